Background: an optimization exercise with open tools, aiming at small area and a short achievable clock period. Do not read the settings as production practice.
At most, simulation tests tie the RTL to the original design; equivalence was not proved.
Runs are listed by start time; runs that overlapped did not see each other's results, and the first one shown may already differ from the original design.
Not every run is shown, and edits may drop behaviour that the tests do not exercise.
The RTL of run 6 was laid out without a check of its function.
No activity file was given, so power comes from the tool's default toggle rates.

==> design/flow/design.v <==
module fifo #(
    parameter DEPTH = 32,          
    parameter DATA_WIDTH = 8,      
    parameter PTR_SIZE = 5
) (
    input  wire                   clk,
    input  wire                   rst,
    input  wire                   wr_en,
    input  wire                   re_en,
    input  wire [DATA_WIDTH-1:0]  data_in,
    output wire [DATA_WIDTH-1:0]  data_out,
    output wire                   empty,
    output wire                   full
);
    reg [DATA_WIDTH-1:0] memory [0:DEPTH-1];
    reg [PTR_SIZE-1:0] wr_ptr;
    reg [PTR_SIZE-1:0] rd_ptr;
    reg empty_reg;
    reg full_reg;
    integer i;
    wire wr_fire = wr_en && !full_reg;
    wire rd_fire = re_en && !empty_reg;
    wire [PTR_SIZE-1:0] used = wr_ptr - rd_ptr;
    always @ (posedge clk or posedge rst) begin
        if (rst)
            wr_ptr <= 0;
        else if (wr_fire)
            wr_ptr <= wr_ptr + 1;
    end
    always @ (posedge clk or posedge rst) begin
        if (rst)
            empty_reg <= 1;
        else if (wr_fire && !rd_fire)
            empty_reg <= 0;
        else if (rd_fire && !wr_fire && (used == 1))
            empty_reg <= 1;
    end
    always @ (posedge clk or posedge rst) begin
        if (rst)
            full_reg <= 0;
        else if (wr_fire && !rd_fire && (used == DEPTH - 1))
            full_reg <= 1;
        else if (rd_fire && !wr_fire)
            full_reg <= 0;
    end
    always @ (posedge clk or posedge rst) begin
        if (rst)
            rd_ptr <= 0;
        else if (rd_fire)
            rd_ptr <= rd_ptr + 1;
    end
    always @ (posedge clk or posedge rst) begin
        if (rst) begin
            for (i = 0; i < DEPTH; i = i + 1)
                memory[i] <= {DATA_WIDTH{1'b0}};
        end else if (wr_fire)
            memory[wr_ptr[$clog2(DEPTH)-1:0]] <= data_in;
    end
    assign data_out = (empty_reg) ? {DATA_WIDTH{1'bx}} : memory[rd_ptr[$clog2(DEPTH)-1:0]];
    assign empty = empty_reg;
    assign full  = full_reg;
endmodule
module multiplier #(
    parameter DATA_WIDTH    = 8,                   
    parameter PRODUCT_WIDTH = DATA_WIDTH * 2
) (
    input  wire [DATA_WIDTH-1:0] in1,         
    input  wire [DATA_WIDTH-1:0] in2,          
    output wire [PRODUCT_WIDTH-1:0] product 
);
    assign product = in1 * in2;
endmodule
module adder #(
    parameter DATA_WIDTH = 8,              
    parameter SUM_WIDTH  = DATA_WIDTH + 1   
)(
    input  wire [DATA_WIDTH-1:0] in1,        
    input  wire [DATA_WIDTH-1:0] in2,        
    output wire [SUM_WIDTH-1:0] sum          
);
    assign sum = in1 + in2;
endmodule
module component (
    input  wire         clk,
    input  wire         rst,
    input  wire [31:0]  fifo1_data_in,
    input  wire [31:0]  fifo2_data_in,
    input  wire [31:0]  fifo3_data_in,
    input  wire         fifo1_write_en,
    input  wire         fifo2_write_en,
    input  wire         fifo3_write_en,
    input  wire         fifo1_read_en,
    input  wire         fifo2_read_en,
    input  wire         fifo3_read_en,
    output wire [31:0]  result_out,
    output wire         fifo1_empty,
    output wire         fifo2_empty,
    output wire         fifo3_empty,
    output wire         fifo1_full,
    output wire         fifo2_full,
    output wire         fifo3_full
);
    wire [31:0] fifo1_data_out;
    wire [31:0] fifo2_data_out;
    wire [31:0] fifo3_data_out;
    wire [31:0] mult_result;
    fifo #(
        .DEPTH(16),
        .DATA_WIDTH(32),
        .PTR_SIZE(5)
    ) fifo1_inst (
        .clk(clk),
        .rst(rst),
        .wr_en(fifo1_write_en),
        .re_en(fifo1_read_en),
        .data_in(fifo1_data_in),
        .data_out(fifo1_data_out),
        .empty(fifo1_empty),
        .full(fifo1_full)
    );
    fifo #(
        .DEPTH(16),
        .DATA_WIDTH(32),
        .PTR_SIZE(5)
    ) fifo2_inst (
        .clk(clk),
        .rst(rst),
        .wr_en(fifo2_write_en),
        .re_en(fifo2_read_en),
        .data_in(fifo2_data_in),
        .data_out(fifo2_data_out),
        .empty(fifo2_empty),
        .full(fifo2_full)
    );
    fifo #(
        .DEPTH(16),
        .DATA_WIDTH(32),
        .PTR_SIZE(5)
    ) fifo3_inst (
        .clk(clk),
        .rst(rst),
        .wr_en(fifo3_write_en),
        .re_en(fifo3_read_en),
        .data_in(fifo3_data_in),
        .data_out(fifo3_data_out),
        .empty(fifo3_empty),
        .full(fifo3_full)
    );
    multiplier #(
        .DATA_WIDTH(32),
        .PRODUCT_WIDTH(32)
    ) mult_inst (
        .in1(fifo1_data_out),
        .in2(fifo2_data_out),
        .product(mult_result)
    );
    adder #(
        .DATA_WIDTH(32),
        .SUM_WIDTH(32)
    ) adder_inst (
        .in1(mult_result),
        .in2(fifo3_data_out),
        .sum(result_out)
    );
endmodule
==> design/flow/run.sh <==
#!/bin/bash
# synth_recipe.tcl (not shown) runs the flow's synth.tcl, then flattens the netlist and writes it again
# the make line also repeats each setting of config.mk as NAME=value (left out here)
make -C /OpenROAD-flow-scripts/flow DESIGN_CONFIG=/design/flow/config.mk WORK_HOME=/design/flow/orfs CLKGATE_MAP_FILE= SYNTH_SCRIPT=/design/flow/synth_recipe.tcl finish
==> design/flow/config.mk <==
export PLATFORM = sky130hd
export DESIGN_NAME = component
export DESIGN_NICKNAME = component
export VERILOG_FILES = /design/flow/design.v
export SDC_FILE = /design/flow/constraint.sdc
export NUM_CORES = 4
export LEC_CHECK = 0
export CAP_MARGIN = 20
export CORE_MARGIN = 2
export CORE_UTILIZATION = 45
export PLACE_DENSITY = 0.6
export SLEW_MARGIN = 20
==> design/flow/constraint.sdc <==
create_clock -name core_clock -period 13.0 [get_ports {clk}]
set_input_delay 2.6000 -clock core_clock [delete_from_list [all_inputs] [get_ports {clk}]]
set_output_delay 2.6000 -clock core_clock [all_outputs]
set_load 0.01 [all_outputs]
==> notes.md, run 1 <==
Clock Skew=43.9 ps; initial DRC count=just over 5000; Via Count=approximately 59000; status=complete, no violations; post-route setup TNS=0 ps; critical path required time=approximately 10000 ps; Multi-input gate area=0.0442 mm²; Slew Limit Fails=0; clk root buf=clkbuf_16; area share of the largest cell type after synthesis=0.453; Die Wd=between 400 and 500 µm; count leader, synth=dfrtp_1; number of flops mapped to enable cells by yosys=0; relative slew slack=0.249; crit path DAT=around 10000 ps; crit path time final=roughly 13000 ps; Nets=a little under 8000; Ys Warns=2; fraction of registers with async set/reset=1.00; register area=0.0394 mm²; register area share after synthesis=0.453; cell mode on critical path=fa_1; prevailing post-synth register cell=dfrtp_1; fillers=16600; Avg Cell Area, Syn=around 12 µm²; gr ovfl total=0; hold path cells=1; Synth area leaders=dfrtp_1, mux2_2, fa_1; Initial Util=0.452; maximum single-stage delay on the critical path=between 500 and 600 ps; final WL=~270000 µm; Crit Path Max Fanout=17; CTS tree=done; clock buffer depth=3; biggest regs=fifo1_inst.memory (512), fifo2_inst.memory (512), fifo3_inst.memory (512); row count=approximately 160; post-route ant nets=0; cts bufs inserted=170; Yosys cell types=96; Final Cycle Share=0.973; r2r worst-path depth=5; Area Growth Syn to Fin=13.9%; Hold Violations, Final=0; first-pass GRT wire length=about 410000 µm; Place WS=about 98 ps; H-tree depth=4; Initial DRT Pass Iterations=6; FMAX=0.0790 GHz; DRC=0; Synth Cell Area=between 0.08 and 0.09 mm²; Critical Path Sink Type=primary output; vias in the first global route=61300; Mapped Nets=7810; CP startpoint kind=register; layout cells sized above 1=0.328; RD Place Congestion=just over 0.9; clk latency of the worst-skew pair=between 800 and 900 ps; CTS sink count=around 1600; largest net degree at the start of global routing=roughly 190; R2R setup slack=around 9500 ps; Least-Margin Pin Slew=around 1100 ps; Yosys reg bits=1572; Worst Slack Setup Final=346 ps; slowest CP cell=dfrtp_4; Synth top cells by count=dfrtp_1, mux2_2, inv_1, fa_1, nor2_1; routed len/inst=about 27 µm; vias per cell=about 6; die outline area=0.196 mm²; max_cap viols=0; Cells after Synth=7105; clk slew on worst S/H paths=roughly 60 ps; kind of critical path=reg2out; Port Buf Inserts=141; GRT Overall Usage=0.275; chip height=443 µm; Ports=142; final core occ=0.515; Core Area=0.192 mm²; Final Setup Violations=0; hold crit path type=reg2reg; initial antenna violation count=13; Synth area leader=dfrtp_1; detailed placement HPWL=roughly 170000 µm
==> routing by layer <==
layer  global-route usage  part of all wire  vias up
met5                    0           0.00030        -
met4               0.0803             0.027       14
met3               0.0428             0.061      438
met2                0.448              0.48     1895
met1                0.378              0.43    31600
li1                     -                 -    25100
==> cells in the final DEF (no fill, tap or decap), drive strengths merged, types with 33 or more instances in the layout <==
master and n:
a221oi 94, clkinv 33, nand2b 109, a222oi 81, and3 43, fa 441
buf 353, mux2i 71, xnor2 94, ha 160, o21ai 112, inv 541
a21oi 107, nor2b 49, nor2 366, nand2 290, dfrtp 1569, a22oi 214
clkbuf 263, a31oi 34, nand3 99, nand4 34, and2 42, clkdlybuf4s50 137
a22o 81, mux2 1559, or2 35
==> logic make-up (layout without fill, tap and decap cells) <==
group / count (synthesis) / in the layout / share of synthesized area
muxes: 1638 / 1638 / 0.213
AOI/OAI and AO/OA: 964 / 964 / 0.0843
other: 0 / 4 / 0
xor gates and xnor gates: 119 / 119 / 0.0127
adders and majority gates: 601 / 601 / 0.125
and+or+nand+nor: 1136 / 1136 / 0.0624
buffers and inverters: 1075 / 1340 / 0.0496
DFF: 1572 / 1572 / 0.453
==> stage by stage <==
stage	cells	instance area [µm²]	hold WS [ps]
final	9900	98800	489
after global routing	9899	98800	510
after CTS	9877	98400	492
after detailed placement	9550	92200	481
after global placement	9550	92200	477
after floorplan	7105	86800	462
==> worst max-delay path: cells and delay by family, from the launching register on <==
kind | cells | cell delay, ps
DFF | 1 | 570
AOI/OAI and AO/OA | 7 | 1620
and+or+nand+nor | 6 | 1230
buffers and inverters | 11 | 1860
adders and majority gates | 9 | 3890
==> layout make-up <==
cell class	count	area share
clock inverter	45	0.00508
clock buffer	262	0.0511
sequential	1572	0.398
timing repair buffer	494	0.0459
antenna	4	0.000101
inverter	539	0.0206
tap	2526	0.0320
multi-input combinational	4458	0.447
==> path summary, 6_finish.rpt <==
check / from / end
max: fifo1_inst.rd_ptr[2]$_DFFE_PP0P_ / result_out[28]
min: fifo1_inst.wr_ptr[4]$_DFFE_PP0P_ / fifo1_inst.wr_ptr[4]$_DFFE_PP0P_
max reg2reg: fifo3_inst.full_reg$_DFFE_PP0P_ / fifo3_inst.memory[3][27]$_DFFE_PP0P_
min reg2reg: fifo1_inst.wr_ptr[4]$_DFFE_PP0P_ / fifo1_inst.wr_ptr[4]$_DFFE_PP0P_
max in group asynchronous: rst / fifo1_inst.memory[15][10]$_DFFE_PP0P_
min in group asynchronous: rst / fifo3_inst.memory[5][8]$_DFFE_PP0P_
==> repair_timing <==
action | CTS | global route
pin swaps | 15 | 18
hold buffers | 0 | 0
gates resized for setup | 107 | 48
endpoints found under the setup margin | 8 | 7
setup buffers | 20 | 19
Power of run 1 is left out: the tool's default activity adds up to more than one toggle a clock period on the data nets, which glitch-free logic cannot reach.
==> run 2: too many edits to list; what changed since run 1 <==
design/flow/design.v: 165 -> 3295 lines; modules unchanged: 0
  fifo: edited, 62 -> 56 lines
  multiplier: edited, 10 -> 2930 lines, shown in part
  adder: edited, 10 -> 254 lines
  component: edited, 83 -> 55 lines
==> module fifo as of run 2 <==
module fifo #(
    parameter DATA_WIDTH = 32
) (
    input  wire                   clk,
    input  wire                   rst,
    input  wire                   wr_en,
    input  wire                   re_en,
    input  wire [DATA_WIDTH-1:0]  data_in,
    output wire [DATA_WIDTH-1:0]  next_head,
    output wire                   empty,
    output wire                   full
);
    localparam MDEPTH = 15;
    reg [DATA_WIDTH-1:0] memory [0:MDEPTH-1];
    reg [DATA_WIDTH-1:0] head;
    reg [3:0] wr_ptr;
    reg [3:0] rd_ptr;
    reg [4:0] count;
    reg empty_reg;
    reg full_reg;
    reg one_reg;
    integer i;
    wire wr_fire = wr_en && !full_reg;
    wire rd_fire = re_en && !empty_reg;
    wire ld_din = wr_fire && (empty_reg || (rd_fire && one_reg));
    wire ld_mem = rd_fire && !one_reg;
    wire push   = wr_fire && !ld_din;
    assign next_head = ld_din ? data_in : (ld_mem ? memory[rd_ptr] : head);
    wire [4:0] count_next = count + {4'd0, wr_fire} - {4'd0, rd_fire};
    always @ (posedge clk or posedge rst) begin
        if (rst) begin
            wr_ptr    <= 4'd0;
            rd_ptr    <= 4'd0;
            count     <= 5'd0;
            empty_reg <= 1'b1;
            full_reg  <= 1'b0;
            one_reg   <= 1'b0;
        end else begin
            if (push)
                wr_ptr <= (wr_ptr == MDEPTH - 1) ? 4'd0 : wr_ptr + 4'd1;
            if (ld_mem)
                rd_ptr <= (rd_ptr == MDEPTH - 1) ? 4'd0 : rd_ptr + 4'd1;
            count     <= count_next;
            empty_reg <= (count_next == 5'd0);
            full_reg  <= (count_next == 5'd16);
            one_reg   <= (count_next == 5'd1);
        end
    end
    always @ (posedge clk) begin
        head <= next_head;
        if (push)
            memory[wr_ptr] <= data_in;
    end
    assign empty = empty_reg;
    assign full  = full_reg;
endmodule
==> module multiplier, changes in run 2, first 104 of 2937 lines <==
@@ -1,10 +1,2930 @@
 module multiplier #(
-    parameter DATA_WIDTH    = 8,                   
-    parameter PRODUCT_WIDTH = DATA_WIDTH * 2
+    parameter NB = 125
 ) (
-    input  wire [DATA_WIDTH-1:0] in1,         
-    input  wire [DATA_WIDTH-1:0] in2,          
-    output wire [PRODUCT_WIDTH-1:0] product 
+    input  wire [31:0] a,
+    input  wire [31:0] b,
+    input  wire [31:0] c,
+    output wire [NB-1:0] rows
 );
-    assign product = in1 * in2;
+    wire t1;
+    wire t2;
+    wire t3;
+    wire t4;
+    wire t5;
+    wire t6;
+    wire t7;
+    wire t8;
+    wire t9;
+    wire t10;
+    wire t11;
+    wire t12;
+    wire t13;
+    wire t14;
+    wire t15;
+    wire t16;
+    wire t17;
+    wire t18;
+    wire t19;
+    wire t20;
+    wire t21;
+    wire t22;
+    wire t23;
+    wire t24;
+    wire t25;
+    wire t26;
+    wire t27;
+    wire t28;
+    wire t29;
+    wire t30;
+    wire t31;
+    wire t32;
+    wire t33;
+    wire t34;
+    wire t35;
+    wire t36;
+    wire t37;
+    wire t38;
+    wire t39;
+    wire t40;
+    wire t41;
+    wire t42;
+    wire t43;
+    wire t44;
+    wire t45;
+    wire t46;
+    wire t47;
+    wire t48;
+    wire t49;
+    wire t50;
+    wire t51;
+    wire t52;
+    wire t53;
+    wire t54;
+    wire t55;
+    wire t56;
+    wire t57;
+    wire t58;
+    wire t59;
+    wire t60;
+    wire t61;
+    wire t62;
+    wire t63;
+    wire t64;
+    wire t65;
+    wire t66;
+    wire t67;
+    wire t68;
+    wire t69;
+    wire t70;
+    wire t71;
+    wire t72;
+    wire t73;
+    wire t74;
+    wire t75;
+    wire t76;
+    wire t77;
+    wire t78;
+    wire t79;
+    wire t80;
+    wire t81;
+    wire t82;
+    wire t83;
+    wire t84;
+    wire t85;
+    wire t86;
+    wire t87;
+    wire t88;
+    wire t89;
==> module adder as of run 2 <==
module adder #(
    parameter NB = 125
) (
    input  wire [NB-1:0] rows,
    output wire [31:0] sum
);
    wire u1;
    wire u2;
    wire u3;
    wire u4;
    wire u5;
    wire u6;
    wire u7;
    wire u8;
    wire u9;
    wire u10;
    wire u11;
    wire u12;
    wire u13;
    wire u14;
    wire u15;
    wire u16;
    wire u17;
    wire u18;
    wire u19;
    wire u20;
    wire u21;
    wire u22;
    wire u23;
    wire u24;
    wire u25;
    wire u26;
    wire u27;
    wire u28;
    wire u29;
    wire u30;
    wire u31;
    wire u32;
    wire u33;
    wire u34;
    wire u35;
    wire u36;
    wire u37;
    wire u38;
    wire u39;
    wire u40;
    wire u41;
    wire u42;
    wire u43;
    wire u44;
    wire u45;
    wire u46;
    wire u47;
    wire u48;
    wire u49;
    wire u50;
    wire u51;
    wire u52;
    wire u53;
    wire u54;
    wire u55;
    wire u56;
    wire u57;
    wire u58;
    wire u59;
    wire u60;
    wire u61;
    wire u62;
    wire u63;
    wire u64;
    wire u65;
    wire u66;
    wire u67;
    wire u68;
    wire u69;
    wire u70;
    wire u71;
    wire u72;
    wire u73;
    wire u74;
    wire u75;
    wire u76;
    wire u77;
    wire u78;
    wire u79;
    wire u80;
    wire u81;
    wire u82;
    wire u83;
    wire u84;
    wire u85;
    wire u86;
    wire u87;
    wire u88;
    wire u89;
    wire u90;
    wire u91;
    wire u92;
    wire u93;
    wire u94;
    wire u95;
    wire u96;
    wire u97;
    wire u98;
    wire u99;
    wire u100;
    wire u101;
    wire u102;
    wire u103;
    wire u104;
    wire u105;
    wire u106;
    wire u107;
    wire u108;
    wire u109;
    wire u110;
    wire u111;
    wire u112;
    wire u113;
    wire u114;
    wire u115;
    wire u116;
    wire u117;
    wire u118;
    wire u119;
    wire u120;
    wire u121;
    wire u122;
    assign u1 = rows[5] ^ rows[6];
    assign u2 = rows[5] & rows[6];
    assign u3 = rows[9] ^ rows[10] ^ rows[11];
    assign u4 = (rows[9] & rows[10]) | (rows[9] & rows[11]) | (rows[10] & rows[11]);
    assign u5 = rows[13] ^ rows[14] ^ rows[15];
    assign u6 = (rows[13] & rows[14]) | (rows[13] & rows[15]) | (rows[14] & rows[15]);
    assign u7 = rows[17] ^ rows[18] ^ rows[19];
    assign u8 = (rows[17] & rows[18]) | (rows[17] & rows[19]) | (rows[18] & rows[19]);
    assign u9 = rows[21] ^ rows[22] ^ rows[23];
    assign u10 = (rows[21] & rows[22]) | (rows[21] & rows[23]) | (rows[22] & rows[23]);
    assign u11 = rows[25] ^ rows[26] ^ rows[27];
    assign u12 = (rows[25] & rows[26]) | (rows[25] & rows[27]) | (rows[26] & rows[27]);
    assign u13 = rows[29] ^ rows[30] ^ rows[31];
    assign u14 = (rows[29] & rows[30]) | (rows[29] & rows[31]) | (rows[30] & rows[31]);
    assign u15 = rows[33] ^ rows[34] ^ rows[35];
    assign u16 = (rows[33] & rows[34]) | (rows[33] & rows[35]) | (rows[34] & rows[35]);
    assign u17 = rows[37] ^ rows[38] ^ rows[39];
    assign u18 = (rows[37] & rows[38]) | (rows[37] & rows[39]) | (rows[38] & rows[39]);
    assign u19 = rows[41] ^ rows[42] ^ rows[43];
    assign u20 = (rows[41] & rows[42]) | (rows[41] & rows[43]) | (rows[42] & rows[43]);
    assign u21 = rows[45] ^ rows[46] ^ rows[47];
    assign u22 = (rows[45] & rows[46]) | (rows[45] & rows[47]) | (rows[46] & rows[47]);
    assign u23 = rows[49] ^ rows[50] ^ rows[51];
    assign u24 = (rows[49] & rows[50]) | (rows[49] & rows[51]) | (rows[50] & rows[51]);
    assign u25 = rows[53] ^ rows[54] ^ rows[55];
    assign u26 = (rows[53] & rows[54]) | (rows[53] & rows[55]) | (rows[54] & rows[55]);
    assign u27 = rows[57] ^ rows[58] ^ rows[59];
    assign u28 = (rows[57] & rows[58]) | (rows[57] & rows[59]) | (rows[58] & rows[59]);
    assign u29 = rows[61] ^ rows[62] ^ rows[63];
    assign u30 = (rows[61] & rows[62]) | (rows[61] & rows[63]) | (rows[62] & rows[63]);
    assign u31 = rows[65] ^ rows[66] ^ rows[67];
    assign u32 = (rows[65] & rows[66]) | (rows[65] & rows[67]) | (rows[66] & rows[67]);
    assign u33 = rows[69] ^ rows[70] ^ rows[71];
    assign u34 = (rows[69] & rows[70]) | (rows[69] & rows[71]) | (rows[70] & rows[71]);
    assign u35 = rows[73] ^ rows[74] ^ rows[75];
    assign u36 = (rows[73] & rows[74]) | (rows[73] & rows[75]) | (rows[74] & rows[75]);
    assign u37 = rows[77] ^ rows[78] ^ rows[79];
    assign u38 = (rows[77] & rows[78]) | (rows[77] & rows[79]) | (rows[78] & rows[79]);
    assign u39 = rows[81] ^ rows[82] ^ rows[83];
    assign u40 = (rows[81] & rows[82]) | (rows[81] & rows[83]) | (rows[82] & rows[83]);
    assign u41 = rows[85] ^ rows[86] ^ rows[87];
    assign u42 = (rows[85] & rows[86]) | (rows[85] & rows[87]) | (rows[86] & rows[87]);
    assign u43 = rows[89] ^ rows[90] ^ rows[91];
    assign u44 = (rows[89] & rows[90]) | (rows[89] & rows[91]) | (rows[90] & rows[91]);
    assign u45 = rows[93] ^ rows[94] ^ rows[95];
    assign u46 = (rows[93] & rows[94]) | (rows[93] & rows[95]) | (rows[94] & rows[95]);
    assign u47 = rows[97] ^ rows[98] ^ rows[99];
    assign u48 = (rows[97] & rows[98]) | (rows[97] & rows[99]) | (rows[98] & rows[99]);
    assign u49 = rows[101] ^ rows[102] ^ rows[103];
    assign u50 = (rows[101] & rows[102]) | (rows[101] & rows[103]) | (rows[102] & rows[103]);
    assign u51 = rows[105] ^ rows[106] ^ rows[107];
    assign u52 = (rows[105] & rows[106]) | (rows[105] & rows[107]) | (rows[106] & rows[107]);
    assign u53 = rows[109] ^ rows[110] ^ rows[111];
    assign u54 = (rows[109] & rows[110]) | (rows[109] & rows[111]) | (rows[110] & rows[111]);
    assign u55 = rows[113] ^ rows[114] ^ rows[115];
    assign u56 = (rows[113] & rows[114]) | (rows[113] & rows[115]) | (rows[114] & rows[115]);
    assign u57 = rows[117] ^ rows[118] ^ rows[119];
    assign u58 = (rows[117] & rows[118]) | (rows[117] & rows[119]) | (rows[118] & rows[119]);
    assign u59 = rows[121] ^ rows[122] ^ rows[123];
    assign u60 = (rows[121] & rows[122]) | (rows[121] & rows[123]) | (rows[122] & rows[123]);
    assign u61 = rows[2] ^ rows[3];
    assign u62 = rows[2] & rows[3];
    assign u63 = rows[7] ^ rows[8] ^ u1;
    assign u64 = (rows[7] & rows[8]) | (rows[7] & u1) | (rows[8] & u1);
    assign u65 = rows[12] ^ u2 ^ u3;
    assign u66 = (rows[12] & u2) | (rows[12] & u3) | (u2 & u3);
    assign u67 = rows[16] ^ u4 ^ u5;
    assign u68 = (rows[16] & u4) | (rows[16] & u5) | (u4 & u5);
    assign u69 = rows[20] ^ u6 ^ u7;
    assign u70 = (rows[20] & u6) | (rows[20] & u7) | (u6 & u7);
    assign u71 = rows[24] ^ u8 ^ u9;
    assign u72 = (rows[24] & u8) | (rows[24] & u9) | (u8 & u9);
    assign u73 = rows[28] ^ u10 ^ u11;
    assign u74 = (rows[28] & u10) | (rows[28] & u11) | (u10 & u11);
    assign u75 = rows[32] ^ u12 ^ u13;
    assign u76 = (rows[32] & u12) | (rows[32] & u13) | (u12 & u13);
    assign u77 = rows[36] ^ u14 ^ u15;
    assign u78 = (rows[36] & u14) | (rows[36] & u15) | (u14 & u15);
    assign u79 = rows[40] ^ u16 ^ u17;
    assign u80 = (rows[40] & u16) | (rows[40] & u17) | (u16 & u17);
    assign u81 = rows[44] ^ u18 ^ u19;
    assign u82 = (rows[44] & u18) | (rows[44] & u19) | (u18 & u19);
    assign u83 = rows[48] ^ u20 ^ u21;
    assign u84 = (rows[48] & u20) | (rows[48] & u21) | (u20 & u21);
    assign u85 = rows[52] ^ u22 ^ u23;
    assign u86 = (rows[52] & u22) | (rows[52] & u23) | (u22 & u23);
    assign u87 = rows[56] ^ u24 ^ u25;
    assign u88 = (rows[56] & u24) | (rows[56] & u25) | (u24 & u25);
    assign u89 = rows[60] ^ u26 ^ u27;
    assign u90 = (rows[60] & u26) | (rows[60] & u27) | (u26 & u27);
    assign u91 = rows[64] ^ u28 ^ u29;
    assign u92 = (rows[64] & u28) | (rows[64] & u29) | (u28 & u29);
    assign u93 = rows[68] ^ u30 ^ u31;
    assign u94 = (rows[68] & u30) | (rows[68] & u31) | (u30 & u31);
    assign u95 = rows[72] ^ u32 ^ u33;
    assign u96 = (rows[72] & u32) | (rows[72] & u33) | (u32 & u33);
    assign u97 = rows[76] ^ u34 ^ u35;
    assign u98 = (rows[76] & u34) | (rows[76] & u35) | (u34 & u35);
    assign u99 = rows[80] ^ u36 ^ u37;
    assign u100 = (rows[80] & u36) | (rows[80] & u37) | (u36 & u37);
    assign u101 = rows[84] ^ u38 ^ u39;
    assign u102 = (rows[84] & u38) | (rows[84] & u39) | (u38 & u39);
    assign u103 = rows[88] ^ u40 ^ u41;
    assign u104 = (rows[88] & u40) | (rows[88] & u41) | (u40 & u41);
    assign u105 = rows[92] ^ u42 ^ u43;
    assign u106 = (rows[92] & u42) | (rows[92] & u43) | (u42 & u43);
    assign u107 = rows[96] ^ u44 ^ u45;
    assign u108 = (rows[96] & u44) | (rows[96] & u45) | (u44 & u45);
    assign u109 = rows[100] ^ u46 ^ u47;
    assign u110 = (rows[100] & u46) | (rows[100] & u47) | (u46 & u47);
    assign u111 = rows[104] ^ u48 ^ u49;
    assign u112 = (rows[104] & u48) | (rows[104] & u49) | (u48 & u49);
    assign u113 = rows[108] ^ u50 ^ u51;
    assign u114 = (rows[108] & u50) | (rows[108] & u51) | (u50 & u51);
    assign u115 = rows[112] ^ u52 ^ u53;
    assign u116 = (rows[112] & u52) | (rows[112] & u53) | (u52 & u53);
    assign u117 = rows[116] ^ u54 ^ u55;
    assign u118 = (rows[116] & u54) | (rows[116] & u55) | (u54 & u55);
    assign u119 = rows[120] ^ u56 ^ u57;
    assign u120 = (rows[120] & u56) | (rows[120] & u57) | (u56 & u57);
    assign u121 = rows[124] ^ u58 ^ u59;
    assign u122 = (rows[124] & u58) | (rows[124] & u59) | (u58 & u59);
    wire [31:0] x = {u120, u118, u116, u114, u112, u110, u108, u106, u104, u102, u100, u98, u96, u94, u92, u90, u88, u86, u84, u82, u80, u78, u76, u74, u72, u70, u68, u66, u64, u62, rows[4], rows[0]};
    wire [31:0] y = {u121, u119, u117, u115, u113, u111, u109, u107, u105, u103, u101, u99, u97, u95, u93, u91, u89, u87, u85, u83, u81, u79, u77, u75, u73, u71, u69, u67, u65, u63, u61, rows[1]};
    assign sum = x + y;
endmodule
==> module component as of run 2 <==
module component (
    input  wire         clk,
    input  wire         rst,
    input  wire [31:0]  fifo1_data_in,
    input  wire [31:0]  fifo2_data_in,
    input  wire [31:0]  fifo3_data_in,
    input  wire         fifo1_write_en,
    input  wire         fifo2_write_en,
    input  wire         fifo3_write_en,
    input  wire         fifo1_read_en,
    input  wire         fifo2_read_en,
    input  wire         fifo3_read_en,
    output wire [31:0]  result_out,
    output wire         fifo1_empty,
    output wire         fifo2_empty,
    output wire         fifo3_empty,
    output wire         fifo1_full,
    output wire         fifo2_full,
    output wire         fifo3_full
);
    wire [31:0] fifo1_next;
    wire [31:0] fifo2_next;
    wire [31:0] fifo3_next;
    fifo #(.DATA_WIDTH(32)) fifo1_inst (
        .clk(clk), .rst(rst),
        .wr_en(fifo1_write_en), .re_en(fifo1_read_en),
        .data_in(fifo1_data_in), .next_head(fifo1_next),
        .empty(fifo1_empty), .full(fifo1_full)
    );
    fifo #(.DATA_WIDTH(32)) fifo2_inst (
        .clk(clk), .rst(rst),
        .wr_en(fifo2_write_en), .re_en(fifo2_read_en),
        .data_in(fifo2_data_in), .next_head(fifo2_next),
        .empty(fifo2_empty), .full(fifo2_full)
    );
    fifo #(.DATA_WIDTH(32)) fifo3_inst (
        .clk(clk), .rst(rst),
        .wr_en(fifo3_write_en), .re_en(fifo3_read_en),
        .data_in(fifo3_data_in), .next_head(fifo3_next),
        .empty(fifo3_empty), .full(fifo3_full)
    );
    localparam NB = 125;   
    wire [NB-1:0] rows_next;
    reg  [NB-1:0] rows;
    multiplier #(.NB(NB)) mult_inst (
        .a(fifo1_next), .b(fifo2_next), .c(fifo3_next),
        .rows(rows_next)
    );
    always @ (posedge clk)
        rows <= rows_next;
    adder #(.NB(NB)) adder_inst (
        .rows(rows),
        .sum(result_out)
    );
endmodule
==> run 2 against run 1 <==
Still clean. Die area is 9.1% lower. Via count is 29% lower. Global-route usage is 4.8 points lower. Largest cell class is now registers.
==> notes.md, run 2 <==
CTS tree=done; relative slew slack=0.236 (-0.0129); clk slew on worst S/H paths=60 ps (about the same); GRT Overall Usage=0.227 (-0.0479); RSZ-0062 raised after global routing=no; clk root buf=clkbuf_16; die outline area=0.178 mm² (-9.1%); Least-Margin Pin Slew=1140 ps (+20.1 ps); post-route setup TNS=0 ps (unchanged); H-tree depth=4 (unchanged); Final Setup Violations=0 (unchanged); count leader, synth=edfxtp_1; CTS sink count=1704 (+8.4%); fraction of registers with async set/reset=0.0282 (-0.972); Yosys cell types=79 (-18%); Finished Layout Cells=7490 (-24%); Hold Path End=fifo3_inst.head[16]$_DFF_P_; Yosys reg bits=1704 (+8.4%); Ys Warns=2 (unchanged); detailed placement HPWL=125000 µm (-28%); Initial DRT Pass Iterations=6 (unchanged); Setup Buffers After CTS=0 (-100%); Mapped Nets=5442 (-30%); Synth Cell Area=0.0788 mm² (-9.2%); Final Cycle Share=0.700 (-0.274); Synth area leader=edfxtp_1; DRC=0 (unchanged); n_diodes=0 (-4); Critical Path Sink Type=register; FMAX=0.110 GHz (+39%); chip height=422 µm (-4.7%); cts bufs inserted=177 (+4.1%); Avg Cell Area, Syn=16.3 µm² (+34%); critical path required time=13700 ps (+3300 ps); Critical R2R Capture=rows[124]$_DFF_P_; biggest regs=fifo1_inst.memory (480), fifo2_inst.memory (480), fifo3_inst.memory (480); RD Place Congestion=0.888 (-2.2%); clock buffer depth=3 (unchanged); register area share after synthesis=0.620 (+0.166); worst hold start=fifo3_inst.head[16]$_DFF_P_; layout cells sized above 1=0.159 (-0.170); Slew Limit Fails=0 (unchanged); routed len/inst=26.7 µm (-2.2%); final WL=200000 µm (-26%); gr ovfl total=0 (unchanged); placed insts=7163 (-25%); Nets=5636 (-29%); fillers=14300 (-14%); area share of the largest cell type after synthesis=0.551 (+0.0983); vias per cell=5.58 (-6.3%); Via Count=41800 (-29%); Die Wd=422 µm (-4.7%); CP startpoint kind=input port; Cells after Synth=4823 (-32%); clk latency of the worst-skew pair=830 ps (about the same); status=complete, no violations; row count=153 (-5.0%); crit path time final=9100 ps (-3560 ps); worst r2r src=fifo1_inst.rd_ptr[0]$_DFFE_PP0N_; Port Buf Inserts=141 (unchanged); initial DRC count=3835 (-25%); Clock Skew=37.5 ps (-6.34 ps); number of flops mapped to enable cells by yosys=1445 (+1445); hold crit path type=reg2reg; Crit Path Max Fanout=29 (+12); max_cap viols=0 (unchanged); Multi-input gate area=0.0275 mm² (-38%); commonest non-fill, non-tap cell in the layout=edfxtp_1; hold path cells=2 (+1); commonest non-fill, non-tap cells in the layout=edfxtp_1, nand2_1, fa_1, inv_1, mux4_2; post-route ant nets=0 (unchanged); Initial Util=0.453 (+0.00123); r2r worst-path depth=20 (+15); vias in the first global route=43500 (-29%); initial antenna violation count=13 (unchanged); Ports=142 (unchanged); prevailing post-synth register cell=edfxtp_1; Area Growth Syn to Fin=12.7%; R2R setup slack=4840 ps (-4610 ps); Synth area leaders=edfxtp_1, fa_1, mux4_2; largest net degree at the start of global routing=112 (-40%); register area=0.0489 mm² (+24%); kind of critical path=in2reg; Synth top cells by count=edfxtp_1, nand2_1, fa_1, inv_1, mux4_2; hold buffers post-CTS=0 (unchanged); Core Area=0.174 mm² (-9.5%); crit path DAT=9790 ps (-260 ps); Resize count post-CTS=0 (-100%); first-pass GRT wire length=296000 µm (-27%); Hold Violations, Final=0 (unchanged)
[run 2: cell types whose count changed after synthesis, moves of 93 or more]
cell / change
mux2_2: -1553
dfrtp_1: -1524
edfxtp_1: +1445
mux4_2: +332
nand2_1: +225
nor2_1: -224
dfxtp_1: +211
a22oi_1: -198
clkbuf_1: -194
inv_1: -154
and2_1: +109
a221oi_1: -93
[run 2: cell type report]
class,count,area share
Clock buffer,242,0.0539
Clock inverter,85,0.00985
Inverter,393,0.0166
Multi-Input combinational cell,2478,0.310
Sequential cell,1704,0.550
Tap cell,2325,0.0328
Timing Repair Buffer,263,0.0265
[run 2: layer usage]
metal,vias up,GRT usage,wire length [µm]
met5,-,0,118
met4,16,0.0664,5230
met3,327,0.0352,11500
met2,1312,0.373,98900
met1,22300,0.314,84200
li1,17900,-,-
[run 2: critical path, stage by stage]
cell and delay (ps):
clkdlybuf4s50_1 660, nor3b_2 220, buf_4 400, a21oi_1 230
a22o_1 230, a31oi_1 820, inv_1 700, nand2_1 240
fa_1 460, fa_1 490, fa_1 450, xor2_1 180
xnor2_1 220, xnor2_1 170, xnor2_1 160, xnor2_1 160
xnor2_1 150, xnor3_1 270, xor3_1 360, xnor3_1 380
xnor3_1 200
[run 2: how the worst max path moves through the flow]
stage / slack [ps] / cells past startpoint / end / from
after floorplan: 4640 / 26 / rows[124]$_DFF_P_ / fifo1_write_en
after global placement: 3440 / 23 / rows[124]$_DFF_P_ / fifo1_read_en
after detailed placement: 3230 / 21 / rows[124]$_DFF_P_ / fifo1_read_en
after CTS: 3870 / 16 / result_out[31] / fifo3_inst.head[3]$_DFFE_PP_
after global routing: 3680 / 21 / rows[124]$_DFF_P_ / fifo1_read_en
final: 3900 / 21 / rows[124]$_DFF_P_ / fifo1_read_en
[run 2: cell families (layout without fill, tap and decap cells)]
logic type,Yosys count,count (layout),share of synthesized area
simple gates,990,990,0.0575
xor+xnor,95,95,0.0121
buf+inv,641,983,0.0352
fa+ha+maj,515,515,0.124
compound gates,373,373,0.0307
flops,1704,1704,0.620
mux,505,505,0.121
[run 2: through the flow]
step,instance area (µm²),hold WS [ps],util,setup slack [ps]
detailed placement,83100,559,0.478,3230
floorplan,78800,454,-,4640
global placement,83100,564,0.478,3440
CTS,88800,577,0.511,3870
finish,88800,589,0.511,3900
global route,88800,615,0.511,3680
Power of run 2 is left out for the same reason.
==> inputs of run 3 (changes only) <==
--- a/design/flow/design.v
+++ b/design/flow/design.v
@@ -15,34 +15,43 @@
     reg [DATA_WIDTH-1:0] head;
     reg [3:0] wr_ptr;
-    reg [3:0] rd_ptr;
+    reg [MDEPTH-1:0] rd_sel;    
     reg [4:0] count;
     reg empty_reg;
     reg full_reg;
     reg one_reg;
+    reg many_reg;
     integer i;
     wire wr_fire = wr_en && !full_reg;
     wire rd_fire = re_en && !empty_reg;
-    wire ld_din = wr_fire && (empty_reg || (rd_fire && one_reg));
-    wire ld_mem = rd_fire && !one_reg;
+    wire ld_din = wr_en && (empty_reg || (re_en && one_reg));
+    wire ld_mem = re_en && many_reg;
     wire push   = wr_fire && !ld_din;
-    assign next_head = ld_din ? data_in : (ld_mem ? memory[rd_ptr] : head);
+    reg [DATA_WIDTH-1:0] mem_out;
+    always @* begin
+        mem_out = {DATA_WIDTH{1'b0}};
+        for (i = 0; i < MDEPTH; i = i + 1)
+            mem_out = mem_out | (memory[i] & {DATA_WIDTH{rd_sel[i]}});
+    end
+    assign next_head = ld_din ? data_in : (ld_mem ? mem_out : head);
     wire [4:0] count_next = count + {4'd0, wr_fire} - {4'd0, rd_fire};
     always @ (posedge clk or posedge rst) begin
         if (rst) begin
             wr_ptr    <= 4'd0;
-            rd_ptr    <= 4'd0;
+            rd_sel    <= {{(MDEPTH-1){1'b0}}, 1'b1};
             count     <= 5'd0;
             empty_reg <= 1'b1;
             full_reg  <= 1'b0;
             one_reg   <= 1'b0;
+            many_reg  <= 1'b0;
         end else begin
             if (push)
                 wr_ptr <= (wr_ptr == MDEPTH - 1) ? 4'd0 : wr_ptr + 4'd1;
             if (ld_mem)
-                rd_ptr <= (rd_ptr == MDEPTH - 1) ? 4'd0 : rd_ptr + 4'd1;
+                rd_sel <= {rd_sel[MDEPTH-2:0], rd_sel[MDEPTH-1]};
             count     <= count_next;
             empty_reg <= (count_next == 5'd0);
             full_reg  <= (count_next == 5'd16);
             one_reg   <= (count_next == 5'd1);
+            many_reg  <= (count_next >= 5'd2);
         end
     end
@@ -56,5 +65,5 @@
 endmodule
 module multiplier #(
-    parameter NB = 125
+    parameter NB = 182
 ) (
     input  wire [31:0] a,
@@ -1347,118 +1356,4 @@
     wire t1283;
     wire t1284;
-    wire t1285;
-    wire t1286;
-    wire t1287;
-    wire t1288;
-    wire t1289;
-    wire t1290;
-    wire t1291;
-    wire t1292;
-    wire t1293;
-    wire t1294;
-    wire t1295;
-    wire t1296;
-    wire t1297;
-    wire t1298;
-    wire t1299;
-    wire t1300;
-    wire t1301;
-    wire t1302;
-    wire t1303;
-    wire t1304;
-    wire t1305;
-    wire t1306;
-    wire t1307;
-    wire t1308;
-    wire t1309;
-    wire t1310;
-    wire t1311;
-    wire t1312;
-    wire t1313;
-    wire t1314;
-    wire t1315;
-    wire t1316;
-    wire t1317;
-    wire t1318;
-    wire t1319;
-    wire t1320;
-    wire t1321;
-    wire t1322;
-    wire t1323;
-    wire t1324;
-    wire t1325;
-    wire t1326;
-    wire t1327;
-    wire t1328;
-    wire t1329;
-    wire t1330;
-    wire t1331;
-    wire t1332;
-    wire t1333;
-    wire t1334;
-    wire t1335;
-    wire t1336;
-    wire t1337;
-    wire t1338;
-    wire t1339;
-    wire t1340;
-    wire t1341;
-    wire t1342;
-    wire t1343;
-    wire t1344;
-    wire t1345;
-    wire t1346;
-    wire t1347;
-    wire t1348;
-    wire t1349;
-    wire t1350;
-    wire t1351;
-    wire t1352;
-    wire t1353;
-    wire t1354;
-    wire t1355;
-    wire t1356;
-    wire t1357;
-    wire t1358;
-    wire t1359;
-    wire t1360;
-    wire t1361;
-    wire t1362;
-    wire t1363;
-    wire t1364;
-    wire t1365;
-    wire t1366;
-    wire t1367;
-    wire t1368;
-    wire t1369;
-    wire t1370;
-    wire t1371;
-    wire t1372;
-    wire t1373;
-    wire t1374;
-    wire t1375;
-    wire t1376;
-    wire t1377;
-    wire t1378;
-    wire t1379;
-    wire t1380;
-    wire t1381;
-    wire t1382;
-    wire t1383;
-    wire t1384;
-    wire t1385;
-    wire t1386;
-    wire t1387;
-    wire t1388;
-    wire t1389;
-    wire t1390;
-    wire t1391;
-    wire t1392;
-    wire t1393;
-    wire t1394;
-    wire t1395;
-    wire t1396;
-    wire t1397;
-    wire t1398;
     assign t1 = a[0] & b[0];
     assign t2 = a[0] & b[1];
@@ -2745,118 +2640,4 @@
     assign t1283 = t1123 ^ t1125 ^ t1127;
     assign t1284 = (t1123 & t1125) | (t1123 & t1127) | (t1125 & t1127);
-    assign t1285 = t7 ^ t8;
-    assign t1286 = t7 & t8;
-    assign t1287 = t11 ^ t12 ^ t13;
-    assign t1288 = (t11 & t12) | (t11 & t13) | (t12 & t13);
-    assign t1289 = t14 ^ t15;
-    assign t1290 = t14 & t15;
-    assign t1291 = t18 ^ t19 ^ t20;
-    assign t1292 = (t18 & t19) | (t18 & t20) | (t19 & t20);
-    assign t1293 = t21 ^ c[5] ^ t1129;
-    assign t1294 = (t21 & c[5]) | (t21 & t1129) | (c[5] & t1129);
-    assign t1295 = t27 ^ t28 ^ c[6];
-    assign t1296 = (t27 & t28) | (t27 & c[6]) | (t28 & c[6]);
-    assign t1297 = t1130 ^ t1131 ^ t1133;
-    assign t1298 = (t1130 & t1131) | (t1130 & t1133) | (t1131 & t1133);
-    assign t1299 = c[7] ^ t1132 ^ t1134;
-    assign t1300 = (c[7] & t1132) | (c[7] & t1134) | (t1132 & t1134);
-    assign t1301 = t1135 ^ t1137 ^ t1139;
-    assign t1302 = (t1135 & t1137) | (t1135 & t1139) | (t1137 & t1139);
-    assign t1303 = t1136 ^ t1138 ^ t1140;
-    assign t1304 = (t1136 & t1138) | (t1136 & t1140) | (t1138 & t1140);
-    assign t1305 = t1141 ^ t1143 ^ t1145;
-    assign t1306 = (t1141 & t1143) | (t1141 & t1145) | (t1143 & t1145);
-    assign t1307 = t1142 ^ t1144 ^ t1146;
-    assign t1308 = (t1142 & t1144) | (t1142 & t1146) | (t1144 & t1146);
-    assign t1309 = t1147 ^ t1149 ^ t1151;
-    assign t1310 = (t1147 & t1149) | (t1147 & t1151) | (t1149 & t1151);
-    assign t1311 = t1148 ^ t1150 ^ t1152;
-    assign t1312 = (t1148 & t1150) | (t1148 & t1152) | (t1150 & t1152);
-    assign t1313 = t1153 ^ t1155 ^ t1157;
-    assign t1314 = (t1153 & t1155) | (t1153 & t1157) | (t1155 & t1157);
-    assign t1315 = t1154 ^ t1156 ^ t1158;
-    assign t1316 = (t1154 & t1156) | (t1154 & t1158) | (t1156 & t1158);
-    assign t1317 = t1159 ^ t1161 ^ t1163;
-    assign t1318 = (t1159 & t1161) | (t1159 & t1163) | (t1161 & t1163);
-    assign t1319 = t1160 ^ t1162 ^ t1164;
-    assign t1320 = (t1160 & t1162) | (t1160 & t1164) | (t1162 & t1164);
-    assign t1321 = t1165 ^ t1167 ^ t1169;
-    assign t1322 = (t1165 & t1167) | (t1165 & t1169) | (t1167 & t1169);
-    assign t1323 = t1166 ^ t1168 ^ t1170;
-    assign t1324 = (t1166 & t1168) | (t1166 & t1170) | (t1168 & t1170);
-    assign t1325 = t1171 ^ t1173 ^ t1175;
-    assign t1326 = (t1171 & t1173) | (t1171 & t1175) | (t1173 & t1175);
-    assign t1327 = t1172 ^ t1174 ^ t1176;
-    assign t1328 = (t1172 & t1174) | (t1172 & t1176) | (t1174 & t1176);
-    assign t1329 = t1177 ^ t1179 ^ t1181;
-    assign t1330 = (t1177 & t1179) | (t1177 & t1181) | (t1179 & t1181);
-    assign t1331 = t1178 ^ t1180 ^ t1182;
-    assign t1332 = (t1178 & t1180) | (t1178 & t1182) | (t1180 & t1182);
-    assign t1333 = t1183 ^ t1185 ^ t1187;
-    assign t1334 = (t1183 & t1185) | (t1183 & t1187) | (t1185 & t1187);
-    assign t1335 = t1184 ^ t1186 ^ t1188;
-    assign t1336 = (t1184 & t1186) | (t1184 & t1188) | (t1186 & t1188);
-    assign t1337 = t1189 ^ t1191 ^ t1193;
-    assign t1338 = (t1189 & t1191) | (t1189 & t1193) | (t1191 & t1193);
-    assign t1339 = t1190 ^ t1192 ^ t1194;
-    assign t1340 = (t1190 & t1192) | (t1190 & t1194) | (t1192 & t1194);
-    assign t1341 = t1195 ^ t1197 ^ t1199;
-    assign t1342 = (t1195 & t1197) | (t1195 & t1199) | (t1197 & t1199);
-    assign t1343 = t1196 ^ t1198 ^ t1200;
-    assign t1344 = (t1196 & t1198) | (t1196 & t1200) | (t1198 & t1200);
-    assign t1345 = t1201 ^ t1203 ^ t1205;
-    assign t1346 = (t1201 & t1203) | (t1201 & t1205) | (t1203 & t1205);
-    assign t1347 = t1202 ^ t1204 ^ t1206;
-    assign t1348 = (t1202 & t1204) | (t1202 & t1206) | (t1204 & t1206);
-    assign t1349 = t1207 ^ t1209 ^ t1211;
-    assign t1350 = (t1207 & t1209) | (t1207 & t1211) | (t1209 & t1211);
-    assign t1351 = t1208 ^ t1210 ^ t1212;
-    assign t1352 = (t1208 & t1210) | (t1208 & t1212) | (t1210 & t1212);
-    assign t1353 = t1213 ^ t1215 ^ t1217;
-    assign t1354 = (t1213 & t1215) | (t1213 & t1217) | (t1215 & t1217);
-    assign t1355 = t1214 ^ t1216 ^ t1218;
-    assign t1356 = (t1214 & t1216) | (t1214 & t1218) | (t1216 & t1218);
-    assign t1357 = t1219 ^ t1221 ^ t1223;
-    assign t1358 = (t1219 & t1221) | (t1219 & t1223) | (t1221 & t1223);
-    assign t1359 = t1220 ^ t1222 ^ t1224;
-    assign t1360 = (t1220 & t1222) | (t1220 & t1224) | (t1222 & t1224);
-    assign t1361 = t1225 ^ t1227 ^ t1229;
-    assign t1362 = (t1225 & t1227) | (t1225 & t1229) | (t1227 & t1229);
-    assign t1363 = t1226 ^ t1228 ^ t1230;
-    assign t1364 = (t1226 & t1228) | (t1226 & t1230) | (t1228 & t1230);
-    assign t1365 = t1231 ^ t1233 ^ t1235;
-    assign t1366 = (t1231 & t1233) | (t1231 & t1235) | (t1233 & t1235);
-    assign t1367 = t1232 ^ t1234 ^ t1236;
-    assign t1368 = (t1232 & t1234) | (t1232 & t1236) | (t1234 & t1236);
-    assign t1369 = t1237 ^ t1239 ^ t1241;
-    assign t1370 = (t1237 & t1239) | (t1237 & t1241) | (t1239 & t1241);
-    assign t1371 = t1238 ^ t1240 ^ t1242;
-    assign t1372 = (t1238 & t1240) | (t1238 & t1242) | (t1240 & t1242);
-    assign t1373 = t1243 ^ t1245 ^ t1247;
-    assign t1374 = (t1243 & t1245) | (t1243 & t1247) | (t1245 & t1247);
-    assign t1375 = t1244 ^ t1246 ^ t1248;
-    assign t1376 = (t1244 & t1246) | (t1244 & t1248) | (t1246 & t1248);
-    assign t1377 = t1249 ^ t1251 ^ t1253;
-    assign t1378 = (t1249 & t1251) | (t1249 & t1253) | (t1251 & t1253);
-    assign t1379 = t1250 ^ t1252 ^ t1254;
-    assign t1380 = (t1250 & t1252) | (t1250 & t1254) | (t1252 & t1254);
-    assign t1381 = t1255 ^ t1257 ^ t1259;
-    assign t1382 = (t1255 & t1257) | (t1255 & t1259) | (t1257 & t1259);
-    assign t1383 = t1256 ^ t1258 ^ t1260;
-    assign t1384 = (t1256 & t1258) | (t1256 & t1260) | (t1258 & t1260);
-    assign t1385 = t1261 ^ t1263 ^ t1265;
-    assign t1386 = (t1261 & t1263) | (t1261 & t1265) | (t1263 & t1265);
-    assign t1387 = t1262 ^ t1264 ^ t1266;
-    assign t1388 = (t1262 & t1264) | (t1262 & t1266) | (t1264 & t1266);
-    assign t1389 = t1267 ^ t1269 ^ t1271;
-    assign t1390 = (t1267 & t1269) | (t1267 & t1271) | (t1269 & t1271);
-    assign t1391 = t1268 ^ t1270 ^ t1272;
-    assign t1392 = (t1268 & t1270) | (t1268 & t1272) | (t1270 & t1272);
-    assign t1393 = t1273 ^ t1275 ^ t1277;
-    assign t1394 = (t1273 & t1275) | (t1273 & t1277) | (t1275 & t1277);
-    assign t1395 = t1274 ^ t1276 ^ t1278;
-    assign t1396 = (t1274 & t1276) | (t1274 & t1278) | (t1276 & t1278);
-    assign t1397 = t1279 ^ t1281 ^ t1283;
-    assign t1398 = (t1279 & t1281) | (t1279 & t1283) | (t1281 & t1283);
     assign rows[0] = t1;   
     assign rows[1] = c[0];   
@@ -2868,123 +2649,180 @@
     assign rows[7] = t6;   
     assign rows[8] = c[2];   
-    assign rows[9] = t9;   
-    assign rows[10] = t10;   
-    assign rows[11] = c[3];   
-    assign rows[12] = t1285;   
-    assign rows[13] = c[4];   
-    assign rows[14] = t1286;   
-    assign rows[15] = t1287;   
-    assign rows[16] = t1289;   
-    assign rows[17] = t1288;   
-    assign rows[18] = t1290;   
-    assign rows[19] = t1291;   
-    assign rows[20] = t1293;   
-    assign rows[21] = t1292;   
-    assign rows[22] = t1294;   
-    assign rows[23] = t1295;   
-    assign rows[24] = t1297;   
-    assign rows[25] = t1296;   
-    assign rows[26] = t1298;   
-    assign rows[27] = t1299;   
-    assign rows[28] = t1301;   
-    assign rows[29] = t1300;   
-    assign rows[30] = t1302;   
-    assign rows[31] = t1303;   
-    assign rows[32] = t1305;   
-    assign rows[33] = t1304;   
-    assign rows[34] = t1306;   
-    assign rows[35] = t1307;   
-    assign rows[36] = t1309;   
-    assign rows[37] = t1308;   
-    assign rows[38] = t1310;   
-    assign rows[39] = t1311;   
-    assign rows[40] = t1313;   
-    assign rows[41] = t1312;   
-    assign rows[42] = t1314;   
-    assign rows[43] = t1315;   
-    assign rows[44] = t1317;   
-    assign rows[45] = t1316;   
-    assign rows[46] = t1318;   
-    assign rows[47] = t1319;   
-    assign rows[48] = t1321;   
-    assign rows[49] = t1320;   
-    assign rows[50] = t1322;   
-    assign rows[51] = t1323;   
-    assign rows[52] = t1325;   
-    assign rows[53] = t1324;   
-    assign rows[54] = t1326;   
-    assign rows[55] = t1327;   
-    assign rows[56] = t1329;   
-    assign rows[57] = t1328;   
-    assign rows[58] = t1330;   
-    assign rows[59] = t1331;   
-    assign rows[60] = t1333;   
-    assign rows[61] = t1332;   
-    assign rows[62] = t1334;   
-    assign rows[63] = t1335;   
-    assign rows[64] = t1337;   
-    assign rows[65] = t1336;   
-    assign rows[66] = t1338;   
-    assign rows[67] = t1339;   
-    assign rows[68] = t1341;   
-    assign rows[69] = t1340;   
-    assign rows[70] = t1342;   
-    assign rows[71] = t1343;   
-    assign rows[72] = t1345;   
-    assign rows[73] = t1344;   
-    assign rows[74] = t1346;   
-    assign rows[75] = t1347;   
-    assign rows[76] = t1349;   
-    assign rows[77] = t1348;   
-    assign rows[78] = t1350;   
-    assign rows[79] = t1351;   
-    assign rows[80] = t1353;   
-    assign rows[81] = t1352;   
-    assign rows[82] = t1354;   
-    assign rows[83] = t1355;   
-    assign rows[84] = t1357;   
-    assign rows[85] = t1356;   
-    assign rows[86] = t1358;   
-    assign rows[87] = t1359;   
-    assign rows[88] = t1361;   
-    assign rows[89] = t1360;   
-    assign rows[90] = t1362;   
-    assign rows[91] = t1363;   
-    assign rows[92] = t1365;   
-    assign rows[93] = t1364;   
-    assign rows[94] = t1366;   
-    assign rows[95] = t1367;   
-    assign rows[96] = t1369;   
-    assign rows[97] = t1368;   
-    assign rows[98] = t1370;   
-    assign rows[99] = t1371;   
-    assign rows[100] = t1373;   
-    assign rows[101] = t1372;   
-    assign rows[102] = t1374;   
-    assign rows[103] = t1375;   
-    assign rows[104] = t1377;   
-    assign rows[105] = t1376;   
-    assign rows[106] = t1378;   
-    assign rows[107] = t1379;   
-    assign rows[108] = t1381;   
-    assign rows[109] = t1380;   
-    assign rows[110] = t1382;   
-    assign rows[111] = t1383;   
-    assign rows[112] = t1385;   
-    assign rows[113] = t1384;   
-    assign rows[114] = t1386;   
-    assign rows[115] = t1387;   
-    assign rows[116] = t1389;   
-    assign rows[117] = t1388;   
-    assign rows[118] = t1390;   
-    assign rows[119] = t1391;   
-    assign rows[120] = t1393;   
-    assign rows[121] = t1392;   
-    assign rows[122] = t1394;   
-    assign rows[123] = t1395;   
-    assign rows[124] = t1397;   
+    assign rows[9] = t7;   
+    assign rows[10] = t8;   
+    assign rows[11] = t9;   
+    assign rows[12] = t10;   
+    assign rows[13] = c[3];   
+    assign rows[14] = t11;   
+    assign rows[15] = t12;   
+    assign rows[16] = t13;   
+    assign rows[17] = t14;   
+    assign rows[18] = t15;   
+    assign rows[19] = c[4];   
+    assign rows[20] = t18;   
+    assign rows[21] = t19;   
+    assign rows[22] = t20;   
+    assign rows[23] = t21;   
+    assign rows[24] = c[5];   
+    assign rows[25] = t1129;   
+    assign rows[26] = t27;   
+    assign rows[27] = t28;   
+    assign rows[28] = c[6];   
+    assign rows[29] = t1130;   
+    assign rows[30] = t1131;   
+    assign rows[31] = t1133;   
+    assign rows[32] = c[7];   
+    assign rows[33] = t1132;   
+    assign rows[34] = t1134;   
+    assign rows[35] = t1135;   
+    assign rows[36] = t1137;   
+    assign rows[37] = t1139;   
+    assign rows[38] = t1136;   
+    assign rows[39] = t1138;   
+    assign rows[40] = t1140;   
+    assign rows[41] = t1141;   
+    assign rows[42] = t1143;   
+    assign rows[43] = t1145;   
+    assign rows[44] = t1142;   
+    assign rows[45] = t1144;   
+    assign rows[46] = t1146;   
+    assign rows[47] = t1147;   
+    assign rows[48] = t1149;   
+    assign rows[49] = t1151;   
+    assign rows[50] = t1148;   
+    assign rows[51] = t1150;   
+    assign rows[52] = t1152;   
+    assign rows[53] = t1153;   
+    assign rows[54] = t1155;   
+    assign rows[55] = t1157;   
+    assign rows[56] = t1154;   
+    assign rows[57] = t1156;   
+    assign rows[58] = t1158;   
+    assign rows[59] = t1159;   
+    assign rows[60] = t1161;   
+    assign rows[61] = t1163;   
+    assign rows[62] = t1160;   
+    assign rows[63] = t1162;   
+    assign rows[64] = t1164;   
+    assign rows[65] = t1165;   
+    assign rows[66] = t1167;   
+    assign rows[67] = t1169;   
+    assign rows[68] = t1166;   
+    assign rows[69] = t1168;   
+    assign rows[70] = t1170;   
+    assign rows[71] = t1171;   
+    assign rows[72] = t1173;   
+    assign rows[73] = t1175;   
+    assign rows[74] = t1172;   
+    assign rows[75] = t1174;   
+    assign rows[76] = t1176;   
+    assign rows[77] = t1177;   
+    assign rows[78] = t1179;   
+    assign rows[79] = t1181;   
+    assign rows[80] = t1178;   
+    assign rows[81] = t1180;   
+    assign rows[82] = t1182;   
+    assign rows[83] = t1183;   
+    assign rows[84] = t1185;   
+    assign rows[85] = t1187;   
+    assign rows[86] = t1184;   
+    assign rows[87] = t1186;   
+    assign rows[88] = t1188;   
+    assign rows[89] = t1189;   
+    assign rows[90] = t1191;   
+    assign rows[91] = t1193;   
+    assign rows[92] = t1190;   
+    assign rows[93] = t1192;   
+    assign rows[94] = t1194;   
+    assign rows[95] = t1195;   
+    assign rows[96] = t1197;   
+    assign rows[97] = t1199;   
+    assign rows[98] = t1196;   
+    assign rows[99] = t1198;   
+    assign rows[100] = t1200;   
+    assign rows[101] = t1201;   
+    assign rows[102] = t1203;   
+    assign rows[103] = t1205;   
+    assign rows[104] = t1202;   
+    assign rows[105] = t1204;   
+    assign rows[106] = t1206;   
+    assign rows[107] = t1207;   
+    assign rows[108] = t1209;   
+    assign rows[109] = t1211;   
+    assign rows[110] = t1208;   
+    assign rows[111] = t1210;   
+    assign rows[112] = t1212;   
+    assign rows[113] = t1213;   
+    assign rows[114] = t1215;   
+    assign rows[115] = t1217;   
+    assign rows[116] = t1214;   
+    assign rows[117] = t1216;   
+    assign rows[118] = t1218;   
+    assign rows[119] = t1219;   
+    assign rows[120] = t1221;   
+    assign rows[121] = t1223;   
+    assign rows[122] = t1220;   
+    assign rows[123] = t1222;   
+    assign rows[124] = t1224;   
+    assign rows[125] = t1225;   
+    assign rows[126] = t1227;   
+    assign rows[127] = t1229;   
+    assign rows[128] = t1226;   
+    assign rows[129] = t1228;   
+    assign rows[130] = t1230;   
+    assign rows[131] = t1231;   
+    assign rows[132] = t1233;   
+    assign rows[133] = t1235;   
+    assign rows[134] = t1232;   
+    assign rows[135] = t1234;   
+    assign rows[136] = t1236;   
+    assign rows[137] = t1237;   
+    assign rows[138] = t1239;   
+    assign rows[139] = t1241;   
+    assign rows[140] = t1238;   
+    assign rows[141] = t1240;   
+    assign rows[142] = t1242;   
+    assign rows[143] = t1243;   
+    assign rows[144] = t1245;   
+    assign rows[145] = t1247;   
+    assign rows[146] = t1244;   
+    assign rows[147] = t1246;   
+    assign rows[148] = t1248;   
+    assign rows[149] = t1249;   
+    assign rows[150] = t1251;   
+    assign rows[151] = t1253;   
+    assign rows[152] = t1250;   
+    assign rows[153] = t1252;   
+    assign rows[154] = t1254;   
+    assign rows[155] = t1255;   
+    assign rows[156] = t1257;   
+    assign rows[157] = t1259;   
+    assign rows[158] = t1256;   
+    assign rows[159] = t1258;   
+    assign rows[160] = t1260;   
+    assign rows[161] = t1261;   
+    assign rows[162] = t1263;   
+    assign rows[163] = t1265;   
+    assign rows[164] = t1262;   
+    assign rows[165] = t1264;   
+    assign rows[166] = t1266;   
+    assign rows[167] = t1267;   
+    assign rows[168] = t1269;   
+    assign rows[169] = t1271;   
+    assign rows[170] = t1268;   
+    assign rows[171] = t1270;   
+    assign rows[172] = t1272;   
+    assign rows[173] = t1273;   
+    assign rows[174] = t1275;   
+    assign rows[175] = t1277;   
+    assign rows[176] = t1274;   
+    assign rows[177] = t1276;   
+    assign rows[178] = t1278;   
+    assign rows[179] = t1279;   
+    assign rows[180] = t1281;   
+    assign rows[181] = t1283;   
 endmodule
 module adder #(
-    parameter NB = 125
+    parameter NB = 182
 ) (
     input  wire [NB-1:0] rows,
@@ -3113,128 +2951,356 @@
     wire u121;
     wire u122;
-    assign u1 = rows[5] ^ rows[6];
-    assign u2 = rows[5] & rows[6];
-    assign u3 = rows[9] ^ rows[10] ^ rows[11];
-    assign u4 = (rows[9] & rows[10]) | (rows[9] & rows[11]) | (rows[10] & rows[11]);
-    assign u5 = rows[13] ^ rows[14] ^ rows[15];
-    assign u6 = (rows[13] & rows[14]) | (rows[13] & rows[15]) | (rows[14] & rows[15]);
-    assign u7 = rows[17] ^ rows[18] ^ rows[19];
-    assign u8 = (rows[17] & rows[18]) | (rows[17] & rows[19]) | (rows[18] & rows[19]);
-    assign u9 = rows[21] ^ rows[22] ^ rows[23];
-    assign u10 = (rows[21] & rows[22]) | (rows[21] & rows[23]) | (rows[22] & rows[23]);
-    assign u11 = rows[25] ^ rows[26] ^ rows[27];
-    assign u12 = (rows[25] & rows[26]) | (rows[25] & rows[27]) | (rows[26] & rows[27]);
+    wire u123;
+    wire u124;
+    wire u125;
+    wire u126;
+    wire u127;
+    wire u128;
+    wire u129;
+    wire u130;
+    wire u131;
+    wire u132;
+    wire u133;
+    wire u134;
+    wire u135;
+    wire u136;
+    wire u137;
+    wire u138;
+    wire u139;
+    wire u140;
+    wire u141;
+    wire u142;
+    wire u143;
+    wire u144;
+    wire u145;
+    wire u146;
+    wire u147;
+    wire u148;
+    wire u149;
+    wire u150;
+    wire u151;
+    wire u152;
+    wire u153;
+    wire u154;
+    wire u155;
+    wire u156;
+    wire u157;
+    wire u158;
+    wire u159;
+    wire u160;
+    wire u161;
+    wire u162;
+    wire u163;
+    wire u164;
+    wire u165;
+    wire u166;
+    wire u167;
+    wire u168;
+    wire u169;
+    wire u170;
+    wire u171;
+    wire u172;
+    wire u173;
+    wire u174;
+    wire u175;
+    wire u176;
+    wire u177;
+    wire u178;
+    wire u179;
+    wire u180;
+    wire u181;
+    wire u182;
+    wire u183;
+    wire u184;
+    wire u185;
+    wire u186;
+    wire u187;
+    wire u188;
+    wire u189;
+    wire u190;
+    wire u191;
+    wire u192;
+    wire u193;
+    wire u194;
+    wire u195;
+    wire u196;
+    wire u197;
+    wire u198;
+    wire u199;
+    wire u200;
+    wire u201;
+    wire u202;
+    wire u203;
+    wire u204;
+    wire u205;
+    wire u206;
+    wire u207;
+    wire u208;
+    wire u209;
+    wire u210;
+    wire u211;
+    wire u212;
+    wire u213;
+    wire u214;
+    wire u215;
+    wire u216;
+    wire u217;
+    wire u218;
+    wire u219;
+    wire u220;
+    wire u221;
+    wire u222;
+    wire u223;
+    wire u224;
+    wire u225;
+    wire u226;
+    wire u227;
+    wire u228;
+    wire u229;
+    wire u230;
+    wire u231;
+    wire u232;
+    wire u233;
+    wire u234;
+    wire u235;
+    wire u236;
+    assign u1 = rows[9] ^ rows[10];
+    assign u2 = rows[9] & rows[10];
+    assign u3 = rows[14] ^ rows[15] ^ rows[16];
+    assign u4 = (rows[14] & rows[15]) | (rows[14] & rows[16]) | (rows[15] & rows[16]);
+    assign u5 = rows[17] ^ rows[18];
+    assign u6 = rows[17] & rows[18];
+    assign u7 = rows[20] ^ rows[21] ^ rows[22];
+    assign u8 = (rows[20] & rows[21]) | (rows[20] & rows[22]) | (rows[21] & rows[22]);
+    assign u9 = rows[23] ^ rows[24] ^ rows[25];
+    assign u10 = (rows[23] & rows[24]) | (rows[23] & rows[25]) | (rows[24] & rows[25]);
+    assign u11 = rows[26] ^ rows[27] ^ rows[28];
+    assign u12 = (rows[26] & rows[27]) | (rows[26] & rows[28]) | (rows[27] & rows[28]);
     assign u13 = rows[29] ^ rows[30] ^ rows[31];
     assign u14 = (rows[29] & rows[30]) | (rows[29] & rows[31]) | (rows[30] & rows[31]);
-    assign u15 = rows[33] ^ rows[34] ^ rows[35];
-    assign u16 = (rows[33] & rows[34]) | (rows[33] & rows[35]) | (rows[34] & rows[35]);
-    assign u17 = rows[37] ^ rows[38] ^ rows[39];
-    assign u18 = (rows[37] & rows[38]) | (rows[37] & rows[39]) | (rows[38] & rows[39]);
-    assign u19 = rows[41] ^ rows[42] ^ rows[43];
-    assign u20 = (rows[41] & rows[42]) | (rows[41] & rows[43]) | (rows[42] & rows[43]);
-    assign u21 = rows[45] ^ rows[46] ^ rows[47];
-    assign u22 = (rows[45] & rows[46]) | (rows[45] & rows[47]) | (rows[46] & rows[47]);
-    assign u23 = rows[49] ^ rows[50] ^ rows[51];
-    assign u24 = (rows[49] & rows[50]) | (rows[49] & rows[51]) | (rows[50] & rows[51]);
-    assign u25 = rows[53] ^ rows[54] ^ rows[55];
-    assign u26 = (rows[53] & rows[54]) | (rows[53] & rows[55]) | (rows[54] & rows[55]);
-    assign u27 = rows[57] ^ rows[58] ^ rows[59];
-    assign u28 = (rows[57] & rows[58]) | (rows[57] & rows[59]) | (rows[58] & rows[59]);
-    assign u29 = rows[61] ^ rows[62] ^ rows[63];
-    assign u30 = (rows[61] & rows[62]) | (rows[61] & rows[63]) | (rows[62] & rows[63]);
-    assign u31 = rows[65] ^ rows[66] ^ rows[67];
-    assign u32 = (rows[65] & rows[66]) | (rows[65] & rows[67]) | (rows[66] & rows[67]);
-    assign u33 = rows[69] ^ rows[70] ^ rows[71];
-    assign u34 = (rows[69] & rows[70]) | (rows[69] & rows[71]) | (rows[70] & rows[71]);
-    assign u35 = rows[73] ^ rows[74] ^ rows[75];
-    assign u36 = (rows[73] & rows[74]) | (rows[73] & rows[75]) | (rows[74] & rows[75]);
-    assign u37 = rows[77] ^ rows[78] ^ rows[79];
-    assign u38 = (rows[77] & rows[78]) | (rows[77] & rows[79]) | (rows[78] & rows[79]);
-    assign u39 = rows[81] ^ rows[82] ^ rows[83];
-    assign u40 = (rows[81] & rows[82]) | (rows[81] & rows[83]) | (rows[82] & rows[83]);
-    assign u41 = rows[85] ^ rows[86] ^ rows[87];
-    assign u42 = (rows[85] & rows[86]) | (rows[85] & rows[87]) | (rows[86] & rows[87]);
-    assign u43 = rows[89] ^ rows[90] ^ rows[91];
-    assign u44 = (rows[89] & rows[90]) | (rows[89] & rows[91]) | (rows[90] & rows[91]);
-    assign u45 = rows[93] ^ rows[94] ^ rows[95];
-    assign u46 = (rows[93] & rows[94]) | (rows[93] & rows[95]) | (rows[94] & rows[95]);
-    assign u47 = rows[97] ^ rows[98] ^ rows[99];
-    assign u48 = (rows[97] & rows[98]) | (rows[97] & rows[99]) | (rows[98] & rows[99]);
-    assign u49 = rows[101] ^ rows[102] ^ rows[103];
-    assign u50 = (rows[101] & rows[102]) | (rows[101] & rows[103]) | (rows[102] & rows[103]);
-    assign u51 = rows[105] ^ rows[106] ^ rows[107];
-    assign u52 = (rows[105] & rows[106]) | (rows[105] & rows[107]) | (rows[106] & rows[107]);
-    assign u53 = rows[109] ^ rows[110] ^ rows[111];
-    assign u54 = (rows[109] & rows[110]) | (rows[109] & rows[111]) | (rows[110] & rows[111]);
-    assign u55 = rows[113] ^ rows[114] ^ rows[115];
-    assign u56 = (rows[113] & rows[114]) | (rows[113] & rows[115]) | (rows[114] & rows[115]);
-    assign u57 = rows[117] ^ rows[118] ^ rows[119];
-    assign u58 = (rows[117] & rows[118]) | (rows[117] & rows[119]) | (rows[118] & rows[119]);
-    assign u59 = rows[121] ^ rows[122] ^ rows[123];
-    assign u60 = (rows[121] & rows[122]) | (rows[121] & rows[123]) | (rows[122] & rows[123]);
-    assign u61 = rows[2] ^ rows[3];
-    assign u62 = rows[2] & rows[3];
-    assign u63 = rows[7] ^ rows[8] ^ u1;
-    assign u64 = (rows[7] & rows[8]) | (rows[7] & u1) | (rows[8] & u1);
-    assign u65 = rows[12] ^ u2 ^ u3;
-    assign u66 = (rows[12] & u2) | (rows[12] & u3) | (u2 & u3);
-    assign u67 = rows[16] ^ u4 ^ u5;
-    assign u68 = (rows[16] & u4) | (rows[16] & u5) | (u4 & u5);
-    assign u69 = rows[20] ^ u6 ^ u7;
-    assign u70 = (rows[20] & u6) | (rows[20] & u7) | (u6 & u7);
-    assign u71 = rows[24] ^ u8 ^ u9;
-    assign u72 = (rows[24] & u8) | (rows[24] & u9) | (u8 & u9);
-    assign u73 = rows[28] ^ u10 ^ u11;
-    assign u74 = (rows[28] & u10) | (rows[28] & u11) | (u10 & u11);
-    assign u75 = rows[32] ^ u12 ^ u13;
-    assign u76 = (rows[32] & u12) | (rows[32] & u13) | (u12 & u13);
-    assign u77 = rows[36] ^ u14 ^ u15;
-    assign u78 = (rows[36] & u14) | (rows[36] & u15) | (u14 & u15);
-    assign u79 = rows[40] ^ u16 ^ u17;
-    assign u80 = (rows[40] & u16) | (rows[40] & u17) | (u16 & u17);
-    assign u81 = rows[44] ^ u18 ^ u19;
-    assign u82 = (rows[44] & u18) | (rows[44] & u19) | (u18 & u19);
-    assign u83 = rows[48] ^ u20 ^ u21;
-    assign u84 = (rows[48] & u20) | (rows[48] & u21) | (u20 & u21);
-    assign u85 = rows[52] ^ u22 ^ u23;
-    assign u86 = (rows[52] & u22) | (rows[52] & u23) | (u22 & u23);
-    assign u87 = rows[56] ^ u24 ^ u25;
-    assign u88 = (rows[56] & u24) | (rows[56] & u25) | (u24 & u25);
-    assign u89 = rows[60] ^ u26 ^ u27;
-    assign u90 = (rows[60] & u26) | (rows[60] & u27) | (u26 & u27);
-    assign u91 = rows[64] ^ u28 ^ u29;
-    assign u92 = (rows[64] & u28) | (rows[64] & u29) | (u28 & u29);
-    assign u93 = rows[68] ^ u30 ^ u31;
-    assign u94 = (rows[68] & u30) | (rows[68] & u31) | (u30 & u31);
-    assign u95 = rows[72] ^ u32 ^ u33;
-    assign u96 = (rows[72] & u32) | (rows[72] & u33) | (u32 & u33);
-    assign u97 = rows[76] ^ u34 ^ u35;
-    assign u98 = (rows[76] & u34) | (rows[76] & u35) | (u34 & u35);
-    assign u99 = rows[80] ^ u36 ^ u37;
-    assign u100 = (rows[80] & u36) | (rows[80] & u37) | (u36 & u37);
-    assign u101 = rows[84] ^ u38 ^ u39;
-    assign u102 = (rows[84] & u38) | (rows[84] & u39) | (u38 & u39);
-    assign u103 = rows[88] ^ u40 ^ u41;
-    assign u104 = (rows[88] & u40) | (rows[88] & u41) | (u40 & u41);
-    assign u105 = rows[92] ^ u42 ^ u43;
-    assign u106 = (rows[92] & u42) | (rows[92] & u43) | (u42 & u43);
-    assign u107 = rows[96] ^ u44 ^ u45;
-    assign u108 = (rows[96] & u44) | (rows[96] & u45) | (u44 & u45);
-    assign u109 = rows[100] ^ u46 ^ u47;
-    assign u110 = (rows[100] & u46) | (rows[100] & u47) | (u46 & u47);
-    assign u111 = rows[104] ^ u48 ^ u49;
-    assign u112 = (rows[104] & u48) | (rows[104] & u49) | (u48 & u49);
-    assign u113 = rows[108] ^ u50 ^ u51;
-    assign u114 = (rows[108] & u50) | (rows[108] & u51) | (u50 & u51);
-    assign u115 = rows[112] ^ u52 ^ u53;
-    assign u116 = (rows[112] & u52) | (rows[112] & u53) | (u52 & u53);
-    assign u117 = rows[116] ^ u54 ^ u55;
-    assign u118 = (rows[116] & u54) | (rows[116] & u55) | (u54 & u55);
-    assign u119 = rows[120] ^ u56 ^ u57;
-    assign u120 = (rows[120] & u56) | (rows[120] & u57) | (u56 & u57);
-    assign u121 = rows[124] ^ u58 ^ u59;
-    assign u122 = (rows[124] & u58) | (rows[124] & u59) | (u58 & u59);
-    wire [31:0] x = {u120, u118, u116, u114, u112, u110, u108, u106, u104, u102, u100, u98, u96, u94, u92, u90, u88, u86, u84, u82, u80, u78, u76, u74, u72, u70, u68, u66, u64, u62, rows[4], rows[0]};
-    wire [31:0] y = {u121, u119, u117, u115, u113, u111, u109, u107, u105, u103, u101, u99, u97, u95, u93, u91, u89, u87, u85, u83, u81, u79, u77, u75, u73, u71, u69, u67, u65, u63, u61, rows[1]};
+    assign u15 = rows[32] ^ rows[33] ^ rows[34];
+    assign u16 = (rows[32] & rows[33]) | (rows[32] & rows[34]) | (rows[33] & rows[34]);
+    assign u17 = rows[35] ^ rows[36] ^ rows[37];
+    assign u18 = (rows[35] & rows[36]) | (rows[35] & rows[37]) | (rows[36] & rows[37]);
+    assign u19 = rows[38] ^ rows[39] ^ rows[40];
+    assign u20 = (rows[38] & rows[39]) | (rows[38] & rows[40]) | (rows[39] & rows[40]);
+    assign u21 = rows[41] ^ rows[42] ^ rows[43];
+    assign u22 = (rows[41] & rows[42]) | (rows[41] & rows[43]) | (rows[42] & rows[43]);
+    assign u23 = rows[44] ^ rows[45] ^ rows[46];
+    assign u24 = (rows[44] & rows[45]) | (rows[44] & rows[46]) | (rows[45] & rows[46]);
+    assign u25 = rows[47] ^ rows[48] ^ rows[49];
+    assign u26 = (rows[47] & rows[48]) | (rows[47] & rows[49]) | (rows[48] & rows[49]);
+    assign u27 = rows[50] ^ rows[51] ^ rows[52];
+    assign u28 = (rows[50] & rows[51]) | (rows[50] & rows[52]) | (rows[51] & rows[52]);
+    assign u29 = rows[53] ^ rows[54] ^ rows[55];
+    assign u30 = (rows[53] & rows[54]) | (rows[53] & rows[55]) | (rows[54] & rows[55]);
+    assign u31 = rows[56] ^ rows[57] ^ rows[58];
+    assign u32 = (rows[56] & rows[57]) | (rows[56] & rows[58]) | (rows[57] & rows[58]);
+    assign u33 = rows[59] ^ rows[60] ^ rows[61];
+    assign u34 = (rows[59] & rows[60]) | (rows[59] & rows[61]) | (rows[60] & rows[61]);
+    assign u35 = rows[62] ^ rows[63] ^ rows[64];
+    assign u36 = (rows[62] & rows[63]) | (rows[62] & rows[64]) | (rows[63] & rows[64]);
+    assign u37 = rows[65] ^ rows[66] ^ rows[67];
+    assign u38 = (rows[65] & rows[66]) | (rows[65] & rows[67]) | (rows[66] & rows[67]);
+    assign u39 = rows[68] ^ rows[69] ^ rows[70];
+    assign u40 = (rows[68] & rows[69]) | (rows[68] & rows[70]) | (rows[69] & rows[70]);
+    assign u41 = rows[71] ^ rows[72] ^ rows[73];
+    assign u42 = (rows[71] & rows[72]) | (rows[71] & rows[73]) | (rows[72] & rows[73]);
+    assign u43 = rows[74] ^ rows[75] ^ rows[76];
+    assign u44 = (rows[74] & rows[75]) | (rows[74] & rows[76]) | (rows[75] & rows[76]);
+    assign u45 = rows[77] ^ rows[78] ^ rows[79];
+    assign u46 = (rows[77] & rows[78]) | (rows[77] & rows[79]) | (rows[78] & rows[79]);
+    assign u47 = rows[80] ^ rows[81] ^ rows[82];
+    assign u48 = (rows[80] & rows[81]) | (rows[80] & rows[82]) | (rows[81] & rows[82]);
+    assign u49 = rows[83] ^ rows[84] ^ rows[85];
+    assign u50 = (rows[83] & rows[84]) | (rows[83] & rows[85]) | (rows[84] & rows[85]);
+    assign u51 = rows[86] ^ rows[87] ^ rows[88];
+    assign u52 = (rows[86] & rows[87]) | (rows[86] & rows[88]) | (rows[87] & rows[88]);
+    assign u53 = rows[89] ^ rows[90] ^ rows[91];
+    assign u54 = (rows[89] & rows[90]) | (rows[89] & rows[91]) | (rows[90] & rows[91]);
+    assign u55 = rows[92] ^ rows[93] ^ rows[94];
+    assign u56 = (rows[92] & rows[93]) | (rows[92] & rows[94]) | (rows[93] & rows[94]);
+    assign u57 = rows[95] ^ rows[96] ^ rows[97];
+    assign u58 = (rows[95] & rows[96]) | (rows[95] & rows[97]) | (rows[96] & rows[97]);
+    assign u59 = rows[98] ^ rows[99] ^ rows[100];
+    assign u60 = (rows[98] & rows[99]) | (rows[98] & rows[100]) | (rows[99] & rows[100]);
+    assign u61 = rows[101] ^ rows[102] ^ rows[103];
+    assign u62 = (rows[101] & rows[102]) | (rows[101] & rows[103]) | (rows[102] & rows[103]);
+    assign u63 = rows[104] ^ rows[105] ^ rows[106];
+    assign u64 = (rows[104] & rows[105]) | (rows[104] & rows[106]) | (rows[105] & rows[106]);
+    assign u65 = rows[107] ^ rows[108] ^ rows[109];
+    assign u66 = (rows[107] & rows[108]) | (rows[107] & rows[109]) | (rows[108] & rows[109]);
+    assign u67 = rows[110] ^ rows[111] ^ rows[112];
+    assign u68 = (rows[110] & rows[111]) | (rows[110] & rows[112]) | (rows[111] & rows[112]);
+    assign u69 = rows[113] ^ rows[114] ^ rows[115];
+    assign u70 = (rows[113] & rows[114]) | (rows[113] & rows[115]) | (rows[114] & rows[115]);
+    assign u71 = rows[116] ^ rows[117] ^ rows[118];
+    assign u72 = (rows[116] & rows[117]) | (rows[116] & rows[118]) | (rows[117] & rows[118]);
+    assign u73 = rows[119] ^ rows[120] ^ rows[121];
+    assign u74 = (rows[119] & rows[120]) | (rows[119] & rows[121]) | (rows[120] & rows[121]);
+    assign u75 = rows[122] ^ rows[123] ^ rows[124];
+    assign u76 = (rows[122] & rows[123]) | (rows[122] & rows[124]) | (rows[123] & rows[124]);
+    assign u77 = rows[125] ^ rows[126] ^ rows[127];
+    assign u78 = (rows[125] & rows[126]) | (rows[125] & rows[127]) | (rows[126] & rows[127]);
+    assign u79 = rows[128] ^ rows[129] ^ rows[130];
+    assign u80 = (rows[128] & rows[129]) | (rows[128] & rows[130]) | (rows[129] & rows[130]);
+    assign u81 = rows[131] ^ rows[132] ^ rows[133];
+    assign u82 = (rows[131] & rows[132]) | (rows[131] & rows[133]) | (rows[132] & rows[133]);
+    assign u83 = rows[134] ^ rows[135] ^ rows[136];
+    assign u84 = (rows[134] & rows[135]) | (rows[134] & rows[136]) | (rows[135] & rows[136]);
+    assign u85 = rows[137] ^ rows[138] ^ rows[139];
+    assign u86 = (rows[137] & rows[138]) | (rows[137] & rows[139]) | (rows[138] & rows[139]);
+    assign u87 = rows[140] ^ rows[141] ^ rows[142];
+    assign u88 = (rows[140] & rows[141]) | (rows[140] & rows[142]) | (rows[141] & rows[142]);
+    assign u89 = rows[143] ^ rows[144] ^ rows[145];
+    assign u90 = (rows[143] & rows[144]) | (rows[143] & rows[145]) | (rows[144] & rows[145]);
+    assign u91 = rows[146] ^ rows[147] ^ rows[148];
+    assign u92 = (rows[146] & rows[147]) | (rows[146] & rows[148]) | (rows[147] & rows[148]);
+    assign u93 = rows[149] ^ rows[150] ^ rows[151];
+    assign u94 = (rows[149] & rows[150]) | (rows[149] & rows[151]) | (rows[150] & rows[151]);
+    assign u95 = rows[152] ^ rows[153] ^ rows[154];
+    assign u96 = (rows[152] & rows[153]) | (rows[152] & rows[154]) | (rows[153] & rows[154]);
+    assign u97 = rows[155] ^ rows[156] ^ rows[157];
+    assign u98 = (rows[155] & rows[156]) | (rows[155] & rows[157]) | (rows[156] & rows[157]);
+    assign u99 = rows[158] ^ rows[159] ^ rows[160];
+    assign u100 = (rows[158] & rows[159]) | (rows[158] & rows[160]) | (rows[159] & rows[160]);
+    assign u101 = rows[161] ^ rows[162] ^ rows[163];
+    assign u102 = (rows[161] & rows[162]) | (rows[161] & rows[163]) | (rows[162] & rows[163]);
+    assign u103 = rows[164] ^ rows[165] ^ rows[166];
+    assign u104 = (rows[164] & rows[165]) | (rows[164] & rows[166]) | (rows[165] & rows[166]);
+    assign u105 = rows[167] ^ rows[168] ^ rows[169];
+    assign u106 = (rows[167] & rows[168]) | (rows[167] & rows[169]) | (rows[168] & rows[169]);
+    assign u107 = rows[170] ^ rows[171] ^ rows[172];
+    assign u108 = (rows[170] & rows[171]) | (rows[170] & rows[172]) | (rows[171] & rows[172]);
+    assign u109 = rows[173] ^ rows[174] ^ rows[175];
+    assign u110 = (rows[173] & rows[174]) | (rows[173] & rows[175]) | (rows[174] & rows[175]);
+    assign u111 = rows[176] ^ rows[177] ^ rows[178];
+    assign u112 = (rows[176] & rows[177]) | (rows[176] & rows[178]) | (rows[177] & rows[178]);
+    assign u113 = rows[179] ^ rows[180] ^ rows[181];
+    assign u114 = (rows[179] & rows[180]) | (rows[179] & rows[181]) | (rows[180] & rows[181]);
+    assign u115 = rows[5] ^ rows[6];
+    assign u116 = rows[5] & rows[6];
+    assign u117 = rows[11] ^ rows[12] ^ rows[13];
+    assign u118 = (rows[11] & rows[12]) | (rows[11] & rows[13]) | (rows[12] & rows[13]);
+    assign u119 = rows[19] ^ u2 ^ u3;
+    assign u120 = (rows[19] & u2) | (rows[19] & u3) | (u2 & u3);
+    assign u121 = u4 ^ u6 ^ u7;
+    assign u122 = (u4 & u6) | (u4 & u7) | (u6 & u7);
+    assign u123 = u8 ^ u10 ^ u11;
+    assign u124 = (u8 & u10) | (u8 & u11) | (u10 & u11);
+    assign u125 = u12 ^ u14 ^ u15;
+    assign u126 = (u12 & u14) | (u12 & u15) | (u14 & u15);
+    assign u127 = u16 ^ u18 ^ u19;
+    assign u128 = (u16 & u18) | (u16 & u19) | (u18 & u19);
+    assign u129 = u20 ^ u22 ^ u23;
+    assign u130 = (u20 & u22) | (u20 & u23) | (u22 & u23);
+    assign u131 = u24 ^ u26 ^ u27;
+    assign u132 = (u24 & u26) | (u24 & u27) | (u26 & u27);
+    assign u133 = u28 ^ u30 ^ u31;
+    assign u134 = (u28 & u30) | (u28 & u31) | (u30 & u31);
+    assign u135 = u32 ^ u34 ^ u35;
+    assign u136 = (u32 & u34) | (u32 & u35) | (u34 & u35);
+    assign u137 = u36 ^ u38 ^ u39;
+    assign u138 = (u36 & u38) | (u36 & u39) | (u38 & u39);
+    assign u139 = u40 ^ u42 ^ u43;
+    assign u140 = (u40 & u42) | (u40 & u43) | (u42 & u43);
+    assign u141 = u44 ^ u46 ^ u47;
+    assign u142 = (u44 & u46) | (u44 & u47) | (u46 & u47);
+    assign u143 = u48 ^ u50 ^ u51;
+    assign u144 = (u48 & u50) | (u48 & u51) | (u50 & u51);
+    assign u145 = u52 ^ u54 ^ u55;
+    assign u146 = (u52 & u54) | (u52 & u55) | (u54 & u55);
+    assign u147 = u56 ^ u58 ^ u59;
+    assign u148 = (u56 & u58) | (u56 & u59) | (u58 & u59);
+    assign u149 = u60 ^ u62 ^ u63;
+    assign u150 = (u60 & u62) | (u60 & u63) | (u62 & u63);
+    assign u151 = u64 ^ u66 ^ u67;
+    assign u152 = (u64 & u66) | (u64 & u67) | (u66 & u67);
+    assign u153 = u68 ^ u70 ^ u71;
+    assign u154 = (u68 & u70) | (u68 & u71) | (u70 & u71);
+    assign u155 = u72 ^ u74 ^ u75;
+    assign u156 = (u72 & u74) | (u72 & u75) | (u74 & u75);
+    assign u157 = u76 ^ u78 ^ u79;
+    assign u158 = (u76 & u78) | (u76 & u79) | (u78 & u79);
+    assign u159 = u80 ^ u82 ^ u83;
+    assign u160 = (u80 & u82) | (u80 & u83) | (u82 & u83);
+    assign u161 = u84 ^ u86 ^ u87;
+    assign u162 = (u84 & u86) | (u84 & u87) | (u86 & u87);
+    assign u163 = u88 ^ u90 ^ u91;
+    assign u164 = (u88 & u90) | (u88 & u91) | (u90 & u91);
+    assign u165 = u92 ^ u94 ^ u95;
+    assign u166 = (u92 & u94) | (u92 & u95) | (u94 & u95);
+    assign u167 = u96 ^ u98 ^ u99;
+    assign u168 = (u96 & u98) | (u96 & u99) | (u98 & u99);
+    assign u169 = u100 ^ u102 ^ u103;
+    assign u170 = (u100 & u102) | (u100 & u103) | (u102 & u103);
+    assign u171 = u104 ^ u106 ^ u107;
+    assign u172 = (u104 & u106) | (u104 & u107) | (u106 & u107);
+    assign u173 = u108 ^ u110 ^ u111;
+    assign u174 = (u108 & u110) | (u108 & u111) | (u110 & u111);
+    assign u175 = rows[2] ^ rows[3];
+    assign u176 = rows[2] & rows[3];
+    assign u177 = rows[7] ^ rows[8] ^ u115;
+    assign u178 = (rows[7] & rows[8]) | (rows[7] & u115) | (rows[8] & u115);
+    assign u179 = u1 ^ u116 ^ u117;
+    assign u180 = (u1 & u116) | (u1 & u117) | (u116 & u117);
+    assign u181 = u5 ^ u118 ^ u119;
+    assign u182 = (u5 & u118) | (u5 & u119) | (u118 & u119);
+    assign u183 = u9 ^ u120 ^ u121;
+    assign u184 = (u9 & u120) | (u9 & u121) | (u120 & u121);
+    assign u185 = u13 ^ u122 ^ u123;
+    assign u186 = (u13 & u122) | (u13 & u123) | (u122 & u123);
+    assign u187 = u17 ^ u124 ^ u125;
+    assign u188 = (u17 & u124) | (u17 & u125) | (u124 & u125);
+    assign u189 = u21 ^ u126 ^ u127;
+    assign u190 = (u21 & u126) | (u21 & u127) | (u126 & u127);
+    assign u191 = u25 ^ u128 ^ u129;
+    assign u192 = (u25 & u128) | (u25 & u129) | (u128 & u129);
+    assign u193 = u29 ^ u130 ^ u131;
+    assign u194 = (u29 & u130) | (u29 & u131) | (u130 & u131);
+    assign u195 = u33 ^ u132 ^ u133;
+    assign u196 = (u33 & u132) | (u33 & u133) | (u132 & u133);
+    assign u197 = u37 ^ u134 ^ u135;
+    assign u198 = (u37 & u134) | (u37 & u135) | (u134 & u135);
+    assign u199 = u41 ^ u136 ^ u137;
+    assign u200 = (u41 & u136) | (u41 & u137) | (u136 & u137);
+    assign u201 = u45 ^ u138 ^ u139;
+    assign u202 = (u45 & u138) | (u45 & u139) | (u138 & u139);
+    assign u203 = u49 ^ u140 ^ u141;
+    assign u204 = (u49 & u140) | (u49 & u141) | (u140 & u141);
+    assign u205 = u53 ^ u142 ^ u143;
+    assign u206 = (u53 & u142) | (u53 & u143) | (u142 & u143);
+    assign u207 = u57 ^ u144 ^ u145;
+    assign u208 = (u57 & u144) | (u57 & u145) | (u144 & u145);
+    assign u209 = u61 ^ u146 ^ u147;
+    assign u210 = (u61 & u146) | (u61 & u147) | (u146 & u147);
+    assign u211 = u65 ^ u148 ^ u149;
+    assign u212 = (u65 & u148) | (u65 & u149) | (u148 & u149);
+    assign u213 = u69 ^ u150 ^ u151;
+    assign u214 = (u69 & u150) | (u69 & u151) | (u150 & u151);
+    assign u215 = u73 ^ u152 ^ u153;
+    assign u216 = (u73 & u152) | (u73 & u153) | (u152 & u153);
+    assign u217 = u77 ^ u154 ^ u155;
+    assign u218 = (u77 & u154) | (u77 & u155) | (u154 & u155);
+    assign u219 = u81 ^ u156 ^ u157;
+    assign u220 = (u81 & u156) | (u81 & u157) | (u156 & u157);
+    assign u221 = u85 ^ u158 ^ u159;
+    assign u222 = (u85 & u158) | (u85 & u159) | (u158 & u159);
+    assign u223 = u89 ^ u160 ^ u161;
+    assign u224 = (u89 & u160) | (u89 & u161) | (u160 & u161);
+    assign u225 = u93 ^ u162 ^ u163;
+    assign u226 = (u93 & u162) | (u93 & u163) | (u162 & u163);
+    assign u227 = u97 ^ u164 ^ u165;
+    assign u228 = (u97 & u164) | (u97 & u165) | (u164 & u165);
+    assign u229 = u101 ^ u166 ^ u167;
+    assign u230 = (u101 & u166) | (u101 & u167) | (u166 & u167);
+    assign u231 = u105 ^ u168 ^ u169;
+    assign u232 = (u105 & u168) | (u105 & u169) | (u168 & u169);
+    assign u233 = u109 ^ u170 ^ u171;
+    assign u234 = (u109 & u170) | (u109 & u171) | (u170 & u171);
+    assign u235 = u113 ^ u172 ^ u173;
+    assign u236 = (u113 & u172) | (u113 & u173) | (u172 & u173);
+    wire [31:0] x = {u234, u232, u230, u228, u226, u224, u222, u220, u218, u216, u214, u212, u210, u208, u206, u204, u202, u200, u198, u196, u194, u192, u190, u188, u186, u184, u182, u180, u178, u176, rows[4], rows[0]};
+    wire [31:0] y = {u235, u233, u231, u229, u227, u225, u223, u221, u219, u217, u215, u213, u211, u209, u207, u205, u203, u201, u199, u197, u195, u193, u191, u189, u187, u185, u183, u181, u179, u177, u175, rows[1]};
     assign sum = x + y;
 endmodule
@@ -3280,5 +3346,5 @@
         .empty(fifo3_empty), .full(fifo3_full)
     );
-    localparam NB = 125;   
+    localparam NB = 182;   
     wire [NB-1:0] rows_next;
     reg  [NB-1:0] rows;
--- a/design/flow/config.mk
+++ b/design/flow/config.mk
@@ -10,3 +10,4 @@
 export CORE_UTILIZATION = 45
 export PLACE_DENSITY = 0.6
+export SETUP_SLACK_MARGIN = 5
 export SLEW_MARGIN = 20
==> run 3 against run 2 <==
Synthesized cell count up 15%. Critical path type is now reg2out. Utilization up 0.45 points. Worst hold slack worse by 63 ps. Highest routed layer unchanged. Die area down 0.35%. Largest cell class unchanged.
==> notes.md, run 3 <==
commonest non-fill, non-tap cell in the layout=edfxtp_1; largest family of logic cells by synthesized area=adder cells; Least-Margin Pin Slew=1090 ps (-51.1 ps); Synth Area in Compound Gates=0.0945 (+0.0638); placed instance area=0.0829 mm² (-0.25%); Cells after Synth=5569 (+15%); fraction of registers with async set/reset=0.0468 (+0.0187); Yosys reg bits=1794 (+5.3%); cts bufs inserted=180 (+1.7%); Synth top cells by count=edfxtp_1, inv_1, nand2_1, a22oi_1, fa_1; final WL=232000 µm (+16%); Nets=6377 (+13%); crit path DAT=5350 ps (-4440 ps); CP startpoint kind=register; Die Wd=422 µm (-0.18%); hold buffers post-CTS=0 (unchanged); largest net degree at the start of global routing=52 (-54%); Synth area leaders=edfxtp_1, fa_1, dfxtp_1; Final Setup Violations=0 (unchanged); status=complete, no violations; clk latency of the worst-skew pair=850 ps (+20 ps); Crit Path Max Fanout=4 (-86%); Ports=142 (unchanged); FMAX=0.126 GHz (+14%); vias per cell=5.83 (+4.4%); first-pass GRT wire length=338000 µm (+14%); Hold Violations, Final=0 (unchanged); die outline area=0.178 mm² (-0.35%); highest metal used=met5; area share of the largest cell type after synthesis=0.554 (+0.00311); count leader, synth=edfxtp_1; gr ovfl total=0 (unchanged); commonest non-fill, non-tap cells in the layout=edfxtp_1, nand2_1, inv_1, a22oi_1, fa_1; number of flops mapped to enable cells by yosys=1448 (+0.21%); post-synthesis xor/xnor area fraction=0.0117 (-0.000355); layout cells sized above 1=0.106 (-0.0521); Initial DRT Pass Iterations=6 (unchanged); Via Count=48100 (+15%); Mapped Nets=6188 (+14%); Yosys cell types=70 (-11%); GRT Overall Usage=0.260 (+0.0336); adder-cell share of the synthesized area=0.124 (+0.000442); Clock Skew=63.6 ps (+26.1 ps); post-route setup TNS=0 ps (unchanged); CTS tree=done; metal1 wirelength=94700 µm (+13%); crit path time final=7950 ps (-1150 ps); RD Place Congestion=0.883 (-0.62%); Core Area=0.174 mm² (-0.11%); routed len/inst=28.2 µm (+5.6%); row count=153 (unchanged); Initial Util=0.452 (-0.00111); Critical Path Sink Type=primary output; fillers=14400 (+0.82%); relative slew slack=0.266 (+0.0300); Synth area leader=edfxtp_1; biggest regs=fifo1_inst.memory (480), fifo2_inst.memory (480), fifo3_inst.memory (480); final core occ=0.515 (+0.00449); DRC=0 (unchanged); clock buffer depth=3 (unchanged); vias in the first global route=48700 (+12%); hold crit path type=reg2reg; prevailing post-synth register cell=edfxtp_1; register area share after synthesis=0.648 (+0.0279); Synth Cell Area=0.0785 mm² (-0.36%); met2 routed WL=110000 µm (+11%); critical path required time=10400 ps (-3300 ps); post-route design area=0.0895 mm² (+0.77%); Avg Cell Area, Syn=14.1 µm² (-14%); chip height=422 µm (-0.18%); hold slack=526 ps (-62.9 ps); CTS sink count=1794 (+5.3%); Synth Area in Simple Gates=0.0727 (+0.0152); initial antenna violation count=12 (-1); met3 wire len=19900 µm (+73%); max_cap viols=0 (unchanged); Ys Warns=2 (unchanged); clk slew on worst S/H paths=60 ps (about the same); Final Cycle Share=0.612 (-0.0881); Area Growth Syn to Fin=14.0%; multiplexer share of the synthesized area=0 (-0.121); H-tree depth=4 (unchanged); Port Buf Inserts=141 (unchanged); initial DRC count=5364 (+40%); RSZ-0062 raised after global routing=yes; post-route ant nets=0 (unchanged); clk root buf=clkbuf_16; kind of critical path=reg2out; Slew Limit Fails=0 (unchanged); detailed placement HPWL=133000 µm (+6.9%)
[run 3: cell count changes after synthesis, moves of 61 or more]
cell	previous run	this run
buf_2	34	95
mux4_2	340	0
mux2i_1	147	0
nand4_1	5	92
nand2_1	515	610
inv_1	382	610
a22oi_1	15	514
a221oi_1	0	63
[run 3: repair_timing]
action,CTS,global route
pin swaps,14,16
endpoints found under the hold margin,0,0
gates resized for setup,51,42
setup endpoints to repair,20,17
setup buffers,8,6
[run 3: layout make-up]
class / count / area, µm² / share of cell area
Clock inverter: 87 / 1030 / 0.0115
Inverter: 620 / 2330 / 0.0260
Tap cell: 2325 / 2910 / 0.0325
Multi-Input combinational cell: 2840 / 24500 / 0.274
Timing Repair Buffer: 322 / 2750 / 0.0308
Sequential cell: 1794 / 50800 / 0.568
Antenna cell: 7 / 17.5 / 0.000196
Clock buffer: 245 / 5050 / 0.0565
[run 3: metal layers]
| metal | vias up | track usage |
|---|---|---|
| li1 | 20200 | - |
| met1 | 25100 | 0.357 |
| met2 | 2239 | 0.419 |
| met3 | 420 | 0.0486 |
| met4 | 10 | 0.0888 |
| met5 | - | 0 |
[run 3: path summary, 6_finish.rpt]
check | cells after the start | from | slack [ps] | to
setup reg to reg | 15 | fifo1_inst.rd_sel[13]$_DFFE_PP0P_ | 7010 | rows[169]$_DFF_P_
hold / removal | 2 | fifo3_inst.head[25]$_DFF_P_ | 530 | fifo3_inst.head[25]$_DFF_P_
max in group asynchronous | 3 | rst | 9430 | fifo2_inst.many_reg$_DFF_PP0_
min in group asynchronous | 2 | rst | 2270 | fifo1_inst.rd_sel[13]$_DFFE_PP0P_
setup / recovery | 16 | rows[56]$_DFF_P_ | 5050 | result_out[31]
hold reg to reg | 2 | fifo3_inst.head[25]$_DFF_P_ | 530 | fifo3_inst.head[25]$_DFF_P_
[run 3: critical path, stage by stage (launching register included)]
cell and delay [ps]:
dfxtp_1 300, inv_1 50, fa_1 530, inv_1 60, fa_1 510, fa_1 510, ha_1 360, nand4_1 180
nor3_2 80, and3_1 180, a31o_2 270, o221ai_4 390, o21bai_4 110, a31o_2 310, a211oi_2 210, xnor2_1 140
dlygate4sd2_1 300
[run 3: cells by family after synthesis]
| group | Yosys count |
|---|---|
| adder cells (fa/ha/maj) | 515 |
| AO/OA/AOI/OAI | 989 |
| buffers and inverters | 935 |
| flip-flops | 1794 |
| XOR/XNOR | 102 |
| AND/OR/NAND/NOR | 1234 |
[run 3: metrics by stage]
| step | std cells | setup slack [ps] |
|---|---|---|
| CTS | 8227 | 4870 |
| floorplan | 5569 | 6060 |
| finish | 8240 | 5050 |
| global route | 8236 | 4890 |
| global placement | 7887 | 4730 |
| detailed placement | 7887 | 4630 |
Power of run 3 is not shown: the default activity estimate is doubtful for this run.
==> inputs of run 4 (changes only) <==
==> design/flow/flow/run.sh (new file) <==
#!/bin/bash
set -euo pipefail
MARGIN=${MARGIN:-6}
bash standard.sh \
  SETUP_SLACK_MARGIN=$MARGIN \
  "CTS_ARGS=-sink_clustering_enable -repair_clock_nets -dont_use_dummy_load -buf_list sky130_fd_sc_hd__clkbuf_8" \
  "BUFFER_PORTS_ARGS=-buffer_cell sky130_fd_sc_hd__buf_2" \
  finish > make_finish.log 2>&1
==> design/flow/standard.sh (new file) <==
#!/bin/bash
# synth_recipe.tcl (not shown) runs the flow's synth.tcl, then flattens the netlist and writes it again
# the make line also repeats each setting of config.mk as NAME=value (left out here)
make -C /OpenROAD-flow-scripts/flow DESIGN_CONFIG=/design/flow/config.mk WORK_HOME=/design/flow/orfs CLKGATE_MAP_FILE= SYNTH_SCRIPT=/design/flow/synth_recipe.tcl "${@:-finish}"
--- a/design/flow/config.mk
+++ b/design/flow/config.mk
@@ -10,4 +10,3 @@
 export CORE_UTILIZATION = 45
 export PLACE_DENSITY = 0.6
-export SETUP_SLACK_MARGIN = 5
 export SLEW_MARGIN = 20
removed: design/flow/run.sh
==> run 4 against run 3 <==
Worst hold slack hardly changed. Register-to-register slack improved by 330 ps. Clock skew increased by 31 ps. First-iteration DRC count is 3.3% higher. Wire length up 0.81%. Utilization shrank 1.1 points. Setup slack lost 60 ps. Final cell count about the same. Maximum frequency fell by 0.75%. Non-clock buffer count rose by 19. Critical path depth rose by 2. Sequential share of layout area grew 1.3 points. Critical path type unchanged. Critical endpoint unchanged. Largest cell class unchanged. Highest routed layer unchanged.
==> notes.md, run 4 <==
slowest CP cell=fa_1; DRC=0 (unchanged); Ports=142 (unchanged); Ys Warns=2 (unchanged); commonest non-fill, non-tap cell in the layout=edfxtp_1; crit path DAT=5410 ps (+60 ps); Avg Cell Area, Syn=14.1 µm² (unchanged); Least-Margin Pin Slew=1210 ps (+123 ps); gr ovfl total=0 (unchanged); status=complete, no violations; CTS sink count=1794 (unchanged); clk latency of the worst-skew pair=1040 ps (+190 ps); Slew Limit Fails=0 (unchanged); post-synthesis xor/xnor area fraction=0.0117 (unchanged); RD Place Congestion=0.887 (+0.48%); RSZ-0062 raised after global routing=yes; Crit Path Max Fanout=4 (unchanged); Final Cycle Share=0.616 (+0.00465); Synth Area in Compound Gates=0.0945 (unchanged); Synth Cell Area=0.0785 mm² (unchanged); register area share after synthesis=0.648 (unchanged); Synth area leader=edfxtp_1; chip height=422 µm (unchanged); count leader, synth=edfxtp_1; routed len/inst=28.4 µm (+0.77%); Yosys reg bits=1794 (unchanged); first-pass GRT wire length=338000 µm (+0.11%); biggest regs=fifo1_inst.memory (480), fifo2_inst.memory (480), fifo3_inst.memory (480); final core occ=0.504 (-0.0111); relative slew slack=0.183 (-0.0825); Mapped Nets=6188 (unchanged); Initial Util=0.452 (unchanged); met3 GRT Util=0.0552 (+0.00663); hold slack=527 ps (+0.194 ps); layout cells sized above 1=0.146 (+0.0393); max_cap viols=0 (unchanged); FMAX=0.125 GHz (-0.75%); vias per cell=5.88 (+0.91%); post-route ant nets=0 (unchanged); Synth Area in Simple Gates=0.0727 (unchanged); multiplexer share of the synthesized area=0 (unchanged); vias in the first global route=49300 (+1.1%); Core Area=0.174 mm² (unchanged); largest family of logic cells by synthesized area=adder cells; Worst path top cell family by delay=adder cells; maximum single-stage delay on the critical path=550 ps (+20 ps); prevailing post-synth register cell=edfxtp_1; Initial DRT Pass Iterations=6 (unchanged); die outline area=0.178 mm² (unchanged); fraction of registers with async set/reset=0.0468 (unchanged); cell mode on critical path=fa_1; Worst Slack Setup Final=4990 ps (-60.5 ps); CP startpoint kind=register; CP Buf/Inv Count=5 (+2); GR met1 Demand/Resource=0.358 (+0.00131); commonest non-fill, non-tap cells in the layout=edfxtp_1, nand2_1, inv_1, a22oi_1, fa_1; area share of the largest cell type after synthesis=0.554 (unchanged); row count=153 (unchanged); detailed placement HPWL=132000 µm (-0.85%); Synth area leaders=edfxtp_1, fa_1, dfxtp_1; CTS tree=done; clk root buf=clkbuf_8; Port Buf Inserts=141 (unchanged); number of flops mapped to enable cells by yosys=1448 (unchanged); adder-cell share of the synthesized area=0.124 (unchanged); Hold Violations, Final=0 (unchanged); critical path cell sequence=inv_2 -> fa_1 -> inv_1 -> fa_1 -> fa_1 -> ha_4 -> buf_4 -> buf_4 -> nand3_1 -> nor3_2 -> and3_1 -> a31o_2 -> o221ai_4 -> o21bai_4 -> a31o_4 -> a211oi_2 -> xnor2_1 -> buf_2; post-route setup TNS=0 ps (unchanged); Die Wd=422 µm (unchanged); cts bufs inserted=311 (+73%); hold buffers post-CTS=0 (unchanged); H-tree depth=5 (+1); hold crit path type=reg2reg; Via Count=48500 (+0.96%); crit path time final=8010 ps (+60.5 ps); M2 GR Usage=0.413 (-0.00598); Critical Path Sink Type=primary output; Area Growth Syn to Fin=11.5%; kind of critical path=reg2out; Synth top cells by count=edfxtp_1, inv_1, nand2_1, a22oi_1, fa_1; Nets=6528 (+2.4%); largest net degree at the start of global routing=58 (+12%); GRT Overall Usage=0.261 (+0.000429); initial DRC count=5543 (+3.3%); Place WS=4940 ps (+316 ps); final WL=234000 µm (+0.81%); initial antenna violation count=32 (+20); GRT busiest layer=met2; Clock Skew=94.9 ps (+31.3 ps); clk slew on worst S/H paths=60 ps (about the same); clock buffer depth=4 (+1); Yosys cell types=70 (unchanged); Cells after Synth=5569 (unchanged); critical path required time=10400 ps (about the same); Final Setup Violations=0 (unchanged)
-- run 4: layer usage --
layer  wire (µm)  vias up
met2      110000     2502
met3       21800      509
met5         169        -
li1            -    20300
met4        7630       26
met1       94500    25100
-- run 4: final timing paths --
check / slack [ps] / depth (start not counted) / to / from
worst min register to register: 530 / 2 / fifo1_inst.rd_sel[14]$_DFFE_PP0P_ / fifo1_inst.rd_sel[14]$_DFFE_PP0P_
worst max-delay path: 4990 / 18 / result_out[31] / rows[44]$_DFF_P_
max in group asynchronous: 10020 / 3 / fifo2_inst.rd_sel[14]$_DFFE_PP0P_ / rst
worst min-delay path: 530 / 2 / fifo1_inst.rd_sel[14]$_DFFE_PP0P_ / fifo1_inst.rd_sel[14]$_DFFE_PP0P_
min in group asynchronous: 1710 / 2 / fifo3_inst.rd_sel[7]$_DFFE_PP0P_ / rst
worst max register to register: 7340 / 17 / rows[180]$_DFF_P_ / fifo1_inst.rd_sel[3]$_DFFE_PP0P_
-- run 4: kinds of logic after synthesis --
kind of cell / count (synthesis)
AO/OA/AOI/OAI: 989
adder cells (fa/ha/maj): 515
XOR/XNOR: 102
flip-flops: 1794
AND/OR/NAND/NOR: 1234
buffers and inverters: 935
-- run 4: final cells by class --
class	instances	area (µm²)
fillers	14600	86100
flip-flops and latches	1794	50800
multi-input cells	2840	24800
clock buffers	311	4280
well taps	2325	2910
inverters	620	2340
repair buffers	341	2300
diodes	12	30.0
repair inverters	1	5.00
-- run 4: timing repair --
item | 4_1_cts | 5_1_grt
gates resized for setup | 108 | 49
setup buffers | 24 | 18
cloned | 0 | 1
pin swaps | 58 | 49
endpoints found under the setup margin | 26 | 32
-- run 4: through the flow --
stage          std cells  area, µm²
3_5_place_dp        7878      82200
4_1_cts             8213      87200
3_3_place_gp        7878      82200
5_1_grt             8242      87500
6_report            8244      87500
2_1_floorplan       5569      78500
-- run 4: worst reg2reg max path, cell delays in order, from the launching register on --
cell,delay [ps]
dfrtp_1,700
buf_4,440
a22oi_1,210
nand4_1,190
nor2_1,150
o31a_1,480
clkinvlp_4,460
and2_1,300
fa_1,510
fa_1,410
inv_1,90
fa_1,410
fa_1,440
xnor2_1,210
xnor2_1,150
xnor2_1,160
xnor2_1,150
xnor2_1,130
Power of run 4 is not shown: the default activity estimate is doubtful for this run.
==> run 5: too many edits to list; what changed since run 4 <==
design/flow/design.v: 3361 -> 3239 lines; modules unchanged: 2
  multiplier: edited, 2759 -> 2871 lines, shown in part
  adder: edited, 482 -> 248 lines
==> module multiplier, changes in run 5, first 77 of 1944 lines <==
@@ -1291,4 +1291,60 @@
     wire t1283;
     wire t1284;
+    wire t1285;
+    wire t1286;
+    wire t1287;
+    wire t1288;
+    wire t1289;
+    wire t1290;
+    wire t1291;
+    wire t1292;
+    wire t1293;
+    wire t1294;
+    wire t1295;
+    wire t1296;
+    wire t1297;
+    wire t1298;
+    wire t1299;
+    wire t1300;
+    wire t1301;
+    wire t1302;
+    wire t1303;
+    wire t1304;
+    wire t1305;
+    wire t1306;
+    wire t1307;
+    wire t1308;
+    wire t1309;
+    wire t1310;
+    wire t1311;
+    wire t1312;
+    wire t1313;
+    wire t1314;
+    wire t1315;
+    wire t1316;
+    wire t1317;
+    wire t1318;
+    wire t1319;
+    wire t1320;
+    wire t1321;
+    wire t1322;
+    wire t1323;
+    wire t1324;
+    wire t1325;
+    wire t1326;
+    wire t1327;
+    wire t1328;
+    wire t1329;
+    wire t1330;
+    wire t1331;
+    wire t1332;
+    wire t1333;
+    wire t1334;
+    wire t1335;
+    wire t1336;
+    wire t1337;
+    wire t1338;
+    wire t1339;
+    wire t1340;
     assign t1 = a[0] & b[0];
     assign t2 = a[0] & b[1];
@@ -1839,740 +1895,796 @@
     assign t547 = t475 ^ t476;
     assign t548 = t475 & t476;
-    assign t549 = t497 ^ t498 ^ t499;
-    assign t550 = (t497 & t498) | (t497 & t499) | (t498 & t499);
-    assign t551 = t500 ^ t501 ^ t502;
-    assign t552 = (t500 & t501) | (t500 & t502) | (t501 & t502);
-    assign t553 = t503 ^ t504 ^ t505;
-    assign t554 = (t503 & t504) | (t503 & t505) | (t504 & t505);
-    assign t555 = t506 ^ t507 ^ t508;
-    assign t556 = (t506 & t507) | (t506 & t508) | (t507 & t508);
-    assign t557 = t509 ^ t510;
-    assign t558 = t509 & t510;
-    assign t559 = t172 ^ t173;
-    assign t560 = t172 & t173;
-    assign t561 = t191 ^ t192 ^ t193;
==> module adder as of run 5 <==
module adder #(
    parameter NB = 182
) (
    input  wire [NB-1:0] rows,
    output wire [31:0] sum
);
    wire u1;
    wire u2;
    wire u3;
    wire u4;
    wire u5;
    wire u6;
    wire u7;
    wire u8;
    wire u9;
    wire u10;
    wire u11;
    wire u12;
    wire u13;
    wire u14;
    wire u15;
    wire u16;
    wire u17;
    wire u18;
    wire u19;
    wire u20;
    wire u21;
    wire u22;
    wire u23;
    wire u24;
    wire u25;
    wire u26;
    wire u27;
    wire u28;
    wire u29;
    wire u30;
    wire u31;
    wire u32;
    wire u33;
    wire u34;
    wire u35;
    wire u36;
    wire u37;
    wire u38;
    wire u39;
    wire u40;
    wire u41;
    wire u42;
    wire u43;
    wire u44;
    wire u45;
    wire u46;
    wire u47;
    wire u48;
    wire u49;
    wire u50;
    wire u51;
    wire u52;
    wire u53;
    wire u54;
    wire u55;
    wire u56;
    wire u57;
    wire u58;
    wire u59;
    wire u60;
    wire u61;
    wire u62;
    wire u63;
    wire u64;
    wire u65;
    wire u66;
    wire u67;
    wire u68;
    wire u69;
    wire u70;
    wire u71;
    wire u72;
    wire u73;
    wire u74;
    wire u75;
    wire u76;
    wire u77;
    wire u78;
    wire u79;
    wire u80;
    wire u81;
    wire u82;
    wire u83;
    wire u84;
    wire u85;
    wire u86;
    wire u87;
    wire u88;
    wire u89;
    wire u90;
    wire u91;
    wire u92;
    wire u93;
    wire u94;
    wire u95;
    wire u96;
    wire u97;
    wire u98;
    wire u99;
    wire u100;
    wire u101;
    wire u102;
    wire u103;
    wire u104;
    wire u105;
    wire u106;
    wire u107;
    wire u108;
    wire u109;
    wire u110;
    wire u111;
    wire u112;
    wire u113;
    wire u114;
    wire u115;
    wire u116;
    wire u117;
    wire u118;
    wire u119;
    assign u1 = rows[5] ^ rows[6];
    assign u2 = rows[5] & rows[6];
    assign u3 = rows[9] ^ rows[10] ^ rows[11];
    assign u4 = (rows[9] & rows[10]) | (rows[9] & rows[11]) | (rows[10] & rows[11]);
    assign u5 = rows[13] ^ rows[14] ^ rows[15];
    assign u6 = (rows[13] & rows[14]) | (rows[13] & rows[15]) | (rows[14] & rows[15]);
    assign u7 = rows[17] ^ rows[18] ^ rows[19];
    assign u8 = (rows[17] & rows[18]) | (rows[17] & rows[19]) | (rows[18] & rows[19]);
    assign u9 = rows[21] ^ rows[22] ^ rows[23];
    assign u10 = (rows[21] & rows[22]) | (rows[21] & rows[23]) | (rows[22] & rows[23]);
    assign u11 = rows[25] ^ rows[26] ^ rows[27];
    assign u12 = (rows[25] & rows[26]) | (rows[25] & rows[27]) | (rows[26] & rows[27]);
    assign u13 = rows[29] ^ rows[30] ^ rows[31];
    assign u14 = (rows[29] & rows[30]) | (rows[29] & rows[31]) | (rows[30] & rows[31]);
    assign u15 = rows[33] ^ rows[34] ^ rows[35];
    assign u16 = (rows[33] & rows[34]) | (rows[33] & rows[35]) | (rows[34] & rows[35]);
    assign u17 = rows[37] ^ rows[38] ^ rows[39];
    assign u18 = (rows[37] & rows[38]) | (rows[37] & rows[39]) | (rows[38] & rows[39]);
    assign u19 = rows[41] ^ rows[42] ^ rows[43];
    assign u20 = (rows[41] & rows[42]) | (rows[41] & rows[43]) | (rows[42] & rows[43]);
    assign u21 = rows[45] ^ rows[46] ^ rows[47];
    assign u22 = (rows[45] & rows[46]) | (rows[45] & rows[47]) | (rows[46] & rows[47]);
    assign u23 = rows[49] ^ rows[50] ^ rows[51];
    assign u24 = (rows[49] & rows[50]) | (rows[49] & rows[51]) | (rows[50] & rows[51]);
    assign u25 = rows[53] ^ rows[54] ^ rows[55];
    assign u26 = (rows[53] & rows[54]) | (rows[53] & rows[55]) | (rows[54] & rows[55]);
    assign u27 = rows[57] ^ rows[58] ^ rows[59];
    assign u28 = (rows[57] & rows[58]) | (rows[57] & rows[59]) | (rows[58] & rows[59]);
    assign u29 = rows[61] ^ rows[62] ^ rows[63];
    assign u30 = (rows[61] & rows[62]) | (rows[61] & rows[63]) | (rows[62] & rows[63]);
    assign u31 = rows[65] ^ rows[66] ^ rows[67];
    assign u32 = (rows[65] & rows[66]) | (rows[65] & rows[67]) | (rows[66] & rows[67]);
    assign u33 = rows[69] ^ rows[70] ^ rows[71];
    assign u34 = (rows[69] & rows[70]) | (rows[69] & rows[71]) | (rows[70] & rows[71]);
    assign u35 = rows[73] ^ rows[74] ^ rows[75];
    assign u36 = (rows[73] & rows[74]) | (rows[73] & rows[75]) | (rows[74] & rows[75]);
    assign u37 = rows[77] ^ rows[78] ^ rows[79];
    assign u38 = (rows[77] & rows[78]) | (rows[77] & rows[79]) | (rows[78] & rows[79]);
    assign u39 = rows[81] ^ rows[82] ^ rows[83];
    assign u40 = (rows[81] & rows[82]) | (rows[81] & rows[83]) | (rows[82] & rows[83]);
    assign u41 = rows[85] ^ rows[86] ^ rows[87];
    assign u42 = (rows[85] & rows[86]) | (rows[85] & rows[87]) | (rows[86] & rows[87]);
    assign u43 = rows[89] ^ rows[90] ^ rows[91];
    assign u44 = (rows[89] & rows[90]) | (rows[89] & rows[91]) | (rows[90] & rows[91]);
    assign u45 = rows[93] ^ rows[94] ^ rows[95];
    assign u46 = (rows[93] & rows[94]) | (rows[93] & rows[95]) | (rows[94] & rows[95]);
    assign u47 = rows[97] ^ rows[98] ^ rows[99];
    assign u48 = (rows[97] & rows[98]) | (rows[97] & rows[99]) | (rows[98] & rows[99]);
    assign u49 = rows[101] ^ rows[102] ^ rows[103];
    assign u50 = (rows[101] & rows[102]) | (rows[101] & rows[103]) | (rows[102] & rows[103]);
    assign u51 = rows[105] ^ rows[106] ^ rows[107];
    assign u52 = (rows[105] & rows[106]) | (rows[105] & rows[107]) | (rows[106] & rows[107]);
    assign u53 = rows[109] ^ rows[110] ^ rows[111];
    assign u54 = (rows[109] & rows[110]) | (rows[109] & rows[111]) | (rows[110] & rows[111]);
    assign u55 = rows[113] ^ rows[114] ^ rows[115];
    assign u56 = (rows[113] & rows[114]) | (rows[113] & rows[115]) | (rows[114] & rows[115]);
    assign u57 = rows[117] ^ rows[118] ^ rows[119];
    assign u58 = (rows[117] & rows[118]) | (rows[117] & rows[119]) | (rows[118] & rows[119]);
    assign u59 = rows[2] ^ rows[3];
    assign u60 = rows[2] & rows[3];
    assign u61 = rows[7] ^ rows[8] ^ u1;
    assign u62 = (rows[7] & rows[8]) | (rows[7] & u1) | (rows[8] & u1);
    assign u63 = rows[12] ^ u2 ^ u3;
    assign u64 = (rows[12] & u2) | (rows[12] & u3) | (u2 & u3);
    assign u65 = rows[16] ^ u4 ^ u5;
    assign u66 = (rows[16] & u4) | (rows[16] & u5) | (u4 & u5);
    assign u67 = rows[20] ^ u6 ^ u7;
    assign u68 = (rows[20] & u6) | (rows[20] & u7) | (u6 & u7);
    assign u69 = rows[24] ^ u8 ^ u9;
    assign u70 = (rows[24] & u8) | (rows[24] & u9) | (u8 & u9);
    assign u71 = rows[28] ^ u10 ^ u11;
    assign u72 = (rows[28] & u10) | (rows[28] & u11) | (u10 & u11);
    assign u73 = rows[32] ^ u12 ^ u13;
    assign u74 = (rows[32] & u12) | (rows[32] & u13) | (u12 & u13);
    assign u75 = rows[36] ^ u14 ^ u15;
    assign u76 = (rows[36] & u14) | (rows[36] & u15) | (u14 & u15);
    assign u77 = rows[40] ^ u16 ^ u17;
    assign u78 = (rows[40] & u16) | (rows[40] & u17) | (u16 & u17);
    assign u79 = rows[44] ^ u18 ^ u19;
    assign u80 = (rows[44] & u18) | (rows[44] & u19) | (u18 & u19);
    assign u81 = rows[48] ^ u20 ^ u21;
    assign u82 = (rows[48] & u20) | (rows[48] & u21) | (u20 & u21);
    assign u83 = rows[52] ^ u22 ^ u23;
    assign u84 = (rows[52] & u22) | (rows[52] & u23) | (u22 & u23);
    assign u85 = rows[56] ^ u24 ^ u25;
    assign u86 = (rows[56] & u24) | (rows[56] & u25) | (u24 & u25);
    assign u87 = rows[60] ^ u26 ^ u27;
    assign u88 = (rows[60] & u26) | (rows[60] & u27) | (u26 & u27);
    assign u89 = rows[64] ^ u28 ^ u29;
    assign u90 = (rows[64] & u28) | (rows[64] & u29) | (u28 & u29);
    assign u91 = rows[68] ^ u30 ^ u31;
    assign u92 = (rows[68] & u30) | (rows[68] & u31) | (u30 & u31);
    assign u93 = rows[72] ^ u32 ^ u33;
    assign u94 = (rows[72] & u32) | (rows[72] & u33) | (u32 & u33);
    assign u95 = rows[76] ^ u34 ^ u35;
    assign u96 = (rows[76] & u34) | (rows[76] & u35) | (u34 & u35);
    assign u97 = rows[80] ^ u36 ^ u37;
    assign u98 = (rows[80] & u36) | (rows[80] & u37) | (u36 & u37);
    assign u99 = rows[84] ^ u38 ^ u39;
    assign u100 = (rows[84] & u38) | (rows[84] & u39) | (u38 & u39);
    assign u101 = rows[88] ^ u40 ^ u41;
    assign u102 = (rows[88] & u40) | (rows[88] & u41) | (u40 & u41);
    assign u103 = rows[92] ^ u42 ^ u43;
    assign u104 = (rows[92] & u42) | (rows[92] & u43) | (u42 & u43);
    assign u105 = rows[96] ^ u44 ^ u45;
    assign u106 = (rows[96] & u44) | (rows[96] & u45) | (u44 & u45);
    assign u107 = rows[100] ^ u46 ^ u47;
    assign u108 = (rows[100] & u46) | (rows[100] & u47) | (u46 & u47);
    assign u109 = rows[104] ^ u48 ^ u49;
    assign u110 = (rows[104] & u48) | (rows[104] & u49) | (u48 & u49);
    assign u111 = rows[108] ^ u50 ^ u51;
    assign u112 = (rows[108] & u50) | (rows[108] & u51) | (u50 & u51);
    assign u113 = rows[112] ^ u52 ^ u53;
    assign u114 = (rows[112] & u52) | (rows[112] & u53) | (u52 & u53);
    assign u115 = rows[116] ^ u54 ^ u55;
    assign u116 = (rows[116] & u54) | (rows[116] & u55) | (u54 & u55);
    assign u117 = rows[120] ^ u56 ^ u57;
    assign u118 = (rows[120] & u56) | (rows[120] & u57) | (u56 & u57);
    assign u119 = rows[121] ^ rows[122] ^ rows[123] ^ rows[124] ^ rows[125] ^ rows[126] ^ rows[127] ^ rows[128] ^ rows[129] ^ rows[130] ^ rows[131] ^ rows[132] ^ rows[133] ^ rows[134] ^ rows[135] ^ rows[136] ^ rows[137] ^ rows[138] ^ rows[139] ^ rows[140] ^ rows[141] ^ rows[142] ^ rows[143] ^ rows[144] ^ rows[145] ^ rows[146] ^ rows[147] ^ rows[148] ^ rows[149] ^ rows[150] ^ rows[151] ^ rows[152] ^ rows[153] ^ rows[154] ^ rows[155] ^ rows[156] ^ rows[157] ^ rows[158] ^ rows[159] ^ rows[160] ^ rows[161] ^ rows[162] ^ rows[163] ^ rows[164] ^ rows[165] ^ rows[166] ^ rows[167] ^ rows[168] ^ rows[169] ^ rows[170] ^ rows[171] ^ rows[172] ^ rows[173] ^ rows[174] ^ rows[175] ^ rows[176] ^ rows[177] ^ rows[178] ^ rows[179] ^ rows[180] ^ rows[181] ^ u58 ^ u118;
    wire [31:0] x = {u119, u116, u114, u112, u110, u108, u106, u104, u102, u100, u98, u96, u94, u92, u90, u88, u86, u84, u82, u80, u78, u76, u74, u72, u70, u68, u66, u64, u62, u60, rows[4], rows[0]};
    wire [31:0] y = {1'b0, u117, u115, u113, u111, u109, u107, u105, u103, u101, u99, u97, u95, u93, u91, u89, u87, u85, u83, u81, u79, u77, u75, u73, u71, u69, u67, u65, u63, u61, u59, rows[1]};
    assign sum = x + y;
endmodule
==> design/flow/flow/run.sh (replaced) <==
#!/bin/bash
set -euo pipefail
MARGIN=${MARGIN:-6}
bash standard.sh \
  SETUP_SLACK_MARGIN=$MARGIN \
  "CTS_ARGS=-sink_clustering_enable -repair_clock_nets -dont_use_dummy_load -buf_list sky130_fd_sc_hd__clkbuf_16 -sink_clustering_size 30 -sink_clustering_max_diameter 100" \
  "BUFFER_PORTS_ARGS=-buffer_cell sky130_fd_sc_hd__buf_2" \
  finish > make_finish.log 2>&1
==> run 5 against run 4 <==
Global-route usage is 0.27 points higher. Flip-flop and latch count is 2 higher. Critical path type is now in2reg. Critical path depth is 1 lower. Worst hold slack better by 79 ps. Die area is 2.0% lower. Largest cell class unchanged. Register-to-register slack worse by 340 ps.
==> notes.md, run 5 <==
final WL=230000 µm (-1.8%); hold buffers post-CTS=0 (unchanged); Hold Path End=fifo3_inst.wr_ptr[1]$_DFFE_PP0P_; CP startpoint kind=input port; Clock Skew=138 ps (+43.2 ps); R2R setup slack=7000 ps (-340 ps); initial antenna violation count=25 (-22%); number of flops mapped to enable cells by yosys=1446 (-0.14%); clk slew on worst S/H paths=120 ps (+60 ps); chip height=417 µm (-0.99%); hold path cells=2 (unchanged); relative slew slack=0.207 (+0.0240); r2r worst-path depth=17 (unchanged); RSZ-0062 raised after global routing=yes; prevailing post-synth register cell=edfxtp_1; fraction of registers with async set/reset=0.0468 (-0.0000521); vias in the first global route=46800 (-5.0%); Critical Path Sink Type=register; post-route ant nets=0 (unchanged); initial DRC count=5832 (+5.2%); routed len/inst=29.8 µm (+5.0%); Initial Util=0.453 (+0.00137); Synth top cells by count=edfxtp_1, a22oi_1, nor2_1, inv_1, fa_1; max_cap viols=0 (unchanged); commonest non-fill, non-tap cells in the layout=edfxtp_1, a22oi_1, nor2_1, inv_1, fa_1; layout cells sized above 1=0.0978 (-0.0480); H-tree depth=3 (-2); clock buffer depth=3 (-1); Via Count=46700 (-3.7%); Cells after Synth=5398 (-3.1%); post-route setup TNS=0 ps (unchanged); Hold Violations, Final=0 (unchanged); clk root buf=clkbuf_16; GRT busiest layer=met2; Die Wd=417 µm (-0.99%); clk latency of the worst-skew pair=780 ps (-260 ps); die outline area=0.174 mm² (-2.0%); CTS tree=done; Critical R2R Capture=rows[120]$_DFF_P_; Synth Cell Area=0.0769 mm² (-2.0%); largest net degree at the start of global routing=65 (+12%); count leader, synth=edfxtp_1; Synth area leaders=edfxtp_1, fa_1, dfxtp_1; peak supply drop=between 0.0002 and 0.00025 V; met3 GRT Util=0.0394 (-0.0158); detailed placement HPWL=139000 µm (+5.1%); Ports=142 (unchanged); hold crit path type=reg2reg; Port Buf Inserts=141 (unchanged); Area Growth Syn to Fin=8.03%; RD Place Congestion=0.944 (+6.5%); area share of the largest cell type after synthesis=0.564 (+0.0105); Yosys cell types=65 (-7.1%); Ys Warns=2 (unchanged); register area share after synthesis=0.661 (+0.0134); Place WS=4820 ps (-121 ps); Worst Slack Setup Final=6040 ps (+1060 ps); PwrDens=approximately 240 mW/mm²; Least-Margin Pin Slew=1180 ps (-35.7 ps); cts bufs inserted=73 (-77%); DRC=0 (unchanged); commonest non-fill, non-tap cell in the layout=edfxtp_1; status=complete, no violations; FMAX=0.144 GHz (+15%); GR met1 Demand/Resource=0.360 (+0.00191); Synth area leader=edfxtp_1; Initial DRT Pass Iterations=5 (-1); GRT Overall Usage=0.263 (+0.00271); kind of critical path=in2reg; first-pass GRT wire length=333000 µm (-1.6%); Mapped Nets=6017 (-2.8%); biggest regs=fifo1_inst.memory (480), fifo2_inst.memory (480), fifo3_inst.memory (480); M2 GR Usage=0.440 (+0.0269); Nets=6104 (-6.5%); Core Area=0.170 mm² (-2.3%); worst hold start=fifo3_inst.wr_ptr[1]$_DFFE_PP0P_; gr ovfl total=0 (unchanged); Final Setup Violations=0 (unchanged); critical path required time=13590 ps (+3190 ps); crit path time final=6960 ps (-1060 ps); vias per cell=6.06 (+3.0%); Yosys reg bits=1796 (+0.11%); worst r2r src=fifo1_inst.rd_sel[8]$_DFFE_PP0P_; origin of the worst setup path=fifo1_read_en; Avg Cell Area, Syn=14.3 µm² (+1.1%); Final Cycle Share=0.535 (-0.0812); row count=151 (-1.3%); leak pwr=slightly below 30 nW; CTS sink count=1796 (+0.11%); Slew Limit Fails=0 (unchanged); crit path DAT=7550 ps (+2140 ps); Crit Path Max Fanout=47 (+43)
==> run 5: changes by cell type in the layout (fill, tap and decap cells not counted), moves of 64 or more <==
cell,delta
nand2_1,-250
and2_1,-177
inv_1,-143
clkbuf_8,-311
a21oi_1,+64
nor2_1,+356
clkbuf_16,+73
==> run 5: worst max path at each step <==
stage                     cells past startpoint  slack, ps                 to
final                                        17       6040  rows[116]$_DFF_P_
after global routing                         12       5890     result_out[27]
after CTS                                    14       5950     result_out[29]
after detailed placement                     18       4820  rows[120]$_DFF_P_
after global placement                       18       4870  rows[120]$_DFF_P_
after floorplan                              17       6180  rows[120]$_DFF_P_
==> run 5: per-layer routing <==
metal	wire, µm	share of wire
met2	113000	0.49
met5	147	0.00064
met1	91300	0.40
met4	6980	0.030
met3	18900	0.082
==> run 5: layout make-up <==
| type | instances | area [µm²] |
|---|---|---|
| antenna | 10 | 25.0 |
| clock buffer | 73 | 1830 |
| fill | 14500 | 86600 |
| inverter | 479 | 1830 |
| multi-input combinational | 2823 | 23800 |
| sequential | 1796 | 50900 |
| tap | 2218 | 2780 |
| timing repair buffer | 312 | 2030 |
==> run 5: cells by family after synthesis <==
family                   count (synthesis)  synth area share
AO/OA/AOI/OAI                         1019            0.0952
XOR/XNOR                               100            0.0114
adder cells (fa/ha/maj)                515             0.127
buffers and inverters                  779            0.0387
flip-flops                            1796             0.661
multiplexers                             1          0.000130
AND/OR/NAND/NOR                       1188            0.0669
==> run 5: through the flow <==
| step | hold WS, ps | utilization | power, W | instance area [µm²] | instances |
|---|---|---|---|---|---|
| 2_1_floorplan | 533 | - | 0.0134 | 76900 | 5398 |
| 3_3_place_gp | 582 | 0.476 | 0.0171 | 80800 | 7610 |
| 3_5_place_dp | 590 | 0.476 | 0.0172 | 80800 | 7611 |
| 4_1_cts | 618 | 0.488 | 0.0202 | 82900 | 7693 |
| 5_1_grt | 663 | 0.490 | 0.0216 | 83100 | 7707 |
| 6_report | 605 | 0.490 | 0.0201 | 83100 | 7711 |
==> run 5: worst max-delay path, stage by stage <==
cell      delay (ps)
buf_2            120
nand2_2           70
buf_8            220
a21oi_1          170
nand4_1          100
nor2_1           260
o31a_1           650
clkinv_1         500
nand2_1          210
fa_1             460
fa_1             510
inv_1             70
fa_1             530
inv_1             50
fa_1             490
inv_1             50
fa_1             430
==> run 5: where the power goes <==
part	internal (W)	switching [W]	leakage [nW]	total (W)
clock network	0.00102	0.00168	0.900	0.00270
registers	0.00713	0.000291	16.4	0.00742
logic	0.00364	0.00637	12.4	0.0100
==> run 5: timing repair <==
| item | CTS | global route |
|---|---|---|
| resized for setup | 38 | 35 |
| endpoints found under the setup margin | 24 | 30 |
| hold endpoints to repair | 0 | 0 |
| buffers inserted | 9 | 8 |
| pin swaps | 13 | 26 |
==> inputs of run 6 (changes only) <==
--- a/design/flow/design.v
+++ b/design/flow/design.v
@@ -65,5 +65,5 @@
 endmodule
 module multiplier #(
-    parameter NB = 182
+    parameter NB = 154
 ) (
     input  wire [31:0] a,
@@ -1412,4 +1412,62 @@
     wire t1339;
     wire t1340;
+    wire t1341;
+    wire t1342;
+    wire t1343;
+    wire t1344;
+    wire t1345;
+    wire t1346;
+    wire t1347;
+    wire t1348;
+    wire t1349;
+    wire t1350;
+    wire t1351;
+    wire t1352;
+    wire t1353;
+    wire t1354;
+    wire t1355;
+    wire t1356;
+    wire t1357;
+    wire t1358;
+    wire t1359;
+    wire t1360;
+    wire t1361;
+    wire t1362;
+    wire t1363;
+    wire t1364;
+    wire t1365;
+    wire t1366;
+    wire t1367;
+    wire t1368;
+    wire t1369;
+    wire t1370;
+    wire t1371;
+    wire t1372;
+    wire t1373;
+    wire t1374;
+    wire t1375;
+    wire t1376;
+    wire t1377;
+    wire t1378;
+    wire t1379;
+    wire t1380;
+    wire t1381;
+    wire t1382;
+    wire t1383;
+    wire t1384;
+    wire t1385;
+    wire t1386;
+    wire t1387;
+    wire t1388;
+    wire t1389;
+    wire t1390;
+    wire t1391;
+    wire t1392;
+    wire t1393;
+    wire t1394;
+    wire t1395;
+    wire t1396;
+    wire t1397;
+    wire t1398;
     assign t1 = a[0] & b[0];
     assign t2 = a[0] & b[1];
@@ -2752,4 +2810,62 @@
     assign t1339 = t1225 ^ t1227 ^ t1229;
     assign t1340 = (t1225 & t1227) | (t1225 & t1229) | (t1227 & t1229);
+    assign t1341 = t4 ^ t5;
+    assign t1342 = t4 & t5;
+    assign t1343 = t9 ^ t10 ^ c[3];
+    assign t1344 = (t9 & t10) | (t9 & c[3]) | (t10 & c[3]);
+    assign t1345 = c[4] ^ t1232 ^ t1233;
+    assign t1346 = (c[4] & t1232) | (c[4] & t1233) | (t1232 & t1233);
+    assign t1347 = t1234 ^ t1236 ^ t1237;
+    assign t1348 = (t1234 & t1236) | (t1234 & t1237) | (t1236 & t1237);
+    assign t1349 = t1238 ^ t1240 ^ t1241;
+    assign t1350 = (t1238 & t1240) | (t1238 & t1241) | (t1240 & t1241);
+    assign t1351 = t1242 ^ t1244 ^ t1245;
+    assign t1352 = (t1242 & t1244) | (t1242 & t1245) | (t1244 & t1245);
+    assign t1353 = t1246 ^ t1248 ^ t1249;
+    assign t1354 = (t1246 & t1248) | (t1246 & t1249) | (t1248 & t1249);
+    assign t1355 = t1250 ^ t1252 ^ t1253;
+    assign t1356 = (t1250 & t1252) | (t1250 & t1253) | (t1252 & t1253);
+    assign t1357 = t1254 ^ t1256 ^ t1257;
+    assign t1358 = (t1254 & t1256) | (t1254 & t1257) | (t1256 & t1257);
+    assign t1359 = t1258 ^ t1260 ^ t1261;
+    assign t1360 = (t1258 & t1260) | (t1258 & t1261) | (t1260 & t1261);
+    assign t1361 = t1262 ^ t1264 ^ t1265;
+    assign t1362 = (t1262 & t1264) | (t1262 & t1265) | (t1264 & t1265);
+    assign t1363 = t1266 ^ t1268 ^ t1269;
+    assign t1364 = (t1266 & t1268) | (t1266 & t1269) | (t1268 & t1269);
+    assign t1365 = t1270 ^ t1272 ^ t1273;
+    assign t1366 = (t1270 & t1272) | (t1270 & t1273) | (t1272 & t1273);
+    assign t1367 = t1274 ^ t1276 ^ t1277;
+    assign t1368 = (t1274 & t1276) | (t1274 & t1277) | (t1276 & t1277);
+    assign t1369 = t1278 ^ t1280 ^ t1281;
+    assign t1370 = (t1278 & t1280) | (t1278 & t1281) | (t1280 & t1281);
+    assign t1371 = t1282 ^ t1284 ^ t1285;
+    assign t1372 = (t1282 & t1284) | (t1282 & t1285) | (t1284 & t1285);
+    assign t1373 = t1286 ^ t1288 ^ t1289;
+    assign t1374 = (t1286 & t1288) | (t1286 & t1289) | (t1288 & t1289);
+    assign t1375 = t1290 ^ t1292 ^ t1293;
+    assign t1376 = (t1290 & t1292) | (t1290 & t1293) | (t1292 & t1293);
+    assign t1377 = t1294 ^ t1296 ^ t1297;
+    assign t1378 = (t1294 & t1296) | (t1294 & t1297) | (t1296 & t1297);
+    assign t1379 = t1298 ^ t1300 ^ t1301;
+    assign t1380 = (t1298 & t1300) | (t1298 & t1301) | (t1300 & t1301);
+    assign t1381 = t1302 ^ t1304 ^ t1305;
+    assign t1382 = (t1302 & t1304) | (t1302 & t1305) | (t1304 & t1305);
+    assign t1383 = t1306 ^ t1308 ^ t1309;
+    assign t1384 = (t1306 & t1308) | (t1306 & t1309) | (t1308 & t1309);
+    assign t1385 = t1310 ^ t1312 ^ t1313;
+    assign t1386 = (t1310 & t1312) | (t1310 & t1313) | (t1312 & t1313);
+    assign t1387 = t1314 ^ t1316 ^ t1317;
+    assign t1388 = (t1314 & t1316) | (t1314 & t1317) | (t1316 & t1317);
+    assign t1389 = t1318 ^ t1320 ^ t1321;
+    assign t1390 = (t1318 & t1320) | (t1318 & t1321) | (t1320 & t1321);
+    assign t1391 = t1322 ^ t1324 ^ t1325;
+    assign t1392 = (t1322 & t1324) | (t1322 & t1325) | (t1324 & t1325);
+    assign t1393 = t1326 ^ t1328 ^ t1329;
+    assign t1394 = (t1326 & t1328) | (t1326 & t1329) | (t1328 & t1329);
+    assign t1395 = t1330 ^ t1332 ^ t1333;
+    assign t1396 = (t1330 & t1332) | (t1330 & t1333) | (t1332 & t1333);
+    assign t1397 = t1334 ^ t1336 ^ t1337;
+    assign t1398 = (t1334 & t1336) | (t1334 & t1337) | (t1336 & t1337);
     assign rows[0] = t1;   
     assign rows[1] = c[0];   
@@ -2757,184 +2873,156 @@
     assign rows[3] = t3;   
     assign rows[4] = c[1];   
-    assign rows[5] = t4;   
-    assign rows[6] = t5;   
-    assign rows[7] = t6;   
-    assign rows[8] = c[2];   
-    assign rows[9] = t9;   
-    assign rows[10] = t10;   
-    assign rows[11] = c[3];   
-    assign rows[12] = t1231;   
-    assign rows[13] = c[4];   
-    assign rows[14] = t1232;   
-    assign rows[15] = t1233;   
-    assign rows[16] = t1235;   
-    assign rows[17] = t1234;   
-    assign rows[18] = t1236;   
-    assign rows[19] = t1237;   
-    assign rows[20] = t1239;   
-    assign rows[21] = t1238;   
-    assign rows[22] = t1240;   
-    assign rows[23] = t1241;   
-    assign rows[24] = t1243;   
-    assign rows[25] = t1242;   
-    assign rows[26] = t1244;   
-    assign rows[27] = t1245;   
-    assign rows[28] = t1247;   
-    assign rows[29] = t1246;   
-    assign rows[30] = t1248;   
-    assign rows[31] = t1249;   
-    assign rows[32] = t1251;   
-    assign rows[33] = t1250;   
-    assign rows[34] = t1252;   
-    assign rows[35] = t1253;   
-    assign rows[36] = t1255;   
-    assign rows[37] = t1254;   
-    assign rows[38] = t1256;   
-    assign rows[39] = t1257;   
-    assign rows[40] = t1259;   
-    assign rows[41] = t1258;   
-    assign rows[42] = t1260;   
-    assign rows[43] = t1261;   
-    assign rows[44] = t1263;   
-    assign rows[45] = t1262;   
-    assign rows[46] = t1264;   
-    assign rows[47] = t1265;   
-    assign rows[48] = t1267;   
-    assign rows[49] = t1266;   
-    assign rows[50] = t1268;   
-    assign rows[51] = t1269;   
-    assign rows[52] = t1271;   
-    assign rows[53] = t1270;   
-    assign rows[54] = t1272;   
-    assign rows[55] = t1273;   
-    assign rows[56] = t1275;   
-    assign rows[57] = t1274;   
-    assign rows[58] = t1276;   
-    assign rows[59] = t1277;   
-    assign rows[60] = t1279;   
-    assign rows[61] = t1278;   
-    assign rows[62] = t1280;   
-    assign rows[63] = t1281;   
-    assign rows[64] = t1283;   
-    assign rows[65] = t1282;   
-    assign rows[66] = t1284;   
-    assign rows[67] = t1285;   
-    assign rows[68] = t1287;   
-    assign rows[69] = t1286;   
-    assign rows[70] = t1288;   
-    assign rows[71] = t1289;   
-    assign rows[72] = t1291;   
-    assign rows[73] = t1290;   
-    assign rows[74] = t1292;   
-    assign rows[75] = t1293;   
-    assign rows[76] = t1295;   
-    assign rows[77] = t1294;   
-    assign rows[78] = t1296;   
-    assign rows[79] = t1297;   
-    assign rows[80] = t1299;   
-    assign rows[81] = t1298;   
-    assign rows[82] = t1300;   
-    assign rows[83] = t1301;   
-    assign rows[84] = t1303;   
-    assign rows[85] = t1302;   
-    assign rows[86] = t1304;   
-    assign rows[87] = t1305;   
-    assign rows[88] = t1307;   
-    assign rows[89] = t1306;   
-    assign rows[90] = t1308;   
-    assign rows[91] = t1309;   
-    assign rows[92] = t1311;   
-    assign rows[93] = t1310;   
-    assign rows[94] = t1312;   
-    assign rows[95] = t1313;   
-    assign rows[96] = t1315;   
-    assign rows[97] = t1314;   
-    assign rows[98] = t1316;   
-    assign rows[99] = t1317;   
-    assign rows[100] = t1319;   
-    assign rows[101] = t1318;   
-    assign rows[102] = t1320;   
-    assign rows[103] = t1321;   
-    assign rows[104] = t1323;   
-    assign rows[105] = t1322;   
-    assign rows[106] = t1324;   
-    assign rows[107] = t1325;   
-    assign rows[108] = t1327;   
-    assign rows[109] = t1326;   
-    assign rows[110] = t1328;   
-    assign rows[111] = t1329;   
-    assign rows[112] = t1331;   
-    assign rows[113] = t1330;   
-    assign rows[114] = t1332;   
-    assign rows[115] = t1333;   
-    assign rows[116] = t1335;   
-    assign rows[117] = t1334;   
-    assign rows[118] = t1336;   
-    assign rows[119] = t1337;   
-    assign rows[120] = t1339;   
-    assign rows[121] = t497;   
-    assign rows[122] = t498;   
-    assign rows[123] = t499;   
-    assign rows[124] = t500;   
-    assign rows[125] = t501;   
-    assign rows[126] = t502;   
-    assign rows[127] = t503;   
-    assign rows[128] = t504;   
-    assign rows[129] = t505;   
-    assign rows[130] = t506;   
-    assign rows[131] = t507;   
-    assign rows[132] = t508;   
-    assign rows[133] = t509;   
-    assign rows[134] = t510;   
-    assign rows[135] = t511;   
-    assign rows[136] = t512;   
-    assign rows[137] = t513;   
-    assign rows[138] = t514;   
-    assign rows[139] = t515;   
-    assign rows[140] = t516;   
-    assign rows[141] = t517;   
-    assign rows[142] = t518;   
-    assign rows[143] = t519;   
-    assign rows[144] = t520;   
-    assign rows[145] = t521;   
-    assign rows[146] = t522;   
-    assign rows[147] = t523;   
-    assign rows[148] = t524;   
-    assign rows[149] = t525;   
-    assign rows[150] = t526;   
-    assign rows[151] = t527;   
-    assign rows[152] = t528;   
-    assign rows[153] = c[31];   
-    assign rows[154] = t542;   
-    assign rows[155] = t544;   
-    assign rows[156] = t546;   
-    assign rows[157] = t548;   
-    assign rows[158] = t694;   
-    assign rows[159] = t696;   
-    assign rows[160] = t698;   
-    assign rows[161] = t700;   
-    assign rows[162] = t702;   
-    assign rows[163] = t704;   
-    assign rows[164] = t706;   
-    assign rows[165] = t708;   
-    assign rows[166] = t710;   
-    assign rows[167] = t898;   
-    assign rows[168] = t900;   
-    assign rows[169] = t902;   
-    assign rows[170] = t904;   
-    assign rows[171] = t906;   
-    assign rows[172] = t908;   
-    assign rows[173] = t1074;   
-    assign rows[174] = t1076;   
-    assign rows[175] = t1078;   
-    assign rows[176] = t1080;   
-    assign rows[177] = t1226;   
-    assign rows[178] = t1228;   
-    assign rows[179] = t1230;   
-    assign rows[180] = t1338;   
-    assign rows[181] = t1340;   
+    assign rows[5] = t6;   
+    assign rows[6] = c[2];   
+    assign rows[7] = t1341;   
+    assign rows[8] = t1231;   
+    assign rows[9] = t1342;   
+    assign rows[10] = t1343;   
+    assign rows[11] = t1235;   
+    assign rows[12] = t1344;   
+    assign rows[13] = t1345;   
+    assign rows[14] = t1239;   
+    assign rows[15] = t1346;   
+    assign rows[16] = t1347;   
+    assign rows[17] = t1243;   
+    assign rows[18] = t1348;   
+    assign rows[19] = t1349;   
+    assign rows[20] = t1247;   
+    assign rows[21] = t1350;   
+    assign rows[22] = t1351;   
+    assign rows[23] = t1251;   
+    assign rows[24] = t1352;   
+    assign rows[25] = t1353;   
+    assign rows[26] = t1255;   
+    assign rows[27] = t1354;   
+    assign rows[28] = t1355;   
+    assign rows[29] = t1259;   
+    assign rows[30] = t1356;   
+    assign rows[31] = t1357;   
+    assign rows[32] = t1263;   
+    assign rows[33] = t1358;   
+    assign rows[34] = t1359;   
+    assign rows[35] = t1267;   
+    assign rows[36] = t1360;   
+    assign rows[37] = t1361;   
+    assign rows[38] = t1271;   
+    assign rows[39] = t1362;   
+    assign rows[40] = t1363;   
+    assign rows[41] = t1275;   
+    assign rows[42] = t1364;   
+    assign rows[43] = t1365;   
+    assign rows[44] = t1279;   
+    assign rows[45] = t1366;   
+    assign rows[46] = t1367;   
+    assign rows[47] = t1283;   
+    assign rows[48] = t1368;   
+    assign rows[49] = t1369;   
+    assign rows[50] = t1287;   
+    assign rows[51] = t1370;   
+    assign rows[52] = t1371;   
+    assign rows[53] = t1291;   
+    assign rows[54] = t1372;   
+    assign rows[55] = t1373;   
+    assign rows[56] = t1295;   
+    assign rows[57] = t1374;   
+    assign rows[58] = t1375;   
+    assign rows[59] = t1299;   
+    assign rows[60] = t1376;   
+    assign rows[61] = t1377;   
+    assign rows[62] = t1303;   
+    assign rows[63] = t1378;   
+    assign rows[64] = t1379;   
+    assign rows[65] = t1307;   
+    assign rows[66] = t1380;   
+    assign rows[67] = t1381;   
+    assign rows[68] = t1311;   
+    assign rows[69] = t1382;   
+    assign rows[70] = t1383;   
+    assign rows[71] = t1315;   
+    assign rows[72] = t1384;   
+    assign rows[73] = t1385;   
+    assign rows[74] = t1319;   
+    assign rows[75] = t1386;   
+    assign rows[76] = t1387;   
+    assign rows[77] = t1323;   
+    assign rows[78] = t1388;   
+    assign rows[79] = t1389;   
+    assign rows[80] = t1327;   
+    assign rows[81] = t1390;   
+    assign rows[82] = t1391;   
+    assign rows[83] = t1331;   
+    assign rows[84] = t1392;   
+    assign rows[85] = t1393;   
+    assign rows[86] = t1335;   
+    assign rows[87] = t1394;   
+    assign rows[88] = t1395;   
+    assign rows[89] = t1339;   
+    assign rows[90] = t1396;   
+    assign rows[91] = t1397;   
+    assign rows[92] = t497;   
+    assign rows[93] = t498;   
+    assign rows[94] = t499;   
+    assign rows[95] = t500;   
+    assign rows[96] = t501;   
+    assign rows[97] = t502;   
+    assign rows[98] = t503;   
+    assign rows[99] = t504;   
+    assign rows[100] = t505;   
+    assign rows[101] = t506;   
+    assign rows[102] = t507;   
+    assign rows[103] = t508;   
+    assign rows[104] = t509;   
+    assign rows[105] = t510;   
+    assign rows[106] = t511;   
+    assign rows[107] = t512;   
+    assign rows[108] = t513;   
+    assign rows[109] = t514;   
+    assign rows[110] = t515;   
+    assign rows[111] = t516;   
+    assign rows[112] = t517;   
+    assign rows[113] = t518;   
+    assign rows[114] = t519;   
+    assign rows[115] = t520;   
+    assign rows[116] = t521;   
+    assign rows[117] = t522;   
+    assign rows[118] = t523;   
+    assign rows[119] = t524;   
+    assign rows[120] = t525;   
+    assign rows[121] = t526;   
+    assign rows[122] = t527;   
+    assign rows[123] = t528;   
+    assign rows[124] = c[31];   
+    assign rows[125] = t542;   
+    assign rows[126] = t544;   
+    assign rows[127] = t546;   
+    assign rows[128] = t548;   
+    assign rows[129] = t694;   
+    assign rows[130] = t696;   
+    assign rows[131] = t698;   
+    assign rows[132] = t700;   
+    assign rows[133] = t702;   
+    assign rows[134] = t704;   
+    assign rows[135] = t706;   
+    assign rows[136] = t708;   
+    assign rows[137] = t710;   
+    assign rows[138] = t898;   
+    assign rows[139] = t900;   
+    assign rows[140] = t902;   
+    assign rows[141] = t904;   
+    assign rows[142] = t906;   
+    assign rows[143] = t908;   
+    assign rows[144] = t1074;   
+    assign rows[145] = t1076;   
+    assign rows[146] = t1078;   
+    assign rows[147] = t1080;   
+    assign rows[148] = t1226;   
+    assign rows[149] = t1228;   
+    assign rows[150] = t1230;   
+    assign rows[151] = t1338;   
+    assign rows[152] = t1340;   
+    assign rows[153] = t1398;   
 endmodule
 module adder #(
-    parameter NB = 182
+    parameter NB = 154
 ) (
     input  wire [NB-1:0] rows,
@@ -3002,183 +3090,67 @@
     wire u60;
     wire u61;
-    wire u62;
-    wire u63;
-    wire u64;
-    wire u65;
-    wire u66;
-    wire u67;
-    wire u68;
-    wire u69;
-    wire u70;
-    wire u71;
-    wire u72;
-    wire u73;
-    wire u74;
-    wire u75;
-    wire u76;
-    wire u77;
-    wire u78;
-    wire u79;
-    wire u80;
-    wire u81;
-    wire u82;
-    wire u83;
-    wire u84;
-    wire u85;
-    wire u86;
-    wire u87;
-    wire u88;
-    wire u89;
-    wire u90;
-    wire u91;
-    wire u92;
-    wire u93;
-    wire u94;
-    wire u95;
-    wire u96;
-    wire u97;
-    wire u98;
-    wire u99;
-    wire u100;
-    wire u101;
-    wire u102;
-    wire u103;
-    wire u104;
-    wire u105;
-    wire u106;
-    wire u107;
-    wire u108;
-    wire u109;
-    wire u110;
-    wire u111;
-    wire u112;
-    wire u113;
-    wire u114;
-    wire u115;
-    wire u116;
-    wire u117;
-    wire u118;
-    wire u119;
-    assign u1 = rows[5] ^ rows[6];
-    assign u2 = rows[5] & rows[6];
-    assign u3 = rows[9] ^ rows[10] ^ rows[11];
-    assign u4 = (rows[9] & rows[10]) | (rows[9] & rows[11]) | (rows[10] & rows[11]);
-    assign u5 = rows[13] ^ rows[14] ^ rows[15];
-    assign u6 = (rows[13] & rows[14]) | (rows[13] & rows[15]) | (rows[14] & rows[15]);
-    assign u7 = rows[17] ^ rows[18] ^ rows[19];
-    assign u8 = (rows[17] & rows[18]) | (rows[17] & rows[19]) | (rows[18] & rows[19]);
-    assign u9 = rows[21] ^ rows[22] ^ rows[23];
-    assign u10 = (rows[21] & rows[22]) | (rows[21] & rows[23]) | (rows[22] & rows[23]);
-    assign u11 = rows[25] ^ rows[26] ^ rows[27];
-    assign u12 = (rows[25] & rows[26]) | (rows[25] & rows[27]) | (rows[26] & rows[27]);
-    assign u13 = rows[29] ^ rows[30] ^ rows[31];
-    assign u14 = (rows[29] & rows[30]) | (rows[29] & rows[31]) | (rows[30] & rows[31]);
-    assign u15 = rows[33] ^ rows[34] ^ rows[35];
-    assign u16 = (rows[33] & rows[34]) | (rows[33] & rows[35]) | (rows[34] & rows[35]);
-    assign u17 = rows[37] ^ rows[38] ^ rows[39];
-    assign u18 = (rows[37] & rows[38]) | (rows[37] & rows[39]) | (rows[38] & rows[39]);
-    assign u19 = rows[41] ^ rows[42] ^ rows[43];
-    assign u20 = (rows[41] & rows[42]) | (rows[41] & rows[43]) | (rows[42] & rows[43]);
-    assign u21 = rows[45] ^ rows[46] ^ rows[47];
-    assign u22 = (rows[45] & rows[46]) | (rows[45] & rows[47]) | (rows[46] & rows[47]);
-    assign u23 = rows[49] ^ rows[50] ^ rows[51];
-    assign u24 = (rows[49] & rows[50]) | (rows[49] & rows[51]) | (rows[50] & rows[51]);
-    assign u25 = rows[53] ^ rows[54] ^ rows[55];
-    assign u26 = (rows[53] & rows[54]) | (rows[53] & rows[55]) | (rows[54] & rows[55]);
-    assign u27 = rows[57] ^ rows[58] ^ rows[59];
-    assign u28 = (rows[57] & rows[58]) | (rows[57] & rows[59]) | (rows[58] & rows[59]);
-    assign u29 = rows[61] ^ rows[62] ^ rows[63];
-    assign u30 = (rows[61] & rows[62]) | (rows[61] & rows[63]) | (rows[62] & rows[63]);
-    assign u31 = rows[65] ^ rows[66] ^ rows[67];
-    assign u32 = (rows[65] & rows[66]) | (rows[65] & rows[67]) | (rows[66] & rows[67]);
-    assign u33 = rows[69] ^ rows[70] ^ rows[71];
-    assign u34 = (rows[69] & rows[70]) | (rows[69] & rows[71]) | (rows[70] & rows[71]);
-    assign u35 = rows[73] ^ rows[74] ^ rows[75];
-    assign u36 = (rows[73] & rows[74]) | (rows[73] & rows[75]) | (rows[74] & rows[75]);
-    assign u37 = rows[77] ^ rows[78] ^ rows[79];
-    assign u38 = (rows[77] & rows[78]) | (rows[77] & rows[79]) | (rows[78] & rows[79]);
-    assign u39 = rows[81] ^ rows[82] ^ rows[83];
-    assign u40 = (rows[81] & rows[82]) | (rows[81] & rows[83]) | (rows[82] & rows[83]);
-    assign u41 = rows[85] ^ rows[86] ^ rows[87];
-    assign u42 = (rows[85] & rows[86]) | (rows[85] & rows[87]) | (rows[86] & rows[87]);
-    assign u43 = rows[89] ^ rows[90] ^ rows[91];
-    assign u44 = (rows[89] & rows[90]) | (rows[89] & rows[91]) | (rows[90] & rows[91]);
-    assign u45 = rows[93] ^ rows[94] ^ rows[95];
-    assign u46 = (rows[93] & rows[94]) | (rows[93] & rows[95]) | (rows[94] & rows[95]);
-    assign u47 = rows[97] ^ rows[98] ^ rows[99];
-    assign u48 = (rows[97] & rows[98]) | (rows[97] & rows[99]) | (rows[98] & rows[99]);
-    assign u49 = rows[101] ^ rows[102] ^ rows[103];
-    assign u50 = (rows[101] & rows[102]) | (rows[101] & rows[103]) | (rows[102] & rows[103]);
-    assign u51 = rows[105] ^ rows[106] ^ rows[107];
-    assign u52 = (rows[105] & rows[106]) | (rows[105] & rows[107]) | (rows[106] & rows[107]);
-    assign u53 = rows[109] ^ rows[110] ^ rows[111];
-    assign u54 = (rows[109] & rows[110]) | (rows[109] & rows[111]) | (rows[110] & rows[111]);
-    assign u55 = rows[113] ^ rows[114] ^ rows[115];
-    assign u56 = (rows[113] & rows[114]) | (rows[113] & rows[115]) | (rows[114] & rows[115]);
-    assign u57 = rows[117] ^ rows[118] ^ rows[119];
-    assign u58 = (rows[117] & rows[118]) | (rows[117] & rows[119]) | (rows[118] & rows[119]);
-    assign u59 = rows[2] ^ rows[3];
-    assign u60 = rows[2] & rows[3];
-    assign u61 = rows[7] ^ rows[8] ^ u1;
-    assign u62 = (rows[7] & rows[8]) | (rows[7] & u1) | (rows[8] & u1);
-    assign u63 = rows[12] ^ u2 ^ u3;
-    assign u64 = (rows[12] & u2) | (rows[12] & u3) | (u2 & u3);
-    assign u65 = rows[16] ^ u4 ^ u5;
-    assign u66 = (rows[16] & u4) | (rows[16] & u5) | (u4 & u5);
-    assign u67 = rows[20] ^ u6 ^ u7;
-    assign u68 = (rows[20] & u6) | (rows[20] & u7) | (u6 & u7);
-    assign u69 = rows[24] ^ u8 ^ u9;
-    assign u70 = (rows[24] & u8) | (rows[24] & u9) | (u8 & u9);
-    assign u71 = rows[28] ^ u10 ^ u11;
-    assign u72 = (rows[28] & u10) | (rows[28] & u11) | (u10 & u11);
-    assign u73 = rows[32] ^ u12 ^ u13;
-    assign u74 = (rows[32] & u12) | (rows[32] & u13) | (u12 & u13);
-    assign u75 = rows[36] ^ u14 ^ u15;
-    assign u76 = (rows[36] & u14) | (rows[36] & u15) | (u14 & u15);
-    assign u77 = rows[40] ^ u16 ^ u17;
-    assign u78 = (rows[40] & u16) | (rows[40] & u17) | (u16 & u17);
-    assign u79 = rows[44] ^ u18 ^ u19;
-    assign u80 = (rows[44] & u18) | (rows[44] & u19) | (u18 & u19);
-    assign u81 = rows[48] ^ u20 ^ u21;
-    assign u82 = (rows[48] & u20) | (rows[48] & u21) | (u20 & u21);
-    assign u83 = rows[52] ^ u22 ^ u23;
-    assign u84 = (rows[52] & u22) | (rows[52] & u23) | (u22 & u23);
-    assign u85 = rows[56] ^ u24 ^ u25;
-    assign u86 = (rows[56] & u24) | (rows[56] & u25) | (u24 & u25);
-    assign u87 = rows[60] ^ u26 ^ u27;
-    assign u88 = (rows[60] & u26) | (rows[60] & u27) | (u26 & u27);
-    assign u89 = rows[64] ^ u28 ^ u29;
-    assign u90 = (rows[64] & u28) | (rows[64] & u29) | (u28 & u29);
-    assign u91 = rows[68] ^ u30 ^ u31;
-    assign u92 = (rows[68] & u30) | (rows[68] & u31) | (u30 & u31);
-    assign u93 = rows[72] ^ u32 ^ u33;
-    assign u94 = (rows[72] & u32) | (rows[72] & u33) | (u32 & u33);
-    assign u95 = rows[76] ^ u34 ^ u35;
-    assign u96 = (rows[76] & u34) | (rows[76] & u35) | (u34 & u35);
-    assign u97 = rows[80] ^ u36 ^ u37;
-    assign u98 = (rows[80] & u36) | (rows[80] & u37) | (u36 & u37);
-    assign u99 = rows[84] ^ u38 ^ u39;
-    assign u100 = (rows[84] & u38) | (rows[84] & u39) | (u38 & u39);
-    assign u101 = rows[88] ^ u40 ^ u41;
-    assign u102 = (rows[88] & u40) | (rows[88] & u41) | (u40 & u41);
-    assign u103 = rows[92] ^ u42 ^ u43;
-    assign u104 = (rows[92] & u42) | (rows[92] & u43) | (u42 & u43);
-    assign u105 = rows[96] ^ u44 ^ u45;
-    assign u106 = (rows[96] & u44) | (rows[96] & u45) | (u44 & u45);
-    assign u107 = rows[100] ^ u46 ^ u47;
-    assign u108 = (rows[100] & u46) | (rows[100] & u47) | (u46 & u47);
-    assign u109 = rows[104] ^ u48 ^ u49;
-    assign u110 = (rows[104] & u48) | (rows[104] & u49) | (u48 & u49);
-    assign u111 = rows[108] ^ u50 ^ u51;
-    assign u112 = (rows[108] & u50) | (rows[108] & u51) | (u50 & u51);
-    assign u113 = rows[112] ^ u52 ^ u53;
-    assign u114 = (rows[112] & u52) | (rows[112] & u53) | (u52 & u53);
-    assign u115 = rows[116] ^ u54 ^ u55;
-    assign u116 = (rows[116] & u54) | (rows[116] & u55) | (u54 & u55);
-    assign u117 = rows[120] ^ u56 ^ u57;
-    assign u118 = (rows[120] & u56) | (rows[120] & u57) | (u56 & u57);
-    assign u119 = rows[121] ^ rows[122] ^ rows[123] ^ rows[124] ^ rows[125] ^ rows[126] ^ rows[127] ^ rows[128] ^ rows[129] ^ rows[130] ^ rows[131] ^ rows[132] ^ rows[133] ^ rows[134] ^ rows[135] ^ rows[136] ^ rows[137] ^ rows[138] ^ rows[139] ^ rows[140] ^ rows[141] ^ rows[142] ^ rows[143] ^ rows[144] ^ rows[145] ^ rows[146] ^ rows[147] ^ rows[148] ^ rows[149] ^ rows[150] ^ rows[151] ^ rows[152] ^ rows[153] ^ rows[154] ^ rows[155] ^ rows[156] ^ rows[157] ^ rows[158] ^ rows[159] ^ rows[160] ^ rows[161] ^ rows[162] ^ rows[163] ^ rows[164] ^ rows[165] ^ rows[166] ^ rows[167] ^ rows[168] ^ rows[169] ^ rows[170] ^ rows[171] ^ rows[172] ^ rows[173] ^ rows[174] ^ rows[175] ^ rows[176] ^ rows[177] ^ rows[178] ^ rows[179] ^ rows[180] ^ rows[181] ^ u58 ^ u118;
-    wire [31:0] x = {u119, u116, u114, u112, u110, u108, u106, u104, u102, u100, u98, u96, u94, u92, u90, u88, u86, u84, u82, u80, u78, u76, u74, u72, u70, u68, u66, u64, u62, u60, rows[4], rows[0]};
-    wire [31:0] y = {1'b0, u117, u115, u113, u111, u109, u107, u105, u103, u101, u99, u97, u95, u93, u91, u89, u87, u85, u83, u81, u79, u77, u75, u73, u71, u69, u67, u65, u63, u61, u59, rows[1]};
+    assign u1 = rows[2] ^ rows[3];
+    assign u2 = rows[2] & rows[3];
+    assign u3 = rows[5] ^ rows[6] ^ rows[7];
+    assign u4 = (rows[5] & rows[6]) | (rows[5] & rows[7]) | (rows[6] & rows[7]);
+    assign u5 = rows[8] ^ rows[9] ^ rows[10];
+    assign u6 = (rows[8] & rows[9]) | (rows[8] & rows[10]) | (rows[9] & rows[10]);
+    assign u7 = rows[11] ^ rows[12] ^ rows[13];
+    assign u8 = (rows[11] & rows[12]) | (rows[11] & rows[13]) | (rows[12] & rows[13]);
+    assign u9 = rows[14] ^ rows[15] ^ rows[16];
+    assign u10 = (rows[14] & rows[15]) | (rows[14] & rows[16]) | (rows[15] & rows[16]);
+    assign u11 = rows[17] ^ rows[18] ^ rows[19];
+    assign u12 = (rows[17] & rows[18]) | (rows[17] & rows[19]) | (rows[18] & rows[19]);
+    assign u13 = rows[20] ^ rows[21] ^ rows[22];
+    assign u14 = (rows[20] & rows[21]) | (rows[20] & rows[22]) | (rows[21] & rows[22]);
+    assign u15 = rows[23] ^ rows[24] ^ rows[25];
+    assign u16 = (rows[23] & rows[24]) | (rows[23] & rows[25]) | (rows[24] & rows[25]);
+    assign u17 = rows[26] ^ rows[27] ^ rows[28];
+    assign u18 = (rows[26] & rows[27]) | (rows[26] & rows[28]) | (rows[27] & rows[28]);
+    assign u19 = rows[29] ^ rows[30] ^ rows[31];
+    assign u20 = (rows[29] & rows[30]) | (rows[29] & rows[31]) | (rows[30] & rows[31]);
+    assign u21 = rows[32] ^ rows[33] ^ rows[34];
+    assign u22 = (rows[32] & rows[33]) | (rows[32] & rows[34]) | (rows[33] & rows[34]);
+    assign u23 = rows[35] ^ rows[36] ^ rows[37];
+    assign u24 = (rows[35] & rows[36]) | (rows[35] & rows[37]) | (rows[36] & rows[37]);
+    assign u25 = rows[38] ^ rows[39] ^ rows[40];
+    assign u26 = (rows[38] & rows[39]) | (rows[38] & rows[40]) | (rows[39] & rows[40]);
+    assign u27 = rows[41] ^ rows[42] ^ rows[43];
+    assign u28 = (rows[41] & rows[42]) | (rows[41] & rows[43]) | (rows[42] & rows[43]);
+    assign u29 = rows[44] ^ rows[45] ^ rows[46];
+    assign u30 = (rows[44] & rows[45]) | (rows[44] & rows[46]) | (rows[45] & rows[46]);
+    assign u31 = rows[47] ^ rows[48] ^ rows[49];
+    assign u32 = (rows[47] & rows[48]) | (rows[47] & rows[49]) | (rows[48] & rows[49]);
+    assign u33 = rows[50] ^ rows[51] ^ rows[52];
+    assign u34 = (rows[50] & rows[51]) | (rows[50] & rows[52]) | (rows[51] & rows[52]);
+    assign u35 = rows[53] ^ rows[54] ^ rows[55];
+    assign u36 = (rows[53] & rows[54]) | (rows[53] & rows[55]) | (rows[54] & rows[55]);
+    assign u37 = rows[56] ^ rows[57] ^ rows[58];
+    assign u38 = (rows[56] & rows[57]) | (rows[56] & rows[58]) | (rows[57] & rows[58]);
+    assign u39 = rows[59] ^ rows[60] ^ rows[61];
+    assign u40 = (rows[59] & rows[60]) | (rows[59] & rows[61]) | (rows[60] & rows[61]);
+    assign u41 = rows[62] ^ rows[63] ^ rows[64];
+    assign u42 = (rows[62] & rows[63]) | (rows[62] & rows[64]) | (rows[63] & rows[64]);
+    assign u43 = rows[65] ^ rows[66] ^ rows[67];
+    assign u44 = (rows[65] & rows[66]) | (rows[65] & rows[67]) | (rows[66] & rows[67]);
+    assign u45 = rows[68] ^ rows[69] ^ rows[70];
+    assign u46 = (rows[68] & rows[69]) | (rows[68] & rows[70]) | (rows[69] & rows[70]);
+    assign u47 = rows[71] ^ rows[72] ^ rows[73];
+    assign u48 = (rows[71] & rows[72]) | (rows[71] & rows[73]) | (rows[72] & rows[73]);
+    assign u49 = rows[74] ^ rows[75] ^ rows[76];
+    assign u50 = (rows[74] & rows[75]) | (rows[74] & rows[76]) | (rows[75] & rows[76]);
+    assign u51 = rows[77] ^ rows[78] ^ rows[79];
+    assign u52 = (rows[77] & rows[78]) | (rows[77] & rows[79]) | (rows[78] & rows[79]);
+    assign u53 = rows[80] ^ rows[81] ^ rows[82];
+    assign u54 = (rows[80] & rows[81]) | (rows[80] & rows[82]) | (rows[81] & rows[82]);
+    assign u55 = rows[83] ^ rows[84] ^ rows[85];
+    assign u56 = (rows[83] & rows[84]) | (rows[83] & rows[85]) | (rows[84] & rows[85]);
+    assign u57 = rows[86] ^ rows[87] ^ rows[88];
+    assign u58 = (rows[86] & rows[87]) | (rows[86] & rows[88]) | (rows[87] & rows[88]);
+    assign u59 = rows[89] ^ rows[90] ^ rows[91];
+    assign u60 = (rows[89] & rows[90]) | (rows[89] & rows[91]) | (rows[90] & rows[91]);
+    assign u61 = rows[92] ^ rows[93] ^ rows[94] ^ rows[95] ^ rows[96] ^ rows[97] ^ rows[98] ^ rows[99] ^ rows[100] ^ rows[101] ^ rows[102] ^ rows[103] ^ rows[104] ^ rows[105] ^ rows[106] ^ rows[107] ^ rows[108] ^ rows[109] ^ rows[110] ^ rows[111] ^ rows[112] ^ rows[113] ^ rows[114] ^ rows[115] ^ rows[116] ^ rows[117] ^ rows[118] ^ rows[119] ^ rows[120] ^ rows[121] ^ rows[122] ^ rows[123] ^ rows[124] ^ rows[125] ^ rows[126] ^ rows[127] ^ rows[128] ^ rows[129] ^ rows[130] ^ rows[131] ^ rows[132] ^ rows[133] ^ rows[134] ^ rows[135] ^ rows[136] ^ rows[137] ^ rows[138] ^ rows[139] ^ rows[140] ^ rows[141] ^ rows[142] ^ rows[143] ^ rows[144] ^ rows[145] ^ rows[146] ^ rows[147] ^ rows[148] ^ rows[149] ^ rows[150] ^ rows[151] ^ rows[152] ^ rows[153] ^ u60;
+    wire [31:0] x = {u61, u58, u56, u54, u52, u50, u48, u46, u44, u42, u40, u38, u36, u34, u32, u30, u28, u26, u24, u22, u20, u18, u16, u14, u12, u10, u8, u6, u4, u2, rows[4], rows[0]};
+    wire [31:0] y = {1'b0, u59, u57, u55, u53, u51, u49, u47, u45, u43, u41, u39, u37, u35, u33, u31, u29, u27, u25, u23, u21, u19, u17, u15, u13, u11, u9, u7, u5, u3, u1, rows[1]};
     assign sum = x + y;
 endmodule
@@ -3224,5 +3196,5 @@
         .empty(fifo3_empty), .full(fifo3_full)
     );
-    localparam NB = 182;   
+    localparam NB = 154;   
     wire [NB-1:0] rows_next;
     reg  [NB-1:0] rows;
==> run 6 against run 5 <==
Still clean. Worst hold slack better by 9.7 ps. Die area decreased by 0.51%. Combinational power hardly changed. Clock skew shrank 25 ps. Setup slack gained 82 ps. Final cell count grew 0.60%. Sequential power decreased by 1%. Clock-buffer cell count down 1. Critical path depth grew 1. Final area fell by 0.20%. Non-clock buffer count grew 21. Largest cell class unchanged.
==> notes.md, run 6 <==
Slew Limit Fails=0 (unchanged); routed len/inst=29.2 µm (-2.1%); register area share after synthesis=0.657 (-0.00364); post-route design area=0.0829 mm² (-0.20%); DRC=0 (unchanged); crit path time final=6870 ps (-81.6 ps); placed instance area=0.0805 mm² (-0.39%); biggest regs=fifo1_inst.memory (480), fifo2_inst.memory (480), fifo3_inst.memory (480); Mapped Nets=6047 (+0.50%); Initial Util=0.453 (-0.000826); detailed placement HPWL=135000 µm (-3.0%); CTS sink count=1770 (-1.4%); Die Wd=416 µm (-0.26%); Cells after Synth=5428 (+0.56%); placed insts=7639 (+0.37%); Synth top cells by count=edfxtp_1, inv_1, a22oi_1, nor2_1, fa_1; CTS tree=done; relative slew slack=0.214 (+0.00671); Yosys reg bits=1770 (-1.4%); count leader, synth=edfxtp_1; Initial DRT Pass Iterations=6 (+1); hold buffers post-CTS=0 (unchanged); layout cells sized above 1=0.0985 (+0.000743); leak pwr=29.4 nW (-1.0%); kind of critical path=in2reg; hold crit path type=reg2reg; die outline area=0.173 mm² (-0.51%); area share of the largest cell type after synthesis=0.567 (+0.00214); PwrDens=238 mW/mm² (-1.5%); Synth area leader=edfxtp_1; max_cap viols=0 (unchanged); post-route ant nets=0 (unchanged); Least-Margin Pin Slew=1180 ps (+2.37 ps); Avg Cell Area, Syn=14.1 µm² (-1.1%); Nets=6154 (+0.82%); clk slew on worst S/H paths=110 ps (about the same); Hold Violations, Final=0 (unchanged); initial DRC count=5675 (-2.7%); R2R setup slack=6870 ps (-130 ps); Worst path top cell family by delay=adder cells; gr ovfl total=0 (unchanged); final core occ=0.490 (+0.000658); post-route setup TNS=0 ps (unchanged); fraction of registers with async set/reset=0.0475 (+0.000687); H-tree depth=3 (unchanged); Ports=142 (unchanged); critical path required time=13580 ps (about the same); prevailing post-synth register cell=edfxtp_1; Final Cycle Share=0.529 (-0.00627); final WL=226000 µm (-1.5%); commonest non-fill, non-tap cell in the layout=edfxtp_1; Synth Cell Area=0.0765 mm² (-0.52%); chip height=416 µm (-0.26%); Synth area leaders=edfxtp_1, fa_1, dfxtp_1; initial antenna violation count=25 (unchanged); peak supply drop=0.000267 V (+15%); FMAX=0.145 GHz (+1.2%); Final Setup Violations=0 (unchanged); Ys Warns=2 (unchanged); Port Buf Inserts=141 (unchanged); cts bufs inserted=72 (-1.4%); critical path cell sequence=buf_2 -> nand2_2 -> buf_12 -> a21oi_1 -> nand4_1 -> nor2_1 -> o31a_1 -> inv_1 -> nand2_1 -> fa_1 -> inv_1 -> fa_1 -> inv_1 -> fa_1 -> fa_1 -> inv_1 -> fa_1 -> fa_1; vias in the first global route=46900 (+0.19%); GRT Overall Usage=0.260 (-0.00384); Clock Skew=113 ps (-24.9 ps); Yosys cell types=57 (-12%); largest net degree at the start of global routing=66 (+1.5%); clk latency of the worst-skew pair=790 ps (about the same); first-pass GRT wire length=328000 µm (-1.6%); Crit Path Max Fanout=47 (unchanged); vias per cell=6.00 (-0.98%); Finished Layout Cells=7757 (+0.60%); CP startpoint kind=input port; cell mode on critical path=fa_1; clock buffer depth=3 (unchanged); number of flops mapped to enable cells by yosys=1444 (-0.14%); Critical Path Sink Type=register; Area Growth Syn to Fin=8.37%; row count=151 (unchanged); commonest non-fill, non-tap cells in the layout=edfxtp_1, a22oi_1, inv_1, fa_1, nor2_1; Via Count=46500 (-0.39%); RSZ-0062 raised after global routing=yes; clk root buf=clkbuf_16; RD Place Congestion=0.923 (-2.2%); slowest CP cell=fa_1; CP Buf/Inv Count=6 (unchanged); maximum single-stage delay on the critical path=610 ps (-40 ps); Core Area=0.169 mm² (-0.33%); fillers=14400 (-0.65%); crit path DAT=7450 ps (-100 ps); status=complete, no violations
[run 6: cell types whose count changed in the layout (fill, tap and decap cells not counted), moves of 10 or more]
| cell | before | now |
|---|---|---|
| nand2_1 | 358 | 392 |
| dfxtp_1 | 265 | 242 |
| nor2b_1 | 16 | 31 |
| clkinvlp_4 | 7 | 21 |
| inv_1 | 457 | 513 |
| nor2_1 | 473 | 416 |
| buf_4 | 163 | 173 |
| and2_1 | 5 | 15 |
| a21oi_1 | 139 | 153 |
| a21oi_2 | 34 | 20 |
[run 6: repair_timing]
item	CTS	global route
setup buffers	6	32
cloned	1	1
gates resized for setup	31	51
setup endpoints to repair	28	22
pin swaps	4	3
[run 6: power by group]
| part | switching, W | internal [W] | leakage, nW |
|---|---|---|---|
| clock network | 0.00165 | 0.00100 | 0.887 |
| logic | 0.00624 | 0.00355 | 12.3 |
| registers | 0.000281 | 0.00705 | 16.1 |
[run 6: worst reg2reg max path: stages (launching register included)]
cell and delay (ps):
dfrtp_1 810, buf_4 500, a22oi_1 170, nand4_1 250
nor2_1 130, nor3_4 420, a21oi_4 80, clkinv_2 160
nand2_2 80, fa_1 510, fa_1 430, inv_1 90
fa_1 470, fa_1 530, inv_1 50, fa_2 350
fa_1 540, inv_1 50, fa_1 420
[run 6: worst paths after layout]
check	cells past startpoint	endpoint	start
setup / recovery	18	rows[70]$_DFF_P_	fifo2_read_en
setup reg to reg	18	rows[91]$_DFF_P_	fifo1_inst.rd_sel[4]$_DFFE_PP0P_
min in group asynchronous	2	fifo3_inst.rd_sel[2]$_DFFE_PP0P_	rst
hold / removal	2	fifo3_inst.wr_ptr[1]$_DFFE_PP0P_	fifo3_inst.wr_ptr[1]$_DFFE_PP0P_
hold reg to reg	2	fifo3_inst.wr_ptr[1]$_DFFE_PP0P_	fifo3_inst.wr_ptr[1]$_DFFE_PP0P_
max in group asynchronous	3	fifo1_inst.count[3]$_DFF_PP0_	rst
[run 6: final cells by class]
| cell class | instances | area [µm²] | area share |
|---|---|---|---|
| multi-input combinational | 2817 | 23600 | 0.285 |
| timing repair inverter | 1 | 5.00 | 0.0000603 |
| sequential | 1770 | 50300 | 0.607 |
| timing repair buffer | 333 | 2300 | 0.0277 |
| clock buffer | 72 | 1800 | 0.0217 |
| tap | 2218 | 2780 | 0.0335 |
| antenna | 6 | 15.0 | 0.000181 |
| inverter | 540 | 2120 | 0.0255 |
[run 6: per-stage QoR]
step | hold slack [ps] | power (W) | worst slack [ps]
floorplan | 535 | 0.0133 | 6010
global placement | 573 | 0.0169 | 4620
detailed placement | 595 | 0.0171 | 4560
CTS | 615 | 0.0198 | 5950
global route | 655 | 0.0212 | 5980
finish | 615 | 0.0198 | 6130
[run 6: cells by family (layout without fill, tap and decap cells)]
family                   after synthesis  in the layout  synth area share
buffers and inverters                842            946            0.0413
flip-flops                          1770           1770             0.657
AND/OR/NAND/NOR                     1188           1188            0.0676
XOR/XNOR                             101            101            0.0116
other                                  0              6                 0
adder cells (fa/ha/maj)              515            515             0.127
AO/OA/AOI/OAI                       1012           1013            0.0947
[run 6: layer usage]
| layer | track usage | vias to the layer above | wire length (µm) |
|---|---|---|---|
| li1 | - | 19600 | - |
| met1 | 0.349 | 24300 | 90000 |
| met2 | 0.435 | 2293 | 110000 |
| met3 | 0.0418 | 394 | 18500 |
| met4 | 0.0772 | 28 | 7250 |
| met5 | 0 | - | 197 |
==> inputs of run 7 (changes only) <==
--- a/design/flow/design.v
+++ b/design/flow/design.v
@@ -11,20 +11,25 @@
     output wire                   full
 );
-    localparam MDEPTH = 15;
+    localparam MDEPTH = 14;
     reg [DATA_WIDTH-1:0] memory [0:MDEPTH-1];
-    reg [DATA_WIDTH-1:0] head;
+    reg [DATA_WIDTH-1:0] head;       
+    reg [DATA_WIDTH-1:0] second;     
     reg [3:0] wr_ptr;
-    reg [MDEPTH-1:0] rd_sel;    
+    reg [MDEPTH-1:0] rd_sel;         
     reg [4:0] count;
     reg empty_reg;
     reg full_reg;
-    reg one_reg;
-    reg many_reg;
+    reg one_reg;                     
+    reg two_reg;                     
+    reg many_reg;                    
     integer i;
     wire wr_fire = wr_en && !full_reg;
     wire rd_fire = re_en && !empty_reg;
-    wire ld_din = wr_en && (empty_reg || (re_en && one_reg));
-    wire ld_mem = re_en && many_reg;
-    wire push   = wr_fire && !ld_din;
+    wire ld_din  = wr_en && (empty_reg || (re_en && one_reg));
+    wire ld_sec  = re_en && (two_reg || many_reg);
+    wire sec_din = wr_en && ((one_reg && !re_en) || (two_reg && re_en));
+    wire pop     = re_en && many_reg;
+    wire push    = wr_fire && !ld_din && !sec_din;
+    assign next_head = ld_din ? data_in : (ld_sec ? second : head);
     reg [DATA_WIDTH-1:0] mem_out;
     always @* begin
@@ -33,5 +38,4 @@
             mem_out = mem_out | (memory[i] & {DATA_WIDTH{rd_sel[i]}});
     end
-    assign next_head = ld_din ? data_in : (ld_mem ? mem_out : head);
     wire [4:0] count_next = count + {4'd0, wr_fire} - {4'd0, rd_fire};
     always @ (posedge clk or posedge rst) begin
@@ -43,9 +47,10 @@
             full_reg  <= 1'b0;
             one_reg   <= 1'b0;
+            two_reg   <= 1'b0;
             many_reg  <= 1'b0;
         end else begin
             if (push)
                 wr_ptr <= (wr_ptr == MDEPTH - 1) ? 4'd0 : wr_ptr + 4'd1;
-            if (ld_mem)
+            if (pop)
                 rd_sel <= {rd_sel[MDEPTH-2:0], rd_sel[MDEPTH-1]};
             count     <= count_next;
@@ -53,9 +58,14 @@
             full_reg  <= (count_next == 5'd16);
             one_reg   <= (count_next == 5'd1);
-            many_reg  <= (count_next >= 5'd2);
+            two_reg   <= (count_next == 5'd2);
+            many_reg  <= (count_next >= 5'd3);
         end
     end
     always @ (posedge clk) begin
         head <= next_head;
+        if (sec_din)
+            second <= data_in;
+        else if (pop)
+            second <= mem_out;
         if (push)
             memory[wr_ptr] <= data_in;
--- a/design/flow/flow/run.sh
+++ b/design/flow/flow/run.sh
@@ -1,5 +1,5 @@
 #!/bin/bash
 set -euo pipefail
-MARGIN=${MARGIN:-6}
+MARGIN=${MARGIN:-7.5}
 bash standard.sh \
   SETUP_SLACK_MARGIN=$MARGIN \
==> run 7 against run 6 <==
Critical endpoint is now result_out[24]. Setup slack improved by 210 ps. Final area rose by 7.8%. Highest routed layer unchanged. Register-to-register slack improved by 1000 ps.
==> notes.md, run 7 <==
status=complete, no violations; chip height=418 µm (+0.46%); worst r2r src=fifo2_inst.empty_reg$_DFF_PP1_; prevailing post-synth register cell=edfxtp_1; multiplexer share of the synthesized area=0.0159 (+0.0159); CTS tree=done; commonest non-fill, non-tap cell in the layout=edfxtp_1; DRC=0 (unchanged); Initial Util=0.452 (-0.000843); Clock Skew=85.2 ps (-28.0 ps); Area Growth Syn to Fin=15.8%; FMAX=0.150 GHz (+3.2%); count leader, synth=edfxtp_1; Synth Area in Compound Gates=0.102 (+0.00731); GRT Overall Usage=0.267 (+0.00785); crit path time final=6660 ps (-212 ps); initial antenna violation count=21 (-16%); register area share after synthesis=0.651 (-0.00602); maximum single-stage delay on the critical path=580 ps (-30 ps); relative slew slack=0.279 (+0.0650); largest net degree at the start of global routing=66 (unchanged); Hold Violations, Final=0 (unchanged); gr ovfl total=0 (unchanged); CP Buf/Inv Count=2 (-4); detailed placement HPWL=137000 µm (+1.6%); hold buffers post-CTS=0 (unchanged); Mapped Nets=5980 (-1.1%); Avg Cell Area, Syn=14.4 µm² (+2.2%); area share of the largest cell type after synthesis=0.561 (-0.00519); largest family of logic cells by synthesized area=adder cells; initial DRC count=5468 (-3.6%); kind of critical path=reg2out; Hold Path End=fifo2_inst.rd_sel[13]$_DFFE_PP0P_; die outline area=0.175 mm² (+0.91%); clk root buf=clkbuf_16; max_cap viols=0 (unchanged); clock buffer depth=3 (unchanged); row count=152 (+0.66%); Yosys reg bits=1770 (unchanged); vias per cell=5.95 (-0.81%); CP startpoint kind=register; Synth Cell Area=0.0772 mm² (+0.92%); critical path cell sequence=fa_1 -> ha_4 -> a21o_1 -> a21oi_2 -> nand4_1 -> a31oi_4 -> buf_12 -> o211ai_4 -> a221o_2 -> a2111o_1 -> nand3_2 -> buf_6; hold crit path type=reg2reg; vias in the first global route=47900 (+2.1%); r2r worst-path depth=18 (unchanged); clk latency of the worst-skew pair=750 ps (-40 ps); Core Area=0.171 mm² (+1.1%); commonest non-fill, non-tap cells in the layout=edfxtp_1, nor2_1, inv_1, fa_1, nand2_1; CTS sink count=1770 (unchanged); Crit Path Max Fanout=5 (-89%); R2R setup slack=7880 ps (+1010 ps); Synth Area in Simple Gates=0.0511 (-0.0165); H-tree depth=3 (unchanged); Critical R2R Capture=rows[85]$_DFF_P_; first-pass GRT wire length=339000 µm (+3.6%); clk slew on worst S/H paths=110 ps (about the same); Initial DRT Pass Iterations=6 (unchanged); fraction of registers with async set/reset=0.0475 (unchanged); Ports=142 (unchanged); post-route setup TNS=0 ps (unchanged); Final Setup Violations=0 (unchanged); RD Place Congestion=0.920 (-0.31%); adder-cell share of the synthesized area=0.126 (-0.00116); Via Count=47500 (+2.0%); Slew Limit Fails=0 (unchanged); post-route ant nets=0 (unchanged); Cells after Synth=5361 (-1.2%); hold path cells=1 (-1); worst hold start=fifo2_inst.rd_sel[12]$_DFFE_PP0P_; final WL=235000 µm (+3.7%); Synth area leaders=edfxtp_1, fa_1, dfxtp_1; cts bufs inserted=73 (+1.4%); Die Wd=418 µm (+0.46%); layout cells sized above 1=0.212 (+0.113); Final Cycle Share=0.512 (-0.0163); critical path required time=10400 ps (-3180 ps); number of flops mapped to enable cells by yosys=1444 (unchanged); Nets=6357 (+3.3%); Ys Warns=2 (unchanged); Least-Margin Pin Slew=1080 ps (-97.5 ps); post-synthesis xor/xnor area fraction=0.0119 (+0.000348); Port Buf Inserts=141 (unchanged); crit path DAT=4060 ps (-3390 ps); biggest regs=fifo1_inst.memory (448), fifo2_inst.memory (448), fifo3_inst.memory (448); slowest CP cell=fa_1; routed len/inst=29.4 µm (+0.81%); RSZ-0062 raised after global routing=yes; Synth top cells by count=edfxtp_1, nor2_1, inv_1, fa_1, nand2_1; Critical Path Sink Type=primary output; Worst path top cell family by delay=compound AO/OA/AOI/OAI gates; Yosys cell types=61 (+7.0%); Synth area leader=edfxtp_1
## run 7: changes by cell type in the layout (fill, tap and decap cells not counted), moves of 96 or more
cell,change
a21oi_1,-98
a221oi_1,+233
a22o_1,+136
a22oi_1,-338
a41oi_1,+96
fa_1,-104
fa_2,+104
nand2_1,-101
nand4_1,-120
## run 7: what timing repair did
item | CTS | global route
pin swaps | 155 | 118
endpoints found under the setup margin | 116 | 93
buffers inserted | 230 | 47
resized for setup | 550 | 170
cloned | 34 | 3
## run 7: layout make-up
type	instances	area (µm²)
timing repair buffer	594	6230
clock buffer	73	1830
multi-input combinational	2744	26000
inverter	555	2280
antenna	7	17.5
fill	13800	81600
tap	2233	2790
sequential	1770	50300
## run 7: per-layer routing
layer,GRT usage,share of wire,vias to the layer above
li1,-,-,20000
met1,0.363,0.40,24900
met2,0.442,0.48,2128
met3,0.0378,0.078,452
met4,0.0926,0.040,12
met5,0,0.00030,-
## run 7: how the worst max path moves through the flow
stage,start,endpoint,slack [ps],depth (start not counted)
finish,rows[25]$_DFF_P_,result_out[24],6340,12
global route,fifo3_inst.head[2]$_DFFE_PP_,result_out[31],6200,14
CTS,fifo3_inst.head[2]$_DFFE_PP_,result_out[31],6190,14
detailed placement,fifo2_read_en,rows[91]$_DFF_P_,4280,17
global placement,fifo2_read_en,rows[91]$_DFF_P_,4390,17
floorplan,fifo1_read_en,rows[91]$_DFF_P_,6160,18
## run 7: worst register-to-register path, delay by kind of cell, from the launching register on
kind / cells / cell delay [ps]
adder cells (fa/ha/maj): 6 / 2910
buffers and inverters: 7 / 1010
flip-flops: 1 / 600
AND/OR/NAND/NOR: 3 / 310
AO/OA/AOI/OAI: 2 / 210
## run 7: cell families (layout without fill, tap and decap cells)
group           count (synthesis)  count (layout)
mux                           117             117
buf+inv                       848            1222
simple gates                 1002            1003
fa+ha+maj                     515             515
other cells                     0               7
compound gates               1004            1004
flops                        1770            1770
xor+xnor                      105             105
## run 7: per-stage QoR
stage	area [µm²]	instances	setup WS, ps	util	hold slack, ps
after CTS	88400	7919	6190	0.517	519
after floorplan	77800	5361	6160	-	481
after global placement	81400	7580	4390	0.476	490
final	89400	7976	6340	0.523	516
after global routing	89400	7973	6200	0.523	535
after detailed placement	81400	7582	4280	0.476	494
Power of run 7 is not shown: the default activity estimate is doubtful for this run.
==> run 8: too many edits to list; what changed since run 7 <==
design/flow/design.v: 3221 -> 1939 lines; modules unchanged: 1
  multiplier: edited, 2959 -> 1673 lines, shown in part
  adder: edited, 132 -> 136 lines
  component: edited, 55 -> 55 lines
==> module multiplier as of run 8, first 124 of 1673 lines <==
module multiplier #(
    parameter NB = 124
) (
    input  wire [31:0] a,
    input  wire [31:0] b,
    input  wire [31:0] c,
    output wire [NB-1:0] rows
);
    wire t1;
    wire t2;
    wire t3;
    wire t4;
    wire t5;
    wire t6;
    wire t7;
    wire t8;
    wire t9;
    wire t10;
    wire t11;
    wire t12;
    wire t13;
    wire t14;
    wire t15;
    wire t16;
    wire t17;
    wire t18;
    wire t19;
    wire t20;
    wire t21;
    wire t22;
    wire t23;
    wire t24;
    wire t25;
    wire t26;
    wire t27;
    wire t28;
    wire t29;
    wire t30;
    wire t31;
    wire t32;
    wire t33;
    wire t34;
    wire t35;
    wire t36;
    wire t37;
    wire t38;
    wire t39;
    wire t40;
    wire t41;
    wire t42;
    wire t43;
    wire t44;
    wire t45;
    wire t46;
    wire t47;
    wire t48;
    wire t49;
    wire t50;
    wire t51;
    wire t52;
    wire t53;
    wire t54;
    wire t55;
    wire t56;
    wire t57;
    wire t58;
    wire t59;
    wire t60;
    wire t61;
    wire t62;
    wire t63;
    wire t64;
    wire t65;
    wire t66;
    wire t67;
    wire t68;
    wire t69;
    wire t70;
    wire t71;
    wire t72;
    wire t73;
    wire t74;
    wire t75;
    wire t76;
    wire t77;
    wire t78;
    wire t79;
    wire t80;
    wire t81;
    wire t82;
    wire t83;
    wire t84;
    wire t85;
    wire t86;
    wire t87;
    wire t88;
    wire t89;
    wire t90;
    wire t91;
    wire t92;
    wire t93;
    wire t94;
    wire t95;
    wire t96;
    wire t97;
    wire t98;
    wire t99;
    wire t100;
    wire t101;
    wire t102;
    wire t103;
    wire t104;
    wire t105;
    wire t106;
    wire t107;
    wire t108;
    wire t109;
    wire t110;
    wire t111;
    wire t112;
    wire t113;
    wire t114;
    wire t115;
    wire t116;
==> module adder as of run 8 <==
module adder #(
    parameter NB = 124
) (
    input  wire [NB-1:0] rows,
    output wire [31:0] sum
);
    wire u1;
    wire u2;
    wire u3;
    wire u4;
    wire u5;
    wire u6;
    wire u7;
    wire u8;
    wire u9;
    wire u10;
    wire u11;
    wire u12;
    wire u13;
    wire u14;
    wire u15;
    wire u16;
    wire u17;
    wire u18;
    wire u19;
    wire u20;
    wire u21;
    wire u22;
    wire u23;
    wire u24;
    wire u25;
    wire u26;
    wire u27;
    wire u28;
    wire u29;
    wire u30;
    wire u31;
    wire u32;
    wire u33;
    wire u34;
    wire u35;
    wire u36;
    wire u37;
    wire u38;
    wire u39;
    wire u40;
    wire u41;
    wire u42;
    wire u43;
    wire u44;
    wire u45;
    wire u46;
    wire u47;
    wire u48;
    wire u49;
    wire u50;
    wire u51;
    wire u52;
    wire u53;
    wire u54;
    wire u55;
    wire u56;
    wire u57;
    wire u58;
    wire u59;
    wire u60;
    wire u61;
    wire u62;
    wire u63;
    assign u1 = rows[0] ^ rows[1];
    assign u2 = rows[0] & rows[1];
    assign u3 = rows[3] ^ rows[4];
    assign u4 = rows[3] & rows[4];
    assign u5 = rows[5] ^ rows[6] ^ rows[7];
    assign u6 = (rows[5] & rows[6]) | (rows[5] & rows[7]) | (rows[6] & rows[7]);
    assign u7 = rows[8] ^ rows[9] ^ rows[10];
    assign u8 = (rows[8] & rows[9]) | (rows[8] & rows[10]) | (rows[9] & rows[10]);
    assign u9 = rows[11] ^ rows[12] ^ rows[13];
    assign u10 = (rows[11] & rows[12]) | (rows[11] & rows[13]) | (rows[12] & rows[13]);
    assign u11 = rows[14] ^ rows[15] ^ rows[16];
    assign u12 = (rows[14] & rows[15]) | (rows[14] & rows[16]) | (rows[15] & rows[16]);
    assign u13 = rows[17] ^ rows[18] ^ rows[19];
    assign u14 = (rows[17] & rows[18]) | (rows[17] & rows[19]) | (rows[18] & rows[19]);
    assign u15 = rows[20] ^ rows[21] ^ rows[22];
    assign u16 = (rows[20] & rows[21]) | (rows[20] & rows[22]) | (rows[21] & rows[22]);
    assign u17 = rows[23] ^ rows[24] ^ rows[25];
    assign u18 = (rows[23] & rows[24]) | (rows[23] & rows[25]) | (rows[24] & rows[25]);
    assign u19 = rows[26] ^ rows[27] ^ rows[28];
    assign u20 = (rows[26] & rows[27]) | (rows[26] & rows[28]) | (rows[27] & rows[28]);
    assign u21 = rows[29] ^ rows[30] ^ rows[31];
    assign u22 = (rows[29] & rows[30]) | (rows[29] & rows[31]) | (rows[30] & rows[31]);
    assign u23 = rows[32] ^ rows[33] ^ rows[34];
    assign u24 = (rows[32] & rows[33]) | (rows[32] & rows[34]) | (rows[33] & rows[34]);
    assign u25 = rows[35] ^ rows[36] ^ rows[37];
    assign u26 = (rows[35] & rows[36]) | (rows[35] & rows[37]) | (rows[36] & rows[37]);
    assign u27 = rows[38] ^ rows[39] ^ rows[40];
    assign u28 = (rows[38] & rows[39]) | (rows[38] & rows[40]) | (rows[39] & rows[40]);
    assign u29 = rows[41] ^ rows[42] ^ rows[43];
    assign u30 = (rows[41] & rows[42]) | (rows[41] & rows[43]) | (rows[42] & rows[43]);
    assign u31 = rows[44] ^ rows[45] ^ rows[46];
    assign u32 = (rows[44] & rows[45]) | (rows[44] & rows[46]) | (rows[45] & rows[46]);
    assign u33 = rows[47] ^ rows[48] ^ rows[49];
    assign u34 = (rows[47] & rows[48]) | (rows[47] & rows[49]) | (rows[48] & rows[49]);
    assign u35 = rows[50] ^ rows[51] ^ rows[52];
    assign u36 = (rows[50] & rows[51]) | (rows[50] & rows[52]) | (rows[51] & rows[52]);
    assign u37 = rows[53] ^ rows[54] ^ rows[55];
    assign u38 = (rows[53] & rows[54]) | (rows[53] & rows[55]) | (rows[54] & rows[55]);
    assign u39 = rows[56] ^ rows[57] ^ rows[58];
    assign u40 = (rows[56] & rows[57]) | (rows[56] & rows[58]) | (rows[57] & rows[58]);
    assign u41 = rows[59] ^ rows[60] ^ rows[61];
    assign u42 = (rows[59] & rows[60]) | (rows[59] & rows[61]) | (rows[60] & rows[61]);
    assign u43 = rows[62] ^ rows[63] ^ rows[64];
    assign u44 = (rows[62] & rows[63]) | (rows[62] & rows[64]) | (rows[63] & rows[64]);
    assign u45 = rows[65] ^ rows[66] ^ rows[67];
    assign u46 = (rows[65] & rows[66]) | (rows[65] & rows[67]) | (rows[66] & rows[67]);
    assign u47 = rows[68] ^ rows[69] ^ rows[70];
    assign u48 = (rows[68] & rows[69]) | (rows[68] & rows[70]) | (rows[69] & rows[70]);
    assign u49 = rows[71] ^ rows[72] ^ rows[73];
    assign u50 = (rows[71] & rows[72]) | (rows[71] & rows[73]) | (rows[72] & rows[73]);
    assign u51 = rows[74] ^ rows[75] ^ rows[76];
    assign u52 = (rows[74] & rows[75]) | (rows[74] & rows[76]) | (rows[75] & rows[76]);
    assign u53 = rows[77] ^ rows[78] ^ rows[79];
    assign u54 = (rows[77] & rows[78]) | (rows[77] & rows[79]) | (rows[78] & rows[79]);
    assign u55 = rows[80] ^ rows[81] ^ rows[82];
    assign u56 = (rows[80] & rows[81]) | (rows[80] & rows[82]) | (rows[81] & rows[82]);
    assign u57 = rows[83] ^ rows[84] ^ rows[85];
    assign u58 = (rows[83] & rows[84]) | (rows[83] & rows[85]) | (rows[84] & rows[85]);
    assign u59 = rows[86] ^ rows[87] ^ rows[88];
    assign u60 = (rows[86] & rows[87]) | (rows[86] & rows[88]) | (rows[87] & rows[88]);
    assign u61 = rows[89] ^ rows[90] ^ rows[91];
    assign u62 = (rows[89] & rows[90]) | (rows[89] & rows[91]) | (rows[90] & rows[91]);
    assign u63 = rows[92] ^ rows[93] ^ rows[94] ^ rows[95] ^ rows[96] ^ rows[97] ^ rows[98] ^ rows[99] ^ rows[100] ^ rows[101] ^ rows[102] ^ rows[103] ^ rows[104] ^ rows[105] ^ rows[106] ^ rows[107] ^ rows[108] ^ rows[109] ^ rows[110] ^ rows[111] ^ rows[112] ^ rows[113] ^ rows[114] ^ rows[115] ^ rows[116] ^ rows[117] ^ rows[118] ^ rows[119] ^ rows[120] ^ rows[121] ^ rows[122] ^ rows[123] ^ u62;
    wire [31:0] x = {u63, u60, u58, u56, u54, u52, u50, u48, u46, u44, u42, u40, u38, u36, u34, u32, u30, u28, u26, u24, u22, u20, u18, u16, u14, u12, u10, u8, u6, u4, u2, rows[2]};
    wire [31:0] y = {1'b0, u61, u59, u57, u55, u53, u51, u49, u47, u45, u43, u41, u39, u37, u35, u33, u31, u29, u27, u25, u23, u21, u19, u17, u15, u13, u11, u9, u7, u5, u3, u1};
    assign sum = x + y;
endmodule
==> module component, changes in run 8 <==
@@ -40,5 +40,5 @@
         .empty(fifo3_empty), .full(fifo3_full)
     );
-    localparam NB = 154;   
+    localparam NB = 124;   
     wire [NB-1:0] rows_next;
     reg  [NB-1:0] rows;
==> design/flow/flow/run.sh (replaced) <==
#!/bin/bash
set -euo pipefail
MARGIN=${MARGIN:-6.5}
bash standard.sh \
  SETUP_SLACK_MARGIN=$MARGIN \
  "CTS_ARGS=-sink_clustering_enable -repair_clock_nets -dont_use_dummy_load -buf_list sky130_fd_sc_hd__clkbuf_16 -sink_clustering_size 24 -sink_clustering_max_diameter 90" \
  "BUFFER_PORTS_ARGS=-buffer_cell sky130_fd_sc_hd__buf_2" \
  finish > make_finish.log 2>&1
==> run 8 against run 7 <==
Critical endpoint is now rows[64]$_DFF_P_. Maximum frequency rose by 1.8%. Synthesized cell count rose by 4.5%. Critical path depth rose by 5. Via count rose by 12%. Setup slack improved by 120 ps. Final area fell by 2.8%. Worst hold slack got worse by 13 ps. Clock-buffer cell count rose by 16. Final cell count barely moved. Sequential share of layout area rose by 0.86 points. Clock skew rose by 39 ps.
==> notes.md, run 8 <==
Via Count=53000 (+12%); kind of critical path=in2reg; CTS tree=done; r2r worst-path depth=16 (-2); GRT Overall Usage=0.282 (+0.0143); first-pass GRT wire length=361000 µm (+6.5%); Core Area=0.170 mm² (-0.66%); clk root buf=clkbuf_16; Ys Warns=2 (unchanged); detailed placement HPWL=145000 µm (+6.3%); status=complete, no violations; die outline area=0.175 mm² (-0.14%); largest net degree at the start of global routing=66 (unchanged); FMAX=0.153 GHz (+1.8%); Nets=6156 (-3.2%); Critical Path Sink Type=register; CP startpoint kind=input port; hold path cells=1 (unchanged); crit path DAT=7130 ps (+3070 ps); prevailing post-synth register cell=edfxtp_1; Yosys cell types=75 (+23%); Port Buf Inserts=141 (unchanged); hold buffers post-CTS=0 (unchanged); vias per cell=6.65 (+12%); Initial DRT Pass Iterations=13 (+7); worst r2r src=fifo1_inst.empty_reg$_DFF_PP1_; Final Setup Violations=0 (unchanged); Crit Path Max Fanout=22 (+17); Synth area leader=edfxtp_1; Place WS=4480 ps (+200 ps); H-tree depth=3 (unchanged); RD Place Congestion=0.967 (+5.1%); worst hold start=fifo2_inst.wr_ptr[0]$_DFFE_PP0P_; RSZ-0062 raised after global routing=yes; Hold Violations, Final=0 (unchanged); Ports=142 (unchanged); Cells after Synth=5601 (+4.5%); Critical R2R Capture=rows[64]$_DFF_P_; chip height=418 µm (about the same); number of flops mapped to enable cells by yosys=1445 (+0.069%); fraction of registers with async set/reset=0.0484 (+0.000902); Synth area leaders=edfxtp_1, fa_1, dfxtp_1; post-route ant nets=0 (unchanged); initial DRC count=7846 (+43%); clk slew on worst S/H paths=90 ps (-20 ps); layout cells sized above 1=0.173 (-0.0392); Least-Margin Pin Slew=1180 ps (+93.6 ps); Initial Util=0.454 (+0.00236); initial antenna violation count=26 (+24%); CTS sink count=1737 (-1.9%); register area share after synthesis=0.644 (-0.00753); count leader, synth=edfxtp_1; routed len/inst=32.4 µm (+10%); Avg Cell Area, Syn=13.8 µm² (-4.4%); fillers=14100 (+2.1%); final WL=259000 µm (+10%); Mapped Nets=6003 (+0.38%); R2R setup slack=7880 ps (about the same); vias in the first global route=50500 (+5.5%); relative slew slack=0.208 (-0.0706); row count=151 (-0.66%); critical path required time=13580 ps (+3180 ps); Worst Slack Setup Final=6450 ps (+115 ps); Final Cycle Share=0.504 (-0.00885); cts bufs inserted=89 (+22%); Synth Cell Area=0.0771 mm² (-0.14%); Yosys reg bits=1737 (-1.9%); Hold Path End=fifo2_inst.wr_ptr[0]$_DFFE_PP0P_; Die Wd=418 µm (about the same); max_cap viols=0 (unchanged); commonest non-fill, non-tap cell in the layout=edfxtp_1; Clock Skew=124 ps (+38.5 ps); crit path time final=6550 ps (-115 ps); clk latency of the worst-skew pair=790 ps (+40 ps); clock buffer depth=3 (unchanged); area share of the largest cell type after synthesis=0.563 (+0.00117); gr ovfl total=0 (unchanged); biggest regs=fifo1_inst.memory (448), fifo2_inst.memory (448), fifo3_inst.memory (448); post-route setup TNS=0 ps (unchanged); Synth top cells by count=edfxtp_1, clkbuf_1, a21oi_1, a221oi_1, o21ai_0; hold crit path type=reg2reg; Area Growth Syn to Fin=12.7%; DRC=0 (unchanged); commonest non-fill, non-tap cells in the layout=edfxtp_1, a21oi_1, buf_4, a221oi_1, o21ai_0; Slew Limit Fails=0 (unchanged)
==> run 8: changes by cell type in the layout (fill, tap and decap cells not counted), moves of 197 or more <==
cell,change
o221ai_1,+197
nor2_1,-316
inv_1,-227
o21ai_0,+223
o22ai_1,+214
a21oi_1,+244
==> run 8: worst max-delay path by stage <==
stage | slack, ps | from | endpoint | cells past startpoint
global route | 6350 | fifo1_read_en | rows[64]$_DFF_P_ | 17
finish | 6450 | fifo1_read_en | rows[64]$_DFF_P_ | 17
CTS | 6470 | fifo2_read_en | rows[82]$_DFF_P_ | 20
detailed placement | 4480 | fifo2_read_en | rows[82]$_DFF_P_ | 20
floorplan | 6230 | fifo2_read_en | rows[85]$_DFF_P_ | 21
global placement | 4520 | fifo2_read_en | rows[82]$_DFF_P_ | 20
==> run 8: critical path, cell delays in order <==
cell	delay, ps
buf_2	170
a21oi_4	100
buf_12	150
nor2b_4	240
buf_4	180
a21oi_2	70
buf_6	210
clkinvlp_4	180
buf_6	310
o22ai_1	120
o21ai_0	170
o221ai_1	420
fa_1	690
fa_1	510
inv_1	50
fa_1	440
fa_1	450
==> run 8: kinds of logic after synthesis <==
kind of cell	after synthesis	share of synthesized area
AND/OR/NAND/NOR	599	0.0329
multiplexers	130	0.0178
adder cells (fa/ha/maj)	298	0.0699
AO/OA/AOI/OAI	1963	0.182
XOR/XNOR	105	0.0123
buffers and inverters	769	0.0407
flip-flops	1737	0.644
==> run 8: timing repair <==
action / 4_1_cts / 5_1_grt
gates resized for setup: 212 / 197
endpoints found under the setup margin: 87 / 36
gates cloned: 18 / 32
buffers inserted: 56 / 147
pin swaps: 19 / 55
==> run 8: final cells by class <==
cell class                      instances  area [µm²]  share of cell area
Antenna cell                            7        17.5            0.000201
Clock buffer                           89        2230              0.0256
Inverter                              282        1260              0.0145
Multi-Input combinational cell       3110       26100               0.300
Sequential cell                      1737       49700               0.571
Tap cell                             2218        2780              0.0319
Timing Repair Buffer                  531        4880              0.0562
Timing Repair inverter                  3        22.5            0.000259
==> run 8: per-stage QoR <==
stage          hold WS, ps  instance area, µm²  utilization  instances
2_1_floorplan          462               77500            -       5601
3_3_place_gp           480               80300        0.473       7628
3_5_place_dp           489               80300        0.473       7628
4_1_cts                503               84300        0.496       7791
5_1_grt                516               86900        0.512       7973
6_report               503               86900        0.512       7977
==> run 8: per-layer routing <==
metal / wire length, µm / GRT usage
met1: 102000 / 0.383
met2: 118000 / 0.447
met3: 26300 / 0.0612
met4: 12700 / 0.0987
met5: 169 / 0
Power of run 8 is not shown: default switching activity piles up to over one toggle a cycle in this logic, so the estimate is an artifact.
--- run 9: outline of the changes from run 8 ---
design/flow/design.v: 1939 -> 3249 lines; modules unchanged: 1
  multiplier: edited, 1673 -> 2871 lines, shown in part
  adder: edited, 136 -> 248 lines
  component: edited, 55 -> 55 lines
==> module multiplier as of run 9, first 124 of 2871 lines <==
module multiplier #(
    parameter NB = 182
) (
    input  wire [31:0] a,
    input  wire [31:0] b,
    input  wire [31:0] c,
    output wire [NB-1:0] rows
);
    wire t1;
    wire t2;
    wire t3;
    wire t4;
    wire t5;
    wire t6;
    wire t7;
    wire t8;
    wire t9;
    wire t10;
    wire t11;
    wire t12;
    wire t13;
    wire t14;
    wire t15;
    wire t16;
    wire t17;
    wire t18;
    wire t19;
    wire t20;
    wire t21;
    wire t22;
    wire t23;
    wire t24;
    wire t25;
    wire t26;
    wire t27;
    wire t28;
    wire t29;
    wire t30;
    wire t31;
    wire t32;
    wire t33;
    wire t34;
    wire t35;
    wire t36;
    wire t37;
    wire t38;
    wire t39;
    wire t40;
    wire t41;
    wire t42;
    wire t43;
    wire t44;
    wire t45;
    wire t46;
    wire t47;
    wire t48;
    wire t49;
    wire t50;
    wire t51;
    wire t52;
    wire t53;
    wire t54;
    wire t55;
    wire t56;
    wire t57;
    wire t58;
    wire t59;
    wire t60;
    wire t61;
    wire t62;
    wire t63;
    wire t64;
    wire t65;
    wire t66;
    wire t67;
    wire t68;
    wire t69;
    wire t70;
    wire t71;
    wire t72;
    wire t73;
    wire t74;
    wire t75;
    wire t76;
    wire t77;
    wire t78;
    wire t79;
    wire t80;
    wire t81;
    wire t82;
    wire t83;
    wire t84;
    wire t85;
    wire t86;
    wire t87;
    wire t88;
    wire t89;
    wire t90;
    wire t91;
    wire t92;
    wire t93;
    wire t94;
    wire t95;
    wire t96;
    wire t97;
    wire t98;
    wire t99;
    wire t100;
    wire t101;
    wire t102;
    wire t103;
    wire t104;
    wire t105;
    wire t106;
    wire t107;
    wire t108;
    wire t109;
    wire t110;
    wire t111;
    wire t112;
    wire t113;
    wire t114;
    wire t115;
    wire t116;
==> module adder as of run 9 <==
module adder #(
    parameter NB = 182
) (
    input  wire [NB-1:0] rows,
    output wire [31:0] sum
);
    wire u1;
    wire u2;
    wire u3;
    wire u4;
    wire u5;
    wire u6;
    wire u7;
    wire u8;
    wire u9;
    wire u10;
    wire u11;
    wire u12;
    wire u13;
    wire u14;
    wire u15;
    wire u16;
    wire u17;
    wire u18;
    wire u19;
    wire u20;
    wire u21;
    wire u22;
    wire u23;
    wire u24;
    wire u25;
    wire u26;
    wire u27;
    wire u28;
    wire u29;
    wire u30;
    wire u31;
    wire u32;
    wire u33;
    wire u34;
    wire u35;
    wire u36;
    wire u37;
    wire u38;
    wire u39;
    wire u40;
    wire u41;
    wire u42;
    wire u43;
    wire u44;
    wire u45;
    wire u46;
    wire u47;
    wire u48;
    wire u49;
    wire u50;
    wire u51;
    wire u52;
    wire u53;
    wire u54;
    wire u55;
    wire u56;
    wire u57;
    wire u58;
    wire u59;
    wire u60;
    wire u61;
    wire u62;
    wire u63;
    wire u64;
    wire u65;
    wire u66;
    wire u67;
    wire u68;
    wire u69;
    wire u70;
    wire u71;
    wire u72;
    wire u73;
    wire u74;
    wire u75;
    wire u76;
    wire u77;
    wire u78;
    wire u79;
    wire u80;
    wire u81;
    wire u82;
    wire u83;
    wire u84;
    wire u85;
    wire u86;
    wire u87;
    wire u88;
    wire u89;
    wire u90;
    wire u91;
    wire u92;
    wire u93;
    wire u94;
    wire u95;
    wire u96;
    wire u97;
    wire u98;
    wire u99;
    wire u100;
    wire u101;
    wire u102;
    wire u103;
    wire u104;
    wire u105;
    wire u106;
    wire u107;
    wire u108;
    wire u109;
    wire u110;
    wire u111;
    wire u112;
    wire u113;
    wire u114;
    wire u115;
    wire u116;
    wire u117;
    wire u118;
    wire u119;
    assign u1 = rows[5] ^ rows[6];
    assign u2 = rows[5] & rows[6];
    assign u3 = rows[9] ^ rows[10] ^ rows[11];
    assign u4 = (rows[9] & rows[10]) | (rows[9] & rows[11]) | (rows[10] & rows[11]);
    assign u5 = rows[13] ^ rows[14] ^ rows[15];
    assign u6 = (rows[13] & rows[14]) | (rows[13] & rows[15]) | (rows[14] & rows[15]);
    assign u7 = rows[17] ^ rows[18] ^ rows[19];
    assign u8 = (rows[17] & rows[18]) | (rows[17] & rows[19]) | (rows[18] & rows[19]);
    assign u9 = rows[21] ^ rows[22] ^ rows[23];
    assign u10 = (rows[21] & rows[22]) | (rows[21] & rows[23]) | (rows[22] & rows[23]);
    assign u11 = rows[25] ^ rows[26] ^ rows[27];
    assign u12 = (rows[25] & rows[26]) | (rows[25] & rows[27]) | (rows[26] & rows[27]);
    assign u13 = rows[29] ^ rows[30] ^ rows[31];
    assign u14 = (rows[29] & rows[30]) | (rows[29] & rows[31]) | (rows[30] & rows[31]);
    assign u15 = rows[33] ^ rows[34] ^ rows[35];
    assign u16 = (rows[33] & rows[34]) | (rows[33] & rows[35]) | (rows[34] & rows[35]);
    assign u17 = rows[37] ^ rows[38] ^ rows[39];
    assign u18 = (rows[37] & rows[38]) | (rows[37] & rows[39]) | (rows[38] & rows[39]);
    assign u19 = rows[41] ^ rows[42] ^ rows[43];
    assign u20 = (rows[41] & rows[42]) | (rows[41] & rows[43]) | (rows[42] & rows[43]);
    assign u21 = rows[45] ^ rows[46] ^ rows[47];
    assign u22 = (rows[45] & rows[46]) | (rows[45] & rows[47]) | (rows[46] & rows[47]);
    assign u23 = rows[49] ^ rows[50] ^ rows[51];
    assign u24 = (rows[49] & rows[50]) | (rows[49] & rows[51]) | (rows[50] & rows[51]);
    assign u25 = rows[53] ^ rows[54] ^ rows[55];
    assign u26 = (rows[53] & rows[54]) | (rows[53] & rows[55]) | (rows[54] & rows[55]);
    assign u27 = rows[57] ^ rows[58] ^ rows[59];
    assign u28 = (rows[57] & rows[58]) | (rows[57] & rows[59]) | (rows[58] & rows[59]);
    assign u29 = rows[61] ^ rows[62] ^ rows[63];
    assign u30 = (rows[61] & rows[62]) | (rows[61] & rows[63]) | (rows[62] & rows[63]);
    assign u31 = rows[65] ^ rows[66] ^ rows[67];
    assign u32 = (rows[65] & rows[66]) | (rows[65] & rows[67]) | (rows[66] & rows[67]);
    assign u33 = rows[69] ^ rows[70] ^ rows[71];
    assign u34 = (rows[69] & rows[70]) | (rows[69] & rows[71]) | (rows[70] & rows[71]);
    assign u35 = rows[73] ^ rows[74] ^ rows[75];
    assign u36 = (rows[73] & rows[74]) | (rows[73] & rows[75]) | (rows[74] & rows[75]);
    assign u37 = rows[77] ^ rows[78] ^ rows[79];
    assign u38 = (rows[77] & rows[78]) | (rows[77] & rows[79]) | (rows[78] & rows[79]);
    assign u39 = rows[81] ^ rows[82] ^ rows[83];
    assign u40 = (rows[81] & rows[82]) | (rows[81] & rows[83]) | (rows[82] & rows[83]);
    assign u41 = rows[85] ^ rows[86] ^ rows[87];
    assign u42 = (rows[85] & rows[86]) | (rows[85] & rows[87]) | (rows[86] & rows[87]);
    assign u43 = rows[89] ^ rows[90] ^ rows[91];
    assign u44 = (rows[89] & rows[90]) | (rows[89] & rows[91]) | (rows[90] & rows[91]);
    assign u45 = rows[93] ^ rows[94] ^ rows[95];
    assign u46 = (rows[93] & rows[94]) | (rows[93] & rows[95]) | (rows[94] & rows[95]);
    assign u47 = rows[97] ^ rows[98] ^ rows[99];
    assign u48 = (rows[97] & rows[98]) | (rows[97] & rows[99]) | (rows[98] & rows[99]);
    assign u49 = rows[101] ^ rows[102] ^ rows[103];
    assign u50 = (rows[101] & rows[102]) | (rows[101] & rows[103]) | (rows[102] & rows[103]);
    assign u51 = rows[105] ^ rows[106] ^ rows[107];
    assign u52 = (rows[105] & rows[106]) | (rows[105] & rows[107]) | (rows[106] & rows[107]);
    assign u53 = rows[109] ^ rows[110] ^ rows[111];
    assign u54 = (rows[109] & rows[110]) | (rows[109] & rows[111]) | (rows[110] & rows[111]);
    assign u55 = rows[113] ^ rows[114] ^ rows[115];
    assign u56 = (rows[113] & rows[114]) | (rows[113] & rows[115]) | (rows[114] & rows[115]);
    assign u57 = rows[117] ^ rows[118] ^ rows[119];
    assign u58 = (rows[117] & rows[118]) | (rows[117] & rows[119]) | (rows[118] & rows[119]);
    assign u59 = rows[2] ^ rows[3];
    assign u60 = rows[2] & rows[3];
    assign u61 = rows[7] ^ rows[8] ^ u1;
    assign u62 = (rows[7] & rows[8]) | (rows[7] & u1) | (rows[8] & u1);
    assign u63 = rows[12] ^ u2 ^ u3;
    assign u64 = (rows[12] & u2) | (rows[12] & u3) | (u2 & u3);
    assign u65 = rows[16] ^ u4 ^ u5;
    assign u66 = (rows[16] & u4) | (rows[16] & u5) | (u4 & u5);
    assign u67 = rows[20] ^ u6 ^ u7;
    assign u68 = (rows[20] & u6) | (rows[20] & u7) | (u6 & u7);
    assign u69 = rows[24] ^ u8 ^ u9;
    assign u70 = (rows[24] & u8) | (rows[24] & u9) | (u8 & u9);
    assign u71 = rows[28] ^ u10 ^ u11;
    assign u72 = (rows[28] & u10) | (rows[28] & u11) | (u10 & u11);
    assign u73 = rows[32] ^ u12 ^ u13;
    assign u74 = (rows[32] & u12) | (rows[32] & u13) | (u12 & u13);
    assign u75 = rows[36] ^ u14 ^ u15;
    assign u76 = (rows[36] & u14) | (rows[36] & u15) | (u14 & u15);
    assign u77 = rows[40] ^ u16 ^ u17;
    assign u78 = (rows[40] & u16) | (rows[40] & u17) | (u16 & u17);
    assign u79 = rows[44] ^ u18 ^ u19;
    assign u80 = (rows[44] & u18) | (rows[44] & u19) | (u18 & u19);
    assign u81 = rows[48] ^ u20 ^ u21;
    assign u82 = (rows[48] & u20) | (rows[48] & u21) | (u20 & u21);
    assign u83 = rows[52] ^ u22 ^ u23;
    assign u84 = (rows[52] & u22) | (rows[52] & u23) | (u22 & u23);
    assign u85 = rows[56] ^ u24 ^ u25;
    assign u86 = (rows[56] & u24) | (rows[56] & u25) | (u24 & u25);
    assign u87 = rows[60] ^ u26 ^ u27;
    assign u88 = (rows[60] & u26) | (rows[60] & u27) | (u26 & u27);
    assign u89 = rows[64] ^ u28 ^ u29;
    assign u90 = (rows[64] & u28) | (rows[64] & u29) | (u28 & u29);
    assign u91 = rows[68] ^ u30 ^ u31;
    assign u92 = (rows[68] & u30) | (rows[68] & u31) | (u30 & u31);
    assign u93 = rows[72] ^ u32 ^ u33;
    assign u94 = (rows[72] & u32) | (rows[72] & u33) | (u32 & u33);
    assign u95 = rows[76] ^ u34 ^ u35;
    assign u96 = (rows[76] & u34) | (rows[76] & u35) | (u34 & u35);
    assign u97 = rows[80] ^ u36 ^ u37;
    assign u98 = (rows[80] & u36) | (rows[80] & u37) | (u36 & u37);
    assign u99 = rows[84] ^ u38 ^ u39;
    assign u100 = (rows[84] & u38) | (rows[84] & u39) | (u38 & u39);
    assign u101 = rows[88] ^ u40 ^ u41;
    assign u102 = (rows[88] & u40) | (rows[88] & u41) | (u40 & u41);
    assign u103 = rows[92] ^ u42 ^ u43;
    assign u104 = (rows[92] & u42) | (rows[92] & u43) | (u42 & u43);
    assign u105 = rows[96] ^ u44 ^ u45;
    assign u106 = (rows[96] & u44) | (rows[96] & u45) | (u44 & u45);
    assign u107 = rows[100] ^ u46 ^ u47;
    assign u108 = (rows[100] & u46) | (rows[100] & u47) | (u46 & u47);
    assign u109 = rows[104] ^ u48 ^ u49;
    assign u110 = (rows[104] & u48) | (rows[104] & u49) | (u48 & u49);
    assign u111 = rows[108] ^ u50 ^ u51;
    assign u112 = (rows[108] & u50) | (rows[108] & u51) | (u50 & u51);
    assign u113 = rows[112] ^ u52 ^ u53;
    assign u114 = (rows[112] & u52) | (rows[112] & u53) | (u52 & u53);
    assign u115 = rows[116] ^ u54 ^ u55;
    assign u116 = (rows[116] & u54) | (rows[116] & u55) | (u54 & u55);
    assign u117 = rows[120] ^ u56 ^ u57;
    assign u118 = (rows[120] & u56) | (rows[120] & u57) | (u56 & u57);
    assign u119 = rows[121] ^ rows[122] ^ rows[123] ^ rows[124] ^ rows[125] ^ rows[126] ^ rows[127] ^ rows[128] ^ rows[129] ^ rows[130] ^ rows[131] ^ rows[132] ^ rows[133] ^ rows[134] ^ rows[135] ^ rows[136] ^ rows[137] ^ rows[138] ^ rows[139] ^ rows[140] ^ rows[141] ^ rows[142] ^ rows[143] ^ rows[144] ^ rows[145] ^ rows[146] ^ rows[147] ^ rows[148] ^ rows[149] ^ rows[150] ^ rows[151] ^ rows[152] ^ rows[153] ^ rows[154] ^ rows[155] ^ rows[156] ^ rows[157] ^ rows[158] ^ rows[159] ^ rows[160] ^ rows[161] ^ rows[162] ^ rows[163] ^ rows[164] ^ rows[165] ^ rows[166] ^ rows[167] ^ rows[168] ^ rows[169] ^ rows[170] ^ rows[171] ^ rows[172] ^ rows[173] ^ rows[174] ^ rows[175] ^ rows[176] ^ rows[177] ^ rows[178] ^ rows[179] ^ rows[180] ^ rows[181] ^ u58 ^ u118;
    wire [31:0] x = {u119, u116, u114, u112, u110, u108, u106, u104, u102, u100, u98, u96, u94, u92, u90, u88, u86, u84, u82, u80, u78, u76, u74, u72, u70, u68, u66, u64, u62, u60, rows[4], rows[0]};
    wire [31:0] y = {1'b0, u117, u115, u113, u111, u109, u107, u105, u103, u101, u99, u97, u95, u93, u91, u89, u87, u85, u83, u81, u79, u77, u75, u73, u71, u69, u67, u65, u63, u61, u59, rows[1]};
    assign sum = x + y;
endmodule
==> module component, changes in run 9 <==
@@ -40,5 +40,5 @@
         .empty(fifo3_empty), .full(fifo3_full)
     );
-    localparam NB = 124;   
+    localparam NB = 182;   
     wire [NB-1:0] rows_next;
     reg  [NB-1:0] rows;
--- a/design/flow/flow/run.sh
+++ b/design/flow/flow/run.sh
@@ -1,5 +1,5 @@
 #!/bin/bash
 set -euo pipefail
-MARGIN=${MARGIN:-6.5}
+MARGIN=${MARGIN:-6.3}
 bash standard.sh \
   SETUP_SLACK_MARGIN=$MARGIN \
==> run 9 against run 8 <==
Global-route usage is 2.9 points lower. Area after synthesis is 0.77% higher. Non-clock buffer count fell by 232. Clock skew fell by 29 ps. Die area rose by 0.76%. Worst hold slack improved by 21 ps. Final cell count is 2.7% lower. Clock-buffer cell count up 2. Utilization is 1.9 points lower. Sequential share of layout area is 3.0 points higher. Wire length is 14% lower. Critical path type is now reg2out.
==> notes.md, run 9 <==
Avg Cell Area, Syn=14.5 µm² (+5.6%); slowest CP cell=fa_2; status=complete, no violations; Port Buf Inserts=141 (unchanged); relative slew slack=0.228 (+0.0196); H-tree depth=3 (unchanged); Hold Violations, Final=0 (unchanged); max_cap viols=0 (unchanged); vias in the first global route=46300 (-8.4%); Clock Skew=95.0 ps (-28.7 ps); Via Count=45800 (-14%); Slew Limit Fails=0 (unchanged); Final Cycle Share=0.516 (+0.0121); crit path DAT=4100 ps (-3030 ps); post-route ant nets=0 (unchanged); RD Place Congestion=0.938 (-3.0%); crit path time final=6700 ps (+157 ps); gr ovfl total=0 (unchanged); die outline area=0.176 mm² (+0.76%); Yosys cell types=66 (-12%); number of flops mapped to enable cells by yosys=1446 (+0.069%); Synth Cell Area=0.0777 mm² (+0.77%); DRC=0 (unchanged); worst r2r src=fifo1_inst.empty_reg$_DFF_PP1_; first-pass GRT wire length=324000 µm (-10%); FMAX=0.149 GHz (-2.3%); Mapped Nets=5966 (-0.62%); Synth area leader=edfxtp_1; Synth area leaders=edfxtp_1, fa_1, dfxtp_1; row count=152 (+0.66%); commonest non-fill, non-tap cell in the layout=edfxtp_1; critical path cell sequence=fa_1 -> fa_2 -> ha_4 -> o21ai_0 -> nor3_2 -> nand2_4 -> buf_4 -> a31oi_1 -> nor2_1 -> nor2_1 -> o21ai_0 -> xnor2_1 -> buf_2; CTS sink count=1796 (+3.4%); Initial Util=0.453 (-0.00104); layout cells sized above 1=0.110 (-0.0624); initial antenna violation count=39 (+50%); Initial DRT Pass Iterations=5 (-8); final WL=222000 µm (-14%); CP Buf/Inv Count=2 (-5); chip height=420 µm (+0.38%); clock buffer depth=3 (unchanged); hold path cells=1 (unchanged); critical path required time=10400 ps (-3180 ps); cts bufs inserted=91 (+2.2%); post-route design area=0.0846 mm² (-2.7%); clk latency of the worst-skew pair=760 ps (-30 ps); Worst path top cell family by delay=adder cells; final core occ=0.493 (-0.0189); Yosys reg bits=1796 (+3.4%); Area Growth Syn to Fin=8.81%; fillers=14700 (+3.9%); Ys Warns=2 (unchanged); Crit Path Max Fanout=4 (-82%); kind of critical path=reg2out; RSZ-0062 raised after global routing=yes; count leader, synth=edfxtp_1; prevailing post-synth register cell=edfxtp_1; placed instance area=0.0816 mm² (+1.6%); largest net degree at the start of global routing=66 (unchanged); Nets=6063 (-1.5%); hold crit path type=reg2reg; Synth top cells by count=edfxtp_1, nor2_1, inv_1, fa_1, nand2_1; r2r worst-path depth=17 (+1); routed len/inst=28.6 µm (-12%); Critical R2R Capture=rows[120]$_DFF_P_; Die Wd=420 µm (+0.38%); GRT Overall Usage=0.253 (-0.0288); clk slew on worst S/H paths=90 ps (about the same); Critical Path Sink Type=primary output; vias per cell=5.90 (-11%); R2R setup slack=7850 ps (-30 ps); fraction of registers with async set/reset=0.0468 (-0.00159); Ports=142 (unchanged); maximum single-stage delay on the critical path=660 ps (-30 ps); CTS tree=done; CP startpoint kind=register; clk root buf=clkbuf_16; post-route setup TNS=0 ps (unchanged); commonest non-fill, non-tap cells in the layout=edfxtp_1, nor2_1, inv_1, fa_1, nand2_1; Core Area=0.172 mm² (+1.0%); worst hold start=fifo3_inst.wr_ptr[0]$_DFFE_PP0P_; area share of the largest cell type after synthesis=0.559 (-0.00390); Least-Margin Pin Slew=1160 ps (-16.9 ps); register area share after synthesis=0.654 (+0.0104); detailed placement HPWL=136000 µm (-6.7%); biggest regs=fifo1_inst.memory (448), fifo2_inst.memory (448), fifo3_inst.memory (448); Final Setup Violations=0 (unchanged); initial DRC count=4563 (-42%); Hold Path End=fifo3_inst.wr_ptr[0]$_DFFE_PP0P_; Cells after Synth=5347 (-4.5%); hold buffers post-CTS=0 (unchanged)
==> run 9: cell count changes after synthesis, sizes merged, moves of 115 or more <==
| cell | before | now |
|---|---|---|
| o21ai | 301 | 49 |
| a21oi | 349 | 126 |
| buf | 152 | 37 |
| nor2 | 225 | 621 |
| fa | 221 | 439 |
| inv | 274 | 488 |
| o221ai | 224 | 0 |
| o22ai | 218 | 0 |
==> run 9: kinds of logic after synthesis <==
group / Yosys count / synth area share
multiplexers: 118 / 0.0159
AO/OA/AOI/OAI: 1004 / 0.102
AND/OR/NAND/NOR: 1021 / 0.0523
flip-flops: 1796 / 0.654
buffers and inverters: 789 / 0.0387
adder cells (fa/ha/maj): 515 / 0.125
XOR/XNOR: 104 / 0.0117
==> run 9: cell type report <==
type | count | area, µm² | share of cell area
Timing Repair Buffer | 299 | 1950 | 0.0230
Antenna cell | 9 | 22.5 | 0.000266
Clock buffer | 91 | 2280 | 0.0269
Inverter | 494 | 1870 | 0.0222
Tap cell | 2310 | 2890 | 0.0342
Sequential cell | 1796 | 50900 | 0.601
Multi-Input combinational cell | 2762 | 24700 | 0.292
==> run 9: how the worst max path moves through the flow <==
stage	startpoint	endpoint	slack, ps	depth (start not counted)
after CTS	fifo3_inst.head[3]$_DFFE_PP_	result_out[30]	6230	14
after global placement	fifo1_read_en	rows[120]$_DFF_P_	4810	14
after detailed placement	fifo1_read_en	rows[120]$_DFF_P_	4680	14
final	rows[17]$_DFF_P_	result_out[19]	6300	13
after floorplan	fifo2_read_en	rows[120]$_DFF_P_	6290	15
after global routing	rows[17]$_DFF_P_	result_out[19]	6120	13
==> run 9: what timing repair did <==
item / CTS / global route
gates resized for setup: 62 / 43
setup buffers: 9 / 8
setup endpoints to repair: 56 / 25
pin swaps: 27 / 12
==> run 9: through the flow <==
stage               std cells  setup WS (ps)  hold WS, ps
floorplan                5347           6290          482
global placement         7644           4810          499
detailed placement       7644           4680          505
CTS                      7744           6230          521
global route             7760           6120          550
finish                   7761           6300          524
==> run 9: per-layer routing <==
metal / up-vias / GRT usage / part of all wire / routed length, µm
met3: 344 / 0.0379 / 0.072 / 16100
li1: 19500 / - / - / -
met2: 1857 / 0.414 / 0.48 / 106000
met5: - / 0 / 0.00081 / 179
met1: 24100 / 0.353 / 0.42 / 92900
met4: 30 / 0.0703 / 0.029 / 6500
Power of run 9 is not shown: the default activity estimate is doubtful for this run.
==> inputs of run 10 (changes only) <==
==> design/flow/flow/run.sh (replaced) <==
#!/bin/bash
set -euo pipefail
MARGIN=${MARGIN:-6.3}
bash standard.sh \
  SETUP_SLACK_MARGIN=$MARGIN \
  "CTS_ARGS=-sink_clustering_enable -repair_clock_nets -dont_use_dummy_load -buf_list sky130_fd_sc_hd__clkbuf_16 -sink_clustering_size 27 -sink_clustering_max_diameter 90" \
  "BUFFER_PORTS_ARGS=-buffer_cell sky130_fd_sc_hd__buf_2" \
  finish > make_finish.log 2>&1
--- a/design/flow/config.mk
+++ b/design/flow/config.mk
@@ -8,5 +8,5 @@
 export CAP_MARGIN = 20
 export CORE_MARGIN = 2
-export CORE_UTILIZATION = 45
-export PLACE_DENSITY = 0.6
+export CORE_UTILIZATION = 55
+export PLACE_DENSITY = 0.7
 export SLEW_MARGIN = 20
==> run 10 against run 9 <==
Global-route usage up 4.1 points. Final area down 0.97%. Critical endpoint is now result_out[30]. Highest routed layer unchanged. Setup slack better by 76 ps. Clock skew up 1.7 ps. Non-clock buffer count down 7. Register-to-register slack better by 50 ps. Area after synthesis unchanged. Critical path depth down 1.
==> notes.md, run 10 <==
first-pass GRT wire length=312000 µm (-3.5%); Core Area=0.140 mm² (-18%); relative slew slack=0.210 (-0.0178); H-tree depth=3 (unchanged); Hold Path End=fifo1_inst.rd_sel[3]$_DFFE_PP0P_; final WL=212000 µm (-4.4%); largest net degree at the start of global routing=66 (unchanged); Die Wd=380 µm (-9.5%); RSZ-0062 raised after global routing=yes; Critical Path Sink Type=primary output; number of flops mapped to enable cells by yosys=1446 (unchanged); Avg Cell Area, Syn=14.5 µm² (unchanged); post-route ant nets=0 (unchanged); kind of critical path=reg2out; prevailing post-synth register cell=edfxtp_1; layout cells sized above 1=0.108 (-0.00226); CTS tree=done; Synth top cells by count=edfxtp_1, nor2_1, inv_1, fa_1, nand2_1; status=complete, no violations; fillers=10500 (-28%); gr ovfl total=0 (unchanged); commonest non-fill, non-tap cells in the layout=edfxtp_1, nor2_1, inv_1, fa_1, nand2_1; post-synthesis xor/xnor area fraction=0.0117 (unchanged); Ys Warns=2 (unchanged); Area Growth Syn to Fin=7.75%; row count=137 (-9.9%); critical path required time=10400 ps (about the same); initial DRC count=5627 (+23%); R2R setup slack=7900 ps (+50 ps); Hold Violations, Final=0 (unchanged); Ports=142 (unchanged); multiplexer share of the synthesized area=0.0159 (unchanged); cts bufs inserted=81 (-11%); DRC=0 (unchanged); commonest non-fill, non-tap cell in the layout=edfxtp_1; Synth Cell Area=0.0777 mm² (unchanged); crit path DAT=4030 ps (-70 ps); Synth Area in Compound Gates=0.102 (unchanged); count leader, synth=edfxtp_1; Clock Skew=96.7 ps (+1.70 ps); worst hold start=fifo1_inst.rd_sel[3]$_DFFE_PP0P_; hold crit path type=reg2reg; GRT Overall Usage=0.294 (+0.0413); routed len/inst=29.0 µm (+1.5%); Mapped Nets=5966 (unchanged); largest family of logic cells by synthesized area=adder cells; area share of the largest cell type after synthesis=0.559 (unchanged); RD Place Congestion=0.955 (+1.8%); die outline area=0.144 mm² (-18%); biggest regs=fifo1_inst.memory (448), fifo2_inst.memory (448), fifo3_inst.memory (448); max_cap viols=0 (unchanged); Port Buf Inserts=141 (unchanged); Synth area leaders=edfxtp_1, fa_1, dfxtp_1; Crit Path Max Fanout=5 (+1); CP startpoint kind=register; register area share after synthesis=0.654 (unchanged); clk root buf=clkbuf_16; Via Count=46200 (+0.88%); detailed placement HPWL=131000 µm (-3.7%); worst r2r src=fifo1_inst.two_reg$_DFF_PP0_; hold path cells=1 (unchanged); r2r worst-path depth=17 (unchanged); Final Cycle Share=0.510 (-0.00585); clk latency of the worst-skew pair=720 ps (-40 ps); clock buffer depth=3 (unchanged); crit path time final=6630 ps (-76.1 ps); Initial DRT Pass Iterations=6 (+1); Initial Util=0.556 (+0.103); Multi-input gate area=0.0247 mm² (about the same); Critical R2R Capture=rows[120]$_DFF_P_; Yosys reg bits=1796 (unchanged); CTS sink count=1796 (unchanged); Cells after Synth=5347 (unchanged); Slew Limit Fails=0 (unchanged); slowest CP cell=fa_2; initial antenna violation count=25 (-36%); register area=0.0509 mm² (about the same); chip height=380 µm (-9.5%); maximum single-stage delay on the critical path=620 ps (-40 ps); adder-cell share of the synthesized area=0.125 (unchanged); hold buffers post-CTS=0 (unchanged); FMAX=0.151 GHz (+1.1%); Synth Area in Simple Gates=0.0523 (unchanged); vias in the first global route=46500 (+0.46%); clk slew on worst S/H paths=100 ps (about the same); post-route setup TNS=0 ps (unchanged); Least-Margin Pin Slew=1170 ps (+14.4 ps); Yosys cell types=66 (unchanged); Final Setup Violations=0 (unchanged); Synth area leader=edfxtp_1; Nets=6047 (-0.26%); critical path cell sequence=fa_2 -> fa_1 -> ha_4 -> o211ai_1 -> a21oi_2 -> a21oi_2 -> a31oi_4 -> nand3b_1 -> o2111a_2 -> nor3_2 -> nand3b_1 -> buf_2; vias per cell=6.32 (+7.1%); fraction of registers with async set/reset=0.0468 (unchanged)
## run 10: cell counts after synthesis
Identical to the previous run, type by type.
## run 10: metal layers
metal / up-vias / wire length [µm] / GRT usage / share of wire
li1: 19400 / - / - / -
met1: 23700 / 84100 / 0.423 / 0.40
met2: 2661 / 98500 / 0.460 / 0.46
met3: 406 / 22000 / 0.0516 / 0.10
met4: 18 / 7430 / 0.0957 / 0.035
met5: - / 115 / 0 / 0.00054
## run 10: final cells by class
class,instances,area share
clock buffers,81,0.0242
well taps,1876,0.0280
diodes,6,0.000179
multi-input cells,2763,0.295
repair buffers,292,0.0227
flip-flops and latches,1796,0.607
inverters,494,0.0224
## run 10: stage by stage
step	instance area, µm²	worst slack [ps]	instances	util	hold WS (ps)
global route	83700	6170	7306	0.599	542
finish	83700	6370	7308	0.599	515
global placement	81000	5150	7199	0.579	489
detailed placement	81000	5170	7200	0.579	496
CTS	83400	6300	7290	0.596	518
floorplan	77800	6290	5347	-	482
## run 10: what timing repair did
item	4_1_cts	5_1_grt
gates resized for setup	49	45
setup endpoints to repair	46	31
setup buffers	8	12
pin swaps	22	24
cloned	1	0
## run 10: cell families after synthesis
group / count (synthesis)
simple gates: 1021
xor+xnor: 104
buf+inv: 789
compound gates: 1004
flops: 1796
fa+ha+maj: 515
mux: 118
## run 10: worst max-delay path by stage
stage / start / endpoint / slack [ps] / cells after the start
after floorplan: fifo2_read_en / rows[120]$_DFF_P_ / 6290 / 15
after global placement: fifo1_read_en / rows[120]$_DFF_P_ / 5150 / 14
after detailed placement: fifo2_read_en / rows[120]$_DFF_P_ / 5170 / 14
after CTS: fifo3_inst.head[3]$_DFFE_PP_ / result_out[17] / 6300 / 14
after global routing: rows[25]$_DFF_P_ / result_out[30] / 6170 / 12
final: rows[19]$_DFF_P_ / result_out[30] / 6370 / 12
## run 10: worst max-delay path, delay by kind of cell (launching register included)
kind | cells | cell delay (ps)
buffers and inverters | 1 | 140
AO/OA/AOI/OAI | 5 | 1030
AND/OR/NAND/NOR | 3 | 410
flip-flops | 1 | 330
adder cells (fa/ha/maj) | 3 | 1390
Power of run 10 is not shown: the default activity estimate is doubtful for this run.
==> inputs of run 11 (changes only) <==
==> design/flow/design.v: back to that of run 8 <==
==> design/flow/flow/run.sh (replaced) <==
#!/bin/bash
set -euo pipefail
MARGIN=${MARGIN:-6.2}
bash standard.sh \
  SETUP_SLACK_MARGIN=$MARGIN \
  "CTS_ARGS=-sink_clustering_enable -repair_clock_nets -dont_use_dummy_load -buf_list sky130_fd_sc_hd__clkbuf_16 -sink_clustering_size 24 -sink_clustering_max_diameter 90" \
  "BUFFER_PORTS_ARGS=-buffer_cell sky130_fd_sc_hd__buf_2" \
  finish > make_finish.log 2>&1
--- a/design/flow/config.mk
+++ b/design/flow/config.mk
@@ -8,5 +8,5 @@
 export CAP_MARGIN = 20
 export CORE_MARGIN = 2
-export CORE_UTILIZATION = 55
-export PLACE_DENSITY = 0.7
+export CORE_UTILIZATION = 45
+export PLACE_DENSITY = 0.6
 export SLEW_MARGIN = 20
==> run 11 against run 10 <==
Maximum frequency decreased by 1.5%. Area after synthesis decreased by 0.76%. Clock-buffer cell count increased by 10. Non-clock buffer count increased by 69. Clock skew decreased by 2.5 ps. Via count increased by 11%.
==> notes.md, run 11 <==
Slew Limit Fails=0 (unchanged); RD Place Congestion=0.933 (-2.3%); vias per cell=6.60 (+4.5%); CP startpoint kind=input port; Final Setup Violations=0 (unchanged); status=complete, no violations; max_cap viols=0 (unchanged); first-pass GRT wire length=348000 µm (+11%); Synth top cells by count=edfxtp_1, clkbuf_1, a21oi_1, a221oi_1, o21ai_0; Place WS=4440 ps (-736 ps); Cells after Synth=5601 (+4.8%); Avg Cell Area, Syn=13.8 µm² (-5.3%); Finished Layout Cells=7796 (+6.7%); highest metal used=met5; detailed placement HPWL=146000 µm (+12%); initial antenna violation count=24 (-4.0%); routed len/inst=31.1 µm (+7.1%); GRT Overall Usage=0.270 (-0.0243); Yosys reg bits=1737 (-3.3%); gr ovfl total=0 (unchanged); number of flops mapped to enable cells by yosys=1445 (-0.069%); relative slew slack=0.187 (-0.0230); Die Wd=418 µm (+10%); Crit Path Max Fanout=27 (+22); Least-Margin Pin Slew=1220 ps (+46.9 ps); Clock Skew=94.2 ps (-2.51 ps); commonest non-fill, non-tap cells in the layout=edfxtp_1, a21oi_1, a221oi_1, o21ai_0, inv_1; chip height=418 µm (+10%); area share of the largest cell type after synthesis=0.563 (+0.00390); metal1 wirelength=98500 µm (+17%); Ys Warns=2 (unchanged); Final Cycle Share=0.517 (+0.00762); Core Area=0.170 mm² (+21%); initial DRC count=6415 (+14%); CTS sink count=1737 (-3.3%); Critical Path Sink Type=register; DRC=0 (unchanged); hold slack=494 ps (-21.3 ps); clk slew on worst S/H paths=60 ps (-40 ps); biggest regs=fifo1_inst.memory (448), fifo2_inst.memory (448), fifo3_inst.memory (448); clk latency of the worst-skew pair=740 ps (+20 ps); Mapped Nets=6003 (+0.62%); met2 routed WL=112000 µm (+14%); critical path required time=13520 ps (+3120 ps); cts bufs inserted=91 (+12%); Yosys cell types=75 (+14%); largest net degree at the start of global routing=69 (+4.5%); placed insts=7633 (+6.0%); CTS tree=done; Hold Violations, Final=0 (unchanged); Synth area leaders=edfxtp_1, fa_1, dfxtp_1; Synth Cell Area=0.0771 mm² (-0.76%); vias in the first global route=49500 (+6.5%); count leader, synth=edfxtp_1; Nets=5977 (-1.2%); hold crit path type=reg2reg; Initial Util=0.454 (-0.102); crit path time final=6730 ps (+99.0 ps); Worst Slack Setup Final=6270 ps (-99.0 ps); met3 wire len=20800 µm (-5.5%); Via Count=51500 (+11%); Port Buf Inserts=141 (unchanged); crit path DAT=7250 ps (+3220 ps); kind of critical path=in2reg; FMAX=0.149 GHz (-1.5%); fraction of registers with async set/reset=0.0484 (+0.00159); row count=151 (+10%); Area Growth Syn to Fin=8.93%; register area share after synthesis=0.644 (-0.0104); H-tree depth=3 (unchanged); fillers=14400 (+37%); final WL=242000 µm (+14%); layout cells sized above 1=0.131 (+0.0233); post-route setup TNS=0 ps (unchanged); clk root buf=clkbuf_16; Ports=142 (unchanged); post-route ant nets=0 (unchanged); clock buffer depth=3 (unchanged); Synth area leader=edfxtp_1; prevailing post-synth register cell=edfxtp_1; Initial DRT Pass Iterations=8 (+2); RSZ-0062 raised after global routing=yes; die outline area=0.175 mm² (+21%); commonest non-fill, non-tap cell in the layout=edfxtp_1
run 11: area by class of cell:
| class | instances | area, µm² | share of cell area |
|---|---|---|---|
| antenna | 5 | 12.5 | 0.000149 |
| clock buffer | 91 | 2280 | 0.0271 |
| inverter | 282 | 1150 | 0.0137 |
| multi-input combinational | 3102 | 25300 | 0.302 |
| sequential | 1737 | 49700 | 0.591 |
| tap | 2218 | 2780 | 0.0330 |
| timing repair buffer | 361 | 2790 | 0.0332 |
run 11: per-stage QoR:
stage	util	instance area [µm²]
after detailed placement	0.473	80300
after CTS	0.489	83100
after global routing	0.495	84000
after floorplan	-	77400
after global placement	0.473	80300
final	0.495	84000
run 11: worst max-delay path: stages:
cell     delay [ps]
buf_2           310
and2_4          350
buf_4           160
nor2_4           40
a21oi_4         160
buf_12          190
nand2_2         400
o22ai_1         350
a21oi_2          70
fa_1            540
inv_1            50
fa_1            480
fa_2            580
inv_1            60
fa_2            390
fa_1            450
run 11: worst paths after layout:
kind                                                  startpoint                           endpoint  slack [ps]  cells past startpoint
worst max register to register     fifo1_inst.many_reg$_DFF_PP0_                   rows[67]$_DFF_P_        7810                     14
max in group asynchronous                                    rst  fifo1_inst.rd_sel[11]$_DFFE_PP0P_        9840                      3
min in group asynchronous                                    rst  fifo3_inst.rd_sel[10]$_DFFE_PP0P_        1870                      2
worst max-delay path                              fifo2_write_en                   rows[76]$_DFF_P_        6270                     16
worst min-delay path            fifo2_inst.wr_ptr[0]$_DFFE_PP0P_   fifo2_inst.wr_ptr[0]$_DFFE_PP0P_         490                      1
worst min register to register  fifo2_inst.wr_ptr[0]$_DFFE_PP0P_   fifo2_inst.wr_ptr[0]$_DFFE_PP0P_         490                      1
run 11: kinds of logic (layout without fill, tap and decap cells):
kind of cell / count (synthesis) / count (layout) / share of synthesized area
mux: 130 / 130 / 0.0178
simple gates: 599 / 605 / 0.0329
other cells: 0 / 5 / 0
compound gates: 1963 / 1964 / 0.182
flops: 1737 / 1737 / 0.644
xor+xnor: 105 / 105 / 0.0123
buf+inv: 769 / 734 / 0.0407
fa+ha+maj: 298 / 298 / 0.0699
run 11: layer usage:
| layer | vias up | global-route usage |
|---|---|---|
| met5 | - | 0 |
| met4 | 26 | 0.0942 |
| met3 | 600 | 0.0463 |
| met2 | 2690 | 0.430 |
| met1 | 26400 | 0.374 |
| li1 | 21800 | - |
run 11: what timing repair did:
action / 4_1_cts / 5_1_grt
hold buffers: 0 / 0
setup endpoints to repair: 67 / 33
cloned: 4 / 11
buffers inserted: 15 / 37
pin swaps: 1 / 8
resized for setup: 84 / 103
Power of run 11 is not shown: default switching activity piles up to over one toggle a cycle in this logic, so the estimate is an artifact.
--- run 12: outline of the changes from run 11 ---
design/flow/design.v: 1939 -> 3248 lines; modules unchanged: 0
  fifo: edited, 75 -> 74 lines
  multiplier: edited, 1673 -> 2871 lines, shown in part
  adder: edited, 136 -> 248 lines
  component: edited, 55 -> 55 lines
==> module fifo, changes in run 12 <==
@@ -27,9 +27,8 @@
     wire rd_fire = re_en && !empty_reg;
     wire ld_din  = wr_en && (empty_reg || (re_en && one_reg));
-    wire ld_sec  = re_en && (two_reg || many_reg);
     wire sec_din = wr_en && ((one_reg && !re_en) || (two_reg && re_en));
     wire pop     = re_en && many_reg;
     wire push    = wr_fire && !ld_din && !sec_din;
-    assign next_head = ld_din ? data_in : (ld_sec ? second : head);
+    assign next_head = ld_din ? data_in : (re_en ? second : head);
     reg [DATA_WIDTH-1:0] mem_out;
     always @* begin
==> module multiplier as of run 12, first 124 of 2871 lines <==
module multiplier #(
    parameter NB = 182
) (
    input  wire [31:0] a,
    input  wire [31:0] b,
    input  wire [31:0] c,
    output wire [NB-1:0] rows
);
    wire t1;
    wire t2;
    wire t3;
    wire t4;
    wire t5;
    wire t6;
    wire t7;
    wire t8;
    wire t9;
    wire t10;
    wire t11;
    wire t12;
    wire t13;
    wire t14;
    wire t15;
    wire t16;
    wire t17;
    wire t18;
    wire t19;
    wire t20;
    wire t21;
    wire t22;
    wire t23;
    wire t24;
    wire t25;
    wire t26;
    wire t27;
    wire t28;
    wire t29;
    wire t30;
    wire t31;
    wire t32;
    wire t33;
    wire t34;
    wire t35;
    wire t36;
    wire t37;
    wire t38;
    wire t39;
    wire t40;
    wire t41;
    wire t42;
    wire t43;
    wire t44;
    wire t45;
    wire t46;
    wire t47;
    wire t48;
    wire t49;
    wire t50;
    wire t51;
    wire t52;
    wire t53;
    wire t54;
    wire t55;
    wire t56;
    wire t57;
    wire t58;
    wire t59;
    wire t60;
    wire t61;
    wire t62;
    wire t63;
    wire t64;
    wire t65;
    wire t66;
    wire t67;
    wire t68;
    wire t69;
    wire t70;
    wire t71;
    wire t72;
    wire t73;
    wire t74;
    wire t75;
    wire t76;
    wire t77;
    wire t78;
    wire t79;
    wire t80;
    wire t81;
    wire t82;
    wire t83;
    wire t84;
    wire t85;
    wire t86;
    wire t87;
    wire t88;
    wire t89;
    wire t90;
    wire t91;
    wire t92;
    wire t93;
    wire t94;
    wire t95;
    wire t96;
    wire t97;
    wire t98;
    wire t99;
    wire t100;
    wire t101;
    wire t102;
    wire t103;
    wire t104;
    wire t105;
    wire t106;
    wire t107;
    wire t108;
    wire t109;
    wire t110;
    wire t111;
    wire t112;
    wire t113;
    wire t114;
    wire t115;
    wire t116;
==> module adder as of run 12 <==
module adder #(
    parameter NB = 182
) (
    input  wire [NB-1:0] rows,
    output wire [31:0] sum
);
    wire u1;
    wire u2;
    wire u3;
    wire u4;
    wire u5;
    wire u6;
    wire u7;
    wire u8;
    wire u9;
    wire u10;
    wire u11;
    wire u12;
    wire u13;
    wire u14;
    wire u15;
    wire u16;
    wire u17;
    wire u18;
    wire u19;
    wire u20;
    wire u21;
    wire u22;
    wire u23;
    wire u24;
    wire u25;
    wire u26;
    wire u27;
    wire u28;
    wire u29;
    wire u30;
    wire u31;
    wire u32;
    wire u33;
    wire u34;
    wire u35;
    wire u36;
    wire u37;
    wire u38;
    wire u39;
    wire u40;
    wire u41;
    wire u42;
    wire u43;
    wire u44;
    wire u45;
    wire u46;
    wire u47;
    wire u48;
    wire u49;
    wire u50;
    wire u51;
    wire u52;
    wire u53;
    wire u54;
    wire u55;
    wire u56;
    wire u57;
    wire u58;
    wire u59;
    wire u60;
    wire u61;
    wire u62;
    wire u63;
    wire u64;
    wire u65;
    wire u66;
    wire u67;
    wire u68;
    wire u69;
    wire u70;
    wire u71;
    wire u72;
    wire u73;
    wire u74;
    wire u75;
    wire u76;
    wire u77;
    wire u78;
    wire u79;
    wire u80;
    wire u81;
    wire u82;
    wire u83;
    wire u84;
    wire u85;
    wire u86;
    wire u87;
    wire u88;
    wire u89;
    wire u90;
    wire u91;
    wire u92;
    wire u93;
    wire u94;
    wire u95;
    wire u96;
    wire u97;
    wire u98;
    wire u99;
    wire u100;
    wire u101;
    wire u102;
    wire u103;
    wire u104;
    wire u105;
    wire u106;
    wire u107;
    wire u108;
    wire u109;
    wire u110;
    wire u111;
    wire u112;
    wire u113;
    wire u114;
    wire u115;
    wire u116;
    wire u117;
    wire u118;
    wire u119;
    assign u1 = rows[5] ^ rows[6];
    assign u2 = rows[5] & rows[6];
    assign u3 = rows[9] ^ rows[10] ^ rows[11];
    assign u4 = (rows[9] & rows[10]) | (rows[9] & rows[11]) | (rows[10] & rows[11]);
    assign u5 = rows[13] ^ rows[14] ^ rows[15];
    assign u6 = (rows[13] & rows[14]) | (rows[13] & rows[15]) | (rows[14] & rows[15]);
    assign u7 = rows[17] ^ rows[18] ^ rows[19];
    assign u8 = (rows[17] & rows[18]) | (rows[17] & rows[19]) | (rows[18] & rows[19]);
    assign u9 = rows[21] ^ rows[22] ^ rows[23];
    assign u10 = (rows[21] & rows[22]) | (rows[21] & rows[23]) | (rows[22] & rows[23]);
    assign u11 = rows[25] ^ rows[26] ^ rows[27];
    assign u12 = (rows[25] & rows[26]) | (rows[25] & rows[27]) | (rows[26] & rows[27]);
    assign u13 = rows[29] ^ rows[30] ^ rows[31];
    assign u14 = (rows[29] & rows[30]) | (rows[29] & rows[31]) | (rows[30] & rows[31]);
    assign u15 = rows[33] ^ rows[34] ^ rows[35];
    assign u16 = (rows[33] & rows[34]) | (rows[33] & rows[35]) | (rows[34] & rows[35]);
    assign u17 = rows[37] ^ rows[38] ^ rows[39];
    assign u18 = (rows[37] & rows[38]) | (rows[37] & rows[39]) | (rows[38] & rows[39]);
    assign u19 = rows[41] ^ rows[42] ^ rows[43];
    assign u20 = (rows[41] & rows[42]) | (rows[41] & rows[43]) | (rows[42] & rows[43]);
    assign u21 = rows[45] ^ rows[46] ^ rows[47];
    assign u22 = (rows[45] & rows[46]) | (rows[45] & rows[47]) | (rows[46] & rows[47]);
    assign u23 = rows[49] ^ rows[50] ^ rows[51];
    assign u24 = (rows[49] & rows[50]) | (rows[49] & rows[51]) | (rows[50] & rows[51]);
    assign u25 = rows[53] ^ rows[54] ^ rows[55];
    assign u26 = (rows[53] & rows[54]) | (rows[53] & rows[55]) | (rows[54] & rows[55]);
    assign u27 = rows[57] ^ rows[58] ^ rows[59];
    assign u28 = (rows[57] & rows[58]) | (rows[57] & rows[59]) | (rows[58] & rows[59]);
    assign u29 = rows[61] ^ rows[62] ^ rows[63];
    assign u30 = (rows[61] & rows[62]) | (rows[61] & rows[63]) | (rows[62] & rows[63]);
    assign u31 = rows[65] ^ rows[66] ^ rows[67];
    assign u32 = (rows[65] & rows[66]) | (rows[65] & rows[67]) | (rows[66] & rows[67]);
    assign u33 = rows[69] ^ rows[70] ^ rows[71];
    assign u34 = (rows[69] & rows[70]) | (rows[69] & rows[71]) | (rows[70] & rows[71]);
    assign u35 = rows[73] ^ rows[74] ^ rows[75];
    assign u36 = (rows[73] & rows[74]) | (rows[73] & rows[75]) | (rows[74] & rows[75]);
    assign u37 = rows[77] ^ rows[78] ^ rows[79];
    assign u38 = (rows[77] & rows[78]) | (rows[77] & rows[79]) | (rows[78] & rows[79]);
    assign u39 = rows[81] ^ rows[82] ^ rows[83];
    assign u40 = (rows[81] & rows[82]) | (rows[81] & rows[83]) | (rows[82] & rows[83]);
    assign u41 = rows[85] ^ rows[86] ^ rows[87];
    assign u42 = (rows[85] & rows[86]) | (rows[85] & rows[87]) | (rows[86] & rows[87]);
    assign u43 = rows[89] ^ rows[90] ^ rows[91];
    assign u44 = (rows[89] & rows[90]) | (rows[89] & rows[91]) | (rows[90] & rows[91]);
    assign u45 = rows[93] ^ rows[94] ^ rows[95];
    assign u46 = (rows[93] & rows[94]) | (rows[93] & rows[95]) | (rows[94] & rows[95]);
    assign u47 = rows[97] ^ rows[98] ^ rows[99];
    assign u48 = (rows[97] & rows[98]) | (rows[97] & rows[99]) | (rows[98] & rows[99]);
    assign u49 = rows[101] ^ rows[102] ^ rows[103];
    assign u50 = (rows[101] & rows[102]) | (rows[101] & rows[103]) | (rows[102] & rows[103]);
    assign u51 = rows[105] ^ rows[106] ^ rows[107];
    assign u52 = (rows[105] & rows[106]) | (rows[105] & rows[107]) | (rows[106] & rows[107]);
    assign u53 = rows[109] ^ rows[110] ^ rows[111];
    assign u54 = (rows[109] & rows[110]) | (rows[109] & rows[111]) | (rows[110] & rows[111]);
    assign u55 = rows[113] ^ rows[114] ^ rows[115];
    assign u56 = (rows[113] & rows[114]) | (rows[113] & rows[115]) | (rows[114] & rows[115]);
    assign u57 = rows[117] ^ rows[118] ^ rows[119];
    assign u58 = (rows[117] & rows[118]) | (rows[117] & rows[119]) | (rows[118] & rows[119]);
    assign u59 = rows[2] ^ rows[3];
    assign u60 = rows[2] & rows[3];
    assign u61 = rows[7] ^ rows[8] ^ u1;
    assign u62 = (rows[7] & rows[8]) | (rows[7] & u1) | (rows[8] & u1);
    assign u63 = rows[12] ^ u2 ^ u3;
    assign u64 = (rows[12] & u2) | (rows[12] & u3) | (u2 & u3);
    assign u65 = rows[16] ^ u4 ^ u5;
    assign u66 = (rows[16] & u4) | (rows[16] & u5) | (u4 & u5);
    assign u67 = rows[20] ^ u6 ^ u7;
    assign u68 = (rows[20] & u6) | (rows[20] & u7) | (u6 & u7);
    assign u69 = rows[24] ^ u8 ^ u9;
    assign u70 = (rows[24] & u8) | (rows[24] & u9) | (u8 & u9);
    assign u71 = rows[28] ^ u10 ^ u11;
    assign u72 = (rows[28] & u10) | (rows[28] & u11) | (u10 & u11);
    assign u73 = rows[32] ^ u12 ^ u13;
    assign u74 = (rows[32] & u12) | (rows[32] & u13) | (u12 & u13);
    assign u75 = rows[36] ^ u14 ^ u15;
    assign u76 = (rows[36] & u14) | (rows[36] & u15) | (u14 & u15);
    assign u77 = rows[40] ^ u16 ^ u17;
    assign u78 = (rows[40] & u16) | (rows[40] & u17) | (u16 & u17);
    assign u79 = rows[44] ^ u18 ^ u19;
    assign u80 = (rows[44] & u18) | (rows[44] & u19) | (u18 & u19);
    assign u81 = rows[48] ^ u20 ^ u21;
    assign u82 = (rows[48] & u20) | (rows[48] & u21) | (u20 & u21);
    assign u83 = rows[52] ^ u22 ^ u23;
    assign u84 = (rows[52] & u22) | (rows[52] & u23) | (u22 & u23);
    assign u85 = rows[56] ^ u24 ^ u25;
    assign u86 = (rows[56] & u24) | (rows[56] & u25) | (u24 & u25);
    assign u87 = rows[60] ^ u26 ^ u27;
    assign u88 = (rows[60] & u26) | (rows[60] & u27) | (u26 & u27);
    assign u89 = rows[64] ^ u28 ^ u29;
    assign u90 = (rows[64] & u28) | (rows[64] & u29) | (u28 & u29);
    assign u91 = rows[68] ^ u30 ^ u31;
    assign u92 = (rows[68] & u30) | (rows[68] & u31) | (u30 & u31);
    assign u93 = rows[72] ^ u32 ^ u33;
    assign u94 = (rows[72] & u32) | (rows[72] & u33) | (u32 & u33);
    assign u95 = rows[76] ^ u34 ^ u35;
    assign u96 = (rows[76] & u34) | (rows[76] & u35) | (u34 & u35);
    assign u97 = rows[80] ^ u36 ^ u37;
    assign u98 = (rows[80] & u36) | (rows[80] & u37) | (u36 & u37);
    assign u99 = rows[84] ^ u38 ^ u39;
    assign u100 = (rows[84] & u38) | (rows[84] & u39) | (u38 & u39);
    assign u101 = rows[88] ^ u40 ^ u41;
    assign u102 = (rows[88] & u40) | (rows[88] & u41) | (u40 & u41);
    assign u103 = rows[92] ^ u42 ^ u43;
    assign u104 = (rows[92] & u42) | (rows[92] & u43) | (u42 & u43);
    assign u105 = rows[96] ^ u44 ^ u45;
    assign u106 = (rows[96] & u44) | (rows[96] & u45) | (u44 & u45);
    assign u107 = rows[100] ^ u46 ^ u47;
    assign u108 = (rows[100] & u46) | (rows[100] & u47) | (u46 & u47);
    assign u109 = rows[104] ^ u48 ^ u49;
    assign u110 = (rows[104] & u48) | (rows[104] & u49) | (u48 & u49);
    assign u111 = rows[108] ^ u50 ^ u51;
    assign u112 = (rows[108] & u50) | (rows[108] & u51) | (u50 & u51);
    assign u113 = rows[112] ^ u52 ^ u53;
    assign u114 = (rows[112] & u52) | (rows[112] & u53) | (u52 & u53);
    assign u115 = rows[116] ^ u54 ^ u55;
    assign u116 = (rows[116] & u54) | (rows[116] & u55) | (u54 & u55);
    assign u117 = rows[120] ^ u56 ^ u57;
    assign u118 = (rows[120] & u56) | (rows[120] & u57) | (u56 & u57);
    assign u119 = rows[121] ^ rows[122] ^ rows[123] ^ rows[124] ^ rows[125] ^ rows[126] ^ rows[127] ^ rows[128] ^ rows[129] ^ rows[130] ^ rows[131] ^ rows[132] ^ rows[133] ^ rows[134] ^ rows[135] ^ rows[136] ^ rows[137] ^ rows[138] ^ rows[139] ^ rows[140] ^ rows[141] ^ rows[142] ^ rows[143] ^ rows[144] ^ rows[145] ^ rows[146] ^ rows[147] ^ rows[148] ^ rows[149] ^ rows[150] ^ rows[151] ^ rows[152] ^ rows[153] ^ rows[154] ^ rows[155] ^ rows[156] ^ rows[157] ^ rows[158] ^ rows[159] ^ rows[160] ^ rows[161] ^ rows[162] ^ rows[163] ^ rows[164] ^ rows[165] ^ rows[166] ^ rows[167] ^ rows[168] ^ rows[169] ^ rows[170] ^ rows[171] ^ rows[172] ^ rows[173] ^ rows[174] ^ rows[175] ^ rows[176] ^ rows[177] ^ rows[178] ^ rows[179] ^ rows[180] ^ rows[181] ^ u58 ^ u118;
    wire [31:0] x = {u119, u116, u114, u112, u110, u108, u106, u104, u102, u100, u98, u96, u94, u92, u90, u88, u86, u84, u82, u80, u78, u76, u74, u72, u70, u68, u66, u64, u62, u60, rows[4], rows[0]};
    wire [31:0] y = {1'b0, u117, u115, u113, u111, u109, u107, u105, u103, u101, u99, u97, u95, u93, u91, u89, u87, u85, u83, u81, u79, u77, u75, u73, u71, u69, u67, u65, u63, u61, u59, rows[1]};
    assign sum = x + y;
endmodule
==> module component, changes in run 12 <==
@@ -40,5 +40,5 @@
         .empty(fifo3_empty), .full(fifo3_full)
     );
-    localparam NB = 124;   
+    localparam NB = 182;   
     wire [NB-1:0] rows_next;
     reg  [NB-1:0] rows;
==> design/flow/flow/run.sh (replaced) <==
#!/bin/bash
set -euo pipefail
MARGIN=${MARGIN:-6.3}
bash standard.sh \
  SETUP_SLACK_MARGIN=$MARGIN \
  "CTS_ARGS=-sink_clustering_enable -repair_clock_nets -dont_use_dummy_load -buf_list sky130_fd_sc_hd__clkbuf_16 -sink_clustering_size 27 -sink_clustering_max_diameter 90" \
  "BUFFER_PORTS_ARGS=-buffer_cell sky130_fd_sc_hd__buf_2" \
  finish > make_finish.log 2>&1
--- a/design/flow/config.mk
+++ b/design/flow/config.mk
@@ -8,5 +8,5 @@
 export CAP_MARGIN = 20
 export CORE_MARGIN = 2
-export CORE_UTILIZATION = 45
-export PLACE_DENSITY = 0.6
+export CORE_UTILIZATION = 55
+export PLACE_DENSITY = 0.7
 export SLEW_MARGIN = 20
==> run 12 against run 11 <==
Via count fell by 12%. Clock skew fell by 11 ps. Area after synthesis grew 0.69%. Clock-buffer cell count decreased by 12. First-iteration DRC count down 22%. Sequential share of layout area is 1.7 points higher. Utilization rose by 10 points. Worst hold slack improved by 36 ps. Wire length shrank 14%. Final cell count fell by 6.9%. Flip-flop and latch count rose by 59. Largest cell class unchanged. Highest routed layer unchanged.
==> notes.md, run 12 <==
status=complete, no violations; count leader, synth=edfxtp_1; DRC=0 (unchanged); Synth Area in Simple Gates=0.0503 (+0.0174); fillers=10600 (-26%); Crit Path Max Fanout=3 (-89%); Synth area leaders=edfxtp_1, fa_1, dfxtp_1; Initial Util=0.555 (+0.101); Final Cycle Share=0.550 (+0.0321); kind of critical path=reg2out; biggest regs=fifo1_inst.memory (448), fifo2_inst.memory (448), fifo3_inst.memory (448); Cells after Synth=5301 (-5.4%); Yosys reg bits=1796 (+3.4%); initial antenna violation count=18 (-25%); Synth area leader=edfxtp_1; routed len/inst=28.8 µm (-7.2%); clk root buf=clkbuf_16; Clock Skew=83.0 ps (-11.2 ps); crit path DAT=4540 ps (-2710 ps); Area Growth Syn to Fin=7.67%; max_cap viols=0 (unchanged); Avg Cell Area, Syn=14.7 µm² (+6.4%); cts bufs inserted=79 (-13%); row count=137 (-9.3%); Initial DRT Pass Iterations=6 (-2); prevailing post-synth register cell=edfxtp_1; Least-Margin Pin Slew=1130 ps (-86.6 ps); r2r worst-path depth=14 (unchanged); commonest non-fill, non-tap cells in the layout=edfxtp_1, nor2_1, inv_1, fa_1, a221oi_1; Synth Area in Compound Gates=0.101 (-0.0815); die outline area=0.144 mm² (-17%); gr ovfl total=0 (unchanged); multiplexer share of the synthesized area=0.0183 (+0.000457); H-tree depth=3 (unchanged); detailed placement HPWL=130000 µm (-11%); CP startpoint kind=register; Ports=142 (unchanged); post-synthesis xor/xnor area fraction=0.0118 (-0.000471); Yosys cell types=57 (-24%); clock buffer depth=3 (unchanged); RSZ-0062 raised after global routing=yes; Synth Cell Area=0.0777 mm² (+0.69%); clk latency of the worst-skew pair=740 ps (about the same); first-pass GRT wire length=307000 µm (-12%); Die Wd=380 µm (-9.1%); critical path required time=10400 ps (-3120 ps); hold buffers post-CTS=0 (unchanged); largest family of logic cells by synthesized area=adder cells; number of flops mapped to enable cells by yosys=1446 (+0.069%); register area share after synthesis=0.655 (+0.0109); Mapped Nets=5920 (-1.4%); area share of the largest cell type after synthesis=0.559 (-0.00348); Worst Slack Setup Final=5860 ps (-417 ps); vias per cell=6.28 (-5.0%); Slew Limit Fails=0 (unchanged); final WL=209000 µm (-14%); Critical Path Sink Type=primary output; chip height=380 µm (-9.1%); Nets=5995 (+0.30%); vias in the first global route=46100 (-6.9%); Hold Violations, Final=0 (unchanged); RD Place Congestion=0.959 (+2.8%); post-route ant nets=0 (unchanged); clk slew on worst S/H paths=100 ps (+40 ps); Synth top cells by count=edfxtp_1, nor2_1, inv_1, fa_1, a221oi_1; Ys Warns=2 (unchanged); commonest non-fill, non-tap cell in the layout=edfxtp_1; relative slew slack=0.237 (+0.0498); adder-cell share of the synthesized area=0.125 (+0.0556); GRT Overall Usage=0.289 (+0.0195); crit path time final=7140 ps (+417 ps); hold path cells=1 (unchanged); Final Setup Violations=0 (unchanged); Core Area=0.140 mm² (-18%); R2R setup slack=7920 ps (+110 ps); fraction of registers with async set/reset=0.0468 (-0.00159); Place WS=5210 ps (+769 ps); Port Buf Inserts=141 (unchanged); hold crit path type=reg2reg; post-route setup TNS=0 ps (unchanged); FMAX=0.140 GHz (-5.8%); CTS tree=done; largest net degree at the start of global routing=68 (-1.4%); Via Count=45500 (-12%); layout cells sized above 1=0.107 (-0.0242); initial DRC count=4978 (-22%); CTS sink count=1796 (+3.4%)
[run 12: layout make-up]
class                   count  area [µm²]  share of cell area
repair buffers            295        1920              0.0230
diodes                      6        15.0            0.000180
flip-flops and latches   1796       50900               0.608
multi-input cells        2717       24600               0.295
inverters                 487        1850              0.0221
well taps                1876        2350              0.0281
clock buffers              79        1980              0.0236
[run 12: repair_timing]
| action | 4_1_cts | 5_1_grt |
|---|---|---|
| pin swaps | 27 | 32 |
| cloned | 2 | 1 |
| hold endpoints to repair | 0 | 0 |
| endpoints found under the setup margin | 50 | 37 |
| resized for setup | 61 | 40 |
| setup buffers | 9 | 13 |
[run 12: kinds of logic after synthesis]
logic type / count (synthesis)
DFF: 1796
muxes: 136
AOI/OAI and AO/OA: 973
adders and majority gates: 515
xor gates and xnor gates: 105
and+or+nand+nor: 985
buffers and inverters: 791
[run 12: final timing paths]
| kind | from | to |
|---|---|---|
| min in group asynchronous | rst | fifo2_inst.rd_sel[4]$_DFFE_PP0P_ |
| min | fifo3_inst.wr_ptr[0]$_DFFE_PP0P_ | fifo3_inst.wr_ptr[0]$_DFFE_PP0P_ |
| max in group asynchronous | rst | fifo1_inst.rd_sel[8]$_DFFE_PP0P_ |
| min reg2reg | fifo3_inst.wr_ptr[0]$_DFFE_PP0P_ | fifo3_inst.wr_ptr[0]$_DFFE_PP0P_ |
| max reg2reg | fifo1_inst.empty_reg$_DFF_PP1_ | rows[108]$_DFF_P_ |
| max | rows[25]$_DFF_P_ | result_out[31] |
[run 12: metal layers]
metal	part of all wire	global-route usage	vias to the layer above
met5	0.00065	0	-
met4	0.036	0.0944	22
met3	0.11	0.0715	421
met2	0.47	0.455	2409
met1	0.39	0.399	23400
li1	-	-	19300
[run 12: worst max-delay path: stages, from the launching register on]
cell and delay, ps:
dfxtp_1 330, fa_1 580, fa_1 460, ha_4 310, and2_4 160, nor3b_4 400, a2111oi_4 130, buf_4 180
o31ai_4 340, a31o_4 230, nand4_1 150, a31oi_2 240, xnor2_1 140, buf_2 160
[run 12: metrics by stage]
step / utilization / instances / instance area [µm²] / hold WS (ps)
floorplan: - / 5301 / 77800 / 481
global route: 0.598 / 7255 / 83600 / 567
detailed placement: 0.579 / 7146 / 80900 / 513
global placement: 0.579 / 7145 / 80900 / 502
CTS: 0.596 / 7236 / 83300 / 528
finish: 0.598 / 7256 / 83600 / 530
Power of run 12 is not shown: the default activity estimate is doubtful for this run.
==> inputs of run 13 (changes only) <==
--- a/design/flow/flow/run.sh
+++ b/design/flow/flow/run.sh
@@ -1,5 +1,5 @@
 #!/bin/bash
 set -euo pipefail
-MARGIN=${MARGIN:-6.3}
+MARGIN=${MARGIN:-6.5}
 bash standard.sh \
   SETUP_SLACK_MARGIN=$MARGIN \
==> run 13 against run 12 <==
Final cell count up 0.18%. Clock skew down 26 ps. Die area unchanged. Sequential share of layout area down 0.37 points. Register-to-register slack better by 190 ps. Synthesized cell count unchanged. Critical path depth up 1. Final area up 0.62%. Worst hold slack worse by 3.4 ps. Wire length up 0.59%. Utilization up 0.37 points. Critical endpoint is now result_out[12].
==> notes.md, run 13 <==
Synth top cells by count=edfxtp_1, nor2_1, inv_1, fa_1, a221oi_1; first-pass GRT wire length=308000 µm (+0.49%); Crit Path Max Fanout=5 (+2); clk latency of the worst-skew pair=730 ps (about the same); Synth area leaders=edfxtp_1, fa_1, dfxtp_1; detailed placement HPWL=129000 µm (about the same); crit path DAT=4540 ps (about the same); r2r worst-path depth=13 (-1); hold path cells=1 (unchanged); Synth area leader=edfxtp_1; vias per cell=6.32 (+0.66%); row count=137 (unchanged); Ports=142 (unchanged); Cells after Synth=5301 (unchanged); largest net degree at the start of global routing=68 (unchanged); Via Count=45900 (+0.84%); die outline area=0.144 mm² (unchanged); count leader, synth=edfxtp_1; Ys Warns=2 (unchanged); layout cells sized above 1=0.115 (+0.00760); RSZ-0062 raised after global routing=yes; kind of critical path=reg2out; post-route ant nets=0 (unchanged); hold buffers post-CTS=0 (unchanged); Core Area=0.140 mm² (unchanged); Critical Path Sink Type=primary output; biggest regs=fifo1_inst.memory (448), fifo2_inst.memory (448), fifo3_inst.memory (448); max_cap viols=0 (unchanged); relative slew slack=0.246 (+0.00881); Yosys cell types=57 (unchanged); CTS sink count=1796 (unchanged); CTS tree=done; Avg Cell Area, Syn=14.7 µm² (unchanged); hold crit path type=reg2reg; Yosys reg bits=1796 (unchanged); commonest non-fill, non-tap cell in the layout=edfxtp_1; register area share after synthesis=0.655 (unchanged); Initial Util=0.555 (unchanged); chip height=380 µm (unchanged); cts bufs inserted=80 (+1.3%); clock buffer depth=3 (unchanged); initial DRC count=5773 (+16%); post-route setup TNS=0 ps (unchanged); area share of the largest cell type after synthesis=0.559 (unchanged); status=complete, no violations; clk slew on worst S/H paths=100 ps (about the same); crit path time final=7140 ps (-4.18 ps); prevailing post-synth register cell=edfxtp_1; number of flops mapped to enable cells by yosys=1446 (unchanged); critical path required time=10400 ps (about the same); initial antenna violation count=19 (+1); Port Buf Inserts=141 (unchanged); fraction of registers with async set/reset=0.0468 (unchanged); commonest non-fill, non-tap cells in the layout=edfxtp_1, nor2_1, inv_1, fa_1, a221oi_1; Hold Violations, Final=0 (unchanged); final WL=210000 µm (+0.59%); H-tree depth=3 (unchanged); RD Place Congestion=0.969 (+1.0%); Least-Margin Pin Slew=1120 ps (-13.1 ps); Slew Limit Fails=0 (unchanged); clk root buf=clkbuf_16; Nets=6005 (+0.17%); Die Wd=380 µm (unchanged); Final Cycle Share=0.549 (about the same); Area Growth Syn to Fin=8.34%; Synth Cell Area=0.0777 mm² (unchanged); FMAX=0.140 GHz (about the same); Initial DRT Pass Iterations=6 (unchanged); Clock Skew=56.7 ps (-26.3 ps); GRT Overall Usage=0.290 (+0.000687); Final Setup Violations=0 (unchanged); gr ovfl total=0 (unchanged); vias in the first global route=45700 (-0.88%); routed len/inst=29.0 µm (+0.41%); CP startpoint kind=register; DRC=0 (unchanged); Mapped Nets=5920 (unchanged)
-- run 13: layer usage --
| layer | routed length [µm] | part of all wire | track usage | up-vias |
|---|---|---|---|---|
| met5 | 134 | 0.00064 | 0 | - |
| met4 | 7040 | 0.033 | 0.0866 | 22 |
| met3 | 21800 | 0.10 | 0.0598 | 411 |
| met2 | 98000 | 0.47 | 0.457 | 2563 |
| met1 | 83500 | 0.40 | 0.412 | 23600 |
| li1 | - | - | - | 19300 |
-- run 13: through the flow --
stage / instance area, µm² / hold slack, ps / setup WS [ps] / util / cells
after global routing: 84100 / 540 / 5710 / 0.601 / 7265
final: 84100 / 527 / 5860 / 0.602 / 7269
after detailed placement: 80900 / 500 / 4680 / 0.579 / 7131
after CTS: 83600 / 523 / 5780 / 0.598 / 7233
after global placement: 80900 / 489 / 4800 / 0.578 / 7130
after floorplan: 78000 / 481 / 6420 / - / 5301
-- run 13: worst paths after layout --
kind,start,slack (ps),endpoint
worst max-delay path,fifo3_inst.head[4]$_DFFE_PP_,5860,result_out[12]
worst min-delay path,fifo3_inst.rd_sel[7]$_DFFE_PP0P_,530,fifo3_inst.rd_sel[7]$_DFFE_PP0P_
worst max register to register,fifo2_inst.one_reg$_DFF_PP0_,8110,rows[120]$_DFF_P_
worst min register to register,fifo3_inst.rd_sel[7]$_DFFE_PP0P_,530,fifo3_inst.rd_sel[7]$_DFFE_PP0P_
max in group asynchronous,rst,9870,fifo1_inst.rd_sel[5]$_DFFE_PP0P_
min in group asynchronous,rst,1860,fifo2_inst.rd_sel[4]$_DFFE_PP0P_
-- run 13: cell type report --
| class | instances | area [µm²] |
|---|---|---|
| fill | 10500 | 55700 |
| multi-input combinational | 2716 | 24800 |
| antenna | 9 | 22.5 |
| inverter | 487 | 1870 |
| sequential | 1796 | 50900 |
| timing repair buffer | 305 | 2220 |
| clock buffer | 80 | 2000 |
| tap | 1876 | 2350 |
-- run 13: cell families (layout without fill, tap and decap cells) --
group                      count (synthesis)  count (layout)  share of synthesized area
other                                      0               9                          0
AOI/OAI and AO/OA                        973             974                      0.101
and+or+nand+nor                          985             986                     0.0503
xor gates and xnor gates                 105             105                     0.0118
DFF                                     1796            1796                      0.655
muxes                                    136             136                     0.0183
buffers and inverters                    791             872                     0.0384
adders and majority gates                515             515                      0.125
-- run 13: critical path, stage by stage (launching register included) --
cell,delay (ps)
edfxtp_1,550
fa_2,610
fa_1,470
ha_4,270
a21o_1,210
a21oi_4,220
a21oi_4,120
buf_4,150
buf_6,110
buf_6,110
a211o_4,280
a21o_1,170
a21oi_2,160
xnor2_2,180
buf_4,200
-- run 13: repair_timing --
item                       in CTS  in global routing
setup endpoints to repair      93                 41
pin swaps                      37                 31
resized for setup             111                 51
cloned                          2                  2
setup buffers                  20                 25
Power of run 13 is not shown: the default activity estimate is doubtful for this run.
==> inputs of run 14 (changes only) <==
--- a/design/flow/design.v
+++ b/design/flow/design.v
@@ -16,5 +16,5 @@
     reg [DATA_WIDTH-1:0] second;     
     reg [3:0] wr_ptr;
-    reg [MDEPTH-1:0] rd_sel;         
+    reg [3:0] rd_ptr;
     reg [4:0] count;
     reg empty_reg;
@@ -27,13 +27,14 @@
     wire rd_fire = re_en && !empty_reg;
     wire ld_din  = wr_en && (empty_reg || (re_en && one_reg));
+    wire ld_sec  = re_en && (two_reg || many_reg);
     wire sec_din = wr_en && ((one_reg && !re_en) || (two_reg && re_en));
     wire pop     = re_en && many_reg;
     wire push    = wr_fire && !ld_din && !sec_din;
-    assign next_head = ld_din ? data_in : (re_en ? second : head);
+    assign next_head = ld_din ? data_in : (ld_sec ? second : head);
     reg [DATA_WIDTH-1:0] mem_out;
     always @* begin
         mem_out = {DATA_WIDTH{1'b0}};
         for (i = 0; i < MDEPTH; i = i + 1)
-            mem_out = mem_out | (memory[i] & {DATA_WIDTH{rd_sel[i]}});
+            mem_out = mem_out | (memory[i] & {DATA_WIDTH{rd_ptr == i}});
     end
     wire [4:0] count_next = count + {4'd0, wr_fire} - {4'd0, rd_fire};
@@ -41,5 +42,5 @@
         if (rst) begin
             wr_ptr    <= 4'd0;
-            rd_sel    <= {{(MDEPTH-1){1'b0}}, 1'b1};
+            rd_ptr    <= 4'd0;
             count     <= 5'd0;
             empty_reg <= 1'b1;
@@ -52,5 +53,5 @@
                 wr_ptr <= (wr_ptr == MDEPTH - 1) ? 4'd0 : wr_ptr + 4'd1;
             if (pop)
-                rd_sel <= {rd_sel[MDEPTH-2:0], rd_sel[MDEPTH-1]};
+                rd_ptr <= (rd_ptr == MDEPTH - 1) ? 4'd0 : rd_ptr + 4'd1;
             count     <= count_next;
             empty_reg <= (count_next == 5'd0);
--- a/design/flow/flow/run.sh
+++ b/design/flow/flow/run.sh
@@ -1,5 +1,5 @@
 #!/bin/bash
 set -euo pipefail
-MARGIN=${MARGIN:-6.5}
+MARGIN=${MARGIN:-6.3}
 bash standard.sh \
   SETUP_SLACK_MARGIN=$MARGIN \
==> run 14 against run 13 <==
Global-route usage grew 1.2 points. Clock-buffer cell count shrank 2. Non-clock buffer count shrank 2. Highest routed layer unchanged. Final area shrank 1.3%. Area after synthesis shrank 1.1%. First-iteration DRC count shrank 4.2%. Wire length grew 2.0%. Utilization shrank 0.42 points. Flip-flop and latch count shrank 30.
==> notes.md, run 14 <==
status=complete, no violations; Initial Util=0.553 (-0.00247); Ys Warns=2 (unchanged); kind of critical path=reg2out; Initial DRT Pass Iterations=5 (-1); Yosys cell types=66 (+16%); post-route ant nets=0 (unchanged); count leader, synth=edfxtp_1; register area share after synthesis=0.652 (-0.00283); Crit Path Max Fanout=4 (-1); FMAX=0.147 GHz (+4.6%); prevailing post-synth register cell=edfxtp_1; detailed placement HPWL=127000 µm (-2.3%); Slew Limit Fails=0 (unchanged); chip height=378 µm (-0.52%); first-pass GRT wire length=311000 µm (+0.92%); fraction of registers with async set/reset=0.0306 (-0.0162); Ports=142 (unchanged); Critical Path Sink Type=primary output; M2 GR Usage=0.478 (+0.0217); critical path cell sequence=fa_1 -> fa_1 -> ha_4 -> nand2_4 -> nor3_4 -> a2111oi_4 -> o32ai_4 -> nand2_2 -> a211o_4 -> o21ai_4 -> xnor2_1 -> buf_2; routed len/inst=29.3 µm (+1.3%); initial antenna violation count=38 (+19); Finished Layout Cells=7320 (+0.70%); post-route setup TNS=0 ps (unchanged); commonest non-fill, non-tap cell in the layout=edfxtp_1; Synth area leader=edfxtp_1; Synth Cell Area=0.0768 mm² (-1.1%); RSZ-0062 raised after global routing=yes; slowest CP cell=fa_1; clk slew on worst S/H paths=100 ps (about the same); Via Count=46400 (+1.0%); Final Cycle Share=0.525 (-0.0243); H-tree depth=3 (unchanged); layout cells sized above 1=0.107 (-0.00815); crit path DAT=4220 ps (-320 ps); maximum single-stage delay on the critical path=550 ps (-60 ps); clock buffer depth=3 (unchanged); Avg Cell Area, Syn=14.5 µm² (-1.2%); DRC=0 (unchanged); clk root buf=clkbuf_16; initial DRC count=5532 (-4.2%); CTS sink count=1766 (-1.7%); Place WS=5270 ps (+596 ps); cts bufs inserted=78 (-2.5%); met3 GRT Util=0.0550 (-0.00476); commonest non-fill, non-tap cells in the layout=edfxtp_1, nor2_1, inv_1, fa_1, nand2_1; biggest regs=fifo1_inst.memory (448), fifo2_inst.memory (448), fifo3_inst.memory (448); final core occ=0.597 (-0.00421); number of flops mapped to enable cells by yosys=1446 (unchanged); critical path required time=10400 ps (about the same); Mapped Nets=5930 (+0.17%); RD Place Congestion=0.974 (+0.57%); Least-Margin Pin Slew=1130 ps (+13.0 ps); GR met1 Demand/Resource=0.417 (+0.00534); largest net degree at the start of global routing=66 (-2.9%); Synth area leaders=edfxtp_1, fa_1, dfxtp_1; Worst Slack Setup Final=6180 ps (+316 ps); clk latency of the worst-skew pair=730 ps (about the same); Core Area=0.139 mm² (-0.61%); Hold Violations, Final=0 (unchanged); crit path time final=6820 ps (-316 ps); GRT busiest layer=met2; CP startpoint kind=register; Clock Skew=90.8 ps (+34.1 ps); Final Setup Violations=0 (unchanged); hold crit path type=reg2reg; Port Buf Inserts=141 (unchanged); area share of the largest cell type after synthesis=0.565 (+0.00596); Cells after Synth=5311 (+0.19%); Nets=6051 (+0.77%); max_cap viols=0 (unchanged); GRT Overall Usage=0.302 (+0.0116); gr ovfl total=0 (unchanged); placed insts=7211 (+1.1%); vias in the first global route=46000 (+0.71%); Yosys reg bits=1766 (-1.7%); cell mode on critical path=fa_1; vias per cell=6.34 (+0.29%); row count=137 (unchanged); final WL=215000 µm (+2.0%); die outline area=0.143 mm² (-1.0%); Synth top cells by count=edfxtp_1, nor2_1, inv_1, fa_1, nand2_1; CTS tree=done; Area Growth Syn to Fin=8.06%; relative slew slack=0.244 (-0.00160); Die Wd=378 µm (-0.52%)
run 14: area by class of cell:
class                      instances  area [µm²]
fill                           10500       56000
sequential                      1766       50100
multi-input combinational       2787       24700
tap                             1876        2350
timing repair buffer             303        1980
clock buffer                      78        1950
inverter                         496        1870
antenna                           14        35.0
run 14: metal layers:
metal / wire length (µm) / vias to the layer above
li1: - / 19400
met1: 82800 / 23800
met2: 101000 / 2661
met3: 22400 / 464
met4: 8290 / 26
met5: 185 / -
run 14: cells by family (layout without fill, tap and decap cells):
kind of cell             Yosys count  count (layout)  share of synthesized area
AO/OA/AOI/OAI                   1022            1022                      0.105
other                              0              14                          0
XOR/XNOR                         108             108                     0.0123
multiplexers                      76              76                    0.00995
flip-flops                      1766            1766                      0.652
buffers and inverters            758             877                     0.0382
adder cells (fa/ha/maj)          515             515                      0.127
AND/OR/NAND/NOR                 1066            1066                     0.0557
run 14: final timing paths:
check | from | to | slack (ps) | cells after the start
setup reg to reg | fifo1_inst.many_reg$_DFF_PP0_ | rows[120]$_DFF_P_ | 7920 | 16
setup / recovery | rows[27]$_DFF_P_ | result_out[31] | 6180 | 12
max in group asynchronous | rst | fifo2_inst.wr_ptr[3]$_DFFE_PP0P_ | 10360 | 3
hold / removal | fifo1_inst.wr_ptr[0]$_DFFE_PP0P_ | fifo1_inst.wr_ptr[0]$_DFFE_PP0P_ | 520 | 1
hold reg to reg | fifo1_inst.wr_ptr[0]$_DFFE_PP0P_ | fifo1_inst.wr_ptr[0]$_DFFE_PP0P_ | 520 | 1
min in group asynchronous | rst | fifo1_inst.count[0]$_DFF_PP0_ | 2070 | 3
run 14: stage by stage:
step | cell area, µm² | hold WS [ps]
6_report | 83000 | 517
3_3_place_gp | 80500 | 502
3_5_place_dp | 80500 | 503
2_1_floorplan | 76900 | 481
5_1_grt | 83000 | 559
4_1_cts | 82800 | 519
run 14: repair_timing:
action | 4_1_cts | 5_1_grt
buffers inserted | 8 | 9
endpoints found under the setup margin | 43 | 30
resized for setup | 43 | 35
pin swaps | 24 | 27
hold buffers | 0 | 0
run 14: critical path, delay by kind of cell (launching register included):
family	cells	cell delay [ps]
buffers and inverters	1	160
AND/OR/NAND/NOR	3	410
flip-flops	1	340
adder cells (fa/ha/maj)	3	1410
AO/OA/AOI/OAI	4	1080
XOR/XNOR	1	120
Power of run 14 is left out: the tool's default activity adds up to more than one toggle a clock period on the data nets, which glitch-free logic cannot reach.
==> inputs of run 15 (changes only) <==
--- a/design/flow/config.mk
+++ b/design/flow/config.mk
@@ -8,5 +8,5 @@
 export CAP_MARGIN = 20
 export CORE_MARGIN = 2
-export CORE_UTILIZATION = 55
-export PLACE_DENSITY = 0.7
+export CORE_UTILIZATION = 65
+export PLACE_DENSITY = 0.8
 export SLEW_MARGIN = 20
==> run 15 against run 14 <==
Global-route usage is 4.9 points higher. Flip-flop and latch count did not move. Setup slack better by 40 ps. Register-to-register slack better by 70 ps. Largest cell class unchanged. Utilization rose by 10 points. Highest routed layer unchanged. Die area fell by 15%. Sequential share of layout area grew 0.38 points. Via count is 1.7% higher.
==> notes.md, run 15 <==
Synth Cell Area=0.0768 mm² (unchanged); hold crit path type=reg2reg; post-route setup TNS=0 ps (unchanged); final WL=211000 µm (-1.8%); post-route ant nets=0 (unchanged); fraction of registers with async set/reset=0.0306 (unchanged); status=complete, no violations; Core Area=0.118 mm² (-15%); GRT Overall Usage=0.351 (+0.0495); Cells after Synth=5311 (unchanged); Worst Slack Setup Final=6220 ps (+39.7 ps); Place WS=5190 ps (-87.6 ps); r2r worst-path depth=14 (-2); Ports=142 (unchanged); Port Buf Inserts=141 (unchanged); met3 GRT Util=0.0834 (+0.0284); crit path DAT=4180 ps (-40 ps); chip height=348 µm (-7.9%); R2R setup slack=7990 ps (+70 ps); Die Wd=348 µm (-7.9%); Synth top cells by count=edfxtp_1, nor2_1, inv_1, fa_1, nand2_1; Synth area leaders=edfxtp_1, fa_1, dfxtp_1; area share of the largest cell type after synthesis=0.565 (unchanged); Critical R2R Capture=rows[120]$_DFF_P_; Slew Limit Fails=0 (unchanged); die outline area=0.121 mm² (-15%); detailed placement HPWL=124000 µm (-1.9%); Area Growth Syn to Fin=7.39%; kind of critical path=reg2out; crit path time final=6780 ps (-39.7 ps); vias per cell=6.77 (+6.8%); biggest regs=fifo1_inst.memory (448), fifo2_inst.memory (448), fifo3_inst.memory (448); critical path required time=10400 ps (about the same); Final Setup Violations=0 (unchanged); layout cells sized above 1=0.105 (-0.00126); Avg Cell Area, Syn=14.5 µm² (unchanged); FMAX=0.147 GHz (+0.58%); register area share after synthesis=0.652 (unchanged); hold path cells=1 (unchanged); CTS sink count=1766 (unchanged); number of flops mapped to enable cells by yosys=1446 (unchanged); RSZ-0062 raised after global routing=yes; Least-Margin Pin Slew=1120 ps (-16.0 ps); DRC=0 (unchanged); CTS tree=done; Initial DRT Pass Iterations=6 (+1); cts bufs inserted=78 (unchanged); Clock Skew=75.1 ps (-15.7 ps); worst hold start=fifo1_inst.wr_ptr[0]$_DFFE_PP0P_; routed len/inst=30.2 µm (+3.1%); gr ovfl total=0 (unchanged); initial DRC count=7028 (+27%); Hold Violations, Final=0 (unchanged); clock buffer depth=3 (unchanged); GR met1 Demand/Resource=0.479 (+0.0621); worst r2r src=fifo2_inst.many_reg$_DFF_PP0_; post-route design area=0.0825 mm² (-0.62%); row count=126 (-8.0%); Yosys reg bits=1766 (unchanged); hold slack=522 ps (+4.65 ps); Yosys cell types=66 (unchanged); clk root buf=clkbuf_16; vias in the first global route=47300 (+2.8%); commonest non-fill, non-tap cell in the layout=edfxtp_1; Nets=6040 (-0.18%); Mapped Nets=5930 (unchanged); Hold Path End=fifo1_inst.wr_ptr[0]$_DFFE_PP0P_; initial antenna violation count=28 (-26%); RD Place Congestion=0.973 (-0.17%); H-tree depth=3 (unchanged); Ys Warns=2 (unchanged); prevailing post-synth register cell=edfxtp_1; largest net degree at the start of global routing=66 (unchanged); GRT busiest layer=met2; M2 GR Usage=0.547 (+0.0691); Final Cycle Share=0.522 (-0.00305); first-pass GRT wire length=308000 µm (-0.98%); placed instance area=0.0800 mm² (-0.60%); commonest non-fill, non-tap cells in the layout=edfxtp_1, nor2_1, inv_1, fa_1, nand2_1; relative slew slack=0.248 (+0.00359); Critical Path Sink Type=primary output; Crit Path Max Fanout=4 (unchanged); Initial Util=0.653 (+0.101); Synth area leader=edfxtp_1; max_cap viols=0 (unchanged); CP startpoint kind=register; clk slew on worst S/H paths=100 ps (about the same); clk latency of the worst-skew pair=700 ps (-30 ps); Via Count=47200 (+1.7%); count leader, synth=edfxtp_1
run 15: cell count changes in the layout (fill, tap and decap cells not counted), sizes merged:
| cell | delta |
|---|---|
| clkinvlp | -1 |
| inv | +1 |
| diode | +3 |
| buf | -11 |
run 15: worst max path at each step:
stage | endpoint | slack, ps | from
6_report | result_out[24] | 6220 | fifo3_inst.head[3]$_DFFE_PP_
5_1_grt | result_out[31] | 6060 | fifo3_inst.head[3]$_DFFE_PP_
4_1_cts | result_out[31] | 6110 | fifo3_inst.head[3]$_DFFE_PP_
3_5_place_dp | rows[120]$_DFF_P_ | 5190 | fifo2_read_en
3_3_place_gp | rows[120]$_DFF_P_ | 5300 | fifo2_read_en
2_1_floorplan | rows[116]$_DFF_P_ | 6290 | fifo2_read_en
run 15: logic make-up after synthesis:
| family | synth area share |
|---|---|
| flops | 0.652 |
| simple gates | 0.0557 |
| compound gates | 0.105 |
| buf+inv | 0.0382 |
| fa+ha+maj | 0.127 |
| xor+xnor | 0.0123 |
| mux | 0.00995 |
run 15: timing repair:
action,4_1_cts,5_1_grt
gates cloned,0,0
setup buffers,8,7
pin swaps,26,27
resized for setup,39,41
endpoints found under the setup margin,45,26
hold buffers,0,0
run 15: layout make-up:
| cell class | instances | area [µm²] |
|---|---|---|
| flip-flops and latches | 1766 | 50100 |
| fillers | 7415 | 35100 |
| multi-input cells | 2787 | 24700 |
| clock buffers | 78 | 1950 |
| well taps | 1536 | 1920 |
| repair buffers | 292 | 1900 |
| inverters | 496 | 1860 |
| diodes | 17 | 42.5 |
run 15: through the flow:
step	utilization	instances
after floorplan	-	5311
after global placement	0.680	6862
after detailed placement	0.680	6862
after CTS	0.699	6948
after global routing	0.702	6967
final	0.702	6972
run 15: per-layer routing:
metal | up-vias | wire length [µm]
li1 | 19400 | -
met1 | 23500 | 73800
met2 | 3575 | 97200
met3 | 664 | 29200
met4 | 22 | 10500
met5 | - | 132
run 15: critical path, cell delays in order (launching register included):
cell and delay [ps]:
edfxtp_1 410, fa_1 520, inv_2 50, fa_1 520, inv_2 50, ha_4 190
a211oi_4 290, nor2_4 90, o221ai_4 250, a31oi_4 190, a31oi_4 300, buf_6 140
o21bai_1 60, a21oi_1 170, xnor2_1 130, buf_2 150
Power of run 15 is left out for the same reason.
==> inputs of run 16 (changes only) <==
--- a/design/flow/design.v
+++ b/design/flow/design.v
@@ -75,5 +75,5 @@
 endmodule
 module multiplier #(
-    parameter NB = 182
+    parameter NB = 154
 ) (
     input  wire [31:0] a,
@@ -1422,4 +1422,62 @@
     wire t1339;
     wire t1340;
+    wire t1341;
+    wire t1342;
+    wire t1343;
+    wire t1344;
+    wire t1345;
+    wire t1346;
+    wire t1347;
+    wire t1348;
+    wire t1349;
+    wire t1350;
+    wire t1351;
+    wire t1352;
+    wire t1353;
+    wire t1354;
+    wire t1355;
+    wire t1356;
+    wire t1357;
+    wire t1358;
+    wire t1359;
+    wire t1360;
+    wire t1361;
+    wire t1362;
+    wire t1363;
+    wire t1364;
+    wire t1365;
+    wire t1366;
+    wire t1367;
+    wire t1368;
+    wire t1369;
+    wire t1370;
+    wire t1371;
+    wire t1372;
+    wire t1373;
+    wire t1374;
+    wire t1375;
+    wire t1376;
+    wire t1377;
+    wire t1378;
+    wire t1379;
+    wire t1380;
+    wire t1381;
+    wire t1382;
+    wire t1383;
+    wire t1384;
+    wire t1385;
+    wire t1386;
+    wire t1387;
+    wire t1388;
+    wire t1389;
+    wire t1390;
+    wire t1391;
+    wire t1392;
+    wire t1393;
+    wire t1394;
+    wire t1395;
+    wire t1396;
+    wire t1397;
+    wire t1398;
     assign t1 = a[0] & b[0];
     assign t2 = a[0] & b[1];
@@ -2762,4 +2820,62 @@
     assign t1339 = t1225 ^ t1227 ^ t1229;
     assign t1340 = (t1225 & t1227) | (t1225 & t1229) | (t1227 & t1229);
+    assign t1341 = t4 ^ t5;
+    assign t1342 = t4 & t5;
+    assign t1343 = t9 ^ t10 ^ c[3];
+    assign t1344 = (t9 & t10) | (t9 & c[3]) | (t10 & c[3]);
+    assign t1345 = c[4] ^ t1232 ^ t1233;
+    assign t1346 = (c[4] & t1232) | (c[4] & t1233) | (t1232 & t1233);
+    assign t1347 = t1234 ^ t1236 ^ t1237;
+    assign t1348 = (t1234 & t1236) | (t1234 & t1237) | (t1236 & t1237);
+    assign t1349 = t1238 ^ t1240 ^ t1241;
+    assign t1350 = (t1238 & t1240) | (t1238 & t1241) | (t1240 & t1241);
+    assign t1351 = t1242 ^ t1244 ^ t1245;
+    assign t1352 = (t1242 & t1244) | (t1242 & t1245) | (t1244 & t1245);
+    assign t1353 = t1246 ^ t1248 ^ t1249;
+    assign t1354 = (t1246 & t1248) | (t1246 & t1249) | (t1248 & t1249);
+    assign t1355 = t1250 ^ t1252 ^ t1253;
+    assign t1356 = (t1250 & t1252) | (t1250 & t1253) | (t1252 & t1253);
+    assign t1357 = t1254 ^ t1256 ^ t1257;
+    assign t1358 = (t1254 & t1256) | (t1254 & t1257) | (t1256 & t1257);
+    assign t1359 = t1258 ^ t1260 ^ t1261;
+    assign t1360 = (t1258 & t1260) | (t1258 & t1261) | (t1260 & t1261);
+    assign t1361 = t1262 ^ t1264 ^ t1265;
+    assign t1362 = (t1262 & t1264) | (t1262 & t1265) | (t1264 & t1265);
+    assign t1363 = t1266 ^ t1268 ^ t1269;
+    assign t1364 = (t1266 & t1268) | (t1266 & t1269) | (t1268 & t1269);
+    assign t1365 = t1270 ^ t1272 ^ t1273;
+    assign t1366 = (t1270 & t1272) | (t1270 & t1273) | (t1272 & t1273);
+    assign t1367 = t1274 ^ t1276 ^ t1277;
+    assign t1368 = (t1274 & t1276) | (t1274 & t1277) | (t1276 & t1277);
+    assign t1369 = t1278 ^ t1280 ^ t1281;
+    assign t1370 = (t1278 & t1280) | (t1278 & t1281) | (t1280 & t1281);
+    assign t1371 = t1282 ^ t1284 ^ t1285;
+    assign t1372 = (t1282 & t1284) | (t1282 & t1285) | (t1284 & t1285);
+    assign t1373 = t1286 ^ t1288 ^ t1289;
+    assign t1374 = (t1286 & t1288) | (t1286 & t1289) | (t1288 & t1289);
+    assign t1375 = t1290 ^ t1292 ^ t1293;
+    assign t1376 = (t1290 & t1292) | (t1290 & t1293) | (t1292 & t1293);
+    assign t1377 = t1294 ^ t1296 ^ t1297;
+    assign t1378 = (t1294 & t1296) | (t1294 & t1297) | (t1296 & t1297);
+    assign t1379 = t1298 ^ t1300 ^ t1301;
+    assign t1380 = (t1298 & t1300) | (t1298 & t1301) | (t1300 & t1301);
+    assign t1381 = t1302 ^ t1304 ^ t1305;
+    assign t1382 = (t1302 & t1304) | (t1302 & t1305) | (t1304 & t1305);
+    assign t1383 = t1306 ^ t1308 ^ t1309;
+    assign t1384 = (t1306 & t1308) | (t1306 & t1309) | (t1308 & t1309);
+    assign t1385 = t1310 ^ t1312 ^ t1313;
+    assign t1386 = (t1310 & t1312) | (t1310 & t1313) | (t1312 & t1313);
+    assign t1387 = t1314 ^ t1316 ^ t1317;
+    assign t1388 = (t1314 & t1316) | (t1314 & t1317) | (t1316 & t1317);
+    assign t1389 = t1318 ^ t1320 ^ t1321;
+    assign t1390 = (t1318 & t1320) | (t1318 & t1321) | (t1320 & t1321);
+    assign t1391 = t1322 ^ t1324 ^ t1325;
+    assign t1392 = (t1322 & t1324) | (t1322 & t1325) | (t1324 & t1325);
+    assign t1393 = t1326 ^ t1328 ^ t1329;
+    assign t1394 = (t1326 & t1328) | (t1326 & t1329) | (t1328 & t1329);
+    assign t1395 = t1330 ^ t1332 ^ t1333;
+    assign t1396 = (t1330 & t1332) | (t1330 & t1333) | (t1332 & t1333);
+    assign t1397 = t1334 ^ t1336 ^ t1337;
+    assign t1398 = (t1334 & t1336) | (t1334 & t1337) | (t1336 & t1337);
     assign rows[0] = t1;   
     assign rows[1] = c[0];   
@@ -2767,184 +2883,156 @@
     assign rows[3] = t3;   
     assign rows[4] = c[1];   
-    assign rows[5] = t4;   
-    assign rows[6] = t5;   
-    assign rows[7] = t6;   
-    assign rows[8] = c[2];   
-    assign rows[9] = t9;   
-    assign rows[10] = t10;   
-    assign rows[11] = c[3];   
-    assign rows[12] = t1231;   
-    assign rows[13] = c[4];   
-    assign rows[14] = t1232;   
-    assign rows[15] = t1233;   
-    assign rows[16] = t1235;   
-    assign rows[17] = t1234;   
-    assign rows[18] = t1236;   
-    assign rows[19] = t1237;   
-    assign rows[20] = t1239;   
-    assign rows[21] = t1238;   
-    assign rows[22] = t1240;   
-    assign rows[23] = t1241;   
-    assign rows[24] = t1243;   
-    assign rows[25] = t1242;   
-    assign rows[26] = t1244;   
-    assign rows[27] = t1245;   
-    assign rows[28] = t1247;   
-    assign rows[29] = t1246;   
-    assign rows[30] = t1248;   
-    assign rows[31] = t1249;   
-    assign rows[32] = t1251;   
-    assign rows[33] = t1250;   
-    assign rows[34] = t1252;   
-    assign rows[35] = t1253;   
-    assign rows[36] = t1255;   
-    assign rows[37] = t1254;   
-    assign rows[38] = t1256;   
-    assign rows[39] = t1257;   
-    assign rows[40] = t1259;   
-    assign rows[41] = t1258;   
-    assign rows[42] = t1260;   
-    assign rows[43] = t1261;   
-    assign rows[44] = t1263;   
-    assign rows[45] = t1262;   
-    assign rows[46] = t1264;   
-    assign rows[47] = t1265;   
-    assign rows[48] = t1267;   
-    assign rows[49] = t1266;   
-    assign rows[50] = t1268;   
-    assign rows[51] = t1269;   
-    assign rows[52] = t1271;   
-    assign rows[53] = t1270;   
-    assign rows[54] = t1272;   
-    assign rows[55] = t1273;   
-    assign rows[56] = t1275;   
-    assign rows[57] = t1274;   
-    assign rows[58] = t1276;   
-    assign rows[59] = t1277;   
-    assign rows[60] = t1279;   
-    assign rows[61] = t1278;   
-    assign rows[62] = t1280;   
-    assign rows[63] = t1281;   
-    assign rows[64] = t1283;   
-    assign rows[65] = t1282;   
-    assign rows[66] = t1284;   
-    assign rows[67] = t1285;   
-    assign rows[68] = t1287;   
-    assign rows[69] = t1286;   
-    assign rows[70] = t1288;   
-    assign rows[71] = t1289;   
-    assign rows[72] = t1291;   
-    assign rows[73] = t1290;   
-    assign rows[74] = t1292;   
-    assign rows[75] = t1293;   
-    assign rows[76] = t1295;   
-    assign rows[77] = t1294;   
-    assign rows[78] = t1296;   
-    assign rows[79] = t1297;   
-    assign rows[80] = t1299;   
-    assign rows[81] = t1298;   
-    assign rows[82] = t1300;   
-    assign rows[83] = t1301;   
-    assign rows[84] = t1303;   
-    assign rows[85] = t1302;   
-    assign rows[86] = t1304;   
-    assign rows[87] = t1305;   
-    assign rows[88] = t1307;   
-    assign rows[89] = t1306;   
-    assign rows[90] = t1308;   
-    assign rows[91] = t1309;   
-    assign rows[92] = t1311;   
-    assign rows[93] = t1310;   
-    assign rows[94] = t1312;   
-    assign rows[95] = t1313;   
-    assign rows[96] = t1315;   
-    assign rows[97] = t1314;   
-    assign rows[98] = t1316;   
-    assign rows[99] = t1317;   
-    assign rows[100] = t1319;   
-    assign rows[101] = t1318;   
-    assign rows[102] = t1320;   
-    assign rows[103] = t1321;   
-    assign rows[104] = t1323;   
-    assign rows[105] = t1322;   
-    assign rows[106] = t1324;   
-    assign rows[107] = t1325;   
-    assign rows[108] = t1327;   
-    assign rows[109] = t1326;   
-    assign rows[110] = t1328;   
-    assign rows[111] = t1329;   
-    assign rows[112] = t1331;   
-    assign rows[113] = t1330;   
-    assign rows[114] = t1332;   
-    assign rows[115] = t1333;   
-    assign rows[116] = t1335;   
-    assign rows[117] = t1334;   
-    assign rows[118] = t1336;   
-    assign rows[119] = t1337;   
-    assign rows[120] = t1339;   
-    assign rows[121] = t497;   
-    assign rows[122] = t498;   
-    assign rows[123] = t499;   
-    assign rows[124] = t500;   
-    assign rows[125] = t501;   
-    assign rows[126] = t502;   
-    assign rows[127] = t503;   
-    assign rows[128] = t504;   
-    assign rows[129] = t505;   
-    assign rows[130] = t506;   
-    assign rows[131] = t507;   
-    assign rows[132] = t508;   
-    assign rows[133] = t509;   
-    assign rows[134] = t510;   
-    assign rows[135] = t511;   
-    assign rows[136] = t512;   
-    assign rows[137] = t513;   
-    assign rows[138] = t514;   
-    assign rows[139] = t515;   
-    assign rows[140] = t516;   
-    assign rows[141] = t517;   
-    assign rows[142] = t518;   
-    assign rows[143] = t519;   
-    assign rows[144] = t520;   
-    assign rows[145] = t521;   
-    assign rows[146] = t522;   
-    assign rows[147] = t523;   
-    assign rows[148] = t524;   
-    assign rows[149] = t525;   
-    assign rows[150] = t526;   
-    assign rows[151] = t527;   
-    assign rows[152] = t528;   
-    assign rows[153] = c[31];   
-    assign rows[154] = t542;   
-    assign rows[155] = t544;   
-    assign rows[156] = t546;   
-    assign rows[157] = t548;   
-    assign rows[158] = t694;   
-    assign rows[159] = t696;   
-    assign rows[160] = t698;   
-    assign rows[161] = t700;   
-    assign rows[162] = t702;   
-    assign rows[163] = t704;   
-    assign rows[164] = t706;   
-    assign rows[165] = t708;   
-    assign rows[166] = t710;   
-    assign rows[167] = t898;   
-    assign rows[168] = t900;   
-    assign rows[169] = t902;   
-    assign rows[170] = t904;   
-    assign rows[171] = t906;   
-    assign rows[172] = t908;   
-    assign rows[173] = t1074;   
-    assign rows[174] = t1076;   
-    assign rows[175] = t1078;   
-    assign rows[176] = t1080;   
-    assign rows[177] = t1226;   
-    assign rows[178] = t1228;   
-    assign rows[179] = t1230;   
-    assign rows[180] = t1338;   
-    assign rows[181] = t1340;   
+    assign rows[5] = t6;   
+    assign rows[6] = c[2];   
+    assign rows[7] = t1341;   
+    assign rows[8] = t1231;   
+    assign rows[9] = t1342;   
+    assign rows[10] = t1343;   
+    assign rows[11] = t1235;   
+    assign rows[12] = t1344;   
+    assign rows[13] = t1345;   
+    assign rows[14] = t1239;   
+    assign rows[15] = t1346;   
+    assign rows[16] = t1347;   
+    assign rows[17] = t1243;   
+    assign rows[18] = t1348;   
+    assign rows[19] = t1349;   
+    assign rows[20] = t1247;   
+    assign rows[21] = t1350;   
+    assign rows[22] = t1351;   
+    assign rows[23] = t1251;   
+    assign rows[24] = t1352;   
+    assign rows[25] = t1353;   
+    assign rows[26] = t1255;   
+    assign rows[27] = t1354;   
+    assign rows[28] = t1355;   
+    assign rows[29] = t1259;   
+    assign rows[30] = t1356;   
+    assign rows[31] = t1357;   
+    assign rows[32] = t1263;   
+    assign rows[33] = t1358;   
+    assign rows[34] = t1359;   
+    assign rows[35] = t1267;   
+    assign rows[36] = t1360;   
+    assign rows[37] = t1361;   
+    assign rows[38] = t1271;   
+    assign rows[39] = t1362;   
+    assign rows[40] = t1363;   
+    assign rows[41] = t1275;   
+    assign rows[42] = t1364;   
+    assign rows[43] = t1365;   
+    assign rows[44] = t1279;   
+    assign rows[45] = t1366;   
+    assign rows[46] = t1367;   
+    assign rows[47] = t1283;   
+    assign rows[48] = t1368;   
+    assign rows[49] = t1369;   
+    assign rows[50] = t1287;   
+    assign rows[51] = t1370;   
+    assign rows[52] = t1371;   
+    assign rows[53] = t1291;   
+    assign rows[54] = t1372;   
+    assign rows[55] = t1373;   
+    assign rows[56] = t1295;   
+    assign rows[57] = t1374;   
+    assign rows[58] = t1375;   
+    assign rows[59] = t1299;   
+    assign rows[60] = t1376;   
+    assign rows[61] = t1377;   
+    assign rows[62] = t1303;   
+    assign rows[63] = t1378;   
+    assign rows[64] = t1379;   
+    assign rows[65] = t1307;   
+    assign rows[66] = t1380;   
+    assign rows[67] = t1381;   
+    assign rows[68] = t1311;   
+    assign rows[69] = t1382;   
+    assign rows[70] = t1383;   
+    assign rows[71] = t1315;   
+    assign rows[72] = t1384;   
+    assign rows[73] = t1385;   
+    assign rows[74] = t1319;   
+    assign rows[75] = t1386;   
+    assign rows[76] = t1387;   
+    assign rows[77] = t1323;   
+    assign rows[78] = t1388;   
+    assign rows[79] = t1389;   
+    assign rows[80] = t1327;   
+    assign rows[81] = t1390;   
+    assign rows[82] = t1391;   
+    assign rows[83] = t1331;   
+    assign rows[84] = t1392;   
+    assign rows[85] = t1393;   
+    assign rows[86] = t1335;   
+    assign rows[87] = t1394;   
+    assign rows[88] = t1395;   
+    assign rows[89] = t1339;   
+    assign rows[90] = t1396;   
+    assign rows[91] = t1397;   
+    assign rows[92] = t497;   
+    assign rows[93] = t498;   
+    assign rows[94] = t499;   
+    assign rows[95] = t500;   
+    assign rows[96] = t501;   
+    assign rows[97] = t502;   
+    assign rows[98] = t503;   
+    assign rows[99] = t504;   
+    assign rows[100] = t505;   
+    assign rows[101] = t506;   
+    assign rows[102] = t507;   
+    assign rows[103] = t508;   
+    assign rows[104] = t509;   
+    assign rows[105] = t510;   
+    assign rows[106] = t511;   
+    assign rows[107] = t512;   
+    assign rows[108] = t513;   
+    assign rows[109] = t514;   
+    assign rows[110] = t515;   
+    assign rows[111] = t516;   
+    assign rows[112] = t517;   
+    assign rows[113] = t518;   
+    assign rows[114] = t519;   
+    assign rows[115] = t520;   
+    assign rows[116] = t521;   
+    assign rows[117] = t522;   
+    assign rows[118] = t523;   
+    assign rows[119] = t524;   
+    assign rows[120] = t525;   
+    assign rows[121] = t526;   
+    assign rows[122] = t527;   
+    assign rows[123] = t528;   
+    assign rows[124] = c[31];   
+    assign rows[125] = t542;   
+    assign rows[126] = t544;   
+    assign rows[127] = t546;   
+    assign rows[128] = t548;   
+    assign rows[129] = t694;   
+    assign rows[130] = t696;   
+    assign rows[131] = t698;   
+    assign rows[132] = t700;   
+    assign rows[133] = t702;   
+    assign rows[134] = t704;   
+    assign rows[135] = t706;   
+    assign rows[136] = t708;   
+    assign rows[137] = t710;   
+    assign rows[138] = t898;   
+    assign rows[139] = t900;   
+    assign rows[140] = t902;   
+    assign rows[141] = t904;   
+    assign rows[142] = t906;   
+    assign rows[143] = t908;   
+    assign rows[144] = t1074;   
+    assign rows[145] = t1076;   
+    assign rows[146] = t1078;   
+    assign rows[147] = t1080;   
+    assign rows[148] = t1226;   
+    assign rows[149] = t1228;   
+    assign rows[150] = t1230;   
+    assign rows[151] = t1338;   
+    assign rows[152] = t1340;   
+    assign rows[153] = t1398;   
 endmodule
 module adder #(
-    parameter NB = 182
+    parameter NB = 154
 ) (
     input  wire [NB-1:0] rows,
@@ -3012,183 +3100,67 @@
     wire u60;
     wire u61;
-    wire u62;
-    wire u63;
-    wire u64;
-    wire u65;
-    wire u66;
-    wire u67;
-    wire u68;
-    wire u69;
-    wire u70;
-    wire u71;
-    wire u72;
-    wire u73;
-    wire u74;
-    wire u75;
-    wire u76;
-    wire u77;
-    wire u78;
-    wire u79;
-    wire u80;
-    wire u81;
-    wire u82;
-    wire u83;
-    wire u84;
-    wire u85;
-    wire u86;
-    wire u87;
-    wire u88;
-    wire u89;
-    wire u90;
-    wire u91;
-    wire u92;
-    wire u93;
-    wire u94;
-    wire u95;
-    wire u96;
-    wire u97;
-    wire u98;
-    wire u99;
-    wire u100;
-    wire u101;
-    wire u102;
-    wire u103;
-    wire u104;
-    wire u105;
-    wire u106;
-    wire u107;
-    wire u108;
-    wire u109;
-    wire u110;
-    wire u111;
-    wire u112;
-    wire u113;
-    wire u114;
-    wire u115;
-    wire u116;
-    wire u117;
-    wire u118;
-    wire u119;
-    assign u1 = rows[5] ^ rows[6];
-    assign u2 = rows[5] & rows[6];
-    assign u3 = rows[9] ^ rows[10] ^ rows[11];
-    assign u4 = (rows[9] & rows[10]) | (rows[9] & rows[11]) | (rows[10] & rows[11]);
-    assign u5 = rows[13] ^ rows[14] ^ rows[15];
-    assign u6 = (rows[13] & rows[14]) | (rows[13] & rows[15]) | (rows[14] & rows[15]);
-    assign u7 = rows[17] ^ rows[18] ^ rows[19];
-    assign u8 = (rows[17] & rows[18]) | (rows[17] & rows[19]) | (rows[18] & rows[19]);
-    assign u9 = rows[21] ^ rows[22] ^ rows[23];
-    assign u10 = (rows[21] & rows[22]) | (rows[21] & rows[23]) | (rows[22] & rows[23]);
-    assign u11 = rows[25] ^ rows[26] ^ rows[27];
-    assign u12 = (rows[25] & rows[26]) | (rows[25] & rows[27]) | (rows[26] & rows[27]);
-    assign u13 = rows[29] ^ rows[30] ^ rows[31];
-    assign u14 = (rows[29] & rows[30]) | (rows[29] & rows[31]) | (rows[30] & rows[31]);
-    assign u15 = rows[33] ^ rows[34] ^ rows[35];
-    assign u16 = (rows[33] & rows[34]) | (rows[33] & rows[35]) | (rows[34] & rows[35]);
-    assign u17 = rows[37] ^ rows[38] ^ rows[39];
-    assign u18 = (rows[37] & rows[38]) | (rows[37] & rows[39]) | (rows[38] & rows[39]);
-    assign u19 = rows[41] ^ rows[42] ^ rows[43];
-    assign u20 = (rows[41] & rows[42]) | (rows[41] & rows[43]) | (rows[42] & rows[43]);
-    assign u21 = rows[45] ^ rows[46] ^ rows[47];
-    assign u22 = (rows[45] & rows[46]) | (rows[45] & rows[47]) | (rows[46] & rows[47]);
-    assign u23 = rows[49] ^ rows[50] ^ rows[51];
-    assign u24 = (rows[49] & rows[50]) | (rows[49] & rows[51]) | (rows[50] & rows[51]);
-    assign u25 = rows[53] ^ rows[54] ^ rows[55];
-    assign u26 = (rows[53] & rows[54]) | (rows[53] & rows[55]) | (rows[54] & rows[55]);
-    assign u27 = rows[57] ^ rows[58] ^ rows[59];
-    assign u28 = (rows[57] & rows[58]) | (rows[57] & rows[59]) | (rows[58] & rows[59]);
-    assign u29 = rows[61] ^ rows[62] ^ rows[63];
-    assign u30 = (rows[61] & rows[62]) | (rows[61] & rows[63]) | (rows[62] & rows[63]);
-    assign u31 = rows[65] ^ rows[66] ^ rows[67];
-    assign u32 = (rows[65] & rows[66]) | (rows[65] & rows[67]) | (rows[66] & rows[67]);
-    assign u33 = rows[69] ^ rows[70] ^ rows[71];
-    assign u34 = (rows[69] & rows[70]) | (rows[69] & rows[71]) | (rows[70] & rows[71]);
-    assign u35 = rows[73] ^ rows[74] ^ rows[75];
-    assign u36 = (rows[73] & rows[74]) | (rows[73] & rows[75]) | (rows[74] & rows[75]);
-    assign u37 = rows[77] ^ rows[78] ^ rows[79];
-    assign u38 = (rows[77] & rows[78]) | (rows[77] & rows[79]) | (rows[78] & rows[79]);
-    assign u39 = rows[81] ^ rows[82] ^ rows[83];
-    assign u40 = (rows[81] & rows[82]) | (rows[81] & rows[83]) | (rows[82] & rows[83]);
-    assign u41 = rows[85] ^ rows[86] ^ rows[87];
-    assign u42 = (rows[85] & rows[86]) | (rows[85] & rows[87]) | (rows[86] & rows[87]);
-    assign u43 = rows[89] ^ rows[90] ^ rows[91];
-    assign u44 = (rows[89] & rows[90]) | (rows[89] & rows[91]) | (rows[90] & rows[91]);
-    assign u45 = rows[93] ^ rows[94] ^ rows[95];
-    assign u46 = (rows[93] & rows[94]) | (rows[93] & rows[95]) | (rows[94] & rows[95]);
-    assign u47 = rows[97] ^ rows[98] ^ rows[99];
-    assign u48 = (rows[97] & rows[98]) | (rows[97] & rows[99]) | (rows[98] & rows[99]);
-    assign u49 = rows[101] ^ rows[102] ^ rows[103];
-    assign u50 = (rows[101] & rows[102]) | (rows[101] & rows[103]) | (rows[102] & rows[103]);
-    assign u51 = rows[105] ^ rows[106] ^ rows[107];
-    assign u52 = (rows[105] & rows[106]) | (rows[105] & rows[107]) | (rows[106] & rows[107]);
-    assign u53 = rows[109] ^ rows[110] ^ rows[111];
-    assign u54 = (rows[109] & rows[110]) | (rows[109] & rows[111]) | (rows[110] & rows[111]);
-    assign u55 = rows[113] ^ rows[114] ^ rows[115];
-    assign u56 = (rows[113] & rows[114]) | (rows[113] & rows[115]) | (rows[114] & rows[115]);
-    assign u57 = rows[117] ^ rows[118] ^ rows[119];
-    assign u58 = (rows[117] & rows[118]) | (rows[117] & rows[119]) | (rows[118] & rows[119]);
-    assign u59 = rows[2] ^ rows[3];
-    assign u60 = rows[2] & rows[3];
-    assign u61 = rows[7] ^ rows[8] ^ u1;
-    assign u62 = (rows[7] & rows[8]) | (rows[7] & u1) | (rows[8] & u1);
-    assign u63 = rows[12] ^ u2 ^ u3;
-    assign u64 = (rows[12] & u2) | (rows[12] & u3) | (u2 & u3);
-    assign u65 = rows[16] ^ u4 ^ u5;
-    assign u66 = (rows[16] & u4) | (rows[16] & u5) | (u4 & u5);
-    assign u67 = rows[20] ^ u6 ^ u7;
-    assign u68 = (rows[20] & u6) | (rows[20] & u7) | (u6 & u7);
-    assign u69 = rows[24] ^ u8 ^ u9;
-    assign u70 = (rows[24] & u8) | (rows[24] & u9) | (u8 & u9);
-    assign u71 = rows[28] ^ u10 ^ u11;
-    assign u72 = (rows[28] & u10) | (rows[28] & u11) | (u10 & u11);
-    assign u73 = rows[32] ^ u12 ^ u13;
-    assign u74 = (rows[32] & u12) | (rows[32] & u13) | (u12 & u13);
-    assign u75 = rows[36] ^ u14 ^ u15;
-    assign u76 = (rows[36] & u14) | (rows[36] & u15) | (u14 & u15);
-    assign u77 = rows[40] ^ u16 ^ u17;
-    assign u78 = (rows[40] & u16) | (rows[40] & u17) | (u16 & u17);
-    assign u79 = rows[44] ^ u18 ^ u19;
-    assign u80 = (rows[44] & u18) | (rows[44] & u19) | (u18 & u19);
-    assign u81 = rows[48] ^ u20 ^ u21;
-    assign u82 = (rows[48] & u20) | (rows[48] & u21) | (u20 & u21);
-    assign u83 = rows[52] ^ u22 ^ u23;
-    assign u84 = (rows[52] & u22) | (rows[52] & u23) | (u22 & u23);
-    assign u85 = rows[56] ^ u24 ^ u25;
-    assign u86 = (rows[56] & u24) | (rows[56] & u25) | (u24 & u25);
-    assign u87 = rows[60] ^ u26 ^ u27;
-    assign u88 = (rows[60] & u26) | (rows[60] & u27) | (u26 & u27);
-    assign u89 = rows[64] ^ u28 ^ u29;
-    assign u90 = (rows[64] & u28) | (rows[64] & u29) | (u28 & u29);
-    assign u91 = rows[68] ^ u30 ^ u31;
-    assign u92 = (rows[68] & u30) | (rows[68] & u31) | (u30 & u31);
-    assign u93 = rows[72] ^ u32 ^ u33;
-    assign u94 = (rows[72] & u32) | (rows[72] & u33) | (u32 & u33);
-    assign u95 = rows[76] ^ u34 ^ u35;
-    assign u96 = (rows[76] & u34) | (rows[76] & u35) | (u34 & u35);
-    assign u97 = rows[80] ^ u36 ^ u37;
-    assign u98 = (rows[80] & u36) | (rows[80] & u37) | (u36 & u37);
-    assign u99 = rows[84] ^ u38 ^ u39;
-    assign u100 = (rows[84] & u38) | (rows[84] & u39) | (u38 & u39);
-    assign u101 = rows[88] ^ u40 ^ u41;
-    assign u102 = (rows[88] & u40) | (rows[88] & u41) | (u40 & u41);
-    assign u103 = rows[92] ^ u42 ^ u43;
-    assign u104 = (rows[92] & u42) | (rows[92] & u43) | (u42 & u43);
-    assign u105 = rows[96] ^ u44 ^ u45;
-    assign u106 = (rows[96] & u44) | (rows[96] & u45) | (u44 & u45);
-    assign u107 = rows[100] ^ u46 ^ u47;
-    assign u108 = (rows[100] & u46) | (rows[100] & u47) | (u46 & u47);
-    assign u109 = rows[104] ^ u48 ^ u49;
-    assign u110 = (rows[104] & u48) | (rows[104] & u49) | (u48 & u49);
-    assign u111 = rows[108] ^ u50 ^ u51;
-    assign u112 = (rows[108] & u50) | (rows[108] & u51) | (u50 & u51);
-    assign u113 = rows[112] ^ u52 ^ u53;
-    assign u114 = (rows[112] & u52) | (rows[112] & u53) | (u52 & u53);
-    assign u115 = rows[116] ^ u54 ^ u55;
-    assign u116 = (rows[116] & u54) | (rows[116] & u55) | (u54 & u55);
-    assign u117 = rows[120] ^ u56 ^ u57;
-    assign u118 = (rows[120] & u56) | (rows[120] & u57) | (u56 & u57);
-    assign u119 = rows[121] ^ rows[122] ^ rows[123] ^ rows[124] ^ rows[125] ^ rows[126] ^ rows[127] ^ rows[128] ^ rows[129] ^ rows[130] ^ rows[131] ^ rows[132] ^ rows[133] ^ rows[134] ^ rows[135] ^ rows[136] ^ rows[137] ^ rows[138] ^ rows[139] ^ rows[140] ^ rows[141] ^ rows[142] ^ rows[143] ^ rows[144] ^ rows[145] ^ rows[146] ^ rows[147] ^ rows[148] ^ rows[149] ^ rows[150] ^ rows[151] ^ rows[152] ^ rows[153] ^ rows[154] ^ rows[155] ^ rows[156] ^ rows[157] ^ rows[158] ^ rows[159] ^ rows[160] ^ rows[161] ^ rows[162] ^ rows[163] ^ rows[164] ^ rows[165] ^ rows[166] ^ rows[167] ^ rows[168] ^ rows[169] ^ rows[170] ^ rows[171] ^ rows[172] ^ rows[173] ^ rows[174] ^ rows[175] ^ rows[176] ^ rows[177] ^ rows[178] ^ rows[179] ^ rows[180] ^ rows[181] ^ u58 ^ u118;
-    wire [31:0] x = {u119, u116, u114, u112, u110, u108, u106, u104, u102, u100, u98, u96, u94, u92, u90, u88, u86, u84, u82, u80, u78, u76, u74, u72, u70, u68, u66, u64, u62, u60, rows[4], rows[0]};
-    wire [31:0] y = {1'b0, u117, u115, u113, u111, u109, u107, u105, u103, u101, u99, u97, u95, u93, u91, u89, u87, u85, u83, u81, u79, u77, u75, u73, u71, u69, u67, u65, u63, u61, u59, rows[1]};
+    assign u1 = rows[2] ^ rows[3];
+    assign u2 = rows[2] & rows[3];
+    assign u3 = rows[5] ^ rows[6] ^ rows[7];
+    assign u4 = (rows[5] & rows[6]) | (rows[5] & rows[7]) | (rows[6] & rows[7]);
+    assign u5 = rows[8] ^ rows[9] ^ rows[10];
+    assign u6 = (rows[8] & rows[9]) | (rows[8] & rows[10]) | (rows[9] & rows[10]);
+    assign u7 = rows[11] ^ rows[12] ^ rows[13];
+    assign u8 = (rows[11] & rows[12]) | (rows[11] & rows[13]) | (rows[12] & rows[13]);
+    assign u9 = rows[14] ^ rows[15] ^ rows[16];
+    assign u10 = (rows[14] & rows[15]) | (rows[14] & rows[16]) | (rows[15] & rows[16]);
+    assign u11 = rows[17] ^ rows[18] ^ rows[19];
+    assign u12 = (rows[17] & rows[18]) | (rows[17] & rows[19]) | (rows[18] & rows[19]);
+    assign u13 = rows[20] ^ rows[21] ^ rows[22];
+    assign u14 = (rows[20] & rows[21]) | (rows[20] & rows[22]) | (rows[21] & rows[22]);
+    assign u15 = rows[23] ^ rows[24] ^ rows[25];
+    assign u16 = (rows[23] & rows[24]) | (rows[23] & rows[25]) | (rows[24] & rows[25]);
+    assign u17 = rows[26] ^ rows[27] ^ rows[28];
+    assign u18 = (rows[26] & rows[27]) | (rows[26] & rows[28]) | (rows[27] & rows[28]);
+    assign u19 = rows[29] ^ rows[30] ^ rows[31];
+    assign u20 = (rows[29] & rows[30]) | (rows[29] & rows[31]) | (rows[30] & rows[31]);
+    assign u21 = rows[32] ^ rows[33] ^ rows[34];
+    assign u22 = (rows[32] & rows[33]) | (rows[32] & rows[34]) | (rows[33] & rows[34]);
+    assign u23 = rows[35] ^ rows[36] ^ rows[37];
+    assign u24 = (rows[35] & rows[36]) | (rows[35] & rows[37]) | (rows[36] & rows[37]);
+    assign u25 = rows[38] ^ rows[39] ^ rows[40];
+    assign u26 = (rows[38] & rows[39]) | (rows[38] & rows[40]) | (rows[39] & rows[40]);
+    assign u27 = rows[41] ^ rows[42] ^ rows[43];
+    assign u28 = (rows[41] & rows[42]) | (rows[41] & rows[43]) | (rows[42] & rows[43]);
+    assign u29 = rows[44] ^ rows[45] ^ rows[46];
+    assign u30 = (rows[44] & rows[45]) | (rows[44] & rows[46]) | (rows[45] & rows[46]);
+    assign u31 = rows[47] ^ rows[48] ^ rows[49];
+    assign u32 = (rows[47] & rows[48]) | (rows[47] & rows[49]) | (rows[48] & rows[49]);
+    assign u33 = rows[50] ^ rows[51] ^ rows[52];
+    assign u34 = (rows[50] & rows[51]) | (rows[50] & rows[52]) | (rows[51] & rows[52]);
+    assign u35 = rows[53] ^ rows[54] ^ rows[55];
+    assign u36 = (rows[53] & rows[54]) | (rows[53] & rows[55]) | (rows[54] & rows[55]);
+    assign u37 = rows[56] ^ rows[57] ^ rows[58];
+    assign u38 = (rows[56] & rows[57]) | (rows[56] & rows[58]) | (rows[57] & rows[58]);
+    assign u39 = rows[59] ^ rows[60] ^ rows[61];
+    assign u40 = (rows[59] & rows[60]) | (rows[59] & rows[61]) | (rows[60] & rows[61]);
+    assign u41 = rows[62] ^ rows[63] ^ rows[64];
+    assign u42 = (rows[62] & rows[63]) | (rows[62] & rows[64]) | (rows[63] & rows[64]);
+    assign u43 = rows[65] ^ rows[66] ^ rows[67];
+    assign u44 = (rows[65] & rows[66]) | (rows[65] & rows[67]) | (rows[66] & rows[67]);
+    assign u45 = rows[68] ^ rows[69] ^ rows[70];
+    assign u46 = (rows[68] & rows[69]) | (rows[68] & rows[70]) | (rows[69] & rows[70]);
+    assign u47 = rows[71] ^ rows[72] ^ rows[73];
+    assign u48 = (rows[71] & rows[72]) | (rows[71] & rows[73]) | (rows[72] & rows[73]);
+    assign u49 = rows[74] ^ rows[75] ^ rows[76];
+    assign u50 = (rows[74] & rows[75]) | (rows[74] & rows[76]) | (rows[75] & rows[76]);
+    assign u51 = rows[77] ^ rows[78] ^ rows[79];
+    assign u52 = (rows[77] & rows[78]) | (rows[77] & rows[79]) | (rows[78] & rows[79]);
+    assign u53 = rows[80] ^ rows[81] ^ rows[82];
+    assign u54 = (rows[80] & rows[81]) | (rows[80] & rows[82]) | (rows[81] & rows[82]);
+    assign u55 = rows[83] ^ rows[84] ^ rows[85];
+    assign u56 = (rows[83] & rows[84]) | (rows[83] & rows[85]) | (rows[84] & rows[85]);
+    assign u57 = rows[86] ^ rows[87] ^ rows[88];
+    assign u58 = (rows[86] & rows[87]) | (rows[86] & rows[88]) | (rows[87] & rows[88]);
+    assign u59 = rows[89] ^ rows[90] ^ rows[91];
+    assign u60 = (rows[89] & rows[90]) | (rows[89] & rows[91]) | (rows[90] & rows[91]);
+    assign u61 = rows[92] ^ rows[93] ^ rows[94] ^ rows[95] ^ rows[96] ^ rows[97] ^ rows[98] ^ rows[99] ^ rows[100] ^ rows[101] ^ rows[102] ^ rows[103] ^ rows[104] ^ rows[105] ^ rows[106] ^ rows[107] ^ rows[108] ^ rows[109] ^ rows[110] ^ rows[111] ^ rows[112] ^ rows[113] ^ rows[114] ^ rows[115] ^ rows[116] ^ rows[117] ^ rows[118] ^ rows[119] ^ rows[120] ^ rows[121] ^ rows[122] ^ rows[123] ^ rows[124] ^ rows[125] ^ rows[126] ^ rows[127] ^ rows[128] ^ rows[129] ^ rows[130] ^ rows[131] ^ rows[132] ^ rows[133] ^ rows[134] ^ rows[135] ^ rows[136] ^ rows[137] ^ rows[138] ^ rows[139] ^ rows[140] ^ rows[141] ^ rows[142] ^ rows[143] ^ rows[144] ^ rows[145] ^ rows[146] ^ rows[147] ^ rows[148] ^ rows[149] ^ rows[150] ^ rows[151] ^ rows[152] ^ rows[153] ^ u60;
+    wire [31:0] x = {u61, u58, u56, u54, u52, u50, u48, u46, u44, u42, u40, u38, u36, u34, u32, u30, u28, u26, u24, u22, u20, u18, u16, u14, u12, u10, u8, u6, u4, u2, rows[4], rows[0]};
+    wire [31:0] y = {1'b0, u59, u57, u55, u53, u51, u49, u47, u45, u43, u41, u39, u37, u35, u33, u31, u29, u27, u25, u23, u21, u19, u17, u15, u13, u11, u9, u7, u5, u3, u1, rows[1]};
     assign sum = x + y;
 endmodule
@@ -3234,5 +3206,5 @@
         .empty(fifo3_empty), .full(fifo3_full)
     );
-    localparam NB = 182;   
+    localparam NB = 154;   
     wire [NB-1:0] rows_next;
     reg  [NB-1:0] rows;
--- a/design/flow/config.mk
+++ b/design/flow/config.mk
@@ -8,5 +8,5 @@
 export CAP_MARGIN = 20
 export CORE_MARGIN = 2
-export CORE_UTILIZATION = 65
-export PLACE_DENSITY = 0.8
+export CORE_UTILIZATION = 55
+export PLACE_DENSITY = 0.7
 export SLEW_MARGIN = 20
==> run 16 against run 15 <==
Via count rose by 0.40%. Die area rose by 17%. Global-route usage fell by 4.1 points. First-iteration DRC count fell by 15%. Flip-flop and latch count fell by 26. Clock skew rose by 16 ps. Register-to-register slack got worse by 340 ps. Synthesized cell count rose by 0.77%.
==> notes.md, run 16 <==
Avg Cell Area, Syn=14.3 µm² (-1.3%); register area share after synthesis=0.648 (-0.00379); Synth Cell Area=0.0765 mm² (-0.50%); r2r worst-path depth=15 (+1); Yosys cell types=58 (-12%); Synth top cells by count=edfxtp_1, nor2_1, inv_1, fa_1, nand2_1; vias in the first global route=47000 (-0.57%); CTS tree=done; Clock Skew=91.3 ps (+16.2 ps); CTS sink count=1740 (-1.5%); initial antenna violation count=36 (+29%); RSZ-0062 raised after global routing=yes; prevailing post-synth register cell=edfxtp_1; critical path required time=13550 ps (+3150 ps); Multi-input gate area=0.0248 mm² (+0.15%); CP startpoint kind=input port; Core Area=0.138 mm² (+17%); first-pass GRT wire length=318000 µm (+3.3%); Via Count=47400 (+0.40%); Finished Layout Cells=7336 (+5.2%); register area=0.0496 mm² (-1.1%); row count=136 (+7.9%); clk latency of the worst-skew pair=750 ps (+50 ps); area share of the largest cell type after synthesis=0.567 (+0.00205); Initial DRT Pass Iterations=8 (+2); worst hold start=fifo1_inst.wr_ptr[0]$_DFFE_PP0P_; Mapped Nets=5971 (+0.69%); Die Wd=377 µm (+8.3%); Least-Margin Pin Slew=1180 ps (+60.8 ps); Hold Path End=fifo1_inst.wr_ptr[0]$_DFFE_PP0P_; Yosys reg bits=1740 (-1.5%); relative slew slack=0.215 (-0.0327); max_cap viols=0 (unchanged); Crit Path Max Fanout=8 (+4); hold slack=530 ps (+7.90 ps); RD Place Congestion=0.961 (-1.2%); Synth area leader=edfxtp_1; crit path time final=6700 ps (-86.2 ps); GRT Overall Usage=0.310 (-0.0407); Synth area leaders=edfxtp_1, fa_1, dfxtp_1; Cells after Synth=5352 (+0.77%); biggest regs=fifo1_inst.memory (448), fifo2_inst.memory (448), fifo3_inst.memory (448); hold crit path type=reg2reg; cell mode on critical path=fa_1; worst r2r src=fifo1_inst.many_reg$_DFF_PP0_; final core occ=0.606 (-0.0955); slowest CP cell=fa_1; critical path cell sequence=buf_2 -> o21ai_4 -> buf_12 -> mux2i_1 -> nor2_2 -> a21oi_4 -> buf_4 -> nor2_1 -> fa_1 -> inv_1 -> fa_1 -> fa_1 -> fa_1 -> inv_1 -> fa_1 -> fa_1; status=complete, no violations; Ports=142 (unchanged); commonest non-fill, non-tap cells in the layout=edfxtp_1, nor2_1, inv_1, fa_1, nand2_1; chip height=377 µm (+8.3%); die outline area=0.142 mm² (+17%); post-route setup TNS=0 ps (unchanged); H-tree depth=3 (unchanged); Port Buf Inserts=141 (unchanged); Ys Warns=2 (unchanged); count leader, synth=edfxtp_1; Final Cycle Share=0.515 (-0.00663); fraction of registers with async set/reset=0.0310 (+0.000457); final WL=222000 µm (+5.3%); Critical Path Sink Type=register; Nets=6153 (+1.9%); clk slew on worst S/H paths=100 ps (about the same); Worst path top cell family by delay=adder cells; Area Growth Syn to Fin=9.13%; vias per cell=6.46 (-4.6%); FMAX=0.149 GHz (+1.3%); largest net degree at the start of global routing=66 (unchanged); Initial Util=0.555 (-0.0980); Hold Violations, Final=0 (unchanged); number of flops mapped to enable cells by yosys=1444 (-0.14%); layout cells sized above 1=0.115 (+0.00960); Critical R2R Capture=rows[76]$_DFF_P_; crit path DAT=7250 ps (+3070 ps); Final Setup Violations=0 (unchanged); initial DRC count=5968 (-15%); hold path cells=1 (unchanged); fillers=10200 (+38%); clk root buf=clkbuf_16; gr ovfl total=0 (unchanged); commonest non-fill, non-tap cell in the layout=edfxtp_1; clock buffer depth=3 (unchanged); routed len/inst=30.3 µm (+0.11%); placed insts=7166 (+4.4%); R2R setup slack=7650 ps (-340 ps); hold buffers post-CTS=0 (unchanged); DRC=0 (unchanged); kind of critical path=in2reg; post-route ant nets=0 (unchanged); cts bufs inserted=77 (-1.3%); CP Buf/Inv Count=5 (+1); maximum single-stage delay on the critical path=590 ps (+70 ps); detailed placement HPWL=126000 µm (+1.2%); Slew Limit Fails=0 (unchanged)
[run 16: cell types whose count changed after synthesis, moves of 14 or more]
cell / before / now
inv_1: 488 / 550
clkbuf_1: 176 / 208
buf_2: 63 / 35
dfxtp_1: 266 / 242
a22oi_1: 158 / 172
nand2_1: 304 / 318
[run 16: layer usage]
metal / global-route usage / wire length, µm / vias up / part of all wire
met3: 0.0659 / 25100 / 571 / 0.11
met5: 0 / 264 / - / 0.0012
met1: 0.421 / 82700 / 24200 / 0.37
li1: - / - / 19600 / -
met2: 0.494 / 104000 / 2938 / 0.47
met4: 0.123 / 10300 / 40 / 0.046
[run 16: kinds of logic (layout without fill, tap and decap cells)]
family	count (synthesis)	after routing	synth area share
AOI/OAI and AO/OA	1025	1032	0.105
xor gates and xnor gates	109	109	0.0125
adders and majority gates	515	515	0.127
buffers and inverters	816	989	0.0406
DFF	1740	1740	0.648
muxes	77	77	0.0101
other	0	10	0
and+or+nand+nor	1070	1070	0.0558
[run 16: worst max-delay path by stage]
stage / end / cells after the start / slack [ps] / start
2_1_floorplan: rows[91]$_DFF_P_ / 18 / 6140 / fifo1_read_en
3_3_place_gp: rows[82]$_DFF_P_ / 15 / 4620 / fifo1_read_en
3_5_place_dp: rows[85]$_DFF_P_ / 15 / 4540 / fifo1_read_en
4_1_cts: rows[91]$_DFF_P_ / 19 / 6250 / fifo1_read_en
5_1_grt: rows[73]$_DFF_P_ / 17 / 6260 / fifo1_read_en
6_report: rows[76]$_DFF_P_ / 16 / 6300 / fifo1_read_en
[run 16: repair_timing]
action                                  in CTS  in global routing
endpoints found under the setup margin      62                 26
setup buffers                               19                 47
pin swaps                                    2                  6
gates cloned                                 9                  7
gates resized for setup                     37                 77
[run 16: cell type report]
type	count	area share
tap	1794	0.0269
timing repair buffer	355	0.0330
clock buffer	77	0.0231
inverter	557	0.0259
sequential	1740	0.594
antenna	10	0.000300
multi-input combinational	2803	0.297
[run 16: through the flow]
step                      worst slack, ps  instance area (µm²)
after detailed placement             4540                80100
after global placement               4620                80100
final                                6300                83400
after global routing                 6260                83400
after floorplan                      6140                76700
after CTS                            6250                82500
Power of run 16 is left out for the same reason.
==> inputs of run 17 (changes only) <==
==> design/flow/design.v (replaced) <==
module fifo #(
    parameter DATA_WIDTH = 32
) (
    input  wire                   clk,
    input  wire                   rst,
    input  wire                   wr_en,
    input  wire                   re_en,
    input  wire [DATA_WIDTH-1:0]  data_in,
    output wire [DATA_WIDTH-1:0]  next_head,
    output wire                   empty,
    output wire                   full
);
    localparam MDEPTH = 14;
    reg [DATA_WIDTH-1:0] memory [0:MDEPTH-1];
    reg [DATA_WIDTH-1:0] head;       
    reg [DATA_WIDTH-1:0] second;     
    reg [3:0] wr_ptr;
    reg [3:0] rd_ptr;
    reg [4:0] count;
    reg empty_reg;
    reg full_reg;
    reg one_reg;                     
    reg two_reg;                     
    reg many_reg;                    
    integer i;
    wire wr_fire = wr_en && !full_reg;
    wire rd_fire = re_en && !empty_reg;
    wire ld_din  = wr_en && (empty_reg || (re_en && one_reg));
    wire ld_sec  = re_en && (two_reg || many_reg);
    wire sec_din = wr_en && ((one_reg && !re_en) || (two_reg && re_en));
    wire pop     = re_en && many_reg;
    wire push    = wr_fire && !ld_din && !sec_din;
    assign next_head = ld_din ? data_in : (ld_sec ? second : head);
    reg [DATA_WIDTH-1:0] mem_out;
    always @* begin
        mem_out = {DATA_WIDTH{1'b0}};
        for (i = 0; i < MDEPTH; i = i + 1)
            mem_out = mem_out | (memory[i] & {DATA_WIDTH{rd_ptr == i}});
    end
    wire [4:0] count_next = count + {4'd0, wr_fire} - {4'd0, rd_fire};
    always @ (posedge clk or posedge rst) begin
        if (rst) begin
            wr_ptr    <= 4'd0;
            rd_ptr    <= 4'd0;
            count     <= 5'd0;
            empty_reg <= 1'b1;
            full_reg  <= 1'b0;
            one_reg   <= 1'b0;
            two_reg   <= 1'b0;
            many_reg  <= 1'b0;
        end else begin
            if (push)
                wr_ptr <= (wr_ptr == MDEPTH - 1) ? 4'd0 : wr_ptr + 4'd1;
            if (pop)
                rd_ptr <= (rd_ptr == MDEPTH - 1) ? 4'd0 : rd_ptr + 4'd1;
            count     <= count_next;
            empty_reg <= (count_next == 5'd0);
            full_reg  <= (count_next == 5'd16);
            one_reg   <= (count_next == 5'd1);
            two_reg   <= (count_next == 5'd2);
            many_reg  <= (count_next >= 5'd3);
        end
    end
    always @ (posedge clk) begin
        head <= next_head;
        if (sec_din)
            second <= data_in;
        else if (pop)
            second <= mem_out;
        if (push)
            memory[wr_ptr] <= data_in;
    end
    assign empty = empty_reg;
    assign full  = full_reg;
endmodule
module multiplier #(
    parameter NB = 124
) (
    input  wire [31:0] a,
    input  wire [31:0] b,
    input  wire [31:0] c,
    output wire [NB-1:0] rows
);
    wire t1;
    wire t2;
    wire t3;
    wire t4;
    wire t5;
    wire t6;
    wire t7;
    wire t8;
    wire t9;
    wire t10;
    wire t11;
    wire t12;
    wire t13;
    wire t14;
    wire t15;
    wire t16;
    wire t17;
    wire t18;
    wire t19;
    wire t20;
    wire t21;
    wire t22;
    wire t23;
    wire t24;
    wire t25;
    wire t26;
    wire t27;
    wire t28;
    wire t29;
    wire t30;
    wire t31;
    wire t32;
    wire t33;
    wire t34;
    wire t35;
    wire t36;
    wire t37;
    wire t38;
    wire t39;
    wire t40;
    wire t41;
    wire t42;
    wire t43;
    wire t44;
    wire t45;
    wire t46;
    wire t47;
    wire t48;
    wire t49;
    wire t50;
    wire t51;
    wire t52;
    wire t53;
    wire t54;
    wire t55;
    wire t56;
    wire t57;
    wire t58;
    wire t59;
    wire t60;
    wire t61;
    wire t62;
    wire t63;
    wire t64;
    wire t65;
    wire t66;
    wire t67;
    wire t68;
    wire t69;
    wire t70;
    wire t71;
    wire t72;
    wire t73;
    wire t74;
    wire t75;
    wire t76;
    wire t77;
    wire t78;
    wire t79;
    wire t80;
    wire t81;
    wire t82;
    wire t83;
    wire t84;
    wire t85;
    wire t86;
    wire t87;
    wire t88;
    wire t89;
    wire t90;
    wire t91;
    wire t92;
    wire t93;
    wire t94;
    wire t95;
    wire t96;
    wire t97;
    wire t98;
    wire t99;
    wire t100;
    wire t101;
    wire t102;
    wire t103;
    wire t104;
    wire t105;
    wire t106;
    wire t107;
    wire t108;
    wire t109;
    wire t110;
    wire t111;
    wire t112;
    wire t113;
    wire t114;
    wire t115;
    wire t116;
    wire t117;
    wire t118;
    wire t119;
    wire t120;
    wire t121;
    wire t122;
    wire t123;
    wire t124;
    wire t125;
    wire t126;
    wire t127;
    wire t128;
    wire t129;
    wire t130;
    wire t131;
    wire t132;
    wire t133;
    wire t134;
    wire t135;
    wire t136;
    wire t137;
    wire t138;
    wire t139;
    wire t140;
    wire t141;
    wire t142;
    wire t143;
    wire t144;
    wire t145;
    wire t146;
    wire t147;
    wire t148;
    wire t149;
    wire t150;
    wire t151;
    wire t152;
    wire t153;
    wire t154;
    wire t155;
    wire t156;
    wire t157;
    wire t158;
    wire t159;
    wire t160;
    wire t161;
    wire t162;
    wire t163;
    wire t164;
    wire t165;
    wire t166;
    wire t167;
    wire t168;
    wire t169;
    wire t170;
    wire t171;
    wire t172;
    wire t173;
    wire t174;
    wire t175;
    wire t176;
    wire t177;
    wire t178;
    wire t179;
    wire t180;
    wire t181;
    wire t182;
    wire t183;
    wire t184;
    wire t185;
    wire t186;
    wire t187;
    wire t188;
    wire t189;
    wire t190;
    wire t191;
    wire t192;
    wire t193;
    wire t194;
    wire t195;
    wire t196;
    wire t197;
    wire t198;
    wire t199;
    wire t200;
    wire t201;
    wire t202;
    wire t203;
    wire t204;
    wire t205;
    wire t206;
    wire t207;
    wire t208;
    wire t209;
    wire t210;
    wire t211;
    wire t212;
    wire t213;
    wire t214;
    wire t215;
    wire t216;
    wire t217;
    wire t218;
    wire t219;
    wire t220;
    wire t221;
    wire t222;
    wire t223;
    wire t224;
    wire t225;
    wire t226;
    wire t227;
    wire t228;
    wire t229;
    wire t230;
    wire t231;
    wire t232;
    wire t233;
    wire t234;
    wire t235;
    wire t236;
    wire t237;
    wire t238;
    wire t239;
    wire t240;
    wire t241;
    wire t242;
    wire t243;
    wire t244;
    wire t245;
    wire t246;
    wire t247;
    wire t248;
    wire t249;
    wire t250;
    wire t251;
    wire t252;
    wire t253;
    wire t254;
    wire t255;
    wire t256;
    wire t257;
    wire t258;
    wire t259;
    wire t260;
    wire t261;
    wire t262;
    wire t263;
    wire t264;
    wire t265;
    wire t266;
    wire t267;
    wire t268;
    wire t269;
    wire t270;
    wire t271;
    wire t272;
    wire t273;
    wire t274;
    wire t275;
    wire t276;
    wire t277;
    wire t278;
    wire t279;
    wire t280;
    wire t281;
    wire t282;
    wire t283;
    wire t284;
    wire t285;
    wire t286;
    wire t287;
    wire t288;
    wire t289;
    wire t290;
    wire t291;
    wire t292;
    wire t293;
    wire t294;
    wire t295;
    wire t296;
    wire t297;
    wire t298;
    wire t299;
    wire t300;
    wire t301;
    wire t302;
    wire t303;
    wire t304;
    wire t305;
    wire t306;
    wire t307;
    wire t308;
    wire t309;
    wire t310;
    wire t311;
    wire t312;
    wire t313;
    wire t314;
    wire t315;
    wire t316;
    wire t317;
    wire t318;
    wire t319;
    wire t320;
    wire t321;
    wire t322;
    wire t323;
    wire t324;
    wire t325;
    wire t326;
    wire t327;
    wire t328;
    wire t329;
    wire t330;
    wire t331;
    wire t332;
    wire t333;
    wire t334;
    wire t335;
    wire t336;
    wire t337;
    wire t338;
    wire t339;
    wire t340;
    wire t341;
    wire t342;
    wire t343;
    wire t344;
    wire t345;
    wire t346;
    wire t347;
    wire t348;
    wire t349;
    wire t350;
    wire t351;
    wire t352;
    wire t353;
    wire t354;
    wire t355;
    wire t356;
    wire t357;
    wire t358;
    wire t359;
    wire t360;
    wire t361;
    wire t362;
    wire t363;
    wire t364;
    wire t365;
    wire t366;
    wire t367;
    wire t368;
    wire t369;
    wire t370;
    wire t371;
    wire t372;
    wire t373;
    wire t374;
    wire t375;
    wire t376;
    wire t377;
    wire t378;
    wire t379;
    wire t380;
    wire t381;
    wire t382;
    wire t383;
    wire t384;
    wire t385;
    wire t386;
    wire t387;
    wire t388;
    wire t389;
    wire t390;
    wire t391;
    wire t392;
    wire t393;
    wire t394;
    wire t395;
    wire t396;
    wire t397;
    wire t398;
    wire t399;
    wire t400;
    wire t401;
    wire t402;
    wire t403;
    wire t404;
    wire t405;
    wire t406;
    wire t407;
    wire t408;
    wire t409;
    wire t410;
    wire t411;
    wire t412;
    wire t413;
    wire t414;
    wire t415;
    wire t416;
    wire t417;
    wire t418;
    wire t419;
    wire t420;
    wire t421;
    wire t422;
    wire t423;
    wire t424;
    wire t425;
    wire t426;
    wire t427;
    wire t428;
    wire t429;
    wire t430;
    wire t431;
    wire t432;
    wire t433;
    wire t434;
    wire t435;
    wire t436;
    wire t437;
    wire t438;
    wire t439;
    wire t440;
    wire t441;
    wire t442;
    wire t443;
    wire t444;
    wire t445;
    wire t446;
    wire t447;
    wire t448;
    wire t449;
    wire t450;
    wire t451;
    wire t452;
    wire t453;
    wire t454;
    wire t455;
    wire t456;
    wire t457;
    wire t458;
    wire t459;
    wire t460;
    wire t461;
    wire t462;
    wire t463;
    wire t464;
    wire t465;
    wire t466;
    wire t467;
    wire t468;
    wire t469;
    wire t470;
    wire t471;
    wire t472;
    wire t473;
    wire t474;
    wire t475;
    wire t476;
    wire t477;
    wire t478;
    wire t479;
    wire t480;
    wire t481;
    wire t482;
    wire t483;
    wire t484;
    wire t485;
    wire t486;
    wire t487;
    wire t488;
    wire t489;
    wire t490;
    wire t491;
    wire t492;
    wire t493;
    wire t494;
    wire t495;
    wire t496;
    wire t497;
    wire t498;
    wire t499;
    wire t500;
    wire t501;
    wire t502;
    wire t503;
    wire t504;
    wire t505;
    wire t506;
    wire t507;
    wire t508;
    wire t509;
    wire t510;
    wire t511;
    wire t512;
    wire t513;
    wire t514;
    wire t515;
    wire t516;
    wire t517;
    wire t518;
    wire t519;
    wire t520;
    wire t521;
    wire t522;
    wire t523;
    wire t524;
    wire t525;
    wire t526;
    wire t527;
    wire t528;
    wire t529;
    wire t530;
    wire t531;
    wire t532;
    wire t533;
    wire t534;
    wire t535;
    wire t536;
    wire t537;
    wire t538;
    wire t539;
    wire t540;
    wire t541;
    wire t542;
    wire t543;
    wire t544;
    wire t545;
    wire t546;
    wire t547;
    wire t548;
    wire t549;
    wire t550;
    wire t551;
    wire t552;
    wire t553;
    wire t554;
    wire t555;
    wire t556;
    wire t557;
    wire t558;
    wire t559;
    wire t560;
    wire t561;
    wire t562;
    wire t563;
    wire t564;
    wire t565;
    wire t566;
    wire t567;
    wire t568;
    wire t569;
    wire t570;
    wire t571;
    wire t572;
    wire t573;
    wire t574;
    wire t575;
    wire t576;
    wire t577;
    wire t578;
    wire t579;
    wire t580;
    wire t581;
    wire t582;
    wire t583;
    wire t584;
    wire t585;
    wire t586;
    wire t587;
    wire t588;
    wire t589;
    wire t590;
    wire t591;
    wire t592;
    wire t593;
    wire t594;
    wire t595;
    wire t596;
    wire t597;
    wire t598;
    wire t599;
    wire t600;
    wire t601;
    wire t602;
    wire t603;
    wire t604;
    wire t605;
    wire t606;
    wire t607;
    wire t608;
    wire t609;
    wire t610;
    wire t611;
    wire t612;
    wire t613;
    wire t614;
    wire t615;
    wire t616;
    wire t617;
    wire t618;
    wire t619;
    wire t620;
    wire t621;
    wire t622;
    wire t623;
    wire t624;
    wire t625;
    wire t626;
    wire t627;
    wire t628;
    wire t629;
    wire t630;
    wire t631;
    wire t632;
    wire t633;
    wire t634;
    wire t635;
    wire t636;
    wire t637;
    wire t638;
    wire t639;
    wire t640;
    wire t641;
    wire t642;
    wire t643;
    wire t644;
    wire t645;
    wire t646;
    wire t647;
    wire t648;
    wire t649;
    wire t650;
    wire t651;
    wire t652;
    wire t653;
    wire t654;
    wire t655;
    wire t656;
    wire t657;
    wire t658;
    wire t659;
    wire t660;
    wire t661;
    wire t662;
    wire t663;
    wire t664;
    wire t665;
    wire t666;
    wire t667;
    wire t668;
    wire t669;
    wire t670;
    wire t671;
    wire t672;
    wire t673;
    wire t674;
    wire t675;
    wire t676;
    wire t677;
    wire t678;
    wire t679;
    wire t680;
    wire t681;
    wire t682;
    wire t683;
    wire t684;
    wire t685;
    wire t686;
    wire t687;
    wire t688;
    wire t689;
    wire t690;
    wire t691;
    wire t692;
    wire t693;
    wire t694;
    wire t695;
    wire t696;
    wire t697;
    wire t698;
    wire t699;
    wire t700;
    wire t701;
    wire t702;
    wire t703;
    wire t704;
    wire t705;
    wire t706;
    wire t707;
    wire t708;
    wire t709;
    wire t710;
    wire t711;
    wire t712;
    wire t713;
    wire t714;
    wire t715;
    wire t716;
    wire t717;
    wire t718;
    wire t719;
    wire t720;
    wire t721;
    wire t722;
    wire t723;
    wire t724;
    wire t725;
    wire t726;
    wire t727;
    wire t728;
    wire t729;
    wire t730;
    wire t731;
    wire t732;
    wire t733;
    wire t734;
    wire t735;
    wire t736;
    wire t737;
    wire t738;
    wire t739;
    wire t740;
    wire t741;
    wire t742;
    wire t743;
    wire t744;
    wire t745;
    wire t746;
    wire t747;
    wire t748;
    wire t749;
    wire t750;
    wire t751;
    wire t752;
    wire t753;
    wire t754;
    wire t755;
    wire t756;
    wire t757;
    wire t758;
    wire t759;
    wire t760;
    wire t761;
    wire t762;
    wire t763;
    wire t764;
    wire t765;
    wire t766;
    wire t767;
    wire t768;
    wire t769;
    wire t770;
    assign t1 = b[0] ^ 1'b0;
    assign t2 = (b[1] & ~b[0] & ~1'b0) | (~b[1] & b[0] & 1'b0);
    assign t3 = b[1];
    assign t4 = (t1 & a[0]) ^ t3;
    assign t5 = ((t1 & a[1]) | (t2 & a[0])) ^ t3;
    assign t6 = ((t1 & a[2]) | (t2 & a[1])) ^ t3;
    assign t7 = ((t1 & a[3]) | (t2 & a[2])) ^ t3;
    assign t8 = ((t1 & a[4]) | (t2 & a[3])) ^ t3;
    assign t9 = ((t1 & a[5]) | (t2 & a[4])) ^ t3;
    assign t10 = ((t1 & a[6]) | (t2 & a[5])) ^ t3;
    assign t11 = ((t1 & a[7]) | (t2 & a[6])) ^ t3;
    assign t12 = ((t1 & a[8]) | (t2 & a[7])) ^ t3;
    assign t13 = ((t1 & a[9]) | (t2 & a[8])) ^ t3;
    assign t14 = ((t1 & a[10]) | (t2 & a[9])) ^ t3;
    assign t15 = ((t1 & a[11]) | (t2 & a[10])) ^ t3;
    assign t16 = ((t1 & a[12]) | (t2 & a[11])) ^ t3;
    assign t17 = ((t1 & a[13]) | (t2 & a[12])) ^ t3;
    assign t18 = ((t1 & a[14]) | (t2 & a[13])) ^ t3;
    assign t19 = ((t1 & a[15]) | (t2 & a[14])) ^ t3;
    assign t20 = ((t1 & a[16]) | (t2 & a[15])) ^ t3;
    assign t21 = ((t1 & a[17]) | (t2 & a[16])) ^ t3;
    assign t22 = ((t1 & a[18]) | (t2 & a[17])) ^ t3;
    assign t23 = ((t1 & a[19]) | (t2 & a[18])) ^ t3;
    assign t24 = ((t1 & a[20]) | (t2 & a[19])) ^ t3;
    assign t25 = ((t1 & a[21]) | (t2 & a[20])) ^ t3;
    assign t26 = ((t1 & a[22]) | (t2 & a[21])) ^ t3;
    assign t27 = ((t1 & a[23]) | (t2 & a[22])) ^ t3;
    assign t28 = ((t1 & a[24]) | (t2 & a[23])) ^ t3;
    assign t29 = ((t1 & a[25]) | (t2 & a[24])) ^ t3;
    assign t30 = ((t1 & a[26]) | (t2 & a[25])) ^ t3;
    assign t31 = ((t1 & a[27]) | (t2 & a[26])) ^ t3;
    assign t32 = ((t1 & a[28]) | (t2 & a[27])) ^ t3;
    assign t33 = ((t1 & a[29]) | (t2 & a[28])) ^ t3;
    assign t34 = ((t1 & a[30]) | (t2 & a[29])) ^ t3;
    assign t35 = ((t1 & a[31]) | (t2 & a[30])) ^ t3;
    assign t36 = b[2] ^ b[1];
    assign t37 = (b[3] & ~b[2] & ~b[1]) | (~b[3] & b[2] & b[1]);
    assign t38 = b[3];
    assign t39 = (t36 & a[0]) ^ t38;
    assign t40 = ((t36 & a[1]) | (t37 & a[0])) ^ t38;
    assign t41 = ((t36 & a[2]) | (t37 & a[1])) ^ t38;
    assign t42 = ((t36 & a[3]) | (t37 & a[2])) ^ t38;
    assign t43 = ((t36 & a[4]) | (t37 & a[3])) ^ t38;
    assign t44 = ((t36 & a[5]) | (t37 & a[4])) ^ t38;
    assign t45 = ((t36 & a[6]) | (t37 & a[5])) ^ t38;
    assign t46 = ((t36 & a[7]) | (t37 & a[6])) ^ t38;
    assign t47 = ((t36 & a[8]) | (t37 & a[7])) ^ t38;
    assign t48 = ((t36 & a[9]) | (t37 & a[8])) ^ t38;
    assign t49 = ((t36 & a[10]) | (t37 & a[9])) ^ t38;
    assign t50 = ((t36 & a[11]) | (t37 & a[10])) ^ t38;
    assign t51 = ((t36 & a[12]) | (t37 & a[11])) ^ t38;
    assign t52 = ((t36 & a[13]) | (t37 & a[12])) ^ t38;
    assign t53 = ((t36 & a[14]) | (t37 & a[13])) ^ t38;
    assign t54 = ((t36 & a[15]) | (t37 & a[14])) ^ t38;
    assign t55 = ((t36 & a[16]) | (t37 & a[15])) ^ t38;
    assign t56 = ((t36 & a[17]) | (t37 & a[16])) ^ t38;
    assign t57 = ((t36 & a[18]) | (t37 & a[17])) ^ t38;
    assign t58 = ((t36 & a[19]) | (t37 & a[18])) ^ t38;
    assign t59 = ((t36 & a[20]) | (t37 & a[19])) ^ t38;
    assign t60 = ((t36 & a[21]) | (t37 & a[20])) ^ t38;
    assign t61 = ((t36 & a[22]) | (t37 & a[21])) ^ t38;
    assign t62 = ((t36 & a[23]) | (t37 & a[22])) ^ t38;
    assign t63 = ((t36 & a[24]) | (t37 & a[23])) ^ t38;
    assign t64 = ((t36 & a[25]) | (t37 & a[24])) ^ t38;
    assign t65 = ((t36 & a[26]) | (t37 & a[25])) ^ t38;
    assign t66 = ((t36 & a[27]) | (t37 & a[26])) ^ t38;
    assign t67 = ((t36 & a[28]) | (t37 & a[27])) ^ t38;
    assign t68 = ((t36 & a[29]) | (t37 & a[28])) ^ t38;
    assign t69 = b[4] ^ b[3];
    assign t70 = (b[5] & ~b[4] & ~b[3]) | (~b[5] & b[4] & b[3]);
    assign t71 = b[5];
    assign t72 = (t69 & a[0]) ^ t71;
    assign t73 = ((t69 & a[1]) | (t70 & a[0])) ^ t71;
    assign t74 = ((t69 & a[2]) | (t70 & a[1])) ^ t71;
    assign t75 = ((t69 & a[3]) | (t70 & a[2])) ^ t71;
    assign t76 = ((t69 & a[4]) | (t70 & a[3])) ^ t71;
    assign t77 = ((t69 & a[5]) | (t70 & a[4])) ^ t71;
    assign t78 = ((t69 & a[6]) | (t70 & a[5])) ^ t71;
    assign t79 = ((t69 & a[7]) | (t70 & a[6])) ^ t71;
    assign t80 = ((t69 & a[8]) | (t70 & a[7])) ^ t71;
    assign t81 = ((t69 & a[9]) | (t70 & a[8])) ^ t71;
    assign t82 = ((t69 & a[10]) | (t70 & a[9])) ^ t71;
    assign t83 = ((t69 & a[11]) | (t70 & a[10])) ^ t71;
    assign t84 = ((t69 & a[12]) | (t70 & a[11])) ^ t71;
    assign t85 = ((t69 & a[13]) | (t70 & a[12])) ^ t71;
    assign t86 = ((t69 & a[14]) | (t70 & a[13])) ^ t71;
    assign t87 = ((t69 & a[15]) | (t70 & a[14])) ^ t71;
    assign t88 = ((t69 & a[16]) | (t70 & a[15])) ^ t71;
    assign t89 = ((t69 & a[17]) | (t70 & a[16])) ^ t71;
    assign t90 = ((t69 & a[18]) | (t70 & a[17])) ^ t71;
    assign t91 = ((t69 & a[19]) | (t70 & a[18])) ^ t71;
    assign t92 = ((t69 & a[20]) | (t70 & a[19])) ^ t71;
    assign t93 = ((t69 & a[21]) | (t70 & a[20])) ^ t71;
    assign t94 = ((t69 & a[22]) | (t70 & a[21])) ^ t71;
    assign t95 = ((t69 & a[23]) | (t70 & a[22])) ^ t71;
    assign t96 = ((t69 & a[24]) | (t70 & a[23])) ^ t71;
    assign t97 = ((t69 & a[25]) | (t70 & a[24])) ^ t71;
    assign t98 = ((t69 & a[26]) | (t70 & a[25])) ^ t71;
    assign t99 = ((t69 & a[27]) | (t70 & a[26])) ^ t71;
    assign t100 = b[6] ^ b[5];
    assign t101 = (b[7] & ~b[6] & ~b[5]) | (~b[7] & b[6] & b[5]);
    assign t102 = b[7];
    assign t103 = (t100 & a[0]) ^ t102;
    assign t104 = ((t100 & a[1]) | (t101 & a[0])) ^ t102;
    assign t105 = ((t100 & a[2]) | (t101 & a[1])) ^ t102;
    assign t106 = ((t100 & a[3]) | (t101 & a[2])) ^ t102;
    assign t107 = ((t100 & a[4]) | (t101 & a[3])) ^ t102;
    assign t108 = ((t100 & a[5]) | (t101 & a[4])) ^ t102;
    assign t109 = ((t100 & a[6]) | (t101 & a[5])) ^ t102;
    assign t110 = ((t100 & a[7]) | (t101 & a[6])) ^ t102;
    assign t111 = ((t100 & a[8]) | (t101 & a[7])) ^ t102;
    assign t112 = ((t100 & a[9]) | (t101 & a[8])) ^ t102;
    assign t113 = ((t100 & a[10]) | (t101 & a[9])) ^ t102;
    assign t114 = ((t100 & a[11]) | (t101 & a[10])) ^ t102;
    assign t115 = ((t100 & a[12]) | (t101 & a[11])) ^ t102;
    assign t116 = ((t100 & a[13]) | (t101 & a[12])) ^ t102;
    assign t117 = ((t100 & a[14]) | (t101 & a[13])) ^ t102;
    assign t118 = ((t100 & a[15]) | (t101 & a[14])) ^ t102;
    assign t119 = ((t100 & a[16]) | (t101 & a[15])) ^ t102;
    assign t120 = ((t100 & a[17]) | (t101 & a[16])) ^ t102;
    assign t121 = ((t100 & a[18]) | (t101 & a[17])) ^ t102;
    assign t122 = ((t100 & a[19]) | (t101 & a[18])) ^ t102;
    assign t123 = ((t100 & a[20]) | (t101 & a[19])) ^ t102;
    assign t124 = ((t100 & a[21]) | (t101 & a[20])) ^ t102;
    assign t125 = ((t100 & a[22]) | (t101 & a[21])) ^ t102;
    assign t126 = ((t100 & a[23]) | (t101 & a[22])) ^ t102;
    assign t127 = ((t100 & a[24]) | (t101 & a[23])) ^ t102;
    assign t128 = ((t100 & a[25]) | (t101 & a[24])) ^ t102;
    assign t129 = b[8] ^ b[7];
    assign t130 = (b[9] & ~b[8] & ~b[7]) | (~b[9] & b[8] & b[7]);
    assign t131 = b[9];
    assign t132 = (t129 & a[0]) ^ t131;
    assign t133 = ((t129 & a[1]) | (t130 & a[0])) ^ t131;
    assign t134 = ((t129 & a[2]) | (t130 & a[1])) ^ t131;
    assign t135 = ((t129 & a[3]) | (t130 & a[2])) ^ t131;
    assign t136 = ((t129 & a[4]) | (t130 & a[3])) ^ t131;
    assign t137 = ((t129 & a[5]) | (t130 & a[4])) ^ t131;
    assign t138 = ((t129 & a[6]) | (t130 & a[5])) ^ t131;
    assign t139 = ((t129 & a[7]) | (t130 & a[6])) ^ t131;
    assign t140 = ((t129 & a[8]) | (t130 & a[7])) ^ t131;
    assign t141 = ((t129 & a[9]) | (t130 & a[8])) ^ t131;
    assign t142 = ((t129 & a[10]) | (t130 & a[9])) ^ t131;
    assign t143 = ((t129 & a[11]) | (t130 & a[10])) ^ t131;
    assign t144 = ((t129 & a[12]) | (t130 & a[11])) ^ t131;
    assign t145 = ((t129 & a[13]) | (t130 & a[12])) ^ t131;
    assign t146 = ((t129 & a[14]) | (t130 & a[13])) ^ t131;
    assign t147 = ((t129 & a[15]) | (t130 & a[14])) ^ t131;
    assign t148 = ((t129 & a[16]) | (t130 & a[15])) ^ t131;
    assign t149 = ((t129 & a[17]) | (t130 & a[16])) ^ t131;
    assign t150 = ((t129 & a[18]) | (t130 & a[17])) ^ t131;
    assign t151 = ((t129 & a[19]) | (t130 & a[18])) ^ t131;
    assign t152 = ((t129 & a[20]) | (t130 & a[19])) ^ t131;
    assign t153 = ((t129 & a[21]) | (t130 & a[20])) ^ t131;
    assign t154 = ((t129 & a[22]) | (t130 & a[21])) ^ t131;
    assign t155 = ((t129 & a[23]) | (t130 & a[22])) ^ t131;
    assign t156 = b[10] ^ b[9];
    assign t157 = (b[11] & ~b[10] & ~b[9]) | (~b[11] & b[10] & b[9]);
    assign t158 = b[11];
    assign t159 = (t156 & a[0]) ^ t158;
    assign t160 = ((t156 & a[1]) | (t157 & a[0])) ^ t158;
    assign t161 = ((t156 & a[2]) | (t157 & a[1])) ^ t158;
    assign t162 = ((t156 & a[3]) | (t157 & a[2])) ^ t158;
    assign t163 = ((t156 & a[4]) | (t157 & a[3])) ^ t158;
    assign t164 = ((t156 & a[5]) | (t157 & a[4])) ^ t158;
    assign t165 = ((t156 & a[6]) | (t157 & a[5])) ^ t158;
    assign t166 = ((t156 & a[7]) | (t157 & a[6])) ^ t158;
    assign t167 = ((t156 & a[8]) | (t157 & a[7])) ^ t158;
    assign t168 = ((t156 & a[9]) | (t157 & a[8])) ^ t158;
    assign t169 = ((t156 & a[10]) | (t157 & a[9])) ^ t158;
    assign t170 = ((t156 & a[11]) | (t157 & a[10])) ^ t158;
    assign t171 = ((t156 & a[12]) | (t157 & a[11])) ^ t158;
    assign t172 = ((t156 & a[13]) | (t157 & a[12])) ^ t158;
    assign t173 = ((t156 & a[14]) | (t157 & a[13])) ^ t158;
    assign t174 = ((t156 & a[15]) | (t157 & a[14])) ^ t158;
    assign t175 = ((t156 & a[16]) | (t157 & a[15])) ^ t158;
    assign t176 = ((t156 & a[17]) | (t157 & a[16])) ^ t158;
    assign t177 = ((t156 & a[18]) | (t157 & a[17])) ^ t158;
    assign t178 = ((t156 & a[19]) | (t157 & a[18])) ^ t158;
    assign t179 = ((t156 & a[20]) | (t157 & a[19])) ^ t158;
    assign t180 = ((t156 & a[21]) | (t157 & a[20])) ^ t158;
    assign t181 = b[12] ^ b[11];
    assign t182 = (b[13] & ~b[12] & ~b[11]) | (~b[13] & b[12] & b[11]);
    assign t183 = b[13];
    assign t184 = (t181 & a[0]) ^ t183;
    assign t185 = ((t181 & a[1]) | (t182 & a[0])) ^ t183;
    assign t186 = ((t181 & a[2]) | (t182 & a[1])) ^ t183;
    assign t187 = ((t181 & a[3]) | (t182 & a[2])) ^ t183;
    assign t188 = ((t181 & a[4]) | (t182 & a[3])) ^ t183;
    assign t189 = ((t181 & a[5]) | (t182 & a[4])) ^ t183;
    assign t190 = ((t181 & a[6]) | (t182 & a[5])) ^ t183;
    assign t191 = ((t181 & a[7]) | (t182 & a[6])) ^ t183;
    assign t192 = ((t181 & a[8]) | (t182 & a[7])) ^ t183;
    assign t193 = ((t181 & a[9]) | (t182 & a[8])) ^ t183;
    assign t194 = ((t181 & a[10]) | (t182 & a[9])) ^ t183;
    assign t195 = ((t181 & a[11]) | (t182 & a[10])) ^ t183;
    assign t196 = ((t181 & a[12]) | (t182 & a[11])) ^ t183;
    assign t197 = ((t181 & a[13]) | (t182 & a[12])) ^ t183;
    assign t198 = ((t181 & a[14]) | (t182 & a[13])) ^ t183;
    assign t199 = ((t181 & a[15]) | (t182 & a[14])) ^ t183;
    assign t200 = ((t181 & a[16]) | (t182 & a[15])) ^ t183;
    assign t201 = ((t181 & a[17]) | (t182 & a[16])) ^ t183;
    assign t202 = ((t181 & a[18]) | (t182 & a[17])) ^ t183;
    assign t203 = ((t181 & a[19]) | (t182 & a[18])) ^ t183;
    assign t204 = b[14] ^ b[13];
    assign t205 = (b[15] & ~b[14] & ~b[13]) | (~b[15] & b[14] & b[13]);
    assign t206 = b[15];
    assign t207 = (t204 & a[0]) ^ t206;
    assign t208 = ((t204 & a[1]) | (t205 & a[0])) ^ t206;
    assign t209 = ((t204 & a[2]) | (t205 & a[1])) ^ t206;
    assign t210 = ((t204 & a[3]) | (t205 & a[2])) ^ t206;
    assign t211 = ((t204 & a[4]) | (t205 & a[3])) ^ t206;
    assign t212 = ((t204 & a[5]) | (t205 & a[4])) ^ t206;
    assign t213 = ((t204 & a[6]) | (t205 & a[5])) ^ t206;
    assign t214 = ((t204 & a[7]) | (t205 & a[6])) ^ t206;
    assign t215 = ((t204 & a[8]) | (t205 & a[7])) ^ t206;
    assign t216 = ((t204 & a[9]) | (t205 & a[8])) ^ t206;
    assign t217 = ((t204 & a[10]) | (t205 & a[9])) ^ t206;
    assign t218 = ((t204 & a[11]) | (t205 & a[10])) ^ t206;
    assign t219 = ((t204 & a[12]) | (t205 & a[11])) ^ t206;
    assign t220 = ((t204 & a[13]) | (t205 & a[12])) ^ t206;
    assign t221 = ((t204 & a[14]) | (t205 & a[13])) ^ t206;
    assign t222 = ((t204 & a[15]) | (t205 & a[14])) ^ t206;
    assign t223 = ((t204 & a[16]) | (t205 & a[15])) ^ t206;
    assign t224 = ((t204 & a[17]) | (t205 & a[16])) ^ t206;
    assign t225 = b[16] ^ b[15];
    assign t226 = (b[17] & ~b[16] & ~b[15]) | (~b[17] & b[16] & b[15]);
    assign t227 = b[17];
    assign t228 = (t225 & a[0]) ^ t227;
    assign t229 = ((t225 & a[1]) | (t226 & a[0])) ^ t227;
    assign t230 = ((t225 & a[2]) | (t226 & a[1])) ^ t227;
    assign t231 = ((t225 & a[3]) | (t226 & a[2])) ^ t227;
    assign t232 = ((t225 & a[4]) | (t226 & a[3])) ^ t227;
    assign t233 = ((t225 & a[5]) | (t226 & a[4])) ^ t227;
    assign t234 = ((t225 & a[6]) | (t226 & a[5])) ^ t227;
    assign t235 = ((t225 & a[7]) | (t226 & a[6])) ^ t227;
    assign t236 = ((t225 & a[8]) | (t226 & a[7])) ^ t227;
    assign t237 = ((t225 & a[9]) | (t226 & a[8])) ^ t227;
    assign t238 = ((t225 & a[10]) | (t226 & a[9])) ^ t227;
    assign t239 = ((t225 & a[11]) | (t226 & a[10])) ^ t227;
    assign t240 = ((t225 & a[12]) | (t226 & a[11])) ^ t227;
    assign t241 = ((t225 & a[13]) | (t226 & a[12])) ^ t227;
    assign t242 = ((t225 & a[14]) | (t226 & a[13])) ^ t227;
    assign t243 = ((t225 & a[15]) | (t226 & a[14])) ^ t227;
    assign t244 = b[18] ^ b[17];
    assign t245 = (b[19] & ~b[18] & ~b[17]) | (~b[19] & b[18] & b[17]);
    assign t246 = b[19];
    assign t247 = (t244 & a[0]) ^ t246;
    assign t248 = ((t244 & a[1]) | (t245 & a[0])) ^ t246;
    assign t249 = ((t244 & a[2]) | (t245 & a[1])) ^ t246;
    assign t250 = ((t244 & a[3]) | (t245 & a[2])) ^ t246;
    assign t251 = ((t244 & a[4]) | (t245 & a[3])) ^ t246;
    assign t252 = ((t244 & a[5]) | (t245 & a[4])) ^ t246;
    assign t253 = ((t244 & a[6]) | (t245 & a[5])) ^ t246;
    assign t254 = ((t244 & a[7]) | (t245 & a[6])) ^ t246;
    assign t255 = ((t244 & a[8]) | (t245 & a[7])) ^ t246;
    assign t256 = ((t244 & a[9]) | (t245 & a[8])) ^ t246;
    assign t257 = ((t244 & a[10]) | (t245 & a[9])) ^ t246;
    assign t258 = ((t244 & a[11]) | (t245 & a[10])) ^ t246;
    assign t259 = ((t244 & a[12]) | (t245 & a[11])) ^ t246;
    assign t260 = ((t244 & a[13]) | (t245 & a[12])) ^ t246;
    assign t261 = b[20] ^ b[19];
    assign t262 = (b[21] & ~b[20] & ~b[19]) | (~b[21] & b[20] & b[19]);
    assign t263 = b[21];
    assign t264 = (t261 & a[0]) ^ t263;
    assign t265 = ((t261 & a[1]) | (t262 & a[0])) ^ t263;
    assign t266 = ((t261 & a[2]) | (t262 & a[1])) ^ t263;
    assign t267 = ((t261 & a[3]) | (t262 & a[2])) ^ t263;
    assign t268 = ((t261 & a[4]) | (t262 & a[3])) ^ t263;
    assign t269 = ((t261 & a[5]) | (t262 & a[4])) ^ t263;
    assign t270 = ((t261 & a[6]) | (t262 & a[5])) ^ t263;
    assign t271 = ((t261 & a[7]) | (t262 & a[6])) ^ t263;
    assign t272 = ((t261 & a[8]) | (t262 & a[7])) ^ t263;
    assign t273 = ((t261 & a[9]) | (t262 & a[8])) ^ t263;
    assign t274 = ((t261 & a[10]) | (t262 & a[9])) ^ t263;
    assign t275 = ((t261 & a[11]) | (t262 & a[10])) ^ t263;
    assign t276 = b[22] ^ b[21];
    assign t277 = (b[23] & ~b[22] & ~b[21]) | (~b[23] & b[22] & b[21]);
    assign t278 = b[23];
    assign t279 = (t276 & a[0]) ^ t278;
    assign t280 = ((t276 & a[1]) | (t277 & a[0])) ^ t278;
    assign t281 = ((t276 & a[2]) | (t277 & a[1])) ^ t278;
    assign t282 = ((t276 & a[3]) | (t277 & a[2])) ^ t278;
    assign t283 = ((t276 & a[4]) | (t277 & a[3])) ^ t278;
    assign t284 = ((t276 & a[5]) | (t277 & a[4])) ^ t278;
    assign t285 = ((t276 & a[6]) | (t277 & a[5])) ^ t278;
    assign t286 = ((t276 & a[7]) | (t277 & a[6])) ^ t278;
    assign t287 = ((t276 & a[8]) | (t277 & a[7])) ^ t278;
    assign t288 = ((t276 & a[9]) | (t277 & a[8])) ^ t278;
    assign t289 = b[24] ^ b[23];
    assign t290 = (b[25] & ~b[24] & ~b[23]) | (~b[25] & b[24] & b[23]);
    assign t291 = b[25];
    assign t292 = (t289 & a[0]) ^ t291;
    assign t293 = ((t289 & a[1]) | (t290 & a[0])) ^ t291;
    assign t294 = ((t289 & a[2]) | (t290 & a[1])) ^ t291;
    assign t295 = ((t289 & a[3]) | (t290 & a[2])) ^ t291;
    assign t296 = ((t289 & a[4]) | (t290 & a[3])) ^ t291;
    assign t297 = ((t289 & a[5]) | (t290 & a[4])) ^ t291;
    assign t298 = ((t289 & a[6]) | (t290 & a[5])) ^ t291;
    assign t299 = ((t289 & a[7]) | (t290 & a[6])) ^ t291;
    assign t300 = b[26] ^ b[25];
    assign t301 = (b[27] & ~b[26] & ~b[25]) | (~b[27] & b[26] & b[25]);
    assign t302 = b[27];
    assign t303 = (t300 & a[0]) ^ t302;
    assign t304 = ((t300 & a[1]) | (t301 & a[0])) ^ t302;
    assign t305 = ((t300 & a[2]) | (t301 & a[1])) ^ t302;
    assign t306 = ((t300 & a[3]) | (t301 & a[2])) ^ t302;
    assign t307 = ((t300 & a[4]) | (t301 & a[3])) ^ t302;
    assign t308 = ((t300 & a[5]) | (t301 & a[4])) ^ t302;
    assign t309 = b[28] ^ b[27];
    assign t310 = (b[29] & ~b[28] & ~b[27]) | (~b[29] & b[28] & b[27]);
    assign t311 = b[29];
    assign t312 = (t309 & a[0]) ^ t311;
    assign t313 = ((t309 & a[1]) | (t310 & a[0])) ^ t311;
    assign t314 = ((t309 & a[2]) | (t310 & a[1])) ^ t311;
    assign t315 = ((t309 & a[3]) | (t310 & a[2])) ^ t311;
    assign t316 = b[30] ^ b[29];
    assign t317 = (b[31] & ~b[30] & ~b[29]) | (~b[31] & b[30] & b[29]);
    assign t318 = b[31];
    assign t319 = (t316 & a[0]) ^ t318;
    assign t320 = ((t316 & a[1]) | (t317 & a[0])) ^ t318;
    assign t321 = t26 ^ t59;
    assign t322 = t26 & t59;
    assign t323 = t27 ^ t60;
    assign t324 = t27 & t60;
    assign t325 = t28 ^ t61 ^ t92;
    assign t326 = (t28 & t61) | (t28 & t92) | (t61 & t92);
    assign t327 = t121 ^ t148;
    assign t328 = t121 & t148;
    assign t329 = t29 ^ t62 ^ t93;
    assign t330 = (t29 & t62) | (t29 & t93) | (t62 & t93);
    assign t331 = t122 ^ t149;
    assign t332 = t122 & t149;
    assign t333 = t30 ^ t63 ^ t94;
    assign t334 = (t30 & t63) | (t30 & t94) | (t63 & t94);
    assign t335 = t123 ^ t150 ^ t175;
    assign t336 = (t123 & t150) | (t123 & t175) | (t150 & t175);
    assign t337 = t198 ^ t219;
    assign t338 = t198 & t219;
    assign t339 = t31 ^ t64 ^ t95;
    assign t340 = (t31 & t64) | (t31 & t95) | (t64 & t95);
    assign t341 = t124 ^ t151 ^ t176;
    assign t342 = (t124 & t151) | (t124 & t176) | (t151 & t176);
    assign t343 = t199 ^ t220;
    assign t344 = t199 & t220;
    assign t345 = t32 ^ t65 ^ t96;
    assign t346 = (t32 & t65) | (t32 & t96) | (t65 & t96);
    assign t347 = t125 ^ t152 ^ t177;
    assign t348 = (t125 & t152) | (t125 & t177) | (t152 & t177);
    assign t349 = t200 ^ t221 ^ t240;
    assign t350 = (t200 & t221) | (t200 & t240) | (t221 & t240);
    assign t351 = t257 ^ t272;
    assign t352 = t257 & t272;
    assign t353 = t33 ^ t66 ^ t97;
    assign t354 = (t33 & t66) | (t33 & t97) | (t66 & t97);
    assign t355 = t126 ^ t153 ^ t178;
    assign t356 = (t126 & t153) | (t126 & t178) | (t153 & t178);
    assign t357 = t201 ^ t222 ^ t241;
    assign t358 = (t201 & t222) | (t201 & t241) | (t222 & t241);
    assign t359 = t258 ^ t273;
    assign t360 = t258 & t273;
    assign t361 = t34 ^ t67 ^ t98;
    assign t362 = (t34 & t67) | (t34 & t98) | (t67 & t98);
    assign t363 = t127 ^ t154 ^ t179;
    assign t364 = (t127 & t154) | (t127 & t179) | (t154 & t179);
    assign t365 = t202 ^ t223 ^ t242;
    assign t366 = (t202 & t223) | (t202 & t242) | (t223 & t242);
    assign t367 = t259 ^ t274 ^ t287;
    assign t368 = (t259 & t274) | (t259 & t287) | (t274 & t287);
    assign t369 = t298 ^ t307;
    assign t370 = t298 & t307;
    assign t371 = t18 ^ t51;
    assign t372 = t18 & t51;
    assign t373 = t19 ^ t52;
    assign t374 = t19 & t52;
    assign t375 = t20 ^ t53 ^ t84;
    assign t376 = (t20 & t53) | (t20 & t84) | (t53 & t84);
    assign t377 = t113 ^ t140;
    assign t378 = t113 & t140;
    assign t379 = t21 ^ t54 ^ t85;
    assign t380 = (t21 & t54) | (t21 & t85) | (t54 & t85);
    assign t381 = t114 ^ t141;
    assign t382 = t114 & t141;
    assign t383 = t22 ^ t55 ^ t86;
    assign t384 = (t22 & t55) | (t22 & t86) | (t55 & t86);
    assign t385 = t115 ^ t142 ^ t167;
    assign t386 = (t115 & t142) | (t115 & t167) | (t142 & t167);
    assign t387 = t190 ^ t211;
    assign t388 = t190 & t211;
    assign t389 = t23 ^ t56 ^ t87;
    assign t390 = (t23 & t56) | (t23 & t87) | (t56 & t87);
    assign t391 = t116 ^ t143 ^ t168;
    assign t392 = (t116 & t143) | (t116 & t168) | (t143 & t168);
    assign t393 = t191 ^ t212;
    assign t394 = t191 & t212;
    assign t395 = t24 ^ t57 ^ t88;
    assign t396 = (t24 & t57) | (t24 & t88) | (t57 & t88);
    assign t397 = t117 ^ t144 ^ t169;
    assign t398 = (t117 & t144) | (t117 & t169) | (t144 & t169);
    assign t399 = t192 ^ t213 ^ t232;
    assign t400 = (t192 & t213) | (t192 & t232) | (t213 & t232);
    assign t401 = t249 ^ t264;
    assign t402 = t249 & t264;
    assign t403 = t25 ^ t58 ^ t89;
    assign t404 = (t25 & t58) | (t25 & t89) | (t58 & t89);
    assign t405 = t118 ^ t145 ^ t170;
    assign t406 = (t118 & t145) | (t118 & t170) | (t145 & t170);
    assign t407 = t193 ^ t214 ^ t233;
    assign t408 = (t193 & t214) | (t193 & t233) | (t214 & t233);
    assign t409 = t250 ^ t265;
    assign t410 = t250 & t265;
    assign t411 = t90 ^ t119 ^ t146;
    assign t412 = (t90 & t119) | (t90 & t146) | (t119 & t146);
    assign t413 = t171 ^ t194 ^ t215;
    assign t414 = (t171 & t194) | (t171 & t215) | (t194 & t215);
    assign t415 = t234 ^ t251 ^ t266;
    assign t416 = (t234 & t251) | (t234 & t266) | (t251 & t266);
    assign t417 = t279 ^ t278 ^ c[22];
    assign t418 = (t279 & t278) | (t279 & c[22]) | (t278 & c[22]);
    assign t419 = t91 ^ t120 ^ t147;
    assign t420 = (t91 & t120) | (t91 & t147) | (t120 & t147);
    assign t421 = t172 ^ t195 ^ t216;
    assign t422 = (t172 & t195) | (t172 & t216) | (t195 & t216);
    assign t423 = t235 ^ t252 ^ t267;
    assign t424 = (t235 & t252) | (t235 & t267) | (t252 & t267);
    assign t425 = t280 ^ c[23] ^ t322;
    assign t426 = (t280 & c[23]) | (t280 & t322) | (c[23] & t322);
    assign t427 = t173 ^ t196 ^ t217;
    assign t428 = (t173 & t196) | (t173 & t217) | (t196 & t217);
    assign t429 = t236 ^ t253 ^ t268;
    assign t430 = (t236 & t253) | (t236 & t268) | (t253 & t268);
    assign t431 = t281 ^ t292 ^ t291;
    assign t432 = (t281 & t292) | (t281 & t291) | (t292 & t291);
    assign t433 = c[24] ^ t324 ^ t325;
    assign t434 = (c[24] & t324) | (c[24] & t325) | (t324 & t325);
    assign t435 = t174 ^ t197 ^ t218;
    assign t436 = (t174 & t197) | (t174 & t218) | (t197 & t218);
    assign t437 = t237 ^ t254 ^ t269;
    assign t438 = (t237 & t254) | (t237 & t269) | (t254 & t269);
    assign t439 = t282 ^ t293 ^ c[25];
    assign t440 = (t282 & t293) | (t282 & c[25]) | (t293 & c[25]);
    assign t441 = t326 ^ t328 ^ t329;
    assign t442 = (t326 & t328) | (t326 & t329) | (t328 & t329);
    assign t443 = t238 ^ t255 ^ t270;
    assign t444 = (t238 & t255) | (t238 & t270) | (t255 & t270);
    assign t445 = t283 ^ t294 ^ t303;
    assign t446 = (t283 & t294) | (t283 & t303) | (t294 & t303);
    assign t447 = t302 ^ c[26] ^ t330;
    assign t448 = (t302 & c[26]) | (t302 & t330) | (c[26] & t330);
    assign t449 = t332 ^ t333 ^ t335;
    assign t450 = (t332 & t333) | (t332 & t335) | (t333 & t335);
    assign t451 = t239 ^ t256 ^ t271;
    assign t452 = (t239 & t256) | (t239 & t271) | (t256 & t271);
    assign t453 = t284 ^ t295 ^ t304;
    assign t454 = (t284 & t295) | (t284 & t304) | (t295 & t304);
    assign t455 = c[27] ^ t334 ^ t336;
    assign t456 = (c[27] & t334) | (c[27] & t336) | (t334 & t336);
    assign t457 = t338 ^ t339 ^ t341;
    assign t458 = (t338 & t339) | (t338 & t341) | (t339 & t341);
    assign t459 = t285 ^ t296 ^ t305;
    assign t460 = (t285 & t296) | (t285 & t305) | (t296 & t305);
    assign t461 = t312 ^ t311 ^ c[28];
    assign t462 = (t312 & t311) | (t312 & c[28]) | (t311 & c[28]);
    assign t463 = t340 ^ t342 ^ t344;
    assign t464 = (t340 & t342) | (t340 & t344) | (t342 & t344);
    assign t465 = t345 ^ t347 ^ t349;
    assign t466 = (t345 & t347) | (t345 & t349) | (t347 & t349);
    assign t467 = t286 ^ t297 ^ t306;
    assign t468 = (t286 & t297) | (t286 & t306) | (t297 & t306);
    assign t469 = t313 ^ c[29] ^ t346;
    assign t470 = (t313 & c[29]) | (t313 & t346) | (c[29] & t346);
    assign t471 = t348 ^ t350 ^ t352;
    assign t472 = (t348 & t350) | (t348 & t352) | (t350 & t352);
    assign t473 = t353 ^ t355 ^ t357;
    assign t474 = (t353 & t355) | (t353 & t357) | (t355 & t357);
    assign t475 = t314 ^ t319 ^ t318;
    assign t476 = (t314 & t319) | (t314 & t318) | (t319 & t318);
    assign t477 = c[30] ^ t354 ^ t356;
    assign t478 = (c[30] & t354) | (c[30] & t356) | (t354 & t356);
    assign t479 = t358 ^ t360 ^ t361;
    assign t480 = (t358 & t360) | (t358 & t361) | (t360 & t361);
    assign t481 = t363 ^ t365 ^ t367;
    assign t482 = (t363 & t365) | (t363 & t367) | (t365 & t367);
    assign t483 = t12 ^ t45;
    assign t484 = t12 & t45;
    assign t485 = t13 ^ t46;
    assign t486 = t13 & t46;
    assign t487 = t14 ^ t47 ^ t78;
    assign t488 = (t14 & t47) | (t14 & t78) | (t47 & t78);
    assign t489 = t107 ^ t134;
    assign t490 = t107 & t134;
    assign t491 = t15 ^ t48 ^ t79;
    assign t492 = (t15 & t48) | (t15 & t79) | (t48 & t79);
    assign t493 = t108 ^ t135;
    assign t494 = t108 & t135;
    assign t495 = t16 ^ t49 ^ t80;
    assign t496 = (t16 & t49) | (t16 & t80) | (t49 & t80);
    assign t497 = t109 ^ t136 ^ t161;
    assign t498 = (t109 & t136) | (t109 & t161) | (t136 & t161);
    assign t499 = t184 ^ t183;
    assign t500 = t184 & t183;
    assign t501 = t17 ^ t50 ^ t81;
    assign t502 = (t17 & t50) | (t17 & t81) | (t50 & t81);
    assign t503 = t110 ^ t137 ^ t162;
    assign t504 = (t110 & t137) | (t110 & t162) | (t137 & t162);
    assign t505 = t185 ^ c[13];
    assign t506 = t185 & c[13];
    assign t507 = t82 ^ t111 ^ t138;
    assign t508 = (t82 & t111) | (t82 & t138) | (t111 & t138);
    assign t509 = t163 ^ t186 ^ t207;
    assign t510 = (t163 & t186) | (t163 & t207) | (t186 & t207);
    assign t511 = t206 ^ c[14] ^ t371;
    assign t512 = (t206 & c[14]) | (t206 & t371) | (c[14] & t371);
    assign t513 = t83 ^ t112 ^ t139;
    assign t514 = (t83 & t112) | (t83 & t139) | (t112 & t139);
    assign t515 = t164 ^ t187 ^ t208;
    assign t516 = (t164 & t187) | (t164 & t208) | (t187 & t208);
    assign t517 = c[15] ^ t372 ^ t373;
    assign t518 = (c[15] & t372) | (c[15] & t373) | (t372 & t373);
    assign t519 = t165 ^ t188 ^ t209;
    assign t520 = (t165 & t188) | (t165 & t209) | (t188 & t209);
    assign t521 = t228 ^ t227 ^ c[16];
    assign t522 = (t228 & t227) | (t228 & c[16]) | (t227 & c[16]);
    assign t523 = t374 ^ t375 ^ t377;
    assign t524 = (t374 & t375) | (t374 & t377) | (t375 & t377);
    assign t525 = t166 ^ t189 ^ t210;
    assign t526 = (t166 & t189) | (t166 & t210) | (t189 & t210);
    assign t527 = t229 ^ c[17] ^ t376;
    assign t528 = (t229 & c[17]) | (t229 & t376) | (c[17] & t376);
    assign t529 = t378 ^ t379 ^ t381;
    assign t530 = (t378 & t379) | (t378 & t381) | (t379 & t381);
    assign t531 = t230 ^ t247 ^ t246;
    assign t532 = (t230 & t247) | (t230 & t246) | (t247 & t246);
    assign t533 = c[18] ^ t380 ^ t382;
    assign t534 = (c[18] & t380) | (c[18] & t382) | (t380 & t382);
    assign t535 = t383 ^ t385 ^ t387;
    assign t536 = (t383 & t385) | (t383 & t387) | (t385 & t387);
    assign t537 = t231 ^ t248 ^ c[19];
    assign t538 = (t231 & t248) | (t231 & c[19]) | (t248 & c[19]);
    assign t539 = t384 ^ t386 ^ t388;
    assign t540 = (t384 & t386) | (t384 & t388) | (t386 & t388);
    assign t541 = t389 ^ t391 ^ t393;
    assign t542 = (t389 & t391) | (t389 & t393) | (t391 & t393);
    assign t543 = t263 ^ c[20] ^ t390;
    assign t544 = (t263 & c[20]) | (t263 & t390) | (c[20] & t390);
    assign t545 = t392 ^ t394 ^ t395;
    assign t546 = (t392 & t394) | (t392 & t395) | (t394 & t395);
    assign t547 = t397 ^ t399 ^ t401;
    assign t548 = (t397 & t399) | (t397 & t401) | (t399 & t401);
    assign t549 = c[21] ^ t396 ^ t398;
    assign t550 = (c[21] & t396) | (c[21] & t398) | (t396 & t398);
    assign t551 = t400 ^ t402 ^ t403;
    assign t552 = (t400 & t402) | (t400 & t403) | (t402 & t403);
    assign t553 = t405 ^ t407 ^ t409;
    assign t554 = (t405 & t407) | (t405 & t409) | (t407 & t409);
    assign t555 = t321 ^ t404 ^ t406;
    assign t556 = (t321 & t404) | (t321 & t406) | (t404 & t406);
    assign t557 = t408 ^ t410 ^ t411;
    assign t558 = (t408 & t410) | (t408 & t411) | (t410 & t411);
    assign t559 = t413 ^ t415 ^ t417;
    assign t560 = (t413 & t415) | (t413 & t417) | (t415 & t417);
    assign t561 = t323 ^ t412 ^ t414;
    assign t562 = (t323 & t412) | (t323 & t414) | (t412 & t414);
    assign t563 = t416 ^ t418 ^ t419;
    assign t564 = (t416 & t418) | (t416 & t419) | (t418 & t419);
    assign t565 = t421 ^ t423 ^ t425;
    assign t566 = (t421 & t423) | (t421 & t425) | (t423 & t425);
    assign t567 = t327 ^ t420 ^ t422;
    assign t568 = (t327 & t420) | (t327 & t422) | (t420 & t422);
    assign t569 = t424 ^ t426 ^ t427;
    assign t570 = (t424 & t426) | (t424 & t427) | (t426 & t427);
    assign t571 = t429 ^ t431 ^ t433;
    assign t572 = (t429 & t431) | (t429 & t433) | (t431 & t433);
    assign t573 = t331 ^ t428 ^ t430;
    assign t574 = (t331 & t428) | (t331 & t430) | (t428 & t430);
    assign t575 = t432 ^ t434 ^ t435;
    assign t576 = (t432 & t434) | (t432 & t435) | (t434 & t435);
    assign t577 = t437 ^ t439 ^ t441;
    assign t578 = (t437 & t439) | (t437 & t441) | (t439 & t441);
    assign t579 = t337 ^ t436 ^ t438;
    assign t580 = (t337 & t436) | (t337 & t438) | (t436 & t438);
    assign t581 = t440 ^ t442 ^ t443;
    assign t582 = (t440 & t442) | (t440 & t443) | (t442 & t443);
    assign t583 = t445 ^ t447 ^ t449;
    assign t584 = (t445 & t447) | (t445 & t449) | (t447 & t449);
    assign t585 = t343 ^ t444 ^ t446;
    assign t586 = (t343 & t444) | (t343 & t446) | (t444 & t446);
    assign t587 = t448 ^ t450 ^ t451;
    assign t588 = (t448 & t450) | (t448 & t451) | (t450 & t451);
    assign t589 = t453 ^ t455 ^ t457;
    assign t590 = (t453 & t455) | (t453 & t457) | (t455 & t457);
    assign t591 = t351 ^ t452 ^ t454;
    assign t592 = (t351 & t452) | (t351 & t454) | (t452 & t454);
    assign t593 = t456 ^ t458 ^ t459;
    assign t594 = (t456 & t458) | (t456 & t459) | (t458 & t459);
    assign t595 = t461 ^ t463 ^ t465;
    assign t596 = (t461 & t463) | (t461 & t465) | (t463 & t465);
    assign t597 = t359 ^ t460 ^ t462;
    assign t598 = (t359 & t460) | (t359 & t462) | (t460 & t462);
    assign t599 = t464 ^ t466 ^ t467;
    assign t600 = (t464 & t466) | (t464 & t467) | (t466 & t467);
    assign t601 = t469 ^ t471 ^ t473;
    assign t602 = (t469 & t471) | (t469 & t473) | (t471 & t473);
    assign t603 = t369 ^ t468 ^ t470;
    assign t604 = (t369 & t468) | (t369 & t470) | (t468 & t470);
    assign t605 = t472 ^ t474 ^ t475;
    assign t606 = (t472 & t474) | (t472 & t475) | (t474 & t475);
    assign t607 = t477 ^ t479 ^ t481;
    assign t608 = (t477 & t479) | (t477 & t481) | (t479 & t481);
    assign t609 = t8 ^ t41;
    assign t610 = t8 & t41;
    assign t611 = t9 ^ t42;
    assign t612 = t9 & t42;
    assign t613 = t10 ^ t43 ^ t74;
    assign t614 = (t10 & t43) | (t10 & t74) | (t43 & t74);
    assign t615 = t103 ^ t102;
    assign t616 = t103 & t102;
    assign t617 = t11 ^ t44 ^ t75;
    assign t618 = (t11 & t44) | (t11 & t75) | (t44 & t75);
    assign t619 = t104 ^ c[7];
    assign t620 = t104 & c[7];
    assign t621 = t76 ^ t105 ^ t132;
    assign t622 = (t76 & t105) | (t76 & t132) | (t105 & t132);
    assign t623 = t131 ^ c[8] ^ t483;
    assign t624 = (t131 & c[8]) | (t131 & t483) | (c[8] & t483);
    assign t625 = t77 ^ t106 ^ t133;
    assign t626 = (t77 & t106) | (t77 & t133) | (t106 & t133);
    assign t627 = c[9] ^ t484 ^ t485;
    assign t628 = (c[9] & t484) | (c[9] & t485) | (t484 & t485);
    assign t629 = t159 ^ t158 ^ c[10];
    assign t630 = (t159 & t158) | (t159 & c[10]) | (t158 & c[10]);
    assign t631 = t486 ^ t487 ^ t489;
    assign t632 = (t486 & t487) | (t486 & t489) | (t487 & t489);
    assign t633 = t160 ^ c[11] ^ t488;
    assign t634 = (t160 & c[11]) | (t160 & t488) | (c[11] & t488);
    assign t635 = t490 ^ t491 ^ t493;
    assign t636 = (t490 & t491) | (t490 & t493) | (t491 & t493);
    assign t637 = c[12] ^ t492 ^ t494;
    assign t638 = (c[12] & t492) | (c[12] & t494) | (t492 & t494);
    assign t639 = t495 ^ t497 ^ t499;
    assign t640 = (t495 & t497) | (t495 & t499) | (t497 & t499);
    assign t641 = t496 ^ t498 ^ t500;
    assign t642 = (t496 & t498) | (t496 & t500) | (t498 & t500);
    assign t643 = t501 ^ t503 ^ t505;
    assign t644 = (t501 & t503) | (t501 & t505) | (t503 & t505);
    assign t645 = t502 ^ t504 ^ t506;
    assign t646 = (t502 & t504) | (t502 & t506) | (t504 & t506);
    assign t647 = t507 ^ t509 ^ t511;
    assign t648 = (t507 & t509) | (t507 & t511) | (t509 & t511);
    assign t649 = t508 ^ t510 ^ t512;
    assign t650 = (t508 & t510) | (t508 & t512) | (t510 & t512);
    assign t651 = t513 ^ t515 ^ t517;
    assign t652 = (t513 & t515) | (t513 & t517) | (t515 & t517);
    assign t653 = t514 ^ t516 ^ t518;
    assign t654 = (t514 & t516) | (t514 & t518) | (t516 & t518);
    assign t655 = t519 ^ t521 ^ t523;
    assign t656 = (t519 & t521) | (t519 & t523) | (t521 & t523);
    assign t657 = t520 ^ t522 ^ t524;
    assign t658 = (t520 & t522) | (t520 & t524) | (t522 & t524);
    assign t659 = t525 ^ t527 ^ t529;
    assign t660 = (t525 & t527) | (t525 & t529) | (t527 & t529);
    assign t661 = t526 ^ t528 ^ t530;
    assign t662 = (t526 & t528) | (t526 & t530) | (t528 & t530);
    assign t663 = t531 ^ t533 ^ t535;
    assign t664 = (t531 & t533) | (t531 & t535) | (t533 & t535);
    assign t665 = t532 ^ t534 ^ t536;
    assign t666 = (t532 & t534) | (t532 & t536) | (t534 & t536);
    assign t667 = t537 ^ t539 ^ t541;
    assign t668 = (t537 & t539) | (t537 & t541) | (t539 & t541);
    assign t669 = t538 ^ t540 ^ t542;
    assign t670 = (t538 & t540) | (t538 & t542) | (t540 & t542);
    assign t671 = t543 ^ t545 ^ t547;
    assign t672 = (t543 & t545) | (t543 & t547) | (t545 & t547);
    assign t673 = t544 ^ t546 ^ t548;
    assign t674 = (t544 & t546) | (t544 & t548) | (t546 & t548);
    assign t675 = t549 ^ t551 ^ t553;
    assign t676 = (t549 & t551) | (t549 & t553) | (t551 & t553);
    assign t677 = t550 ^ t552 ^ t554;
    assign t678 = (t550 & t552) | (t550 & t554) | (t552 & t554);
    assign t679 = t555 ^ t557 ^ t559;
    assign t680 = (t555 & t557) | (t555 & t559) | (t557 & t559);
    assign t681 = t556 ^ t558 ^ t560;
    assign t682 = (t556 & t558) | (t556 & t560) | (t558 & t560);
    assign t683 = t561 ^ t563 ^ t565;
    assign t684 = (t561 & t563) | (t561 & t565) | (t563 & t565);
    assign t685 = t562 ^ t564 ^ t566;
    assign t686 = (t562 & t564) | (t562 & t566) | (t564 & t566);
    assign t687 = t567 ^ t569 ^ t571;
    assign t688 = (t567 & t569) | (t567 & t571) | (t569 & t571);
    assign t689 = t568 ^ t570 ^ t572;
    assign t690 = (t568 & t570) | (t568 & t572) | (t570 & t572);
    assign t691 = t573 ^ t575 ^ t577;
    assign t692 = (t573 & t575) | (t573 & t577) | (t575 & t577);
    assign t693 = t574 ^ t576 ^ t578;
    assign t694 = (t574 & t576) | (t574 & t578) | (t576 & t578);
    assign t695 = t579 ^ t581 ^ t583;
    assign t696 = (t579 & t581) | (t579 & t583) | (t581 & t583);
    assign t697 = t580 ^ t582 ^ t584;
    assign t698 = (t580 & t582) | (t580 & t584) | (t582 & t584);
    assign t699 = t585 ^ t587 ^ t589;
    assign t700 = (t585 & t587) | (t585 & t589) | (t587 & t589);
    assign t701 = t586 ^ t588 ^ t590;
    assign t702 = (t586 & t588) | (t586 & t590) | (t588 & t590);
    assign t703 = t591 ^ t593 ^ t595;
    assign t704 = (t591 & t593) | (t591 & t595) | (t593 & t595);
    assign t705 = t592 ^ t594 ^ t596;
    assign t706 = (t592 & t594) | (t592 & t596) | (t594 & t596);
    assign t707 = t597 ^ t599 ^ t601;
    assign t708 = (t597 & t599) | (t597 & t601) | (t599 & t601);
    assign t709 = t598 ^ t600 ^ t602;
    assign t710 = (t598 & t600) | (t598 & t602) | (t600 & t602);
    assign t711 = t603 ^ t605 ^ t607;
    assign t712 = (t603 & t605) | (t603 & t607) | (t605 & t607);
    assign t713 = t6 ^ t39;
    assign t714 = t6 & t39;
    assign t715 = t7 ^ t40;
    assign t716 = t7 & t40;
    assign t717 = t72 ^ t71 ^ c[4];
    assign t718 = (t72 & t71) | (t72 & c[4]) | (t71 & c[4]);
    assign t719 = t73 ^ c[5] ^ t610;
    assign t720 = (t73 & c[5]) | (t73 & t610) | (c[5] & t610);
    assign t721 = c[6] ^ t612 ^ t613;
    assign t722 = (c[6] & t612) | (c[6] & t613) | (t612 & t613);
    assign t723 = t614 ^ t616 ^ t617;
    assign t724 = (t614 & t616) | (t614 & t617) | (t616 & t617);
    assign t725 = t618 ^ t620 ^ t621;
    assign t726 = (t618 & t620) | (t618 & t621) | (t620 & t621);
    assign t727 = t622 ^ t624 ^ t625;
    assign t728 = (t622 & t624) | (t622 & t625) | (t624 & t625);
    assign t729 = t626 ^ t628 ^ t629;
    assign t730 = (t626 & t628) | (t626 & t629) | (t628 & t629);
    assign t731 = t630 ^ t632 ^ t633;
    assign t732 = (t630 & t632) | (t630 & t633) | (t632 & t633);
    assign t733 = t634 ^ t636 ^ t637;
    assign t734 = (t634 & t636) | (t634 & t637) | (t636 & t637);
    assign t735 = t638 ^ t640 ^ t641;
    assign t736 = (t638 & t640) | (t638 & t641) | (t640 & t641);
    assign t737 = t642 ^ t644 ^ t645;
    assign t738 = (t642 & t644) | (t642 & t645) | (t644 & t645);
    assign t739 = t646 ^ t648 ^ t649;
    assign t740 = (t646 & t648) | (t646 & t649) | (t648 & t649);
    assign t741 = t650 ^ t652 ^ t653;
    assign t742 = (t650 & t652) | (t650 & t653) | (t652 & t653);
    assign t743 = t654 ^ t656 ^ t657;
    assign t744 = (t654 & t656) | (t654 & t657) | (t656 & t657);
    assign t745 = t658 ^ t660 ^ t661;
    assign t746 = (t658 & t660) | (t658 & t661) | (t660 & t661);
    assign t747 = t662 ^ t664 ^ t665;
    assign t748 = (t662 & t664) | (t662 & t665) | (t664 & t665);
    assign t749 = t666 ^ t668 ^ t669;
    assign t750 = (t666 & t668) | (t666 & t669) | (t668 & t669);
    assign t751 = t670 ^ t672 ^ t673;
    assign t752 = (t670 & t672) | (t670 & t673) | (t672 & t673);
    assign t753 = t674 ^ t676 ^ t677;
    assign t754 = (t674 & t676) | (t674 & t677) | (t676 & t677);
    assign t755 = t678 ^ t680 ^ t681;
    assign t756 = (t678 & t680) | (t678 & t681) | (t680 & t681);
    assign t757 = t682 ^ t684 ^ t685;
    assign t758 = (t682 & t684) | (t682 & t685) | (t684 & t685);
    assign t759 = t686 ^ t688 ^ t689;
    assign t760 = (t686 & t688) | (t686 & t689) | (t688 & t689);
    assign t761 = t690 ^ t692 ^ t693;
    assign t762 = (t690 & t692) | (t690 & t693) | (t692 & t693);
    assign t763 = t694 ^ t696 ^ t697;
    assign t764 = (t694 & t696) | (t694 & t697) | (t696 & t697);
    assign t765 = t698 ^ t700 ^ t701;
    assign t766 = (t698 & t700) | (t698 & t701) | (t700 & t701);
    assign t767 = t702 ^ t704 ^ t705;
    assign t768 = (t702 & t704) | (t702 & t705) | (t704 & t705);
    assign t769 = t706 ^ t708 ^ t709;
    assign t770 = (t706 & t708) | (t706 & t709) | (t708 & t709);
    assign rows[0] = t4;   
    assign rows[1] = t3;   
    assign rows[2] = c[0];   
    assign rows[3] = t5;   
    assign rows[4] = c[1];   
    assign rows[5] = t38;   
    assign rows[6] = c[2];   
    assign rows[7] = t713;   
    assign rows[8] = c[3];   
    assign rows[9] = t714;   
    assign rows[10] = t715;   
    assign rows[11] = t609;   
    assign rows[12] = t716;   
    assign rows[13] = t717;   
    assign rows[14] = t611;   
    assign rows[15] = t718;   
    assign rows[16] = t719;   
    assign rows[17] = t615;   
    assign rows[18] = t720;   
    assign rows[19] = t721;   
    assign rows[20] = t619;   
    assign rows[21] = t722;   
    assign rows[22] = t723;   
    assign rows[23] = t623;   
    assign rows[24] = t724;   
    assign rows[25] = t725;   
    assign rows[26] = t627;   
    assign rows[27] = t726;   
    assign rows[28] = t727;   
    assign rows[29] = t631;   
    assign rows[30] = t728;   
    assign rows[31] = t729;   
    assign rows[32] = t635;   
    assign rows[33] = t730;   
    assign rows[34] = t731;   
    assign rows[35] = t639;   
    assign rows[36] = t732;   
    assign rows[37] = t733;   
    assign rows[38] = t643;   
    assign rows[39] = t734;   
    assign rows[40] = t735;   
    assign rows[41] = t647;   
    assign rows[42] = t736;   
    assign rows[43] = t737;   
    assign rows[44] = t651;   
    assign rows[45] = t738;   
    assign rows[46] = t739;   
    assign rows[47] = t655;   
    assign rows[48] = t740;   
    assign rows[49] = t741;   
    assign rows[50] = t659;   
    assign rows[51] = t742;   
    assign rows[52] = t743;   
    assign rows[53] = t663;   
    assign rows[54] = t744;   
    assign rows[55] = t745;   
    assign rows[56] = t667;   
    assign rows[57] = t746;   
    assign rows[58] = t747;   
    assign rows[59] = t671;   
    assign rows[60] = t748;   
    assign rows[61] = t749;   
    assign rows[62] = t675;   
    assign rows[63] = t750;   
    assign rows[64] = t751;   
    assign rows[65] = t679;   
    assign rows[66] = t752;   
    assign rows[67] = t753;   
    assign rows[68] = t683;   
    assign rows[69] = t754;   
    assign rows[70] = t755;   
    assign rows[71] = t687;   
    assign rows[72] = t756;   
    assign rows[73] = t757;   
    assign rows[74] = t691;   
    assign rows[75] = t758;   
    assign rows[76] = t759;   
    assign rows[77] = t695;   
    assign rows[78] = t760;   
    assign rows[79] = t761;   
    assign rows[80] = t699;   
    assign rows[81] = t762;   
    assign rows[82] = t763;   
    assign rows[83] = t703;   
    assign rows[84] = t764;   
    assign rows[85] = t765;   
    assign rows[86] = t707;   
    assign rows[87] = t766;   
    assign rows[88] = t767;   
    assign rows[89] = t711;   
    assign rows[90] = t768;   
    assign rows[91] = t769;   
    assign rows[92] = t35;   
    assign rows[93] = t68;   
    assign rows[94] = t99;   
    assign rows[95] = t128;   
    assign rows[96] = t155;   
    assign rows[97] = t180;   
    assign rows[98] = t203;   
    assign rows[99] = t224;   
    assign rows[100] = t243;   
    assign rows[101] = t260;   
    assign rows[102] = t275;   
    assign rows[103] = t288;   
    assign rows[104] = t299;   
    assign rows[105] = t308;   
    assign rows[106] = t315;   
    assign rows[107] = t320;   
    assign rows[108] = c[31];   
    assign rows[109] = t362;   
    assign rows[110] = t364;   
    assign rows[111] = t366;   
    assign rows[112] = t368;   
    assign rows[113] = t370;   
    assign rows[114] = t476;   
    assign rows[115] = t478;   
    assign rows[116] = t480;   
    assign rows[117] = t482;   
    assign rows[118] = t604;   
    assign rows[119] = t606;   
    assign rows[120] = t608;   
    assign rows[121] = t710;   
    assign rows[122] = t712;   
    assign rows[123] = t770;   
endmodule
module adder #(
    parameter NB = 124
) (
    input  wire [NB-1:0] rows,
    output wire [31:0] sum
);
    wire u1;
    wire u2;
    wire u3;
    wire u4;
    wire u5;
    wire u6;
    wire u7;
    wire u8;
    wire u9;
    wire u10;
    wire u11;
    wire u12;
    wire u13;
    wire u14;
    wire u15;
    wire u16;
    wire u17;
    wire u18;
    wire u19;
    wire u20;
    wire u21;
    wire u22;
    wire u23;
    wire u24;
    wire u25;
    wire u26;
    wire u27;
    wire u28;
    wire u29;
    wire u30;
    wire u31;
    wire u32;
    wire u33;
    wire u34;
    wire u35;
    wire u36;
    wire u37;
    wire u38;
    wire u39;
    wire u40;
    wire u41;
    wire u42;
    wire u43;
    wire u44;
    wire u45;
    wire u46;
    wire u47;
    wire u48;
    wire u49;
    wire u50;
    wire u51;
    wire u52;
    wire u53;
    wire u54;
    wire u55;
    wire u56;
    wire u57;
    wire u58;
    wire u59;
    wire u60;
    wire u61;
    wire u62;
    wire u63;
    assign u1 = rows[0] ^ rows[1];
    assign u2 = rows[0] & rows[1];
    assign u3 = rows[3] ^ rows[4];
    assign u4 = rows[3] & rows[4];
    assign u5 = rows[5] ^ rows[6] ^ rows[7];
    assign u6 = (rows[5] & rows[6]) | (rows[5] & rows[7]) | (rows[6] & rows[7]);
    assign u7 = rows[8] ^ rows[9] ^ rows[10];
    assign u8 = (rows[8] & rows[9]) | (rows[8] & rows[10]) | (rows[9] & rows[10]);
    assign u9 = rows[11] ^ rows[12] ^ rows[13];
    assign u10 = (rows[11] & rows[12]) | (rows[11] & rows[13]) | (rows[12] & rows[13]);
    assign u11 = rows[14] ^ rows[15] ^ rows[16];
    assign u12 = (rows[14] & rows[15]) | (rows[14] & rows[16]) | (rows[15] & rows[16]);
    assign u13 = rows[17] ^ rows[18] ^ rows[19];
    assign u14 = (rows[17] & rows[18]) | (rows[17] & rows[19]) | (rows[18] & rows[19]);
    assign u15 = rows[20] ^ rows[21] ^ rows[22];
    assign u16 = (rows[20] & rows[21]) | (rows[20] & rows[22]) | (rows[21] & rows[22]);
    assign u17 = rows[23] ^ rows[24] ^ rows[25];
    assign u18 = (rows[23] & rows[24]) | (rows[23] & rows[25]) | (rows[24] & rows[25]);
    assign u19 = rows[26] ^ rows[27] ^ rows[28];
    assign u20 = (rows[26] & rows[27]) | (rows[26] & rows[28]) | (rows[27] & rows[28]);
    assign u21 = rows[29] ^ rows[30] ^ rows[31];
    assign u22 = (rows[29] & rows[30]) | (rows[29] & rows[31]) | (rows[30] & rows[31]);
    assign u23 = rows[32] ^ rows[33] ^ rows[34];
    assign u24 = (rows[32] & rows[33]) | (rows[32] & rows[34]) | (rows[33] & rows[34]);
    assign u25 = rows[35] ^ rows[36] ^ rows[37];
    assign u26 = (rows[35] & rows[36]) | (rows[35] & rows[37]) | (rows[36] & rows[37]);
    assign u27 = rows[38] ^ rows[39] ^ rows[40];
    assign u28 = (rows[38] & rows[39]) | (rows[38] & rows[40]) | (rows[39] & rows[40]);
    assign u29 = rows[41] ^ rows[42] ^ rows[43];
    assign u30 = (rows[41] & rows[42]) | (rows[41] & rows[43]) | (rows[42] & rows[43]);
    assign u31 = rows[44] ^ rows[45] ^ rows[46];
    assign u32 = (rows[44] & rows[45]) | (rows[44] & rows[46]) | (rows[45] & rows[46]);
    assign u33 = rows[47] ^ rows[48] ^ rows[49];
    assign u34 = (rows[47] & rows[48]) | (rows[47] & rows[49]) | (rows[48] & rows[49]);
    assign u35 = rows[50] ^ rows[51] ^ rows[52];
    assign u36 = (rows[50] & rows[51]) | (rows[50] & rows[52]) | (rows[51] & rows[52]);
    assign u37 = rows[53] ^ rows[54] ^ rows[55];
    assign u38 = (rows[53] & rows[54]) | (rows[53] & rows[55]) | (rows[54] & rows[55]);
    assign u39 = rows[56] ^ rows[57] ^ rows[58];
    assign u40 = (rows[56] & rows[57]) | (rows[56] & rows[58]) | (rows[57] & rows[58]);
    assign u41 = rows[59] ^ rows[60] ^ rows[61];
    assign u42 = (rows[59] & rows[60]) | (rows[59] & rows[61]) | (rows[60] & rows[61]);
    assign u43 = rows[62] ^ rows[63] ^ rows[64];
    assign u44 = (rows[62] & rows[63]) | (rows[62] & rows[64]) | (rows[63] & rows[64]);
    assign u45 = rows[65] ^ rows[66] ^ rows[67];
    assign u46 = (rows[65] & rows[66]) | (rows[65] & rows[67]) | (rows[66] & rows[67]);
    assign u47 = rows[68] ^ rows[69] ^ rows[70];
    assign u48 = (rows[68] & rows[69]) | (rows[68] & rows[70]) | (rows[69] & rows[70]);
    assign u49 = rows[71] ^ rows[72] ^ rows[73];
    assign u50 = (rows[71] & rows[72]) | (rows[71] & rows[73]) | (rows[72] & rows[73]);
    assign u51 = rows[74] ^ rows[75] ^ rows[76];
    assign u52 = (rows[74] & rows[75]) | (rows[74] & rows[76]) | (rows[75] & rows[76]);
    assign u53 = rows[77] ^ rows[78] ^ rows[79];
    assign u54 = (rows[77] & rows[78]) | (rows[77] & rows[79]) | (rows[78] & rows[79]);
    assign u55 = rows[80] ^ rows[81] ^ rows[82];
    assign u56 = (rows[80] & rows[81]) | (rows[80] & rows[82]) | (rows[81] & rows[82]);
    assign u57 = rows[83] ^ rows[84] ^ rows[85];
    assign u58 = (rows[83] & rows[84]) | (rows[83] & rows[85]) | (rows[84] & rows[85]);
    assign u59 = rows[86] ^ rows[87] ^ rows[88];
    assign u60 = (rows[86] & rows[87]) | (rows[86] & rows[88]) | (rows[87] & rows[88]);
    assign u61 = rows[89] ^ rows[90] ^ rows[91];
    assign u62 = (rows[89] & rows[90]) | (rows[89] & rows[91]) | (rows[90] & rows[91]);
    assign u63 = rows[92] ^ rows[93] ^ rows[94] ^ rows[95] ^ rows[96] ^ rows[97] ^ rows[98] ^ rows[99] ^ rows[100] ^ rows[101] ^ rows[102] ^ rows[103] ^ rows[104] ^ rows[105] ^ rows[106] ^ rows[107] ^ rows[108] ^ rows[109] ^ rows[110] ^ rows[111] ^ rows[112] ^ rows[113] ^ rows[114] ^ rows[115] ^ rows[116] ^ rows[117] ^ rows[118] ^ rows[119] ^ rows[120] ^ rows[121] ^ rows[122] ^ rows[123] ^ u62;
    wire [31:0] x = {u63, u60, u58, u56, u54, u52, u50, u48, u46, u44, u42, u40, u38, u36, u34, u32, u30, u28, u26, u24, u22, u20, u18, u16, u14, u12, u10, u8, u6, u4, u2, rows[2]};
    wire [31:0] y = {1'b0, u61, u59, u57, u55, u53, u51, u49, u47, u45, u43, u41, u39, u37, u35, u33, u31, u29, u27, u25, u23, u21, u19, u17, u15, u13, u11, u9, u7, u5, u3, u1};
    assign sum = x + y;
endmodule
module component (
    input  wire         clk,
    input  wire         rst,
    input  wire [31:0]  fifo1_data_in,
    input  wire [31:0]  fifo2_data_in,
    input  wire [31:0]  fifo3_data_in,
    input  wire         fifo1_write_en,
    input  wire         fifo2_write_en,
    input  wire         fifo3_write_en,
    input  wire         fifo1_read_en,
    input  wire         fifo2_read_en,
    input  wire         fifo3_read_en,
    output wire [31:0]  result_out,
    output wire         fifo1_empty,
    output wire         fifo2_empty,
    output wire         fifo3_empty,
    output wire         fifo1_full,
    output wire         fifo2_full,
    output wire         fifo3_full
);
    wire [31:0] fifo1_next;
    wire [31:0] fifo2_next;
    wire [31:0] fifo3_next;
    fifo #(.DATA_WIDTH(32)) fifo1_inst (
        .clk(clk), .rst(rst),
        .wr_en(fifo1_write_en), .re_en(fifo1_read_en),
        .data_in(fifo1_data_in), .next_head(fifo1_next),
        .empty(fifo1_empty), .full(fifo1_full)
    );
    fifo #(.DATA_WIDTH(32)) fifo2_inst (
        .clk(clk), .rst(rst),
        .wr_en(fifo2_write_en), .re_en(fifo2_read_en),
        .data_in(fifo2_data_in), .next_head(fifo2_next),
        .empty(fifo2_empty), .full(fifo2_full)
    );
    fifo #(.DATA_WIDTH(32)) fifo3_inst (
        .clk(clk), .rst(rst),
        .wr_en(fifo3_write_en), .re_en(fifo3_read_en),
        .data_in(fifo3_data_in), .next_head(fifo3_next),
        .empty(fifo3_empty), .full(fifo3_full)
    );
    localparam NB = 124;   
    wire [NB-1:0] rows_next;
    reg  [NB-1:0] rows;
    multiplier #(.NB(NB)) mult_inst (
        .a(fifo1_next), .b(fifo2_next), .c(fifo3_next),
        .rows(rows_next)
    );
    always @ (posedge clk)
        rows <= rows_next;
    adder #(.NB(NB)) adder_inst (
        .rows(rows),
        .sum(result_out)
    );
endmodule
--- a/design/flow/config.mk
+++ b/design/flow/config.mk
@@ -8,5 +8,5 @@
 export CAP_MARGIN = 20
 export CORE_MARGIN = 2
-export CORE_UTILIZATION = 55
-export PLACE_DENSITY = 0.7
+export CORE_UTILIZATION = 65
+export PLACE_DENSITY = 0.8
 export SLEW_MARGIN = 20
==> run 17 against run 16 <==
Utilization grew 11 points. Final cell count shrank 2.3%. Worst hold slack lost 30 ps. Non-clock buffer count grew 50. Final area shrank 0.57%. Register-to-register slack gained 180 ps. First-iteration DRC count grew 72%. Highest routed layer unchanged.
==> notes.md, run 17 <==
status=complete, no violations; critical path required time=13580 ps (+30 ps); gr ovfl total=0 (unchanged); Least-Margin Pin Slew=1290 ps (+114 ps); H-tree depth=3 (unchanged); hold path cells=1 (unchanged); routed len/inst=32.4 µm (+7.0%); commonest non-fill, non-tap cell in the layout=edfxtp_1; initial antenna violation count=34 (-5.6%); biggest regs=fifo1_inst.memory (448), fifo2_inst.memory (448), fifo3_inst.memory (448); maximum single-stage delay on the critical path=540 ps (-50 ps); CP Buf/Inv Count=7 (+2); Die Wd=347 µm (-8.0%); Mapped Nets=5990 (+0.32%); Ys Warns=2 (unchanged); Finished Layout Cells=7165 (-2.3%); Nets=6031 (-2.0%); CTS tree=done; Clock Skew=76.6 ps (-14.6 ps); critical path cell sequence=buf_2 -> a21oi_2 -> nor2b_4 -> buf_12 -> o21a_1 -> buf_4 -> clkinv_1 -> buf_8 -> o221ai_1 -> a21oi_1 -> ha_1 -> fa_1 -> inv_1 -> fa_2 -> inv_2 -> fa_2 -> fa_1; Port Buf Inserts=141 (unchanged); Via Count=53600 (+13%); Ports=142 (unchanged); RSZ-0062 raised after global routing=yes; RD Place Congestion=0.977 (+1.7%); cts bufs inserted=75 (-2.6%); Synth area leaders=edfxtp_1, fa_1, dfxtp_1; final WL=232000 µm (+4.5%); post-route ant nets=0 (unchanged); number of flops mapped to enable cells by yosys=1445 (+0.069%); detailed placement HPWL=130000 µm (+3.7%); max_cap viols=0 (unchanged); Yosys cell types=83 (+43%); vias in the first global route=51300 (+9.1%); prevailing post-synth register cell=edfxtp_1; placed insts=6957 (-2.9%); Hold Violations, Final=0 (unchanged); post-route setup TNS=0 ps (unchanged); first-pass GRT wire length=334000 µm (+5.1%); crit path DAT=7260 ps (about the same); Synth top cells by count=edfxtp_1, a21oi_1, clkbuf_1, a221oi_1, o21ai_0; row count=125 (-8.1%); clk latency of the worst-skew pair=720 ps (-30 ps); CTS sink count=1707 (-1.9%); r2r worst-path depth=18 (+3); Yosys reg bits=1707 (-1.9%); Levels on crit path=17 (+1); initial DRC count=10300 (+72%); placed instance area=0.0790 mm² (-1.4%); Slew Limit Fails=0 (unchanged); Synth area leader=edfxtp_1; R2R setup slack=7830 ps (+180 ps); FMAX=0.150 GHz (+0.33%); CP startpoint kind=input port; clk root buf=clkbuf_16; Worst path top cell family by delay=adder cells; Critical Path Sink Type=register; area share of the largest cell type after synthesis=0.568 (+0.00108); Final Setup Violations=0 (unchanged); Avg Cell Area, Syn=13.7 µm² (-4.3%); Cells after Synth=5588 (+4.4%); Initial DRT Pass Iterations=13 (+5); layout cells sized above 1=0.142 (+0.0274); relative slew slack=0.139 (-0.0760); Synth Cell Area=0.0764 mm² (-0.12%); chip height=347 µm (-8.0%); largest net degree at the start of global routing=70 (+6.1%); Initial Util=0.656 (+0.101); Final Cycle Share=0.513 (-0.00171); fillers=7340 (-28%); clock buffer depth=3 (unchanged); Core Area=0.116 mm² (-15%); fraction of registers with async set/reset=0.0316 (+0.000600); post-route design area=0.0830 mm² (-0.57%); slowest CP cell=fa_1; kind of critical path=in2reg; crit path time final=6680 ps (-22.2 ps); vias per cell=7.48 (+16%); die outline area=0.120 mm² (-15%); count leader, synth=edfxtp_1; Crit Path Max Fanout=31 (+23); clk slew on worst S/H paths=110 ps (about the same); DRC=0 (unchanged); hold crit path type=reg2reg; GRT Overall Usage=0.377 (+0.0665); Area Growth Syn to Fin=8.65%; register area share after synthesis=0.640 (-0.00773); commonest non-fill, non-tap cells in the layout=edfxtp_1, a21oi_1, a221oi_1, o21ai_0, nand2_1
## run 17: cell types whose count changed after synthesis, sizes merged, moves of 207 or more
cell	previous run	this run
a21oi	135	342
fa	439	221
inv	551	274
nor2	637	261
o21ai	55	307
o221ai	0	223
o22ai	0	219
## run 17: per-stage QoR
stage               hold WS, ps  worst slack [ps]   util
global route                519              6210  0.713
floorplan                   461              6230      -
CTS                         502              6290  0.701
finish                      500              6320  0.713
global placement            478              4320  0.679
detailed placement          483              4210  0.679
## run 17: worst paths after layout
path                                                   from                                to
hold reg to reg            fifo2_inst.wr_ptr[0]$_DFFE_PP0P_  fifo2_inst.wr_ptr[0]$_DFFE_PP0P_
max in group asynchronous                               rst     fifo3_inst.count[1]$_DFF_PP0_
hold / removal             fifo2_inst.wr_ptr[0]$_DFFE_PP0P_  fifo2_inst.wr_ptr[0]$_DFFE_PP0P_
setup reg to reg              fifo2_inst.many_reg$_DFF_PP0_                  rows[76]$_DFF_P_
setup / recovery                              fifo1_read_en                  rows[91]$_DFF_P_
min in group asynchronous                               rst  fifo2_inst.wr_ptr[1]$_DFFE_PP0P_
## run 17: area by class of cell
type / instances / area, µm² / share of cell area
clock buffer: 75 / 1880 / 0.0226
timing repair buffer: 405 / 3230 / 0.0390
tap: 1524 / 1910 / 0.0230
timing repair inverter: 3 / 20.0 / 0.000241
antenna: 14 / 35.0 / 0.000422
sequential: 1707 / 48900 / 0.590
inverter: 282 / 1190 / 0.0143
multi-input combinational: 3155 / 25800 / 0.311
## run 17: repair_timing
item | in CTS | in global routing
cloned | 9 | 18
resized for setup | 102 | 115
pin swaps | 10 | 23
hold buffers | 0 | 0
setup buffers | 18 | 74
setup endpoints to repair | 85 | 40
## run 17: per-layer routing
| metal | share of wire | vias to the layer above | GRT usage |
|---|---|---|---|
| met4 | 0.061 | 30 | 0.178 |
| met5 | 0.0015 | - | 0 |
| li1 | - | 21900 | - |
| met3 | 0.15 | 1131 | 0.103 |
| met1 | 0.34 | 25800 | 0.507 |
| met2 | 0.45 | 4740 | 0.576 |
## run 17: cell families (layout without fill, tap and decap cells)
logic type / Yosys count / count (layout) / synth area share
AO/OA/AOI/OAI: 1969 / 1972 / 0.186
XOR/XNOR: 107 / 107 / 0.0128
adder cells (fa/ha/maj): 298 / 298 / 0.0706
buffers and inverters: 737 / 765 / 0.0404
flip-flops: 1707 / 1707 / 0.640
multiplexers: 88 / 88 / 0.0118
other: 0 / 14 / 0
AND/OR/NAND/NOR: 682 / 690 / 0.0382
## run 17: worst register-to-register path, cell delays in order, from the launching register on
cell and delay [ps]:
dfrtp_1 440, o21ai_4 300, buf_12 220, buf_4 160, mux2i_1 180, nor2_1 100, a21oi_4 230, inv_6 150
xnor2_4 290, nand2_4 210, o22ai_1 210, a21oi_2 70, fa_1 540, inv_1 50, fa_2 480, fa_2 370
fa_1 510, inv_1 60, fa_1 470
Power of run 17 is left out for the same reason.
==> inputs of run 18 (changes only) <==
==> design/flow/design.v: back to that of run 14 <==
--- a/design/flow/config.mk
+++ b/design/flow/config.mk
@@ -8,5 +8,5 @@
 export CAP_MARGIN = 20
 export CORE_MARGIN = 2
-export CORE_UTILIZATION = 65
-export PLACE_DENSITY = 0.8
+export CORE_UTILIZATION = 72
+export PLACE_DENSITY = 0.85
 export SLEW_MARGIN = 20
==> run 18 against run 17 <==
Final area shrank 0.62%. Wire length fell by 7.5%. Global-route usage increased by 2.2 points. Maximum frequency decreased by 1.7%. Synthesized cell count is 5.0% lower. Flip-flop and latch count rose by 59. Non-clock buffer count decreased by 108. First-iteration DRC count shrank 25%. Clock-buffer cell count rose by 2. Utilization rose by 6.8 points. Setup slack got worse by 120 ps.
==> notes.md, run 18 <==
status=complete, no violations; commonest non-fill, non-tap cells in the layout=edfxtp_1, nor2_1, inv_1, fa_1, nand2_1; Cells after Synth=5311 (-5.0%); clk root buf=clkbuf_16; Initial DRT Pass Iterations=8 (-5); met2 routed WL=100000 µm (-3.1%); clk latency of the worst-skew pair=730 ps (about the same); Synth top cells by count=edfxtp_1, nor2_1, inv_1, fa_1, nand2_1; Synth area leader=edfxtp_1; Final Setup Violations=0 (unchanged); detailed placement HPWL=126000 µm (-3.1%); area share of the largest cell type after synthesis=0.565 (-0.00313); cell mode on critical path=fa_2; worst hold start=fifo3_inst.wr_ptr[0]$_DFFE_PP0P_; maximum single-stage delay on the critical path=630 ps (+90 ps); Synth Cell Area=0.0768 mm² (+0.62%); clk slew on worst S/H paths=100 ps (about the same); crit path DAT=4190 ps (-3070 ps); Worst path top cell family by delay=adder cells; Hold Violations, Final=0 (unchanged); fraction of registers with async set/reset=0.0306 (-0.00106); vias in the first global route=49200 (-4.0%); Avg Cell Area, Syn=14.5 µm² (+5.9%); clock buffer depth=3 (unchanged); crit path time final=6790 ps (+115 ps); post-route ant nets=0 (unchanged); Least-Margin Pin Slew=1300 ps (+8.68 ps); GRT Overall Usage=0.399 (+0.0219); Yosys reg bits=1766 (+3.5%); placed insts=6718 (-3.4%); hold slack=523 ps (+23.5 ps); Critical Path Sink Type=primary output; Finished Layout Cells=6835 (-4.6%); Ys Warns=2 (unchanged); met3 wire len=30900 µm (-13%); number of flops mapped to enable cells by yosys=1446 (+0.069%); highest metal used=met5; r2r worst-path depth=14 (-4); cts bufs inserted=77 (+2.7%); biggest regs=fifo1_inst.memory (448), fifo2_inst.memory (448), fifo3_inst.memory (448); count leader, synth=edfxtp_1; metal1 wirelength=71500 µm (-9.0%); kind of critical path=reg2out; relative slew slack=0.124 (-0.0149); worst r2r src=fifo2_inst.many_reg$_DFF_PP0_; Port Buf Inserts=141 (unchanged); final core occ=0.781 (+0.0681); CTS tree=done; row count=119 (-4.8%); initial DRC count=7721 (-25%); Crit Path Max Fanout=4 (-87%); vias per cell=7.06 (-5.7%); commonest non-fill, non-tap cell in the layout=edfxtp_1; Slew Limit Fails=0 (unchanged); critical path cell sequence=fa_2 -> fa_2 -> ha_4 -> and3_4 -> o211ai_1 -> o32ai_4 -> nand2_2 -> a211o_4 -> o21ai_4 -> xnor2_2 -> buf_2; DRC=0 (unchanged); Ports=142 (unchanged); routed len/inst=31.4 µm (-3.1%); origin of the worst setup path=rows[47]$_DFF_P_; layout cells sized above 1=0.107 (-0.0349); final WL=215000 µm (-7.5%); Levels on crit path=11 (-6); Mapped Nets=5930 (-1.0%); Die Wd=331 µm (-4.6%); Area Growth Syn to Fin=7.30%; critical path required time=10400 ps (-3180 ps); post-route setup TNS=0 ps (unchanged); RSZ-0062 raised after global routing=yes; prevailing post-synth register cell=edfxtp_1; Via Count=48200 (-10%); Synth area leaders=edfxtp_1, fa_1, dfxtp_1; FMAX=0.147 GHz (-1.7%); CP startpoint kind=register; die outline area=0.109 mm² (-9.1%); chip height=331 µm (-4.6%); Core Area=0.106 mm² (-9.3%); Yosys cell types=66 (-20%); hold crit path type=reg2reg; max_cap viols=0 (unchanged); slowest CP cell=fa_2; initial antenna violation count=24 (-29%); CP Buf/Inv Count=1 (-6); Final Cycle Share=0.522 (+0.00885); register area share after synthesis=0.652 (+0.0115); hold buffers post-CTS=0 (unchanged); Nets=6046 (+0.25%); largest net degree at the start of global routing=66 (-5.7%); first-pass GRT wire length=312000 µm (-6.6%); hold path cells=1 (unchanged); CTS sink count=1766 (+3.5%); RD Place Congestion=0.953 (-2.5%); gr ovfl total=0 (unchanged); Clock Skew=84.9 ps (+8.25 ps); H-tree depth=3 (unchanged); Initial Util=0.728 (+0.0716)
run 18: cell types whose count changed after synthesis, sizes merged, moves of 209 or more:
cell and change:
o21ai -250, inv +220, o22ai -218, nor2 +381
fa +218, o221ai -222, a21oi -209
run 18: kinds of logic after synthesis:
group                      after synthesis  synth area share
and+or+nand+nor                       1066            0.0557
xor gates and xnor gates               108            0.0123
buffers and inverters                  758            0.0382
DFF                                   1766             0.652
adders and majority gates              515             0.127
AOI/OAI and AO/OA                     1022             0.105
muxes                                   76           0.00995
run 18: timing repair:
item | 4_1_cts | 5_1_grt
buffers inserted | 11 | 8
resized for setup | 58 | 31
pin swaps | 30 | 22
gates cloned | 2 | 0
endpoints found under the setup margin | 49 | 40
run 18: cell type report:
type	instances	area, µm²
Antenna cell	19	47.5
Clock buffer	77	1930
Fill cell	5694	23100
Inverter	496	1870
Multi-Input combinational cell	2789	24800
Sequential cell	1766	50100
Tap cell	1391	1740
Timing Repair Buffer	297	1920
run 18: final timing paths:
kind	to	slack (ps)
worst max-delay path	result_out[31]	6210
worst min-delay path	fifo3_inst.wr_ptr[0]$_DFFE_PP0P_	520
worst max register to register	rows[120]$_DFF_P_	7870
worst min register to register	fifo3_inst.wr_ptr[0]$_DFFE_PP0P_	520
max in group asynchronous	fifo2_inst.wr_ptr[3]$_DFFE_PP0P_	10370
min in group asynchronous	fifo1_inst.rd_ptr[3]$_DFFE_PP0P_	2090
run 18: per-layer routing:
| layer | vias to the layer above | global-route usage |
|---|---|---|
| met5 | - | 0 |
| li1 | 19400 | - |
| met3 | 816 | 0.103 |
| met2 | 4215 | 0.614 |
| met4 | 14 | 0.204 |
| met1 | 23800 | 0.535 |
run 18: worst register-to-register path, delay by kind of cell, from the launching register on:
family	cells	cell delay, ps
AOI/OAI and AO/OA	2	310
adders and majority gates	5	2490
buffers and inverters	4	1240
DFF	1	450
muxes	1	300
and+or+nand+nor	2	260
run 18: stage by stage:
stage,setup WS [ps],cell area (µm²)
after CTS,6170,82200
after detailed placement,4890,79900
after global routing,6110,82400
after global placement,4670,79800
final,6210,82500
after floorplan,6290,76900
Power of run 18 is left out for the same reason.

==> port drivers added, routing unchanged <==
The flow's constraints put no driver on any port. The routed layouts listed below were extracted and timed again, unchanged, in two steps.
Step 1 sets driving cells, clkbuf_16 on the clock port and buf_2 on the other inputs (assumed; they add their load-dependent delay and slew).
Step 2 also shifts input and output timing later by t, the mid clock arrival at the registers, as if the neighbouring blocks saw the same clock.
a / b / c = ideal ports / drivers / drivers and shift; a / b = the first two.
run | t (ns) | slack for setup (ns) | hold slack, ns | slew at the worst register clock pin (ns) | pins driven straight from the clock port
run 1 | 0.905 | 0.346 / 0.259 / 1.164 | 0.489 / 0.489 / 0.489 | 0.07 / 0.07 | 1
run 2 | 0.897 | 3.904 / 3.960 / 3.063 | 0.589 / 0.589 / 0.589 | 0.07 / 0.07 | 1
run 3 | 0.908 | 5.049 / 4.960 / 4.573 | 0.526 / 0.526 / 0.526 | 0.07 / 0.07 | 1
run 4 | 1.063 | 4.989 / 4.908 / 5.218 | 0.527 / 0.527 / 0.527 | 0.06 / 0.06 | 1
run 5 | 0.802 | 6.044 / 5.989 / 5.274 | 0.605 / 0.605 / 0.605 | 0.12 / 0.12 | 1
run 6 | 0.814 | 6.126 / 6.036 / 5.383 | 0.615 / 0.615 / 0.615 | 0.12 / 0.12 | 1
run 7 | 0.797 | 6.338 / 6.244 / 5.704 | 0.516 / 0.516 / 0.516 | 0.12 / 0.12 | 1
run 8 | 0.811 | 6.453 / 6.475 / 5.664 | 0.503 / 0.503 / 0.503 | 0.10 / 0.10 | 1
run 9 | 0.799 | 6.296 / 6.208 / 5.626 | 0.524 / 0.524 / 0.524 | 0.10 / 0.10 | 1
run 10 | 0.770 | 6.372 / 6.292 / 5.670 | 0.515 / 0.515 / 0.515 | 0.10 / 0.10 | 1
run 11 | 0.778 | 6.273 / 6.265 / 5.522 | 0.494 / 0.494 / 0.494 | 0.10 / 0.10 | 1
run 12 | 0.773 | 5.856 / 5.781 / 5.678 | 0.530 / 0.530 / 0.530 | 0.12 / 0.12 | 1
run 13 | 0.778 | 5.860 / 5.779 / 5.757 | 0.527 / 0.527 / 0.527 | 0.11 / 0.11 | 1
run 14 | 0.770 | 6.177 / 6.101 / 5.665 | 0.517 / 0.517 / 0.517 | 0.10 / 0.10 | 1
run 15 | 0.746 | 6.216 / 6.137 / 5.752 | 0.522 / 0.522 / 0.522 | 0.11 / 0.11 | 1
run 16 | 0.785 | 6.302 / 6.365 / 5.579 | 0.530 / 0.530 / 0.530 | 0.11 / 0.11 | 1
run 17 | 0.760 | 6.325 / 6.329 / 5.607 | 0.500 / 0.500 / 0.500 | 0.11 / 0.11 | 1
run 18 | 0.754 | 6.210 / 6.131 / 5.635 | 0.523 / 0.523 / 0.523 | 0.11 / 0.11 | 1
After both steps every run listed still meets setup and hold. For run 2, which loses most, drivers alone change the setup slack by +0.056 ns; drivers and shift together by -0.841 ns.
